Background: an optimization exercise with open tools, aiming at small area, a short achievable clock period and few clock cycles per item. Do not read the settings as production practice.
At most, simulation tests tie the RTL to the original design; equivalence was not proved.
Order is by start time. A run may have started before the one above it ended, and the first run may already hold edits.
The series may have gaps, and a smaller design here may also do less where the tests do not look.
No functional check of the RTL was part of runs 6 to 17, 19, 24, 25, 30, 33 to 36, 38, 39, 43, 49 and 50.

==> design/flow/run.sh <==
#!/bin/bash
# synth_recipe.tcl (not shown) runs the flow's synth.tcl, then flattens the netlist and writes it again
# the make line also repeats each setting of config.mk as NAME=value (left out here)
make -C /OpenROAD-flow-scripts/flow DESIGN_CONFIG=/design/flow/config.mk WORK_HOME=/design/flow/orfs CLKGATE_MAP_FILE= SYNTH_SCRIPT=/design/flow/synth_recipe.tcl finish
==> design/flow/config.mk <==
export PLATFORM = sky130hd
export DESIGN_NAME = logarithm
export DESIGN_NICKNAME = logarithm
export VERILOG_FILES = /design/flow/design.v
export SDC_FILE = /design/flow/constraint.sdc
export NUM_CORES = 4
export LEC_CHECK = 0
export CAP_MARGIN = 20
export CORE_MARGIN = 2
export CORE_UTILIZATION = 40
export SLEW_MARGIN = 20
==> design/flow/constraint.sdc <==
create_clock -name core_clock -period 9.0 [get_ports {clk}]
set_input_delay 1.8000 -clock core_clock [delete_from_list [all_inputs] [get_ports {clk}]]
set_output_delay 1.8000 -clock core_clock [all_outputs]
set_load 0.01 [all_outputs]
==> design/flow/design.v <==
module logarithm #(
	parameter n = 16,
	parameter m = 24,
	parameter k = 5 ,
	parameter p = 24
) (
	input        clk  ,  
	input        reset,  
	input        start,
	input  [0:n] x    ,
	output [1:p] y    ,
	output reg   done
);
	reg [2:0] current_state;
	reg [2:0] next_state   ;
	wire      z_gt2        ;
	wire      i_positive   ;
	reg [2:0] sel_z        ;
	reg       load_z       ;
	reg       sel_i        ;
	reg       load_i       ;
	reg       shift_y      ;
	reg  [  m+1:0] z           ;
	wire [  m+1:0] trunc_square;
	wire [  m+1:0] trunc_div   ;
	wire [  m+1:0] z_input     ;
	reg  [  k-1:0] i           ;
	wire [  k-1:0] i_input     ;
	wire [  k-1:0] i_minus_1   ;
	reg  [    1:p] yy          ;
	wire [    m:0] mult_in     ;
	wire [2*m+1:0] mult_out    ;
	assign z_input = (sel_z == 2'd00) ?  {1'b0, x, {(m-n){1'd0}}} :
	(sel_z == 2'd01) ? 	trunc_square :
	trunc_div;
	assign mult_in     = z[m:0];
	assign mult_out     = mult_in * mult_in;
	assign trunc_square = mult_out[2*m+1:m];
	assign trunc_div    = {1'd0, z[m+1:1]};
	always @(posedge clk or negedge reset) begin : proc_z
		if(~reset) begin
			z <= 0;
		end else begin
			if (load_z == 1'b1)
				z <= z_input;
		end
	end
	assign i_input = sel_i ? i_minus_1 : p;
	assign i_minus_1 = i - 1;
	wire [15:0] binary_p = p;
	always @(posedge clk or negedge reset) begin : proc_i
		if(~reset) begin
			i <= 0;
		end else begin
			if (load_i == 1'b1)
				i <= i_input;
		end
	end
	always @(posedge clk or negedge reset) begin : proc_yy
		if(~reset) begin
			yy <= 0;
		end else begin
			if (shift_y == 1'b1)
				yy <= {yy[2:p], z[m+1]};
		end
	end
	always @(posedge clk or negedge reset) begin : proc_current_state
		if(~reset) begin
			current_state <= 0;
		end else begin
			current_state <= next_state;
		end
	end
	assign i_positive = i ? 1 : 0;
	assign z_gt2 = z[m+1];
	assign y = yy;
	always @(*) begin
		next_state = current_state;
		case (current_state)
			3'd0 : begin
				if (~start)
					next_state = 3'd1;
			end
			3'd1 : begin
				if (start)
					next_state = 3'd2;
			end
			3'd2 : begin
				next_state = 3'd3;
			end
			3'd3 : begin
				next_state = 3'd4;
			end
			3'd4 : begin
				if (z_gt2)
					next_state = 3'd5;
				else
					next_state = 3'd6;
			end
			3'd5 : begin
				next_state = 3'd6;
			end
			3'd6 : begin
				if (i_positive)
					next_state = 3'd3;
				else
					next_state = 3'd0;
			end
			default : next_state = 3'd0;
		endcase
	end
	always @(*) begin
		case (current_state)
			3'd0, 3'd1: begin
				sel_z   = 2'b00;
				load_z  = 1'b0;
				sel_i   = 1'b0;
				load_i  = 1'b0;
				shift_y = 1'b0;
				done    = 1'b1;
			end
			3'd2 : begin
				sel_z   = 2'b00;
				load_z  = 1'b1;
				sel_i   = 1'b0;
				load_i  = 1'b1;
				shift_y = 1'b0;
				done    = 1'b0;
			end
			3'd3 : begin
				sel_z   = 2'b01;
				load_z  = 1'b1;
				sel_i   = 1'b1;
				load_i  = 1'b1;
				shift_y = 1'b0;
				done    = 1'b0;
			end
			3'd4 : begin
				sel_z   = 2'b00;
				load_z  = 1'b0;
				sel_i   = 1'b0;
				load_i  = 1'b0;
				shift_y = 1'b1;
				done    = 1'b0;
			end
			3'd5 : begin
				sel_z   = 2'b10;
				load_z  = 1'b1;
				sel_i   = 1'b0;
				load_i  = 1'b0;
				shift_y = 1'b0;
				done    = 1'b0;
			end
			3'd6 : begin
				sel_z   = 2'b00;
				load_z  = 1'b0;
				sel_i   = 1'b0;
				load_i  = 1'b0;
				shift_y = 1'b0;
				done    = 1'b0;
			end
			default : begin
				sel_z   = 2'b00;
				load_z  = 1'b0;
				sel_i   = 1'b0;
				load_i  = 1'b0;
				shift_y = 1'b0;
				done    = 1'b0;
			end
		endcase
	end
endmodule
==> reports/qor.yml, run 1 <==
status:
  outcome: "no timing/DRC/antenna violations"
finish:
  layout_commonest_cell: "inv_1"
  nFillCells: 5026
  fin_nets: 2954
  layout-drive-gt1-share_pct: 3.68
  syn_to_final_growth_pct: 7.03
  diodes: 0
  final_cell_mix: "679 x inv_1, 465 x fa_1, 239 x nand2_1"
  final_area_sq_um: 22000
  instances_no_fill: 2963
critical_path:
  endpoint: "z[22]"
  crit_arrival_ns: 8.26
  r2r_cells: 23
  crit_start: "z[9]"
  critPathRequiredTime_ns: 9.25
  end_kind: "flop"
  critPathKind: "reg2reg"
  r2r_slack_ns: 0.99
  reg2reg_to: "z[22]"
  r2r_start: "z[9]"
  startpoint_type: "flop"
  critPathMaxFanout: 24
timing:
  worst_hold_slack_ns: 0.470
  rsz0062_at_grt: "false"
  worstMarginPinSlew_ns: 1.15
  fin_tns_setup_ns: 0
  maxSlewViolCount: 0
  finalCriticalPeriod_ns: 8.01
  fmax_mhz: 125
  finalClockSkew_ns: 0.00595
  hold_viol: 0
  finalCritPeriodShare_pct: 88.9
  final-setup-viol-count: 0
  relSlewSlack_pct: 23.3
logic_synthesis:
  syn_area_sq_um: 20600
  yosys_warnings: 1
  synth-async-reset-ratio_pct: 100
  synth_edf_count: 0
  postSynthCellCount: 2292
  yosys-top-cells-area: "fa_1 45%, inv_1 12%, ha_1 12%"
  synth_top_flop_cell: "dfrtp_1"
  yosysTopAreaCellShare_pct: 45.2
  yosys.area.top_type: "fa_1"
  syn_avg_cell_area_sq_um: 8.98
  synth_seq_cells: 58
  yosysSeqAreaShare_pct: 7.05
  yosys.cell_types.count: 64
global_routing:
  grt.total_usage_pct: 20.9
  grt_max_degree: 59
  grt_pass1_vias: 16500
  antenna_found_initial: 1
  grt_first_pass_wirelength_microns: 88000
  overflow: 0
placement:
  placed_cell_area_sq_um: 21700
  place_congestion: 0.918
  port_buffers: 44
  dp_hpwl_microns: 44100
  dp.cells: 2948
clock_tree:
  cts.clk_slew.worst_paths_ns: 0.05
  clk_latency_ns: 0.33
  tritoncts: "built"
  cts-root-buf: "clkbuf_16"
  cts_setup_buffers: 0
  cts_inserted_buffers: 9
  clockBufferDepth: 2
  cts_sinks: 58
  post_cts_resized: 0
  ctsHoldBuffers: 0
  cts_max_level: 3
floorplanning:
  die_h_microns: 231
  die-width_microns: 231
  fp.coreArea_sq_um: 51100
  boundaryPins: 45
  start_util_pct: 40.3
  die_area_sq_um: 53300
  rows: 83
hold_path:
  min_path_type: "reg2reg"
flow_run:
  drv_cap: 0
detailed_routing:
  drc_errors: 0
  vias_per_cell: 5.01
  num_vias: 14900
  avgRoutedWirePerCell_microns: 17.9
  drt_first_pass_iters: 5
  ant_nets: 0
  drtIter0Drc: 855
  wirelength_microns: 53000
## stage by stage
step	worst slack (ns)	util, %
2_1_floorplan	2.00	-
5_1_grt	0.645	43.1
3_3_place_gp	1.08	42.5
4_1_cts	1.03	43.1
6_report	0.995	43.1
3_5_place_dp	1.11	42.5
## worst min path at each step
stage / end / depth (start not counted) / slack (ns) / from
2_1_floorplan: i[4] / 1 / 0.44 / i[4]
3_3_place_gp: i[4] / 1 / 0.45 / i[4]
3_5_place_dp: i[4] / 1 / 0.47 / i[4]
4_1_cts: i[4] / 1 / 0.47 / i[4]
5_1_grt: i[4] / 1 / 0.49 / i[4]
6_report: i[3] / 1 / 0.47 / i[3]
## worst max-delay path, stage by stage (launching register included)
cell and delay [ns]:
dfrtp_1 1.09, inv_1 0.44, nor2_1 0.38, inv_1 0.11, fa_1 0.51, inv_1 0.05, fa_1 0.51, fa_1 0.56
ha_1 0.15, inv_1 0.05, fa_1 0.47, inv_1 0.06, fa_1 0.44, fa_1 0.48, ha_1 0.39, and3_1 0.24
and4_1 0.22, a32o_2 0.27, nor4_1 0.35, o31ai_2 0.21, a31oi_1 0.42, o211ai_1 0.18, xnor2_1 0.15, a21oi_1 0.15
## synth_stat cells, drive strengths merged, types with 6 or more instances
cell type,instances
inv,679
fa,465
nand2,239
ha,190
and2,122
clkbuf,90
a21oi,71
nor2,65
dfrtp,58
o21ai,37
mux2,25
a21o,21
nand3,19
xnor2,19
a31oi,16
xor2,16
nor2b,15
nand4,12
o21bai,12
nor3,10
a221oi,9
o22ai,9
and3,8
nand2b,8
o211ai,8
mux2i,7
buf,6
## per-layer routing
metal  track usage [%]  up-vias  part of all wire [%]
met1              27.4     7545                    41
met5                 0        -                 0.023
li1                  -     6751                     -
met3              1.84       96                   5.3
met2              37.1      458                    50
met4              5.56        2                   2.8
## state kept, by name (all words and copies together), names as in the netlist
register       flops
i                  5
z                 26
current_state      3
yy                24
## cell type report
cell class                      instances  area [sq um]  area share, %
Tap cell                              680           851           3.86
Clock inverter                          6          82.6          0.375
Multi-Input combinational cell       1459         16200           73.6
Sequential cell                        58          1450           6.59
Timing Repair Buffer                   72           646           2.93
Inverter                              679          2550           11.6
Clock buffer                            9           225           1.02
## kinds of logic (layout without fill, tap and decap cells)
logic type | Yosys count | count (layout) | synth area share, %
XOR/XNOR | 35 | 35 | 1.49
buffers and inverters | 775 | 766 | 14.1
flip-flops | 58 | 58 | 7.05
AO/OA/AOI/OAI | 220 | 220 | 6.89
AND/OR/NAND/NOR | 517 | 517 | 11.9
adder cells (fa/ha/maj) | 655 | 655 | 56.8
multiplexers | 32 | 32 | 1.71
Testbench counts, summed over its fixed seeds: cycles 139,586, items 1,600.
Power of run 1 is left out: the tool's default activity adds up to more than one toggle a clock period on the data nets, which glitch-free logic cannot reach.
==> run 2: changes to the inputs <==
==> design/flow/design.v (replaced) <==
module logarithm #(
	parameter n = 16,
	parameter m = 24,
	parameter k = 5 ,
	parameter p = 24
) (
	input        clk  ,  
	input        reset,  
	input        start,
	input  [0:n] x    ,
	output [1:p] y    ,
	output       done
);
	reg  [23:0] f;
	reg  [24:0] r;           
	wire [47:0] sq = f * f;
	wire [25:0] s  = {2'b00, sq[47:24]} + {1'b0, f, 1'b0};
	wire        b  = s[25] | s[24];
	wire [23:0] fn = b ? {s[25], s[23:1]} : s[23:0];
	always @(posedge clk)
		f <= r[24] ? {x[1:n], {(m-n){1'b0}}} : fn;
	always @(posedge clk or negedge reset) begin
		if (~reset)
			r[24] <= 1'b1;
		else if (start | ~r[24])
			r[24] <= start ? 1'b0 : r[23];
	end
	always @(posedge clk) begin
		if (start | ~r[24])
			r[23:0] <= start ? 24'd1 : {r[22:0], b & x[0]};
	end
	assign done = r[24];
	assign y    = r[23:0];
endmodule
==> reports/qor.yml, run 2 <==
status:
  outcome: "no timing/DRC/antenna violations"
clock_tree:
  ctsHoldBuffers: 0
  cts_max_level: 2
  cts_sinks: 49
  tritoncts: "built"
  clk_latency_ns: 0.29
  cts-root-buf: "clkbuf_16"
  cts_inserted_buffers: 5
  clockBufferDepth: 2
  cts.clk_slew.worst_paths_ns: 0.07
placement:
  place_congestion: 0.906
  port_buffers: 44
  dp_hpwl_microns: 40800
  dp.cells: 2782
global_routing:
  grt.total_usage_pct: 21.0
  antenna_found_initial: 1
  grt_first_pass_wirelength_microns: 78500
  overflow: 0
  grt_pass1_vias: 15300
  grt_max_degree: 44
finish:
  ff_latch_area_sq_um: 1280
  largestRegisters: "r x25, f x24"
  diodes: 0
  regMostFlops: "r"
  instances_no_fill: 2826
  final_cell_mix: "561 x inv_1, 412 x fa_1, 190 x buf_4"
  multiInputGateArea_sq_um: 15600
  largest_reg_flops: 25
  fin_nets: 2863
  layout-drive-gt1-share_pct: 17.6
  layout_commonest_cell: "inv_1"
  syn_to_final_growth_pct: 20.5
  nFillCells: 4278
critical_path:
  critPathRequiredTime_ns: 9.21
  critPathKind: "reg2reg"
  slowest_stage: "fa_1"
  slowest_delay_ns: 0.54
  end_kind: "flop"
  crit_arrival_ns: 9.04
  critPathMaxFanout: 6
  startpoint_type: "flop"
floorplanning:
  die-width_microns: 220
  boundaryPins: 45
  die_h_microns: 220
  fp.coreArea_sq_um: 45600
  die_area_sq_um: 48200
  rows: 78
  start_util_pct: 40.8
timing:
  finalCriticalPeriod_ns: 8.83
  fin_tns_setup_ns: 0
  relSlewSlack_pct: 40.2
  fmax_mhz: 113
  finalClockSkew_ns: 0.00870
  final-setup-viol-count: 0
  finalCritPeriodShare_pct: 98.1
  hold_viol: 0
  maxSlewViolCount: 0
  rsz0062_at_grt: "true"
  worstMarginPinSlew_ns: 0.895
logic_synthesis:
  yosys.cell_types.count: 62
  syn_area_sq_um: 18600
  yosysSeqAreaShare_pct: 6.61
  yosys-top-cells-area: "fa_1 46%, ha_1 13%, inv_1 12%"
  yosys_warnings: 1
  yosysTopAreaCellShare_pct: 45.6
  yosys.area.top_type: "fa_1"
  postSynthCellCount: 2015
  synth.most_common_cell: "inv_1"
  synth_edf_count: 24
  syn_avg_cell_area_sq_um: 9.22
  synth-async-reset-ratio_pct: 2.04
  synthTopCellsByCount: "573 x inv_1, 423 x fa_1, 195 x ha_1"
  synth_top_flop_cell: "edfxtp_1"
  synth_seq_cells: 49
hold_path:
  min_path_type: "reg2reg"
detailed_routing:
  wirelength_microns: 48700
  avgRoutedWirePerCell_microns: 17.2
  drt_first_pass_iters: 5
  ant_nets: 0
  drc_errors: 0
  vias_per_cell: 4.95
  num_vias: 14000
  drtIter0Drc: 765
flow_run:
  drv_cap: 0
==> run 2: cell count changes after synthesis, sizes merged, moves of 24 or more <==
cell	change
dfrtp	-58
clkbuf	-26
fa	-42
dfxtp	+24
nand2	-56
inv	-106
edfxtp	+24
==> run 2: final timing paths <==
kind                       startpoint    end  slack (ns)  depth (start not counted)
setup / recovery                 f[5]  f[18]        0.17                         37
max in group asynchronous       reset  r[24]        7.18                          1
hold / removal                  r[23]  r[24]        0.53                          2
hold reg to reg                 r[23]  r[24]        0.53                          2
setup reg to reg                 f[5]  f[18]        0.17                         37
min in group asynchronous       reset  r[24]        1.80                          1
==> run 2: area by class of cell <==
class,count,share of cell area [%]
tap,600,3.35
sequential,49,5.72
multi-input combinational,1324,69.7
clock inverter,3,0.307
timing repair buffer,272,10.8
inverter,573,9.61
clock buffer,5,0.559
==> run 2: worst max-delay path, delay by kind of cell (launching register included) <==
kind,cells,cell delay (ns)
AO/OA/AOI/OAI,13,2.77
adder cells (fa/ha/maj),9,4.05
buffers and inverters,9,0.43
flip-flops,1,0.34
AND/OR/NAND/NOR,6,1.16
==> run 2: through the flow <==
step | cell area [sq um] | utilization, % | worst slack [ns] | hold WS, ns
finish | 22400 | 49.1 | 0.170 | 0.534
floorplan | 18600 | - | 0.00299 | 0.535
detailed placement | 21100 | 46.3 | -0.200 | 0.529
global route | 22400 | 49.1 | -0.140 | 0.590
global placement | 21100 | 46.3 | -0.190 | 0.507
CTS | 21400 | 47.0 | 0.00948 | 0.539
==> run 2: cells by family after synthesis <==
kind of cell,after synthesis,share of synthesized area (%)
DFF,49,6.61
AOI/OAI and AO/OA,203,7.28
adders and majority gates,618,58.7
xor gates and xnor gates,46,2.17
and+or+nand+nor,454,12.0
buffers and inverters,642,13.0
muxes,3,0.175
==> run 2: what timing repair did <==
action / in CTS / in global routing
endpoints found under the setup margin: 25 / 25
pin swaps: 12 / 103
gates resized for setup: 30 / 180
setup buffers: 2 / 35
cloned: 0 / 0
==> run 2: layer usage <==
metal / track usage (%) / routed length, microns
met5: 0 / 0
met4: 4.89 / 1210
met3: 2.17 / 2010
met2: 38.8 / 25600
met1: 26.2 / 20000
Testbench counts for the RTL of run 2, summed over its fixed seeds: cycles 41,600, items 1,600.
Power of run 2 is left out for the same reason.
==> run 3: too many edits to list; what changed since run 2 <==
design/flow/design.v: 34 -> 1048 lines; modules unchanged: 0
  logarithm: edited, 34 -> 1048 lines, not shown
==> reports/qor.yml, run 3 <==
flow_run:
  drv_cap: 0
global_routing:
  grt_max_degree: 37
  grt.total_usage_pct: 21.3
  antenna_found_initial: 1
  grt_first_pass_wirelength_microns: 51300
  overflow: 0
  grt_pass1_vias: 9555
timing:
  finalCriticalPeriod_ns: 6.86
  fin_tns_setup_ns: 0
  relSlewSlack_pct: 41.0
  rsz0062_at_grt: "false"
  worstMarginPinSlew_ns: 0.884
  finalCritPeriodShare_pct: 76.2
  worst_hold_slack_ns: 0.536
  final-setup-viol-count: 0
  finalClockSkew_ns: 0.0102
  maxSlewViolCount: 0
  fmax_mhz: 146
  hold_viol: 0
critical_path:
  slowest_delay_ns: 0.90
  critPathRequiredTime_ns: 9.23
  crit_arrival_ns: 7.09
  cp.depth: 19
  end_kind: "flop"
  critPathKind: "reg2reg"
  r2r_start: "f[8]"
  cp_cell_sequence: "inv_1 > nor2_1 > fa_1 > inv_1 > fa_1 > fa_1 > inv_1 > fa_1 > fa_1 > ha_1 > a21oi_4 > o21ai_1 > or4_1 > or3_4 > and3_4 > or4b_4 > a21o_1 > a21oi_2 > o22a_1"
  path_buf_inv: 3
  r2r_slack_ns: 2.14
  worst_path_most_repeated_cell: "fa_1"
  endpoint: "f[23]"
  startpoint_type: "flop"
  path_delay_family: "adder cells"
  crit_start: "f[8]"
  critPathMaxFanout: 18
  reg2reg_to: "f[23]"
  r2r_cells: 19
  slowest_stage: "dfxtp_1"
logic_synthesis:
  synth.most_common_cell: "inv_1"
  yosysTopAreaCellShare_pct: 39.2
  synth_top_flop_cell: "edfxtp_1"
  yosys_warnings: 1
  yosysSeqAreaShare_pct: 10.5
  syn_avg_cell_area_sq_um: 8.65
  syn_area_sq_um: 11700
  synth_seq_cells: 49
  yosys-top-cells-area: "fa_1 39%, inv_1 9.8%, ha_1 8.2%"
  synth-async-reset-ratio_pct: 2.04
  synthTopCellsByCount: "305 x inv_1, 229 x fa_1, 165 x nand2_1"
  yosys.cell_types.count: 62
  yosys.area.top_type: "fa_1"
  postSynthCellCount: 1352
  synth_edf_count: 24
finish:
  layout_commonest_cell: "inv_1"
  regMostFlops: "r"
  nFillCells: 2892
  largestRegisters: "r x25, f x24"
  final_cell_mix: "305 x inv_1, 229 x fa_1, 165 x nand2_1"
  largest_reg_flops: 25
  syn_to_final_growth_pct: 8.54
  layout-drive-gt1-share_pct: 3.52
  fin_nets: 1690
placement:
  dp_hpwl_microns: 24600
  port_buffers: 44
  place_congestion: 0.897
floorplanning:
  die-width_microns: 175
  die_h_microns: 175
  fp.coreArea_sq_um: 28800
  rows: 62
  boundaryPins: 45
  die_area_sq_um: 30600
  start_util_pct: 40.6
clock_tree:
  cts_sinks: 49
  cts_setup_buffers: 0
  tritoncts: "built"
  post_cts_resized: 0
  cts_inserted_buffers: 5
  cts_max_level: 2
  cts.clk_slew.worst_paths_ns: 0.07
  ctsHoldBuffers: 0
  cts-root-buf: "clkbuf_16"
  clockBufferDepth: 2
  clk_latency_ns: 0.29
detailed_routing:
  ant_nets: 0
  drc_errors: 0
  num_vias: 9046
  avgRoutedWirePerCell_microns: 18.0
  drt_first_pass_iters: 5
  vias_per_cell: 5.17
  drtIter0Drc: 526
  wirelength_microns: 31500
hold_path:
  min_path_type: "reg2reg"
status:
  outcome: "no timing/DRC/antenna violations"
[run 3: changes by cell type in the layout (fill, tap and decap cells not counted), sizes merged, moves of 15 or more]
cell,change
nor2,+21
inv,-266
nand2,-17
fa,-194
buf,-205
o21ai,-15
ha,-118
xnor2,-17
[run 3: layer usage]
metal  up-vias  share of wire, %  track usage (%)  wire (microns)
met4         0               2.7             5.69             864
met1      4595                42             28.6           13400
li1       4139                 -                -               -
met5         -                 0                0               0
met3        48               5.9             3.00            1870
met2       264                49             36.2           15400
[run 3: through the flow]
stage	cell area [sq um]	setup slack, ns	cells	utilization [%]
after global placement	12500	2.31	1741	43.6
after CTS	12700	2.12	1749	44.1
final	12700	2.14	1750	44.1
after detailed placement	12500	2.16	1741	43.6
after floorplan	11700	2.94	1352	-
after global routing	12700	1.81	1749	44.1
[run 3: worst min-delay path by stage]
stage	cells past startpoint	end	slack [ns]	startpoint
floorplan	2	r[24]	0.54	r[23]
global placement	2	r[24]	0.48	r[23]
detailed placement	2	r[24]	0.50	r[23]
CTS	2	r[24]	0.53	r[23]
global route	1	r[3]	0.58	r[2]
finish	2	r[24]	0.54	r[23]
[run 3: worst min-delay path, stage by stage (launching register included)]
cell and delay (ns):
edfxtp_1 0.35, nor2_1 0.05, nor2_1 0.09
[run 3: kinds of logic (layout without fill, tap and decap cells)]
logic type               count (synthesis)  in the layout  share of synthesized area, %
AND/OR/NAND/NOR                        437            437                          18.5
buffers and inverters                  368            381                          12.0
adder cells (fa/ha/maj)                306            306                          47.4
AO/OA/AOI/OAI                          160            160                          9.12
flip-flops                              49             49                          10.5
XOR/XNOR                                24             24                          1.80
multiplexers                             8              8                         0.695
other                                    0              1                             0
[run 3: cell type report]
class / instances / area, sq um / share of cell area, %
antenna: 1 / 2.50 / 0.0197
clock buffer: 5 / 125 / 0.986
clock inverter: 3 / 23.8 / 0.187
inverter: 306 / 1150 / 9.05
multi-input combinational: 935 / 9070 / 71.5
sequential: 49 / 1230 / 9.67
tap: 384 / 480 / 3.79
timing repair buffer: 67 / 613 / 4.83
Testbench counts for the RTL of run 3, summed over its fixed seeds: cycles 41,600, items 1,600.
Power of run 3 is left out for the same reason.
==> run 4: changes to the inputs <==
--- a/design/flow/config.mk
+++ b/design/flow/config.mk
@@ -8,4 +8,6 @@
 export CAP_MARGIN = 20
 export CORE_MARGIN = 2
-export CORE_UTILIZATION = 40
+export CORE_UTILIZATION = 65
+export PLACE_DENSITY = 0.75
+export SETUP_SLACK_MARGIN = 3
 export SLEW_MARGIN = 20
==> reports/qor.yml, run 4 <==
status:
  outcome: "no timing/DRC/antenna violations"
clock_tree:
  cts-root-buf: "clkbuf_16"
  clockBufferDepth: 2
  cts_max_level: 2
  clk_latency_ns: 0.29
  cts_sinks: 49
  cts_inserted_buffers: 5
  tritoncts: "built"
  cts.clk_slew.worst_paths_ns: 0.07
placement:
  port_buffers: 44
  dp_hpwl_microns: 23500
  place_congestion: 0.943
  placed_cell_area_sq_um: 12300
finish:
  multiInputGateArea_sq_um: 9250
  syn_to_final_growth_pct: 17.0
  final_cell_mix: "292 x inv_1, 221 x fa_1, 164 x nand2_1"
  ff_latch_area_sq_um: 1300
  final_area_sq_um: 13700
  layout_commonest_cell: "inv_1"
  regMostFlops: "r"
  layout-drive-gt1-share_pct: 13.0
  largestRegisters: "r x25, f x24"
  nFillCells: 1314
  diodes: 0
  fin_nets: 1761
  largest_reg_flops: 25
logic_synthesis:
  postSynthCellCount: 1352
  yosys.cell_types.count: 62
  synth_edf_count: 24
  synth-async-reset-ratio_pct: 2.04
  synth_top_flop_cell: "edfxtp_1"
  yosys-top-cells-area: "fa_1 39%, inv_1 9.8%, ha_1 8.2%"
  syn_area_sq_um: 11700
  synthTopCellsByCount: "305 x inv_1, 229 x fa_1, 165 x nand2_1"
  synth_seq_cells: 49
  synth.most_common_cell: "inv_1"
  yosysTopAreaCellShare_pct: 39.2
  yosysSeqAreaShare_pct: 10.5
  yosys_warnings: 1
  syn_avg_cell_area_sq_um: 8.65
  yosys.area.top_type: "fa_1"
critical_path:
  slowest_stage: "or4_4"
  critPathKind: "reg2reg"
  cp_cell_sequence: "clkinvlp_4 > buf_4 > nor2_1 > fa_1 > inv_1 > fa_1 > fa_1 > inv_1 > fa_1 > fa_1 > ha_2 > a21oi_1 > o21ai_0 > nor2_1 > and4_1 > or4_4 > nand2_4 > buf_4 > a21oi_1 > a21oi_1 > o21ai_1"
  critPathRequiredTime_ns: 9.13
  end_kind: "flop"
  startpoint_type: "flop"
  slowest_delay_ns: 0.54
  critPathMaxFanout: 8
  r2r_start: "f[20]"
  crit_arrival_ns: 6.00
  crit_start: "f[20]"
  r2r_slack_ns: 3.13
  worst_path_most_repeated_cell: "fa_1"
timing:
  rsz0062_at_grt: "true"
  finalCritPeriodShare_pct: 65.2
  hold_viol: 0
  final-setup-viol-count: 0
  finalClockSkew_ns: 0.00793
  finalCriticalPeriod_ns: 5.87
  fmax_mhz: 170
  fin_tns_setup_ns: 0
  worstMarginPinSlew_ns: 0.888
  maxSlewViolCount: 0
  relSlewSlack_pct: 40.6
detailed_routing:
  drt_first_pass_iters: 6
  ant_nets: 0
  wl_met2_microns: 17700
  vias_per_cell: 5.88
  wl_met1_microns: 12700
  dr.max_layer_used: "met4"
  avgRoutedWirePerCell_microns: 20.8
  drtIter0Drc: 778
  met3_wirelength_microns: 2500
  drc_errors: 0
  num_vias: 9795
  wirelength_microns: 34600
floorplanning:
  die-width_microns: 138
  rows: 49
  boundaryPins: 45
  die_area_sq_um: 19100
  die_h_microns: 138
  fp.coreArea_sq_um: 17800
  start_util_pct: 65.8
hold_path:
  min_path_type: "reg2reg"
  hp-start: "r[23]"
global_routing:
  grt.total_usage_pct: 34.9
  antenna_found_initial: 1
  grt_pass1_vias: 9964
  overflow: 0
  grt_max_degree: 37
  grt_first_pass_wirelength_microns: 52300
flow_run:
  drv_cap: 0
-- run 4: cell types whose count changed in the layout (fill, tap and decap cells not counted), sizes merged --
cell | before | now
diode | 1 | 0
bufbuf | 0 | 3
inv | 308 | 295
clkinvlp | 0 | 11
clkbuf | 5 | 13
buf | 23 | 85
-- run 4: cell type report --
type | instances | area share (%)
Clock buffer | 7 | 1.12
Sequential cell | 49 | 9.53
Tap cell | 229 | 2.09
Multi-Input combinational cell | 935 | 67.6
Clock inverter | 1 | 0.0640
Inverter | 306 | 8.71
Timing Repair Buffer | 138 | 10.9
-- run 4: timing repair --
action                                  CTS  global route
gates resized for setup                  64            72
endpoints found under the setup margin   25            25
gates cloned                              3             5
pin swaps                                 4            24
hold buffers                              0             0
setup buffers                            29            43
-- run 4: path summary, 6_finish.rpt --
path,to,depth (start not counted)
setup / recovery,f[15],21
hold / removal,r[24],2
setup reg to reg,f[15],21
hold reg to reg,r[24],2
max in group asynchronous,r[24],1
min in group asynchronous,r[24],1
-- run 4: cell families (layout without fill, tap and decap cells) --
kind of cell               Yosys count  count (layout)  share of synthesized area, %
AOI/OAI and AO/OA                  160             160                          9.12
xor gates and xnor gates            24              24                          1.80
adders and majority gates          306             306                          47.4
buffers and inverters              368             452                          12.0
DFF                                 49              49                          10.5
muxes                                8               8                         0.695
and+or+nand+nor                    437             437                          18.5
-- run 4: routing by layer --
layer	track usage, %	up-vias
met1	43.9	4870
met5	0	-
met4	14.8	0
met2	61.1	489
met3	4.43	150
li1	-	4286
-- run 4: per-stage QoR --
stage	setup WS (ns)	hold slack, ns	cells	util (%)
after floorplan	3.01	0.535	1352	-
after global placement	2.08	0.483	1577	69.1
after detailed placement	2.03	0.483	1577	69.1
after CTS	3.00	0.500	1617	72.9
after global routing	2.91	0.539	1665	77.0
final	3.13	0.499	1665	77.0
-- run 4: critical path, delay by kind of cell (launching register included) --
| family | cells | cell delay (ns) |
|---|---|---|
| adders and majority gates | 6 | 2.70 |
| and+or+nand+nor | 5 | 1.18 |
| buffers and inverters | 5 | 0.76 |
| AOI/OAI and AO/OA | 5 | 0.66 |
| DFF | 1 | 0.42 |
Power of run 4 is left out for the same reason.
==> run 5: changes to the inputs <==
--- a/design/flow/config.mk
+++ b/design/flow/config.mk
@@ -10,4 +10,3 @@
 export CORE_UTILIZATION = 65
 export PLACE_DENSITY = 0.75
-export SETUP_SLACK_MARGIN = 3
 export SLEW_MARGIN = 20
==> reports/qor.yml, run 5 <==
critical_path:
  reg2reg_to: "f[23]"
  r2r_start: "f[8]"
  r2r_cells: 19
  critPathRequiredTime_ns: 9.24
  startpoint_type: "flop"
  critPathKind: "reg2reg"
  critPathMaxFanout: 18
  r2r_slack_ns: 2.12
  crit_start: "f[8]"
  endpoint: "f[23]"
  end_kind: "flop"
  crit_arrival_ns: 7.11
finish:
  largest_reg_flops: 25
  largestRegisters: "r x25, f x24"
  syn_to_final_growth_pct: 6.71
  fin_nets: 1685
  regMostFlops: "r"
  final_cell_mix: "305 x inv_1, 229 x fa_1, 165 x nand2_1"
  diodes: 0
  layout_commonest_cell: "inv_1"
  final_area_sq_um: 12500
  instances_no_fill: 1589
  layout-drive-gt1-share_pct: 3.16
detailed_routing:
  drc_errors: 0
  drt_first_pass_iters: 5
  num_vias: 9233
  vias_per_cell: 5.81
  avgRoutedWirePerCell_microns: 19.5
  drtIter0Drc: 614
  ant_nets: 0
  wirelength_microns: 30900
logic_synthesis:
  synth.most_common_cell: "inv_1"
  yosysSeqAreaShare_pct: 10.5
  synth_edf_count: 24
  synth_compound_area_share_pct: 9.12
  synth-async-reset-ratio_pct: 2.04
  yosysTopAreaCellShare_pct: 39.2
  yosys.cell_types.count: 62
  synthAdderAreaFrac_pct: 47.4
  syn_area_sq_um: 11700
  yosys.area.top_type: "fa_1"
  synthTopCellsByCount: "305 x inv_1, 229 x fa_1, 165 x nand2_1"
  yosys-top-cells-area: "fa_1 39%, inv_1 9.8%, ha_1 8.2%"
  yosys_warnings: 1
  synth_top_flop_cell: "edfxtp_1"
  synth_xor_area_share_pct: 1.80
  synthMuxAreaShare_pct: 0.695
  postSynthCellCount: 1352
  synth_seq_cells: 49
  synth_top_family_by_area: "adder cells"
  synthSimpleGateAreaFrac_pct: 18.5
  syn_avg_cell_area_sq_um: 8.65
hold_path:
  min_path_type: "reg2reg"
clock_tree:
  cts-root-buf: "clkbuf_16"
  cts_sinks: 49
  cts_max_level: 2
  cts_inserted_buffers: 5
  clockBufferDepth: 2
  ctsHoldBuffers: 0
  clk_latency_ns: 0.29
  post_cts_resized: 0
  tritoncts: "built"
  cts_setup_buffers: 0
  cts.clk_slew.worst_paths_ns: 0.07
floorplanning:
  start_util_pct: 65.8
  fp.coreArea_sq_um: 17800
  die_area_sq_um: 19100
  die_h_microns: 138
  die-width_microns: 138
  rows: 49
  boundaryPins: 45
status:
  outcome: "no timing/DRC/antenna violations"
timing:
  fin_ws_ns: 2.12
  relSlewSlack_pct: 38.5
  finalClockSkew_ns: 0.00499
  fin_tns_setup_ns: 0
  final-setup-viol-count: 0
  hold_viol: 0
  finalCriticalPeriod_ns: 6.88
  finalCritPeriodShare_pct: 76.4
  rsz0062_at_grt: "false"
  maxSlewViolCount: 0
  worstMarginPinSlew_ns: 0.921
  fmax_mhz: 145
global_routing:
  grt.total_usage_pct: 33.0
  grt_max_degree: 37
  grt_pass1_vias: 9740
  grt_first_pass_wirelength_microns: 50100
  overflow: 0
  antenna_found_initial: 0
placement:
  place_congestion: 0.949
  dp_hpwl_microns: 23700
  port_buffers: 44
  placed_cell_area_sq_um: 12300
  dp.cells: 1581
  pre_cts_slack_ns: 2.21
flow_run:
  drv_cap: 0
run 5: cell counts after synthesis:
No cell type changed its count.
run 5: cells by family (layout without fill, tap and decap cells):
kind of cell / after synthesis / count (layout)
simple gates: 437 / 437
buf+inv: 368 / 376
mux: 8 / 8
xor+xnor: 24 / 24
compound gates: 160 / 160
fa+ha+maj: 306 / 306
flops: 49 / 49
run 5: critical path: stages, from the launching register on:
cell	delay (ns)
dfxtp_1	0.93
inv_1	0.45
nor2_1	0.26
fa_1	0.41
inv_1	0.09
fa_1	0.41
fa_1	0.43
inv_1	0.08
fa_1	0.44
fa_1	0.47
ha_1	0.44
a21oi_4	0.17
o21ai_1	0.09
or4_1	0.54
or3_4	0.43
and3_4	0.19
or4b_4	0.52
a21o_1	0.19
a21oi_2	0.13
o22a_1	0.15
run 5: metal layers:
| layer | GRT usage (%) | wire, microns | vias up |
|---|---|---|---|
| met1 | 43.7 | 12200 | 4637 |
| met5 | 0 | 0 | - |
| li1 | - | - | 4129 |
| met2 | 57.8 | 15600 | 380 |
| met3 | 3.19 | 1960 | 87 |
| met4 | 10.7 | 1160 | 0 |
run 5: worst min-delay path by stage:
stage	start	endpoint	slack, ns	depth (start not counted)
after global placement	r[23]	r[24]	0.47	2
after floorplan	r[23]	r[24]	0.54	2
final	r[23]	r[24]	0.52	2
after CTS	r[23]	r[24]	0.52	2
after global routing	r[23]	r[24]	0.57	2
after detailed placement	r[23]	r[24]	0.50	2
run 5: cell type report:
type | instances | area [sq um]
Clock buffer | 6 | 129
Clock inverter | 2 | 38.8
Fill cell | 1458 | 5300
Inverter | 306 | 1150
Multi-Input combinational cell | 935 | 9070
Sequential cell | 49 | 1230
Tap cell | 229 | 287
Timing Repair Buffer | 62 | 576
run 5: through the flow:
stage	hold WS, ns	util [%]
floorplan	0.535	-
global placement	0.473	69.2
detailed placement	0.502	69.2
CTS	0.520	70.2
global route	0.566	70.2
finish	0.515	70.2
Power of run 5 is left out for the same reason.
==> run 6: too many edits to list; what changed since run 5 <==
design/flow/design.v: 1048 -> 807 lines; modules unchanged: 0
  logarithm: edited, 1048 -> 795 lines, shown in part
  log_fa: new, 4 lines
  log_ha: new, 4 lines
  log_han: new, 4 lines
==> module logarithm as of run 6, first 37 of 795 lines <==
module logarithm #(
	parameter n = 16,
	parameter m = 24,
	parameter k = 5 ,
	parameter p = 24
) (
	input        clk  ,  
	input        reset,  
	input        start,
	input  [0:n] x    ,
	output [1:p] y    ,
	output       done
);
	reg  [23:0] f;
	reg  [24:0] r;           
	wire s1;
	wire c2;
	wire s3;
	wire c4;
	wire s5;
	wire c6;
	wire s7;
	wire c8;
	wire s9;
	wire c10;
	wire s11;
	wire c12;
	wire s13;
	wire c14;
	wire s15;
	wire c16;
	wire s17;
	wire c18;
	wire s19;
	wire c20;
	wire s21;
	wire c22;
==> module log_fa as of run 6 <==
module log_fa (input a, input b, input c, output s, output co);
	assign s  = a ^ b ^ c;
	assign co = (a & b) | (a & c) | (b & c);
endmodule
==> module log_ha as of run 6 <==
module log_ha (input a, input b, output s, output co);
	assign s  = a ^ b;
	assign co = a & b;
endmodule
==> module log_han as of run 6 <==
module log_han (input a, input b, output s, output co);
	assign s  = ~(a ^ b);
	assign co = a | b;
endmodule
--- a/design/flow/config.mk
+++ b/design/flow/config.mk
@@ -8,5 +8,7 @@
 export CAP_MARGIN = 20
 export CORE_MARGIN = 2
-export CORE_UTILIZATION = 65
-export PLACE_DENSITY = 0.75
+export CORE_UTILIZATION = 40
+export SETUP_SLACK_MARGIN = 3.5
 export SLEW_MARGIN = 20
+export SYNTH_HIERARCHICAL = 1
+export SYNTH_MINIMUM_KEEP_SIZE = 0
==> reports/qor.yml, run 6 <==
finish:
  instances_no_fill: 1523
  fin_nets: 1504
  layout-drive-gt1-share_pct: 22.0
  largest_reg_flops: 25
  layout_commonest_cell: "nand2_1"
  final_cell_mix: "308 x nand2_1, 224 x fa_1, 69 x buf_4"
  largestRegisters: "r x25, f x24"
  syn_to_final_growth_pct: 29.5
  regMostFlops: "r"
  diodes: 0
timing:
  rsz0062_at_grt: "true"
  finalCritPeriodShare_pct: 60.7
  final-setup-viol-count: 0
  relSlewSlack_pct: 40.4
  maxSlewViolCount: 0
  fin_tns_setup_ns: 0
  finalClockSkew_ns: 0.00965
  hold_viol: 0
  worstMarginPinSlew_ns: 0.895
  fmax_mhz: 183
  finalCriticalPeriod_ns: 5.47
detailed_routing:
  drc_errors: 0
  drtIter0Drc: 947
  vias_per_cell: 5.80
  avgRoutedWirePerCell_microns: 23.2
  drt_first_pass_iters: 5
  wirelength_microns: 35400
  ant_nets: 0
  num_vias: 8835
floorplanning:
  fp.coreArea_sq_um: 25800
  boundaryPins: 45
  start_util_pct: 40.4
  die_area_sq_um: 27400
  rows: 59
  die-width_microns: 166
  die_h_microns: 166
hold_path:
  hold_end: "r[24]"
  whs_path_depth: 2
  min_path_type: "reg2reg"
  hp-start: "r[23]"
clock_tree:
  cts_max_level: 2
  clk_latency_ns: 0.30
  cts_inserted_buffers: 5
  tritoncts: "built"
  ctsHoldBuffers: 0
  cts.clk_slew.worst_paths_ns: 0.07
  cts-root-buf: "clkbuf_16"
  clockBufferDepth: 2
  cts_sinks: 49
critical_path:
  critPathKind: "reg2reg"
  r2r_cells: 18
  r2r_slack_ns: 3.53
  startpoint_type: "flop"
  crit_arrival_ns: 5.59
  r2r_start: "f[20]"
  critPathMaxFanout: 7
  reg2reg_to: "f[11]"
  end_kind: "flop"
  critPathRequiredTime_ns: 9.13
logic_synthesis:
  yosys.area.top_type: "fa_1"
  yosys.cell_types.count: 69
  syn_avg_cell_area_sq_um: 9.89
  synthMuxAreaShare_pct: 0.396
  syn_area_sq_um: 10400
  yosys_warnings: 7
  yosysTopAreaCellShare_pct: 48.5
  synthTopCellsByCount: "312 x nand2_1, 253 x fa_1, 60 x clkbuf_1"
  synth_top_flop_cell: "edfxtp_1"
  postSynthCellCount: 1055
  synthSimpleGateAreaFrac_pct: 17.1
  synth_top_family_by_area: "adder cells"
  synth_compound_area_share_pct: 11.8
  synth_xor_area_share_pct: 1.01
  synthAdderAreaFrac_pct: 53.8
  yosysSeqAreaShare_pct: 11.8
  synth.most_common_cell: "nand2_1"
  yosys-top-cells-area: "fa_1 49%, nand2_1 11%, edfxtp_1 6.9%"
  synth-async-reset-ratio_pct: 2.04
  synth_seq_cells: 49
  synth_edf_count: 24
global_routing:
  antenna_found_initial: 0
  grt_pass1_vias: 8879
  grt_first_pass_wirelength_microns: 50000
  grt.total_usage_pct: 24.4
  grt_max_degree: 42
  overflow: 0
placement:
  port_buffers: 44
  dp_hpwl_microns: 21400
  dp.cells: 1412
  place_congestion: 0.966
status:
  outcome: "no timing/DRC/antenna violations"
flow_run:
  drv_cap: 0
==> run 6: final cells by class <==
type,instances,area [sq um]
Clock buffer,5,125
Clock inverter,3,68.8
Fill cell,2275,12300
Inverter,42,184
Multi-Input combinational cell,922,9320
Sequential cell,49,1320
Tap cell,335,419
Timing Repair Buffer,167,2080
==> run 6: worst max-delay path, cell delays in order (launching register included) <==
cell and delay [ns]:
dfxtp_4 0.44, buf_12 0.13, nand2_1 0.07, fa_1 0.58, fa_1 0.44, fa_2 0.36, fa_1 0.49, fa_1 0.57
ha_4 0.21, a21o_1 0.17, a21o_1 0.19, nor2b_1 0.15, a41o_2 0.30, o211ai_4 0.24, a21oi_4 0.11, buf_6 0.13
o31a_4 0.35, nor4_4 0.30, a221oi_2 0.06
==> run 6: cell families (layout without fill, tap and decap cells) <==
kind of cell / after synthesis / after routing
compound gates: 165 / 168
xor+xnor: 12 / 12
fa+ha+maj: 297 / 297
buf+inv: 108 / 217
flops: 49 / 49
mux: 3 / 3
other cells: 1 / 22
simple gates: 420 / 420
==> run 6: repair_timing <==
item	4_1_cts	5_1_grt
cloned	11	10
endpoints found under the hold margin	0	0
buffers inserted	26	56
pin swaps	12	41
setup endpoints to repair	25	25
gates resized for setup	104	107
==> run 6: per-layer routing <==
metal	wire length (microns)	global-route usage [%]	vias to the layer above
met5	0	0	-
met1	13800	32.7	4519
li1	-	-	3717
met2	16700	40.8	491
met3	3210	3.60	108
met4	1640	8.27	0
==> run 6: how the worst max path moves through the flow <==
stage	endpoint	start	slack, ns	cells after the start
3_5_place_dp	f[14]	f[13]	2.46	16
4_1_cts	f[21]	f[10]	3.43	18
5_1_grt	f[11]	f[16]	3.42	19
2_1_floorplan	f[15]	f[13]	3.53	18
3_3_place_gp	f[14]	f[13]	2.63	16
6_report	f[11]	f[20]	3.53	18
==> run 6: modules after synthesis, one instance, submodules excluded <==
module	cells	times used	area (sq um)
logarithm	802	1	5370
log_fa	1	253	20.0
==> run 6: per-stage QoR <==
stage / worst slack [ns] / area [sq um] / hold WS [ns] / utilization, %
after floorplan: 3.53 / 10500 / 0.535 / -
after global placement: 2.63 / 11300 / 0.497 / 43.7
after detailed placement: 2.46 / 11300 / 0.500 / 43.7
after CTS: 3.43 / 12400 / 0.531 / 47.8
after global routing: 3.42 / 13500 / 0.541 / 52.3
final: 3.53 / 13500 / 0.529 / 52.3
Power of run 6 is left out for the same reason.
==> run 7: changes to the inputs <==
--- a/design/flow/config.mk
+++ b/design/flow/config.mk
@@ -9,5 +9,5 @@
 export CORE_MARGIN = 2
 export CORE_UTILIZATION = 40
-export SETUP_SLACK_MARGIN = 3.5
+export SETUP_SLACK_MARGIN = 4.5
 export SLEW_MARGIN = 20
 export SYNTH_HIERARCHICAL = 1
==> reports/qor.yml, run 7 <==
floorplanning:
  die_h_microns: 166
  die_area_sq_um: 27400
  fp.coreArea_sq_um: 25800
  start_util_pct: 40.4
  die-width_microns: 166
  rows: 59
  boundaryPins: 45
timing:
  fmax_mhz: 182
  maxSlewViolCount: 0
  fin_tns_setup_ns: 0
  worstMarginPinSlew_ns: 0.879
  finalClockSkew_ns: 0.00849
  hold_viol: 0
  rsz0062_at_grt: "true"
  fin_ws_ns: 3.51
  finalCriticalPeriod_ns: 5.49
  finalCritPeriodShare_pct: 61.0
  relSlewSlack_pct: 41.2
  final-setup-viol-count: 0
  worst_hold_slack_ns: 0.530
logic_synthesis:
  yosys_warnings: 7
  yosysSeqAreaShare_pct: 11.8
  synth.most_common_cell: "nand2_1"
  synthSimpleGateAreaFrac_pct: 17.1
  yosys-top-cells-area: "fa_1 49%, nand2_1 11%, edfxtp_1 6.9%"
  yosys.cell_types.count: 69
  yosys.area.top_type: "fa_1"
  synthTopCellsByCount: "312 x nand2_1, 253 x fa_1, 60 x clkbuf_1"
  synth-async-reset-ratio_pct: 2.04
  syn_avg_cell_area_sq_um: 9.89
  synth_compound_area_share_pct: 11.8
  synthMuxAreaShare_pct: 0.396
  synth_edf_count: 24
  postSynthCellCount: 1055
  syn_area_sq_um: 10400
  synth_xor_area_share_pct: 1.01
  synth_top_family_by_area: "adder cells"
  synth_seq_cells: 49
  synthAdderAreaFrac_pct: 53.8
  yosysTopAreaCellShare_pct: 48.5
  synth_top_flop_cell: "edfxtp_1"
finish:
  instances_no_fill: 1529
  syn_to_final_growth_pct: 28.6
  layout_commonest_cell: "nand2_1"
  nFillCells: 2330
  regMostFlops: "r"
  layout-drive-gt1-share_pct: 23.5
  largestRegisters: "r x25, f x24"
  fin_nets: 1510
  final_cell_mix: "301 x nand2_1, 232 x fa_1, 68 x buf_4"
  largest_reg_flops: 25
  diodes: 0
detailed_routing:
  vias_per_cell: 5.85
  drc_errors: 0
  drt_first_pass_iters: 5
  num_vias: 8947
  drtIter0Drc: 755
  wirelength_microns: 36600
  ant_nets: 0
  avgRoutedWirePerCell_microns: 23.9
clock_tree:
  clk_latency_ns: 0.29
  cts_inserted_buffers: 5
  cts-root-buf: "clkbuf_16"
  cts_sinks: 49
  tritoncts: "built"
  clockBufferDepth: 2
  cts_max_level: 2
  cts.clk_slew.worst_paths_ns: 0.07
critical_path:
  worst_path_most_repeated_cell: "fa_2"
  critPathMaxFanout: 6
  startpoint_type: "flop"
  slowest_delay_ns: 0.59
  critPathKind: "reg2reg"
  slowest_stage: "fa_2"
  cp_cell_sequence: "buf_12 > buf_4 > nand2_2 > fa_2 > fa_2 > fa_2 > fa_2 > fa_1 > ha_2 > a21o_1 > a211o_1 > a41oi_4 > o21ai_2 > a22oi_4 > a21oi_4 > buf_6 > buf_6 > o31a_4 > nor2_2 > a211oi_2"
  crit_arrival_ns: 5.64
  critPathRequiredTime_ns: 9.15
  end_kind: "flop"
placement:
  pre_cts_slack_ns: 2.80
  port_buffers: 44
  place_congestion: 0.878
  dp_hpwl_microns: 21600
  dp.cells: 1393
global_routing:
  grt_max_degree: 41
  grt_pass1_vias: 9383
  overflow: 0
  grt_first_pass_wirelength_microns: 55100
  antenna_found_initial: 0
  grt.total_usage_pct: 27.3
status:
  outcome: "no timing/DRC/antenna violations"
hold_path:
  min_path_type: "reg2reg"
flow_run:
  drv_cap: 0
-- run 7: cell counts after synthesis --
No cell type changed its count.
-- run 7: final cells by class --
type / instances / area [sq um] / share of cell area, %
repair buffers: 172 / 1840 / 13.7
clock inverters: 3 / 28.8 / 0.214
multi-input cells: 923 / 9520 / 70.9
well taps: 335 / 419 / 3.12
clock buffers: 5 / 125 / 0.932
flip-flops and latches: 49 / 1320 / 9.80
inverters: 42 / 173 / 1.29
-- run 7: final timing paths --
kind | to | cells after the start | slack (ns) | from
max reg2reg | f[7] | 20 | 3.51 | f[6]
max in group asynchronous | r[24] | 1 | 7.17 | reset
min reg2reg | r[24] | 2 | 0.53 | r[23]
max | f[7] | 20 | 3.51 | f[6]
min | r[24] | 2 | 0.53 | r[23]
min in group asynchronous | r[24] | 1 | 1.81 | reset
-- run 7: worst max-delay path, delay by kind of cell (launching register included) --
kind / cells / cell delay (ns)
adder cells (fa/ha/maj): 6 / 2.63
AO/OA/AOI/OAI: 8 / 1.62
buffers and inverters: 4 / 0.49
flip-flops: 1 / 0.40
AND/OR/NAND/NOR: 2 / 0.19
-- run 7: logic make-up after synthesis --
logic type,count (synthesis)
compound gates,165
buf+inv,108
flops,49
fa+ha+maj,297
mux,3
other cells,1
xor+xnor,12
simple gates,420
-- run 7: Yosys stat by module (local to each module, per instance) --
module	cells	flip-flops and latches	copies in the design	cell area [sq um]
logarithm	802	49	1	5370
log_fa	1	0	253	20.0
-- run 7: repair_timing --
action | in CTS | in global routing
pin swaps | 51 | 41
cloned | 6 | 0
buffers inserted | 91 | 31
resized for setup | 108 | 46
hold buffers | 0 | 0
setup endpoints to repair | 25 | 25
-- run 7: per-layer routing --
metal  up-vias  wire length, microns  track usage (%)
met5         -                     0                0
met4         0                  1650             9.76
met3        98                  2600             5.44
met2       429                 17600             45.4
met1      4692                 14700             35.7
li1       3728                     -                -
-- run 7: metrics by stage --
step	instance area [sq um]	utilization, %
after floorplan	10900	-
after global placement	11300	43.6
after detailed placement	11300	43.6
after CTS	12900	49.9
after global routing	13400	52.0
final	13400	52.0
Power of run 7 is left out for the same reason.
==> run 8: changes to the inputs <==
--- a/design/flow/config.mk
+++ b/design/flow/config.mk
@@ -9,5 +9,5 @@
 export CORE_MARGIN = 2
 export CORE_UTILIZATION = 40
-export SETUP_SLACK_MARGIN = 4.5
+export SETUP_SLACK_MARGIN = 0
 export SLEW_MARGIN = 20
 export SYNTH_HIERARCHICAL = 1
==> reports/qor.yml, run 8 <==
critical_path:
  critPathMaxFanout: 22
  crit_arrival_ns: 6.52
  slowest_stage: "dfxtp_1"
  slowest_delay_ns: 0.81
  critPathRequiredTime_ns: 9.22
  path_delay_family: "adder cells"
  path_buf_inv: 1
  cp_cell_sequence: "buf_4 > nand2_1 > fa_1 > fa_1 > fa_1 > fa_1 > fa_1 > ha_1 > a21o_1 > a211o_1 > a41oi_2 > o21ai_1 > a22oi_4 > a21oi_2 > o31ai_4 > o22ai_1 > a31oi_1"
  end_kind: "flop"
  worst_path_most_repeated_cell: "fa_1"
  startpoint_type: "flop"
  critPathKind: "reg2reg"
clock_tree:
  cts-root-buf: "clkbuf_16"
  tritoncts: "built"
  clk_latency_ns: 0.29
  cts_max_level: 2
  cts_sinks: 49
  cts_inserted_buffers: 5
  cts.clk_slew.worst_paths_ns: 0.07
  cts_setup_buffers: 0
  post_cts_resized: 0
  ctsHoldBuffers: 0
  clockBufferDepth: 2
placement:
  port_buffers: 44
  place_congestion: 0.959
  dp_hpwl_microns: 21800
  pre_cts_slack_ns: 2.74
detailed_routing:
  drt_first_pass_iters: 5
  drtIter0Drc: 525
  met3_wirelength_microns: 1620
  drc_errors: 0
  dr.max_layer_used: "met4"
  wirelength_microns: 28900
  num_vias: 7872
  ant_nets: 0
  wl_met1_microns: 12400
  vias_per_cell: 5.54
  wl_met2_microns: 14500
  avgRoutedWirePerCell_microns: 20.4
logic_synthesis:
  yosysSeqAreaShare_pct: 11.8
  syn_avg_cell_area_sq_um: 9.89
  yosysTopAreaCellShare_pct: 48.5
  yosys_warnings: 7
  yosys.cell_types.count: 69
  synthTopCellsByCount: "312 x nand2_1, 253 x fa_1, 60 x clkbuf_1"
  synth_edf_count: 24
  synth-async-reset-ratio_pct: 2.04
  synth.most_common_cell: "nand2_1"
  synth_top_flop_cell: "edfxtp_1"
  syn_area_sq_um: 10400
  postSynthCellCount: 1055
  synth_seq_cells: 49
  yosys-top-cells-area: "fa_1 49%, nand2_1 11%, edfxtp_1 6.9%"
  yosys.area.top_type: "fa_1"
timing:
  fmax_mhz: 159
  fin_ws_ns: 2.70
  finalCritPeriodShare_pct: 70.0
  hold_viol: 0
  finalClockSkew_ns: 0.00989
  relSlewSlack_pct: 41.2
  rsz0062_at_grt: "false"
  final-setup-viol-count: 0
  maxSlewViolCount: 0
  fin_tns_setup_ns: 0
  worstMarginPinSlew_ns: 0.883
  finalCriticalPeriod_ns: 6.30
finish:
  fin_nets: 1402
  syn_to_final_growth_pct: 9.83
  layout-drive-gt1-share_pct: 5.16
  layout_commonest_cell: "nand2_1"
  diodes: 0
  final_cell_mix: "312 x nand2_1, 253 x fa_1, 44 x ha_1, 44 x clkdlybuf4s50_1, 42 x a21oi_1"
  largestRegisters: "r x25, f x24"
  largest_reg_flops: 25
  regMostFlops: "r"
  nFillCells: 2517
flow_run:
  drv_cap: 0
global_routing:
  antenna_found_initial: 0
  grt_first_pass_wirelength_microns: 47300
  grt_max_degree: 42
  grt_pass1_vias: 8703
  grt.total_usage_pct: 22.7
  overflow: 0
floorplanning:
  die_h_microns: 166
  fp.coreArea_sq_um: 25800
  start_util_pct: 40.4
  die-width_microns: 166
  boundaryPins: 45
  rows: 59
  die_area_sq_um: 27400
hold_path:
  min_path_type: "reg2reg"
status:
  outcome: "no timing/DRC/antenna violations"
-- run 8: cell type report --
cell class	instances	area [sq um]	share of cell area, %
clock buffers	6	129	1.12
clock inverters	2	38.8	0.338
inverters	42	158	1.38
multi-input cells	919	8870	77.4
flip-flops and latches	49	1230	10.7
well taps	335	419	3.66
repair buffers	68	621	5.41
-- run 8: path summary, 6_finish.rpt --
kind / slack, ns / cells after the start / startpoint / end
worst max register to register: 2.70 / 17 / f[17] / f[14]
worst min register to register: 0.52 / 2 / r[23] / r[24]
max in group asynchronous: 7.17 / 1 / reset / r[24]
min in group asynchronous: 1.81 / 1 / reset / r[24]
worst min-delay path: 0.52 / 2 / r[23] / r[24]
worst max-delay path: 2.70 / 17 / f[17] / f[14]
-- run 8: worst register-to-register path, cell delays in order, from the launching register on --
cell and delay, ns:
dfxtp_1 0.81, buf_4 0.29, nand2_1 0.08, fa_1 0.52, fa_1 0.44, fa_1 0.41, fa_1 0.53, fa_1 0.42
ha_1 0.40, a21o_1 0.21, a211o_1 0.33, a41oi_2 0.20, o21ai_1 0.14, a22oi_4 0.20, a21oi_2 0.12, o31ai_4 0.77
o22ai_1 0.19, a31oi_1 0.17
-- run 8: per-stage QoR --
step | cell area (sq um) | util [%] | hold WS, ns | cells
2_1_floorplan | 10500 | - | 0.535 | 1076
3_3_place_gp | 11300 | 43.7 | 0.502 | 1413
3_5_place_dp | 11300 | 43.7 | 0.503 | 1413
4_1_cts | 11500 | 44.4 | 0.523 | 1421
5_1_grt | 11500 | 44.4 | 0.571 | 1421
6_report | 11500 | 44.4 | 0.522 | 1421
-- run 8: kinds of logic (layout without fill, tap and decap cells) --
kind of cell / after synthesis / in the layout / share of synthesized area [%]
flip-flops: 49 / 49 / 11.8
adder cells (fa/ha/maj): 297 / 297 / 53.8
XOR/XNOR: 12 / 12 / 1.01
AO/OA/AOI/OAI: 165 / 165 / 11.8
AND/OR/NAND/NOR: 420 / 420 / 17.1
buffers and inverters: 108 / 118 / 4.11
multiplexers: 3 / 3 / 0.396
other: 1 / 22 / 0.0359
-- run 8: layer usage --
layer,GRT usage (%),vias to the layer above
li1,-,3494
met1,30.6,4092
met2,39.1,258
met3,3.60,28
met4,4.27,0
met5,0,-
-- run 8: per-module statistics from Yosys, one instance, submodules excluded --
| module | times used | flops+latches |
|---|---|---|
| logarithm | 1 | 49 |
| log_fa | 253 | 0 |
Power of run 8 is left out for the same reason.
==> run 9: changes to the inputs <==
--- a/design/flow/config.mk
+++ b/design/flow/config.mk
@@ -9,5 +9,5 @@
 export CORE_MARGIN = 2
 export CORE_UTILIZATION = 40
-export SETUP_SLACK_MARGIN = 0
+export SETUP_SLACK_MARGIN = 2.5
 export SLEW_MARGIN = 20
 export SYNTH_HIERARCHICAL = 1
==> reports/qor.yml, run 9 <==
critical_path:
  r2r_cells: 17
  critPathMaxFanout: 23
  slowest_stage: "fa_1"
  slowest_delay_ns: 0.59
  startpoint_type: "flop"
  critPathKind: "reg2reg"
  crit_arrival_ns: 6.38
  path_delay_family: "adder cells"
  critPathRequiredTime_ns: 9.14
  cp_cell_sequence: "buf_4 > nand2_1 > fa_1 > fa_1 > fa_1 > fa_1 > fa_1 > ha_1 > nand2_1 > o211ai_1 > nand4_1 > a211oi_4 > o211ai_4 > a21oi_2 > o31a_4 > nor4_1 > a221oi_1"
  path_buf_inv: 1
  worst_path_most_repeated_cell: "fa_1"
  end_kind: "flop"
  cp.depth: 17
floorplanning:
  boundaryPins: 45
  die_h_microns: 166
  rows: 59
  fp.coreArea_sq_um: 25800
  die_area_sq_um: 27400
  die-width_microns: 166
  start_util_pct: 40.4
finish:
  layout-drive-gt1-share_pct: 5.70
  largest_reg_flops: 25
  nFillCells: 2512
  fin_nets: 1404
  regMostFlops: "r"
  layout_commonest_cell: "nand2_1"
  final_cell_mix: "312 x nand2_1, 253 x fa_1, 44 x ha_1, 44 x clkdlybuf4s50_1, 42 x a21oi_1"
  largestRegisters: "r x25, f x24"
  ff_latch_area_sq_um: 1230
  syn_to_final_growth_pct: 10.2
  multiInputGateArea_sq_um: 8890
  diodes: 0
placement:
  pre_cts_slack_ns: 2.74
  place_congestion: 0.959
  port_buffers: 44
  dp_hpwl_microns: 21800
clock_tree:
  cts-root-buf: "clkbuf_16"
  cts_max_level: 2
  tritoncts: "built"
  ctsHoldBuffers: 0
  cts_inserted_buffers: 5
  cts.clk_slew.worst_paths_ns: 0.07
  cts_sinks: 49
  clockBufferDepth: 2
  clk_latency_ns: 0.29
timing:
  finalClockSkew_ns: 0.0102
  finalCritPeriodShare_pct: 69.3
  fmax_mhz: 160
  worstMarginPinSlew_ns: 0.912
  maxSlewViolCount: 0
  rsz0062_at_grt: "false"
  final-setup-viol-count: 0
  hold_viol: 0
  fin_ws_ns: 2.76
  relSlewSlack_pct: 39.0
  finalCriticalPeriod_ns: 6.24
  fin_tns_setup_ns: 0
detailed_routing:
  num_vias: 7866
  drc_errors: 0
  drtIter0Drc: 521
  drt_first_pass_iters: 5
  avgRoutedWirePerCell_microns: 20.4
  wirelength_microns: 29100
  ant_nets: 0
  vias_per_cell: 5.53
global_routing:
  antenna_found_initial: 0
  grt_first_pass_wirelength_microns: 47300
  grt_max_degree: 42
  grt.total_usage_pct: 22.7
  overflow: 0
  grt_pass1_vias: 8703
logic_synthesis:
  syn_avg_cell_area_sq_um: 9.89
  yosys.cell_types.count: 69
  yosys.area.top_type: "fa_1"
  synth_top_flop_cell: "edfxtp_1"
  yosys-top-cells-area: "fa_1 49%, nand2_1 11%, edfxtp_1 6.9%"
  synth.most_common_cell: "nand2_1"
  postSynthCellCount: 1055
  yosysSeqAreaShare_pct: 11.8
  syn_area_sq_um: 10400
  synth-async-reset-ratio_pct: 2.04
  yosysTopAreaCellShare_pct: 48.5
  yosys_warnings: 7
  synth_edf_count: 24
  synth_seq_cells: 49
  synthTopCellsByCount: "312 x nand2_1, 253 x fa_1, 60 x clkbuf_1"
hold_path:
  min_path_type: "reg2reg"
  whs_path_depth: 2
status:
  outcome: "no timing/DRC/antenna violations"
flow_run:
  drv_cap: 0
[run 9: area by class of cell]
| cell class | count | area share (%) |
|---|---|---|
| Multi-Input combinational cell | 920 | 77.3 |
| Clock inverter | 2 | 0.337 |
| Timing Repair Buffer | 69 | 5.46 |
| Tap cell | 335 | 3.65 |
| Sequential cell | 49 | 10.7 |
| Clock buffer | 6 | 1.12 |
| Inverter | 42 | 1.37 |
[run 9: routing by layer]
metal  GRT usage (%)  vias to the layer above  share of wire [%]
li1                -                     3495                  -
met1            30.6                     4099                 43
met2            39.1                      252                 50
met4            4.27                        0                1.2
met5               0                        -                  0
met3            3.60                       20                5.5
[run 9: kinds of logic (layout without fill, tap and decap cells)]
| logic type | after synthesis | count (layout) | share of synthesized area, % |
|---|---|---|---|
| and+or+nand+nor | 420 | 420 | 17.1 |
| adders and majority gates | 297 | 297 | 53.8 |
| AOI/OAI and AO/OA | 165 | 166 | 11.8 |
| buffers and inverters | 108 | 119 | 4.11 |
| DFF | 49 | 49 | 11.8 |
| xor gates and xnor gates | 12 | 12 | 1.01 |
| muxes | 3 | 3 | 0.396 |
| other | 1 | 22 | 0.0359 |
[run 9: tightest hold or removal path: stages, from the launching register on]
cell and delay (ns):
edfxtp_1 0.36, nor2_1 0.05, nor2_1 0.08
[run 9: final timing paths]
check | startpoint | to | slack (ns)
hold reg to reg | r[23] | r[24] | 0.52
hold / removal | r[23] | r[24] | 0.52
setup / recovery | f[2] | f[20] | 2.76
min in group asynchronous | reset | r[24] | 1.81
max in group asynchronous | reset | r[24] | 7.17
setup reg to reg | f[2] | f[20] | 2.76
[run 9: timing repair]
action                                  CTS  global route
endpoints found under the hold margin     0             0
resized for setup                         0             5
endpoints found under the setup margin    0            14
buffers inserted                          0             1
[run 9: per-module statistics from Yosys, one instance, submodules excluded]
module     flip-flops and latches  cell area (sq um)  cells
logarithm                      49               5370    802
log_fa                          0               20.0      1
[run 9: metrics by stage]
stage	utilization, %	instances	hold slack (ns)	area [sq um]
after floorplan	-	1076	0.535	10500
after global placement	43.7	1413	0.502	11300
after detailed placement	43.7	1413	0.503	11300
after CTS	44.4	1421	0.523	11500
after global routing	44.5	1423	0.571	11500
final	44.5	1423	0.522	11500
Power of run 9 is left out for the same reason.
==> run 10: too many edits to list; what changed since run 9 <==
design/flow/design.v: 807 -> 1100 lines; modules unchanged: 1
  logarithm: edited, 795 -> 1084 lines, not shown
  log_xor: new, 3 lines
  log_maj: new, 3 lines
  log_xnor: new, 3 lines
  log_or: new, 3 lines
  removed: log_ha, log_han
==> module log_xor as of run 10 <==
module log_xor (input a, input b, output y);
	assign y = a ^ b;
endmodule
==> module log_maj as of run 10 <==
module log_maj (input a, input b, input c, output y);
	assign y = (a & b) | (a & c) | (b & c);
endmodule
==> module log_xnor as of run 10 <==
module log_xnor (input a, input b, output y);
	assign y = ~(a ^ b);
endmodule
==> module log_or as of run 10 <==
module log_or (input a, input b, output y);
	assign y = a | b;
endmodule
--- a/design/flow/config.mk
+++ b/design/flow/config.mk
@@ -9,5 +9,4 @@
 export CORE_MARGIN = 2
 export CORE_UTILIZATION = 40
-export SETUP_SLACK_MARGIN = 2.5
 export SLEW_MARGIN = 20
 export SYNTH_HIERARCHICAL = 1
==> reports/qor.yml, run 10 <==
global_routing:
  antenna_found_initial: 0
  grt.total_usage_pct: 21.4
  grt_pass1_vias: 9365
  grt_max_degree: 37
  overflow: 0
  grt_first_pass_wirelength_microns: 49600
critical_path:
  crit_arrival_ns: 6.69
  path_buf_inv: 2
  path_delay_family: "adder cells"
  slowest_stage: "dfxtp_1"
  end_kind: "flop"
  critPathKind: "reg2reg"
  critPathRequiredTime_ns: 9.19
  critPathMaxFanout: 24
  cp_cell_sequence: "inv_1 > or2_1 > fa_1 > fa_1 > maj3_2 > maj3_2 > ha_1 > a21oi_2 > nand2_1 > a311oi_1 > o22ai_2 > o21ai_2 > o21ai_2 > xnor2_1 > a21oi_4 > buf_16 > mux2_2 > o21a_1"
  startpoint_type: "flop"
  slowest_delay_ns: 1.05
logic_synthesis:
  yosysSeqAreaShare_pct: 10.8
  yosys_warnings: 7
  synthTopCellsByCount: "309 x nand2_1, 187 x xor2_1, 142 x fa_1"
  yosysTopAreaCellShare_pct: 25.1
  postSynthCellCount: 1305
  syn_area_sq_um: 11300
  synth_edf_count: 24
  yosys-top-cells-area: "fa_1 25%, xor2_1 14%, nand2_1 10%"
  yosys.area.top_type: "fa_1"
  yosys.cell_types.count: 68
  synth.most_common_cell: "nand2_1"
  syn_avg_cell_area_sq_um: 8.67
  synth_seq_cells: 49
  synth_top_flop_cell: "edfxtp_1"
  synth-async-reset-ratio_pct: 2.04
timing:
  rsz0062_at_grt: "false"
  fin_tns_setup_ns: 0
  finalCriticalPeriod_ns: 6.50
  worstMarginPinSlew_ns: 1.12
  final-setup-viol-count: 0
  finalClockSkew_ns: 0.00773
  maxSlewViolCount: 0
  relSlewSlack_pct: 25.3
  finalCritPeriodShare_pct: 72.3
  hold_viol: 0
  fmax_mhz: 154
placement:
  port_buffers: 44
  dp_hpwl_microns: 23800
  place_congestion: 0.886
  dp.cells: 1677
finish:
  fin_nets: 1513
  syn_to_final_growth_pct: 8.43
  regMostFlops: "r"
  instances_no_fill: 1686
  diodes: 0
  layout-drive-gt1-share_pct: 11.3
  ff_latch_area_sq_um: 1230
  multiInputGateArea_sq_um: 9600
  largestRegisters: "r x25, f x24"
  final_cell_mix: "309 x nand2_1, 187 x xor2_1, 142 x fa_1"
  layout_commonest_cell: "nand2_1"
  nFillCells: 2822
  largest_reg_flops: 25
clock_tree:
  tritoncts: "built"
  post_cts_resized: 0
  cts_inserted_buffers: 5
  clockBufferDepth: 2
  ctsHoldBuffers: 0
  cts_max_level: 2
  clk_latency_ns: 0.29
  cts-root-buf: "clkbuf_16"
  cts_setup_buffers: 0
  cts.clk_slew.worst_paths_ns: 0.07
  cts_sinks: 49
floorplanning:
  die_area_sq_um: 29700
  die_h_microns: 172
  start_util_pct: 40.7
  boundaryPins: 45
  die-width_microns: 172
  fp.coreArea_sq_um: 27800
  rows: 61
flow_run:
  drv_cap: 0
detailed_routing:
  drtIter0Drc: 624
  wirelength_microns: 30700
  vias_per_cell: 5.46
  num_vias: 9203
  ant_nets: 0
  avgRoutedWirePerCell_microns: 18.2
  drt_first_pass_iters: 5
  drc_errors: 0
hold_path:
  min_path_type: "reg2reg"
status:
  outcome: "no timing/DRC/antenna violations"
[run 10: cell types whose count changed after synthesis, moves of 11 or more]
cell     delta
o21ai_0    +13
a21oi_1    +16
a21o_1     -21
inv_1      +11
xnor2_1    +29
nor2_1     +16
or2_1      +22
maj3_2     +89
fa_1      -111
xor2_1    +181
[run 10: area by class of cell]
class                      count  area share, %
clock buffer                   5           1.02
clock inverter                 3          0.204
inverter                      53           1.62
multi-input combinational   1133           78.2
sequential                    49           10.0
tap                          378           3.85
timing repair buffer          65           5.04
[run 10: cell families (layout without fill, tap and decap cells)]
logic type / count (synthesis) / in the layout / synth area share, %
AND/OR/NAND/NOR: 457 / 457 / 17.5
adder cells (fa/ha/maj): 275 / 275 / 38.8
XOR/XNOR: 222 / 222 / 17.2
AO/OA/AOI/OAI: 168 / 168 / 10.3
buffers and inverters: 123 / 126 / 4.33
flip-flops: 49 / 49 / 10.8
multiplexers: 11 / 11 / 0.995
[run 10: through the flow]
step           util, %  cell area, sq um  hold WS, ns  setup slack, ns
2_1_floorplan        -             11300        0.535             3.99
3_3_place_gp      43.5             12100        0.512             2.31
3_5_place_dp      43.5             12100        0.524             2.28
4_1_cts           44.1             12200        0.543             2.27
5_1_grt           44.2             12300        0.568             2.14
6_report          44.2             12300        0.535             2.50
[run 10: worst reg2reg max path, cell delays in order (launching register included)]
cell and delay, ns:
dfxtp_1 1.05, inv_1 0.40, or2_1 0.33, fa_1 0.43, fa_1 0.45, maj3_2 0.35, maj3_2 0.31, ha_1 0.40
a21oi_2 0.28, nand2_1 0.08, a311oi_1 0.32, o22ai_2 0.24, o21ai_2 0.28, o21ai_2 0.10, xnor2_1 0.18, a21oi_4 0.52
buf_16 0.24, mux2_2 0.34, o21a_1 0.10
[run 10: final timing paths]
check | start | end | slack [ns] | depth (start not counted)
max | f[9] | f[13] | 2.50 | 18
min | r[23] | r[24] | 0.54 | 2
max reg2reg | f[9] | f[13] | 2.50 | 18
min reg2reg | r[23] | r[24] | 0.54 | 2
max in group asynchronous | reset | r[24] | 7.17 | 1
min in group asynchronous | reset | r[24] | 1.81 | 1
[run 10: routing by layer]
metal | GRT usage, % | vias to the layer above | part of all wire (%)
met2 | 37.4 | 246 | 50
met4 | 4.71 | 0 | 1.8
li1 | - | 4316 | -
met3 | 1.26 | 33 | 3.9
met5 | 0 | - | 0
met1 | 29.1 | 4608 | 45
Power of run 10 is left out for the same reason.
## Run 11: large edit since run 10, in outline
design/flow/design.v: 1100 -> 1526 lines; modules unchanged: 5
  logarithm: edited, 1084 -> 1510 lines, not shown
==> reports/qor.yml, run 11 <==
critical_path:
  critPathKind: "reg2reg"
  end_kind: "flop"
  critPathMaxFanout: 23
  startpoint_type: "flop"
  crit_arrival_ns: 6.29
  critPathRequiredTime_ns: 9.19
status:
  outcome: "no timing/DRC/antenna violations"
logic_synthesis:
  syn_area_sq_um: 12600
  synth-async-reset-ratio_pct: 2.04
  synthAdderAreaFrac_pct: 25.1
  yosys.area.top_type: "xor2_1"
  synth_top_family_by_area: "XOR/XNOR gates"
  synth_seq_cells: 49
  synth_edf_count: 24
  synthTopCellsByCount: "471 x xor2_1, 309 x nand2_1, 231 x maj3_2"
  synthSimpleGateAreaFrac_pct: 15.8
  yosysSeqAreaShare_pct: 9.77
  yosys-top-cells-area: "xor2_1 33%, maj3_2 21%, nand2_1 9.2%"
  syn_avg_cell_area_sq_um: 7.91
  synth_xor_area_share_pct: 35.3
  synth_compound_area_share_pct: 9.30
  postSynthCellCount: 1589
  yosys.cell_types.count: 67
  yosys_warnings: 7
  synthMuxAreaShare_pct: 0.896
  synth.most_common_cell: "xor2_1"
  synth_top_flop_cell: "edfxtp_1"
  yosysTopAreaCellShare_pct: 32.8
finish:
  ff_latch_area_sq_um: 1230
  layout-drive-gt1-share_pct: 18.4
  largestRegisters: "r x25, f x24"
  diodes: 0
  final_cell_mix: "471 x xor2_1, 309 x nand2_1, 231 x maj3_2"
  fin_nets: 1659
  regMostFlops: "r"
  syn_to_final_growth_pct: 8.03
  largest_reg_flops: 25
  nFillCells: 3117
  multiInputGateArea_sq_um: 10800
  layout_commonest_cell: "xor2_1"
  utilization_pct: 44.1
  final_area_sq_um: 13600
timing:
  finalCriticalPeriod_ns: 6.10
  hold_viol: 0
  rsz0062_at_grt: "false"
  worstMarginPinSlew_ns: 0.896
  relSlewSlack_pct: 40.1
  final-setup-viol-count: 0
  fmax_mhz: 164
  finalCritPeriodShare_pct: 67.8
  fin_tns_setup_ns: 0
  maxSlewViolCount: 0
  finalClockSkew_ns: 0.00926
clock_tree:
  clk_latency_ns: 0.30
  cts_sinks: 49
  cts_max_level: 2
  post_cts_resized: 0
  cts.clk_slew.worst_paths_ns: 0.07
  cts_inserted_buffers: 5
  clockBufferDepth: 2
  cts_setup_buffers: 0
  ctsHoldBuffers: 0
  cts-root-buf: "clkbuf_16"
  tritoncts: "built"
floorplanning:
  die-width_microns: 181
  die_h_microns: 181
  fp.coreArea_sq_um: 30700
  die_area_sq_um: 32800
  rows: 64
  start_util_pct: 40.9
  boundaryPins: 45
detailed_routing:
  num_vias: 10900
  drt_first_pass_iters: 5
  drtIter0Drc: 723
  wirelength_microns: 35200
  vias_per_cell: 5.49
  drc_errors: 0
  ant_nets: 0
  avgRoutedWirePerCell_microns: 17.7
placement:
  placed_cell_area_sq_um: 13400
  port_buffers: 44
  place_congestion: 0.904
  dp_hpwl_microns: 26900
global_routing:
  grt.total_usage_pct: 21.2
  overflow: 0
  grt_max_degree: 37
  grt_pass1_vias: 10900
  antenna_found_initial: 0
  grt_first_pass_wirelength_microns: 56600
flow_run:
  drv_cap: 0
hold_path:
  min_path_type: "reg2reg"
[run 11: layer usage]
layer	GRT usage, %	share of wire, %
met1	26.0	44
met2	39.7	51
met3	1.55	3.0
met4	5.63	2.2
met5	0	0
[run 11: worst max-delay path, cell delays in order (launching register included)]
cell,delay (ns)
dfxtp_1,0.76
buf_4,0.32
nand2_1,0.10
or2_1,0.29
maj3_2,0.34
xor2_1,0.16
xor2_1,0.27
xor2_1,0.22
xor2_1,0.28
xor2_1,0.21
xor2_1,0.09
ha_1,0.45
a21oi_1,0.17
o21ai_0,0.50
inv_1,0.09
nand3_1,0.18
o21ai_2,0.11
o21ai_2,0.18
xnor2_1,0.12
a21oi_4,0.43
buf_16,0.24
mux2_2,0.35
o21a_1,0.10
[run 11: modules after synthesis (local to each module, per instance)]
module / area [sq um] / flops+latches / cells
logarithm: 5590 / 49 / 852
log_or: 6.26 / 0 / 1
log_xor: 8.76 / 0 / 1
log_maj: 11.3 / 0 / 1
log_xnor: 8.76 / 0 / 1
[run 11: path summary, 6_finish.rpt]
kind | depth (start not counted) | slack [ns] | startpoint | endpoint
worst max-delay path | 22 | 2.90 | f[7] | f[13]
worst min register to register | 2 | 0.50 | r[23] | r[24]
worst max register to register | 22 | 2.90 | f[7] | f[13]
max in group asynchronous | 1 | 7.17 | reset | r[24]
worst min-delay path | 2 | 0.50 | r[23] | r[24]
min in group asynchronous | 1 | 1.81 | reset | r[24]
[run 11: area by class of cell]
class	count	area share [%]
Clock inverter	3	0.212
Timing Repair Buffer	69	4.78
Tap cell	396	3.65
Sequential cell	49	9.04
Inverter	53	1.47
Multi-Input combinational cell	1417	79.9
Clock buffer	5	0.922
[run 11: through the flow]
step | std cells | worst slack, ns | hold slack (ns)
final | 1992 | 2.90 | 0.502
after global routing | 1992 | 2.45 | 0.558
after CTS | 1991 | 2.65 | 0.510
after detailed placement | 1983 | 2.67 | 0.490
after global placement | 1983 | 2.82 | 0.483
after floorplan | 1589 | 4.14 | 0.535
Power of run 11 is left out for the same reason.
==> run 12: changes to the inputs <==
==> design/flow/design.v: back to that of run 6 <==
--- a/design/flow/config.mk
+++ b/design/flow/config.mk
@@ -9,5 +9,5 @@
 export CORE_MARGIN = 2
 export CORE_UTILIZATION = 40
-export SLEW_MARGIN = 20
+export SLEW_MARGIN = 60
 export SYNTH_HIERARCHICAL = 1
 export SYNTH_MINIMUM_KEEP_SIZE = 0
==> reports/qor.yml, run 12 <==
status:
  outcome: "no timing/DRC/antenna violations"
floorplanning:
  die_area_sq_um: 27400
  die-width_microns: 166
  die_h_microns: 166
  boundaryPins: 45
  start_util_pct: 40.4
  rows: 59
  fp.coreArea_sq_um: 25800
finish:
  final_cell_mix: "312 x nand2_1, 253 x fa_1, 44 x ha_1"
  largestRegisters: "r x25, f x24"
  layout_commonest_cell: "nand2_1"
  regMostFlops: "r"
  fin_nets: 1404
  largest_reg_flops: 25
  syn_to_final_growth_pct: 10.0
  layout-drive-gt1-share_pct: 5.70
  diodes: 0
  instances_no_fill: 1423
logic_synthesis:
  yosys_warnings: 7
  syn_avg_cell_area_sq_um: 9.89
  postSynthCellCount: 1055
  synth_seq_cells: 49
  yosysSeqAreaShare_pct: 11.8
  synth.most_common_cell: "nand2_1"
  yosys-top-cells-area: "fa_1 49%, nand2_1 11%, edfxtp_1 6.9%"
  yosysTopAreaCellShare_pct: 48.5
  yosys.area.top_type: "fa_1"
  synth_top_flop_cell: "edfxtp_1"
  synthTopCellsByCount: "312 x nand2_1, 253 x fa_1, 60 x clkbuf_1"
  yosys.cell_types.count: 69
  synth-async-reset-ratio_pct: 2.04
  syn_area_sq_um: 10400
  synth_edf_count: 24
timing:
  worst_hold_slack_ns: 0.531
  maxSlewViolCount: 0
  worstMarginPinSlew_ns: 0.536
  relSlewSlack_pct: 64.2
  fmax_mhz: 162
  fin_ws_ns: 2.84
  finalClockSkew_ns: 0.00393
  finalCritPeriodShare_pct: 68.4
  finalCriticalPeriod_ns: 6.16
  fin_tns_setup_ns: 0
  rsz0062_at_grt: "false"
  final-setup-viol-count: 0
  hold_viol: 0
global_routing:
  grt.total_usage_pct: 22.7
  grt_first_pass_wirelength_microns: 47200
  antenna_found_initial: 0
  grt_max_degree: 42
  overflow: 0
  grt_pass1_vias: 8667
critical_path:
  cp_cell_sequence: "buf_4 > nand2_1 > fa_1 > fa_1 > fa_1 > fa_1 > fa_1 > ha_1 > nand2_1 > o211ai_1 > nand4_1 > a211oi_4 > o211ai_4 > a21oi_2 > o31ai_4 > buf_4 > o41ai_1 > a31oi_1"
  r2r_start: "f[2]"
  slowest_stage: "dfxtp_1"
  reg2reg_to: "f[12]"
  critPathRequiredTime_ns: 9.16
  crit_arrival_ns: 6.32
  r2r_slack_ns: 2.84
  startpoint_type: "flop"
  critPathKind: "reg2reg"
  worst_path_most_repeated_cell: "fa_1"
  end_kind: "flop"
  path_buf_inv: 2
  slowest_delay_ns: 0.59
  critPathMaxFanout: 18
  r2r_cells: 18
  path_delay_family: "adder cells"
detailed_routing:
  avgRoutedWirePerCell_microns: 20.4
  wirelength_microns: 29000
  drt_first_pass_iters: 5
  ant_nets: 0
  wl_met2_microns: 14500
  dr.max_layer_used: "met4"
  drc_errors: 0
  vias_per_cell: 5.61
  drtIter0Drc: 649
  wl_met1_microns: 12200
  num_vias: 7988
  met3_wirelength_microns: 1690
clock_tree:
  clockBufferDepth: 2
  cts_sinks: 49
  tritoncts: "built"
  ctsHoldBuffers: 0
  cts_max_level: 2
  clk_latency_ns: 0.29
  cts.clk_slew.worst_paths_ns: 0.07
  post_cts_resized: 0
  cts_setup_buffers: 0
  cts_inserted_buffers: 5
  cts-root-buf: "clkbuf_16"
hold_path:
  min_path_type: "reg2reg"
  hold_end: "r[24]"
  whs_path_depth: 2
  hp-start: "r[23]"
placement:
  dp_hpwl_microns: 22000
  port_buffers: 44
  dp.cells: 1415
  place_congestion: 0.959
  pre_cts_slack_ns: 2.90
flow_run:
  drv_cap: 0
## run 12: cell count changes in the layout (fill, tap and decap cells not counted), sizes merged, moves of 21 or more
cell and delta:
xnor2 -29, fa +253, xor2 -465, a21o +21, conb +22, maj3 -231
## run 12: kinds of logic (layout without fill, tap and decap cells)
family,after synthesis,after routing,synth area share (%)
simple gates,420,420,17.1
xor+xnor,12,12,1.01
flops,49,49,11.8
other cells,1,22,0.0359
buf+inv,108,120,4.11
compound gates,165,165,11.8
mux,3,3,0.396
fa+ha+maj,297,297,53.8
## run 12: final cells by class
class                      count  area (sq um)
clock inverter                 2          38.8
multi-input combinational    919          8870
tap                          335           419
inverter                      42           158
clock buffer                   6           129
fill                        2523         14400
timing repair buffer          70           628
sequential                    49          1230
## run 12: through the flow
step	utilization [%]	instance area, sq um
global route	44.4	11500
finish	44.4	11500
CTS	44.4	11500
detailed placement	43.8	11300
floorplan	-	10500
global placement	43.7	11300
## run 12: per-layer routing
metal / global-route usage (%) / vias up
met4: 5.05 / 0
li1: - / 3500
met5: 0 / -
met3: 3.47 / 42
met2: 39.3 / 270
met1: 30.2 / 4176
## run 12: tightest hold or removal path, stage by stage (launching register included)
cell and delay (ns):
edfxtp_1 0.36, nor2_1 0.05, nor2_1 0.08
## run 12: per-module statistics from Yosys (local to each module, per instance)
module,cells,flip-flops and latches,times used
log_fa,1,0,253
logarithm,802,49,1
## run 12: worst max-delay path by stage
stage,startpoint,endpoint,slack [ns],depth (start not counted)
6_report,f[2],f[12],2.84,18
3_5_place_dp,f[18],f[20],2.90,17
2_1_floorplan,f[23],f[15],3.48,19
4_1_cts,f[18],f[12],2.87,18
3_3_place_gp,f[2],f[1],2.79,17
5_1_grt,f[18],f[21],2.50,18
Power of run 12 is left out for the same reason.
==> run 13: changes to the inputs <==
--- a/design/flow/config.mk
+++ b/design/flow/config.mk
@@ -9,4 +9,5 @@
 export CORE_MARGIN = 2
 export CORE_UTILIZATION = 40
+export SETUP_SLACK_MARGIN = 3
 export SLEW_MARGIN = 60
 export SYNTH_HIERARCHICAL = 1
==> reports/qor.yml, run 13 <==
critical_path:
  crit_arrival_ns: 5.98
  worst_path_most_repeated_cell: "fa_1"
  end_kind: "flop"
  critPathRequiredTime_ns: 9.14
  slowest_stage: "fa_1"
  critPathKind: "reg2reg"
  startpoint_type: "flop"
  slowest_delay_ns: 0.59
  cp_cell_sequence: "buf_4 > inv_1 > fa_1 > fa_1 > fa_1 > fa_1 > fa_1 > ha_1 > a21o_1 > a21o_1 > nor2b_1 > a41o_1 > o211ai_4 > a21oi_4 > o31a_4 > nor4_2 > a221oi_2"
  critPathMaxFanout: 24
logic_synthesis:
  yosysTopAreaCellShare_pct: 48.5
  synthMuxAreaShare_pct: 0.396
  synth_compound_area_share_pct: 11.8
  synth_top_flop_cell: "edfxtp_1"
  yosys_warnings: 7
  synthAdderAreaFrac_pct: 53.8
  yosys.area.top_type: "fa_1"
  syn_area_sq_um: 10400
  synth_xor_area_share_pct: 1.01
  synth.most_common_cell: "nand2_1"
  synth_top_family_by_area: "adder cells"
  synth-async-reset-ratio_pct: 2.04
  postSynthCellCount: 1055
  synth_edf_count: 24
  synthSimpleGateAreaFrac_pct: 17.1
  syn_avg_cell_area_sq_um: 9.89
  synth_seq_cells: 49
  synthTopCellsByCount: "312 x nand2_1, 253 x fa_1, 60 x clkbuf_1"
  yosys.cell_types.count: 69
  yosysSeqAreaShare_pct: 11.8
  yosys-top-cells-area: "fa_1 49%, nand2_1 11%, edfxtp_1 6.9%"
status:
  outcome: "no timing/DRC/antenna violations"
timing:
  hold_viol: 0
  fin_tns_setup_ns: 0
  fmax_mhz: 171
  relSlewSlack_pct: 65.9
  final-setup-viol-count: 0
  maxSlewViolCount: 0
  worstMarginPinSlew_ns: 0.511
  rsz0062_at_grt: "false"
  finalCriticalPeriod_ns: 5.84
  finalClockSkew_ns: 0.00765
  finalCritPeriodShare_pct: 64.9
  fin_ws_ns: 3.16
detailed_routing:
  ant_nets: 0
  vias_per_cell: 5.53
  avgRoutedWirePerCell_microns: 20.4
  wirelength_microns: 29100
  drtIter0Drc: 549
  num_vias: 7898
  drc_errors: 0
  drt_first_pass_iters: 5
clock_tree:
  cts_sinks: 49
  clk_latency_ns: 0.29
  cts-root-buf: "clkbuf_16"
  clockBufferDepth: 2
  cts.clk_slew.worst_paths_ns: 0.07
  tritoncts: "built"
  cts_inserted_buffers: 5
  cts_max_level: 2
  ctsHoldBuffers: 0
hold_path:
  min_path_type: "reg2reg"
global_routing:
  grt_pass1_vias: 8674
  grt.total_usage_pct: 22.7
  antenna_found_initial: 0
  grt_first_pass_wirelength_microns: 47200
  grt_max_degree: 42
  overflow: 0
finish:
  largest_reg_flops: 25
  final_cell_mix: "312 x nand2_1, 253 x fa_1, 44 x ha_1"
  syn_to_final_growth_pct: 11.5
  fin_nets: 1408
  largestRegisters: "r x25, f x24"
  regMostFlops: "r"
  diodes: 0
  layout-drive-gt1-share_pct: 6.87
  layout_commonest_cell: "nand2_1"
  instances_no_fill: 1427
floorplanning:
  die_area_sq_um: 27400
  die_h_microns: 166
  fp.coreArea_sq_um: 25800
  boundaryPins: 45
  die-width_microns: 166
  rows: 59
  start_util_pct: 40.4
placement:
  place_congestion: 0.959
  pre_cts_slack_ns: 2.90
  port_buffers: 44
  dp.cells: 1415
  dp_hpwl_microns: 22000
flow_run:
  drv_cap: 0
run 13: cell families (layout without fill, tap and decap cells):
| logic type | Yosys count | count (layout) |
|---|---|---|
| compound gates | 165 | 165 |
| xor+xnor | 12 | 12 |
| fa+ha+maj | 297 | 297 |
| buf+inv | 108 | 124 |
| flops | 49 | 49 |
| mux | 3 | 3 |
| other cells | 1 | 22 |
| simple gates | 420 | 420 |
run 13: Yosys stat by module (local to each module, per instance):
module	flip-flops and latches	copies in the design	area, sq um	cells inside
log_fa	0	253	20.0	1
logarithm	49	1	5370	802
run 13: through the flow:
| step | area, sq um | utilization (%) | hold WS (ns) |
|---|---|---|---|
| after global routing | 11600 | 45.0 | 0.559 |
| final | 11600 | 45.0 | 0.537 |
| after CTS | 11500 | 44.5 | 0.527 |
| after global placement | 11300 | 43.7 | 0.502 |
| after floorplan | 10500 | - | 0.535 |
| after detailed placement | 11300 | 43.8 | 0.509 |
run 13: layer usage:
metal	up-vias	track usage, %	share of wire, %
li1	3509	-	-
met1	4101	30.1	43
met2	247	39.3	50
met3	41	3.47	5.2
met4	0	5.05	2.1
met5	-	0	0
run 13: critical path: cells and delay by family, from the launching register on:
family                   cells  cell delay [ns]
adder cells (fa/ha/maj)      6             2.71
AND/OR/NAND/NOR              2             0.49
flip-flops                   1             0.31
buffers and inverters        2             0.54
AO/OA/AOI/OAI                7             1.63
run 13: final cells by class:
cell class              instances  area, sq um
clock buffers                   6          129
multi-input cells             919         8910
repair buffers                 74          722
fillers                      2511        14200
flip-flops and latches         49         1250
inverters                      42          161
well taps                     335          419
clock inverters                 2         38.8
run 13: path summary, 6_finish.rpt:
check | cells after the start | start | endpoint | slack, ns
max | 17 | f[11] | f[20] | 3.16
min | 2 | r[23] | r[24] | 0.54
max reg2reg | 17 | f[11] | f[20] | 3.16
min reg2reg | 2 | r[23] | r[24] | 0.54
max in group asynchronous | 1 | reset | r[24] | 7.18
min in group asynchronous | 1 | reset | r[24] | 1.81
run 13: timing repair:
action,in CTS,in global routing
pin swaps,1,4
endpoints found under the hold margin,0,0
setup endpoints to repair,12,23
setup buffers,1,3
resized for setup,4,29
Power of run 13 is left out for the same reason.
--- run 14: outline of the changes from run 13 ---
design/flow/design.v: 807 -> 833 lines; modules unchanged: 1
  logarithm: edited, 795 -> 817 lines, not shown
  log_xor: new, 3 lines
  log_maj: new, 3 lines
  log_xnor: new, 3 lines
  log_or: new, 3 lines
  removed: log_ha, log_han
==> module log_xor as of run 14 <==
module log_xor (input a, input b, output y);
	assign y = a ^ b;
endmodule
==> module log_maj as of run 14 <==
module log_maj (input a, input b, input c, output y);
	assign y = (a & b) | (a & c) | (b & c);
endmodule
==> module log_xnor as of run 14 <==
module log_xnor (input a, input b, output y);
	assign y = ~(a ^ b);
endmodule
==> module log_or as of run 14 <==
module log_or (input a, input b, output y);
	assign y = a | b;
endmodule
==> reports/qor.yml, run 14 <==
status:
  outcome: "no timing/DRC/antenna violations"
timing:
  worst_hold_slack_ns: 0.495
  finalClockSkew_ns: 0.00744
  fin_tns_setup_ns: 0
  final-setup-viol-count: 0
  rsz0062_at_grt: "true"
  hold_viol: 0
  finalCriticalPeriod_ns: 5.82
  maxSlewViolCount: 0
  relSlewSlack_pct: 64.5
  finalCritPeriodShare_pct: 64.7
  fmax_mhz: 172
  worstMarginPinSlew_ns: 0.529
  fin_ws_ns: 3.18
critical_path:
  crit_arrival_ns: 6.02
  critPathMaxFanout: 14
  startpoint_type: "flop"
  end_kind: "flop"
  critPathKind: "reg2reg"
  critPathRequiredTime_ns: 9.20
hold_path:
  min_path_type: "reg2reg"
global_routing:
  grt_max_degree: 27
  grt_first_pass_wirelength_microns: 49400
  grt_pass1_vias: 9020
  overflow: 0
  antenna_found_initial: 0
  grt.total_usage_pct: 22.4
placement:
  place_congestion: 0.923
  placed_cell_area_sq_um: 11300
  pre_cts_slack_ns: 2.91
  dp_hpwl_microns: 23700
  port_buffers: 44
  dp.cells: 1458
floorplanning:
  die_area_sq_um: 27600
  start_util_pct: 40.5
  die-width_microns: 166
  rows: 59
  boundaryPins: 45
  fp.coreArea_sq_um: 26000
  die_h_microns: 166
detailed_routing:
  drt_first_pass_iters: 5
  vias_per_cell: 5.73
  drtIter0Drc: 660
  ant_nets: 0
  avgRoutedWirePerCell_microns: 20.7
  drc_errors: 0
  wirelength_microns: 30300
  num_vias: 8408
logic_synthesis:
  yosys.area.top_type: "fa_1"
  synth_seq_cells: 49
  yosys_warnings: 7
  postSynthCellCount: 1135
  yosysTopAreaCellShare_pct: 43.9
  yosys-top-cells-area: "fa_1 44%, nand2_1 11%, edfxtp_1 6.8%"
  synth_edf_count: 24
  synth_top_flop_cell: "edfxtp_1"
  synth-async-reset-ratio_pct: 2.04
  synth.most_common_cell: "nand2_1"
  yosysSeqAreaShare_pct: 11.7
  syn_area_sq_um: 10500
  synthTopCellsByCount: "314 x nand2_1, 231 x fa_1, 72 x clkbuf_1"
  yosys.cell_types.count: 66
  syn_avg_cell_area_sq_um: 9.28
clock_tree:
  cts.clk_slew.worst_paths_ns: 0.08
  clk_latency_ns: 0.31
  clockBufferDepth: 2
  cts-root-buf: "clkbuf_16"
  ctsHoldBuffers: 0
  tritoncts: "built"
  cts_inserted_buffers: 5
  cts_max_level: 2
  cts_sinks: 49
finish:
  utilization_pct: 44.2
  diodes: 0
  final_cell_mix: "314 x nand2_1, 231 x fa_1, 48 x a21oi_1"
  layout-drive-gt1-share_pct: 5.57
  largestRegisters: "r x25, f x24"
  nFillCells: 2517
  layout_commonest_cell: "nand2_1"
  regMostFlops: "r"
  final_area_sq_um: 11500
  syn_to_final_growth_pct: 9.11
  fin_nets: 1426
  instances_no_fill: 1467
  largest_reg_flops: 25
flow_run:
  drv_cap: 0
## run 14: cell count changes after synthesis, moves of 8 or more
| cell | previous run | this run |
|---|---|---|
| clkbuf_1 | 60 | 72 |
| nor2_1 | 22 | 34 |
| fa_1 | 253 | 231 |
| a21o_1 | 32 | 14 |
| xnor2_1 | 6 | 32 |
| buf_2 | 1 | 9 |
| or2_1 | 1 | 23 |
| nand3_1 | 9 | 17 |
## run 14: cell families after synthesis
family | count (synthesis) | synth area share (%)
simple gates | 465 | 19.5
compound gates | 175 | 11.3
flops | 49 | 11.7
fa+ha+maj | 275 | 49.1
mux | 2 | 0.202
buf+inv | 125 | 4.56
xor+xnor | 44 | 3.66
## run 14: final timing paths
kind | from | endpoint | slack, ns | cells after the start
max | f[6] | f[22] | 3.18 | 16
min | r[23] | r[24] | 0.50 | 2
max reg2reg | f[6] | f[22] | 3.18 | 16
min reg2reg | r[23] | r[24] | 0.50 | 2
max in group asynchronous | reset | r[24] | 7.19 | 1
min in group asynchronous | reset | r[24] | 1.79 | 1
## run 14: worst max-delay path, cell delays in order (launching register included)
cell and delay, ns:
dfxtp_4 0.48, buf_4 0.23, inv_1 0.16, fa_1 0.59
fa_1 0.44, fa_1 0.42, fa_1 0.52, fa_1 0.42
ha_2 0.42, nand2_1 0.16, nor4b_4 0.38, nand3_2 0.12
a31oi_2 0.29, nor3_2 0.13, or4_1 0.52, o311a_1 0.14
a221o_1 0.28
## run 14: cell type report
type | count | area [sq um] | area share, %
clock inverter | 3 | 28.8 | 0.250
timing repair buffer | 70 | 647 | 5.63
inverter | 44 | 165 | 1.44
sequential | 49 | 1240 | 10.8
clock buffer | 5 | 125 | 1.09
tap | 335 | 419 | 3.65
multi-input combinational | 961 | 8860 | 77.1
## run 14: per-layer routing
layer	routed length (microns)	part of all wire [%]	track usage [%]
met3	1500	4.9	2.26
met5	0	0	0
met4	333	1.1	3.52
met2	15300	50	39.1
met1	13200	44	31.0
## run 14: repair_timing
action | CTS | global route
setup buffers | 0 | 1
pin swaps | 0 | 2
gates resized for setup | 4 | 13
setup endpoints to repair | 2 | 10
## run 14: per-module statistics from Yosys (local to each module, per instance)
module     area, sq um  flops+latches  copies in the design  cells inside
log_or            6.26              0                    22             1
log_xnor          8.76              0                    22             1
logarithm         5580             49                     1           860
log_fa            20.0              0                   231             1
Power of run 14 is left out for the same reason.
==> run 15: changes to the inputs <==
--- a/design/flow/config.mk
+++ b/design/flow/config.mk
@@ -9,5 +9,5 @@
 export CORE_MARGIN = 2
 export CORE_UTILIZATION = 40
-export SETUP_SLACK_MARGIN = 3
+export SETUP_SLACK_MARGIN = 4
 export SLEW_MARGIN = 60
 export SYNTH_HIERARCHICAL = 1
==> reports/qor.yml, run 15 <==
status:
  outcome: "no timing/DRC/antenna violations"
logic_synthesis:
  yosys.cell_types.count: 66
  synth_edf_count: 24
  synth-async-reset-ratio_pct: 2.04
  syn_area_sq_um: 10500
  synthTopCellsByCount: "314 x nand2_1, 231 x fa_1, 72 x clkbuf_1"
  yosys_warnings: 7
  synth_seq_cells: 49
  synth_top_flop_cell: "edfxtp_1"
  yosysSeqAreaShare_pct: 11.7
  yosysTopAreaCellShare_pct: 43.9
  syn_avg_cell_area_sq_um: 9.28
  synth.most_common_cell: "nand2_1"
  postSynthCellCount: 1135
  yosys-top-cells-area: "fa_1 44%, nand2_1 11%, edfxtp_1 6.8%"
  yosys.area.top_type: "fa_1"
clock_tree:
  cts_sinks: 49
  cts.clk_slew.worst_paths_ns: 0.08
  cts_max_level: 2
  clockBufferDepth: 2
  cts_inserted_buffers: 5
  clk_latency_ns: 0.30
  ctsHoldBuffers: 0
  tritoncts: "built"
  cts-root-buf: "clkbuf_16"
finish:
  diodes: 0
  largestRegisters: "r x25, f x24"
  fin_nets: 1555
  final_cell_mix: "302 x nand2_1, 199 x fa_1, 100 x buf_4"
  nFillCells: 2264
  ff_latch_area_sq_um: 1320
  multiInputGateArea_sq_um: 9610
  largest_reg_flops: 25
  syn_to_final_growth_pct: 32.9
  layout_commonest_cell: "nand2_1"
  layout-drive-gt1-share_pct: 26.3
  regMostFlops: "r"
global_routing:
  grt_first_pass_wirelength_microns: 55500
  antenna_found_initial: 0
  grt.total_usage_pct: 26.0
  grt_pass1_vias: 9860
  overflow: 0
  grt_max_degree: 27
critical_path:
  slowest_delay_ns: 0.55
  startpoint_type: "flop"
  worst_path_most_repeated_cell: "fa_1"
  crit_arrival_ns: 5.46
  critPathRequiredTime_ns: 9.19
  reg2reg_to: "f[22]"
  path_buf_inv: 1
  critPathKind: "reg2reg"
  path_delay_family: "adder cells"
  critPathMaxFanout: 6
  cp_cell_sequence: "clkinvlp_4 > fa_2 > fa_1 > fa_1 > fa_1 > fa_1 > ha_4 > and3_4 > nor4b_4 > nand3_2 > a31oi_4 > nor3_4 > or4_1 > o311a_1 > a221o_1"
  cp.depth: 15
  r2r_slack_ns: 3.73
  r2r_cells: 15
  crit_start: "f[7]"
  endpoint: "f[22]"
  end_kind: "flop"
  slowest_stage: "fa_1"
  r2r_start: "f[7]"
timing:
  finalCriticalPeriod_ns: 5.27
  fin_tns_setup_ns: 0
  maxSlewViolCount: 0
  final-setup-viol-count: 0
  hold_viol: 0
  relSlewSlack_pct: 64.1
  finalCritPeriodShare_pct: 58.5
  fmax_mhz: 190
  rsz0062_at_grt: "true"
  worstMarginPinSlew_ns: 0.539
  finalClockSkew_ns: 0.00495
detailed_routing:
  avgRoutedWirePerCell_microns: 22.7
  drt_first_pass_iters: 5
  vias_per_cell: 5.81
  num_vias: 9279
  drc_errors: 0
  drtIter0Drc: 651
  ant_nets: 0
  wirelength_microns: 36200
floorplanning:
  start_util_pct: 40.5
  die_area_sq_um: 27600
  rows: 59
  die-width_microns: 166
  fp.coreArea_sq_um: 26000
  die_h_microns: 166
  boundaryPins: 45
placement:
  place_congestion: 0.890
  port_buffers: 44
  dp_hpwl_microns: 23900
hold_path:
  min_path_type: "reg2reg"
flow_run:
  drv_cap: 0
==> run 15: cell counts after synthesis <==
Identical to the previous run, type by type.
==> run 15: cells by family after synthesis <==
family          Yosys count  synth area share [%]
compound gates          175                  11.3
xor+xnor                 44                  3.66
simple gates            465                  19.5
flops                    49                  11.7
mux                       2                 0.202
fa+ha+maj               275                  49.1
buf+inv                 125                  4.56
==> run 15: per-stage QoR <==
step / hold WS, ns / util, % / std cells / setup WS, ns / instance area (sq um)
floorplan: 0.535 / - / 1135 / 3.92 / 10800
global placement: 0.520 / 43.6 / 1456 / 2.91 / 11300
detailed placement: 0.519 / 43.6 / 1456 / 2.91 / 11300
CTS: 0.551 / 51.4 / 1564 / 3.74 / 13400
global route: 0.587 / 53.9 / 1596 / 3.54 / 14000
finish: 0.543 / 53.9 / 1596 / 3.73 / 14000
==> run 15: worst min path at each step <==
stage / startpoint / end / slack (ns) / cells after the start
finish: r[23] / r[24] / 0.54 / 2
floorplan: r[23] / r[24] / 0.54 / 2
global route: r[5] / r[6] / 0.59 / 1
CTS: r[23] / r[24] / 0.55 / 2
global placement: r[23] / r[24] / 0.52 / 2
detailed placement: r[23] / r[24] / 0.52 / 2
==> run 15: cell type report <==
type,count,area share (%)
Sequential cell,49,9.41
Clock inverter,3,0.206
Timing Repair Buffer,199,16.5
Tap cell,335,2.99
Clock buffer,5,0.894
Inverter,44,1.39
Multi-Input combinational cell,961,68.6
==> run 15: routing by layer <==
metal / global-route usage (%) / part of all wire, %
met3: 4.98 / 7.2
met4: 10.0 / 4.6
met2: 44.7 / 49
met5: 0 / 0
met1: 32.7 / 39
==> run 15: timing repair <==
item | CTS | global route
pin swaps | 61 | 53
buffers inserted | 85 | 32
setup endpoints to repair | 24 | 23
cloned | 15 | 0
resized for setup | 178 | 89
==> run 15: worst min-delay path, delay by kind of cell, from the launching register on <==
family,cells,cell delay [ns]
DFF,1,0.36
and+or+nand+nor,2,0.14
==> run 15: per-module statistics from Yosys, one instance, submodules excluded <==
| module | flip-flops and latches | copies in the design | cell area [sq um] |
|---|---|---|---|
| logarithm | 49 | 1 | 5580 |
| log_xnor | 0 | 22 | 8.76 |
| log_fa | 0 | 231 | 20.0 |
| log_or | 0 | 22 | 6.26 |
Power of run 15 is left out for the same reason.
==> run 16: too many edits to list; what changed since run 15 <==
design/flow/design.v: 833 -> 1478 lines; modules unchanged: 5
  logarithm: edited, 817 -> 1447 lines, not shown
  log_nand: new, 3 lines
  log_nor: new, 3 lines
  log_inv: new, 3 lines
  log_aoi21: new, 3 lines
  log_oai21: new, 3 lines
==> module log_nand as of run 16 <==
module log_nand (input a, input b, output y);
	assign y = ~(a & b);
endmodule
==> module log_nor as of run 16 <==
module log_nor (input a, input b, output y);
	assign y = ~(a | b);
endmodule
==> module log_inv as of run 16 <==
module log_inv (input a, output y);
	assign y = ~a;
endmodule
==> module log_aoi21 as of run 16 <==
module log_aoi21 (input a, input b, input c, output y);
	assign y = ~((a & b) | c);
endmodule
==> module log_oai21 as of run 16 <==
module log_oai21 (input a, input b, input c, output y);
	assign y = ~((a | b) & c);
endmodule
--- a/design/flow/config.mk
+++ b/design/flow/config.mk
@@ -9,5 +9,5 @@
 export CORE_MARGIN = 2
 export CORE_UTILIZATION = 40
-export SETUP_SLACK_MARGIN = 4
+export SETUP_SLACK_MARGIN = 3.5
 export SLEW_MARGIN = 60
 export SYNTH_HIERARCHICAL = 1
==> reports/qor.yml, run 16 <==
status:
  outcome: "no timing/DRC/antenna violations"
logic_synthesis:
  yosysTopAreaCellShare_pct: 44.8
  synth_top_family_by_area: "adder cells"
  yosys.area.top_type: "fa_1"
  synthSimpleGateAreaFrac_pct: 21.3
  synth_seq_cells: 49
  yosys-top-cells-area: "fa_1 45%, nand2_1 14%, edfxtp_1 7.0%"
  synthMuxAreaShare_pct: 0.145
  synth_xor_area_share_pct: 5.93
  syn_avg_cell_area_sq_um: 8.90
  synth_top_flop_cell: "edfxtp_1"
  yosys_warnings: 7
  synthAdderAreaFrac_pct: 44.8
  synth.most_common_cell: "nand2_1"
  synth_compound_area_share_pct: 10.7
  synth_edf_count: 24
  postSynthCellCount: 1161
  syn_area_sq_um: 10300
  synth-async-reset-ratio_pct: 2.04
  yosys.cell_types.count: 50
  synthTopCellsByCount: "373 x nand2_1, 231 x fa_1, 87 x nor2_1"
  yosysSeqAreaShare_pct: 11.9
detailed_routing:
  num_vias: 8530
  wl_met2_microns: 15900
  drt_first_pass_iters: 5
  drc_errors: 0
  avgRoutedWirePerCell_microns: 20.2
  met3_wirelength_microns: 2330
  ant_nets: 0
  dr.max_layer_used: "met4"
  wl_met1_microns: 12700
  vias_per_cell: 5.43
  wirelength_microns: 31700
  drtIter0Drc: 697
finish:
  syn_to_final_growth_pct: 22.3
  nFillCells: 2341
  largest_reg_flops: 25
  layout_commonest_cell: "nand2_1"
  layout-drive-gt1-share_pct: 19.8
  fin_nets: 1490
  final_cell_mix: "368 x nand2_1, 222 x fa_1, 81 x nor2_1"
  regMostFlops: "r"
  largestRegisters: "r x25, f x24"
  diodes: 0
floorplanning:
  boundaryPins: 45
  die-width_microns: 165
  fp.coreArea_sq_um: 25300
  rows: 58
  start_util_pct: 40.9
  die_h_microns: 165
  die_area_sq_um: 27100
placement:
  place_congestion: 0.845
  port_buffers: 44
  dp_hpwl_microns: 21000
global_routing:
  antenna_found_initial: 0
  grt_pass1_vias: 8407
  grt.total_usage_pct: 21.4
  grt_first_pass_wirelength_microns: 44600
  grt_max_degree: 36
  overflow: 0
clock_tree:
  tritoncts: "built"
  cts-root-buf: "clkbuf_16"
  cts.clk_slew.worst_paths_ns: 0.07
  ctsHoldBuffers: 0
  cts_inserted_buffers: 5
  cts_max_level: 2
  clk_latency_ns: 0.29
  cts_sinks: 49
  clockBufferDepth: 2
critical_path:
  path_buf_inv: 5
  critPathKind: "reg2reg"
  critPathRequiredTime_ns: 9.19
  end_kind: "flop"
  critPathMaxFanout: 13
  slowest_delay_ns: 0.58
  startpoint_type: "flop"
  slowest_stage: "fa_1"
  path_delay_family: "adder cells"
  crit_arrival_ns: 5.57
  worst_path_most_repeated_cell: "fa_1"
  cp_cell_sequence: "buf_12 > clkinvlp_4 > fa_1 > fa_1 > fa_1 > fa_1 > fa_1 > nand2_1 > nand2_1 > nor2_4 > nand2_1 > o21ai_2 > a21oi_4 > buf_12 > buf_12 > buf_4 > o21ai_1 > xor2_1 > xnor2_1 > a311oi_1"
timing:
  hold_viol: 0
  finalCriticalPeriod_ns: 5.39
  rsz0062_at_grt: "false"
  fin_tns_setup_ns: 0
  fmax_mhz: 186
  relSlewSlack_pct: 64.4
  worstMarginPinSlew_ns: 0.532
  finalClockSkew_ns: 0.00811
  finalCritPeriodShare_pct: 59.8
  maxSlewViolCount: 0
  final-setup-viol-count: 0
flow_run:
  drv_cap: 0
hold_path:
  min_path_type: "reg2reg"
==> run 16: per-layer routing <==
metal / track usage [%] / up-vias
met3: 2.59 / 50
met5: 0 / -
met2: 37.3 / 372
li1: - / 3770
met1: 28.6 / 4338
met4: 4.62 / 0
==> run 16: worst min-delay path: cells and delay by family (launching register included) <==
| family | cells | cell delay, ns |
|---|---|---|
| AND/OR/NAND/NOR | 2 | 0.13 |
| flip-flops | 1 | 0.36 |
==> run 16: metrics by stage <==
step	utilization, %	instances	hold WS, ns	worst slack [ns]	instance area, sq um
after floorplan	-	1165	0.535	3.51	10300
after detailed placement	43.9	1487	0.528	3.05	11100
after global routing	50.0	1570	0.557	3.45	12600
after CTS	45.4	1503	0.547	3.50	11500
after global placement	43.8	1485	0.506	2.78	11100
final	50.0	1570	0.539	3.61	12600
==> run 16: final timing paths <==
kind	slack, ns	cells past startpoint	to	start
setup / recovery	3.61	20	f[11]	f[11]
hold / removal	0.54	2	r[24]	r[23]
setup reg to reg	3.61	20	f[11]	f[11]
hold reg to reg	0.54	2	r[24]	r[23]
max in group asynchronous	7.17	1	r[24]	reset
min in group asynchronous	1.81	1	r[24]	reset
==> run 16: cell type report <==
cell class / instances / area (sq um) / share of cell area (%)
multi-input cells: 984 / 8710 / 69.0
repair buffers: 146 / 1820 / 14.4
flip-flops and latches: 49 / 1320 / 10.4
well taps: 330 / 413 / 3.27
inverters: 53 / 233 / 1.84
clock buffers: 7 / 133 / 1.05
clock inverters: 1 / 7.51 / 0.0594
==> run 16: cells by family (layout without fill, tap and decap cells) <==
| logic type | Yosys count | in the layout |
|---|---|---|
| simple gates | 533 | 533 |
| fa+ha+maj | 231 | 231 |
| compound gates | 144 | 144 |
| buf+inv | 132 | 207 |
| xor+xnor | 70 | 70 |
| flops | 49 | 49 |
| other cells | 1 | 5 |
| mux | 1 | 1 |
==> run 16: modules after synthesis, one instance, submodules excluded <==
module	area, sq um	cells	flip-flops and latches
log_xnor	8.76	1	0
log_oai21	5.00	1	0
log_or	6.26	1	0
logarithm	3950	599	49
log_inv	3.75	1	0
log_fa	20.0	1	0
log_aoi21	8.76	1	0
log_nand	3.75	1	0
log_nor	3.75	1	0
==> run 16: timing repair <==
action / 4_1_cts / 5_1_grt
pin swaps: 1 / 28
gates cloned: 1 / 17
setup endpoints to repair: 15 / 16
resized for setup: 32 / 111
setup buffers: 7 / 50
Power of run 16 is left out for the same reason.
--- run 17: outline of the changes from run 16 ---
design/flow/design.v: 1478 -> 1926 lines; modules unchanged: 10
  logarithm: edited, 1447 -> 1895 lines, not shown
==> reports/qor.yml, run 17 <==
clock_tree:
  cts_setup_buffers: 0
  clockBufferDepth: 2
  cts_max_level: 2
  cts.clk_slew.worst_paths_ns: 0.08
  cts-root-buf: "clkbuf_16"
  cts_inserted_buffers: 5
  ctsHoldBuffers: 0
  tritoncts: "built"
  cts_sinks: 49
  post_cts_resized: 2
  clk_latency_ns: 0.31
placement:
  dp_hpwl_microns: 29500
  dp.cells: 1762
  pre_cts_slack_ns: 3.33
  port_buffers: 44
  place_congestion: 0.978
  placed_cell_area_sq_um: 12300
detailed_routing:
  drt_first_pass_iters: 5
  num_vias: 9825
  ant_nets: 0
  drtIter0Drc: 869
  wirelength_microns: 37500
  avgRoutedWirePerCell_microns: 21.2
  drc_errors: 0
  vias_per_cell: 5.54
logic_synthesis:
  yosys-top-cells-area: "fa_1 40%, nand2_1 14%, a21oi_2 9.3%"
  yosys.area.top_type: "fa_1"
  syn_avg_cell_area_sq_um: 8.30
  synth.most_common_cell: "nand2_1"
  synth_top_flop_cell: "edfxtp_1"
  synth_edf_count: 24
  synthTopCellsByCount: "440 x nand2_1, 231 x fa_1, 138 x nor2_1"
  yosys.cell_types.count: 47
  synth_seq_cells: 49
  yosys_warnings: 7
  syn_area_sq_um: 11500
  synth-async-reset-ratio_pct: 2.04
  yosysSeqAreaShare_pct: 10.7
  postSynthCellCount: 1383
  yosysTopAreaCellShare_pct: 40.3
finish:
  final_cell_mix: "440 x nand2_1, 231 x fa_1, 129 x nor2_1"
  largestRegisters: "r x25, f x24"
  syn_to_final_growth_pct: 8.98
  layout_commonest_cell: "nand2_1"
  nFillCells: 2860
  fin_nets: 1637
  utilization_pct: 43.9
  layout-drive-gt1-share_pct: 13.3
  final_area_sq_um: 12500
  instances_no_fill: 1772
  regMostFlops: "r"
  largest_reg_flops: 25
hold_path:
  min_path_type: "reg2reg"
  hp-start: "r[23]"
timing:
  maxSlewViolCount: 0
  finalClockSkew_ns: 0.0106
  fin_ws_ns: 3.61
  worst_hold_slack_ns: 0.510
  finalCritPeriodShare_pct: 59.9
  finalCriticalPeriod_ns: 5.39
  fin_tns_setup_ns: 0
  final-setup-viol-count: 0
  rsz0062_at_grt: "true"
  fmax_mhz: 186
  hold_viol: 0
critical_path:
  cp_cell_sequence: "buf_4 > nand2_1 > fa_1 > fa_1 > fa_1 > fa_1 > fa_1 > nand2_1 > nand2_1 > nor2_2 > nand2_1 > nor2_1 > nand2_1 > o21ai_1 > xor2_1 > xnor2_1 > nor2_1 > o21ai_0 > o311ai_1"
  path_delay_family: "adder cells"
  startpoint_type: "flop"
  path_buf_inv: 1
  critPathKind: "reg2reg"
  slowest_stage: "fa_1"
  critPathRequiredTime_ns: 9.17
  critPathMaxFanout: 16
  crit_arrival_ns: 5.56
  slowest_delay_ns: 0.54
  crit_start: "f[4]"
  end_kind: "flop"
  r2r_start: "f[4]"
floorplanning:
  die_area_sq_um: 30100
  boundaryPins: 45
  start_util_pct: 40.3
  die-width_microns: 173
  die_h_microns: 173
  fp.coreArea_sq_um: 28500
  rows: 62
global_routing:
  grt_max_degree: 55
  grt_first_pass_wirelength_microns: 58700
  antenna_found_initial: 1
  grt_pass1_vias: 10100
  overflow: 0
  grt.total_usage_pct: 25.5
status:
  outcome: "no timing/DRC/antenna violations"
flow_run:
  drv_cap: 0
## run 17: worst reg2reg max path: stages (launching register included)
cell	delay (ns)
dfxtp_2	0.49
buf_4	0.30
nand2_1	0.12
fa_1	0.50
fa_1	0.54
fa_1	0.40
fa_1	0.49
fa_1	0.53
nand2_1	0.16
nand2_1	0.13
nor2_2	0.22
nand2_1	0.15
nor2_1	0.19
nand2_1	0.07
o21ai_1	0.31
xor2_1	0.23
xnor2_1	0.18
nor2_1	0.06
o21ai_0	0.09
o311ai_1	0.11
## run 17: Yosys stat by module (local to each module, per instance)
module / copies in the design / flip-flops and latches / cells / area (sq um)
logarithm: 1 / 49 / 608 / 3940
log_nor: 121 / 0 / 1 / 3.75
log_xnor: 22 / 0 / 1 / 8.76
log_inv: 13 / 0 / 1 / 3.75
log_aoi21: 117 / 0 / 1 / 8.76
log_fa: 231 / 0 / 1 / 20.0
log_oai21: 102 / 0 / 1 / 5.00
log_or: 22 / 0 / 1 / 6.26
log_nand: 147 / 0 / 1 / 3.75
## run 17: layout make-up
class / count / area [sq um] / area share [%]
antenna: 1 / 2.50 / 0.0200
sequential: 49 / 1250 / 10.0
multi-input combinational: 1224 / 9840 / 78.6
timing repair buffer: 67 / 638 / 5.10
inverter: 39 / 146 / 1.17
tap: 384 / 480 / 3.84
clock buffer: 5 / 125 / 1.00
clock inverter: 3 / 28.8 / 0.230
## run 17: final timing paths
path	endpoint	slack, ns	depth (start not counted)
hold reg to reg	r[24]	0.51	2
max in group asynchronous	r[24]	7.18	1
hold / removal	r[24]	0.51	2
setup / recovery	f[17]	3.61	19
setup reg to reg	f[17]	3.61	19
min in group asynchronous	r[24]	1.80	1
## run 17: cell families (layout without fill, tap and decap cells)
family                   count (synthesis)  after routing  share of synthesized area (%)
AND/OR/NAND/NOR                        633            633                           22.1
XOR/XNOR                                70             70                           5.34
buffers and inverters                  121            114                           4.34
other                                    2             14                         0.0654
AO/OA/AOI/OAI                          277            277                           17.1
adder cells (fa/ha/maj)                231            231                           40.3
flip-flops                              49             49                           10.7
## run 17: routing by layer
metal  wire, microns  part of all wire (%)  GRT usage, %  vias up
met5               0                     0             0        -
met4             895                   2.4          6.46        0
met3            2950                   7.9          5.37       53
met2           18100                    48          42.0      381
met1           15600                    42          34.4     4971
li1                -                     -             -     4420
Power of run 17 is left out for the same reason.
--- run 18: outline of the changes from run 17 ---
design/flow/design.v: 1926 -> 1506 lines; modules unchanged: 10
  logarithm: edited, 1895 -> 1475 lines, not shown
--- a/design/flow/config.mk
+++ b/design/flow/config.mk
@@ -9,5 +9,5 @@
 export CORE_MARGIN = 2
 export CORE_UTILIZATION = 40
-export SETUP_SLACK_MARGIN = 3.5
+export SETUP_SLACK_MARGIN = 3
 export SLEW_MARGIN = 60
 export SYNTH_HIERARCHICAL = 1
==> reports/qor.yml, run 18 <==
status:
  outcome: "no timing/DRC/antenna violations"
logic_synthesis:
  synth.most_common_cell: "nand2_1"
  synth-async-reset-ratio_pct: 2.04
  yosys-top-cells-area: "fa_1 45%, nand2_1 13%, edfxtp_1 7.0%"
  syn_avg_cell_area_sq_um: 8.69
  yosys_warnings: 7
  yosysTopAreaCellShare_pct: 44.9
  yosys.area.top_type: "fa_1"
  synth_seq_cells: 49
  yosys.cell_types.count: 32
  synth_top_flop_cell: "edfxtp_1"
  postSynthCellCount: 1185
  yosysSeqAreaShare_pct: 11.9
  synth_edf_count: 24
  synthTopCellsByCount: "367 x nand2_1, 231 x fa_1, 76 x clkbuf_1"
  syn_area_sq_um: 10300
placement:
  dp.cells: 1506
  pre_cts_slack_ns: 3.20
  place_congestion: 0.848
  dp_hpwl_microns: 20400
  placed_cell_area_sq_um: 11000
  port_buffers: 44
floorplanning:
  start_util_pct: 40.8
  die-width_microns: 164
  die_h_microns: 164
  fp.coreArea_sq_um: 25300
  boundaryPins: 45
  die_area_sq_um: 27000
  rows: 58
critical_path:
  critPathKind: "reg2reg"
  startpoint_type: "flop"
  end_kind: "flop"
  r2r_start: "f[13]"
  critPathMaxFanout: 25
  crit_arrival_ns: 5.87
  crit_start: "f[13]"
  critPathRequiredTime_ns: 9.21
timing:
  worstMarginPinSlew_ns: 0.568
  hold_viol: 0
  rsz0062_at_grt: "false"
  fin_ws_ns: 3.34
  finalClockSkew_ns: 0.00627
  finalCriticalPeriod_ns: 5.66
  relSlewSlack_pct: 61.8
  final-setup-viol-count: 0
  fin_tns_setup_ns: 0
  maxSlewViolCount: 0
  fmax_mhz: 177
  finalCritPeriodShare_pct: 62.9
global_routing:
  grt_use_met3_pct: 2.66
  gr-usage-met1_pct: 29.8
  grt_max_degree: 44
  grt_pass1_vias: 8442
  grt_busiest_layer: "met2"
  grt.total_usage_pct: 21.6
  grt_first_pass_wirelength_microns: 45100
  antenna_found_initial: 0
  use_met2_pct: 36.7
  overflow: 0
clock_tree:
  cts_inserted_buffers: 5
  clockBufferDepth: 2
  cts_sinks: 49
  cts.clk_slew.worst_paths_ns: 0.07
  tritoncts: "built"
  cts-root-buf: "clkbuf_16"
  clk_latency_ns: 0.29
  cts_max_level: 2
finish:
  regMostFlops: "r"
  final_area_sq_um: 11200
  largestRegisters: "r x25, f x24"
  layout_commonest_cell: "nand2_1"
  diodes: 0
  final_cell_mix: "367 x nand2_1, 231 x fa_1, 73 x nor2_1"
  largest_reg_flops: 25
  layout-drive-gt1-share_pct: 8.70
  fin_nets: 1434
  instances_no_fill: 1514
  syn_to_final_growth_pct: 8.81
detailed_routing:
  num_vias: 8116
  vias_per_cell: 5.36
  drt_first_pass_iters: 5
  drtIter0Drc: 542
  drc_errors: 0
  wirelength_microns: 28300
  ant_nets: 0
  avgRoutedWirePerCell_microns: 18.7
hold_path:
  hp-start: "r[23]"
  min_path_type: "reg2reg"
flow_run:
  drv_cap: 0
-- run 18: cell count changes in the layout (fill, tap and decap cells not counted), sizes merged, moves of 21 or more --
cell,before,now
a21oi,128,83
nand2,441,367
o21ai,118,67
xor2,16,48
nor2,138,73
inv,41,62
xnor2,54,23
-- run 18: worst paths after layout --
path	slack, ns	cells after the start	to
max reg2reg	3.34	19	f[19]
max	3.34	19	f[19]
max in group asynchronous	7.16	1	r[24]
min in group asynchronous	1.82	1	r[24]
min reg2reg	0.54	2	r[24]
min	0.54	2	r[24]
-- run 18: layout make-up --
| cell class | count | area, sq um |
|---|---|---|
| repair buffers | 69 | 628 |
| flip-flops and latches | 49 | 1240 |
| clock buffers | 5 | 125 |
| clock inverters | 3 | 21.3 |
| inverters | 61 | 229 |
| multi-input cells | 997 | 8550 |
| fillers | 2534 | 14000 |
| well taps | 330 | 413 |
-- run 18: cell families after synthesis --
family          count (synthesis)  share of synthesized area, %
xor+xnor                       71                          6.04
flops                          49                          11.9
compound gates                169                          10.7
simple gates                  520                          20.9
other cells                     1                        0.0364
buf+inv                       144                          5.58
fa+ha+maj                     231                          44.9
-- run 18: what timing repair did --
action	in CTS	in global routing
buffers inserted	0	0
hold buffers	0	0
endpoints found under the setup margin	0	12
resized for setup	0	1
-- run 18: worst max-delay path, cell delays in order (launching register included) --
cell	delay [ns]
dfxtp_1	0.31
buf_4	0.33
inv_1	0.22
fa_1	0.59
fa_1	0.46
fa_1	0.51
fa_1	0.52
fa_1	0.59
nand2_1	0.13
nand2_1	0.10
o21ai_1	0.18
a21oi_2	0.17
o21ai_1	0.10
a21oi_4	0.36
inv_1	0.31
a21oi_2	0.18
inv_1	0.05
xor2_1	0.19
a31oi_1	0.10
a21oi_1	0.17
-- run 18: per-stage QoR --
stage                     hold slack [ns]  utilization (%)
final                               0.542             44.4
after global routing                0.572             44.4
after CTS                           0.549             44.3
after detailed placement            0.516             43.7
after global placement              0.512             43.6
after floorplan                     0.535                -
-- run 18: per-layer routing --
layer  wire length (microns)  vias up  part of all wire, %
li1                        -     3666                    -
met1                   11900     4128                   42
met2                   14000      278                   49
met3                    1800       44                  6.3
met4                     575        0                  2.0
met5                       0        -                    0
Testbench counts for the RTL of run 18, summed over its fixed seeds: cycles 41,600, items 1,600.
Power of run 18 is left out for the same reason.
--- run 19: outline of the changes from run 18 ---
design/flow/design.v: 1506 -> 1954 lines; modules unchanged: 10
  logarithm: edited, 1475 -> 1923 lines, not shown
==> reports/qor.yml, run 19 <==
status:
  outcome: "no timing/DRC/antenna violations"
logic_synthesis:
  synth_top_flop_cell: "edfxtp_1"
  synth.most_common_cell: "nand2_1"
  yosysTopAreaCellShare_pct: 40.4
  postSynthCellCount: 1397
  synthTopCellsByCount: "423 x nand2_1, 231 x fa_1, 124 x nor2_1"
  yosysSeqAreaShare_pct: 10.7
  yosys_warnings: 7
  syn_avg_cell_area_sq_um: 8.20
  yosys.cell_types.count: 32
  synth_edf_count: 24
  yosys.area.top_type: "fa_1"
  yosys-top-cells-area: "fa_1 40%, nand2_1 14%, a21oi_2 8.9%"
  synth_seq_cells: 49
  syn_area_sq_um: 11500
  synth-async-reset-ratio_pct: 2.04
placement:
  pre_cts_slack_ns: 3.50
  place_congestion: 0.979
  port_buffers: 44
  dp_hpwl_microns: 28600
clock_tree:
  post_cts_resized: 0
  cts.clk_slew.worst_paths_ns: 0.08
  cts_setup_buffers: 0
  cts_inserted_buffers: 5
  cts_sinks: 49
  clk_latency_ns: 0.31
  tritoncts: "built"
  ctsHoldBuffers: 0
  clockBufferDepth: 2
  cts_max_level: 2
  cts-root-buf: "clkbuf_16"
finish:
  largestRegisters: "r x25, f x24"
  syn_to_final_growth_pct: 8.82
  fin_nets: 1655
  final_cell_mix: "423 x nand2_1, 231 x fa_1, 124 x nor2_1"
  layout-drive-gt1-share_pct: 11.4
  regMostFlops: "r"
  layout_commonest_cell: "nand2_1"
  diodes: 0
  largest_reg_flops: 25
  nFillCells: 2878
  utilization_pct: 44.5
  ff_latch_area_sq_um: 1230
  multiInputGateArea_sq_um: 9780
detailed_routing:
  num_vias: 9899
  wirelength_microns: 37200
  avgRoutedWirePerCell_microns: 20.8
  vias_per_cell: 5.55
  drtIter0Drc: 748
  drt_first_pass_iters: 5
  ant_nets: 0
  drc_errors: 0
global_routing:
  grt_pass1_vias: 10600
  overflow: 0
  grt.total_usage_pct: 25.3
  grt_max_degree: 44
  antenna_found_initial: 0
  grt_first_pass_wirelength_microns: 58800
timing:
  worstMarginPinSlew_ns: 0.508
  relSlewSlack_pct: 65.9
  finalCriticalPeriod_ns: 5.60
  fin_tns_setup_ns: 0
  final-setup-viol-count: 0
  rsz0062_at_grt: "false"
  fmax_mhz: 179
  maxSlewViolCount: 0
  fin_ws_ns: 3.40
  finalCritPeriodShare_pct: 62.2
  finalClockSkew_ns: 0.00843
  hold_viol: 0
floorplanning:
  die-width_microns: 173
  die_area_sq_um: 30000
  die_h_microns: 173
  boundaryPins: 45
  rows: 61
  fp.coreArea_sq_um: 28000
  start_util_pct: 40.9
critical_path:
  crit_arrival_ns: 5.83
  end_kind: "flop"
  critPathMaxFanout: 16
  critPathRequiredTime_ns: 9.24
  critPathKind: "reg2reg"
  startpoint_type: "flop"
flow_run:
  drv_cap: 0
hold_path:
  min_path_type: "reg2reg"
==> run 19: critical path: stages (launching register included) <==
cell,delay (ns)
dfxtp_1,0.64
buf_4,0.33
inv_1,0.20
fa_1,0.48
fa_1,0.51
fa_1,0.54
fa_1,0.46
fa_1,0.53
nand2_1,0.14
nand2_1,0.12
nor2_1,0.26
nand2_1,0.19
nor2_1,0.30
nand2_1,0.09
o21ai_1,0.26
xor2_1,0.21
a31oi_1,0.10
a21oi_1,0.15
==> run 19: cells by family after synthesis <==
group | share of synthesized area (%)
buf+inv | 4.52
fa+ha+maj | 40.4
other cells | 0.0655
flops | 10.7
compound gates | 16.7
xor+xnor | 5.43
simple gates | 22.2
==> run 19: layout make-up <==
cell class | count | share of cell area (%)
clock inverter | 3 | 0.351
inverter | 46 | 1.38
clock buffer | 5 | 1.00
multi-input combinational | 1231 | 78.4
timing repair buffer | 71 | 5.16
sequential | 49 | 9.88
tap | 378 | 3.79
==> run 19: metrics by stage <==
stage          cells  hold WS [ns]  area [sq um]
6_report        1783         0.520         12500
5_1_grt         1783         0.593         12500
4_1_cts         1783         0.528         12500
3_5_place_dp    1775         0.500         12300
3_3_place_gp    1775         0.509         12300
2_1_floorplan   1409         0.535         11500
==> run 19: modules after synthesis, one instance, submodules excluded, excerpt <==
module,flip-flops and latches,cells
log_fa,0,1
log_aoi21,0,1
log_oai21,0,1
log_inv,0,1
log_nor,0,1
log_nand,0,1
==> run 19: per-layer routing <==
layer | share of wire (%) | track usage [%] | vias to the layer above | wire length (microns)
met5 | 0 | 0 | - | 0
met2 | 47 | 42.1 | 380 | 17400
li1 | - | - | 4446 | -
met1 | 44 | 35.0 | 5011 | 16400
met4 | 3.1 | 7.87 | 0 | 1170
met3 | 5.9 | 2.41 | 62 | 2190
==> run 19: worst paths after layout <==
kind                       start    end  slack [ns]  cells past startpoint
max                         f[4]  f[19]        3.40                     17
min                        r[23]  r[24]        0.52                      2
max reg2reg                 f[4]  f[19]        3.40                     17
min reg2reg                r[23]  r[24]        0.52                      2
max in group asynchronous  reset  r[24]        7.18                      1
min in group asynchronous  reset  r[24]        1.80                      1
Power of run 19 is left out for the same reason.
==> run 20: changes to the inputs <==
==> design/flow/design.v: back to that of run 18 <==
--- a/design/flow/config.mk
+++ b/design/flow/config.mk
@@ -8,5 +8,6 @@
 export CAP_MARGIN = 20
 export CORE_MARGIN = 2
-export CORE_UTILIZATION = 40
+export CORE_UTILIZATION = 60
+export PLACE_DENSITY = 0.7
 export SETUP_SLACK_MARGIN = 3
 export SLEW_MARGIN = 60
==> reports/qor.yml, run 20 <==
critical_path:
  cp_cell_sequence: "buf_4 > nand2_1 > fa_1 > fa_1 > fa_1 > fa_1 > fa_1 > nand2_1 > a21oi_2 > o21ai_1 > a21oi_2 > o21ai_1 > a21oi_4 > inv_1 > a21oi_2 > inv_1 > xor2_1 > o21ai_0 > a21oi_1"
  r2r_start: "f[19]"
  critPathMaxFanout: 19
  critPathKind: "reg2reg"
  end_kind: "flop"
  crit_start: "f[19]"
  critPathRequiredTime_ns: 9.22
  slowest_stage: "fa_1"
  worst_path_most_repeated_cell: "fa_1"
  crit_arrival_ns: 5.85
  r2r_cells: 19
  startpoint_type: "flop"
  slowest_delay_ns: 0.58
finish:
  diodes: 0
  fin_nets: 1430
  final_cell_mix: "367 x nand2_1, 231 x fa_1, 73 x nor2_1"
  largest_reg_flops: 25
  largestRegisters: "r x25, f x24"
  layout-drive-gt1-share_pct: 8.73
  layout_commonest_cell: "nand2_1"
  syn_to_final_growth_pct: 7.36
  regMostFlops: "r"
global_routing:
  grt_max_degree: 44
  grt_pass1_vias: 8368
  grt.total_usage_pct: 30.3
  antenna_found_initial: 0
  overflow: 0
  grt_first_pass_wirelength_microns: 43200
timing:
  worstMarginPinSlew_ns: 0.576
  maxSlewViolCount: 0
  finalCritPeriodShare_pct: 62.6
  finalCriticalPeriod_ns: 5.63
  fin_tns_setup_ns: 0
  fmax_mhz: 178
  rsz0062_at_grt: "false"
  hold_viol: 0
  relSlewSlack_pct: 61.6
  final-setup-viol-count: 0
  finalClockSkew_ns: 0.00624
status:
  outcome: "no timing/DRC/antenna violations"
hold_path:
  hp-start: "r[23]"
  min_path_type: "reg2reg"
  whs_path_depth: 2
floorplanning:
  die_area_sq_um: 18200
  fp.coreArea_sq_um: 16700
  start_util_pct: 61.7
  rows: 47
  die_h_microns: 135
  boundaryPins: 45
  die-width_microns: 135
flow_run:
  drv_cap: 0
detailed_routing:
  wirelength_microns: 25900
  drt_first_pass_iters: 5
  drtIter0Drc: 526
  avgRoutedWirePerCell_microns: 18.5
  num_vias: 8070
  vias_per_cell: 5.76
  drc_errors: 0
  ant_nets: 0
clock_tree:
  cts_max_level: 2
  cts_setup_buffers: 0
  cts_sinks: 49
  clk_latency_ns: 0.29
  clockBufferDepth: 2
  cts-root-buf: "clkbuf_16"
  ctsHoldBuffers: 0
  post_cts_resized: 0
  cts.clk_slew.worst_paths_ns: 0.07
  tritoncts: "built"
  cts_inserted_buffers: 5
logic_synthesis:
  syn_area_sq_um: 10300
  yosys_warnings: 7
  synth.most_common_cell: "nand2_1"
  yosysTopAreaCellShare_pct: 44.9
  yosys.area.top_type: "fa_1"
  postSynthCellCount: 1185
  synthTopCellsByCount: "367 x nand2_1, 231 x fa_1, 76 x clkbuf_1"
  yosys.cell_types.count: 32
  synth_seq_cells: 49
  yosysSeqAreaShare_pct: 11.9
  synth-async-reset-ratio_pct: 2.04
  synth_edf_count: 24
  yosys-top-cells-area: "fa_1 45%, nand2_1 13%, edfxtp_1 7.0%"
  syn_avg_cell_area_sq_um: 8.69
  synth_top_flop_cell: "edfxtp_1"
placement:
  dp_hpwl_microns: 19400
  port_buffers: 44
  place_congestion: 0.876
## run 20: changes by cell type after synthesis
cell,change
o21ai_1,-61
a21oi_2,-58
nand2_1,-56
nor2_1,-51
inv_1,+15
conb_1,-1
## run 20: area by class of cell
class                      instances  area, sq um
fill                            1409         5650
sequential                        49         1240
inverter                          61          229
clock buffer                       5          125
multi-input combinational        997         8540
tap                              220          275
clock inverter                     3         48.8
timing repair buffer              65          593
## run 20: final timing paths
path,to,slack [ns]
min reg2reg,r[24],0.53
max reg2reg,f[18],3.37
min in group asynchronous,r[24],1.82
min,r[24],0.53
max in group asynchronous,r[24],7.16
max,f[18],3.37
## run 20: metrics by stage
step | hold slack (ns) | setup slack (ns) | utilization [%] | instance area (sq um) | instances
detailed placement | 0.507 | 3.39 | 65.1 | 10900 | 1392
global placement | 0.492 | 2.98 | 65.0 | 10800 | 1392
floorplan | 0.535 | 3.85 | - | 10300 | 1190
CTS | 0.540 | 3.37 | 66.2 | 11100 | 1400
global route | 0.572 | 3.02 | 66.2 | 11100 | 1400
finish | 0.531 | 3.37 | 66.2 | 11100 | 1400
## run 20: cell families (layout without fill, tap and decap cells)
logic type                 count (synthesis)  after routing  share of synthesized area, %
AOI/OAI and AO/OA                        169            169                          10.7
xor gates and xnor gates                  71             71                          6.04
DFF                                       49             49                          11.9
other                                      1              6                        0.0364
buffers and inverters                    144            134                          5.58
and+or+nand+nor                          520            520                          20.9
adders and majority gates                231            231                          44.9
## run 20: layer usage
layer | global-route usage [%] | up-vias | routed length (microns)
met5 | 0 | - | 0
met4 | 6.25 | 0 | 577
met3 | 3.64 | 40 | 1780
met2 | 50.4 | 317 | 12800
met1 | 43.4 | 4066 | 10800
li1 | - | 3647 | -
## run 20: worst max-delay path: cells and delay by family, from the launching register on
family,cells,cell delay (ns)
buf+inv,3,0.68
flops,1,0.49
xor+xnor,1,0.19
fa+ha+maj,5,2.40
compound gates,8,1.57
simple gates,2,0.20
## run 20: per-module statistics from Yosys (local to each module, per instance)
| module | cell area (sq um) | flip-flops and latches |
|---|---|---|
| log_nand | 3.75 | 0 |
| log_fa | 20.0 | 0 |
| logarithm | 3700 | 49 |
| log_inv | 3.75 | 0 |
| log_aoi21 | 8.76 | 0 |
| log_xnor | 8.76 | 0 |
| log_xor | 8.76 | 0 |
| log_or | 6.26 | 0 |
| log_nor | 3.75 | 0 |
| log_oai21 | 5.00 | 0 |
Testbench counts for the RTL of run 20, summed over its fixed seeds: cycles 41,600, items 1,600.
Power of run 20 is left out for the same reason.
==> run 21: changes to the inputs <==
--- a/design/flow/config.mk
+++ b/design/flow/config.mk
@@ -8,7 +8,6 @@
 export CAP_MARGIN = 20
 export CORE_MARGIN = 2
-export CORE_UTILIZATION = 60
-export PLACE_DENSITY = 0.7
-export SETUP_SLACK_MARGIN = 3
+export CORE_UTILIZATION = 40
+export SETUP_SLACK_MARGIN = 3.5
 export SLEW_MARGIN = 60
 export SYNTH_HIERARCHICAL = 1
==> reports/qor.yml, run 21 <==
status:
  outcome: "no timing/DRC/antenna violations"
clock_tree:
  cts_max_level: 2
  cts.clk_slew.worst_paths_ns: 0.07
  clockBufferDepth: 2
  cts-root-buf: "clkbuf_16"
  tritoncts: "built"
  clk_latency_ns: 0.29
  ctsHoldBuffers: 0
  cts_sinks: 49
  cts_inserted_buffers: 5
critical_path:
  slowest_stage: "fa_1"
  slowest_delay_ns: 0.55
  end_kind: "flop"
  cp_cell_sequence: "buf_4 > nand2_1 > fa_1 > fa_1 > fa_1 > fa_1 > fa_1 > nand2_1 > a21oi_2 > o21ai_1 > a21oi_4 > o21ai_1 > a21oi_4 > clkinvlp_4 > a21oi_2 > inv_1 > xor2_1 > a31oi_1 > a21oi_1"
  critPathMaxFanout: 16
  critPathKind: "reg2reg"
  startpoint_type: "flop"
  crit_arrival_ns: 5.52
  critPathRequiredTime_ns: 9.21
  worst_path_most_repeated_cell: "fa_1"
logic_synthesis:
  synth_edf_count: 24
  synth_top_flop_cell: "edfxtp_1"
  postSynthCellCount: 1185
  syn_area_sq_um: 10300
  synth.most_common_cell: "nand2_1"
  synth_seq_cells: 49
  yosysTopAreaCellShare_pct: 44.9
  yosys_warnings: 7
  yosysSeqAreaShare_pct: 11.9
  synthTopCellsByCount: "367 x nand2_1, 231 x fa_1, 76 x clkbuf_1"
  syn_avg_cell_area_sq_um: 8.69
  yosys-top-cells-area: "fa_1 45%, nand2_1 13%, edfxtp_1 7.0%"
  yosys.area.top_type: "fa_1"
  synth-async-reset-ratio_pct: 2.04
  yosys.cell_types.count: 32
finish:
  final_cell_mix: "367 x nand2_1, 231 x fa_1, 72 x nor2_1"
  final_area_sq_um: 11300
  regMostFlops: "r"
  fin_nets: 1436
  diodes: 0
  largestRegisters: "r x25, f x24"
  largest_reg_flops: 25
  layout-drive-gt1-share_pct: 9.19
  layout_commonest_cell: "nand2_1"
  syn_to_final_growth_pct: 9.99
placement:
  dp_hpwl_microns: 20400
  placed_cell_area_sq_um: 11000
  port_buffers: 44
  place_congestion: 0.848
timing:
  finalCritPeriodShare_pct: 59.0
  fin_tns_setup_ns: 0
  relSlewSlack_pct: 61.6
  worst_hold_slack_ns: 0.542
  finalCriticalPeriod_ns: 5.31
  finalClockSkew_ns: 0.00552
  fmax_mhz: 188
  rsz0062_at_grt: "true"
  maxSlewViolCount: 0
  hold_viol: 0
  final-setup-viol-count: 0
  worstMarginPinSlew_ns: 0.571
global_routing:
  grt_first_pass_wirelength_microns: 45100
  grt.total_usage_pct: 21.7
  grt_max_degree: 44
  grt_pass1_vias: 8446
  overflow: 0
  antenna_found_initial: 0
hold_path:
  min_path_type: "reg2reg"
detailed_routing:
  avgRoutedWirePerCell_microns: 18.9
  vias_per_cell: 5.38
  drc_errors: 0
  num_vias: 8149
  wirelength_microns: 28600
  ant_nets: 0
  drtIter0Drc: 537
  drt_first_pass_iters: 5
floorplanning:
  rows: 58
  die-width_microns: 164
  start_util_pct: 40.8
  boundaryPins: 45
  fp.coreArea_sq_um: 25300
  die_area_sq_um: 27000
  die_h_microns: 164
flow_run:
  drv_cap: 0
## run 21: cell counts after synthesis
Identical to the previous run, type by type.
## run 21: cell type report
| type | instances | area [sq um] |
|---|---|---|
| tap | 330 | 413 |
| inverter | 61 | 233 |
| clock inverter | 3 | 21.3 |
| timing repair buffer | 71 | 723 |
| multi-input combinational | 997 | 8560 |
| sequential | 49 | 1250 |
| clock buffer | 5 | 125 |
| fill | 2512 | 13900 |
## run 21: cell families (layout without fill, tap and decap cells)
| kind of cell | count (synthesis) | after routing | share of synthesized area [%] |
|---|---|---|---|
| AO/OA/AOI/OAI | 169 | 169 | 10.7 |
| XOR/XNOR | 71 | 71 | 6.04 |
| adder cells (fa/ha/maj) | 231 | 231 | 44.9 |
| buffers and inverters | 144 | 140 | 5.58 |
| flip-flops | 49 | 49 | 11.9 |
| other | 1 | 6 | 0.0364 |
| AND/OR/NAND/NOR | 520 | 520 | 20.9 |
## run 21: path summary, 6_finish.rpt
path / cells after the start / from / end / slack [ns]
setup / recovery: 19 / f[19] / f[19] / 3.69
hold / removal: 2 / r[23] / r[24] / 0.54
setup reg to reg: 19 / f[19] / f[19] / 3.69
hold reg to reg: 2 / r[23] / r[24] / 0.54
max in group asynchronous: 1 / reset / r[24] / 7.16
min in group asynchronous: 1 / reset / r[24] / 1.82
## run 21: timing repair
| action | in CTS | in global routing |
|---|---|---|
| gates resized for setup | 2 | 27 |
| setup endpoints to repair | 14 | 17 |
| pin swaps | 0 | 1 |
| setup buffers | 1 | 1 |
## run 21: per-stage QoR
| step | util [%] | worst slack (ns) | instances |
|---|---|---|---|
| after floorplan | - | 3.85 | 1190 |
| after global placement | 43.6 | 2.78 | 1506 |
| after detailed placement | 43.7 | 3.20 | 1506 |
| after CTS | 44.4 | 3.54 | 1515 |
| after global routing | 44.8 | 3.46 | 1516 |
| final | 44.8 | 3.69 | 1516 |
## run 21: worst max-delay path, delay by kind of cell, from the launching register on
kind | cells | cell delay [ns]
and+or+nand+nor | 2 | 0.18
buffers and inverters | 3 | 0.62
DFF | 1 | 0.48
xor gates and xnor gates | 1 | 0.19
AOI/OAI and AO/OA | 8 | 1.35
adders and majority gates | 5 | 2.39
## run 21: routing by layer
metal	routed length, microns	global-route usage (%)
met5	0	0
met4	531	5.14
met3	1670	2.66
met2	14100	36.6
met1	12300	29.9
Power of run 21 is left out for the same reason.
==> run 22: changes to the inputs <==
--- a/design/flow/config.mk
+++ b/design/flow/config.mk
@@ -9,5 +9,5 @@
 export CORE_MARGIN = 2
 export CORE_UTILIZATION = 40
-export SETUP_SLACK_MARGIN = 3.5
+export SETUP_SLACK_MARGIN = 4
 export SLEW_MARGIN = 60
 export SYNTH_HIERARCHICAL = 1
==> reports/qor.yml, run 22 <==
critical_path:
  r2r_start: "f[5]"
  r2r_slack_ns: 4.01
  r2r_cells: 20
  endpoint: "f[12]"
  crit_start: "f[5]"
  critPathKind: "reg2reg"
  startpoint_type: "flop"
  end_kind: "flop"
  reg2reg_to: "f[12]"
  critPathRequiredTime_ns: 9.17
  crit_arrival_ns: 5.16
  critPathMaxFanout: 7
finish:
  regMostFlops: "r"
  layout-drive-gt1-share_pct: 21.7
  syn_to_final_growth_pct: 27.3
  layout_commonest_cell: "nand2_1"
  largest_reg_flops: 25
  largestRegisters: "r x25, f x24"
  multiInputGateArea_sq_um: 8730
  fin_nets: 1541
  instances_no_fill: 1623
  final_cell_mix: "352 x nand2_1, 220 x fa_1, 77 x buf_4"
  ff_latch_area_sq_um: 1320
  nFillCells: 2249
timing:
  finalClockSkew_ns: 0.00753
  finalCriticalPeriod_ns: 4.99
  final-setup-viol-count: 0
  fin_ws_ns: 4.01
  hold_viol: 0
  maxSlewViolCount: 0
  fmax_mhz: 200
  worstMarginPinSlew_ns: 0.497
  relSlewSlack_pct: 66.7
  finalCritPeriodShare_pct: 55.5
  fin_tns_setup_ns: 0
  rsz0062_at_grt: "true"
hold_path:
  min_path_type: "reg2reg"
  hp-start: "r[23]"
  whs_path_depth: 2
  hold_end: "r[24]"
logic_synthesis:
  yosys_warnings: 7
  synthTopCellsByCount: "367 x nand2_1, 231 x fa_1, 76 x clkbuf_1"
  syn_area_sq_um: 10300
  yosys-top-cells-area: "fa_1 45%, nand2_1 13%, edfxtp_1 7.0%"
  yosysTopAreaCellShare_pct: 44.9
  syn_avg_cell_area_sq_um: 8.69
  synth.most_common_cell: "nand2_1"
  yosys.cell_types.count: 32
  synth_top_flop_cell: "edfxtp_1"
  synth_seq_cells: 49
  synth_edf_count: 24
  postSynthCellCount: 1185
  synth-async-reset-ratio_pct: 2.04
  yosys.area.top_type: "fa_1"
  yosysSeqAreaShare_pct: 11.9
clock_tree:
  cts_sinks: 49
  cts_inserted_buffers: 5
  clockBufferDepth: 2
  cts_max_level: 2
  cts-root-buf: "clkbuf_16"
  clk_latency_ns: 0.29
  cts.clk_slew.worst_paths_ns: 0.06
  tritoncts: "built"
  ctsHoldBuffers: 0
floorplanning:
  die_h_microns: 164
  start_util_pct: 40.8
  die_area_sq_um: 27000
  rows: 58
  fp.coreArea_sq_um: 25300
  die-width_microns: 164
  boundaryPins: 45
detailed_routing:
  drtIter0Drc: 744
  num_vias: 8866
  drc_errors: 0
  vias_per_cell: 5.46
  wirelength_microns: 33400
  drt_first_pass_iters: 5
  ant_nets: 0
  avgRoutedWirePerCell_microns: 20.6
global_routing:
  grt_max_degree: 44
  grt_pass1_vias: 8650
  antenna_found_initial: 1
  overflow: 0
  grt_first_pass_wirelength_microns: 46200
  grt.total_usage_pct: 22.4
placement:
  dp_hpwl_microns: 20100
  port_buffers: 44
  dp.cells: 1507
  pre_cts_slack_ns: 3.61
  place_congestion: 0.863
flow_run:
  drv_cap: 0
status:
  outcome: "no timing/DRC/antenna violations"
## run 22: cell counts after synthesis
No cell type changed its count.
## run 22: area by class of cell
class / instances / share of cell area [%]
Antenna cell: 2 / 0.0382
Clock buffer: 7 / 1.17
Clock inverter: 1 / 0.0382
Inverter: 61 / 1.99
Multi-Input combinational cell: 997 / 66.6
Sequential cell: 49 / 10.0
Tap cell: 330 / 3.15
Timing Repair Buffer: 176 / 17.0
## run 22: critical path: stages (launching register included)
cell        delay, ns
dfxtp_4          0.36
buf_12           0.12
buf_12           0.11
clkinvlp_4       0.12
fa_1             0.55
fa_1             0.45
fa_1             0.57
fa_2             0.45
fa_1             0.57
nor2_2           0.08
a21oi_2          0.14
o21ai_2          0.09
a21oi_2          0.13
o21ai_2          0.08
a21oi_4          0.25
clkinv_4         0.16
a21oi_2          0.16
inv_1            0.06
xor2_1           0.17
a31oi_1          0.16
a21oi_1          0.09
## run 22: layer usage
metal	wire length [microns]	global-route usage [%]	share of wire (%)
met5	0	0	0
met4	1080	6.17	3.2
met3	2880	4.32	8.6
met2	16500	38.3	49
met1	12900	29.1	39
## run 22: logic make-up after synthesis
| logic type | count (synthesis) | synth area share (%) |
|---|---|---|
| flip-flops | 49 | 11.9 |
| other | 1 | 0.0364 |
| adder cells (fa/ha/maj) | 231 | 44.9 |
| XOR/XNOR | 71 | 6.04 |
| AND/OR/NAND/NOR | 520 | 20.9 |
| buffers and inverters | 144 | 5.58 |
| AO/OA/AOI/OAI | 169 | 10.7 |
## run 22: per-module statistics from Yosys, one instance, submodules excluded, a selection
module | flip-flops and latches | times used | cell area [sq um]
logarithm | 49 | 1 | 3700
log_fa | 0 | 231 | 20.0
log_xor | 0 | 25 | 8.76
log_xnor | 0 | 22 | 8.76
log_or | 0 | 22 | 6.26
log_oai21 | 0 | 41 | 5.00
log_inv | 0 | 26 | 3.75
log_nand | 0 | 91 | 3.75
## run 22: per-stage QoR
step / hold WS, ns / instance area (sq um) / utilization [%]
3_5_place_dp: 0.500 / 11100 / 43.8
3_3_place_gp: 0.485 / 11000 / 43.7
6_report: 0.514 / 13100 / 51.9
5_1_grt: 0.545 / 13100 / 51.9
2_1_floorplan: 0.535 / 10300 / -
4_1_cts: 0.520 / 11600 / 45.8
## run 22: what timing repair did
item                                    in CTS  in global routing
resized for setup                           59                120
endpoints found under the setup margin      19                 23
pin swaps                                    3                 37
buffers inserted                             6                 78
cloned                                       3                 19
Power of run 22 is left out for the same reason.
==> run 23: changes to the inputs <==
--- a/design/flow/design.v
+++ b/design/flow/design.v
@@ -667,4 +667,6 @@
 	wire cg29;
 	wire ct29;
+	wire ci6;
+	wire ci7;
 	wire cg30;
 	wire ct30;
@@ -674,4 +676,6 @@
 	wire cg33;
 	wire ct33;
+	wire ci8;
+	wire ci9;
 	wire cg34;
 	wire ct34;
@@ -684,6 +688,6 @@
 	wire cg39;
 	wire ct39;
-	wire ci6;
-	wire ci7;
+	wire ci10;
+	wire ci11;
 	wire cg40;
 	wire ct40;
@@ -691,6 +695,6 @@
 	wire ct41;
 	wire cg42;
-	wire ci8;
-	wire ci9;
+	wire ci12;
+	wire ci13;
 	wire cg43;
 	wire ct43;
@@ -709,13 +713,16 @@
 	wire ct50;
 	wire cg51;
-	wire ci10;
+	wire ci14;
+	wire ci15;
 	wire cg52;
 	wire cg53;
 	wire ct53;
 	wire cg54;
-	wire ci11;
-	wire ci12;
+	wire ci16;
+	wire ci17;
 	wire cg55;
 	wire ct55;
+	wire ci18;
+	wire ci19;
 	wire cg56;
 	wire cg57;
@@ -723,4 +730,6 @@
 	wire cg58;
 	wire ct58;
+	wire ci20;
+	wire ci21;
 	wire cg59;
 	wire cg60;
@@ -729,11 +738,11 @@
 	wire cg62;
 	wire ct62;
-	wire ci13;
-	wire ci14;
+	wire ci22;
+	wire ci23;
 	wire cg63;
 	wire ct63;
 	wire cg64;
-	wire ci15;
-	wire ci16;
+	wire ci24;
+	wire ci25;
 	wire cg65;
 	wire ct65;
@@ -748,8 +757,10 @@
 	wire ct70;
 	wire cg71;
-	wire ci17;
-	wire ci18;
+	wire ci26;
+	wire ci27;
 	wire cg72;
 	wire ct72;
+	wire ci28;
+	wire ci29;
 	wire cg73;
 	wire cg74;
@@ -757,11 +768,17 @@
 	wire cg75;
 	wire ct75;
+	wire ci30;
+	wire ci31;
 	wire cg76;
-	wire ci19;
-	wire ci20;
+	wire ci32;
+	wire ci33;
 	wire cg77;
 	wire ct77;
+	wire ci34;
+	wire ci35;
 	wire cg78;
 	wire ct78;
+	wire ci36;
+	wire ci37;
 	wire cg79;
 	wire cg80;
@@ -769,6 +786,10 @@
 	wire cg81;
 	wire ct81;
+	wire ci38;
+	wire ci39;
 	wire cg82;
 	wire ct82;
+	wire ci40;
+	wire ci41;
 	wire cg83;
 	wire cg84;
@@ -776,16 +797,20 @@
 	wire cg85;
 	wire ct85;
+	wire ci42;
+	wire ci43;
 	wire cg86;
 	wire cg87;
 	wire ct87;
-	wire ci21;
-	wire ci22;
+	wire ci44;
+	wire ci45;
 	wire cg88;
 	wire ct88;
 	wire cg89;
 	wire ct89;
+	wire ci46;
+	wire ci47;
 	wire cg90;
-	wire ci23;
-	wire ci24;
+	wire ci48;
+	wire ci49;
 	wire cg91;
 	wire ct91;
@@ -794,4 +819,6 @@
 	wire cg93;
 	wire ct93;
+	wire ci50;
+	wire ci51;
 	wire cg94;
 	wire cg95;
@@ -803,6 +830,8 @@
 	wire cg98;
 	wire ct98;
+	wire ci52;
+	wire ci53;
 	wire cg99;
-	wire ci25;
+	wire ci54;
 	wire cg100;
 	wire ct100;
@@ -1219,9 +1248,9 @@
 	log_inv u_ci1 (cg22, ci1);
 	log_oai21 u_cg23 (ct7, ci1, cg7, cg23);
-	log_inv u_ci2 (cg7, ci2);
-	log_inv u_ci3 (ct7, ci3);
-	log_aoi21 u_cg24 (pt24, ci2, pg24, cg24);
-	log_nand u_ct24 (pt24, ci3, ct24);
-	log_oai21 u_cg25 (ct24, ci1, cg24, cg25);
+	log_inv u_ci2 (pg24, ci2);
+	log_inv u_ci3 (pt24, ci3);
+	log_oai21 u_cg24 (ci3, cg7, ci2, cg24);
+	log_nor u_ct24 (ci3, ct7, ct24);
+	log_aoi21 u_cg25 (ct24, cg22, cg24, cg25);
 	log_aoi21 u_cg26 (pt25, pg24, pg25, cg26);
 	log_nand u_ct26 (pt25, pt24, ct26);
@@ -1229,10 +1258,12 @@
 	log_nor u_ct27 (ct26, ct7, ct27);
 	log_aoi21 u_cg28 (ct27, cg22, cg27, cg28);
-	log_inv u_ci4 (cg26, ci4);
-	log_inv u_ci5 (ct26, ci5);
-	log_aoi21 u_cg29 (pt26, ci4, pg26, cg29);
-	log_nand u_ct29 (pt26, ci5, ct29);
-	log_oai21 u_cg30 (ct29, cg7, cg29, cg30);
-	log_nor u_ct30 (ct29, ct7, ct30);
+	log_inv u_ci4 (pg26, ci4);
+	log_inv u_ci5 (pt26, ci5);
+	log_oai21 u_cg29 (ci5, cg26, ci4, cg29);
+	log_nor u_ct29 (ci5, ct26, ct29);
+	log_inv u_ci6 (cg29, ci6);
+	log_inv u_ci7 (ct29, ci7);
+	log_oai21 u_cg30 (ci7, cg7, ci6, cg30);
+	log_nor u_ct30 (ci7, ct7, ct30);
 	log_aoi21 u_cg31 (ct30, cg22, cg30, cg31);
 	log_aoi21 u_cg32 (pt27, pg26, pg27, cg32);
@@ -1240,7 +1271,9 @@
 	log_oai21 u_cg33 (ct32, cg26, cg32, cg33);
 	log_nor u_ct33 (ct32, ct26, ct33);
-	log_aoi21 u_cg34 (ct33, ci2, cg33, cg34);
-	log_nand u_ct34 (ct33, ci3, ct34);
-	log_oai21 u_cg35 (ct34, ci1, cg34, cg35);
+	log_inv u_ci8 (cg33, ci8);
+	log_inv u_ci9 (ct33, ci9);
+	log_oai21 u_cg34 (ci9, cg7, ci8, cg34);
+	log_nor u_ct34 (ci9, ct7, ct34);
+	log_aoi21 u_cg35 (ct34, cg22, cg34, cg35);
 	log_aoi21 u_cg36 (pt28, cg33, pg28, cg36);
 	log_nand u_ct36 (pt28, ct33, ct36);
@@ -1250,20 +1283,20 @@
 	log_aoi21 u_cg39 (pt29, pg28, pg29, cg39);
 	log_nand u_ct39 (pt29, pt28, ct39);
-	log_inv u_ci6 (cg33, ci6);
-	log_inv u_ci7 (ct33, ci7);
-	log_oai21 u_cg40 (ct39, ci6, cg39, cg40);
-	log_nor u_ct40 (ct39, ci7, ct40);
-	log_aoi21 u_cg41 (ct40, ci2, cg40, cg41);
-	log_nand u_ct41 (ct40, ci3, ct41);
-	log_oai21 u_cg42 (ct41, ci1, cg41, cg42);
-	log_inv u_ci8 (cg39, ci8);
-	log_inv u_ci9 (ct39, ci9);
-	log_aoi21 u_cg43 (pt30, ci8, pg30, cg43);
-	log_nand u_ct43 (pt30, ci9, ct43);
-	log_oai21 u_cg44 (ct43, ci6, cg43, cg44);
-	log_nor u_ct44 (ct43, ci7, ct44);
-	log_aoi21 u_cg45 (ct44, ci2, cg44, cg45);
-	log_nand u_ct45 (ct44, ci3, ct45);
-	log_oai21 u_cg46 (ct45, ci1, cg45, cg46);
+	log_inv u_ci10 (cg39, ci10);
+	log_inv u_ci11 (ct39, ci11);
+	log_aoi21 u_cg40 (ci11, cg33, ci10, cg40);
+	log_nand u_ct40 (ci11, ct33, ct40);
+	log_oai21 u_cg41 (ct40, cg7, cg40, cg41);
+	log_nor u_ct41 (ct40, ct7, ct41);
+	log_aoi21 u_cg42 (ct41, cg22, cg41, cg42);
+	log_inv u_ci12 (pg30, ci12);
+	log_inv u_ci13 (pt30, ci13);
+	log_oai21 u_cg43 (ci13, cg39, ci12, cg43);
+	log_nor u_ct43 (ci13, ct39, ct43);
+	log_aoi21 u_cg44 (ct43, cg33, cg43, cg44);
+	log_nand u_ct44 (ct43, ct33, ct44);
+	log_oai21 u_cg45 (ct44, cg7, cg44, cg45);
+	log_nor u_ct45 (ct44, ct7, ct45);
+	log_aoi21 u_cg46 (ct45, cg22, cg45, cg46);
 	log_aoi21 u_cg47 (pt31, pg30, pg31, cg47);
 	log_nand u_ct47 (pt31, pt30, ct47);
@@ -1275,19 +1308,24 @@
 	log_nor u_ct50 (ct49, ct7, ct50);
 	log_aoi21 u_cg51 (ct50, cg22, cg50, cg51);
-	log_inv u_ci10 (cg51, ci10);
-	log_aoi21 u_cg52 (pt32, ci10, pg32, cg52);
+	log_inv u_ci14 (pg32, ci14);
+	log_inv u_ci15 (pt32, ci15);
+	log_oai21 u_cg52 (ci15, cg51, ci14, cg52);
 	log_aoi21 u_cg53 (pt33, pg32, pg33, cg53);
 	log_nand u_ct53 (pt33, pt32, ct53);
 	log_oai21 u_cg54 (ct53, cg51, cg53, cg54);
-	log_inv u_ci11 (cg53, ci11);
-	log_inv u_ci12 (ct53, ci12);
-	log_aoi21 u_cg55 (pt34, ci11, pg34, cg55);
-	log_nand u_ct55 (pt34, ci12, ct55);
-	log_oai21 u_cg56 (ct55, cg51, cg55, cg56);
+	log_inv u_ci16 (pg34, ci16);
+	log_inv u_ci17 (pt34, ci17);
+	log_oai21 u_cg55 (ci17, cg53, ci16, cg55);
+	log_nor u_ct55 (ci17, ct53, ct55);
+	log_inv u_ci18 (cg55, ci18);
+	log_inv u_ci19 (ct55, ci19);
+	log_oai21 u_cg56 (ci19, cg51, ci18, cg56);
 	log_aoi21 u_cg57 (pt35, pg34, pg35, cg57);
 	log_nand u_ct57 (pt35, pt34, ct57);
 	log_oai21 u_cg58 (ct57, cg53, cg57, cg58);
 	log_nor u_ct58 (ct57, ct53, ct58);
-	log_aoi21 u_cg59 (ct58, ci10, cg58, cg59);
+	log_inv u_ci20 (cg58, ci20);
+	log_inv u_ci21 (ct58, ci21);
+	log_oai21 u_cg59 (ci21, cg51, ci20, cg59);
 	log_aoi21 u_cg60 (pt36, cg58, pg36, cg60);
 	log_nand u_ct60 (pt36, ct58, ct60);
@@ -1295,16 +1333,16 @@
 	log_aoi21 u_cg62 (pt37, pg36, pg37, cg62);
 	log_nand u_ct62 (pt37, pt36, ct62);
-	log_inv u_ci13 (cg58, ci13);
-	log_inv u_ci14 (ct58, ci14);
-	log_oai21 u_cg63 (ct62, ci13, cg62, cg63);
-	log_nor u_ct63 (ct62, ci14, ct63);
-	log_aoi21 u_cg64 (ct63, ci10, cg63, cg64);
-	log_inv u_ci15 (cg62, ci15);
-	log_inv u_ci16 (ct62, ci16);
-	log_aoi21 u_cg65 (pt38, ci15, pg38, cg65);
-	log_nand u_ct65 (pt38, ci16, ct65);
-	log_oai21 u_cg66 (ct65, ci13, cg65, cg66);
-	log_nor u_ct66 (ct65, ci14, ct66);
-	log_aoi21 u_cg67 (ct66, ci10, cg66, cg67);
+	log_inv u_ci22 (cg62, ci22);
+	log_inv u_ci23 (ct62, ci23);
+	log_aoi21 u_cg63 (ci23, cg58, ci22, cg63);
+	log_nand u_ct63 (ci23, ct58, ct63);
+	log_oai21 u_cg64 (ct63, cg51, cg63, cg64);
+	log_inv u_ci24 (pg38, ci24);
+	log_inv u_ci25 (pt38, ci25);
+	log_oai21 u_cg65 (ci25, cg62, ci24, cg65);
+	log_nor u_ct65 (ci25, ct62, ct65);
+	log_aoi21 u_cg66 (ct65, cg58, cg65, cg66);
+	log_nand u_ct66 (ct65, ct58, ct66);
+	log_oai21 u_cg67 (ct66, cg51, cg66, cg67);
 	log_aoi21 u_cg68 (pt39, pg38, pg39, cg68);
 	log_nand u_ct68 (pt39, pt38, ct68);
@@ -1314,51 +1352,69 @@
 	log_nand u_ct70 (ct69, ct58, ct70);
 	log_oai21 u_cg71 (ct70, cg51, cg70, cg71);
-	log_inv u_ci17 (cg70, ci17);
-	log_inv u_ci18 (ct70, ci18);
-	log_aoi21 u_cg72 (pt40, ci17, pg40, cg72);
-	log_nand u_ct72 (pt40, ci18, ct72);
-	log_oai21 u_cg73 (ct72, cg51, cg72, cg73);
+	log_inv u_ci26 (pg40, ci26);
+	log_inv u_ci27 (pt40, ci27);
+	log_oai21 u_cg72 (ci27, cg70, ci26, cg72);
+	log_nor u_ct72 (ci27, ct70, ct72);
+	log_inv u_ci28 (cg72, ci28);
+	log_inv u_ci29 (ct72, ci29);
+	log_oai21 u_cg73 (ci29, cg51, ci28, cg73);
 	log_aoi21 u_cg74 (pt41, pg40, pg41, cg74);
 	log_nand u_ct74 (pt41, pt40, ct74);
 	log_oai21 u_cg75 (ct74, cg70, cg74, cg75);
 	log_nor u_ct75 (ct74, ct70, ct75);
-	log_aoi21 u_cg76 (ct75, ci10, cg75, cg76);
-	log_inv u_ci19 (cg74, ci19);
-	log_inv u_ci20 (ct74, ci20);
-	log_aoi21 u_cg77 (pt42, ci19, pg42, cg77);
-	log_nand u_ct77 (pt42, ci20, ct77);
-	log_oai21 u_cg78 (ct77, cg70, cg77, cg78);
-	log_nor u_ct78 (ct77, ct70, ct78);
-	log_aoi21 u_cg79 (ct78, ci10, cg78, cg79);
+	log_inv u_ci30 (cg75, ci30);
+	log_inv u_ci31 (ct75, ci31);
+	log_oai21 u_cg76 (ci31, cg51, ci30, cg76);
+	log_inv u_ci32 (pg42, ci32);
+	log_inv u_ci33 (pt42, ci33);
+	log_oai21 u_cg77 (ci33, cg74, ci32, cg77);
+	log_nor u_ct77 (ci33, ct74, ct77);
+	log_inv u_ci34 (cg77, ci34);
+	log_inv u_ci35 (ct77, ci35);
+	log_oai21 u_cg78 (ci35, cg70, ci34, cg78);
+	log_nor u_ct78 (ci35, ct70, ct78);
+	log_inv u_ci36 (cg78, ci36);
+	log_inv u_ci37 (ct78, ci37);
+	log_oai21 u_cg79 (ci37, cg51, ci36, cg79);
 	log_aoi21 u_cg80 (pt43, pg42, pg43, cg80);
 	log_nand u_ct80 (pt43, pt42, ct80);
 	log_oai21 u_cg81 (ct80, cg74, cg80, cg81);
 	log_nor u_ct81 (ct80, ct74, ct81);
-	log_aoi21 u_cg82 (ct81, ci17, cg81, cg82);
-	log_nand u_ct82 (ct81, ci18, ct82);
-	log_oai21 u_cg83 (ct82, cg51, cg82, cg83);
+	log_inv u_ci38 (cg81, ci38);
+	log_inv u_ci39 (ct81, ci39);
+	log_oai21 u_cg82 (ci39, cg70, ci38, cg82);
+	log_nor u_ct82 (ci39, ct70, ct82);
+	log_inv u_ci40 (cg82, ci40);
+	log_inv u_ci41 (ct82, ci41);
+	log_oai21 u_cg83 (ci41, cg51, ci40, cg83);
 	log_aoi21 u_cg84 (pt44, cg81, pg44, cg84);
 	log_nand u_ct84 (pt44, ct81, ct84);
 	log_oai21 u_cg85 (ct84, cg70, cg84, cg85);
 	log_nor u_ct85 (ct84, ct70, ct85);
-	log_aoi21 u_cg86 (ct85, ci10, cg85, cg86);
+	log_inv u_ci42 (cg85, ci42);
+	log_inv u_ci43 (ct85, ci43);
+	log_oai21 u_cg86 (ci43, cg51, ci42, cg86);
 	log_aoi21 u_cg87 (pt45, pg44, pg45, cg87);
 	log_nand u_ct87 (pt45, pt44, ct87);
-	log_inv u_ci21 (cg81, ci21);
-	log_inv u_ci22 (ct81, ci22);
-	log_oai21 u_cg88 (ct87, ci21, cg87, cg88);
-	log_nor u_ct88 (ct87, ci22, ct88);
-	log_aoi21 u_cg89 (ct88, ci17, cg88, cg89);
-	log_nand u_ct89 (ct88, ci18, ct89);
-	log_oai21 u_cg90 (ct89, cg51, cg89, cg90);
-	log_inv u_ci23 (cg87, ci23);
-	log_inv u_ci24 (ct87, ci24);
-	log_aoi21 u_cg91 (pt46, ci23, pg46, cg91);
-	log_nand u_ct91 (pt46, ci24, ct91);
-	log_oai21 u_cg92 (ct91, ci21, cg91, cg92);
-	log_nor u_ct92 (ct91, ci22, ct92);
-	log_aoi21 u_cg93 (ct92, ci17, cg92, cg93);
-	log_nand u_ct93 (ct92, ci18, ct93);
-	log_oai21 u_cg94 (ct93, cg51, cg93, cg94);
+	log_inv u_ci44 (cg87, ci44);
+	log_inv u_ci45 (ct87, ci45);
+	log_aoi21 u_cg88 (ci45, cg81, ci44, cg88);
+	log_nand u_ct88 (ci45, ct81, ct88);
+	log_oai21 u_cg89 (ct88, cg70, cg88, cg89);
+	log_nor u_ct89 (ct88, ct70, ct89);
+	log_inv u_ci46 (cg89, ci46);
+	log_inv u_ci47 (ct89, ci47);
+	log_oai21 u_cg90 (ci47, cg51, ci46, cg90);
+	log_inv u_ci48 (pg46, ci48);
+	log_inv u_ci49 (pt46, ci49);
+	log_oai21 u_cg91 (ci49, cg87, ci48, cg91);
+	log_nor u_ct91 (ci49, ct87, ct91);
+	log_aoi21 u_cg92 (ct91, cg81, cg91, cg92);
+	log_nand u_ct92 (ct91, ct81, ct92);
+	log_oai21 u_cg93 (ct92, cg70, cg92, cg93);
+	log_nor u_ct93 (ct92, ct70, ct93);
+	log_inv u_ci50 (cg93, ci50);
+	log_inv u_ci51 (ct93, ci51);
+	log_oai21 u_cg94 (ci51, cg51, ci50, cg94);
 	log_aoi21 u_cg95 (pt47, pg46, pg47, cg95);
 	log_nand u_ct95 (pt47, pt46, ct95);
@@ -1369,34 +1425,36 @@
 	log_oai21 u_cg98 (ct97, cg70, cg97, cg98);
 	log_nor u_ct98 (ct97, ct70, ct98);
-	log_aoi21 u_cg99 (ct98, ci10, cg98, cg99);
-	log_inv u_ci25 (~f[23], ci25);
-	log_aoi21 u_cg100 (ci25, cg98, 1'b0, cg100);
-	log_nand u_ct100 (ci25, ct98, ct100);
+	log_inv u_ci52 (cg98, ci52);
+	log_inv u_ci53 (ct98, ci53);
+	log_oai21 u_cg99 (ci53, cg51, ci52, cg99);
+	log_inv u_ci54 (~f[23], ci54);
+	log_aoi21 u_cg100 (ci54, cg98, 1'b0, cg100);
+	log_nand u_ct100 (ci54, ct98, ct100);
 	log_oai21 u_cg101 (ct100, cg51, cg100, cg101);
 	assign cy[24] = cg23;
-	assign cy[25] = cg25;
+	assign cy[25] = ~cg25;
 	assign cy[26] = ~cg28;
 	assign cy[27] = ~cg31;
-	assign cy[28] = cg35;
+	assign cy[28] = ~cg35;
 	assign cy[29] = ~cg38;
-	assign cy[30] = cg42;
-	assign cy[31] = cg46;
+	assign cy[30] = ~cg42;
+	assign cy[31] = ~cg46;
 	assign cy[32] = ~cg51;
-	assign cy[33] = ~cg52;
+	assign cy[33] = cg52;
 	assign cy[34] = cg54;
 	assign cy[35] = cg56;
-	assign cy[36] = ~cg59;
+	assign cy[36] = cg59;
 	assign cy[37] = cg61;
-	assign cy[38] = ~cg64;
-	assign cy[39] = ~cg67;
+	assign cy[38] = cg64;
+	assign cy[39] = cg67;
 	assign cy[40] = cg71;
 	assign cy[41] = cg73;
-	assign cy[42] = ~cg76;
-	assign cy[43] = ~cg79;
+	assign cy[42] = cg76;
+	assign cy[43] = cg79;
 	assign cy[44] = cg83;
-	assign cy[45] = ~cg86;
+	assign cy[45] = cg86;
 	assign cy[46] = cg90;
 	assign cy[47] = cg94;
-	assign cy[48] = ~cg99;
+	assign cy[48] = cg99;
 	assign cy[49] = cg101;
 	assign pp_[24] = c460 ^ s461;
--- a/design/flow/config.mk
+++ b/design/flow/config.mk
@@ -9,5 +9,5 @@
 export CORE_MARGIN = 2
 export CORE_UTILIZATION = 40
-export SETUP_SLACK_MARGIN = 4
+export SETUP_SLACK_MARGIN = 3.5
 export SLEW_MARGIN = 60
 export SYNTH_HIERARCHICAL = 1
==> reports/qor.yml, run 23 <==
status:
  outcome: "no timing/DRC/antenna violations"
detailed_routing:
  ant_nets: 0
  drc_errors: 0
  num_vias: 8175
  wirelength_microns: 28100
  avgRoutedWirePerCell_microns: 18.2
  drt_first_pass_iters: 5
  drtIter0Drc: 537
  vias_per_cell: 5.31
clock_tree:
  cts_max_level: 2
  ctsHoldBuffers: 0
  post_cts_resized: 1
  cts_inserted_buffers: 5
  cts.clk_slew.worst_paths_ns: 0.08
  cts_sinks: 49
  clockBufferDepth: 2
  cts_setup_buffers: 1
  cts-root-buf: "clkbuf_16"
  tritoncts: "built"
  clk_latency_ns: 0.29
placement:
  placed_cell_area_sq_um: 11100
  dp_hpwl_microns: 20300
  place_congestion: 0.878
  port_buffers: 44
finish:
  final_cell_mix: "358 x nand2_1, 231 x fa_1, 85 x inv_1"
  layout-drive-gt1-share_pct: 8.02
  utilization_pct: 44.7
  final_area_sq_um: 11300
  diodes: 0
  syn_to_final_growth_pct: 9.18
  largest_reg_flops: 25
  regMostFlops: "r"
  layout_commonest_cell: "nand2_1"
  largestRegisters: "r x25, f x24"
  fin_nets: 1460
logic_synthesis:
  yosys-top-cells-area: "fa_1 45%, nand2_1 13%, edfxtp_1 7.0%"
  syn_area_sq_um: 10300
  synth_top_flop_cell: "edfxtp_1"
  synth.most_common_cell: "nand2_1"
  synth_seq_cells: 49
  yosys.cell_types.count: 32
  yosysTopAreaCellShare_pct: 44.7
  postSynthCellCount: 1209
  yosys.area.top_type: "fa_1"
  synth_edf_count: 24
  synth-async-reset-ratio_pct: 2.04
  syn_avg_cell_area_sq_um: 8.56
  yosysSeqAreaShare_pct: 11.9
  synthTopCellsByCount: "359 x nand2_1, 231 x fa_1, 85 x inv_1"
  yosys_warnings: 7
critical_path:
  critPathRequiredTime_ns: 9.18
  reg2reg_to: "f[23]"
  end_kind: "flop"
  r2r_slack_ns: 3.85
  path_buf_inv: 2
  r2r_start: "f[6]"
  path_delay_family: "adder cells"
  critPathKind: "reg2reg"
  startpoint_type: "flop"
  cp_cell_sequence: "buf_4 > inv_1 > fa_1 > fa_1 > fa_1 > fa_1 > fa_1 > nor2_1 > a21oi_2 > o21ai_2 > a21oi_2 > o21ai_1 > a21oi_2 > o21ai_1 > xor2_1 > o21ai_0 > a21oi_1"
  slowest_delay_ns: 0.63
  r2r_cells: 17
  worst_path_most_repeated_cell: "fa_1"
  crit_arrival_ns: 5.33
  critPathMaxFanout: 25
  cp.depth: 17
  slowest_stage: "fa_1"
floorplanning:
  start_util_pct: 41.0
  rows: 58
  die-width_microns: 165
  die_h_microns: 165
  die_area_sq_um: 27200
  fp.coreArea_sq_um: 25300
  boundaryPins: 45
timing:
  maxSlewViolCount: 0
  fmax_mhz: 194
  worstMarginPinSlew_ns: 0.567
  relSlewSlack_pct: 62.1
  finalClockSkew_ns: 0.00659
  final-setup-viol-count: 0
  hold_viol: 0
  fin_tns_setup_ns: 0
  rsz0062_at_grt: "false"
  finalCritPeriodShare_pct: 57.3
  finalCriticalPeriod_ns: 5.15
hold_path:
  whs_path_depth: 2
  hp-start: "r[23]"
  hold_end: "r[24]"
  min_path_type: "reg2reg"
global_routing:
  grt_first_pass_wirelength_microns: 45400
  grt_pass1_vias: 8682
  grt.total_usage_pct: 21.7
  grt_max_degree: 44
  overflow: 0
  antenna_found_initial: 0
flow_run:
  drv_cap: 0
## run 23: cell count changes in the layout (fill, tap and decap cells not counted), sizes merged, moves of 11 or more
cell	previous run	this run
a21oi	83	72
inv	53	86
o21ai	67	78
clkbuf	26	5
buf	110	28
## run 23: cells by family (layout without fill, tap and decap cells)
| family | Yosys count | after routing | synth area share (%) |
|---|---|---|---|
| XOR/XNOR | 71 | 71 | 6.01 |
| adder cells (fa/ha/maj) | 231 | 231 | 44.7 |
| other | 1 | 6 | 0.0362 |
| AND/OR/NAND/NOR | 520 | 520 | 20.8 |
| AO/OA/AOI/OAI | 169 | 169 | 10.2 |
| flip-flops | 49 | 49 | 11.9 |
| buffers and inverters | 168 | 164 | 6.42 |
## run 23: final cells by class
class / count / area, sq um
sequential: 49 / 1240
tap: 330 / 413
clock buffer: 5 / 125
timing repair buffer: 71 / 654
clock inverter: 3 / 28.8
inverter: 85 / 319
fill: 2511 / 14000
multi-input combinational: 997 / 8520
## run 23: stage by stage
step           worst slack (ns)  hold WS, ns  std cells
2_1_floorplan              3.96        0.535       1214
3_3_place_gp               3.15        0.512       1531
3_5_place_dp               3.39        0.517       1531
4_1_cts                    3.60        0.547       1540
5_1_grt                    3.54        0.594       1540
6_report                   3.85        0.527       1540
## run 23: worst max-delay path by stage
| stage | start | end | slack, ns |
|---|---|---|---|
| final | f[6] | f[23] | 3.85 |
| after global routing | f[6] | f[17] | 3.54 |
| after CTS | f[19] | f[10] | 3.60 |
| after detailed placement | f[19] | f[11] | 3.39 |
| after global placement | f[13] | f[23] | 3.15 |
| after floorplan | f[13] | f[11] | 3.96 |
## run 23: layer usage
metal	track usage, %	wire length, microns	vias to the layer above
li1	-	-	3705
met1	28.1	11800	4202
met2	38.9	14300	238
met3	2.44	1490	30
met4	5.10	511	0
met5	0	0	-
## run 23: per-module statistics from Yosys, one instance, submodules excluded
| module | flip-flops and latches | cell area (sq um) | cells inside |
|---|---|---|---|
| log_aoi21 | 0 | 8.76 | 1 |
| log_nor | 0 | 3.75 | 1 |
| log_xnor | 0 | 8.76 | 1 |
| log_oai21 | 0 | 5.00 | 1 |
| log_or | 0 | 6.26 | 1 |
| log_xor | 0 | 8.76 | 1 |
| log_inv | 0 | 3.75 | 1 |
| log_nand | 0 | 3.75 | 1 |
| log_fa | 0 | 20.0 | 1 |
| logarithm | 49 | 3690 | 595 |
Testbench counts for the RTL of run 23, summed over its fixed seeds: cycles 41,600, items 1,600.
Power of run 23 is left out for the same reason.
--- run 24: outline of the changes from run 23 ---
design/flow/design.v: 1564 -> 1713 lines; modules unchanged: 10
  logarithm: edited, 1533 -> 1682 lines, shown in part
==> module logarithm, changes in run 24, first 74 of 866 lines <==
@@ -128,4 +128,5 @@
 	wire s113;
 	wire c114;
+	wire ps113;
 	wire s115;
 	wire c116;
@@ -160,10 +161,13 @@
 	wire s145;
 	wire c146;
+	wire ps145;
 	wire s147;
 	wire c148;
 	wire s149;
 	wire c150;
+	wire ps149;
 	wire s151;
 	wire c152;
+	wire ps151;
 	wire s153;
 	wire c154;
@@ -186,6 +190,8 @@
 	wire s171;
 	wire c172;
+	wire ps171;
 	wire s173;
 	wire c174;
+	wire ps173;
 	wire s175;
 	wire c176;
@@ -276,34 +282,48 @@
 	wire s261;
 	wire c262;
+	wire ps261;
 	wire s263;
 	wire c264;
 	wire s265;
 	wire c266;
+	wire ps265;
 	wire s267;
 	wire c268;
 	wire s269;
 	wire c270;
+	wire ps269;
 	wire s271;
 	wire c272;
+	wire ps271;
 	wire s273;
 	wire c274;
+	wire ps273;
 	wire s275;
 	wire c276;
+	wire ps275;
 	wire s277;
 	wire c278;
+	wire ps277;
 	wire s279;
 	wire c280;
+	wire ps279;
 	wire s281;
 	wire c282;
+	wire ps281;
 	wire s283;
 	wire c284;
+	wire ps283;
 	wire s285;
 	wire c286;
+	wire ps285;
 	wire s287;
 	wire c288;
+	wire ps287;
 	wire s289;
 	wire c290;
+	wire ps289;
 	wire s291;
--- a/design/flow/config.mk
+++ b/design/flow/config.mk
@@ -9,5 +9,5 @@
 export CORE_MARGIN = 2
 export CORE_UTILIZATION = 40
-export SETUP_SLACK_MARGIN = 3.5
+export SETUP_SLACK_MARGIN = 3.8
 export SLEW_MARGIN = 60
 export SYNTH_HIERARCHICAL = 1
==> reports/qor.yml, run 24 <==
status:
  outcome: "no timing/DRC/antenna violations"
finish:
  instances_no_fill: 1653
  diodes: 0
  nFillCells: 2675
  regMostFlops: "r"
  fin_nets: 1513
  largestRegisters: "r x25, f x24"
  layout-drive-gt1-share_pct: 11.4
  largest_reg_flops: 25
  layout_commonest_cell: "nand2_1"
  final_area_sq_um: 11800
  final_cell_mix: "358 x nand2_1, 182 x fa_1, 145 x xor2_1"
  utilization_pct: 44.2
  syn_to_final_growth_pct: 9.42
critical_path:
  critPathMaxFanout: 25
  end_kind: "flop"
  slowest_delay_ns: 0.56
  path_buf_inv: 3
  critPathRequiredTime_ns: 9.23
  slowest_stage: "fa_1"
  critPathKind: "reg2reg"
  startpoint_type: "flop"
  cp_cell_sequence: "buf_4 > inv_1 > fa_1 > xor2_1 > fa_1 > fa_1 > fa_1 > nand2_1 > a21oi_2 > o21ai_1 > a21oi_4 > o21ai_1 > a21oi_4 > buf_12 > o21ai_1 > xor2_1 > a31oi_1 > a21oi_1"
  crit_arrival_ns: 5.04
  worst_path_most_repeated_cell: "fa_1"
  path_delay_family: "adder cells"
global_routing:
  grt_first_pass_wirelength_microns: 46800
  grt_max_degree: 44
  gr-usage-met1_pct: 28.2
  grt_busiest_layer: "met2"
  use_met2_pct: 36.5
  grt_pass1_vias: 8875
  antenna_found_initial: 0
  overflow: 0
  grt_use_met3_pct: 2.07
  grt.total_usage_pct: 21.0
logic_synthesis:
  synth_top_family_by_area: "adder cells"
  synthAdderAreaFrac_pct: 38.9
  synth-async-reset-ratio_pct: 2.04
  yosys.cell_types.count: 33
  yosysTopAreaCellShare_pct: 33.8
  synthTopCellsByCount: "359 x nand2_1, 182 x fa_1, 146 x xor2_1"
  postSynthCellCount: 1309
  synth.most_common_cell: "nand2_1"
  synth_xor_area_share_pct: 13.7
  yosys.area.top_type: "fa_1"
  synth_seq_cells: 49
  syn_area_sq_um: 10800
  synth_edf_count: 24
  yosys-top-cells-area: "fa_1 34%, nand2_1 12%, xor2_1 12%"
  yosysSeqAreaShare_pct: 11.4
  synthMuxAreaShare_pct: 0
  synth_compound_area_share_pct: 9.84
  syn_avg_cell_area_sq_um: 8.24
  synthSimpleGateAreaFrac_pct: 19.9
  synth_top_flop_cell: "edfxtp_1"
  yosys_warnings: 7
detailed_routing:
  drc_errors: 0
  vias_per_cell: 5.25
  ant_nets: 0
  drtIter0Drc: 526
  avgRoutedWirePerCell_microns: 17.6
  drt_first_pass_iters: 5
  wirelength_microns: 29100
  num_vias: 8671
timing:
  finalCriticalPeriod_ns: 4.82
  worstMarginPinSlew_ns: 0.555
  fin_ws_ns: 4.18
  hold_viol: 0
  final-setup-viol-count: 0
  worst_hold_slack_ns: 0.540
  maxSlewViolCount: 0
  rsz0062_at_grt: "false"
  finalClockSkew_ns: 0.00736
  relSlewSlack_pct: 62.7
  fin_tns_setup_ns: 0
  fmax_mhz: 208
  finalCritPeriodShare_pct: 53.5
clock_tree:
  cts_inserted_buffers: 5
  cts-root-buf: "clkbuf_16"
  cts_sinks: 49
  tritoncts: "built"
  cts_max_level: 2
  clockBufferDepth: 2
  clk_latency_ns: 0.29
  cts.clk_slew.worst_paths_ns: 0.07
  ctsHoldBuffers: 0
placement:
  place_congestion: 0.851
  dp.cells: 1643
  pre_cts_slack_ns: 3.66
  port_buffers: 44
  placed_cell_area_sq_um: 11600
  dp_hpwl_microns: 20600
flow_run:
  drv_cap: 0
hold_path:
  min_path_type: "reg2reg"
floorplanning:
  start_util_pct: 40.4
  die_area_sq_um: 28300
  rows: 60
  boundaryPins: 45
  die-width_microns: 168
  die_h_microns: 168
  fp.coreArea_sq_um: 26700
-- run 24: worst reg2reg max path, cell delays in order (launching register included) --
cell     delay (ns)
dfxtp_1        0.31
buf_4          0.33
inv_1          0.21
fa_1           0.56
xor2_1         0.21
fa_1           0.39
fa_1           0.46
fa_1           0.53
nand2_1        0.08
a21oi_2        0.13
o21ai_1        0.11
a21oi_4        0.31
o21ai_1        0.19
a21oi_4        0.17
buf_12         0.17
o21ai_1        0.11
xor2_1         0.21
a31oi_1        0.10
a21oi_1        0.15
-- run 24: what timing repair did --
| action | in CTS | in global routing |
|---|---|---|
| buffers inserted | 1 | 1 |
| pin swaps | 0 | 1 |
| hold endpoints to repair | 0 | 0 |
| resized for setup | 0 | 15 |
| setup endpoints to repair | 17 | 18 |
-- run 24: worst paths after layout --
check / endpoint / start / cells after the start / slack (ns)
max: f[20] / f[10] / 18 / 4.18
min: r[24] / r[23] / 2 / 0.54
max reg2reg: f[20] / f[10] / 18 / 4.18
min reg2reg: r[24] / r[23] / 2 / 0.54
max in group asynchronous: r[24] / reset / 1 / 7.18
min in group asynchronous: r[24] / reset / 1 / 1.81
-- run 24: cells by family (layout without fill, tap and decap cells) --
logic type / after synthesis / in the layout
simple gates: 520 / 520
buf+inv: 170 / 168
fa+ha+maj: 231 / 231
flops: 49 / 49
compound gates: 169 / 169
other cells: 1 / 6
xor+xnor: 169 / 169
-- run 24: per-module statistics from Yosys (local to each module, per instance), a selection --
module	cells inside	flops+latches	cell area, sq um	copies in the design
log_aoi21	1	0	8.76	49
log_fa	1	0	20.0	182
log_inv	1	0	3.75	54
log_maj	1	0	11.3	49
log_nor	1	0	3.75	78
log_or	1	0	6.26	22
logarithm	596	49	3690	1
-- run 24: metal layers --
layer	vias to the layer above	routed length (microns)
met2	224	14300
met1	4348	12700
met3	45	1390
li1	4054	-
met4	0	637
met5	-	0
-- run 24: area by class of cell --
class | count | area (sq um) | share of cell area (%)
Timing Repair Buffer | 73 | 693 | 5.87
Multi-Input combinational cell | 1095 | 8970 | 76.0
Clock inverter | 3 | 25.0 | 0.212
Inverter | 87 | 327 | 2.77
Sequential cell | 49 | 1240 | 10.5
Clock buffer | 5 | 125 | 1.06
Tap cell | 341 | 427 | 3.61
Power of run 24 is left out for the same reason.
==> run 25: changes to the inputs <==
--- a/design/flow/config.mk
+++ b/design/flow/config.mk
@@ -9,5 +9,5 @@
 export CORE_MARGIN = 2
 export CORE_UTILIZATION = 40
-export SETUP_SLACK_MARGIN = 3.8
+export SETUP_SLACK_MARGIN = 4.2
 export SLEW_MARGIN = 60
 export SYNTH_HIERARCHICAL = 1
==> reports/qor.yml, run 25 <==
critical_path:
  path_buf_inv: 1
  worst_path_most_repeated_cell: "xor2_1"
  r2r_start: "f[7]"
  cp_cell_sequence: "nand2_1 > or2_1 > fa_1 > xor2_1 > xor2_1 > xor2_1 > xor2_2 > xor2_1 > xor2_2 > nor2_2 > a21oi_4 > o21ai_4 > a21oi_2 > o21ai_2 > a21oi_4 > buf_12 > o21ai_1 > xor2_1 > a31oi_1 > a21oi_1"
  startpoint_type: "flop"
  slowest_stage: "dfxtp_4"
  r2r_cells: 20
  critPathRequiredTime_ns: 9.23
  end_kind: "flop"
  path_delay_family: "XOR/XNOR gates"
  slowest_delay_ns: 0.56
  crit_arrival_ns: 4.84
  critPathKind: "reg2reg"
  reg2reg_to: "f[20]"
  critPathMaxFanout: 24
  r2r_slack_ns: 4.39
hold_path:
  min_path_type: "reg2reg"
  hold_end: "r[24]"
  hp-start: "r[23]"
  whs_path_depth: 2
timing:
  finalClockSkew_ns: 0.00650
  rsz0062_at_grt: "false"
  hold_viol: 0
  finalCritPeriodShare_pct: 51.2
  fin_tns_setup_ns: 0
  worstMarginPinSlew_ns: 0.557
  finalCriticalPeriod_ns: 4.61
  relSlewSlack_pct: 62.6
  maxSlewViolCount: 0
  final-setup-viol-count: 0
  fmax_mhz: 217
placement:
  port_buffers: 44
  placed_cell_area_sq_um: 11600
  place_congestion: 0.851
  dp_hpwl_microns: 20600
detailed_routing:
  drt_first_pass_iters: 6
  drc_errors: 0
  vias_per_cell: 5.33
  ant_nets: 0
  wirelength_microns: 30700
  num_vias: 8935
  drtIter0Drc: 630
  avgRoutedWirePerCell_microns: 18.3
logic_synthesis:
  yosys_warnings: 7
  synthTopCellsByCount: "359 x nand2_1, 182 x fa_1, 146 x xor2_1"
  postSynthCellCount: 1309
  synth.most_common_cell: "nand2_1"
  syn_area_sq_um: 10800
  yosysSeqAreaShare_pct: 11.4
  synth_top_flop_cell: "edfxtp_1"
  synth_edf_count: 24
  synth_seq_cells: 49
  yosys.area.top_type: "fa_1"
  yosys-top-cells-area: "fa_1 34%, nand2_1 12%, xor2_1 12%"
  syn_avg_cell_area_sq_um: 8.24
  yosysTopAreaCellShare_pct: 33.8
  yosys.cell_types.count: 33
  synth-async-reset-ratio_pct: 2.04
global_routing:
  grt.total_usage_pct: 21.1
  grt_first_pass_wirelength_microns: 47000
  grt_max_degree: 44
  overflow: 0
  grt_pass1_vias: 8892
  antenna_found_initial: 0
floorplanning:
  start_util_pct: 40.4
  rows: 60
  die-width_microns: 168
  fp.coreArea_sq_um: 26700
  die_h_microns: 168
  die_area_sq_um: 28300
  boundaryPins: 45
finish:
  layout_commonest_cell: "nand2_1"
  layout-drive-gt1-share_pct: 15.8
  largestRegisters: "r x25, f x24"
  syn_to_final_growth_pct: 16.1
  final_area_sq_um: 12500
  largest_reg_flops: 25
  regMostFlops: "r"
  final_cell_mix: "354 x nand2_1, 177 x fa_1, 135 x xor2_1"
  fin_nets: 1537
  diodes: 0
clock_tree:
  tritoncts: "built"
  cts.clk_slew.worst_paths_ns: 0.07
  ctsHoldBuffers: 0
  cts-root-buf: "clkbuf_16"
  cts_sinks: 49
  cts_inserted_buffers: 5
  cts_max_level: 2
  clk_latency_ns: 0.29
  clockBufferDepth: 2
status:
  outcome: "no timing/DRC/antenna violations"
flow_run:
  drv_cap: 0
==> run 25: Yosys stat by module, one instance, submodules excluded, excerpt <==
module,copies in the design,cell area [sq um],cells inside,flops+latches
log_aoi21,49,8.76,1,0
log_nand,83,3.75,1,0
log_oai21,51,5.00,1,0
log_xor,123,8.76,1,0
log_or,22,6.26,1,0
log_nor,78,3.75,1,0
log_xnor,22,8.76,1,0
log_inv,54,3.75,1,0
logarithm,1,3690,596,49
==> run 25: timing repair <==
item / 4_1_cts / 5_1_grt
pin swaps: 1 / 25
gates cloned: 1 / 6
buffers inserted: 1 / 18
gates resized for setup: 13 / 107
setup endpoints to repair: 23 / 24
==> run 25: cell families after synthesis <==
family	share of synthesized area, %
other cells	0.0348
simple gates	19.9
fa+ha+maj	38.9
compound gates	9.84
flops	11.4
buf+inv	6.23
xor+xnor	13.7
==> run 25: final cells by class <==
cell class | instances | area (sq um)
Clock buffer | 5 | 125
Clock inverter | 3 | 25.0
Fill cell | 2577 | 14200
Inverter | 87 | 342
Multi-Input combinational cell | 1096 | 9150
Sequential cell | 49 | 1260
Tap cell | 341 | 427
Timing Repair Buffer | 96 | 1200
==> run 25: through the flow <==
| stage | std cells | worst slack, ns | utilization [%] | hold WS, ns |
|---|---|---|---|---|
| floorplan | 1314 | 4.25 | - | 0.535 |
| global placement | 1643 | 3.34 | 43.2 | 0.517 |
| detailed placement | 1643 | 3.66 | 43.2 | 0.523 |
| CTS | 1653 | 4.20 | 44.1 | 0.542 |
| global route | 1677 | 4.13 | 46.9 | 0.587 |
| finish | 1677 | 4.39 | 46.9 | 0.540 |
==> run 25: how the worst max path moves through the flow <==
| stage | startpoint | end | slack, ns | depth (start not counted) |
|---|---|---|---|---|
| floorplan | f[14] | f[10] | 4.25 | 17 |
| global placement | f[7] | f[22] | 3.34 | 15 |
| detailed placement | f[17] | f[22] | 3.66 | 19 |
| CTS | f[16] | f[22] | 4.20 | 17 |
| global route | f[6] | f[11] | 4.13 | 21 |
| finish | f[7] | f[20] | 4.39 | 20 |
==> run 25: per-layer routing <==
metal	part of all wire (%)	global-route usage, %	vias up	wire [microns]
met1	43	28.3	4502	13100
met2	50	36.6	284	15300
met3	5.0	2.07	41	1520
met4	2.4	5.17	0	722
li1	-	-	4108	-
met5	0	0	-	0
Power of run 25 is left out for the same reason.
==> run 26: changes to the inputs <==
==> design/flow/design.v: back to that of run 23 <==
--- a/design/flow/config.mk
+++ b/design/flow/config.mk
@@ -9,5 +9,5 @@
 export CORE_MARGIN = 2
 export CORE_UTILIZATION = 40
-export SETUP_SLACK_MARGIN = 4.2
+export SETUP_SLACK_MARGIN = 3.8
 export SLEW_MARGIN = 60
 export SYNTH_HIERARCHICAL = 1
==> reports/qor.yml, run 26 <==
hold_path:
  whs_path_depth: 2
  min_path_type: "reg2reg"
  hold_end: "r[24]"
  hp-start: "r[23]"
timing:
  rsz0062_at_grt: "false"
  fin_ws_ns: 4.07
  finalClockSkew_ns: 0.00680
  relSlewSlack_pct: 61.3
  final-setup-viol-count: 0
  fin_tns_setup_ns: 0
  worst_hold_slack_ns: 0.527
  maxSlewViolCount: 0
  finalCritPeriodShare_pct: 54.7
  finalCriticalPeriod_ns: 4.93
  fmax_mhz: 203
  worstMarginPinSlew_ns: 0.579
  hold_viol: 0
clock_tree:
  cts.clk_slew.worst_paths_ns: 0.08
  clockBufferDepth: 2
  cts_sinks: 49
  cts_inserted_buffers: 5
  cts_max_level: 2
  cts-root-buf: "clkbuf_16"
  tritoncts: "built"
  ctsHoldBuffers: 0
  clk_latency_ns: 0.29
placement:
  port_buffers: 44
  place_congestion: 0.878
  placed_cell_area_sq_um: 11100
  pre_cts_slack_ns: 3.39
  dp_hpwl_microns: 20300
logic_synthesis:
  synth_edf_count: 24
  synth.most_common_cell: "nand2_1"
  yosysSeqAreaShare_pct: 11.9
  synth_top_flop_cell: "edfxtp_1"
  synth_seq_cells: 49
  synth-async-reset-ratio_pct: 2.04
  yosys-top-cells-area: "fa_1 45%, nand2_1 13%, edfxtp_1 7.0%"
  yosys.area.top_type: "fa_1"
  yosys_warnings: 7
  syn_area_sq_um: 10300
  yosysTopAreaCellShare_pct: 44.7
  syn_avg_cell_area_sq_um: 8.56
  synthTopCellsByCount: "359 x nand2_1, 231 x fa_1, 85 x inv_1"
  postSynthCellCount: 1209
  yosys.cell_types.count: 32
finish:
  syn_to_final_growth_pct: 11.3
  regMostFlops: "r"
  largest_reg_flops: 25
  fin_nets: 1462
  diodes: 0
  layout-drive-gt1-share_pct: 8.75
  final_area_sq_um: 11500
  ff_latch_area_sq_um: 1240
  multiInputGateArea_sq_um: 8570
  final_cell_mix: "357 x nand2_1, 230 x fa_1, 84 x inv_1"
  largestRegisters: "r x25, f x24"
  nFillCells: 2496
  layout_commonest_cell: "nand2_1"
floorplanning:
  die_area_sq_um: 27200
  die-width_microns: 165
  fp.coreArea_sq_um: 25300
  rows: 58
  die_h_microns: 165
  start_util_pct: 41.0
  boundaryPins: 45
global_routing:
  overflow: 0
  use_met2_pct: 39.1
  antenna_found_initial: 0
  grt_first_pass_wirelength_microns: 45400
  grt_pass1_vias: 8693
  grt_busiest_layer: "met2"
  gr-usage-met1_pct: 28.0
  grt.total_usage_pct: 21.7
  grt_use_met3_pct: 2.44
  grt_max_degree: 44
detailed_routing:
  avgRoutedWirePerCell_microns: 18.2
  vias_per_cell: 5.33
  num_vias: 8221
  drc_errors: 0
  drtIter0Drc: 514
  ant_nets: 0
  drt_first_pass_iters: 7
  wirelength_microns: 28100
critical_path:
  critPathKind: "reg2reg"
  end_kind: "flop"
  slowest_stage: "fa_1"
  r2r_slack_ns: 4.07
  r2r_cells: 17
  slowest_delay_ns: 0.59
  critPathRequiredTime_ns: 9.21
  critPathMaxFanout: 25
  reg2reg_to: "f[13]"
  r2r_start: "f[13]"
  path_buf_inv: 2
  cp_cell_sequence: "inv_1 > fa_1 > fa_1 > fa_1 > fa_1 > fa_1 > nor2_1 > a21oi_2 > o21ai_4 > a21oi_2 > o21ai_2 > a21oi_4 > buf_12 > o21ai_1 > xor2_1 > a31oi_1 > a21oi_1"
  crit_arrival_ns: 5.13
  worst_path_most_repeated_cell: "fa_1"
  startpoint_type: "flop"
  path_delay_family: "adder cells"
status:
  outcome: "no timing/DRC/antenna violations"
flow_run:
  drv_cap: 0
-- run 26: kinds of logic after synthesis --
| group | Yosys count | share of synthesized area (%) |
|---|---|---|
| AO/OA/AOI/OAI | 169 | 10.2 |
| XOR/XNOR | 71 | 6.01 |
| adder cells (fa/ha/maj) | 231 | 44.7 |
| buffers and inverters | 168 | 6.42 |
| flip-flops | 49 | 11.9 |
| other | 1 | 0.0362 |
| AND/OR/NAND/NOR | 520 | 20.8 |
-- run 26: how the worst max path moves through the flow --
stage	start	to	slack, ns	depth (start not counted)
after floorplan	f[13]	f[11]	3.96	18
after global placement	f[13]	f[23]	3.15	16
after detailed placement	f[19]	f[11]	3.39	17
after CTS	f[6]	f[22]	3.87	17
after global routing	f[18]	f[11]	3.79	18
final	f[13]	f[13]	4.07	17
-- run 26: layout make-up --
cell class,count,area share (%)
multi-input combinational,997,74.4
sequential,49,10.8
timing repair buffer,73,7.09
clock inverter,3,0.250
tap,330,3.59
inverter,85,2.80
clock buffer,5,1.09
-- run 26: repair_timing --
item                                    CTS  global route
endpoints found under the setup margin   19            19
buffers inserted                          1             2
resized for setup                         7            53
pin swaps                                 0             1
-- run 26: per-module statistics from Yosys (local to each module, per instance) --
module | cells inside | area, sq um | times used
log_nor | 1 | 3.75 | 78
log_or | 1 | 6.26 | 22
logarithm | 595 | 3690 | 1
log_fa | 1 | 20.0 | 231
log_aoi21 | 1 | 8.76 | 48
log_xor | 1 | 8.76 | 25
log_oai21 | 1 | 5.00 | 52
log_xnor | 1 | 8.76 | 22
log_nand | 1 | 3.75 | 83
log_inv | 1 | 3.75 | 53
-- run 26: per-layer routing --
layer | vias to the layer above | wire, microns
li1 | 3707 | -
met1 | 4212 | 11500
met2 | 265 | 14300
met3 | 37 | 1710
met4 | 0 | 620
met5 | - | 0
-- run 26: through the flow --
stage / instances / utilization, %
2_1_floorplan: 1214 / -
3_3_place_gp: 1531 / 43.8
3_5_place_dp: 1531 / 43.9
4_1_cts: 1540 / 44.7
5_1_grt: 1542 / 45.6
6_report: 1542 / 45.6
Testbench counts for the RTL of run 26, summed over its fixed seeds: cycles 41,600, items 1,600.
Power of run 26 is left out for the same reason.
==> run 27: too many edits to list; what changed since run 26 <==
design/flow/design.v: 1564 -> 1564 lines; modules unchanged: 10
  logarithm: edited, 1533 -> 1533 lines, not shown
==> reports/qor.yml, run 27 <==
timing:
  rsz0062_at_grt: "true"
  worst_hold_slack_ns: 0.529
  hold_viol: 0
  worstMarginPinSlew_ns: 0.557
  finalCritPeriodShare_pct: 55.4
  maxSlewViolCount: 0
  finalCriticalPeriod_ns: 4.98
  fmax_mhz: 201
  fin_tns_setup_ns: 0
  finalClockSkew_ns: 0.0101
  relSlewSlack_pct: 62.6
  fin_ws_ns: 4.02
  final-setup-viol-count: 0
global_routing:
  overflow: 0
  grt_max_degree: 44
  grt_pass1_vias: 8423
  grt_first_pass_wirelength_microns: 43700
  antenna_found_initial: 0
  grt.total_usage_pct: 20.5
critical_path:
  slowest_delay_ns: 0.59
  crit_arrival_ns: 5.19
  r2r_slack_ns: 4.02
  end_kind: "flop"
  critPathKind: "reg2reg"
  critPathMaxFanout: 24
  path_delay_family: "adder cells"
  worst_path_most_repeated_cell: "fa_1"
  reg2reg_to: "f[17]"
  slowest_stage: "fa_1"
  r2r_cells: 18
  path_buf_inv: 2
  critPathRequiredTime_ns: 9.21
  startpoint_type: "flop"
  cp_cell_sequence: "buf_4 > nand2_1 > fa_1 > fa_1 > fa_1 > fa_1 > fa_1 > nand2_1 > nand2_1 > nor2_4 > nand2_1 > o21ai_2 > a21oi_4 > buf_12 > o21ai_1 > xor2_1 > a31oi_1 > a21oi_1"
  r2r_start: "f[5]"
clock_tree:
  tritoncts: "built"
  clockBufferDepth: 2
  cts_sinks: 49
  ctsHoldBuffers: 0
  cts_inserted_buffers: 5
  clk_latency_ns: 0.30
  cts.clk_slew.worst_paths_ns: 0.08
  cts_max_level: 2
  cts-root-buf: "clkbuf_16"
finish:
  layout-drive-gt1-share_pct: 8.44
  diodes: 0
  largestRegisters: "r x25, f x24"
  final_area_sq_um: 11400
  utilization_pct: 45.1
  largest_reg_flops: 25
  fin_nets: 1459
  instances_no_fill: 1539
  layout_commonest_cell: "nand2_1"
  regMostFlops: "r"
  syn_to_final_growth_pct: 10.2
  final_cell_mix: "357 x nand2_1, 231 x fa_1, 85 x inv_1"
status:
  outcome: "no timing/DRC/antenna violations"
floorplanning:
  die_h_microns: 165
  die-width_microns: 165
  die_area_sq_um: 27200
  boundaryPins: 45
  fp.coreArea_sq_um: 25300
  rows: 58
  start_util_pct: 41.0
logic_synthesis:
  yosysTopAreaCellShare_pct: 44.7
  synth_seq_cells: 49
  synthTopCellsByCount: "359 x nand2_1, 231 x fa_1, 85 x inv_1"
  syn_avg_cell_area_sq_um: 8.56
  synth.most_common_cell: "nand2_1"
  syn_area_sq_um: 10300
  yosys.cell_types.count: 32
  yosys_warnings: 7
  synth_edf_count: 24
  synth_top_flop_cell: "edfxtp_1"
  synth-async-reset-ratio_pct: 2.04
  postSynthCellCount: 1209
  yosysSeqAreaShare_pct: 11.9
  yosys-top-cells-area: "fa_1 45%, nand2_1 13%, edfxtp_1 7.0%"
  yosys.area.top_type: "fa_1"
hold_path:
  whs_path_depth: 2
  hp-start: "r[23]"
  hold_end: "r[24]"
  min_path_type: "reg2reg"
detailed_routing:
  drtIter0Drc: 551
  wirelength_microns: 26900
  avgRoutedWirePerCell_microns: 17.5
  drc_errors: 0
  num_vias: 8119
  drt_first_pass_iters: 5
  ant_nets: 0
  vias_per_cell: 5.28
placement:
  dp_hpwl_microns: 19600
  placed_cell_area_sq_um: 11100
  place_congestion: 0.848
  dp.cells: 1530
  pre_cts_slack_ns: 3.41
  port_buffers: 44
flow_run:
  drv_cap: 0
## run 27: cell counts after synthesis
Identical to the previous run, type by type.
## run 27: kinds of logic (layout without fill, tap and decap cells)
family                     count (synthesis)  in the layout  synth area share, %
DFF                                       49             49                 11.9
AOI/OAI and AO/OA                        169            169                 10.2
xor gates and xnor gates                  71             71                 6.01
adders and majority gates                231            231                 44.7
buffers and inverters                    168            163                 6.42
other                                      1              6               0.0362
and+or+nand+nor                          520            520                 20.8
## run 27: what timing repair did
item	4_1_cts	5_1_grt
cloned	0	0
setup buffers	1	0
setup endpoints to repair	17	19
pin swaps	0	1
gates resized for setup	5	25
## run 27: worst max path at each step
stage	start	end	slack [ns]	cells past startpoint
6_report	f[5]	f[17]	4.02	18
5_1_grt	f[23]	f[17]	3.79	18
4_1_cts	f[8]	f[17]	3.81	18
3_5_place_dp	f[9]	f[17]	3.41	17
3_3_place_gp	f[3]	f[17]	3.05	16
2_1_floorplan	f[0]	f[11]	4.02	18
## run 27: cell type report
type                       count  area, sq um
sequential                    49         1250
clock buffer                   5          125
fill                        2528        13900
clock inverter                 3         47.5
inverter                      85          319
tap                          330          413
timing repair buffer          70          689
multi-input combinational    997         8560
## run 27: layer usage
layer	up-vias	global-route usage, %	part of all wire, %
met3	40	1.63	4.6
li1	3704	-	-
met5	-	0	0
met4	0	4.55	1.8
met2	215	34.9	49
met1	4160	28.8	45
## run 27: worst reg2reg max path, cell delays in order, from the launching register on
cell and delay (ns):
dfxtp_1 0.31, buf_4 0.32, nand2_1 0.15, fa_1 0.47
fa_1 0.60, fa_1 0.45, fa_1 0.53, fa_1 0.46
nand2_1 0.12, nand2_1 0.14, nor2_4 0.18, nand2_1 0.12
o21ai_2 0.19, a21oi_4 0.05, buf_12 0.16, o21ai_1 0.17
xor2_1 0.19, a31oi_1 0.10, a21oi_1 0.20
## run 27: modules after synthesis, one instance, submodules excluded, a selection
module,cell area (sq um),copies in the design,flops+latches
log_inv,3.75,53,0
log_or,6.26,22,0
log_nor,3.75,78,0
log_xor,8.76,25,0
log_oai21,5.00,52,0
logarithm,3690,1,49
log_xnor,8.76,22,0
log_nand,3.75,83,0
log_aoi21,8.76,48,0
Testbench counts for the RTL of run 27, summed over its fixed seeds: cycles 41,600, items 1,600.
Power of run 27 is left out for the same reason.
==> run 28: changes to the inputs <==
==> design/flow/flow/run.sh (new file) <==
#!/bin/bash
# Standard layout, with the smallest buffer on the ports instead of the
# delay buffer that buffer_ports picks by default.
set -e
export BUFFER_PORTS_ARGS="-buffer_cell sky130_fd_sc_hd__buf_1"
bash standard.sh finish > standard_flow.log 2>&1
==> design/flow/standard.sh (new file) <==
#!/bin/bash
# synth_recipe.tcl (not shown) runs the flow's synth.tcl, then flattens the netlist and writes it again
# the make line also repeats each setting of config.mk as NAME=value (left out here)
make -C /OpenROAD-flow-scripts/flow DESIGN_CONFIG=/design/flow/config.mk WORK_HOME=/design/flow/orfs CLKGATE_MAP_FILE= SYNTH_SCRIPT=/design/flow/synth_recipe.tcl "${@:-finish}"
removed: design/flow/run.sh
==> reports/qor.yml, run 28 <==
detailed_routing:
  drc_errors: 0
  avgRoutedWirePerCell_microns: 17.7
  num_vias: 8053
  drt_first_pass_iters: 5
  drtIter0Drc: 524
  ant_nets: 0
  wirelength_microns: 27300
  vias_per_cell: 5.22
critical_path:
  slowest_stage: "fa_1"
  path_buf_inv: 2
  end_kind: "flop"
  path_delay_family: "adder cells"
  cp.depth: 18
  worst_path_most_repeated_cell: "fa_1"
  critPathKind: "reg2reg"
  startpoint_type: "flop"
  slowest_delay_ns: 0.58
  r2r_cells: 18
  cp_cell_sequence: "buf_6 > nand2_1 > fa_1 > fa_1 > fa_1 > fa_1 > fa_1 > nand2_1 > a21oi_2 > o21ai_1 > a21oi_4 > o21ai_1 > a21oi_4 > buf_12 > o21ai_1 > xor2_1 > a31oi_1 > a21oi_1"
  crit_arrival_ns: 5.24
  critPathMaxFanout: 24
  critPathRequiredTime_ns: 9.23
global_routing:
  overflow: 0
  grt.total_usage_pct: 21.0
  grt_first_pass_wirelength_microns: 44200
  antenna_found_initial: 0
  grt_max_degree: 44
  grt_pass1_vias: 8529
floorplanning:
  die-width_microns: 165
  boundaryPins: 45
  start_util_pct: 41.0
  rows: 58
  fp.coreArea_sq_um: 25300
  die_area_sq_um: 27200
  die_h_microns: 165
logic_synthesis:
  yosysTopAreaCellShare_pct: 44.7
  synth_seq_cells: 49
  yosysSeqAreaShare_pct: 11.9
  yosys-top-cells-area: "fa_1 45%, nand2_1 13%, edfxtp_1 7.0%"
  postSynthCellCount: 1209
  synthTopCellsByCount: "359 x nand2_1, 231 x fa_1, 85 x inv_1"
  syn_avg_cell_area_sq_um: 8.56
  synth.most_common_cell: "nand2_1"
  synth-async-reset-ratio_pct: 2.04
  syn_area_sq_um: 10300
  yosys_warnings: 7
  synth_top_flop_cell: "edfxtp_1"
  synth_edf_count: 24
  yosys.area.top_type: "fa_1"
  yosys.cell_types.count: 32
clock_tree:
  cts_inserted_buffers: 5
  clk_latency_ns: 0.29
  clockBufferDepth: 2
  cts.clk_slew.worst_paths_ns: 0.07
  cts_max_level: 2
  ctsHoldBuffers: 0
  cts-root-buf: "clkbuf_16"
  tritoncts: "built"
  cts_sinks: 49
finish:
  largestRegisters: "r x25, f x24"
  fin_nets: 1464
  nFillCells: 2507
  diodes: 0
  ff_latch_area_sq_um: 1260
  multiInputGateArea_sq_um: 8560
  layout_commonest_cell: "nand2_1"
  layout-drive-gt1-share_pct: 8.98
  final_cell_mix: "358 x nand2_1, 230 x fa_1, 85 x inv_1"
  syn_to_final_growth_pct: 8.08
  largest_reg_flops: 25
  regMostFlops: "r"
placement:
  port_buffers: 44
  place_congestion: 0.847
  dp_hpwl_microns: 19700
hold_path:
  whs_path_depth: 2
  min_path_type: "reg2reg"
timing:
  finalCritPeriodShare_pct: 55.7
  finalCriticalPeriod_ns: 5.01
  worstMarginPinSlew_ns: 0.540
  final-setup-viol-count: 0
  relSlewSlack_pct: 63.9
  hold_viol: 0
  fin_tns_setup_ns: 0
  rsz0062_at_grt: "false"
  finalClockSkew_ns: 0.00943
  maxSlewViolCount: 0
  fmax_mhz: 200
status:
  outcome: "no timing/DRC/antenna violations"
flow_run:
  drv_cap: 0
run 28: cell counts after synthesis:
Identical to the previous run, type by type.
run 28: layout make-up:
cell class | instances | share of cell area, %
inverter | 85 | 2.85
sequential | 49 | 11.3
timing repair buffer | 75 | 4.34
multi-input combinational | 997 | 76.5
tap | 330 | 3.69
clock inverter | 3 | 0.179
clock buffer | 5 | 1.12
run 28: kinds of logic after synthesis:
logic type / Yosys count / synth area share (%)
compound gates: 169 / 10.2
fa+ha+maj: 231 / 44.7
flops: 49 / 11.9
simple gates: 520 / 20.8
buf+inv: 168 / 6.42
xor+xnor: 71 / 6.01
other cells: 1 / 0.0362
run 28: worst paths after layout:
check,startpoint,endpoint,slack [ns]
max in group asynchronous,reset,r[24],7.55
min in group asynchronous,reset,r[24],1.44
min,r[23],r[24],0.54
max reg2reg,f[19],f[16],3.99
max,f[19],f[16],3.99
min reg2reg,r[23],r[24],0.54
run 28: modules after synthesis (local to each module, per instance):
module     cell area (sq um)  copies in the design  cells inside
log_xor                 8.76                    25             1
log_nand                3.75                    83             1
log_fa                  20.0                   231             1
logarithm               3690                     1           595
log_xnor                8.76                    22             1
log_inv                 3.75                    53             1
log_or                  6.26                    22             1
log_oai21               5.00                    52             1
log_nor                 3.75                    78             1
log_aoi21               8.76                    48             1
run 28: tightest hold or removal path, cell delays in order (launching register included):
cell and delay [ns]:
edfxtp_1 0.36, nor2_1 0.05, nor2_1 0.09
run 28: timing repair:
action | 4_1_cts | 5_1_grt
setup endpoints to repair | 17 | 21
setup buffers | 1 | 7
pin swaps | 0 | 1
gates resized for setup | 5 | 28
run 28: metal layers:
layer / track usage (%) / up-vias / wire length [microns]
met5: 0 / - / 0
met4: 4.78 / 0 / 467
met3: 2.29 / 36 / 1390
met2: 35.8 / 229 / 13500
met1: 28.8 / 4066 / 12000
li1: - / 3722 / -
run 28: stage by stage:
step	util (%)	hold slack, ns	instance area (sq um)	setup slack [ns]	instances
global placement	42.6	0.500	10800	2.99	1526
detailed placement	42.8	0.517	10800	3.47	1526
global route	44.3	0.578	11200	3.80	1544
CTS	43.6	0.537	11000	3.80	1535
floorplan	-	0.535	10400	4.02	1214
finish	44.3	0.537	11200	3.99	1544
Power of run 28 is left out for the same reason.
==> run 29: changes to the inputs <==
--- a/design/flow/config.mk
+++ b/design/flow/config.mk
@@ -9,5 +9,5 @@
 export CORE_MARGIN = 2
 export CORE_UTILIZATION = 40
-export SETUP_SLACK_MARGIN = 3.8
+export SETUP_SLACK_MARGIN = 4.0
 export SLEW_MARGIN = 60
 export SYNTH_HIERARCHICAL = 1
==> reports/qor.yml, run 29 <==
status:
  outcome: "no timing/DRC/antenna violations"
placement:
  dp_hpwl_microns: 19700
  port_buffers: 44
  place_congestion: 0.847
critical_path:
  end_kind: "flop"
  critPathKind: "reg2reg"
  startpoint_type: "flop"
  critPathRequiredTime_ns: 9.22
  critPathMaxFanout: 17
  cp_cell_sequence: "buf_12 > nand2_1 > fa_2 > fa_1 > fa_1 > fa_1 > fa_2 > nor2_1 > a21oi_2 > o21ai_4 > a21oi_2 > o21ai_2 > a21oi_4 > buf_12 > o21ai_1 > xor2_1 > a31oi_1 > a21oi_1"
  worst_path_most_repeated_cell: "fa_1"
  slowest_stage: "fa_2"
  crit_arrival_ns: 5.05
  slowest_delay_ns: 0.63
  path_buf_inv: 2
  path_delay_family: "adder cells"
timing:
  hold_viol: 0
  fmax_mhz: 207
  finalCritPeriodShare_pct: 53.6
  relSlewSlack_pct: 63.7
  final-setup-viol-count: 0
  rsz0062_at_grt: "true"
  worstMarginPinSlew_ns: 0.543
  finalCriticalPeriod_ns: 4.83
  finalClockSkew_ns: 0.00962
  maxSlewViolCount: 0
  fin_tns_setup_ns: 0
floorplanning:
  die-width_microns: 165
  die_area_sq_um: 27200
  die_h_microns: 165
  boundaryPins: 45
  fp.coreArea_sq_um: 25300
  rows: 58
  start_util_pct: 41.0
logic_synthesis:
  synth-async-reset-ratio_pct: 2.04
  yosys.cell_types.count: 32
  synth.most_common_cell: "nand2_1"
  yosys_warnings: 7
  yosys.area.top_type: "fa_1"
  synth_top_flop_cell: "edfxtp_1"
  syn_avg_cell_area_sq_um: 8.56
  postSynthCellCount: 1209
  synth_seq_cells: 49
  yosys-top-cells-area: "fa_1 45%, nand2_1 13%, edfxtp_1 7.0%"
  synthTopCellsByCount: "359 x nand2_1, 231 x fa_1, 85 x inv_1"
  yosysTopAreaCellShare_pct: 44.7
  synth_edf_count: 24
  syn_area_sq_um: 10300
  yosysSeqAreaShare_pct: 11.9
global_routing:
  grt_pass1_vias: 8554
  overflow: 0
  antenna_found_initial: 0
  grt_max_degree: 44
  grt_first_pass_wirelength_microns: 44400
  grt.total_usage_pct: 21.0
clock_tree:
  cts_max_level: 2
  cts.clk_slew.worst_paths_ns: 0.07
  cts_inserted_buffers: 5
  tritoncts: "built"
  clockBufferDepth: 2
  cts_sinks: 49
  cts-root-buf: "clkbuf_16"
  clk_latency_ns: 0.30
detailed_routing:
  ant_nets: 0
  drt_first_pass_iters: 5
  drtIter0Drc: 735
  num_vias: 8308
  drc_errors: 0
  wirelength_microns: 29400
  avgRoutedWirePerCell_microns: 18.8
  vias_per_cell: 5.32
hold_path:
  min_path_type: "reg2reg"
finish:
  largestRegisters: "r x25, f x24"
  regMostFlops: "r"
  fin_nets: 1481
  syn_to_final_growth_pct: 12.9
  final_cell_mix: "352 x nand2_1, 227 x fa_1, 85 x inv_1"
  nFillCells: 2446
  diodes: 0
  largest_reg_flops: 25
  layout-drive-gt1-share_pct: 11.9
  layout_commonest_cell: "nand2_1"
flow_run:
  drv_cap: 0
[run 29: path summary, 6_finish.rpt]
| path | startpoint | end | slack, ns | cells after the start |
|---|---|---|---|---|
| setup / recovery | f[21] | f[11] | 4.17 | 18 |
| hold / removal | r[23] | r[24] | 0.54 | 2 |
| setup reg to reg | f[21] | f[11] | 4.17 | 18 |
| hold reg to reg | r[23] | r[24] | 0.54 | 2 |
| max in group asynchronous | reset | r[24] | 7.55 | 1 |
| min in group asynchronous | reset | r[24] | 1.43 | 1 |
[run 29: logic make-up after synthesis]
logic type      after synthesis  share of synthesized area [%]
buf+inv                     168                           6.42
flops                        49                           11.9
xor+xnor                     71                           6.01
fa+ha+maj                   231                           44.7
compound gates              169                           10.2
other cells                   1                         0.0362
simple gates                520                           20.8
[run 29: metrics by stage]
stage          std cells  utilization (%)  hold slack [ns]  area, sq um  worst slack, ns
2_1_floorplan       1214                -            0.535        10400             4.02
3_3_place_gp        1526             42.6            0.500        10800             2.99
3_5_place_dp        1526             42.8            0.517        10800             3.47
4_1_cts             1536             43.8            0.537        11100             3.99
5_1_grt             1561             46.2            0.578        11700             3.96
6_report            1561             46.2            0.537        11700             4.17
[run 29: metal layers]
layer,routed length [microns],global-route usage (%)
met4,566,4.98
met3,1890,2.26
met1,12400,28.9
met5,0,0
met2,14500,36.0
[run 29: layout make-up]
cell class	count	area (sq um)	area share [%]
Timing Repair Buffer	92	906	7.76
Sequential cell	49	1290	11.0
Inverter	85	319	2.73
Tap cell	330	413	3.54
Clock inverter	3	20.0	0.171
Multi-Input combinational cell	997	8600	73.7
Clock buffer	5	125	1.07
[run 29: Yosys stat by module (local to each module, per instance)]
module     copies in the design  cells  flip-flops and latches
log_aoi21                    48      1                       0
log_or                       22      1                       0
log_nor                      78      1                       0
log_xnor                     22      1                       0
log_fa                      231      1                       0
log_nand                     83      1                       0
log_inv                      53      1                       0
log_xor                      25      1                       0
log_oai21                    52      1                       0
logarithm                     1    595                      49
[run 29: repair_timing]
| item | in CTS | in global routing |
|---|---|---|
| hold buffers | 0 | 0 |
| buffers inserted | 2 | 15 |
| setup endpoints to repair | 22 | 24 |
| cloned | 0 | 9 |
| pin swaps | 1 | 11 |
| resized for setup | 18 | 72 |
Power of run 29 is left out for the same reason.
--- run 30: outline of the changes from run 29 ---
design/flow/design.v: 1564 -> 1719 lines; modules unchanged: 10
  logarithm: edited, 1533 -> 1688 lines, shown in part
==> module logarithm, changes in run 30, first 68 of 886 lines <==
@@ -128,4 +128,5 @@
 	wire s113;
 	wire c114;
+	wire ps113;
 	wire s115;
 	wire c116;
@@ -158,16 +159,22 @@
 	wire s143;
 	wire c144;
+	wire ps143;
 	wire s145;
 	wire c146;
+	wire ps145;
 	wire s147;
 	wire c148;
+	wire ps147;
 	wire s149;
 	wire c150;
+	wire ps149;
 	wire s151;
 	wire c152;
 	wire s153;
 	wire c154;
+	wire ps153;
 	wire s155;
 	wire c156;
+	wire ps155;
 	wire s157;
 	wire c158;
@@ -194,4 +201,5 @@
 	wire s179;
 	wire c180;
+	wire ps179;
 	wire s181;
 	wire c182;
@@ -276,38 +284,52 @@
 	wire s261;
 	wire c262;
+	wire ps261;
 	wire s263;
 	wire c264;
 	wire s265;
 	wire c266;
+	wire ps265;
 	wire s267;
 	wire c268;
 	wire s269;
 	wire c270;
+	wire ps269;
 	wire s271;
 	wire c272;
+	wire ps271;
 	wire s273;
 	wire c274;
+	wire ps273;
 	wire s275;
 	wire c276;
+	wire ps275;
 	wire s277;
 	wire c278;
+	wire ps277;
 	wire s279;
 	wire c280;
+	wire ps279;
 	wire s281;
 	wire c282;
 	wire s283;
 	wire c284;
--- a/design/flow/config.mk
+++ b/design/flow/config.mk
@@ -9,5 +9,6 @@
 export CORE_MARGIN = 2
 export CORE_UTILIZATION = 40
-export SETUP_SLACK_MARGIN = 4.0
+export CTS_BUF_LIST = sky130_fd_sc_hd__clkbuf_4 sky130_fd_sc_hd__clkbuf_8
+export SETUP_SLACK_MARGIN = 3.8
 export SLEW_MARGIN = 60
 export SYNTH_HIERARCHICAL = 1
==> reports/qor.yml, run 30 <==
global_routing:
  grt.total_usage_pct: 21.1
  overflow: 0
  grt_pass1_vias: 9315
  antenna_found_initial: 0
  grt_first_pass_wirelength_microns: 47600
  grt_max_degree: 44
finish:
  largest_reg_flops: 25
  syn_to_final_growth_pct: 5.89
  final_cell_mix: "358 x nand2_1, 180 x fa_1, 150 x xor2_1"
  nFillCells: 2698
  largestRegisters: "r x25, f x24"
  layout_commonest_cell: "nand2_1"
  diodes: 0
  regMostFlops: "r"
  final_area_sq_um: 11400
  fin_nets: 1511
  layout-drive-gt1-share_pct: 11.4
floorplanning:
  die-width_microns: 168
  die_h_microns: 168
  die_area_sq_um: 28300
  fp.coreArea_sq_um: 26700
  start_util_pct: 40.4
  rows: 60
  boundaryPins: 45
logic_synthesis:
  syn_avg_cell_area_sq_um: 8.23
  syn_area_sq_um: 10800
  postSynthCellCount: 1313
  synth_edf_count: 24
  yosysSeqAreaShare_pct: 11.4
  yosys.cell_types.count: 33
  synth.most_common_cell: "nand2_1"
  yosys-top-cells-area: "fa_1 33%, nand2_1 12%, xor2_1 12%"
  yosys.area.top_type: "fa_1"
  yosys_warnings: 7
  synth_seq_cells: 49
  yosysTopAreaCellShare_pct: 33.4
  synth-async-reset-ratio_pct: 2.04
  synthTopCellsByCount: "359 x nand2_1, 180 x fa_1, 150 x xor2_1"
  synth_top_flop_cell: "edfxtp_1"
detailed_routing:
  drt_first_pass_iters: 6
  num_vias: 8761
  drtIter0Drc: 458
  avgRoutedWirePerCell_microns: 17.5
  ant_nets: 0
  drc_errors: 0
  vias_per_cell: 5.30
  wirelength_microns: 28900
critical_path:
  crit_arrival_ns: 5.07
  critPathRequiredTime_ns: 9.26
  slowest_stage: "dfxtp_2"
  worst_path_most_repeated_cell: "fa_1"
  slowest_delay_ns: 0.66
  end_kind: "flop"
  critPathKind: "reg2reg"
  cp_cell_sequence: "nand2_1 > fa_1 > xor2_1 > fa_1 > fa_1 > fa_1 > nand2_1 > nand2_1 > nor2_1 > nand2_2 > nor2_1 > a21oi_4 > buf_12 > o21ai_1 > xor2_1 > a31oi_1 > a21oi_1"
  critPathMaxFanout: 25
  startpoint_type: "flop"
hold_path:
  min_path_type: "reg2reg"
timing:
  worst_hold_slack_ns: 0.569
  worstMarginPinSlew_ns: 0.557
  relSlewSlack_pct: 62.9
  final-setup-viol-count: 0
  rsz0062_at_grt: "false"
  maxSlewViolCount: 0
  fmax_mhz: 208
  finalClockSkew_ns: 0.0116
  finalCriticalPeriod_ns: 4.81
  finalCritPeriodShare_pct: 53.4
  hold_viol: 0
  fin_tns_setup_ns: 0
clock_tree:
  cts_max_level: 2
  cts-root-buf: "clkbuf_8"
  clk_latency_ns: 0.32
  tritoncts: "built"
  cts_inserted_buffers: 5
  ctsHoldBuffers: 0
  cts_sinks: 49
  cts.clk_slew.worst_paths_ns: 0.11
  clockBufferDepth: 2
placement:
  port_buffers: 44
  placed_cell_area_sq_um: 11300
  place_congestion: 0.811
  dp_hpwl_microns: 20500
status:
  outcome: "no timing/DRC/antenna violations"
flow_run:
  drv_cap: 0
[run 30: timing repair]
action,CTS,global route
gates resized for setup,0,5
endpoints found under the setup margin,3,17
buffers inserted,1,0
[run 30: cells by family (layout without fill, tap and decap cells)]
family | Yosys count | after routing | share of synthesized area (%)
xor+xnor | 173 | 173 | 14.0
fa+ha+maj | 231 | 231 | 38.7
flops | 49 | 49 | 11.4
buf+inv | 170 | 164 | 6.22
other cells | 1 | 6 | 0.0347
simple gates | 520 | 520 | 19.9
compound gates | 169 | 169 | 9.82
[run 30: final timing paths]
check,from,to,slack [ns],cells past startpoint
max,f[0],f[11],4.19,17
min,r[23],r[24],0.57,2
max reg2reg,f[0],f[11],4.19,17
min reg2reg,r[23],r[24],0.57,2
max in group asynchronous,reset,r[24],7.57,1
min in group asynchronous,reset,r[24],1.41,1
[run 30: area by class of cell]
type                       count  area [sq um]  share of cell area, %
timing repair buffer          69           373                   3.26
sequential                    49          1240                   10.9
tap                          341           427                   3.73
multi-input combinational   1099          8980                   78.5
inverter                      87           327                   2.85
clock buffer                   5          68.8                  0.601
clock inverter                 3          26.3                  0.230
[run 30: Yosys stat by module (local to each module, per instance)]
module,copies in the design,cells,flip-flops and latches
log_nand,83,1,0
log_nor,78,1,0
log_aoi21,49,1,0
log_fa,180,1,0
log_xor,127,1,0
log_xnor,22,1,0
log_or,22,1,0
log_inv,54,1,0
log_oai21,51,1,0
log_maj,51,1,0
logarithm,1,596,49
[run 30: worst max-delay path, delay by kind of cell, from the launching register on]
family	cells	cell delay, ns
fa+ha+maj	4	1.83
simple gates	6	1.13
flops	1	0.66
compound gates	4	0.53
xor+xnor	2	0.41
buf+inv	1	0.16
[run 30: routing by layer]
metal / share of wire (%) / wire [microns] / up-vias / GRT usage [%]
met2: 49 / 14200 / 245 / 36.5
met3: 5.0 / 1450 / 58 / 3.08
met1: 43 / 12600 / 4387 / 27.2
met5: 0 / 0 / - / 0
met4: 2.7 / 770 / 0 / 6.56
li1: - / - / 4071 / -
[run 30: per-stage QoR]
step | std cells | setup slack, ns | util, %
6_report | 1653 | 4.19 | 42.8
5_1_grt | 1653 | 3.81 | 42.8
4_1_cts | 1653 | 4.06 | 42.7
3_5_place_dp | 1644 | 3.81 | 42.2
3_3_place_gp | 1644 | 3.34 | 42.1
2_1_floorplan | 1318 | 4.25 | -
Power of run 30 is left out for the same reason.
## Run 31: large edit since run 30, in outline
design/flow/design.v: 1719 -> 1630 lines; modules unchanged: 10
  logarithm: edited, 1688 -> 1599 lines, shown in part
==> module logarithm, changes in run 31, first 92 of 802 lines <==
@@ -128,5 +128,4 @@
 	wire s113;
 	wire c114;
-	wire ps113;
 	wire s115;
 	wire c116;
@@ -159,22 +158,16 @@
 	wire s143;
 	wire c144;
-	wire ps143;
 	wire s145;
 	wire c146;
-	wire ps145;
 	wire s147;
 	wire c148;
-	wire ps147;
 	wire s149;
 	wire c150;
-	wire ps149;
 	wire s151;
 	wire c152;
 	wire s153;
 	wire c154;
-	wire ps153;
 	wire s155;
 	wire c156;
-	wire ps155;
 	wire s157;
 	wire c158;
@@ -201,5 +194,4 @@
 	wire s179;
 	wire c180;
-	wire ps179;
 	wire s181;
 	wire c182;
@@ -284,52 +276,39 @@
 	wire s261;
 	wire c262;
-	wire ps261;
 	wire s263;
 	wire c264;
 	wire s265;
 	wire c266;
-	wire ps265;
 	wire s267;
 	wire c268;
 	wire s269;
 	wire c270;
-	wire ps269;
 	wire s271;
 	wire c272;
-	wire ps271;
 	wire s273;
 	wire c274;
-	wire ps273;
 	wire s275;
 	wire c276;
-	wire ps275;
 	wire s277;
 	wire c278;
-	wire ps277;
 	wire s279;
 	wire c280;
-	wire ps279;
 	wire s281;
 	wire c282;
+	wire ps281;
 	wire s283;
 	wire c284;
-	wire ps283;
 	wire s285;
 	wire c286;
-	wire ps285;
 	wire s287;
 	wire c288;
-	wire ps287;
 	wire s289;
 	wire c290;
 	wire s291;
 	wire c292;
-	wire ps291;
 	wire s293;
 	wire c294;
-	wire ps293;
 	wire s295;
 	wire c296;
-	wire ps295;
 	wire s297;
 	wire c298;
@@ -338,5 +317,4 @@
 	wire s301;
 	wire c302;
==> reports/qor.yml, run 31 <==
finish:
  regMostFlops: "r"
  syn_to_final_growth_pct: 6.93
  layout-drive-gt1-share_pct: 10.3
  fin_nets: 1482
  largestRegisters: "r x25, f x24"
  instances_no_fill: 1589
  final_cell_mix: "357 x nand2_1, 209 x fa_1, 92 x xor2_1"
  diodes: 0
  layout_commonest_cell: "nand2_1"
  largest_reg_flops: 25
placement:
  pre_cts_slack_ns: 3.64
  place_congestion: 0.806
  dp.cells: 1577
  port_buffers: 44
  dp_hpwl_microns: 20600
logic_synthesis:
  yosys.cell_types.count: 33
  synth_edf_count: 24
  synth-async-reset-ratio_pct: 2.04
  synthTopCellsByCount: "359 x nand2_1, 209 x fa_1, 92 x xor2_1"
  synth.most_common_cell: "nand2_1"
  yosys_warnings: 7
  yosys.area.top_type: "fa_1"
  postSynthCellCount: 1253
  synth_top_flop_cell: "edfxtp_1"
  yosysSeqAreaShare_pct: 11.6
  yosysTopAreaCellShare_pct: 39.7
  syn_area_sq_um: 10500
  yosys-top-cells-area: "fa_1 40%, nand2_1 13%, xor2_1 7.6%"
  syn_avg_cell_area_sq_um: 8.41
  synth_seq_cells: 49
clock_tree:
  ctsHoldBuffers: 0
  tritoncts: "built"
  clk_latency_ns: 0.31
  cts_sinks: 49
  clockBufferDepth: 2
  cts_inserted_buffers: 5
  cts_max_level: 2
  cts-root-buf: "clkbuf_8"
  cts.clk_slew.worst_paths_ns: 0.11
critical_path:
  critPathRequiredTime_ns: 9.25
  slowest_delay_ns: 0.58
  cp.depth: 18
  path_delay_family: "adder cells"
  critPathMaxFanout: 26
  end_kind: "flop"
  path_buf_inv: 2
  critPathKind: "reg2reg"
  cp_cell_sequence: "buf_6 > nand2_1 > fa_1 > fa_1 > fa_1 > maj3_2 > fa_1 > nor2_1 > a21oi_2 > o21ai_2 > a21oi_2 > o21ai_1 > a21oi_4 > buf_6 > o21ai_1 > xor2_1 > a31oi_1 > a21oi_1"
  startpoint_type: "flop"
  crit_arrival_ns: 5.11
  r2r_cells: 18
  worst_path_most_repeated_cell: "fa_1"
  slowest_stage: "fa_1"
timing:
  maxSlewViolCount: 0
  finalCriticalPeriod_ns: 4.86
  rsz0062_at_grt: "false"
  hold_viol: 0
  fin_tns_setup_ns: 0
  finalClockSkew_ns: 0.0128
  relSlewSlack_pct: 65.5
  worstMarginPinSlew_ns: 0.517
  finalCritPeriodShare_pct: 54.0
  final-setup-viol-count: 0
  fin_ws_ns: 4.14
  fmax_mhz: 206
hold_path:
  whs_path_depth: 2
  min_path_type: "reg2reg"
floorplanning:
  rows: 59
  die-width_microns: 166
  start_util_pct: 40.6
  die_area_sq_um: 27700
  die_h_microns: 166
  boundaryPins: 45
  fp.coreArea_sq_um: 26000
global_routing:
  grt.total_usage_pct: 20.8
  grt_max_degree: 44
  grt_first_pass_wirelength_microns: 46400
  antenna_found_initial: 0
  grt_pass1_vias: 8859
  overflow: 0
detailed_routing:
  drtIter0Drc: 434
  num_vias: 8297
  drc_errors: 0
  drt_first_pass_iters: 5
  wirelength_microns: 27500
  ant_nets: 0
  avgRoutedWirePerCell_microns: 17.3
  vias_per_cell: 5.22
flow_run:
  drv_cap: 0
status:
  outcome: "no timing/DRC/antenna violations"
run 31: changes by cell type after synthesis:
| cell | before | now |
|---|---|---|
| xor2_1 | 150 | 92 |
| fa_1 | 180 | 209 |
| maj3_2 | 51 | 22 |
| inv_1 | 87 | 85 |
| a21oi_2 | 49 | 48 |
| o21ai_1 | 54 | 55 |
run 31: cell type report:
class	instances	area [sq um]
Clock inverter	3	17.5
Timing Repair Buffer	71	429
Clock buffer	5	68.8
Fill cell	2594	14700
Inverter	85	319
Multi-Input combinational cell	1041	8750
Tap cell	335	419
Sequential cell	49	1260
run 31: cell families (layout without fill, tap and decap cells):
logic type / after synthesis / after routing / share of synthesized area (%)
other: 1 / 6 / 0.0356
DFF: 49 / 49 / 11.6
buffers and inverters: 168 / 164 / 6.30
adders and majority gates: 231 / 231 / 42.1
AOI/OAI and AO/OA: 169 / 169 / 10.0
xor gates and xnor gates: 115 / 115 / 9.56
and+or+nand+nor: 520 / 520 / 20.4
run 31: per-stage QoR:
step	cell area (sq um)	hold WS, ns	utilization [%]
6_report	11300	0.561	43.4
4_1_cts	11200	0.563	43.0
2_1_floorplan	10600	0.535	-
5_1_grt	11300	0.600	43.4
3_5_place_dp	11000	0.540	42.5
3_3_place_gp	11000	0.516	42.2
run 31: per-module statistics from Yosys, one instance, submodules excluded:
module     cell area (sq um)  copies in the design  flip-flops and latches
logarithm               3690                     1                      49
log_fa                  20.0                   209                       0
log_maj                 11.3                    22                       0
log_aoi21               8.76                    48                       0
log_xnor                8.76                    22                       0
log_xor                 8.76                    69                       0
log_or                  6.26                    22                       0
log_oai21               5.00                    52                       0
log_inv                 3.75                    53                       0
log_nand                3.75                    83                       0
log_nor                 3.75                    78                       0
run 31: path summary, 6_finish.rpt:
path	from	to	slack, ns
min in group asynchronous	reset	r[24]	1.41
min	r[23]	r[24]	0.56
max in group asynchronous	reset	r[24]	7.58
max	f[18]	f[10]	4.14
min reg2reg	r[23]	r[24]	0.56
max reg2reg	f[18]	f[10]	4.14
run 31: per-layer routing:
| layer | track usage, % | wire, microns | up-vias |
|---|---|---|---|
| li1 | - | - | 3873 |
| met1 | 27.6 | 11900 | 4173 |
| met2 | 36.7 | 13800 | 215 |
| met3 | 2.55 | 1320 | 36 |
| met4 | 4.31 | 508 | 0 |
| met5 | 0 | 0 | - |
run 31: repair_timing:
action                     CTS  global route
cloned                       0             0
setup endpoints to repair   17            18
resized for setup            4            21
buffers inserted             1             3
Testbench counts for the RTL of run 31, summed over its fixed seeds: cycles 41,600, items 1,600.
Power of run 31 is left out for the same reason.
==> run 32: changes to the inputs <==
--- a/design/flow/config.mk
+++ b/design/flow/config.mk
@@ -10,4 +10,5 @@
 export CORE_UTILIZATION = 40
 export CTS_BUF_LIST = sky130_fd_sc_hd__clkbuf_4 sky130_fd_sc_hd__clkbuf_8
+export PLACE_DENSITY = 0.75
 export SETUP_SLACK_MARGIN = 3.8
 export SLEW_MARGIN = 60
==> reports/qor.yml, run 32 <==
placement:
  place_congestion: 0.866
  port_buffers: 44
  dp_hpwl_microns: 19500
global_routing:
  antenna_found_initial: 0
  overflow: 0
  grt_pass1_vias: 9128
  grt.total_usage_pct: 19.4
  grt_max_degree: 44
  grt_first_pass_wirelength_microns: 44100
finish:
  largest_reg_flops: 25
  regMostFlops: "r"
  diodes: 0
  largestRegisters: "r x25, f x24"
  nFillCells: 2527
  syn_to_final_growth_pct: 6.35
  fin_nets: 1473
  final_cell_mix: "357 x nand2_1, 209 x fa_1, 92 x xor2_1"
  layout_commonest_cell: "nand2_1"
  utilization_pct: 43.1
  layout-drive-gt1-share_pct: 9.80
critical_path:
  crit_start: "f[18]"
  critPathKind: "reg2reg"
  endpoint: "f[22]"
  crit_arrival_ns: 5.18
  r2r_slack_ns: 4.07
  reg2reg_to: "f[22]"
  r2r_start: "f[18]"
  r2r_cells: 18
  end_kind: "flop"
  worst_path_most_repeated_cell: "fa_1"
  startpoint_type: "flop"
  cp_cell_sequence: "buf_4 > nand2_1 > fa_1 > fa_1 > fa_1 > fa_1 > maj3_2 > nand2_1 > nand2_1 > nor2_1 > nand2_2 > nor2_1 > a21oi_4 > buf_12 > o21ai_1 > xor2_1 > o21ai_0 > a21oi_1"
  critPathMaxFanout: 26
  critPathRequiredTime_ns: 9.25
  slowest_delay_ns: 0.52
  slowest_stage: "fa_1"
floorplanning:
  rows: 59
  boundaryPins: 45
  fp.coreArea_sq_um: 26000
  die-width_microns: 166
  start_util_pct: 40.6
  die_area_sq_um: 27700
  die_h_microns: 166
clock_tree:
  clk_latency_ns: 0.32
  cts-root-buf: "clkbuf_8"
  clockBufferDepth: 2
  cts_max_level: 2
  tritoncts: "built"
  cts_inserted_buffers: 5
  cts.clk_slew.worst_paths_ns: 0.11
  cts_sinks: 49
timing:
  finalCriticalPeriod_ns: 4.93
  fmax_mhz: 203
  worst_hold_slack_ns: 0.540
  hold_viol: 0
  relSlewSlack_pct: 62.3
  finalCritPeriodShare_pct: 54.8
  fin_tns_setup_ns: 0
  finalClockSkew_ns: 0.00981
  final-setup-viol-count: 0
  worstMarginPinSlew_ns: 0.565
  rsz0062_at_grt: "false"
  maxSlewViolCount: 0
status:
  outcome: "no timing/DRC/antenna violations"
logic_synthesis:
  yosysTopAreaCellShare_pct: 39.7
  synthTopCellsByCount: "359 x nand2_1, 209 x fa_1, 92 x xor2_1"
  syn_area_sq_um: 10500
  yosysSeqAreaShare_pct: 11.6
  synth.most_common_cell: "nand2_1"
  synth_edf_count: 24
  yosys_warnings: 7
  synth_seq_cells: 49
  postSynthCellCount: 1253
  yosys.cell_types.count: 33
  syn_avg_cell_area_sq_um: 8.41
  synth_top_flop_cell: "edfxtp_1"
  yosys-top-cells-area: "fa_1 40%, nand2_1 13%, xor2_1 7.6%"
  yosys.area.top_type: "fa_1"
  synth-async-reset-ratio_pct: 2.04
detailed_routing:
  ant_nets: 0
  drtIter0Drc: 709
  vias_per_cell: 5.42
  drc_errors: 0
  avgRoutedWirePerCell_microns: 16.8
  drt_first_pass_iters: 5
  wirelength_microns: 26500
  num_vias: 8564
hold_path:
  min_path_type: "reg2reg"
flow_run:
  drv_cap: 0
## run 32: cell counts after synthesis
Identical to the previous run, type by type.
## run 32: kinds of logic (layout without fill, tap and decap cells)
logic type / count (synthesis) / after routing / synth area share [%]
compound gates: 169 / 169 / 10.0
xor+xnor: 115 / 115 / 9.56
fa+ha+maj: 231 / 231 / 42.1
buf+inv: 168 / 155 / 6.30
flops: 49 / 49 / 11.6
other cells: 1 / 6 / 0.0356
simple gates: 520 / 520 / 20.4
## run 32: area by class of cell
type	instances	area, sq um	area share, %
inverters	85	319	2.85
clock buffers	5	68.8	0.614
repair buffers	62	328	2.92
flip-flops and latches	49	1280	11.4
clock inverters	3	50.0	0.447
multi-input cells	1041	8750	78.0
well taps	335	419	3.74
## run 32: worst min path at each step
stage,from,to,slack [ns],depth (start not counted)
2_1_floorplan,r[23],r[24],0.54,2
3_3_place_gp,r[23],r[24],0.52,2
3_5_place_dp,r[23],r[24],0.50,2
4_1_cts,r[23],r[24],0.54,2
5_1_grt,r[23],r[24],0.61,2
6_report,r[23],r[24],0.54,2
## run 32: metal layers
layer | wire length [microns] | vias to the layer above | global-route usage (%)
met5 | 0 | - | 0
met4 | 597 | 0 | 5.40
met3 | 1980 | 49 | 3.60
met2 | 13200 | 369 | 33.8
met1 | 10700 | 4290 | 24.8
li1 | - | 3856 | -
## run 32: per-module statistics from Yosys (local to each module, per instance)
module	cells inside	flip-flops and latches	area [sq um]	times used
logarithm	595	49	3690	1
log_aoi21	1	0	8.76	48
log_or	1	0	6.26	22
log_maj	1	0	11.3	22
log_nor	1	0	3.75	78
log_nand	1	0	3.75	83
log_inv	1	0	3.75	53
log_oai21	1	0	5.00	52
log_xor	1	0	8.76	69
log_fa	1	0	20.0	209
log_xnor	1	0	8.76	22
## run 32: timing repair
item,4_1_cts,5_1_grt
endpoints found under the setup margin,3,17
gates resized for setup,0,13
hold buffers,0,0
setup buffers,1,0
## run 32: worst max-delay path, delay by kind of cell (launching register included)
kind / cells / cell delay, ns
flops: 1 / 0.33
xor+xnor: 1 / 0.23
buf+inv: 2 / 0.48
fa+ha+maj: 5 / 2.20
simple gates: 6 / 1.06
compound gates: 4 / 0.53
## run 32: stage by stage
step	setup WS, ns	instances	area (sq um)
floorplan	4.17	1258	10600
global route	3.81	1580	11200
global placement	3.25	1569	10900
finish	4.07	1580	11200
CTS	3.91	1580	11100
detailed placement	3.80	1571	11000
Power of run 32 is left out for the same reason.
==> run 33: changes to the inputs <==
--- a/design/flow/design.v
+++ b/design/flow/design.v
@@ -13,5 +13,5 @@
 );
 	reg  [23:0] f;
-	reg  [24:0] r;           
+	reg  [23:0] r;           
 	wire s1;
 	wire c2;
@@ -1579,22 +1579,72 @@
 	wire [25:0] s  = t[49:24];
 	wire        b  = f >= 24'd6949351;
-	wire        ld = r[24];
-	wire        sh = ~ld & b;    
-	wire        sk = ~ld & ~b;   
+	wire        dn = r[23];        
+	wire        sh = ~dn & b;      
+	wire        sk = ~dn & ~b;     
+	wire        hd = dn & ~start;  
+	wire [23:0] fh;
+	log_and u_hold0 (hd, f[0], fh[0]);
+	log_and u_hold1 (hd, f[1], fh[1]);
+	log_and u_hold2 (hd, f[2], fh[2]);
+	log_and u_hold3 (hd, f[3], fh[3]);
+	log_and u_hold4 (hd, f[4], fh[4]);
+	log_and u_hold5 (hd, f[5], fh[5]);
+	log_and u_hold6 (hd, f[6], fh[6]);
+	log_and u_hold7 (hd, f[7], fh[7]);
+	log_and u_hold8 (hd, f[8], fh[8]);
+	log_and u_hold9 (hd, f[9], fh[9]);
+	log_and u_hold10 (hd, f[10], fh[10]);
+	log_and u_hold11 (hd, f[11], fh[11]);
+	log_and u_hold12 (hd, f[12], fh[12]);
+	log_and u_hold13 (hd, f[13], fh[13]);
+	log_and u_hold14 (hd, f[14], fh[14]);
+	log_and u_hold15 (hd, f[15], fh[15]);
+	log_and u_hold16 (hd, f[16], fh[16]);
+	log_and u_hold17 (hd, f[17], fh[17]);
+	log_and u_hold18 (hd, f[18], fh[18]);
+	log_and u_hold19 (hd, f[19], fh[19]);
+	log_and u_hold20 (hd, f[20], fh[20]);
+	log_and u_hold21 (hd, f[21], fh[21]);
+	log_and u_hold22 (hd, f[22], fh[22]);
+	log_and u_hold23 (hd, f[23], fh[23]);
+	wire [23:0] fs;                
+	log_a22oi u_sel0 (sh, s[1], sk, s[0], fs[0]);
+	log_a22oi u_sel1 (sh, s[2], sk, s[1], fs[1]);
+	log_a22oi u_sel2 (sh, s[3], sk, s[2], fs[2]);
+	log_a22oi u_sel3 (sh, s[4], sk, s[3], fs[3]);
+	log_a22oi u_sel4 (sh, s[5], sk, s[4], fs[4]);
+	log_a22oi u_sel5 (sh, s[6], sk, s[5], fs[5]);
+	log_a22oi u_sel6 (sh, s[7], sk, s[6], fs[6]);
+	log_a22oi u_sel7 (sh, s[8], sk, s[7], fs[7]);
+	log_a22oi u_sel8 (sh, s[9], sk, s[8], fs[8]);
+	log_a22oi u_sel9 (sh, s[10], sk, s[9], fs[9]);
+	log_a22oi u_sel10 (sh, s[11], sk, s[10], fs[10]);
+	log_a22oi u_sel11 (sh, s[12], sk, s[11], fs[11]);
+	log_a22oi u_sel12 (sh, s[13], sk, s[12], fs[12]);
+	log_a22oi u_sel13 (sh, s[14], sk, s[13], fs[13]);
+	log_a22oi u_sel14 (sh, s[15], sk, s[14], fs[14]);
+	log_a22oi u_sel15 (sh, s[16], sk, s[15], fs[15]);
+	log_a22oi u_sel16 (sh, s[17], sk, s[16], fs[16]);
+	log_a22oi u_sel17 (sh, s[18], sk, s[17], fs[17]);
+	log_a22oi u_sel18 (sh, s[19], sk, s[18], fs[18]);
+	log_a22oi u_sel19 (sh, s[20], sk, s[19], fs[19]);
+	log_a22oi u_sel20 (sh, s[21], sk, s[20], fs[20]);
+	log_a22oi u_sel21 (sh, s[22], sk, s[21], fs[21]);
+	log_a22oi u_sel22 (sh, s[23], sk, s[22], fs[22]);
+	log_a22oi u_sel23 (sh, s[25], sk, s[23], fs[23]);
 	always @(posedge clk)
-		f <= ({24{sh}} & {s[25], s[23:1]}) | ({24{sk}} & s[23:0]) |
-		     ({24{ld}} & {x[1:n], {(m-n){1'b0}}});
+		f <= ~fs | fh | ({24{start & x[0]}} & {x[1:n], {(m-n){1'b0}}});
 	always @(posedge clk or negedge reset) begin
 		if (~reset)
-			r[24] <= 1'b1;
-		else if (start | ~r[24])
-			r[24] <= start ? 1'b0 : r[23];
+			r[23] <= 1'b1;
+		else if (start | ~r[23])
+			r[23] <= start ? 1'b0 : r[22];
 	end
 	always @(posedge clk) begin
-		if (start | ~r[24])
-			r[23:0] <= start ? 24'd1 : {r[22:0], b & x[0]};
+		if (start | ~r[23])
+			r[22:0] <= start ? 23'd1 : {r[21:0], b};
 	end
-	assign done = r[24];
-	assign y    = r[23:0];
+	assign done = r[23];
+	assign y    = {r[22:0], b};
 endmodule
 module log_fa (input a, input b, input c, output s, output co);
@@ -1608,4 +1658,10 @@
 	assign y = (a & b) | (a & c) | (b & c);
 endmodule
+module log_a22oi (input a, input b, input c, input d, output y);
+	assign y = ~((a & b) | (c & d));
+endmodule
+module log_and (input a, input b, output y);
+	assign y = a & b;
+endmodule
 module log_nand (input a, input b, output y);
 	assign y = ~(a & b);
--- a/design/flow/config.mk
+++ b/design/flow/config.mk
@@ -10,5 +10,4 @@
 export CORE_UTILIZATION = 40
 export CTS_BUF_LIST = sky130_fd_sc_hd__clkbuf_4 sky130_fd_sc_hd__clkbuf_8
-export PLACE_DENSITY = 0.75
 export SETUP_SLACK_MARGIN = 3.8
 export SLEW_MARGIN = 60
==> reports/qor.yml, run 33 <==
global_routing:
  grt.total_usage_pct: 20.2
  grt_first_pass_wirelength_microns: 45300
  overflow: 0
  antenna_found_initial: 0
  use_met2_pct: 35.2
  grt_use_met3_pct: 3.43
  grt_max_degree: 28
  grt_busiest_layer: "met2"
  gr-usage-met1_pct: 26.5
  grt_pass1_vias: 8836
logic_synthesis:
  synth-async-reset-ratio_pct: 2.08
  synth.most_common_cell: "nand2_1"
  yosys.area.top_type: "fa_1"
  synth_top_flop_cell: "dfxtp_1"
  yosys_warnings: 7
  yosys-top-cells-area: "fa_1 39%, nand2_1 13%, xor2_1 7.6%"
  yosysTopAreaCellShare_pct: 39.3
  yosysSeqAreaShare_pct: 11.2
  postSynthCellCount: 1243
  synth_edf_count: 23
  synthTopCellsByCount: "376 x nand2_1, 209 x fa_1, 92 x xor2_1"
  yosys.cell_types.count: 35
  syn_avg_cell_area_sq_um: 8.58
  syn_area_sq_um: 10700
  synth_seq_cells: 48
critical_path:
  path_delay_family: "compound AO/OA/AOI/OAI gates"
  cp_cell_sequence: "buf_4 > nand2_1 > or2_1 > fa_1 > fa_1 > xor2_1 > xor2_1 > xor2_1 > xor2_1 > nand2_1 > a21oi_2 > o21ai_1 > a21oi_2 > o21ai_1 > a21oi_4 > buf_12 > o21ai_1 > xor2_1 > a22oi_2 > nand3b_1"
  startpoint_type: "flop"
  critPathKind: "reg2reg"
  r2r_slack_ns: 4.03
  r2r_cells: 20
  slowest_delay_ns: 0.59
  worst_path_most_repeated_cell: "xor2_1"
  slowest_stage: "fa_1"
  crit_arrival_ns: 5.17
  critPathRequiredTime_ns: 9.20
  end_kind: "flop"
  path_buf_inv: 2
  r2r_start: "f[16]"
  critPathMaxFanout: 17
  reg2reg_to: "f[8]"
placement:
  dp_hpwl_microns: 20400
  place_congestion: 0.850
  port_buffers: 44
finish:
  largestRegisters: "f x24, r x24"
  fin_nets: 1486
  syn_to_final_growth_pct: 7.36
  final_cell_mix: "374 x nand2_1, 209 x fa_1, 92 x xor2_1"
  layout-drive-gt1-share_pct: 11.8
  diodes: 0
  layout_commonest_cell: "nand2_1"
timing:
  hold_viol: 0
  finalClockSkew_ns: 0.0124
  finalCriticalPeriod_ns: 4.97
  finalCritPeriodShare_pct: 55.2
  final-setup-viol-count: 0
  rsz0062_at_grt: "true"
  worst_hold_slack_ns: 0.556
  fin_tns_setup_ns: 0
  fmax_mhz: 201
  maxSlewViolCount: 0
hold_path:
  whs_path_depth: 2
  hp-start: "r[22]"
  min_path_type: "reg2reg"
  hold_end: "r[23]"
detailed_routing:
  drc_errors: 0
  num_vias: 8354
  wirelength_microns: 27700
  drtIter0Drc: 535
  vias_per_cell: 5.24
  ant_nets: 0
  avgRoutedWirePerCell_microns: 17.4
  drt_first_pass_iters: 6
clock_tree:
  clockBufferDepth: 2
  cts_sinks: 48
  cts.clk_slew.worst_paths_ns: 0.11
  cts_max_level: 2
  cts_inserted_buffers: 5
  clk_latency_ns: 0.32
  cts-root-buf: "clkbuf_8"
  tritoncts: "built"
  ctsHoldBuffers: 0
floorplanning:
  fp.coreArea_sq_um: 26100
  boundaryPins: 45
  start_util_pct: 40.8
  die-width_microns: 167
  die_h_microns: 167
  die_area_sq_um: 28000
  rows: 59
status:
  outcome: "no timing/DRC/antenna violations"
flow_run:
  drv_cap: 0
## run 33: changes by cell type after synthesis, sizes merged, moves of 7 or more
cell    delta
o21ai     -25
nand2b     +7
nand3      -8
clkbuf     -8
a21oi     -23
a22oi     +24
nand3b    +17
and2      +25
a31oi     -16
nor2b     -17
nand2     +17
## run 33: worst max path at each step
stage                     startpoint  endpoint  slack [ns]  cells past startpoint
after floorplan                f[22]     f[10]        4.06                     18
after global placement          f[0]      f[8]        3.26                     16
after detailed placement       f[16]     f[18]        3.60                     17
after CTS                      f[14]      f[8]        3.94                     19
after global routing           f[16]      f[9]        3.79                     20
final                          f[16]      f[8]        4.03                     20
## run 33: kinds of logic (layout without fill, tap and decap cells)
kind of cell             Yosys count  in the layout  share of synthesized area, %
XOR/XNOR                         115            115                          9.45
AND/OR/NAND/NOR                  559            559                          22.4
other                              1              6                        0.0352
flip-flops                        48             48                          11.2
adder cells (fa/ha/maj)          231            231                          41.6
buffers and inverters            160            169                          5.78
AO/OA/AOI/OAI                    129            130                          9.57
## run 33: timing repair
item,CTS,global route
cloned,0,1
resized for setup,1,15
endpoints found under the setup margin,17,17
pin swaps,0,1
buffers inserted,1,0
## run 33: per-layer routing
| layer | up-vias | part of all wire, % |
|---|---|---|
| met1 | 4216 | 42 |
| li1 | 3852 | - |
| met5 | - | 0 |
| met4 | 0 | 1.9 |
| met2 | 253 | 49 |
| met3 | 33 | 6.8 |
## run 33: cell type report
cell class	count	area (sq um)
timing repair buffer	74	433
multi-input combinational	1041	8920
inverter	87	327
fill	2625	14700
clock buffer	5	68.8
clock inverter	3	68.8
tap	335	419
sequential	48	1210
## run 33: worst min-delay path, stage by stage (launching register included)
cell      delay, ns
edfxtp_1       0.39
nor2_1         0.05
nor2_1         0.08
## run 33: per-module statistics from Yosys (local to each module, per instance), a selection
module	cell area, sq um	copies in the design	flip-flops and latches
log_oai21	5.00	52	0
log_nand	3.75	83	0
log_fa	20.0	209	0
log_and	6.26	24	0
log_maj	11.3	22	0
logarithm	3360	1	48
## run 33: through the flow
step	util, %	cell area [sq um]	setup WS [ns]	instances
after floorplan	-	10700	4.06	1248
after global placement	42.8	11200	3.26	1580
final	43.8	11400	4.03	1593
after global routing	43.8	11400	3.79	1593
after detailed placement	42.9	11200	3.60	1583
after CTS	43.5	11400	3.94	1592
Power of run 33 is left out for the same reason.
## Run 34: large edit since run 33, in outline
design/flow/design.v: 1686 -> 1852 lines; modules unchanged: 12
  logarithm: edited, 1649 -> 1815 lines, not shown
==> reports/qor.yml, run 34 <==
finish:
  diodes: 0
  syn_to_final_growth_pct: 6.81
  layout_commonest_cell: "nand2_1"
  fin_nets: 1582
  largestRegisters: "r x25, f x24"
  nFillCells: 2745
  final_cell_mix: "377 x nand2_1, 209 x fa_1, 133 x inv_1"
  largest_reg_flops: 25
  instances_no_fill: 1726
  layout-drive-gt1-share_pct: 11.6
  regMostFlops: "r"
critical_path:
  reg2reg_to: "f[18]"
  r2r_start: "f[6]"
  critPathMaxFanout: 25
  r2r_slack_ns: 4.11
  critPathKind: "reg2reg"
  startpoint_type: "flop"
  crit_arrival_ns: 5.12
  r2r_cells: 20
  crit_start: "f[6]"
  end_kind: "flop"
  endpoint: "f[18]"
  critPathRequiredTime_ns: 9.23
logic_synthesis:
  yosysSeqAreaShare_pct: 11.1
  synth.most_common_cell: "nand2_1"
  postSynthCellCount: 1353
  syn_area_sq_um: 11100
  synth_top_family_by_area: "adder cells"
  synth_edf_count: 24
  yosys-top-cells-area: "fa_1 38%, nand2_1 13%, xor2_1 7.3%"
  synthMuxAreaShare_pct: 0
  synthAdderAreaFrac_pct: 40.0
  yosys.area.top_type: "fa_1"
  synth-async-reset-ratio_pct: 2.04
  synth_compound_area_share_pct: 12.0
  yosysTopAreaCellShare_pct: 37.8
  synth_top_flop_cell: "edfxtp_1"
  synthSimpleGateAreaFrac_pct: 20.1
  synthTopCellsByCount: "377 x nand2_1, 209 x fa_1, 133 x inv_1"
  yosys_warnings: 7
  synth_seq_cells: 49
  synth_xor_area_share_pct: 9.09
  syn_avg_cell_area_sq_um: 8.19
  yosys.cell_types.count: 33
timing:
  finalCriticalPeriod_ns: 4.89
  fin_ws_ns: 4.11
  maxSlewViolCount: 0
  finalCritPeriodShare_pct: 54.3
  worstMarginPinSlew_ns: 0.548
  final-setup-viol-count: 0
  fmax_mhz: 205
  hold_viol: 0
  fin_tns_setup_ns: 0
  relSlewSlack_pct: 63.2
  finalClockSkew_ns: 0.00755
  rsz0062_at_grt: "false"
clock_tree:
  cts_max_level: 2
  cts_sinks: 49
  clockBufferDepth: 2
  cts_inserted_buffers: 5
  clk_latency_ns: 0.31
  cts.clk_slew.worst_paths_ns: 0.10
  tritoncts: "built"
  cts-root-buf: "clkbuf_8"
global_routing:
  overflow: 0
  antenna_found_initial: 0
  grt_max_degree: 44
  grt.total_usage_pct: 21.5
  grt_first_pass_wirelength_microns: 49200
  grt_pass1_vias: 9542
floorplanning:
  die_h_microns: 170
  boundaryPins: 45
  die-width_microns: 170
  start_util_pct: 40.9
  fp.coreArea_sq_um: 27100
  die_area_sq_um: 29000
  rows: 60
detailed_routing:
  wirelength_microns: 29700
  num_vias: 8962
  drtIter0Drc: 598
  drc_errors: 0
  avgRoutedWirePerCell_microns: 17.2
  vias_per_cell: 5.19
  drt_first_pass_iters: 5
  ant_nets: 0
hold_path:
  min_path_type: "reg2reg"
  hold_end: "r[11]"
  hp-start: "r[10]"
  whs_path_depth: 1
placement:
  place_congestion: 0.895
  pre_cts_slack_ns: 3.92
  dp_hpwl_microns: 22100
  port_buffers: 44
  dp.cells: 1715
status:
  outcome: "no timing/DRC/antenna violations"
flow_run:
  drv_cap: 0
## run 34: cell types whose count changed after synthesis, moves of 7 or more
cell	before	now
a21oi_1	1	24
a21oi_2	48	81
a22oi_2	24	0
a31oi_1	0	16
and2_1	25	0
clkbuf_1	68	76
inv_1	87	133
nand2b_1	9	2
nand3_1	1	9
nand3b_1	17	0
nor2b_1	22	39
o21ai_0	1	23
## run 34: worst max-delay path, cell delays in order, from the launching register on
cell and delay, ns:
dfxtp_1 0.32, buf_4 0.33, nand2_1 0.14, fa_1 0.41, fa_1 0.45, fa_1 0.53, xor2_1 0.20, xor2_1 0.25
xor2_1 0.19, xor2_1 0.42, nor2_1 0.14, a21oi_2 0.21, o21ai_1 0.10, a21oi_2 0.16, o21ai_4 0.11, buf_8 0.17
a21oi_2 0.11, inv_1 0.05, xor2_1 0.20, a31oi_1 0.11, a21oi_1 0.18
## run 34: per-module statistics from Yosys (local to each module, per instance)
module     cells inside  area, sq um
log_xnor              1         8.76
log_fa                1         20.0
log_nor               1         3.75
log_inv               1         3.75
logarithm           605         3730
log_maj               1         11.3
log_nand              1         3.75
log_oai21             1         5.00
log_xor               1         8.76
log_aoi21             1         8.76
log_or                1         6.26
## run 34: stage by stage
stage / hold WS (ns) / util [%] / instance area (sq um)
after floorplan: 0.535 / - / 11100
after global placement: 0.543 / 42.6 / 11500
after detailed placement: 0.547 / 42.9 / 11600
after CTS: 0.570 / 43.4 / 11800
after global routing: 0.592 / 43.7 / 11800
final: 0.573 / 43.7 / 11800
## run 34: area by class of cell
class | instances | area [sq um] | share of cell area, %
clock buffer | 5 | 68.8 | 0.582
timing repair buffer | 71 | 393 | 3.32
clock inverter | 3 | 68.8 | 0.582
inverter | 133 | 499 | 4.22
sequential | 49 | 1250 | 10.6
tap | 372 | 465 | 3.93
multi-input combinational | 1093 | 9080 | 76.8
## run 34: layer usage
layer / global-route usage (%) / vias to the layer above / part of all wire (%)
met5: 0 / - / 0
met4: 4.91 / 0 / 2.3
met3: 2.51 / 48 / 4.5
met2: 38.9 / 221 / 51
met1: 27.4 / 4533 / 42
li1: - / 4160 / -
## run 34: repair_timing
item,4_1_cts,5_1_grt
setup endpoints to repair,0,14
hold buffers,0,0
setup buffers,0,3
resized for setup,0,11
Power of run 34 is left out for the same reason.
--- run 35: outline of the changes from run 34 ---
design/flow/design.v: 1852 -> 1851 lines; modules unchanged: 12
  logarithm: edited, 1815 -> 1814 lines, not shown
==> reports/qor.yml, run 35 <==
status:
  outcome: "no timing/DRC/antenna violations"
finish:
  fin_nets: 1552
  largest_reg_flops: 25
  largestRegisters: "r x25, f x24"
  final_area_sq_um: 11800
  nFillCells: 2846
  utilization_pct: 42.9
  instances_no_fill: 1773
  regMostFlops: "r"
  final_cell_mix: "359 x nand2_1, 234 x xor2_1, 138 x fa_1"
  layout_commonest_cell: "nand2_1"
  diodes: 0
  layout-drive-gt1-share_pct: 13.5
  syn_to_final_growth_pct: 5.99
timing:
  fmax_mhz: 208
  fin_tns_setup_ns: 0
  finalCritPeriodShare_pct: 53.4
  finalClockSkew_ns: 0.00577
  hold_viol: 0
  finalCriticalPeriod_ns: 4.80
  maxSlewViolCount: 0
  relSlewSlack_pct: 62.2
  final-setup-viol-count: 0
  rsz0062_at_grt: "false"
  worstMarginPinSlew_ns: 0.566
detailed_routing:
  ant_nets: 0
  vias_per_cell: 5.23
  drtIter0Drc: 571
  drc_errors: 0
  num_vias: 9272
  wirelength_microns: 29600
  avgRoutedWirePerCell_microns: 16.7
  drt_first_pass_iters: 6
critical_path:
  r2r_slack_ns: 4.20
  r2r_start: "f[22]"
  critPathRequiredTime_ns: 9.21
  path_delay_family: "adder cells"
  path_buf_inv: 1
  reg2reg_to: "f[23]"
  slowest_stage: "fa_1"
  critPathMaxFanout: 23
  crit_arrival_ns: 5.01
  critPathKind: "reg2reg"
  slowest_delay_ns: 0.57
  end_kind: "flop"
  startpoint_type: "flop"
  cp.depth: 17
  crit_start: "f[22]"
  cp_cell_sequence: "buf_4 > nand2_1 > fa_1 > fa_1 > fa_1 > xor2_1 > xor2_1 > nor2_1 > a21oi_2 > o21ai_2 > a21oi_2 > o21ai_1 > a21oi_2 > o21ai_1 > xor2_1 > o21ai_0 > a21oi_1"
  r2r_cells: 17
  endpoint: "f[23]"
logic_synthesis:
  synth_seq_cells: 49
  yosys_warnings: 7
  yosysSeqAreaShare_pct: 11.0
  postSynthCellCount: 1397
  yosys-top-cells-area: "fa_1 25%, xor2_1 18%, nand2_1 12%"
  synth_edf_count: 24
  yosys.area.top_type: "fa_1"
  yosys.cell_types.count: 33
  synth-async-reset-ratio_pct: 2.04
  synth_top_flop_cell: "edfxtp_1"
  syn_avg_cell_area_sq_um: 8.00
  synth.most_common_cell: "nand2_1"
  syn_area_sq_um: 11200
  synthTopCellsByCount: "359 x nand2_1, 234 x xor2_1, 138 x fa_1"
  yosysTopAreaCellShare_pct: 24.7
placement:
  dp.cells: 1763
  placed_cell_area_sq_um: 11700
  port_buffers: 44
  dp_hpwl_microns: 21100
  place_congestion: 0.830
clock_tree:
  clockBufferDepth: 2
  cts_inserted_buffers: 5
  clk_latency_ns: 0.31
  tritoncts: "built"
  cts_max_level: 2
  cts-root-buf: "clkbuf_8"
  cts.clk_slew.worst_paths_ns: 0.10
  ctsHoldBuffers: 0
  cts_sinks: 49
hold_path:
  whs_path_depth: 2
  min_path_type: "reg2reg"
floorplanning:
  boundaryPins: 45
  die_h_microns: 171
  die_area_sq_um: 29300
  start_util_pct: 40.4
  rows: 61
  fp.coreArea_sq_um: 27600
  die-width_microns: 171
flow_run:
  drv_cap: 0
global_routing:
  grt.total_usage_pct: 21.1
  antenna_found_initial: 0
  grt_max_degree: 44
  grt_first_pass_wirelength_microns: 49100
  overflow: 0
  grt_pass1_vias: 9523
==> run 35: cell types whose count changed after synthesis, sizes merged <==
cell | before | now
nor2 | 85 | 81
a21oi | 105 | 73
nand2 | 377 | 359
o21ai | 75 | 77
inv | 133 | 87
maj3 | 22 | 93
xor2 | 92 | 234
fa | 209 | 138
==> run 35: cells by family after synthesis <==
logic type | share of synthesized area, %
xor+xnor | 20.1
simple gates | 19.2
flops | 11.0
buf+inv | 6.01
other cells | 0.0336
fa+ha+maj | 34.1
compound gates | 9.50
==> run 35: per-layer routing <==
metal | vias to the layer above | wire, microns | GRT usage, %
met5 | - | 0 | 0
met4 | 0 | 495 | 4.31
met3 | 39 | 1180 | 1.16
met2 | 220 | 14600 | 37.3
met1 | 4641 | 13400 | 28.5
li1 | 4372 | - | -
==> run 35: how the worst min path moves through the flow <==
stage	startpoint	end	slack, ns
CTS	r[23]	r[24]	0.54
floorplan	r[23]	r[24]	0.54
finish	r[23]	r[24]	0.54
global placement	r[23]	r[24]	0.47
global route	r[23]	r[24]	0.56
detailed placement	r[23]	r[24]	0.52
==> run 35: through the flow <==
step | hold slack (ns) | worst slack, ns
detailed placement | 0.516 | 3.95
CTS | 0.540 | 3.87
floorplan | 0.535 | 4.25
finish | 0.535 | 4.20
global route | 0.563 | 3.86
global placement | 0.471 | 3.40
==> run 35: Yosys stat by module (local to each module, per instance) <==
module	flip-flops and latches	times used	cells inside
log_xor	0	211	1
log_aoi21	0	49	1
log_fa	0	138	1
logarithm	49	1	596
log_nor	0	78	1
log_or	0	22	1
log_xnor	0	22	1
log_inv	0	54	1
log_maj	0	93	1
log_oai21	0	51	1
log_nand	0	83	1
==> run 35: cell type report <==
type	instances	area [sq um]	area share (%)
multi-input combinational	1183	9330	78.8
sequential	49	1250	10.6
tap	378	473	3.99
timing repair buffer	68	372	3.14
inverter	87	327	2.76
clock buffer	5	68.8	0.581
clock inverter	3	21.3	0.180
==> run 35: repair_timing <==
action / 4_1_cts / 5_1_grt
setup buffers: 0 / 1
endpoints found under the setup margin: 0 / 17
gates resized for setup: 0 / 7
==> run 35: worst min-delay path: stages, from the launching register on <==
cell      delay, ns
edfxtp_1       0.36
nor2_1         0.04
nor2_1         0.09
Power of run 35 is left out for the same reason.
--- run 36: outline of the changes from run 35 ---
design/flow/design.v: 1851 -> 1671 lines; modules unchanged: 12
  logarithm: edited, 1814 -> 1634 lines, shown in part
==> module logarithm as of run 36, first 106 of 1634 lines <==
module logarithm #(
	parameter n = 16,
	parameter m = 24,
	parameter k = 5 ,
	parameter p = 24
) (
	input        clk  ,  
	input        reset,  
	input        start,
	input  [0:n] x    ,
	output [1:p] y    ,
	output       done
);
	reg  [23:0] f;
	wire s1;
	wire c2;
	wire s3;
	wire c4;
	wire s5;
	wire c6;
	wire s7;
	wire c8;
	wire s9;
	wire c10;
	wire s11;
	wire c12;
	wire s13;
	wire c14;
	wire s15;
	wire c16;
	wire s17;
	wire c18;
	wire s19;
	wire c20;
	wire s21;
	wire c22;
	wire s23;
	wire c24;
	wire s25;
	wire c26;
	wire s27;
	wire c28;
	wire s29;
	wire c30;
	wire s31;
	wire c32;
	wire s33;
	wire c34;
	wire s35;
	wire c36;
	wire s37;
	wire c38;
	wire s39;
	wire c40;
	wire s41;
	wire c42;
	wire s43;
	wire c44;
	wire s45;
	wire c46;
	wire s47;
	wire c48;
	wire s49;
	wire c50;
	wire s51;
	wire c52;
	wire s53;
	wire c54;
	wire s55;
	wire c56;
	wire s57;
	wire c58;
	wire s59;
	wire c60;
	wire s61;
	wire c62;
	wire s63;
	wire c64;
	wire s65;
	wire c66;
	wire s67;
	wire c68;
	wire s69;
	wire c70;
	wire s71;
	wire c72;
	wire s73;
	wire c74;
	wire s75;
	wire c76;
	wire s77;
	wire c78;
	wire s79;
	wire c80;
	wire s81;
	wire c82;
	wire s83;
	wire c84;
	wire s85;
	wire c86;
	wire s87;
	wire c88;
	wire s89;
	wire c90;
	wire s91;
	wire c92;
==> reports/qor.yml, run 36 <==
placement:
  pre_cts_slack_ns: 3.72
  port_buffers: 44
  dp_hpwl_microns: 20000
  place_congestion: 0.832
  placed_cell_area_sq_um: 11100
  dp.cells: 1577
critical_path:
  critPathRequiredTime_ns: 9.29
  end_kind: "flop"
  r2r_cells: 18
  critPathKind: "reg2reg"
  crit_arrival_ns: 5.20
  startpoint_type: "flop"
  critPathMaxFanout: 27
clock_tree:
  cts_max_level: 2
  cts.clk_slew.worst_paths_ns: 0.12
  cts-root-buf: "clkbuf_8"
  cts_sinks: 50
  ctsHoldBuffers: 0
  clockBufferDepth: 2
  cts_inserted_buffers: 5
  tritoncts: "built"
  clk_latency_ns: 0.34
global_routing:
  grt_first_pass_wirelength_microns: 45100
  grt_max_degree: 29
  grt_pass1_vias: 8769
  grt.total_usage_pct: 20.0
  overflow: 0
  antenna_found_initial: 0
finish:
  regMostFlops: "f"
  final_cell_mix: "390 x nand2_1, 209 x fa_1, 93 x inv_1"
  instances_no_fill: 1586
  largest_reg_flops: 24
  nFillCells: 2674
  largestRegisters: "f x24, sr x23, q x2"
  fin_nets: 1473
  diodes: 0
  layout-drive-gt1-share_pct: 12.0
  utilization_pct: 42.4
  layout_commonest_cell: "nand2_1"
  syn_to_final_growth_pct: 5.08
  final_area_sq_um: 11300
timing:
  maxSlewViolCount: 0
  relSlewSlack_pct: 66.6
  hold_viol: 0
  final-setup-viol-count: 0
  finalClockSkew_ns: 0.0162
  rsz0062_at_grt: "false"
  finalCritPeriodShare_pct: 54.5
  fmax_mhz: 204
  finalCriticalPeriod_ns: 4.91
  fin_tns_setup_ns: 0
  worst_hold_slack_ns: 0.566
  worstMarginPinSlew_ns: 0.501
  fin_ws_ns: 4.09
logic_synthesis:
  synth_xor_area_share_pct: 9.35
  yosys.cell_types.count: 39
  synthMuxAreaShare_pct: 0
  synth.most_common_cell: "nand2_1"
  synthAdderAreaFrac_pct: 41.1
  synthSimpleGateAreaFrac_pct: 20.0
  yosysTopAreaCellShare_pct: 38.8
  yosysSeqAreaShare_pct: 11.7
  synth_top_family_by_area: "adder cells"
  synth-async-reset-ratio_pct: 2.00
  synth_compound_area_share_pct: 10.2
  yosys.area.top_type: "fa_1"
  syn_area_sq_um: 10800
  synth_seq_cells: 50
  synth_top_flop_cell: "edfxtp_1"
  synth_edf_count: 25
  yosys-top-cells-area: "fa_1 39%, nand2_1 14%, xor2_1 7.5%"
  synthTopCellsByCount: "391 x nand2_1, 209 x fa_1, 94 x inv_1"
  yosys_warnings: 7
  syn_avg_cell_area_sq_um: 8.56
  postSynthCellCount: 1259
detailed_routing:
  wirelength_microns: 26800
  drtIter0Drc: 600
  drt_first_pass_iters: 5
  ant_nets: 0
  drc_errors: 0
  avgRoutedWirePerCell_microns: 16.9
  num_vias: 8225
  vias_per_cell: 5.19
status:
  outcome: "no timing/DRC/antenna violations"
floorplanning:
  die_area_sq_um: 28300
  fp.coreArea_sq_um: 26700
  die-width_microns: 168
  die_h_microns: 168
  boundaryPins: 45
  start_util_pct: 40.3
  rows: 60
hold_path:
  min_path_type: "reg2reg"
  whs_path_depth: 1
flow_run:
  drv_cap: 0
run 36: path summary, 6_finish.rpt:
kind	to	startpoint	slack, ns
max	f[13]	f[20]	4.09
min in group asynchronous	dn	reset	1.38
max reg2reg	f[13]	f[20]	4.09
min	sr[1]	sr[0]	0.57
min reg2reg	sr[1]	sr[0]	0.57
max in group asynchronous	dn	reset	7.60
run 36: modules after synthesis (local to each module, per instance), a selection:
module,cells,area (sq um),times used,flip-flops and latches
log_a22oi,1,12.5,24,0
log_xnor,1,8.76,22,0
log_xor,1,8.76,69,0
log_aoi21,1,8.76,48,0
log_or,1,6.26,22,0
log_nand,1,3.75,83,0
run 36: layer usage:
| layer | global-route usage [%] | part of all wire (%) |
|---|---|---|
| met5 | 0 | 0 |
| met3 | 2.44 | 4.1 |
| met4 | 4.76 | 1.9 |
| met1 | 27.0 | 45 |
| met2 | 34.4 | 49 |
run 36: logic make-up (layout without fill, tap and decap cells):
logic type,after synthesis,count (layout)
xor+xnor,115,115
compound gates,137,137
fa+ha+maj,231,231
flops,50,50
simple gates,534,534
other cells,1,6
buf+inv,191,172
run 36: what timing repair did:
action	4_1_cts	5_1_grt
endpoints found under the hold margin	0	0
resized for setup	1	6
buffers inserted	1	0
pin swaps	0	0
endpoints found under the setup margin	17	17
run 36: worst max-delay path, stage by stage (launching register included):
cell and delay, ns:
dfxtp_1 0.32, buf_4 0.32, nand2_1 0.13, fa_1 0.57
fa_1 0.43, fa_1 0.43, fa_1 0.48, maj3_2 0.33
nand2_1 0.11, nand2_1 0.09, nor2_1 0.16, nand2_1 0.28
nor2_1 0.29, a21oi_4 0.09, buf_12 0.16, o21ai_1 0.17
xor2_1 0.30, a22oi_2 0.12, nand2_1 0.06
run 36: cell type report:
| type | count | area (sq um) | share of cell area, % |
|---|---|---|---|
| Tap cell | 341 | 427 | 3.77 |
| Clock buffer | 5 | 68.8 | 0.608 |
| Sequential cell | 50 | 1280 | 11.3 |
| Multi-Input combinational cell | 1023 | 8770 | 77.4 |
| Timing Repair Buffer | 69 | 377 | 3.33 |
| Clock inverter | 3 | 47.5 | 0.420 |
| Inverter | 95 | 357 | 3.15 |
Power of run 36 is left out for the same reason.
==> run 37: changes to the inputs <==
--- a/design/flow/design.v
+++ b/design/flow/design.v
@@ -1578,14 +1578,19 @@
 	wire [25:0] s  = t[49:24];
 	wire        b  = f >= 24'd6949351;
-	wire ge1 = f >= 24'd3174369;
-	wire ge2 = b;
-	wire ge3 = f >= 24'd11438586;
-	wire tb0 = ge2;
-	wire tb1 = (tb0 ? ge3 : ge1);
-	wire [1:0] tbits = {tb0, tb1};
-	reg  [22:0] sr;          
-	reg  [1:0] q;           
+	wire ge1 = f >= 24'd1518468;
+	wire ge2 = f >= 24'd3174369;
+	wire ge3 = f >= 24'd4980142;
+	wire ge4 = b;
+	wire ge5 = f >= 24'd9096789;
+	wire ge6 = f >= 24'd11438586;
+	wire ge7 = f >= 24'd13992335;
+	wire tb0 = ge4;
+	wire tb1 = (tb0 ? ge6 : ge2);
+	wire tb2 = (tb0 ? (tb1 ? ge7 : ge5) : (tb1 ? ge3 : ge1));
+	wire [2:0] tbits = {tb0, tb1, tb2};
+	reg  [21:0] sr;          
+	reg  [2:0] q;           
 	reg         dn;          
-	wire        last = sr[22] & ~dn;
+	wire        last = sr[21] & ~dn;
 	wire        ld = dn;
 	wire        sh = ~ld & b;    
@@ -1626,10 +1631,10 @@
 	always @(posedge clk) begin
 		if (start | (~dn & ~last))
-			sr <= start ? 23'd1 : {sr[21:0], b};
+			sr <= start ? 22'd1 : {sr[20:0], b};
 		if (last)
 			q <= tbits;
 	end
 	assign done = dn;
-	assign y    = {sr[21:0], q};
+	assign y    = {sr[20:0], q};
 endmodule
 module log_fa (input a, input b, input c, output s, output co);
==> reports/qor.yml, run 37 <==
logic_synthesis:
  synth_edf_count: 25
  synth-async-reset-ratio_pct: 2.00
  yosysTopAreaCellShare_pct: 38.0
  synth_seq_cells: 50
  syn_area_sq_um: 11000
  yosys.area.top_type: "fa_1"
  synth_top_flop_cell: "edfxtp_1"
  yosys_warnings: 7
  yosysSeqAreaShare_pct: 11.4
  synth.most_common_cell: "nand2_1"
  yosys.cell_types.count: 49
  yosys-top-cells-area: "fa_1 38%, nand2_1 13%, xor2_1 7.3%"
  syn_avg_cell_area_sq_um: 8.50
  synthTopCellsByCount: "391 x nand2_1, 209 x fa_1, 94 x inv_1"
  postSynthCellCount: 1294
detailed_routing:
  ant_nets: 0
  drc_errors: 0
  avgRoutedWirePerCell_microns: 17.6
  wirelength_microns: 28600
  vias_per_cell: 5.31
  num_vias: 8625
  drtIter0Drc: 605
  drt_first_pass_iters: 5
critical_path:
  cp.depth: 18
  r2r_start: "f[19]"
  endpoint: "f[11]"
  r2r_slack_ns: 4.08
  cp_cell_sequence: "buf_4 > nand2_1 > fa_1 > fa_1 > fa_1 > fa_1 > maj3_2 > nand2_1 > nand2_1 > nor2_1 > nand2_2 > nor2_1 > a21oi_4 > buf_12 > o21ai_1 > xor2_1 > a22oi_2 > nand2_1"
  crit_start: "f[19]"
  end_kind: "flop"
  r2r_cells: 18
  path_delay_family: "adder cells"
  critPathMaxFanout: 27
  crit_arrival_ns: 5.19
  slowest_delay_ns: 0.59
  startpoint_type: "flop"
  critPathKind: "reg2reg"
  path_buf_inv: 2
  critPathRequiredTime_ns: 9.27
  slowest_stage: "fa_1"
  reg2reg_to: "f[11]"
finish:
  regMostFlops: "f"
  nFillCells: 2699
  layout_commonest_cell: "nand2_1"
  ff_latch_area_sq_um: 1270
  layout-drive-gt1-share_pct: 11.5
  fin_nets: 1511
  syn_to_final_growth_pct: 4.80
  diodes: 0
  utilization_pct: 42.8
  largestRegisters: "f x24, sr x22, q x3"
  largest_reg_flops: 24
  multiInputGateArea_sq_um: 8990
  final_cell_mix: "389 x nand2_1, 209 x fa_1, 93 x inv_1"
global_routing:
  grt_first_pass_wirelength_microns: 47300
  grt_max_degree: 31
  overflow: 0
  grt.total_usage_pct: 20.9
  antenna_found_initial: 0
  grt_pass1_vias: 8939
timing:
  finalCritPeriodShare_pct: 54.7
  fin_tns_setup_ns: 0
  finalCriticalPeriod_ns: 4.92
  maxSlewViolCount: 0
  final-setup-viol-count: 0
  worstMarginPinSlew_ns: 0.596
  hold_viol: 0
  worst_hold_slack_ns: 0.574
  relSlewSlack_pct: 60.1
  rsz0062_at_grt: "true"
  fmax_mhz: 203
  finalClockSkew_ns: 0.0152
flow_run:
  drv_cap: 0
status:
  outcome: "no timing/DRC/antenna violations"
floorplanning:
  rows: 60
  die_h_microns: 170
  die_area_sq_um: 28800
  die-width_microns: 170
  fp.coreArea_sq_um: 27000
  start_util_pct: 40.8
  boundaryPins: 45
hold_path:
  whs_path_depth: 2
  hp-start: "sr[21]"
  min_path_type: "reg2reg"
  hold_end: "dn"
placement:
  dp_hpwl_microns: 21500
  port_buffers: 44
  place_congestion: 0.862
clock_tree:
  post_cts_resized: 1
  cts_sinks: 50
  cts_inserted_buffers: 5
  clk_latency_ns: 0.32
  cts-root-buf: "clkbuf_8"
  clockBufferDepth: 2
  ctsHoldBuffers: 0
  cts_setup_buffers: 1
  tritoncts: "built"
  cts.clk_slew.worst_paths_ns: 0.11
  cts_max_level: 2
-- run 37: stage by stage --
| stage | cells | cell area, sq um | setup slack [ns] |
|---|---|---|---|
| finish | 1624 | 11500 | 4.08 |
| CTS | 1624 | 11500 | 3.89 |
| global route | 1624 | 11500 | 3.80 |
| floorplan | 1299 | 11000 | 3.92 |
| global placement | 1614 | 11300 | 3.29 |
| detailed placement | 1615 | 11400 | 3.55 |
-- run 37: cell families (layout without fill, tap and decap cells) --
group / after synthesis / after routing / synth area share (%)
other: 1 / 6 / 0.0341
adders and majority gates: 231 / 231 / 40.3
AOI/OAI and AO/OA: 153 / 153 / 10.9
buffers and inverters: 189 / 173 / 7.50
DFF: 50 / 50 / 11.4
and+or+nand+nor: 555 / 555 / 20.7
xor gates and xnor gates: 115 / 115 / 9.16
-- run 37: area by class of cell --
type / count / area share, %
Multi-Input combinational cell: 1060 / 78.0
Sequential cell: 50 / 11.0
Tap cell: 341 / 3.70
Timing Repair Buffer: 71 / 3.38
Inverter: 94 / 3.06
Clock buffer: 5 / 0.597
Clock inverter: 3 / 0.250
-- run 37: worst register-to-register path: stages (launching register included) --
cell and delay, ns:
dfxtp_1 0.32, buf_4 0.33, nand2_1 0.15, fa_1 0.59
fa_1 0.46, fa_1 0.43, fa_1 0.49, maj3_2 0.33
nand2_1 0.10, nand2_1 0.07, nor2_1 0.25, nand2_2 0.22
nor2_1 0.23, a21oi_4 0.09, buf_12 0.16, o21ai_1 0.17
xor2_1 0.29, a22oi_2 0.12, nand2_1 0.07
-- run 37: Yosys stat by module, one instance, submodules excluded --
module | flops+latches | area (sq um) | cells inside | copies in the design
log_xnor | 0 | 8.76 | 1 | 22
log_nor | 0 | 3.75 | 1 | 78
log_inv | 0 | 3.75 | 1 | 53
log_maj | 0 | 11.3 | 1 | 22
log_nand | 0 | 3.75 | 1 | 83
logarithm | 50 | 3850 | 612 | 1
log_or | 0 | 6.26 | 1 | 22
log_oai21 | 0 | 5.00 | 1 | 52
log_aoi21 | 0 | 8.76 | 1 | 48
log_a22oi | 0 | 12.5 | 1 | 24
log_xor | 0 | 8.76 | 1 | 69
log_fa | 0 | 20.0 | 1 | 209
-- run 37: metal layers --
layer / up-vias / track usage, % / part of all wire (%)
met5: - / 0 / 0
met4: 0 / 4.20 / 1.8
met3: 33 / 2.98 / 6.4
met2: 294 / 35.6 / 49
met1: 4302 / 28.7 / 43
li1: 3996 / - / -
Testbench counts for the RTL of run 37, summed over its fixed seeds: cycles 38,400, items 1,600.
Power of run 37 is left out for the same reason.
==> run 38: changes to the inputs <==
--- a/design/flow/design.v
+++ b/design/flow/design.v
@@ -1578,19 +1578,28 @@
 	wire [25:0] s  = t[49:24];
 	wire        b  = f >= 24'd6949351;
-	wire ge1 = f >= 24'd1518468;
-	wire ge2 = f >= 24'd3174369;
-	wire ge3 = f >= 24'd4980142;
-	wire ge4 = b;
-	wire ge5 = f >= 24'd9096789;
-	wire ge6 = f >= 24'd11438586;
-	wire ge7 = f >= 24'd13992335;
-	wire tb0 = ge4;
-	wire tb1 = (tb0 ? ge6 : ge2);
-	wire tb2 = (tb0 ? (tb1 ? ge7 : ge5) : (tb1 ? ge3 : ge1));
-	wire [2:0] tbits = {tb0, tb1, tb2};
-	reg  [21:0] sr;          
-	reg  [2:0] q;           
+	wire ge1 = f >= 24'd742791;
+	wire ge2 = f >= 24'd1518468;
+	wire ge3 = f >= 24'd2328488;
+	wire ge4 = f >= 24'd3174369;
+	wire ge5 = f >= 24'd4057702;
+	wire ge6 = f >= 24'd4980142;
+	wire ge7 = f >= 24'd5943423;
+	wire ge8 = b;
+	wire ge9 = f >= 24'd7999816;
+	wire ge10 = f >= 24'd9096789;
+	wire ge11 = f >= 24'd10242329;
+	wire ge12 = f >= 24'd11438586;
+	wire ge13 = f >= 24'd12687807;
+	wire ge14 = f >= 24'd13992335;
+	wire ge15 = f >= 24'd15354619;
+	wire tb0 = ge8;
+	wire tb1 = (tb0 ? ge12 : ge4);
+	wire tb2 = (tb0 ? (tb1 ? ge14 : ge10) : (tb1 ? ge6 : ge2));
+	wire tb3 = (tb0 ? (tb1 ? (tb2 ? ge15 : ge13) : (tb2 ? ge11 : ge9)) : (tb1 ? (tb2 ? ge7 : ge5) : (tb2 ? ge3 : ge1)));
+	wire [3:0] tbits = {tb0, tb1, tb2, tb3};
+	reg  [20:0] sr;          
+	reg  [3:0] q;           
 	reg         dn;          
-	wire        last = sr[21] & ~dn;
+	wire        last = sr[20] & ~dn;
 	wire        ld = dn;
 	wire        sh = ~ld & b;    
@@ -1631,10 +1640,10 @@
 	always @(posedge clk) begin
 		if (start | (~dn & ~last))
-			sr <= start ? 22'd1 : {sr[20:0], b};
+			sr <= start ? 21'd1 : {sr[19:0], b};
 		if (last)
 			q <= tbits;
 	end
 	assign done = dn;
-	assign y    = {sr[20:0], q};
+	assign y    = {sr[19:0], q};
 endmodule
 module log_fa (input a, input b, input c, output s, output co);
==> reports/qor.yml, run 38 <==
detailed_routing:
  drt_first_pass_iters: 5
  vias_per_cell: 5.42
  drc_errors: 0
  wirelength_microns: 32500
  avgRoutedWirePerCell_microns: 18.5
  num_vias: 9501
  ant_nets: 0
  drtIter0Drc: 826
critical_path:
  slowest_delay_ns: 0.62
  crit_arrival_ns: 5.23
  r2r_cells: 17
  cp_cell_sequence: "buf_4 > nand2_1 > fa_1 > fa_1 > fa_1 > fa_1 > nand2_1 > nand2_1 > o21ai_1 > a21oi_4 > o21ai_1 > a21oi_4 > buf_4 > o21ai_1 > xor2_2 > a22oi_2 > nand2_1"
  end_kind: "flop"
  r2r_slack_ns: 4.05
  crit_start: "f[16]"
  endpoint: "f[10]"
  critPathMaxFanout: 30
  slowest_stage: "fa_1"
  startpoint_type: "flop"
  critPathRequiredTime_ns: 9.28
  r2r_start: "f[16]"
  reg2reg_to: "f[10]"
  critPathKind: "reg2reg"
clock_tree:
  clockBufferDepth: 2
  tritoncts: "built"
  cts_inserted_buffers: 5
  cts_max_level: 2
  clk_latency_ns: 0.33
  cts_sinks: 50
  ctsHoldBuffers: 0
  cts.clk_slew.worst_paths_ns: 0.10
  cts-root-buf: "clkbuf_8"
finish:
  layout-drive-gt1-share_pct: 11.3
  utilization_pct: 42.8
  regMostFlops: "f"
  fin_nets: 1596
  diodes: 0
  largest_reg_flops: 24
  syn_to_final_growth_pct: 6.15
  layout_commonest_cell: "nand2_1"
  final_cell_mix: "396 x nand2_1, 209 x fa_1, 95 x inv_1"
  largestRegisters: "f x24, sr x21, q x4"
  instances_no_fill: 1752
logic_synthesis:
  synth_edf_count: 25
  yosysSeqAreaShare_pct: 11.0
  yosys_warnings: 7
  syn_avg_cell_area_sq_um: 8.32
  synth_top_flop_cell: "edfxtp_1"
  postSynthCellCount: 1380
  yosys.area.top_type: "fa_1"
  syn_area_sq_um: 11500
  synth_top_family_by_area: "adder cells"
  synth_seq_cells: 50
  synthSimpleGateAreaFrac_pct: 20.9
  synth.most_common_cell: "nand2_1"
  synth-async-reset-ratio_pct: 2.00
  synthMuxAreaShare_pct: 0
  yosysTopAreaCellShare_pct: 36.4
  synth_compound_area_share_pct: 13.7
  synthTopCellsByCount: "397 x nand2_1, 209 x fa_1, 98 x nor2_1"
  synthAdderAreaFrac_pct: 38.6
  yosys.cell_types.count: 58
  yosys-top-cells-area: "fa_1 36%, nand2_1 13%, xor2_1 7.0%"
  synth_xor_area_share_pct: 8.77
global_routing:
  grt_first_pass_wirelength_microns: 52900
  antenna_found_initial: 0
  grt_pass1_vias: 9765
  overflow: 0
  grt_max_degree: 38
  grt.total_usage_pct: 22.2
timing:
  relSlewSlack_pct: 64.1
  hold_viol: 0
  fin_tns_setup_ns: 0
  final-setup-viol-count: 0
  worstMarginPinSlew_ns: 0.525
  fmax_mhz: 202
  finalClockSkew_ns: 0.00841
  maxSlewViolCount: 0
  finalCriticalPeriod_ns: 4.95
  rsz0062_at_grt: "true"
  finalCritPeriodShare_pct: 55.0
placement:
  place_congestion: 0.893
  dp_hpwl_microns: 23700
  port_buffers: 44
  dp.cells: 1743
floorplanning:
  rows: 62
  die_area_sq_um: 30100
  boundaryPins: 45
  die_h_microns: 173
  start_util_pct: 40.3
  fp.coreArea_sq_um: 28500
  die-width_microns: 173
flow_run:
  drv_cap: 0
status:
  outcome: "no timing/DRC/antenna violations"
hold_path:
  min_path_type: "reg2reg"
-- run 38: changes by cell type after synthesis, moves of 7 or more --
cell,before,now
clkbuf_1,43,52
o21ai_0,3,10
a21oi_1,6,16
nor2_1,88,98
a31oi_1,2,9
nor3_1,4,16
buf_4,27,20
-- run 38: modules after synthesis, one instance, submodules excluded, excerpt --
module,area (sq um),times used,flops+latches
log_fa,20.0,209,0
log_inv,3.75,53,0
log_oai21,5.00,52,0
log_or,6.26,22,0
log_xnor,8.76,22,0
log_xor,8.76,69,0
logarithm,4330,1,50
-- run 38: area by class of cell --
cell class | count | area (sq um)
clock buffers | 5 | 68.8
repair buffers | 73 | 440
flip-flops and latches | 50 | 1260
well taps | 384 | 480
clock inverters | 3 | 45.0
inverters | 97 | 364
fillers | 2862 | 16300
multi-input cells | 1140 | 9520
-- run 38: through the flow --
| step | hold WS [ns] | worst slack [ns] | cell area (sq um) |
|---|---|---|---|
| final | 0.569 | 4.05 | 12200 |
| after global routing | 0.590 | 3.79 | 12200 |
| after CTS | 0.570 | 3.83 | 12100 |
| after detailed placement | 0.530 | 3.54 | 12000 |
| after global placement | 0.541 | 3.51 | 11900 |
| after floorplan | 0.496 | 3.85 | 11500 |
-- run 38: per-layer routing --
layer	wire length, microns	track usage (%)	up-vias
met3	2240	3.55	73
met2	15200	36.5	369
met1	14000	30.1	4701
li1	-	-	4358
met5	0	0	-
met4	999	6.85	0
-- run 38: critical path: cells and delay by family, from the launching register on --
family                     cells  cell delay (ns)
buffers and inverters          2             0.54
AOI/OAI and AO/OA              6             1.30
DFF                            1             0.32
xor gates and xnor gates       1             0.27
and+or+nand+nor                4             0.40
adders and majority gates      4             2.03
-- run 38: timing repair --
item,4_1_cts,5_1_grt
gates resized for setup,2,22
cloned,0,0
buffers inserted,0,1
setup endpoints to repair,17,17
pin swaps,0,1
-- run 38: worst min path at each step --
| stage | start | endpoint | slack, ns | depth (start not counted) |
|---|---|---|---|---|
| 6_report | sr[15] | sr[16] | 0.57 | 1 |
| 2_1_floorplan | sr[20] | dn | 0.50 | 2 |
| 5_1_grt | sr[20] | dn | 0.59 | 2 |
| 4_1_cts | sr[15] | sr[16] | 0.57 | 1 |
| 3_5_place_dp | sr[20] | dn | 0.53 | 2 |
| 3_3_place_gp | sr[0] | sr[1] | 0.54 | 1 |
Power of run 38 is left out for the same reason.
==> run 39: changes to the inputs <==
--- a/design/flow/design.v
+++ b/design/flow/design.v
@@ -1578,31 +1578,40 @@
 	wire [25:0] s  = t[49:24];
 	wire        b  = f >= 24'd6949351;
-	wire ge1 = f >= 24'd742791;
-	wire ge2 = f >= 24'd1518468;
-	wire ge3 = f >= 24'd2328488;
-	wire ge4 = f >= 24'd3174369;
-	wire ge5 = f >= 24'd4057702;
-	wire ge6 = f >= 24'd4980142;
-	wire ge7 = f >= 24'd5943423;
-	wire ge8 = b;
-	wire ge9 = f >= 24'd7999816;
-	wire ge10 = f >= 24'd9096789;
-	wire ge11 = f >= 24'd10242329;
-	wire ge12 = f >= 24'd11438586;
-	wire ge13 = f >= 24'd12687807;
-	wire ge14 = f >= 24'd13992335;
-	wire ge15 = f >= 24'd15354619;
-	wire tb0 = ge8;
-	wire tb1 = (tb0 ? ge12 : ge4);
-	wire tb2 = (tb0 ? (tb1 ? ge14 : ge10) : (tb1 ? ge6 : ge2));
-	wire tb3 = (tb0 ? (tb1 ? (tb2 ? ge15 : ge13) : (tb2 ? ge11 : ge9)) : (tb1 ? (tb2 ? ge7 : ge5) : (tb2 ? ge3 : ge1)));
-	wire [3:0] tbits = {tb0, tb1, tb2, tb3};
-	reg  [20:0] sr;          
-	reg  [3:0] q;           
-	reg         dn;          
-	wire        last = sr[20] & ~dn;
-	wire        ld = dn;
-	wire        sh = ~ld & b;    
-	wire        sk = ~ld & ~b;   
+	wire ge1 = f >= 24'd3174369;
+	wire ge2 = b;
+	wire ge3 = f >= 24'd11438586;
+	wire tb0 = ge2;
+	wire tb1 = (tb0 ? ge3 : ge1);
+	wire [1:0] tbits = {tb0, tb1};
+	reg  [22:0] sr;          
+	wire        dn = sr[22];
+	wire        sh = ~dn & b;      
+	wire        sk = ~dn & ~b;     
+	wire        hd = dn & ~start;  
+	wire [23:0] fh;
+	log_and u_hold0 (hd, f[0], fh[0]);
+	log_and u_hold1 (hd, f[1], fh[1]);
+	log_and u_hold2 (hd, f[2], fh[2]);
+	log_and u_hold3 (hd, f[3], fh[3]);
+	log_and u_hold4 (hd, f[4], fh[4]);
+	log_and u_hold5 (hd, f[5], fh[5]);
+	log_and u_hold6 (hd, f[6], fh[6]);
+	log_and u_hold7 (hd, f[7], fh[7]);
+	log_and u_hold8 (hd, f[8], fh[8]);
+	log_and u_hold9 (hd, f[9], fh[9]);
+	log_and u_hold10 (hd, f[10], fh[10]);
+	log_and u_hold11 (hd, f[11], fh[11]);
+	log_and u_hold12 (hd, f[12], fh[12]);
+	log_and u_hold13 (hd, f[13], fh[13]);
+	log_and u_hold14 (hd, f[14], fh[14]);
+	log_and u_hold15 (hd, f[15], fh[15]);
+	log_and u_hold16 (hd, f[16], fh[16]);
+	log_and u_hold17 (hd, f[17], fh[17]);
+	log_and u_hold18 (hd, f[18], fh[18]);
+	log_and u_hold19 (hd, f[19], fh[19]);
+	log_and u_hold20 (hd, f[20], fh[20]);
+	log_and u_hold21 (hd, f[21], fh[21]);
+	log_and u_hold22 (hd, f[22], fh[22]);
+	log_and u_hold23 (hd, f[23], fh[23]);
 	wire [23:0] fs;              
 	log_a22oi u_sel0 (sh, s[1], sk, s[0], fs[0]);
@@ -1631,19 +1640,17 @@
 	log_a22oi u_sel23 (sh, s[25], sk, s[23], fs[23]);
 	always @(posedge clk)
-		f <= ~fs | ({24{ld & x[0]}} & {x[1:n], {(m-n){1'b0}}});
+		f <= ~fs | fh | ({24{start & x[0]}} & {x[1:n], {(m-n){1'b0}}});
 	always @(posedge clk or negedge reset) begin
 		if (~reset)
-			dn <= 1'b1;
-		else if (start | last)
-			dn <= ~start;
+			sr[22] <= 1'b1;
+		else if (start | ~dn)
+			sr[22] <= start ? 1'b0 : sr[21];
 	end
 	always @(posedge clk) begin
-		if (start | (~dn & ~last))
-			sr <= start ? 21'd1 : {sr[19:0], b};
-		if (last)
-			q <= tbits;
+		if (start | ~dn)
+			sr[21:0] <= start ? 22'd1 : {sr[20:0], b};
 	end
 	assign done = dn;
-	assign y    = {sr[19:0], q};
+	assign y    = {sr[21:0], tbits};
 endmodule
 module log_fa (input a, input b, input c, output s, output co);
==> reports/qor.yml, run 39 <==
clock_tree:
  cts.clk_slew.worst_paths_ns: 0.10
  cts-root-buf: "clkbuf_8"
  cts_inserted_buffers: 5
  clk_latency_ns: 0.31
  cts_sinks: 47
  clockBufferDepth: 2
  cts_max_level: 2
  tritoncts: "built"
placement:
  place_congestion: 0.800
  dp.cells: 1594
  placed_cell_area_sq_um: 11300
  dp_hpwl_microns: 21000
  port_buffers: 44
timing:
  finalCriticalPeriod_ns: 4.96
  worstMarginPinSlew_ns: 0.561
  rsz0062_at_grt: "true"
  hold_viol: 0
  final-setup-viol-count: 0
  relSlewSlack_pct: 62.6
  worst_hold_slack_ns: 0.514
  fmax_mhz: 202
  fin_tns_setup_ns: 0
  maxSlewViolCount: 0
  finalClockSkew_ns: 0.0141
  finalCritPeriodShare_pct: 55.1
detailed_routing:
  ant_nets: 0
  wirelength_microns: 27900
  avgRoutedWirePerCell_microns: 17.4
  drtIter0Drc: 432
  num_vias: 8309
  drc_errors: 0
  drt_first_pass_iters: 5
  vias_per_cell: 5.17
floorplanning:
  die_h_microns: 168
  fp.coreArea_sq_um: 26200
  start_util_pct: 41.0
  die-width_microns: 168
  die_area_sq_um: 28200
  boundaryPins: 45
  rows: 59
critical_path:
  worst_path_most_repeated_cell: "fa_1"
  path_buf_inv: 2
  crit_start: "f[18]"
  crit_arrival_ns: 5.21
  cp.depth: 18
  cp_cell_sequence: "buf_6 > nand2_1 > fa_1 > fa_1 > fa_1 > maj3_2 > fa_1 > nor2_1 > a21oi_2 > o21ai_2 > a21oi_2 > o21ai_1 > a21oi_4 > buf_12 > o21ai_1 > xor2_1 > a22oi_2 > nand3b_1"
  endpoint: "f[10]"
  critPathKind: "reg2reg"
  reg2reg_to: "f[10]"
  path_delay_family: "adder cells"
  r2r_start: "f[18]"
  critPathRequiredTime_ns: 9.25
  r2r_slack_ns: 4.04
  slowest_stage: "fa_1"
  startpoint_type: "flop"
  slowest_delay_ns: 0.57
  critPathMaxFanout: 21
  r2r_cells: 18
  end_kind: "flop"
global_routing:
  antenna_found_initial: 0
  grt.total_usage_pct: 20.5
  grt_max_degree: 29
  grt_pass1_vias: 8832
  overflow: 0
  grt_first_pass_wirelength_microns: 46000
logic_synthesis:
  synth_edf_count: 22
  yosys-top-cells-area: "fa_1 39%, nand2_1 13%, xor2_1 7.5%"
  yosys.cell_types.count: 40
  synth.most_common_cell: "nand2_1"
  yosys.area.top_type: "fa_1"
  yosysTopAreaCellShare_pct: 39.0
  synth_seq_cells: 47
  syn_avg_cell_area_sq_um: 8.52
  yosysSeqAreaShare_pct: 10.9
  synthTopCellsByCount: "374 x nand2_1, 209 x fa_1, 92 x xor2_1"
  synth-async-reset-ratio_pct: 2.13
  postSynthCellCount: 1260
  synth_top_flop_cell: "dfxtp_1"
  syn_area_sq_um: 10700
  yosys_warnings: 7
finish:
  largestRegisters: "f x24, sr x23"
  layout-drive-gt1-share_pct: 11.8
  final_cell_mix: "372 x nand2_1, 209 x fa_1, 92 x xor2_1"
  largest_reg_flops: 24
  instances_no_fill: 1606
  fin_nets: 1499
  syn_to_final_growth_pct: 6.69
  nFillCells: 2593
  diodes: 0
  layout_commonest_cell: "nand2_1"
  final_area_sq_um: 11500
  regMostFlops: "f"
flow_run:
  drv_cap: 0
hold_path:
  min_path_type: "reg2reg"
status:
  outcome: "no timing/DRC/antenna violations"
[run 39: cell types whose count changed in the layout (fill, tap and decap cells not counted), moves of 7 or more]
cell and delta:
a21oi_1 -13, and2_1 +25, buf_6 -8, inv_1 -9, nand3_1 -7, nand2_1 -24, a31oi_1 -8, nand3b_1 +16
o21ai_0 -9, nor3_1 -15, buf_4 +9, nand2b_1 +9, nor2_1 -11
[run 39: cell families (layout without fill, tap and decap cells)]
group           after synthesis  after routing  share of synthesized area [%]
fa+ha+maj                   231            231                           41.3
compound gates              138            138                           10.2
flops                        47             47                           10.9
buf+inv                     163            169                           5.85
xor+xnor                    115            115                           9.38
other cells                   1              6                         0.0349
simple gates                565            565                           22.4
[run 39: through the flow]
stage | util [%] | setup slack (ns)
3_5_place_dp | 42.9 | 3.41
3_3_place_gp | 42.9 | 3.19
5_1_grt | 43.7 | 3.78
6_report | 43.7 | 4.04
2_1_floorplan | - | 4.07
4_1_cts | 43.4 | 3.82
[run 39: worst min-delay path, delay by kind of cell, from the launching register on]
kind,cells,cell delay (ns)
flip-flops,1,0.36
AND/OR/NAND/NOR,2,0.12
[run 39: metal layers]
metal / share of wire [%] / track usage [%] / vias to the layer above
met5: 0 / 0 / -
met1: 44 / 28.0 / 4178
met3: 4.4 / 2.37 / 32
met2: 50 / 35.3 / 192
met4: 1.8 / 4.42 / 0
li1: - / - / 3907
[run 39: worst min path at each step]
stage	from	to	slack (ns)	depth (start not counted)
6_report	sr[21]	sr[22]	0.51	2
5_1_grt	sr[21]	sr[22]	0.57	2
4_1_cts	sr[21]	sr[22]	0.52	2
3_5_place_dp	sr[21]	sr[22]	0.49	2
3_3_place_gp	sr[21]	sr[22]	0.47	2
2_1_floorplan	f[0]	f[0]	0.51	2
[run 39: area by class of cell]
cell class / instances / area [sq um] / share of cell area, %
clock inverters: 3 / 27.5 / 0.240
clock buffers: 5 / 68.8 / 0.601
inverters: 87 / 327 / 2.85
well taps: 335 / 419 / 3.66
repair buffers: 74 / 423 / 3.69
multi-input cells: 1055 / 9010 / 78.6
flip-flops and latches: 47 / 1180 / 10.3
[run 39: repair_timing]
item	CTS	global route
endpoints found under the setup margin	17	17
endpoints found under the hold margin	0	0
buffers inserted	1	3
hold buffers	0	0
resized for setup	5	11
Power of run 39 is left out for the same reason.
==> run 40: changes to the inputs <==
--- a/design/flow/design.v
+++ b/design/flow/design.v
@@ -1578,12 +1578,17 @@
 	wire [25:0] s  = t[49:24];
 	wire        b  = f >= 24'd6949351;
-	wire ge1 = f >= 24'd3174369;
-	wire ge2 = b;
-	wire ge3 = f >= 24'd11438586;
-	wire tb0 = ge2;
-	wire tb1 = (tb0 ? ge3 : ge1);
-	wire [1:0] tbits = {tb0, tb1};
-	reg  [22:0] sr;          
-	wire        dn = sr[22];
+	wire ge1 = f >= 24'd1518468;
+	wire ge2 = f >= 24'd3174369;
+	wire ge3 = f >= 24'd4980142;
+	wire ge4 = b;
+	wire ge5 = f >= 24'd9096789;
+	wire ge6 = f >= 24'd11438586;
+	wire ge7 = f >= 24'd13992335;
+	wire tb0 = ge4;
+	wire tb1 = (tb0 ? ge6 : ge2);
+	wire tb2 = (tb0 ? (tb1 ? ge7 : ge5) : (tb1 ? ge3 : ge1));
+	wire [2:0] tbits = {tb0, tb1, tb2};
+	reg  [21:0] sr;          
+	wire        dn = sr[21];
 	wire        sh = ~dn & b;      
 	wire        sk = ~dn & ~b;     
@@ -1643,14 +1648,14 @@
 	always @(posedge clk or negedge reset) begin
 		if (~reset)
-			sr[22] <= 1'b1;
+			sr[21] <= 1'b1;
 		else if (start | ~dn)
-			sr[22] <= start ? 1'b0 : sr[21];
+			sr[21] <= start ? 1'b0 : sr[20];
 	end
 	always @(posedge clk) begin
 		if (start | ~dn)
-			sr[21:0] <= start ? 22'd1 : {sr[20:0], b};
+			sr[20:0] <= start ? 21'd1 : {sr[19:0], b};
 	end
 	assign done = dn;
-	assign y    = {sr[21:0], tbits};
+	assign y    = {sr[20:0], tbits};
 endmodule
 module log_fa (input a, input b, input c, output s, output co);
==> reports/qor.yml, run 40 <==
status:
  outcome: "no timing/DRC/antenna violations"
clock_tree:
  cts_max_level: 2
  ctsHoldBuffers: 0
  clk_latency_ns: 0.31
  cts-root-buf: "clkbuf_8"
  cts_inserted_buffers: 5
  tritoncts: "built"
  clockBufferDepth: 2
  cts_sinks: 46
  cts.clk_slew.worst_paths_ns: 0.11
timing:
  relSlewSlack_pct: 62.9
  fin_tns_setup_ns: 0
  finalClockSkew_ns: 0.0139
  rsz0062_at_grt: "false"
  maxSlewViolCount: 0
  finalCritPeriodShare_pct: 54.7
  worstMarginPinSlew_ns: 0.552
  finalCriticalPeriod_ns: 4.92
  final-setup-viol-count: 0
  hold_viol: 0
  fmax_mhz: 203
logic_synthesis:
  synthTopCellsByCount: "373 x nand2_1, 209 x fa_1, 92 x xor2_1"
  postSynthCellCount: 1298
  synth.most_common_cell: "nand2_1"
  yosysTopAreaCellShare_pct: 38.0
  yosys.cell_types.count: 54
  yosysSeqAreaShare_pct: 10.3
  synth_edf_count: 21
  synth_top_flop_cell: "dfxtp_1"
  synth-async-reset-ratio_pct: 2.17
  synth_seq_cells: 46
  syn_area_sq_um: 11000
  yosys.area.top_type: "fa_1"
  syn_avg_cell_area_sq_um: 8.48
  yosys_warnings: 7
  yosys-top-cells-area: "fa_1 38%, nand2_1 13%, xor2_1 7.3%"
floorplanning:
  start_util_pct: 40.7
  fp.coreArea_sq_um: 27000
  die_area_sq_um: 28900
  boundaryPins: 45
  die_h_microns: 170
  die-width_microns: 170
  rows: 60
critical_path:
  startpoint_type: "flop"
  path_delay_family: "adder cells"
  end_kind: "flop"
  slowest_stage: "fa_1"
  slowest_delay_ns: 0.55
  critPathRequiredTime_ns: 9.25
  cp_cell_sequence: "buf_6 > nand2_1 > fa_1 > fa_1 > fa_1 > xor2_1 > xor2_1 > fa_1 > nor2_1 > a21oi_2 > o21ai_2 > a21oi_2 > o21ai_1 > a21oi_4 > buf_12 > o21ai_1 > xor2_1 > a22oi_2 > nand3b_1"
  critPathMaxFanout: 26
  path_buf_inv: 2
  worst_path_most_repeated_cell: "fa_1"
  crit_arrival_ns: 5.17
  critPathKind: "reg2reg"
global_routing:
  grt_use_met3_pct: 3.09
  use_met2_pct: 37.4
  grt_pass1_vias: 9172
  grt.total_usage_pct: 21.7
  grt_busiest_layer: "met2"
  grt_first_pass_wirelength_microns: 49300
  antenna_found_initial: 0
  overflow: 0
  grt_max_degree: 31
  gr-usage-met1_pct: 29.0
detailed_routing:
  ant_nets: 0
  wl_met2_microns: 14700
  drc_errors: 0
  wl_met1_microns: 12900
  dr.max_layer_used: "met4"
  avgRoutedWirePerCell_microns: 18.3
  met3_wirelength_microns: 1800
  drtIter0Drc: 607
  drt_first_pass_iters: 5
  vias_per_cell: 5.38
  num_vias: 8851
  wirelength_microns: 30200
finish:
  layout_commonest_cell: "nand2_1"
  regMostFlops: "f"
  fin_nets: 1533
  final_cell_mix: "371 x nand2_1, 209 x fa_1, 92 x xor2_1"
  layout-drive-gt1-share_pct: 12.3
  syn_to_final_growth_pct: 6.17
  nFillCells: 2706
  diodes: 0
  largestRegisters: "f x24, sr x22"
  largest_reg_flops: 24
placement:
  dp_hpwl_microns: 22600
  port_buffers: 44
  place_congestion: 0.892
flow_run:
  drv_cap: 0
hold_path:
  min_path_type: "reg2reg"
run 40: cell count changes after synthesis, moves of 3 or more:
cell	previous run	this run
o211ai_1	0	4
nor3_1	1	5
nor2_1	85	90
nor4_1	1	4
buf_1	3	21
nand3_1	2	6
buf_4	2	7
a21oi_1	2	9
buf_2	7	13
clkbuf_1	64	37
a311oi_1	0	3
run 40: modules after synthesis (local to each module, per instance), excerpt:
module | cells | area (sq um)
log_a22oi | 1 | 12.5
log_and | 1 | 6.26
log_aoi21 | 1 | 8.76
log_fa | 1 | 20.0
log_inv | 1 | 3.75
log_maj | 1 | 11.3
log_nand | 1 | 3.75
log_nor | 1 | 3.75
log_or | 1 | 6.26
log_xnor | 1 | 8.76
log_xor | 1 | 8.76
logarithm | 592 | 3710
run 40: final cells by class:
type,instances,area [sq um],area share [%]
Multi-Input combinational cell,1090,9270,79.3
Sequential cell,46,1140,9.79
Timing Repair Buffer,73,430,3.68
Tap cell,341,427,3.65
Inverter,88,330,2.83
Clock buffer,5,68.8,0.589
Clock inverter,3,23.8,0.203
run 40: final timing paths:
check	endpoint	start	cells after the start	slack (ns)
setup / recovery	f[9]	f[21]	19	4.08
max in group asynchronous	sr[21]	reset	1	7.57
hold / removal	sr[21]	sr[20]	2	0.54
min in group asynchronous	sr[21]	reset	1	1.41
hold reg to reg	sr[21]	sr[20]	2	0.54
setup reg to reg	f[9]	f[21]	19	4.08
run 40: kinds of logic after synthesis:
kind of cell             after synthesis  share of synthesized area [%]
buffers and inverters                167                           6.15
flip-flops                            46                           10.3
AO/OA/AOI/OAI                        158                           11.4
adder cells (fa/ha/maj)              231                           40.2
AND/OR/NAND/NOR                      580                           22.7
other                                  1                         0.0341
XOR/XNOR                             115                           9.15
run 40: per-stage QoR:
step / area [sq um] / util, % / std cells / hold WS [ns] / worst slack (ns)
after floorplan: 11000 / - / 1303 / 0.501 / 4.02
after global placement: 11500 / 42.5 / 1637 / 0.475 / 3.45
after detailed placement: 11500 / 42.6 / 1637 / 0.510 / 3.61
after CTS: 11600 / 43.0 / 1646 / 0.538 / 3.81
after global routing: 11700 / 43.3 / 1646 / 0.561 / 3.80
final: 11700 / 43.3 / 1646 / 0.545 / 4.08
run 40: repair_timing:
action | in CTS | in global routing
setup buffers | 1 | 0
setup endpoints to repair | 17 | 18
resized for setup | 1 | 19
Testbench counts for the RTL of run 40, summed over its fixed seeds: cycles 36,800, items 1,600.
Power of run 40 is left out for the same reason.
==> run 41: changes to the inputs <==
--- a/design/flow/config.mk
+++ b/design/flow/config.mk
@@ -10,5 +10,5 @@
 export CORE_UTILIZATION = 40
 export CTS_BUF_LIST = sky130_fd_sc_hd__clkbuf_4 sky130_fd_sc_hd__clkbuf_8
-export SETUP_SLACK_MARGIN = 3.8
+export SETUP_SLACK_MARGIN = 3.6
 export SLEW_MARGIN = 60
 export SYNTH_HIERARCHICAL = 1
==> reports/qor.yml, run 41 <==
finish:
  nFillCells: 2702
  largestRegisters: "f x24, sr x22"
  fin_nets: 1533
  largest_reg_flops: 24
  syn_to_final_growth_pct: 5.87
  diodes: 0
  ff_latch_area_sq_um: 1140
  final_cell_mix: "371 x nand2_1, 209 x fa_1, 92 x xor2_1"
  multiInputGateArea_sq_um: 9270
  layout-drive-gt1-share_pct: 12.0
  instances_no_fill: 1646
  regMostFlops: "f"
  layout_commonest_cell: "nand2_1"
floorplanning:
  die-width_microns: 170
  boundaryPins: 45
  rows: 60
  die_area_sq_um: 28900
  die_h_microns: 170
  fp.coreArea_sq_um: 27000
  start_util_pct: 40.7
timing:
  worst_hold_slack_ns: 0.534
  final-setup-viol-count: 0
  hold_viol: 0
  rsz0062_at_grt: "false"
  maxSlewViolCount: 0
  relSlewSlack_pct: 62.5
  finalCriticalPeriod_ns: 5.03
  fin_tns_setup_ns: 0
  fmax_mhz: 199
  finalClockSkew_ns: 0.0138
  finalCritPeriodShare_pct: 55.9
  worstMarginPinSlew_ns: 0.557
logic_synthesis:
  yosys.area.top_type: "fa_1"
  synth-async-reset-ratio_pct: 2.17
  synth_compound_area_share_pct: 11.4
  yosys-top-cells-area: "fa_1 38%, nand2_1 13%, xor2_1 7.3%"
  synthTopCellsByCount: "373 x nand2_1, 209 x fa_1, 92 x xor2_1"
  syn_avg_cell_area_sq_um: 8.48
  yosys_warnings: 7
  synth_edf_count: 21
  yosys.cell_types.count: 54
  synth.most_common_cell: "nand2_1"
  synth_top_family_by_area: "adder cells"
  synthMuxAreaShare_pct: 0
  yosysTopAreaCellShare_pct: 38.0
  synthAdderAreaFrac_pct: 40.2
  synth_seq_cells: 46
  synthSimpleGateAreaFrac_pct: 22.7
  synth_top_flop_cell: "dfxtp_1"
  postSynthCellCount: 1298
  syn_area_sq_um: 11000
  yosysSeqAreaShare_pct: 10.3
  synth_xor_area_share_pct: 9.15
clock_tree:
  cts_inserted_buffers: 5
  cts-root-buf: "clkbuf_8"
  tritoncts: "built"
  clockBufferDepth: 2
  clk_latency_ns: 0.31
  cts_max_level: 2
  cts.clk_slew.worst_paths_ns: 0.11
  cts_sinks: 46
  ctsHoldBuffers: 0
flow_run:
  drv_cap: 0
critical_path:
  critPathRequiredTime_ns: 9.20
  startpoint_type: "flop"
  r2r_cells: 19
  end_kind: "flop"
  critPathKind: "reg2reg"
  crit_arrival_ns: 5.24
  critPathMaxFanout: 21
placement:
  port_buffers: 44
  dp_hpwl_microns: 22600
  dp.cells: 1637
  place_congestion: 0.892
global_routing:
  grt_first_pass_wirelength_microns: 49300
  overflow: 0
  grt_pass1_vias: 9169
  antenna_found_initial: 0
  grt_max_degree: 31
  grt.total_usage_pct: 21.7
detailed_routing:
  drc_errors: 0
  drtIter0Drc: 688
  ant_nets: 0
  vias_per_cell: 5.37
  num_vias: 8836
  drt_first_pass_iters: 5
  wirelength_microns: 30300
  avgRoutedWirePerCell_microns: 18.4
status:
  outcome: "no timing/DRC/antenna violations"
hold_path:
  min_path_type: "reg2reg"
  whs_path_depth: 1
run 41: final timing paths:
check | from | endpoint | slack (ns)
min in group asynchronous | reset | sr[21] | 1.41
max | f[6] | f[15] | 3.97
max reg2reg | f[6] | f[15] | 3.97
max in group asynchronous | reset | sr[21] | 7.57
min reg2reg | f[23] | sr[0] | 0.53
min | f[23] | sr[0] | 0.53
run 41: routing by layer:
metal  GRT usage [%]  part of all wire [%]
met1            29.1                    43
met2            37.4                    49
met3            3.09                   5.8
met4            5.28                   2.2
met5               0                     0
run 41: timing repair:
action | in CTS | in global routing
setup buffers | 1 | 0
gates resized for setup | 0 | 9
setup endpoints to repair | 2 | 16
pin swaps | 0 | 0
run 41: per-stage QoR:
stage | util, % | cell area [sq um] | setup WS [ns]
after floorplan | - | 11000 | 4.02
after global placement | 42.5 | 11500 | 3.45
after detailed placement | 42.6 | 11500 | 3.61
after CTS | 43.0 | 11600 | 3.73
after global routing | 43.1 | 11700 | 3.66
final | 43.1 | 11700 | 3.97
run 41: kinds of logic after synthesis:
logic type | Yosys count
other | 1
DFF | 46
adders and majority gates | 231
AOI/OAI and AO/OA | 158
and+or+nand+nor | 580
xor gates and xnor gates | 115
buffers and inverters | 167
run 41: modules after synthesis, one instance, submodules excluded, a selection:
| module | flops+latches | times used | cells inside |
|---|---|---|---|
| log_oai21 | 0 | 52 | 1 |
| log_maj | 0 | 22 | 1 |
| log_or | 0 | 22 | 1 |
| log_aoi21 | 0 | 48 | 1 |
| log_inv | 0 | 53 | 1 |
| log_fa | 0 | 209 | 1 |
| log_and | 0 | 24 | 1 |
run 41: final cells by class:
cell class,count,area share (%)
Clock inverter,3,0.204
Multi-Input combinational cell,1090,79.5
Tap cell,341,3.66
Inverter,88,2.83
Clock buffer,5,0.590
Timing Repair Buffer,73,3.47
Sequential cell,46,9.79
run 41: critical path: stages (launching register included):
cell and delay (ns):
dfxtp_1 0.50, buf_4 0.37, nand2_1 0.13, fa_1 0.47, fa_1 0.55, fa_1 0.47, maj3_2 0.37, xor2_1 0.19
xor2_1 0.28, nand2_1 0.14, a21oi_2 0.21, o21ai_1 0.12, a21oi_2 0.10, o21ai_1 0.10, a21oi_4 0.16, buf_12 0.17
o21ai_1 0.10, xor2_1 0.21, a22oi_2 0.17, nand3b_1 0.08
Power of run 41 is left out for the same reason.
==> run 42: changes to the inputs <==
--- a/design/flow/config.mk
+++ b/design/flow/config.mk
@@ -9,6 +9,5 @@
 export CORE_MARGIN = 2
 export CORE_UTILIZATION = 40
-export CTS_BUF_LIST = sky130_fd_sc_hd__clkbuf_4 sky130_fd_sc_hd__clkbuf_8
-export SETUP_SLACK_MARGIN = 3.6
+export SETUP_SLACK_MARGIN = 4.2
 export SLEW_MARGIN = 60
 export SYNTH_HIERARCHICAL = 1
==> reports/qor.yml, run 42 <==
global_routing:
  grt.total_usage_pct: 21.9
  grt_pass1_vias: 9273
  grt_max_degree: 32
  grt_first_pass_wirelength_microns: 49600
  overflow: 0
  antenna_found_initial: 1
clock_tree:
  cts_inserted_buffers: 5
  clockBufferDepth: 2
  cts.clk_slew.worst_paths_ns: 0.07
  cts_max_level: 2
  cts_sinks: 46
  tritoncts: "built"
  clk_latency_ns: 0.30
  ctsHoldBuffers: 0
  cts-root-buf: "clkbuf_16"
logic_synthesis:
  syn_area_sq_um: 11000
  synthAdderAreaFrac_pct: 40.2
  postSynthCellCount: 1298
  synthSimpleGateAreaFrac_pct: 22.7
  yosysTopAreaCellShare_pct: 38.0
  synthTopCellsByCount: "373 x nand2_1, 209 x fa_1, 92 x xor2_1"
  synth_xor_area_share_pct: 9.15
  yosys.area.top_type: "fa_1"
  synth_seq_cells: 46
  yosys_warnings: 7
  synth_edf_count: 21
  synthMuxAreaShare_pct: 0
  yosys-top-cells-area: "fa_1 38%, nand2_1 13%, xor2_1 7.3%"
  yosys.cell_types.count: 54
  synth-async-reset-ratio_pct: 2.17
  synth_top_family_by_area: "adder cells"
  yosysSeqAreaShare_pct: 10.3
  synth_compound_area_share_pct: 11.4
  synth_top_flop_cell: "dfxtp_1"
  syn_avg_cell_area_sq_um: 8.48
  synth.most_common_cell: "nand2_1"
floorplanning:
  boundaryPins: 45
  start_util_pct: 40.7
  rows: 60
  fp.coreArea_sq_um: 27000
  die_area_sq_um: 28900
  die-width_microns: 170
  die_h_microns: 170
finish:
  layout-drive-gt1-share_pct: 20.4
  largest_reg_flops: 24
  largestRegisters: "f x24, sr x22"
  regMostFlops: "f"
  final_cell_mix: "363 x nand2_1, 198 x fa_1, 90 x xor2_1"
  diodes: 0
  syn_to_final_growth_pct: 20.2
  fin_nets: 1605
  layout_commonest_cell: "nand2_1"
timing:
  fmax_mhz: 211
  final-setup-viol-count: 0
  finalClockSkew_ns: 0.00507
  maxSlewViolCount: 0
  hold_viol: 0
  finalCritPeriodShare_pct: 52.7
  fin_tns_setup_ns: 0
  finalCriticalPeriod_ns: 4.74
  rsz0062_at_grt: "true"
status:
  outcome: "no timing/DRC/antenna violations"
detailed_routing:
  wirelength_microns: 35300
  drt_first_pass_iters: 5
  num_vias: 9460
  drc_errors: 0
  vias_per_cell: 5.51
  ant_nets: 0
  drtIter0Drc: 893
  avgRoutedWirePerCell_microns: 20.5
critical_path:
  slowest_stage: "fa_1"
  slowest_delay_ns: 0.57
  critPathMaxFanout: 14
  worst_path_most_repeated_cell: "fa_1"
  critPathKind: "reg2reg"
  critPathRequiredTime_ns: 9.18
  startpoint_type: "flop"
  cp_cell_sequence: "buf_12 > nand2_1 > fa_1 > fa_1 > fa_1 > maj3_2 > fa_1 > nor2_1 > a21oi_2 > o21ai_4 > a21oi_2 > o21ai_2 > a21oi_4 > clkbuf_16 > o21ai_1 > xor2_1 > a22oi_2 > nand3b_1"
  crit_arrival_ns: 4.93
  end_kind: "flop"
placement:
  dp_hpwl_microns: 22100
  port_buffers: 44
  place_congestion: 0.894
hold_path:
  min_path_type: "reg2reg"
flow_run:
  drv_cap: 0
==> run 42: cell counts after synthesis <==
Identical to the previous run, type by type.
==> run 42: worst max-delay path, delay by kind of cell (launching register included) <==
kind	cells	cell delay [ns]
adders and majority gates	5	2.31
AOI/OAI and AO/OA	7	1.06
DFF	1	0.39
buffers and inverters	2	0.38
and+or+nand+nor	3	0.27
xor gates and xnor gates	1	0.19
==> run 42: stage by stage <==
step | std cells | worst slack (ns) | instance area (sq um) | util, % | hold WS, ns
floorplan | 1303 | 4.21 | 11100 | - | 0.501
global placement | 1636 | 3.88 | 11500 | 42.6 | 0.485
detailed placement | 1636 | 3.78 | 11500 | 42.6 | 0.492
CTS | 1646 | 4.21 | 11800 | 43.7 | 0.520
global route | 1718 | 4.09 | 13200 | 49.0 | 0.547
finish | 1718 | 4.26 | 13200 | 49.0 | 0.511
==> run 42: what timing repair did <==
item,4_1_cts,5_1_grt
setup endpoints to repair,18,18
pin swaps,1,28
cloned,1,24
buffers inserted,1,48
resized for setup,28,138
==> run 42: Yosys stat by module (local to each module, per instance) <==
module | cell area (sq um) | flops+latches | times used
log_a22oi | 12.5 | 0 | 24
log_and | 6.26 | 0 | 24
log_aoi21 | 8.76 | 0 | 48
log_fa | 20.0 | 0 | 209
log_inv | 3.75 | 0 | 53
log_maj | 11.3 | 0 | 22
log_nand | 3.75 | 0 | 83
log_nor | 3.75 | 0 | 78
log_oai21 | 5.00 | 0 | 52
log_or | 6.26 | 0 | 22
log_xnor | 8.76 | 0 | 22
log_xor | 8.76 | 0 | 69
logarithm | 3710 | 46 | 1
==> run 42: path summary, 6_finish.rpt <==
kind                         from      to  slack (ns)  depth (start not counted)
max                         f[18]   f[11]        4.26                         18
max in group asynchronous   reset  sr[21]        7.56                          1
max reg2reg                 f[18]   f[11]        4.26                         18
min                        sr[20]  sr[21]        0.51                          2
min in group asynchronous   reset  sr[21]        1.42                          1
min reg2reg                sr[20]  sr[21]        0.51                          2
==> run 42: metal layers <==
metal  global-route usage, %  part of all wire (%)
met5                       0                     0
met4                    4.76                   3.9
met3                    2.49                   8.0
met2                    37.2                    48
met1                    30.3                    40
==> run 42: final cells by class <==
class                      count  area [sq um]
sequential                    46          1220
multi-input combinational   1091          9450
timing repair buffer         144          1660
clock buffer                   5           125
inverter                      88           334
tap                          341           427
clock inverter                 3          23.8
fill                        2514         13800
Power of run 42 is left out for the same reason.
==> run 43: changes to the inputs <==
--- a/design/flow/design.v
+++ b/design/flow/design.v
@@ -1578,17 +1578,26 @@
 	wire [25:0] s  = t[49:24];
 	wire        b  = f >= 24'd6949351;
-	wire ge1 = f >= 24'd1518468;
-	wire ge2 = f >= 24'd3174369;
-	wire ge3 = f >= 24'd4980142;
-	wire ge4 = b;
-	wire ge5 = f >= 24'd9096789;
-	wire ge6 = f >= 24'd11438586;
-	wire ge7 = f >= 24'd13992335;
-	wire tb0 = ge4;
-	wire tb1 = (tb0 ? ge6 : ge2);
-	wire tb2 = (tb0 ? (tb1 ? ge7 : ge5) : (tb1 ? ge3 : ge1));
-	wire [2:0] tbits = {tb0, tb1, tb2};
-	reg  [21:0] sr;          
-	wire        dn = sr[21];
+	wire ge1 = f >= 24'd742791;
+	wire ge2 = f >= 24'd1518468;
+	wire ge3 = f >= 24'd2328488;
+	wire ge4 = f >= 24'd3174369;
+	wire ge5 = f >= 24'd4057702;
+	wire ge6 = f >= 24'd4980142;
+	wire ge7 = f >= 24'd5943423;
+	wire ge8 = b;
+	wire ge9 = f >= 24'd7999816;
+	wire ge10 = f >= 24'd9096789;
+	wire ge11 = f >= 24'd10242329;
+	wire ge12 = f >= 24'd11438586;
+	wire ge13 = f >= 24'd12687807;
+	wire ge14 = f >= 24'd13992335;
+	wire ge15 = f >= 24'd15354619;
+	wire tb0 = ge8;
+	wire tb1 = (tb0 ? ge12 : ge4);
+	wire tb2 = (tb0 ? (tb1 ? ge14 : ge10) : (tb1 ? ge6 : ge2));
+	wire tb3 = (tb0 ? (tb1 ? (tb2 ? ge15 : ge13) : (tb2 ? ge11 : ge9)) : (tb1 ? (tb2 ? ge7 : ge5) : (tb2 ? ge3 : ge1)));
+	wire [3:0] tbits = {tb0, tb1, tb2, tb3};
+	reg  [20:0] sr;          
+	wire        dn = sr[20];
 	wire        sh = ~dn & b;      
 	wire        sk = ~dn & ~b;     
@@ -1648,14 +1657,14 @@
 	always @(posedge clk or negedge reset) begin
 		if (~reset)
-			sr[21] <= 1'b1;
+			sr[20] <= 1'b1;
 		else if (start | ~dn)
-			sr[21] <= start ? 1'b0 : sr[20];
+			sr[20] <= start ? 1'b0 : sr[19];
 	end
 	always @(posedge clk) begin
 		if (start | ~dn)
-			sr[20:0] <= start ? 21'd1 : {sr[19:0], b};
+			sr[19:0] <= start ? 20'd1 : {sr[18:0], b};
 	end
 	assign done = dn;
-	assign y    = {sr[20:0], tbits};
+	assign y    = {sr[19:0], tbits};
 endmodule
 module log_fa (input a, input b, input c, output s, output co);
--- a/design/flow/config.mk
+++ b/design/flow/config.mk
@@ -9,5 +9,5 @@
 export CORE_MARGIN = 2
 export CORE_UTILIZATION = 40
-export SETUP_SLACK_MARGIN = 4.2
+export SETUP_SLACK_MARGIN = 4.0
 export SLEW_MARGIN = 60
 export SYNTH_HIERARCHICAL = 1
==> reports/qor.yml, run 43 <==
status:
  outcome: "no timing/DRC/antenna violations"
logic_synthesis:
  yosys.area.top_type: "fa_1"
  yosys-top-cells-area: "fa_1 36%, nand2_1 13%, xor2_1 7.0%"
  synth-async-reset-ratio_pct: 2.22
  yosys.cell_types.count: 66
  synth.most_common_cell: "nand2_1"
  yosysTopAreaCellShare_pct: 36.4
  syn_area_sq_um: 11500
  synth_edf_count: 20
  postSynthCellCount: 1384
  yosys_warnings: 7
  synth_top_flop_cell: "dfxtp_1"
  syn_avg_cell_area_sq_um: 8.31
  synth_seq_cells: 45
  yosysSeqAreaShare_pct: 9.62
  synthTopCellsByCount: "388 x nand2_1, 209 x fa_1, 94 x nor2_1"
floorplanning:
  start_util_pct: 40.3
  die_h_microns: 174
  die_area_sq_um: 30100
  fp.coreArea_sq_um: 28500
  boundaryPins: 45
  rows: 62
  die-width_microns: 174
finish:
  diodes: 0
  final_cell_mix: "383 x nand2_1, 202 x fa_1, 87 x nor2_1"
  largestRegisters: "f x24, sr x21"
  nFillCells: 2797
  instances_no_fill: 1830
  layout_commonest_cell: "nand2_1"
  regMostFlops: "f"
  fin_nets: 1674
  layout-drive-gt1-share_pct: 17.4
  largest_reg_flops: 24
  syn_to_final_growth_pct: 16.9
  utilization_pct: 47.1
  final_area_sq_um: 13400
timing:
  hold_viol: 0
  final-setup-viol-count: 0
  worstMarginPinSlew_ns: 0.554
  finalCritPeriodShare_pct: 55.9
  rsz0062_at_grt: "true"
  maxSlewViolCount: 0
  relSlewSlack_pct: 63.0
  fin_tns_setup_ns: 0
  finalCriticalPeriod_ns: 5.03
  fmax_mhz: 199
  fin_ws_ns: 3.97
  worst_hold_slack_ns: 0.516
  finalClockSkew_ns: 0.0107
critical_path:
  cp_cell_sequence: "buf_6 > nand2_1 > a2111oi_0 > a21oi_1 > o41ai_1 > o21ai_0 > and3b_1 > a32oi_2 > buf_1"
  critPathKind: "reg2out"
  slowest_delay_ns: 0.55
  end_kind: "output pin"
  critPathMaxFanout: 31
  critPathRequiredTime_ns: 7.20
  startpoint_type: "flop"
  slowest_stage: "a2111oi_0"
  path_delay_family: "compound AO/OA/AOI/OAI gates"
  crit_arrival_ns: 3.23
  path_buf_inv: 2
detailed_routing:
  vias_per_cell: 5.69
  avgRoutedWirePerCell_microns: 21.7
  num_vias: 10400
  drt_first_pass_iters: 8
  wirelength_microns: 39700
  drc_errors: 0
  ant_nets: 0
  drtIter0Drc: 1103
clock_tree:
  cts-root-buf: "clkbuf_16"
  cts_max_level: 2
  cts_sinks: 45
  tritoncts: "built"
  clk_latency_ns: 0.31
  cts.clk_slew.worst_paths_ns: 0.08
  clockBufferDepth: 2
  cts_inserted_buffers: 5
global_routing:
  grt_max_degree: 36
  grt.total_usage_pct: 24.4
  grt_first_pass_wirelength_microns: 57600
  overflow: 0
  antenna_found_initial: 0
  grt_pass1_vias: 10400
placement:
  place_congestion: 0.937
  placed_cell_area_sq_um: 12100
  dp_hpwl_microns: 26000
  dp.cells: 1764
  port_buffers: 44
  pre_cts_slack_ns: 3.45
hold_path:
  min_path_type: "reg2reg"
flow_run:
  drv_cap: 0
[run 43: cell types whose count changed after synthesis, moves of 7 or more]
| cell | previous run | this run |
|---|---|---|
| clkbuf_1 | 37 | 18 |
| buf_1 | 21 | 39 |
| nor4_1 | 4 | 11 |
| nand2_1 | 373 | 388 |
| o21ai_0 | 3 | 12 |
[run 43: repair_timing]
item	CTS	global route
buffers inserted	6	36
hold buffers	0	0
gates cloned	0	16
setup endpoints to repair	19	18
gates resized for setup	45	89
pin swaps	3	19
[run 43: cells by family (layout without fill, tap and decap cells)]
| logic type | Yosys count | in the layout | synth area share, % |
|---|---|---|---|
| xor gates and xnor gates | 115 | 115 | 8.75 |
| AOI/OAI and AO/OA | 194 | 194 | 13.1 |
| buffers and inverters | 169 | 226 | 5.90 |
| DFF | 45 | 45 | 9.62 |
| and+or+nand+nor | 629 | 629 | 24.1 |
| other | 1 | 6 | 0.0326 |
| adders and majority gates | 231 | 231 | 38.5 |
[run 43: metal layers]
metal	up-vias	global-route usage (%)	share of wire, %
li1	4579	-	-
met1	5163	33.3	41
met2	558	39.9	46
met3	106	3.84	9.2
met4	0	7.74	3.8
met5	-	0	0
[run 43: layout make-up]
cell class | instances | area [sq um] | share of cell area (%)
Sequential cell | 45 | 1170 | 8.68
Inverter | 88 | 334 | 2.48
Multi-Input combinational cell | 1175 | 9930 | 73.8
Clock inverter | 3 | 25.0 | 0.186
Tap cell | 384 | 480 | 3.57
Timing Repair Buffer | 130 | 1390 | 10.3
Clock buffer | 5 | 125 | 0.930
[run 43: path summary, 6_finish.rpt]
check,startpoint,depth (start not counted),slack (ns),end
setup / recovery,f[10],9,3.97,y[24]
hold / removal,sr[19],2,0.52,sr[20]
setup reg to reg,f[14],20,4.08,f[14]
hold reg to reg,sr[19],2,0.52,sr[20]
max in group asynchronous,reset,1,7.57,sr[20]
min in group asynchronous,reset,1,1.41,sr[20]
[run 43: worst reg2reg max path: stages (launching register included)]
cell       delay (ns)
dfxtp_1          0.34
clkbuf_8         0.30
nand2_1          0.21
fa_1             0.53
fa_1             0.40
fa_1             0.46
maj3_2           0.36
xor2_1           0.28
xor2_2           0.26
nand2_1          0.12
a21oi_2          0.20
o21ai_1          0.11
a21oi_2          0.13
o21ai_2          0.08
a21oi_4          0.14
buf_12           0.15
clkbuf_16        0.15
o21ai_1          0.10
xor2_1           0.21
a22oi_2          0.18
nand3b_1         0.10
Power of run 43 is left out for the same reason.
==> run 44: changes to the inputs <==
--- a/design/flow/design.v
+++ b/design/flow/design.v
@@ -1578,26 +1578,17 @@
 	wire [25:0] s  = t[49:24];
 	wire        b  = f >= 24'd6949351;
-	wire ge1 = f >= 24'd742791;
-	wire ge2 = f >= 24'd1518468;
-	wire ge3 = f >= 24'd2328488;
-	wire ge4 = f >= 24'd3174369;
-	wire ge5 = f >= 24'd4057702;
-	wire ge6 = f >= 24'd4980142;
-	wire ge7 = f >= 24'd5943423;
-	wire ge8 = b;
-	wire ge9 = f >= 24'd7999816;
-	wire ge10 = f >= 24'd9096789;
-	wire ge11 = f >= 24'd10242329;
-	wire ge12 = f >= 24'd11438586;
-	wire ge13 = f >= 24'd12687807;
-	wire ge14 = f >= 24'd13992335;
-	wire ge15 = f >= 24'd15354619;
-	wire tb0 = ge8;
-	wire tb1 = (tb0 ? ge12 : ge4);
-	wire tb2 = (tb0 ? (tb1 ? ge14 : ge10) : (tb1 ? ge6 : ge2));
-	wire tb3 = (tb0 ? (tb1 ? (tb2 ? ge15 : ge13) : (tb2 ? ge11 : ge9)) : (tb1 ? (tb2 ? ge7 : ge5) : (tb2 ? ge3 : ge1)));
-	wire [3:0] tbits = {tb0, tb1, tb2, tb3};
-	reg  [20:0] sr;          
-	wire        dn = sr[20];
+	wire ge1 = f >= 24'd1518468;
+	wire ge2 = f >= 24'd3174369;
+	wire ge3 = f >= 24'd4980142;
+	wire ge4 = b;
+	wire ge5 = f >= 24'd9096789;
+	wire ge6 = f >= 24'd11438586;
+	wire ge7 = f >= 24'd13992335;
+	wire tb0 = ge4;
+	wire tb1 = (tb0 ? ge6 : ge2);
+	wire tb2 = (tb0 ? (tb1 ? ge7 : ge5) : (tb1 ? ge3 : ge1));
+	wire [2:0] tbits = {tb0, tb1, tb2};
+	reg  [21:0] sr;          
+	wire        dn = sr[21];
 	wire        sh = ~dn & b;      
 	wire        sk = ~dn & ~b;     
@@ -1657,14 +1648,14 @@
 	always @(posedge clk or negedge reset) begin
 		if (~reset)
-			sr[20] <= 1'b1;
+			sr[21] <= 1'b1;
 		else if (start | ~dn)
-			sr[20] <= start ? 1'b0 : sr[19];
+			sr[21] <= start ? 1'b0 : sr[20];
 	end
 	always @(posedge clk) begin
 		if (start | ~dn)
-			sr[19:0] <= start ? 20'd1 : {sr[18:0], b};
+			sr[20:0] <= start ? 21'd1 : {sr[19:0], b};
 	end
 	assign done = dn;
-	assign y    = {sr[19:0], tbits};
+	assign y    = {sr[20:0], tbits};
 endmodule
 module log_fa (input a, input b, input c, output s, output co);
--- a/design/flow/config.mk
+++ b/design/flow/config.mk
@@ -9,4 +9,5 @@
 export CORE_MARGIN = 2
 export CORE_UTILIZATION = 40
+export CTS_BUF_LIST = sky130_fd_sc_hd__clkbuf_4 sky130_fd_sc_hd__clkbuf_8
 export SETUP_SLACK_MARGIN = 4.0
 export SLEW_MARGIN = 60
==> reports/qor.yml, run 44 <==
clock_tree:
  cts_inserted_buffers: 5
  tritoncts: "built"
  cts-root-buf: "clkbuf_8"
  clockBufferDepth: 2
  cts_sinks: 46
  clk_latency_ns: 0.32
  cts_max_level: 2
  cts.clk_slew.worst_paths_ns: 0.11
logic_synthesis:
  yosysTopAreaCellShare_pct: 38.0
  synth.most_common_cell: "nand2_1"
  synthTopCellsByCount: "373 x nand2_1, 209 x fa_1, 92 x xor2_1"
  yosys.cell_types.count: 54
  yosys_warnings: 7
  synth_top_flop_cell: "dfxtp_1"
  syn_area_sq_um: 11000
  yosysSeqAreaShare_pct: 10.3
  synth-async-reset-ratio_pct: 2.17
  syn_avg_cell_area_sq_um: 8.48
  synth_edf_count: 21
  yosys-top-cells-area: "fa_1 38%, nand2_1 13%, xor2_1 7.3%"
  yosys.area.top_type: "fa_1"
  postSynthCellCount: 1298
  synth_seq_cells: 46
status:
  outcome: "no timing/DRC/antenna violations"
floorplanning:
  rows: 60
  start_util_pct: 40.7
  boundaryPins: 45
  die_area_sq_um: 28900
  fp.coreArea_sq_um: 27000
  die_h_microns: 170
  die-width_microns: 170
global_routing:
  antenna_found_initial: 0
  overflow: 0
  grt_pass1_vias: 9198
  grt_first_pass_wirelength_microns: 49600
  grt.total_usage_pct: 21.8
  grt_max_degree: 31
critical_path:
  path_delay_family: "adder cells"
  path_buf_inv: 2
  critPathMaxFanout: 26
  startpoint_type: "flop"
  critPathKind: "reg2reg"
  slowest_stage: "fa_1"
  end_kind: "flop"
  worst_path_most_repeated_cell: "fa_1"
  slowest_delay_ns: 0.57
  critPathRequiredTime_ns: 9.25
  cp_cell_sequence: "buf_6 > nand2_1 > fa_1 > fa_1 > fa_1 > fa_1 > maj3_2 > nand2_1 > nand2_1 > nor2_2 > nand2_2 > nor2_2 > a21oi_4 > buf_12 > o21ai_1 > xor2_1 > a22oi_2 > nand3b_1"
  crit_arrival_ns: 5.01
placement:
  dp_hpwl_microns: 22600
  port_buffers: 44
  place_congestion: 0.892
detailed_routing:
  num_vias: 8918
  wirelength_microns: 30600
  vias_per_cell: 5.40
  avgRoutedWirePerCell_microns: 18.5
  drc_errors: 0
  ant_nets: 0
  drt_first_pass_iters: 5
  drtIter0Drc: 632
timing:
  worst_hold_slack_ns: 0.546
  rsz0062_at_grt: "false"
  worstMarginPinSlew_ns: 0.561
  fmax_mhz: 210
  final-setup-viol-count: 0
  hold_viol: 0
  relSlewSlack_pct: 62.2
  finalCritPeriodShare_pct: 52.9
  fin_tns_setup_ns: 0
  finalClockSkew_ns: 0.0161
  maxSlewViolCount: 0
  finalCriticalPeriod_ns: 4.76
finish:
  regMostFlops: "f"
  layout-drive-gt1-share_pct: 13.1
  final_cell_mix: "370 x nand2_1, 209 x fa_1, 92 x xor2_1"
  largestRegisters: "f x24, sr x22"
  syn_to_final_growth_pct: 8.15
  nFillCells: 2685
  largest_reg_flops: 24
  fin_nets: 1538
  layout_commonest_cell: "nand2_1"
  diodes: 0
hold_path:
  min_path_type: "reg2reg"
flow_run:
  drv_cap: 0
run 44: what timing repair did:
item                                    4_1_cts  5_1_grt
setup buffers                                 1        3
hold buffers                                  0        0
gates resized for setup                      12       53
cloned                                        1        1
endpoints found under the setup margin       18       18
pin swaps                                     1        0
run 44: cell families after synthesis:
group	synth area share, %
xor+xnor	9.15
fa+ha+maj	40.2
buf+inv	6.15
compound gates	11.4
flops	10.3
other cells	0.0341
simple gates	22.7
run 44: per-stage QoR:
| step | instance area [sq um] | util, % | instances | worst slack, ns |
|---|---|---|---|---|
| final | 11900 | 44.1 | 1651 | 4.24 |
| after floorplan | 11000 | - | 1303 | 4.02 |
| after global placement | 11500 | 42.5 | 1637 | 3.45 |
| after global routing | 11900 | 44.1 | 1651 | 3.99 |
| after detailed placement | 11500 | 42.6 | 1637 | 3.61 |
| after CTS | 11700 | 43.2 | 1647 | 4.03 |
run 44: final timing paths:
kind	depth (start not counted)	to	start	slack, ns
hold reg to reg	2	sr[21]	sr[20]	0.55
setup / recovery	18	f[15]	f[20]	4.24
max in group asynchronous	1	sr[21]	reset	7.57
setup reg to reg	18	f[15]	f[20]	4.24
hold / removal	2	sr[21]	sr[20]	0.55
min in group asynchronous	1	sr[21]	reset	1.41
run 44: cell type report:
| class | count | area (sq um) | share of cell area, % |
|---|---|---|---|
| Timing Repair Buffer | 77 | 594 | 4.99 |
| Tap cell | 341 | 427 | 3.58 |
| Clock inverter | 3 | 23.8 | 0.200 |
| Clock buffer | 5 | 68.8 | 0.578 |
| Sequential cell | 46 | 1160 | 9.73 |
| Inverter | 88 | 330 | 2.77 |
| Multi-Input combinational cell | 1091 | 9310 | 78.1 |
run 44: per-module statistics from Yosys (local to each module, per instance), excerpt:
module,times used,cells inside,area (sq um)
log_and,24,1,6.26
log_aoi21,48,1,8.76
log_inv,53,1,3.75
log_maj,22,1,11.3
log_or,22,1,6.26
log_xnor,22,1,8.76
log_xor,69,1,8.76
logarithm,1,592,3710
run 44: per-layer routing:
layer,routed length [microns],global-route usage [%],vias to the layer above
met1,13200,29.2,4505
li1,-,-,4093
met3,1800,3.07,48
met2,14900,37.6,272
met4,738,5.24,0
met5,0,0,-
Testbench counts for the RTL of run 44, summed over its fixed seeds: cycles 36,800, items 1,600.
Power of run 44 is left out for the same reason.
==> run 45: changes to the inputs <==
--- a/design/flow/config.mk
+++ b/design/flow/config.mk
@@ -9,5 +9,5 @@
 export CORE_MARGIN = 2
 export CORE_UTILIZATION = 40
-export CTS_BUF_LIST = sky130_fd_sc_hd__clkbuf_4 sky130_fd_sc_hd__clkbuf_8
+export CTS_BUF_LIST = sky130_fd_sc_hd__clkbuf_8 sky130_fd_sc_hd__clkbuf_16
 export SETUP_SLACK_MARGIN = 4.0
 export SLEW_MARGIN = 60
==> reports/qor.yml, run 45 <==
status:
  outcome: "no timing/DRC/antenna violations"
clock_tree:
  cts-root-buf: "clkbuf_16"
  cts_max_level: 2
  cts_sinks: 46
  cts_inserted_buffers: 5
  cts.clk_slew.worst_paths_ns: 0.07
  ctsHoldBuffers: 0
  tritoncts: "built"
  clk_latency_ns: 0.30
  clockBufferDepth: 2
critical_path:
  critPathKind: "reg2reg"
  end_kind: "flop"
  startpoint_type: "flop"
  crit_arrival_ns: 5.00
  r2r_slack_ns: 4.24
  critPathMaxFanout: 26
  r2r_cells: 18
  critPathRequiredTime_ns: 9.24
  crit_start: "f[20]"
  r2r_start: "f[20]"
  reg2reg_to: "f[9]"
detailed_routing:
  wirelength_microns: 30900
  ant_nets: 0
  vias_per_cell: 5.42
  wl_met2_microns: 15000
  num_vias: 8957
  wl_met1_microns: 13000
  drt_first_pass_iters: 5
  drc_errors: 0
  met3_wirelength_microns: 2070
  drtIter0Drc: 685
  dr.max_layer_used: "met4"
  avgRoutedWirePerCell_microns: 18.7
global_routing:
  grt_first_pass_wirelength_microns: 49700
  gr-usage-met1_pct: 29.3
  overflow: 0
  grt_use_met3_pct: 3.07
  use_met2_pct: 37.7
  grt.total_usage_pct: 22.0
  grt_busiest_layer: "met2"
  grt_max_degree: 31
  grt_pass1_vias: 9211
  antenna_found_initial: 0
timing:
  worstMarginPinSlew_ns: 0.553
  rsz0062_at_grt: "false"
  fin_tns_setup_ns: 0
  final-setup-viol-count: 0
  worst_hold_slack_ns: 0.528
  maxSlewViolCount: 0
  finalCriticalPeriod_ns: 4.76
  finalClockSkew_ns: 0.00744
  relSlewSlack_pct: 62.8
  finalCritPeriodShare_pct: 52.9
  fmax_mhz: 210
  hold_viol: 0
finish:
  syn_to_final_growth_pct: 9.13
  fin_nets: 1540
  final_cell_mix: "371 x nand2_1, 209 x fa_1, 92 x xor2_1"
  regMostFlops: "f"
  largest_reg_flops: 24
  diodes: 0
  largestRegisters: "f x24, sr x22"
  utilization_pct: 44.5
  instances_no_fill: 1653
  layout_commonest_cell: "nand2_1"
  layout-drive-gt1-share_pct: 13.3
logic_synthesis:
  synth_top_flop_cell: "dfxtp_1"
  syn_avg_cell_area_sq_um: 8.48
  synthAdderAreaFrac_pct: 40.2
  yosysTopAreaCellShare_pct: 38.0
  synth.most_common_cell: "nand2_1"
  yosys.area.top_type: "fa_1"
  synthTopCellsByCount: "373 x nand2_1, 209 x fa_1, 92 x xor2_1"
  yosys_warnings: 7
  synthSimpleGateAreaFrac_pct: 22.7
  synthMuxAreaShare_pct: 0
  yosys-top-cells-area: "fa_1 38%, nand2_1 13%, xor2_1 7.3%"
  yosys.cell_types.count: 54
  synth_compound_area_share_pct: 11.4
  postSynthCellCount: 1298
  synth-async-reset-ratio_pct: 2.17
  synth_top_family_by_area: "adder cells"
  syn_area_sq_um: 11000
  synth_xor_area_share_pct: 9.15
  synth_edf_count: 21
  yosysSeqAreaShare_pct: 10.3
  synth_seq_cells: 46
hold_path:
  hp-start: "sr[20]"
  min_path_type: "reg2reg"
  whs_path_depth: 2
  hold_end: "sr[21]"
placement:
  port_buffers: 44
  place_congestion: 0.892
  dp_hpwl_microns: 22600
  dp.cells: 1637
floorplanning:
  die_h_microns: 170
  boundaryPins: 45
  start_util_pct: 40.7
  fp.coreArea_sq_um: 27000
  rows: 60
  die-width_microns: 170
  die_area_sq_um: 28900
flow_run:
  drv_cap: 0
[run 45: cell counts after synthesis]
Identical to the previous run, type by type.
[run 45: through the flow]
| step | instance area, sq um | setup slack [ns] |
|---|---|---|
| after CTS | 11700 | 4.00 |
| after global placement | 11500 | 3.45 |
| after global routing | 12000 | 3.99 |
| after floorplan | 11000 | 4.02 |
| after detailed placement | 11500 | 3.61 |
| final | 12000 | 4.24 |
[run 45: how the worst max path moves through the flow]
stage / end / cells after the start / slack [ns]
2_1_floorplan: f[10] / 18 / 4.02
3_3_place_gp: f[17] / 18 / 3.45
3_5_place_dp: f[22] / 18 / 3.61
4_1_cts: f[14] / 19 / 4.00
5_1_grt: f[10] / 18 / 3.99
6_report: f[9] / 18 / 4.24
[run 45: logic make-up after synthesis]
| group | after synthesis |
|---|---|
| xor+xnor | 115 |
| simple gates | 580 |
| buf+inv | 167 |
| other cells | 1 |
| compound gates | 158 |
| fa+ha+maj | 231 |
| flops | 46 |
[run 45: Yosys stat by module (local to each module, per instance), excerpt]
module	cell area [sq um]	cells
log_fa	20.0	1
log_a22oi	12.5	1
log_maj	11.3	1
log_xor	8.76	1
log_aoi21	8.76	1
log_xnor	8.76	1
log_and	6.26	1
log_or	6.26	1
log_oai21	5.00	1
log_nand	3.75	1
log_nor	3.75	1
log_inv	3.75	1
[run 45: worst max-delay path: stages (launching register included)]
cell and delay [ns]:
dfxtp_1 0.33, buf_6 0.27, nand2_1 0.13, fa_1 0.57, fa_1 0.44, fa_1 0.43, fa_1 0.49, maj3_2 0.33
nand2_1 0.11, nand2_1 0.09, nor2_2 0.18, nand2_2 0.20, nor2_2 0.21, a21oi_4 0.08, buf_12 0.15, o21ai_1 0.16
xor2_1 0.30, a22oi_2 0.12, nand3b_1 0.09
[run 45: area by class of cell]
| class | instances | area [sq um] |
|---|---|---|
| clock buffers | 5 | 125 |
| multi-input cells | 1091 | 9310 |
| inverters | 88 | 330 |
| well taps | 341 | 427 |
| clock inverters | 3 | 23.8 |
| fillers | 2668 | 15000 |
| flip-flops and latches | 46 | 1160 |
| repair buffers | 79 | 644 |
[run 45: what timing repair did]
action / CTS / global route
pin swaps: 1 / 1
setup endpoints to repair: 18 / 19
cloned: 1 / 3
setup buffers: 1 / 3
gates resized for setup: 10 / 56
hold endpoints to repair: 0 / 0
Power of run 45 is left out for the same reason.
==> run 46: changes to the inputs <==
--- a/design/flow/config.mk
+++ b/design/flow/config.mk
@@ -9,5 +9,4 @@
 export CORE_MARGIN = 2
 export CORE_UTILIZATION = 40
-export CTS_BUF_LIST = sky130_fd_sc_hd__clkbuf_8 sky130_fd_sc_hd__clkbuf_16
 export SETUP_SLACK_MARGIN = 4.0
 export SLEW_MARGIN = 60
==> reports/qor.yml, run 46 <==
status:
  outcome: "no timing/DRC/antenna violations"
logic_synthesis:
  yosys_warnings: 7
  yosysSeqAreaShare_pct: 10.3
  synth_seq_cells: 46
  yosysTopAreaCellShare_pct: 38.0
  syn_avg_cell_area_sq_um: 8.48
  yosys.cell_types.count: 54
  syn_area_sq_um: 11000
  synth_xor_area_share_pct: 9.15
  synthSimpleGateAreaFrac_pct: 22.7
  synth_top_family_by_area: "adder cells"
  yosys.area.top_type: "fa_1"
  yosys-top-cells-area: "fa_1 38%, nand2_1 13%, xor2_1 7.3%"
  synthTopCellsByCount: "373 x nand2_1, 209 x fa_1, 92 x xor2_1"
  synth_compound_area_share_pct: 11.4
  synth-async-reset-ratio_pct: 2.17
  synthAdderAreaFrac_pct: 40.2
  synth_top_flop_cell: "dfxtp_1"
  postSynthCellCount: 1298
  synthMuxAreaShare_pct: 0
  synth_edf_count: 21
  synth.most_common_cell: "nand2_1"
detailed_routing:
  drt_first_pass_iters: 5
  wirelength_microns: 30900
  num_vias: 8957
  drc_errors: 0
  drtIter0Drc: 685
  ant_nets: 0
  avgRoutedWirePerCell_microns: 18.7
  vias_per_cell: 5.42
timing:
  rsz0062_at_grt: "false"
  fmax_mhz: 210
  hold_viol: 0
  worstMarginPinSlew_ns: 0.553
  finalClockSkew_ns: 0.00744
  finalCritPeriodShare_pct: 52.9
  final-setup-viol-count: 0
  fin_tns_setup_ns: 0
  finalCriticalPeriod_ns: 4.76
  maxSlewViolCount: 0
  relSlewSlack_pct: 62.8
critical_path:
  startpoint_type: "flop"
  r2r_slack_ns: 4.24
  slowest_stage: "fa_1"
  critPathKind: "reg2reg"
  r2r_cells: 18
  crit_start: "f[20]"
  r2r_start: "f[20]"
  worst_path_most_repeated_cell: "fa_1"
  reg2reg_to: "f[9]"
  cp_cell_sequence: "buf_6 > nand2_1 > fa_1 > fa_1 > fa_1 > fa_1 > maj3_2 > nand2_1 > nand2_1 > nor2_2 > nand2_2 > nor2_2 > a21oi_4 > buf_12 > o21ai_1 > xor2_1 > a22oi_2 > nand3b_1"
  end_kind: "flop"
  critPathMaxFanout: 26
  critPathRequiredTime_ns: 9.24
  slowest_delay_ns: 0.57
  crit_arrival_ns: 5.00
  endpoint: "f[9]"
floorplanning:
  start_util_pct: 40.7
  boundaryPins: 45
  die-width_microns: 170
  die_h_microns: 170
  die_area_sq_um: 28900
  rows: 60
  fp.coreArea_sq_um: 27000
finish:
  regMostFlops: "f"
  largest_reg_flops: 24
  nFillCells: 2668
  fin_nets: 1540
  multiInputGateArea_sq_um: 9310
  largestRegisters: "f x24, sr x22"
  syn_to_final_growth_pct: 9.13
  diodes: 0
  ff_latch_area_sq_um: 1160
  final_cell_mix: "371 x nand2_1, 209 x fa_1, 92 x xor2_1"
  layout-drive-gt1-share_pct: 13.3
  layout_commonest_cell: "nand2_1"
placement:
  place_congestion: 0.892
  dp_hpwl_microns: 22600
  port_buffers: 44
clock_tree:
  cts.clk_slew.worst_paths_ns: 0.07
  clk_latency_ns: 0.30
  cts_inserted_buffers: 5
  cts-root-buf: "clkbuf_16"
  clockBufferDepth: 2
  cts_max_level: 2
  cts_sinks: 46
  tritoncts: "built"
global_routing:
  grt_pass1_vias: 9211
  antenna_found_initial: 0
  grt.total_usage_pct: 22.0
  overflow: 0
  grt_max_degree: 31
  grt_first_pass_wirelength_microns: 49700
hold_path:
  min_path_type: "reg2reg"
  whs_path_depth: 2
flow_run:
  drv_cap: 0
## run 46: how the worst min path moves through the flow
stage,from,end,slack [ns]
after floorplan,f[4],f[4],0.50
after CTS,f[23],sr[0],0.53
after global routing,sr[20],sr[21],0.55
after detailed placement,f[23],sr[0],0.51
final,sr[20],sr[21],0.53
after global placement,sr[20],sr[21],0.47
## run 46: per-module statistics from Yosys (local to each module, per instance), excerpt
module     area (sq um)  cells  flip-flops and latches
log_maj            11.3      1                       0
log_a22oi          12.5      1                       0
log_aoi21          8.76      1                       0
log_nand           3.75      1                       0
log_and            6.26      1                       0
logarithm          3710    592                      46
log_nor            3.75      1                       0
log_xor            8.76      1                       0
log_fa             20.0      1                       0
log_oai21          5.00      1                       0
log_or             6.26      1                       0
## run 46: per-layer routing
metal | track usage, % | share of wire, %
met1 | 29.3 | 42
met2 | 37.7 | 49
met3 | 3.07 | 6.7
met4 | 6.06 | 2.5
met5 | 0 | 0
## run 46: worst max-delay path: cells and delay by family (launching register included)
kind	cells	cell delay, ns
AO/OA/AOI/OAI	3	0.36
AND/OR/NAND/NOR	7	1.01
flip-flops	1	0.33
adder cells (fa/ha/maj)	5	2.26
XOR/XNOR	1	0.30
buffers and inverters	2	0.42
## run 46: cell type report
cell class,count,share of cell area (%)
sequential,46,9.66
clock buffer,5,1.04
multi-input combinational,1091,77.4
timing repair buffer,79,5.36
clock inverter,3,0.198
inverter,88,2.75
tap,341,3.55
## run 46: timing repair
item / in CTS / in global routing
resized for setup: 10 / 56
setup buffers: 1 / 3
hold buffers: 0 / 0
setup endpoints to repair: 18 / 19
pin swaps: 1 / 1
cloned: 1 / 3
## run 46: logic make-up after synthesis
kind of cell	count (synthesis)
compound gates	158
xor+xnor	115
fa+ha+maj	231
buf+inv	167
flops	46
other cells	1
simple gates	580
## run 46: per-stage QoR
stage | instance area (sq um) | worst slack, ns | cells | utilization (%) | hold WS, ns
floorplan | 11000 | 4.02 | 1303 | - | 0.501
global placement | 11500 | 3.45 | 1637 | 42.5 | 0.475
detailed placement | 11500 | 3.61 | 1637 | 42.6 | 0.510
CTS | 11700 | 4.00 | 1647 | 43.4 | 0.529
global route | 12000 | 3.99 | 1653 | 44.5 | 0.545
finish | 12000 | 4.24 | 1653 | 44.5 | 0.528
Power of run 46 is left out for the same reason.
==> run 47: changes to the inputs <==
--- a/design/flow/config.mk
+++ b/design/flow/config.mk
@@ -9,6 +9,7 @@
 export CORE_MARGIN = 2
 export CORE_UTILIZATION = 40
+export CTS_BUF_LIST = sky130_fd_sc_hd__clkbuf_4 sky130_fd_sc_hd__clkbuf_8
 export SETUP_SLACK_MARGIN = 4.0
-export SLEW_MARGIN = 60
+export SLEW_MARGIN = 80
 export SYNTH_HIERARCHICAL = 1
 export SYNTH_MINIMUM_KEEP_SIZE = 0
==> reports/qor.yml, run 47 <==
floorplanning:
  die_h_microns: 170
  die-width_microns: 170
  fp.coreArea_sq_um: 27000
  start_util_pct: 40.7
  die_area_sq_um: 28900
  boundaryPins: 45
  rows: 60
critical_path:
  crit_arrival_ns: 5.06
  critPathRequiredTime_ns: 9.21
  r2r_cells: 20
  critPathKind: "reg2reg"
  slowest_delay_ns: 0.53
  cp_cell_sequence: "buf_6 > inv_1 > fa_1 > fa_1 > fa_1 > maj3_2 > xor2_1 > xor2_1 > nand2_1 > a21oi_2 > o21ai_1 > a21oi_2 > o21ai_2 > a21oi_4 > buf_6 > buf_4 > o21ai_1 > xor2_1 > a22oi_2 > nand3b_1"
  end_kind: "flop"
  path_delay_family: "adder cells"
  cp.depth: 20
  critPathMaxFanout: 28
  startpoint_type: "flop"
  path_buf_inv: 4
  slowest_stage: "fa_1"
logic_synthesis:
  synth_edf_count: 21
  yosys_warnings: 7
  synth_seq_cells: 46
  yosys.area.top_type: "fa_1"
  syn_avg_cell_area_sq_um: 8.48
  synth-async-reset-ratio_pct: 2.17
  synth_top_flop_cell: "dfxtp_1"
  yosysTopAreaCellShare_pct: 38.0
  syn_area_sq_um: 11000
  postSynthCellCount: 1298
  synth.most_common_cell: "nand2_1"
  yosys-top-cells-area: "fa_1 38%, nand2_1 13%, xor2_1 7.3%"
  yosysSeqAreaShare_pct: 10.3
  synthTopCellsByCount: "373 x nand2_1, 209 x fa_1, 92 x xor2_1"
  yosys.cell_types.count: 54
finish:
  multiInputGateArea_sq_um: 9560
  diodes: 0
  layout-drive-gt1-share_pct: 18.9
  final_cell_mix: "367 x nand2_1, 204 x fa_1, 80 x nor2_1"
  regMostFlops: "f"
  nFillCells: 2600
  largest_reg_flops: 24
  largestRegisters: "f x24, sr x22"
  syn_to_final_growth_pct: 15.8
  fin_nets: 1570
  layout_commonest_cell: "nand2_1"
  ff_latch_area_sq_um: 1190
  instances_no_fill: 1683
flow_run:
  drv_cap: 0
detailed_routing:
  dr.max_layer_used: "met4"
  drtIter0Drc: 619
  num_vias: 9173
  met3_wirelength_microns: 2340
  avgRoutedWirePerCell_microns: 19.3
  drc_errors: 0
  ant_nets: 0
  vias_per_cell: 5.45
  wirelength_microns: 32500
  drt_first_pass_iters: 5
  wl_met1_microns: 13400
  wl_met2_microns: 15900
placement:
  port_buffers: 44
  pre_cts_slack_ns: 3.69
  dp.cells: 1645
  place_congestion: 0.892
  dp_hpwl_microns: 22800
timing:
  finalCritPeriodShare_pct: 53.9
  fin_tns_setup_ns: 0
  hold_viol: 0
  finalCriticalPeriod_ns: 4.85
  fmax_mhz: 206
  final-setup-viol-count: 0
  rsz0062_at_grt: "false"
  finalClockSkew_ns: 0.00442
  maxSlewViolCount: 0
  fin_ws_ns: 4.15
global_routing:
  grt.total_usage_pct: 22.0
  grt_first_pass_wirelength_microns: 49600
  overflow: 0
  antenna_found_initial: 0
  grt_max_degree: 31
  grt_pass1_vias: 9279
clock_tree:
  ctsHoldBuffers: 0
  cts_max_level: 2
  cts.clk_slew.worst_paths_ns: 0.10
  clk_latency_ns: 0.32
  cts_sinks: 46
  tritoncts: "built"
  cts_inserted_buffers: 5
  clockBufferDepth: 2
  cts-root-buf: "clkbuf_8"
status:
  outcome: "no timing/DRC/antenna violations"
hold_path:
  min_path_type: "reg2reg"
  whs_path_depth: 2
run 47: cell families (layout without fill, tap and decap cells):
group                    Yosys count  in the layout  share of synthesized area [%]
AND/OR/NAND/NOR                  580            580                           22.7
adder cells (fa/ha/maj)          231            231                           40.2
buffers and inverters            167            206                           6.15
AO/OA/AOI/OAI                    158            158                           11.4
XOR/XNOR                         115            115                           9.15
flip-flops                        46             46                           10.3
other                              1              6                         0.0341
run 47: area by class of cell:
cell class              count  area share [%]
clock buffers               5           0.539
well taps                 341            3.34
inverters                  88            2.64
repair buffers            110            9.09
multi-input cells        1090            74.9
clock inverters             3           0.186
flip-flops and latches     46            9.30
run 47: stage by stage:
step | utilization [%] | instance area (sq um) | hold WS [ns]
final | 47.2 | 12800 | 0.521
after global routing | 47.2 | 12800 | 0.548
after CTS | 44.6 | 12100 | 0.525
after detailed placement | 43.6 | 11800 | 0.510
after global placement | 42.5 | 11500 | 0.475
after floorplan | - | 11000 | 0.501
run 47: metal layers:
| metal | vias up | global-route usage (%) |
|---|---|---|
| li1 | 4141 | - |
| met1 | 4619 | 29.2 |
| met2 | 357 | 37.7 |
| met3 | 56 | 3.05 |
| met4 | 0 | 6.35 |
| met5 | - | 0 |
run 47: timing repair:
| action | in CTS | in global routing |
|---|---|---|
| pin swaps | 2 | 9 |
| gates cloned | 1 | 9 |
| setup endpoints to repair | 16 | 17 |
| resized for setup | 34 | 60 |
| buffers inserted | 3 | 15 |
run 47: worst paths after layout:
| kind | from | end | slack [ns] |
|---|---|---|---|
| setup / recovery | f[13] | f[18] | 4.15 |
| hold / removal | sr[20] | sr[21] | 0.52 |
| setup reg to reg | f[13] | f[18] | 4.15 |
| hold reg to reg | sr[20] | sr[21] | 0.52 |
| max in group asynchronous | reset | sr[21] | 7.59 |
| min in group asynchronous | reset | sr[21] | 1.39 |
run 47: worst min-delay path, stage by stage (launching register included):
cell and delay (ns):
edfxtp_1 0.37, nor2_1 0.04, nor2_1 0.08
run 47: per-module statistics from Yosys, one instance, submodules excluded:
module,cell area (sq um),flops+latches,cells
log_a22oi,12.5,0,1
log_and,6.26,0,1
log_aoi21,8.76,0,1
log_fa,20.0,0,1
log_inv,3.75,0,1
log_maj,11.3,0,1
log_nand,3.75,0,1
log_nor,3.75,0,1
log_oai21,5.00,0,1
log_or,6.26,0,1
log_xnor,8.76,0,1
log_xor,8.76,0,1
logarithm,3710,46,592
Power of run 47 is left out for the same reason.
==> run 48: changes to the inputs <==
--- a/design/flow/config.mk
+++ b/design/flow/config.mk
@@ -6,10 +6,10 @@
 export NUM_CORES = 4
 export LEC_CHECK = 0
-export CAP_MARGIN = 20
+export CAP_MARGIN = 50
 export CORE_MARGIN = 2
 export CORE_UTILIZATION = 40
 export CTS_BUF_LIST = sky130_fd_sc_hd__clkbuf_4 sky130_fd_sc_hd__clkbuf_8
 export SETUP_SLACK_MARGIN = 4.0
-export SLEW_MARGIN = 80
+export SLEW_MARGIN = 60
 export SYNTH_HIERARCHICAL = 1
 export SYNTH_MINIMUM_KEEP_SIZE = 0
==> reports/qor.yml, run 48 <==
status:
  outcome: "no timing/DRC/antenna violations"
timing:
  rsz0062_at_grt: "false"
  finalCritPeriodShare_pct: 52.9
  maxSlewViolCount: 0
  fmax_mhz: 210
  finalCriticalPeriod_ns: 4.76
  worstMarginPinSlew_ns: 0.561
  final-setup-viol-count: 0
  hold_viol: 0
  relSlewSlack_pct: 62.2
  finalClockSkew_ns: 0.0161
  fin_tns_setup_ns: 0
finish:
  utilization_pct: 44.1
  layout_commonest_cell: "nand2_1"
  syn_to_final_growth_pct: 8.15
  layout-drive-gt1-share_pct: 13.1
  final_cell_mix: "370 x nand2_1, 209 x fa_1, 92 x xor2_1"
  largestRegisters: "f x24, sr x22"
  nFillCells: 2685
  largest_reg_flops: 24
  fin_nets: 1538
  regMostFlops: "f"
  diodes: 0
detailed_routing:
  wirelength_microns: 30600
  ant_nets: 0
  drt_first_pass_iters: 5
  avgRoutedWirePerCell_microns: 18.5
  drtIter0Drc: 632
  num_vias: 8918
  vias_per_cell: 5.40
  drc_errors: 0
clock_tree:
  clockBufferDepth: 2
  cts_max_level: 2
  cts.clk_slew.worst_paths_ns: 0.11
  cts_inserted_buffers: 5
  clk_latency_ns: 0.32
  cts_sinks: 46
  cts-root-buf: "clkbuf_8"
  tritoncts: "built"
critical_path:
  end_kind: "flop"
  reg2reg_to: "f[15]"
  r2r_cells: 18
  critPathRequiredTime_ns: 9.25
  critPathKind: "reg2reg"
  crit_start: "f[20]"
  r2r_start: "f[20]"
  crit_arrival_ns: 5.01
  critPathMaxFanout: 26
  r2r_slack_ns: 4.24
  startpoint_type: "flop"
  endpoint: "f[15]"
logic_synthesis:
  synth_top_flop_cell: "dfxtp_1"
  yosysTopAreaCellShare_pct: 38.0
  syn_area_sq_um: 11000
  yosys-top-cells-area: "fa_1 38%, nand2_1 13%, xor2_1 7.3%"
  yosys.area.top_type: "fa_1"
  syn_avg_cell_area_sq_um: 8.48
  synth_seq_cells: 46
  synth-async-reset-ratio_pct: 2.17
  yosys_warnings: 7
  synth_edf_count: 21
  yosysSeqAreaShare_pct: 10.3
  synth.most_common_cell: "nand2_1"
  synthTopCellsByCount: "373 x nand2_1, 209 x fa_1, 92 x xor2_1"
  postSynthCellCount: 1298
  yosys.cell_types.count: 54
global_routing:
  gr-usage-met1_pct: 29.2
  grt_first_pass_wirelength_microns: 49600
  grt_max_degree: 31
  antenna_found_initial: 0
  use_met2_pct: 37.6
  grt_pass1_vias: 9198
  overflow: 0
  grt_busiest_layer: "met2"
  grt_use_met3_pct: 3.07
  grt.total_usage_pct: 21.8
floorplanning:
  fp.coreArea_sq_um: 27000
  rows: 60
  die_h_microns: 170
  boundaryPins: 45
  start_util_pct: 40.7
  die_area_sq_um: 28900
  die-width_microns: 170
hold_path:
  min_path_type: "reg2reg"
placement:
  dp_hpwl_microns: 22600
  place_congestion: 0.892
  port_buffers: 44
flow_run:
  drv_cap: 0
[run 48: cell counts after synthesis]
No cell type changed its count.
[run 48: repair_timing]
action,CTS,global route
resized for setup,12,53
gates cloned,1,1
pin swaps,1,0
buffers inserted,1,3
hold buffers,0,0
setup endpoints to repair,18,18
[run 48: metrics by stage]
| stage | cells | hold slack, ns | setup slack (ns) | instance area (sq um) |
|---|---|---|---|---|
| 2_1_floorplan | 1303 | 0.501 | 4.02 | 11000 |
| 3_3_place_gp | 1637 | 0.475 | 3.45 | 11500 |
| 3_5_place_dp | 1637 | 0.510 | 3.61 | 11500 |
| 4_1_cts | 1647 | 0.538 | 4.03 | 11700 |
| 5_1_grt | 1651 | 0.561 | 3.99 | 11900 |
| 6_report | 1651 | 0.546 | 4.24 | 11900 |
[run 48: cell families after synthesis]
group                    count (synthesis)  share of synthesized area (%)
AND/OR/NAND/NOR                        580                           22.7
adder cells (fa/ha/maj)                231                           40.2
buffers and inverters                  167                           6.15
AO/OA/AOI/OAI                          158                           11.4
XOR/XNOR                               115                           9.15
flip-flops                              46                           10.3
other                                    1                         0.0341
[run 48: layer usage]
layer	vias up	wire length, microns
met5	-	0
met4	0	738
met3	48	1800
met2	272	14900
met1	4505	13200
li1	4093	-
[run 48: worst max-delay path, cell delays in order, from the launching register on]
cell	delay (ns)
dfxtp_1	0.34
buf_6	0.26
nand2_1	0.13
fa_1	0.57
fa_1	0.44
fa_1	0.43
fa_1	0.49
maj3_2	0.33
nand2_1	0.11
nand2_1	0.09
nor2_2	0.18
nand2_2	0.20
nor2_2	0.20
a21oi_4	0.08
buf_12	0.15
o21ai_1	0.18
xor2_1	0.27
a22oi_2	0.12
nand3b_1	0.09
[run 48: layout make-up]
class,count,area [sq um],share of cell area (%)
clock buffer,5,68.8,0.578
timing repair buffer,77,594,4.99
multi-input combinational,1091,9310,78.1
sequential,46,1160,9.73
clock inverter,3,23.8,0.200
tap,341,427,3.58
inverter,88,330,2.77
[run 48: worst min path at each step]
stage	startpoint	cells past startpoint	to	slack [ns]
floorplan	f[4]	2	f[4]	0.50
global placement	sr[20]	2	sr[21]	0.47
detailed placement	f[23]	1	sr[0]	0.51
CTS	f[23]	1	sr[0]	0.54
global route	sr[20]	2	sr[21]	0.56
finish	sr[20]	2	sr[21]	0.55
Power of run 48 is left out for the same reason.
==> run 49: changes to the inputs <==
--- a/design/flow/design.v
+++ b/design/flow/design.v
@@ -295,5 +295,4 @@
 	wire s281;
 	wire c282;
-	wire ps281;
 	wire s283;
 	wire c284;
@@ -388,40 +387,28 @@
 	wire s373;
 	wire c374;
-	wire ps373;
 	wire s375;
 	wire c376;
 	wire s377;
 	wire c378;
-	wire ps377;
 	wire s379;
 	wire c380;
-	wire ps379;
 	wire s381;
 	wire c382;
-	wire ps381;
 	wire s383;
 	wire c384;
-	wire ps383;
 	wire s385;
 	wire c386;
-	wire ps385;
 	wire s387;
 	wire c388;
-	wire ps387;
 	wire s389;
 	wire c390;
-	wire ps389;
 	wire s391;
 	wire c392;
-	wire ps391;
 	wire s393;
 	wire c394;
-	wire ps393;
 	wire s395;
 	wire c396;
-	wire ps395;
 	wire s397;
 	wire c398;
-	wire ps397;
 	wire s399;
 	wire c400;
@@ -484,8 +471,6 @@
 	wire s457;
 	wire c458;
-	wire ps457;
 	wire s459;
 	wire c460;
-	wire ps459;
 	wire s461;
 	wire c462;
@@ -494,27 +479,20 @@
 	wire s465;
 	wire c466;
-	wire ps465;
 	wire s467;
 	wire c468;
-	wire ps467;
 	wire s469;
 	wire c470;
-	wire ps469;
 	wire s471;
 	wire c472;
-	wire ps471;
 	wire s473;
 	wire c474;
-	wire ps473;
 	wire s475;
 	wire c476;
 	wire s477;
 	wire c478;
-	wire ps477;
 	wire s479;
 	wire c480;
 	wire s481;
 	wire c482;
-	wire ps481;
 	wire s483;
 	wire c484;
@@ -1016,7 +994,5 @@
 	log_fa us277 (s141, c138, s143, s277, c278);
 	log_fa us279 (c140, s145, c142, s279, c280);
-	log_xor ups281 (s147, c144, ps281);
-	log_xor us281 (ps281, s149, s281);
-	log_maj uc282 (s147, c144, s149, c282);
+	log_fa us281 (s147, c144, s149, s281, c282);
 	log_fa us283 (s151, c146, s153, s283, c284);
 	log_fa us285 (c148, c150, s155, s285, c286);
@@ -1066,41 +1042,17 @@
 	log_fa us369 (c248, s251, c250, s369, c370);
 	log_fa us371 (s255, c252, c254, s371, c372);
-	log_xor ups373 (c256, s259, ps373);
-	log_xor us373 (ps373, c258, s373);
-	log_maj uc374 (c256, s259, c258, c374);
+	log_fa us373 (c256, s259, c258, s373, c374);
 	log_fa us375 (c260, s263, c262, s375, c376);
-	log_xor ups377 (s267, c264, ps377);
-	log_xor us377 (ps377, c266, s377);
-	log_maj uc378 (s267, c264, c266, c378);
-	log_xor ups379 (c268, s271, ps379);
-	log_xor us379 (ps379, c270, s379);
-	log_maj uc380 (c268, s271, c270, c380);
-	log_xor ups381 (s275, c272, ps381);
-	log_xor us381 (ps381, c274, s381);
-	log_maj uc382 (s275, c272, c274, c382);
-	log_xor ups383 (s279, c276, ps383);
-	log_xor us383 (ps383, c278, s383);
-	log_maj uc384 (s279, c276, c278, c384);
-	log_xor ups385 (c280, s283, ps385);
-	log_xor us385 (ps385, c282, s385);
-	log_maj uc386 (c280, s283, c282, c386);
-	log_xor ups387 (c284, s287, ps387);
-	log_xor us387 (ps387, c286, s387);
-	log_maj uc388 (c284, s287, c286, c388);
-	log_xor ups389 (s291, c288, ps389);
-	log_xor us389 (ps389, s293, s389);
-	log_maj uc390 (s291, c288, s293, c390);
-	log_xor ups391 (s295, c292, ps391);
-	log_xor us391 (ps391, c294, s391);
-	log_maj uc392 (s295, c292, c294, c392);
-	log_xor ups393 (s299, c296, ps393);
-	log_xor us393 (ps393, s301, s393);
-	log_maj uc394 (s299, c296, s301, c394);
-	log_xor ups395 (c300, s303, ps395);
-	log_xor us395 (ps395, c302, s395);
-	log_maj uc396 (c300, s303, c302, c396);
-	log_xor ups397 (c304, s307, ps397);
-	log_xor us397 (ps397, s309, s397);
-	log_maj uc398 (c304, s307, s309, c398);
+	log_fa us377 (s267, c264, c266, s377, c378);
+	log_fa us379 (c268, s271, c270, s379, c380);
+	log_fa us381 (s275, c272, c274, s381, c382);
+	log_fa us383 (s279, c276, c278, s383, c384);
+	log_fa us385 (c280, s283, c282, s385, c386);
+	log_fa us387 (c284, s287, c286, s387, c388);
+	log_fa us389 (s291, c288, s293, s389, c390);
+	log_fa us391 (s295, c292, c294, s391, c392);
+	log_fa us393 (s299, c296, s301, s393, c394);
+	log_fa us395 (c300, s303, c302, s395, c396);
+	log_fa us397 (c304, s307, s309, s397, c398);
 	log_fa us399 (s311, c308, s313, s399, c400);
 	log_fa us401 (s315, c312, s317, s401, c402);
@@ -1134,35 +1086,17 @@
 	log_fa us453 (s257, s371, c370, s453, c454);
 	log_fa us455 (s261, s373, c372, s455, c456);
-	log_xor ups457 (s265, c374, ps457);
-	log_xor us457 (ps457, s375, s457);
-	log_maj uc458 (s265, c374, s375, c458);
-	log_xor ups459 (s269, s377, ps459);
-	log_xor us459 (ps459, c376, s459);
-	log_maj uc460 (s269, s377, c376, c460);
+	log_fa us457 (s265, c374, s375, s457, c458);
+	log_fa us459 (s269, s377, c376, s459, c460);
 	log_fa us461 (s273, s379, c378, s461, c462);
 	log_fa us463 (s277, s381, c380, s463, c464);
-	log_xor ups465 (s281, s383, ps465);
-	log_xor us465 (ps465, c382, s465);
-	log_maj uc466 (s281, s383, c382, c466);
-	log_xor ups467 (s285, c384, ps467);
-	log_xor us467 (ps467, s385, s467);
-	log_maj uc468 (s285, c384, s385, c468);
-	log_xor ups469 (s289, c386, ps469);
-	log_xor us469 (ps469, s387, s469);
-	log_maj uc470 (s289, c386, s387, c470);
-	log_xor ups471 (c290, c388, ps471);
-	log_xor us471 (ps471, s389, s471);
-	log_maj uc472 (c290, c388, s389, c472);
-	log_xor ups473 (s297, s391, ps473);
-	log_xor us473 (ps473, c390, s473);
-	log_maj uc474 (s297, s391, c390, c474);
+	log_fa us465 (s281, s383, c382, s465, c466);
+	log_fa us467 (s285, c384, s385, s467, c468);
+	log_fa us469 (s289, c386, s387, s469, c470);
+	log_fa us471 (c290, c388, s389, s471, c472);
+	log_fa us473 (s297, s391, c390, s473, c474);
 	log_fa us475 (c298, s393, c392, s475, c476);
-	log_xor ups477 (s305, s395, ps477);
-	log_xor us477 (ps477, c394, s477);
-	log_maj uc478 (s305, s395, c394, c478);
+	log_fa us477 (s305, s395, c394, s477, c478);
 	log_fa us479 (c306, s397, c396, s479, c480);
-	log_xor ups481 (c310, s399, ps481);
-	log_xor us481 (ps481, c398, s481);
-	log_maj uc482 (c310, s399, c398, c482);
+	log_fa us481 (c310, s399, c398, s481, c482);
 	log_fa us483 (c314, s401, c400, s483, c484);
 	log_fa us485 (c318, s403, c402, s485, c486);
--- a/design/flow/config.mk
+++ b/design/flow/config.mk
@@ -6,8 +6,7 @@
 export NUM_CORES = 4
 export LEC_CHECK = 0
-export CAP_MARGIN = 50
+export CAP_MARGIN = 20
 export CORE_MARGIN = 2
 export CORE_UTILIZATION = 40
-export CTS_BUF_LIST = sky130_fd_sc_hd__clkbuf_4 sky130_fd_sc_hd__clkbuf_8
 export SETUP_SLACK_MARGIN = 4.0
 export SLEW_MARGIN = 60
==> reports/qor.yml, run 49 <==
placement:
  dp_hpwl_microns: 21200
  placed_cell_area_sq_um: 11300
  port_buffers: 44
  place_congestion: 0.859
critical_path:
  r2r_slack_ns: 4.17
  r2r_cells: 18
  critPathKind: "reg2reg"
  reg2reg_to: "f[18]"
  r2r_start: "f[0]"
  startpoint_type: "flop"
  critPathMaxFanout: 17
  critPathRequiredTime_ns: 9.19
  end_kind: "flop"
  crit_arrival_ns: 5.02
logic_synthesis:
  synthTopCellsByCount: "373 x nand2_1, 231 x fa_1, 90 x nor2_1"
  yosysTopAreaCellShare_pct: 42.7
  yosysSeqAreaShare_pct: 10.5
  synth.most_common_cell: "nand2_1"
  postSynthCellCount: 1254
  yosys.cell_types.count: 53
  synth_edf_count: 21
  yosys.area.top_type: "fa_1"
  yosys_warnings: 7
  yosys-top-cells-area: "fa_1 43%, nand2_1 13%, edfxtp_1 5.8%"
  syn_avg_cell_area_sq_um: 8.63
  synth_top_flop_cell: "dfxtp_1"
  synth-async-reset-ratio_pct: 2.17
  syn_area_sq_um: 10800
  synth_seq_cells: 46
global_routing:
  overflow: 0
  grt_pass1_vias: 9157
  antenna_found_initial: 2
  grt_first_pass_wirelength_microns: 47900
  grt_max_degree: 32
  grt.total_usage_pct: 21.5
finish:
  regMostFlops: "f"
  layout_commonest_cell: "nand2_1"
  utilization_pct: 46.5
  fin_nets: 1540
  final_area_sq_um: 12400
  ff_latch_area_sq_um: 1190
  largestRegisters: "f x24, sr x22"
  nFillCells: 2510
  largest_reg_flops: 24
  final_cell_mix: "368 x nand2_1, 230 x fa_1, 86 x inv_1"
  syn_to_final_growth_pct: 15.0
  multiInputGateArea_sq_um: 9190
  diodes: 0
  layout-drive-gt1-share_pct: 14.7
hold_path:
  hp-start: "sr[20]"
  min_path_type: "reg2reg"
  whs_path_depth: 2
  hold_end: "sr[21]"
timing:
  relSlewSlack_pct: 59.9
  fin_tns_setup_ns: 0
  finalCritPeriodShare_pct: 53.6
  finalCriticalPeriod_ns: 4.83
  worst_hold_slack_ns: 0.517
  fmax_mhz: 207
  hold_viol: 0
  finalClockSkew_ns: 0.0223
  final-setup-viol-count: 0
  maxSlewViolCount: 0
  worstMarginPinSlew_ns: 0.601
  rsz0062_at_grt: "true"
floorplanning:
  rows: 60
  die_h_microns: 168
  die-width_microns: 168
  boundaryPins: 45
  die_area_sq_um: 28400
  start_util_pct: 40.5
  fp.coreArea_sq_um: 26700
clock_tree:
  clk_latency_ns: 0.32
  cts_inserted_buffers: 5
  cts-root-buf: "clkbuf_16"
  cts_max_level: 2
  ctsHoldBuffers: 0
  cts.clk_slew.worst_paths_ns: 0.10
  tritoncts: "built"
  clockBufferDepth: 2
  cts_sinks: 46
detailed_routing:
  vias_per_cell: 5.45
  ant_nets: 0
  drtIter0Drc: 625
  num_vias: 8893
  avgRoutedWirePerCell_microns: 19.9
  drc_errors: 0
  drt_first_pass_iters: 5
  wirelength_microns: 32400
flow_run:
  drv_cap: 0
status:
  outcome: "no timing/DRC/antenna violations"
run 49: cell types whose count changed after synthesis, sizes merged:
cell  delta
maj3    -22
xor2    -44
fa      +22
run 49: repair_timing:
item	CTS	global route
setup endpoints to repair	17	19
resized for setup	21	100
buffers inserted	1	14
pin swaps	0	7
gates cloned	0	16
run 49: kinds of logic after synthesis:
kind of cell | after synthesis | synth area share [%]
fa+ha+maj | 231 | 42.7
simple gates | 580 | 23.1
buf+inv | 167 | 6.26
flops | 46 | 10.5
xor+xnor | 71 | 5.75
compound gates | 158 | 11.6
other cells | 1 | 0.0347
run 49: through the flow:
stage          worst slack (ns)  cells
5_1_grt                    3.97   1631
4_1_cts                    4.00   1601
2_1_floorplan              4.00   1259
3_3_place_gp               3.44   1592
3_5_place_dp               3.53   1592
6_report                   4.17   1631
run 49: worst max path at each step:
stage,startpoint,end,slack (ns),cells after the start
after floorplan,f[0],f[15],4.00,18
after global placement,f[4],f[21],3.44,16
after detailed placement,f[3],f[12],3.53,17
after CTS,f[18],f[12],4.00,18
after global routing,f[9],f[18],3.97,17
final,f[0],f[18],4.17,18
run 49: layout make-up:
| cell class | instances | share of cell area [%] |
|---|---|---|
| flip-flops and latches | 46 | 9.59 |
| repair buffers | 101 | 9.27 |
| clock inverters | 3 | 0.191 |
| multi-input cells | 1047 | 73.9 |
| well taps | 341 | 3.43 |
| clock buffers | 5 | 1.01 |
| inverters | 88 | 2.66 |
run 49: Yosys stat by module (local to each module, per instance), a selection:
module     times used  flip-flops and latches  cells
log_nand           83                       0      1
log_fa            231                       0      1
log_oai21          52                       0      1
log_aoi21          48                       0      1
log_xor            25                       0      1
log_inv            53                       0      1
run 49: metal layers:
| metal | wire length, microns | GRT usage [%] | vias up |
|---|---|---|---|
| met5 | 0 | 0 | - |
| met4 | 1110 | 5.88 | 0 |
| met3 | 2650 | 3.16 | 48 |
| met2 | 15800 | 36.7 | 379 |
| met1 | 12800 | 28.7 | 4473 |
| li1 | - | - | 3993 |
run 49: critical path: stages (launching register included):
cell and delay [ns]:
dfxtp_4 0.42, buf_12 0.16, nand2_1 0.09, fa_1 0.52, fa_1 0.51, fa_1 0.40, fa_1 0.46, fa_1 0.55
nand2_1 0.13, a21oi_4 0.22, o21ai_4 0.12, a21oi_2 0.15, o21ai_2 0.09, a21oi_4 0.14, buf_12 0.17, o21ai_1 0.09
xor2_1 0.20, a22oi_2 0.17, nand3b_1 0.08
Power of run 49 is left out for the same reason.
## Run 50: large edit since run 49, in outline
design/flow/design.v: 1631 -> 1786 lines; modules unchanged: 12
  logarithm: edited, 1594 -> 1749 lines, shown in part
==> module logarithm, changes in run 50, first 92 of 886 lines <==
@@ -127,4 +127,5 @@
 	wire s113;
 	wire c114;
+	wire ps113;
 	wire s115;
 	wire c116;
@@ -157,16 +158,22 @@
 	wire s143;
 	wire c144;
+	wire ps143;
 	wire s145;
 	wire c146;
+	wire ps145;
 	wire s147;
 	wire c148;
+	wire ps147;
 	wire s149;
 	wire c150;
+	wire ps149;
 	wire s151;
 	wire c152;
 	wire s153;
 	wire c154;
+	wire ps153;
 	wire s155;
 	wire c156;
+	wire ps155;
 	wire s157;
 	wire c158;
@@ -193,4 +200,5 @@
 	wire s179;
 	wire c180;
+	wire ps179;
 	wire s181;
 	wire c182;
@@ -275,38 +283,52 @@
 	wire s261;
 	wire c262;
+	wire ps261;
 	wire s263;
 	wire c264;
 	wire s265;
 	wire c266;
+	wire ps265;
 	wire s267;
 	wire c268;
 	wire s269;
 	wire c270;
+	wire ps269;
 	wire s271;
 	wire c272;
+	wire ps271;
 	wire s273;
 	wire c274;
+	wire ps273;
 	wire s275;
 	wire c276;
+	wire ps275;
 	wire s277;
 	wire c278;
+	wire ps277;
 	wire s279;
 	wire c280;
+	wire ps279;
 	wire s281;
 	wire c282;
 	wire s283;
 	wire c284;
+	wire ps283;
 	wire s285;
 	wire c286;
+	wire ps285;
 	wire s287;
 	wire c288;
+	wire ps287;
 	wire s289;
 	wire c290;
 	wire s291;
 	wire c292;
+	wire ps291;
 	wire s293;
 	wire c294;
+	wire ps293;
 	wire s295;
 	wire c296;
+	wire ps295;
 	wire s297;
 	wire c298;
@@ -315,4 +337,5 @@
 	wire s301;
 	wire c302;
+	wire ps301;
==> reports/qor.yml, run 50 <==
critical_path:
  r2r_slack_ns: 4.26
  path_delay_family: "compound AO/OA/AOI/OAI gates"
  critPathKind: "reg2out"
  slowest_delay_ns: 0.64
  cp_cell_sequence: "buf_4 > nand2_1 > a2111oi_2 > a21oi_1 > o32ai_1 > a32oi_1 > a31o_1 > buf_1"
  reg2reg_to: "f[9]"
  slowest_stage: "a2111oi_2"
  end_kind: "output pin"
  path_buf_inv: 2
  r2r_start: "f[17]"
  critPathRequiredTime_ns: 7.20
  r2r_cells: 19
  crit_arrival_ns: 3.00
  startpoint_type: "flop"
  critPathMaxFanout: 26
placement:
  dp.cells: 1740
  placed_cell_area_sq_um: 11800
  dp_hpwl_microns: 22500
  pre_cts_slack_ns: 3.76
  place_congestion: 0.855
  port_buffers: 44
timing:
  maxSlewViolCount: 0
  final-setup-viol-count: 0
  finalCritPeriodShare_pct: 53.4
  worst_hold_slack_ns: 0.538
  relSlewSlack_pct: 61.7
  fin_ws_ns: 4.20
  worstMarginPinSlew_ns: 0.573
  rsz0062_at_grt: "false"
  finalClockSkew_ns: 0.00658
  finalCriticalPeriod_ns: 4.80
  fin_tns_setup_ns: 0
  fmax_mhz: 208
  hold_viol: 0
logic_synthesis:
  postSynthCellCount: 1362
  yosysTopAreaCellShare_pct: 32.0
  syn_avg_cell_area_sq_um: 8.27
  synth_top_flop_cell: "dfxtp_1"
  synth_seq_cells: 46
  synthTopCellsByCount: "379 x nand2_1, 180 x fa_1, 150 x xor2_1"
  synth-async-reset-ratio_pct: 2.17
  synth_edf_count: 21
  syn_area_sq_um: 11300
  yosys.cell_types.count: 50
  yosys-top-cells-area: "fa_1 32%, nand2_1 13%, xor2_1 12%"
  yosys_warnings: 7
  yosysSeqAreaShare_pct: 10.1
  yosys.area.top_type: "fa_1"
  synth.most_common_cell: "nand2_1"
flow_run:
  drv_cap: 0
clock_tree:
  cts.clk_slew.worst_paths_ns: 0.07
  cts_max_level: 2
  clockBufferDepth: 2
  ctsHoldBuffers: 0
  cts-root-buf: "clkbuf_16"
  cts_sinks: 46
  cts_inserted_buffers: 5
  clk_latency_ns: 0.31
  tritoncts: "built"
finish:
  fin_nets: 1571
  layout_commonest_cell: "nand2_1"
  regMostFlops: "f"
  instances_no_fill: 1750
  multiInputGateArea_sq_um: 9530
  ff_latch_area_sq_um: 1140
  diodes: 0
  largest_reg_flops: 24
  final_area_sq_um: 12100
  utilization_pct: 43.6
  syn_to_final_growth_pct: 7.58
  nFillCells: 2795
  final_cell_mix: "377 x nand2_1, 180 x fa_1, 150 x xor2_1"
  layout-drive-gt1-share_pct: 13.3
  largestRegisters: "f x24, sr x22"
detailed_routing:
  drt_first_pass_iters: 5
  drc_errors: 0
  ant_nets: 0
  vias_per_cell: 5.31
  avgRoutedWirePerCell_microns: 17.5
  drtIter0Drc: 594
  wirelength_microns: 30600
  num_vias: 9289
hold_path:
  whs_path_depth: 2
  min_path_type: "reg2reg"
  hold_end: "sr[21]"
  hp-start: "sr[20]"
global_routing:
  grt_pass1_vias: 9609
  overflow: 0
  grt_max_degree: 35
  grt.total_usage_pct: 21.8
  grt_first_pass_wirelength_microns: 50500
  antenna_found_initial: 0
floorplanning:
  rows: 61
  fp.coreArea_sq_um: 27800
  start_util_pct: 40.5
  die_area_sq_um: 29500
  die_h_microns: 172
  die-width_microns: 172
  boundaryPins: 45
status:
  outcome: "no timing/DRC/antenna violations"
-- run 50: cell types whose count changed after synthesis, moves of 3 or more --
cell,change
nand2_1,+6
buf_1,+7
clkbuf_1,-4
buf_4,-3
xor2_1,+102
o21ai_0,+3
maj3_2,+51
or3_1,+4
a41oi_1,+3
fa_1,-51
nand3_1,-3
nor2_1,-4
-- run 50: area by class of cell --
cell class | count | share of cell area (%)
multi-input combinational | 1154 | 78.7
sequential | 46 | 9.42
timing repair buffer | 75 | 3.99
tap | 378 | 3.90
inverter | 89 | 2.76
clock buffer | 5 | 1.03
clock inverter | 3 | 0.196
-- run 50: metal layers --
metal / vias to the layer above / track usage (%) / routed length, microns
li1: 4309 / - / -
met1: 4632 / 28.1 / 13100
met4: 0 / 6.25 / 835
met2: 295 / 38.3 / 15000
met3: 53 / 2.99 / 1640
met5: - / 0 / 0
-- run 50: cell families after synthesis --
family / Yosys count / share of synthesized area, %
simple gates: 585 / 22.4
other cells: 1 / 0.0333
buf+inv: 167 / 5.90
xor+xnor: 173 / 13.5
flops: 46 / 10.1
fa+ha+maj: 231 / 37.1
compound gates: 159 / 11.0
-- run 50: repair_timing --
action | 4_1_cts | 5_1_grt
resized for setup | 1 | 25
endpoints found under the setup margin | 17 | 17
buffers inserted | 1 | 1
pin swaps | 0 | 0
-- run 50: Yosys stat by module, one instance, submodules excluded, excerpt --
| module | flops+latches | copies in the design | cell area (sq um) |
|---|---|---|---|
| log_aoi21 | 0 | 49 | 8.76 |
| log_or | 0 | 22 | 6.26 |
| log_maj | 0 | 51 | 11.3 |
| logarithm | 46 | 1 | 3700 |
| log_xnor | 0 | 22 | 8.76 |
| log_oai21 | 0 | 51 | 5.00 |
| log_inv | 0 | 54 | 3.75 |
| log_xor | 0 | 127 | 8.76 |
| log_and | 0 | 24 | 6.26 |
| log_nand | 0 | 83 | 3.75 |
-- run 50: worst max path at each step --
| stage | start | cells after the start | end | slack [ns] |
|---|---|---|---|---|
| 2_1_floorplan | f[21] | 20 | f[15] | 4.06 |
| 3_3_place_gp | f[21] | 17 | f[21] | 3.82 |
| 3_5_place_dp | f[9] | 16 | f[18] | 3.76 |
| 4_1_cts | f[22] | 19 | f[23] | 4.05 |
| 5_1_grt | f[19] | 20 | f[10] | 3.99 |
| 6_report | f[5] | 8 | y[24] | 4.20 |
Power of run 50 is left out for the same reason.
## Run 51: large edit since run 50, in outline
design/flow/design.v: 1786 -> 1697 lines; modules unchanged: 12
  logarithm: edited, 1749 -> 1660 lines, shown in part
==> module logarithm, changes in run 51, first 92 of 864 lines <==
@@ -127,5 +127,4 @@
 	wire s113;
 	wire c114;
-	wire ps113;
 	wire s115;
 	wire c116;
@@ -158,22 +157,16 @@
 	wire s143;
 	wire c144;
-	wire ps143;
 	wire s145;
 	wire c146;
-	wire ps145;
 	wire s147;
 	wire c148;
-	wire ps147;
 	wire s149;
 	wire c150;
-	wire ps149;
 	wire s151;
 	wire c152;
 	wire s153;
 	wire c154;
-	wire ps153;
 	wire s155;
 	wire c156;
-	wire ps155;
 	wire s157;
 	wire c158;
@@ -200,5 +193,4 @@
 	wire s179;
 	wire c180;
-	wire ps179;
 	wire s181;
 	wire c182;
@@ -283,52 +275,39 @@
 	wire s261;
 	wire c262;
-	wire ps261;
 	wire s263;
 	wire c264;
 	wire s265;
 	wire c266;
-	wire ps265;
 	wire s267;
 	wire c268;
 	wire s269;
 	wire c270;
-	wire ps269;
 	wire s271;
 	wire c272;
-	wire ps271;
 	wire s273;
 	wire c274;
-	wire ps273;
 	wire s275;
 	wire c276;
-	wire ps275;
 	wire s277;
 	wire c278;
-	wire ps277;
 	wire s279;
 	wire c280;
-	wire ps279;
 	wire s281;
 	wire c282;
+	wire ps281;
 	wire s283;
 	wire c284;
-	wire ps283;
 	wire s285;
 	wire c286;
-	wire ps285;
 	wire s287;
 	wire c288;
-	wire ps287;
 	wire s289;
 	wire c290;
 	wire s291;
 	wire c292;
-	wire ps291;
 	wire s293;
 	wire c294;
-	wire ps293;
 	wire s295;
 	wire c296;
-	wire ps295;
 	wire s297;
 	wire c298;
@@ -337,5 +316,4 @@
 	wire s301;
 	wire c302;
==> reports/qor.yml, run 51 <==
status:
  outcome: "no timing/DRC/antenna violations"
critical_path:
  startpoint_type: "flop"
  r2r_slack_ns: 4.20
  end_kind: "flop"
  critPathMaxFanout: 13
  r2r_start: "f[22]"
  r2r_cells: 18
  critPathKind: "reg2reg"
  reg2reg_to: "f[23]"
  crit_arrival_ns: 4.98
  critPathRequiredTime_ns: 9.18
timing:
  final-setup-viol-count: 0
  finalCriticalPeriod_ns: 4.80
  maxSlewViolCount: 0
  fin_ws_ns: 4.20
  worstMarginPinSlew_ns: 0.611
  hold_viol: 0
  fin_tns_setup_ns: 0
  fmax_mhz: 208
  rsz0062_at_grt: "true"
  finalClockSkew_ns: 0.00416
  finalCritPeriodShare_pct: 53.3
  relSlewSlack_pct: 59.2
floorplanning:
  die_h_microns: 169
  die-width_microns: 169
  die_area_sq_um: 28600
  boundaryPins: 45
  start_util_pct: 40.5
  fp.coreArea_sq_um: 26900
  rows: 60
finish:
  nFillCells: 2680
  layout_commonest_cell: "nand2_1"
  largestRegisters: "f x24, sr x22"
  final_cell_mix: "402 x nand2_1, 209 x fa_1, 92 x xor2_1"
  fin_nets: 1539
  largest_reg_flops: 24
  diodes: 0
  regMostFlops: "f"
  layout-drive-gt1-share_pct: 12.9
  ff_latch_area_sq_um: 1150
  syn_to_final_growth_pct: 8.37
  multiInputGateArea_sq_um: 9200
detailed_routing:
  ant_nets: 0
  avgRoutedWirePerCell_microns: 18.3
  drc_errors: 0
  drt_first_pass_iters: 7
  num_vias: 8856
  wirelength_microns: 30200
  vias_per_cell: 5.36
  drtIter0Drc: 565
logic_synthesis:
  postSynthCellCount: 1298
  synth_seq_cells: 46
  yosys.area.top_type: "fa_1"
  synth_top_flop_cell: "dfxtp_1"
  yosysSeqAreaShare_pct: 10.4
  syn_area_sq_um: 10900
  synth-async-reset-ratio_pct: 2.17
  yosysTopAreaCellShare_pct: 38.4
  synthTopCellsByCount: "405 x nand2_1, 209 x fa_1, 92 x xor2_1"
  yosys_warnings: 7
  syn_avg_cell_area_sq_um: 8.39
  yosys.cell_types.count: 53
  synth_edf_count: 21
  synth.most_common_cell: "nand2_1"
  yosys-top-cells-area: "fa_1 38%, nand2_1 14%, xor2_1 7.4%"
global_routing:
  grt_first_pass_wirelength_microns: 48900
  grt_pass1_vias: 9130
  grt_max_degree: 31
  overflow: 0
  antenna_found_initial: 0
  grt.total_usage_pct: 21.7
clock_tree:
  cts_sinks: 46
  clk_latency_ns: 0.29
  clockBufferDepth: 2
  cts_max_level: 2
  cts.clk_slew.worst_paths_ns: 0.07
  cts_inserted_buffers: 5
  cts-root-buf: "clkbuf_16"
  tritoncts: "built"
  ctsHoldBuffers: 0
hold_path:
  whs_path_depth: 2
  hold_end: "f[11]"
  hp-start: "f[11]"
  min_path_type: "reg2reg"
flow_run:
  drv_cap: 0
placement:
  pre_cts_slack_ns: 3.61
  dp_hpwl_microns: 22000
  port_buffers: 44
  place_congestion: 0.869
==> run 51: timing repair <==
item,CTS,global route
resized for setup,10,39
buffers inserted,2,4
gates cloned,0,0
setup endpoints to repair,17,18
endpoints found under the hold margin,0,0
pin swaps,1,1
==> run 51: worst max-delay path: stages (launching register included) <==
cell and delay [ns]:
dfxtp_4 0.42, buf_4 0.23, nand2_1 0.10, fa_1 0.59, fa_1 0.45, fa_1 0.45
maj3_2 0.34, fa_1 0.56, nand2_1 0.11, a21oi_2 0.26, o21ai_4 0.14, a21oi_4 0.19
buf_12 0.14, o21ai_1 0.08, a21oi_2 0.11, o21ai_1 0.09, xor2_1 0.18, a22oi_2 0.16
nand3_1 0.08
==> run 51: worst max path at each step <==
stage	cells past startpoint	slack [ns]	startpoint	endpoint
after global routing	18	3.98	f[22]	f[21]
after floorplan	18	4.02	f[3]	f[22]
after detailed placement	17	3.61	f[0]	f[22]
after CTS	19	4.03	f[13]	f[22]
after global placement	17	3.33	f[22]	f[10]
final	18	4.20	f[22]	f[23]
==> run 51: cells by family (layout without fill, tap and decap cells) <==
| kind of cell | Yosys count | after routing | share of synthesized area, % |
|---|---|---|---|
| DFF | 46 | 46 | 10.4 |
| AOI/OAI and AO/OA | 158 | 158 | 11.6 |
| adders and majority gates | 231 | 231 | 40.7 |
| other | 1 | 6 | 0.0344 |
| and+or+nand+nor | 580 | 580 | 21.8 |
| xor gates and xnor gates | 115 | 115 | 9.25 |
| buffers and inverters | 167 | 175 | 6.21 |
==> run 51: routing by layer <==
layer | track usage, % | share of wire, %
met1 | 29.5 | 43
met2 | 36.8 | 49
met3 | 3.11 | 6.5
met4 | 5.09 | 2.2
met5 | 0 | 0
==> run 51: metrics by stage <==
stage	instance area, sq um	cells	utilization (%)	hold WS [ns]
after floorplan	10900	1303	-	0.418
after global placement	11400	1637	42.3	0.442
after detailed placement	11400	1638	42.4	0.443
after CTS	11600	1648	43.3	0.461
after global routing	11800	1652	43.9	0.514
final	11800	1652	43.9	0.485
==> run 51: cell type report <==
class                      count  share of cell area (%)
inverter                      88                    2.80
sequential                    46                    9.71
timing repair buffer          79                    4.68
tap                          341                    3.61
clock buffer                   5                    1.06
multi-input combinational   1090                    77.9
clock inverter                 3                   0.201
Testbench counts for the RTL of run 51, summed over its fixed seeds: cycles 36,800, items 1,600.
Power of run 51 is left out for the same reason.
==> run 52: changes to the inputs <==
--- a/design/flow/config.mk
+++ b/design/flow/config.mk
@@ -9,4 +9,5 @@
 export CORE_MARGIN = 2
 export CORE_UTILIZATION = 40
+export CTS_BUF_LIST = sky130_fd_sc_hd__clkbuf_4 sky130_fd_sc_hd__clkbuf_8
 export SETUP_SLACK_MARGIN = 4.0
 export SLEW_MARGIN = 60
==> reports/qor.yml, run 52 <==
timing:
  fin_tns_setup_ns: 0
  finalClockSkew_ns: 0.00320
  finalCriticalPeriod_ns: 4.79
  relSlewSlack_pct: 59.1
  final-setup-viol-count: 0
  finalCritPeriodShare_pct: 53.2
  hold_viol: 0
  maxSlewViolCount: 0
  worstMarginPinSlew_ns: 0.612
  rsz0062_at_grt: "true"
  worst_hold_slack_ns: 0.491
  fmax_mhz: 209
detailed_routing:
  drtIter0Drc: 567
  num_vias: 8909
  drt_first_pass_iters: 5
  drc_errors: 0
  wirelength_microns: 30200
  vias_per_cell: 5.39
  avgRoutedWirePerCell_microns: 18.3
  ant_nets: 0
flow_run:
  drv_cap: 0
clock_tree:
  cts-root-buf: "clkbuf_8"
  cts_sinks: 46
  cts.clk_slew.worst_paths_ns: 0.10
  cts_inserted_buffers: 5
  cts_max_level: 2
  clk_latency_ns: 0.31
  ctsHoldBuffers: 0
  clockBufferDepth: 2
  tritoncts: "built"
finish:
  regMostFlops: "f"
  fin_nets: 1539
  largestRegisters: "f x24, sr x22"
  syn_to_final_growth_pct: 8.01
  layout-drive-gt1-share_pct: 12.9
  largest_reg_flops: 24
  diodes: 0
  final_cell_mix: "402 x nand2_1, 209 x fa_1, 92 x xor2_1"
  layout_commonest_cell: "nand2_1"
logic_synthesis:
  yosysTopAreaCellShare_pct: 38.4
  syn_avg_cell_area_sq_um: 8.39
  yosysSeqAreaShare_pct: 10.4
  syn_area_sq_um: 10900
  synth_edf_count: 21
  synthSimpleGateAreaFrac_pct: 21.8
  synthAdderAreaFrac_pct: 40.7
  synth_compound_area_share_pct: 11.6
  synth_xor_area_share_pct: 9.25
  yosys_warnings: 7
  yosys.cell_types.count: 53
  synth.most_common_cell: "nand2_1"
  synth_seq_cells: 46
  synth_top_flop_cell: "dfxtp_1"
  synth-async-reset-ratio_pct: 2.17
  postSynthCellCount: 1298
  synthMuxAreaShare_pct: 0
  synth_top_family_by_area: "adder cells"
  yosys-top-cells-area: "fa_1 38%, nand2_1 14%, xor2_1 7.4%"
  yosys.area.top_type: "fa_1"
  synthTopCellsByCount: "405 x nand2_1, 209 x fa_1, 92 x xor2_1"
floorplanning:
  rows: 60
  die_h_microns: 169
  die-width_microns: 169
  die_area_sq_um: 28600
  start_util_pct: 40.5
  fp.coreArea_sq_um: 26900
  boundaryPins: 45
placement:
  dp_hpwl_microns: 22000
  place_congestion: 0.869
  port_buffers: 44
global_routing:
  grt_max_degree: 31
  grt.total_usage_pct: 21.7
  grt_pass1_vias: 9127
  grt_first_pass_wirelength_microns: 48900
  antenna_found_initial: 1
  overflow: 0
critical_path:
  end_kind: "flop"
  path_delay_family: "adder cells"
  slowest_delay_ns: 0.57
  cp_cell_sequence: "buf_4 > nand2_1 > fa_1 > fa_1 > fa_1 > maj3_2 > fa_1 > nand2_1 > a21oi_2 > o21ai_4 > a21oi_2 > o21ai_2 > a21oi_4 > buf_12 > o21ai_1 > xor2_1 > a22oi_2 > nand3_1"
  worst_path_most_repeated_cell: "fa_1"
  critPathRequiredTime_ns: 9.21
  critPathMaxFanout: 17
  r2r_slack_ns: 4.21
  crit_arrival_ns: 5.00
  critPathKind: "reg2reg"
  path_buf_inv: 2
  slowest_stage: "fa_1"
  startpoint_type: "flop"
status:
  outcome: "no timing/DRC/antenna violations"
hold_path:
  min_path_type: "reg2reg"
==> run 52: cell counts after synthesis <==
No cell type changed its count.
==> run 52: path summary, 6_finish.rpt <==
check	from	endpoint	cells past startpoint
worst min-delay path	f[11]	f[11]	2
worst min register to register	f[11]	f[11]	2
max in group asynchronous	reset	sr[21]	1
min in group asynchronous	reset	sr[21]	1
worst max register to register	f[22]	f[22]	18
worst max-delay path	f[22]	f[22]	18
==> run 52: kinds of logic (layout without fill, tap and decap cells) <==
family                   after synthesis  in the layout
AND/OR/NAND/NOR                      580            580
adder cells (fa/ha/maj)              231            231
buffers and inverters                167            175
AO/OA/AOI/OAI                        158            158
XOR/XNOR                             115            115
flip-flops                            46             46
other                                  1              6
==> run 52: layout make-up <==
type                       instances  area (sq um)
clock buffer                       5          68.8
clock inverter                     3          23.8
fill                            2685         15100
inverter                          88           330
multi-input combinational       1090          9210
sequential                        46          1150
tap                              341           427
timing repair buffer              79           557
==> run 52: worst reg2reg max path, delay by kind of cell (launching register included) <==
family	cells	cell delay, ns
xor gates and xnor gates	1	0.20
adders and majority gates	5	2.30
and+or+nand+nor	3	0.29
buffers and inverters	2	0.40
AOI/OAI and AO/OA	7	1.07
DFF	1	0.44
==> run 52: metal layers <==
| layer | wire, microns | GRT usage [%] |
|---|---|---|
| met1 | 13000 | 29.4 |
| met2 | 14700 | 36.9 |
| met3 | 1850 | 3.30 |
| met4 | 670 | 4.87 |
| met5 | 13 | 0 |
==> run 52: per-stage QoR <==
stage,utilization [%],area [sq um],std cells,setup WS [ns]
3_5_place_dp,42.4,11400,1638,3.61
5_1_grt,43.8,11800,1652,3.98
4_1_cts,43.1,11600,1648,4.02
6_report,43.8,11800,1652,4.21
2_1_floorplan,-,10900,1303,4.02
3_3_place_gp,42.3,11400,1637,3.33
==> run 52: what timing repair did <==
action                                  4_1_cts  5_1_grt
gates resized for setup                      10       42
buffers inserted                              2        4
endpoints found under the hold margin         0        0
pin swaps                                     1        1
endpoints found under the setup margin       17       18
==> run 52: Yosys stat by module (local to each module, per instance), excerpt <==
module / times used / flops+latches / area, sq um / cells
log_inv: 53 / 0 / 3.75 / 1
log_nand: 107 / 0 / 3.75 / 1
log_fa: 209 / 0 / 20.0 / 1
log_nor: 78 / 0 / 3.75 / 1
log_xor: 69 / 0 / 8.76 / 1
log_a22oi: 24 / 0 / 12.5 / 1
Power of run 52 is left out for the same reason.
==> run 53: changes to the inputs <==
--- a/design/flow/config.mk
+++ b/design/flow/config.mk
@@ -9,6 +9,5 @@
 export CORE_MARGIN = 2
 export CORE_UTILIZATION = 40
-export CTS_BUF_LIST = sky130_fd_sc_hd__clkbuf_4 sky130_fd_sc_hd__clkbuf_8
-export SETUP_SLACK_MARGIN = 4.0
+export SETUP_SLACK_MARGIN = 4.1
 export SLEW_MARGIN = 60
 export SYNTH_HIERARCHICAL = 1
==> reports/qor.yml, run 53 <==
status:
  outcome: "no timing/DRC/antenna violations"
global_routing:
  overflow: 0
  grt_first_pass_wirelength_microns: 48500
  grt_pass1_vias: 9099
  antenna_found_initial: 0
  grt_max_degree: 31
  grt.total_usage_pct: 21.6
logic_synthesis:
  synthSimpleGateAreaFrac_pct: 21.8
  yosys.cell_types.count: 53
  yosysTopAreaCellShare_pct: 38.4
  synth_xor_area_share_pct: 9.25
  synth_edf_count: 21
  yosys-top-cells-area: "fa_1 38%, nand2_1 14%, xor2_1 7.4%"
  postSynthCellCount: 1298
  synth_compound_area_share_pct: 11.6
  synth_top_flop_cell: "dfxtp_1"
  synth_top_family_by_area: "adder cells"
  yosys.area.top_type: "fa_1"
  synth.most_common_cell: "nand2_1"
  syn_area_sq_um: 10900
  synthTopCellsByCount: "405 x nand2_1, 209 x fa_1, 92 x xor2_1"
  syn_avg_cell_area_sq_um: 8.39
  synthMuxAreaShare_pct: 0
  yosysSeqAreaShare_pct: 10.4
  synthAdderAreaFrac_pct: 40.7
  synth_seq_cells: 46
  synth-async-reset-ratio_pct: 2.17
  yosys_warnings: 7
timing:
  worstMarginPinSlew_ns: 0.546
  maxSlewViolCount: 0
  hold_viol: 0
  fmax_mhz: 213
  finalCritPeriodShare_pct: 52.3
  finalCriticalPeriod_ns: 4.70
  rsz0062_at_grt: "false"
  relSlewSlack_pct: 63.4
  finalClockSkew_ns: 0.0134
  worst_hold_slack_ns: 0.503
  fin_tns_setup_ns: 0
  final-setup-viol-count: 0
clock_tree:
  cts-root-buf: "clkbuf_16"
  clockBufferDepth: 2
  cts_inserted_buffers: 5
  cts.clk_slew.worst_paths_ns: 0.07
  cts_max_level: 2
  clk_latency_ns: 0.30
  ctsHoldBuffers: 0
  tritoncts: "built"
  cts_setup_buffers: 1
  post_cts_resized: 12
  cts_sinks: 46
finish:
  syn_to_final_growth_pct: 10.3
  final_cell_mix: "403 x nand2_1, 209 x fa_1, 91 x xor2_1"
  fin_nets: 1543
  layout_commonest_cell: "nand2_1"
  layout-drive-gt1-share_pct: 13.5
  largest_reg_flops: 24
  diodes: 0
  final_area_sq_um: 12000
  utilization_pct: 44.7
  nFillCells: 2651
  regMostFlops: "f"
  largestRegisters: "f x24, sr x22"
hold_path:
  min_path_type: "reg2reg"
critical_path:
  critPathRequiredTime_ns: 9.24
  path_delay_family: "adder cells"
  crit_arrival_ns: 4.94
  end_kind: "flop"
  startpoint_type: "flop"
  slowest_stage: "fa_1"
  slowest_delay_ns: 0.56
  path_buf_inv: 2
  cp_cell_sequence: "buf_12 > nand2_1 > fa_1 > fa_1 > fa_1 > xor2_1 > xor2_1 > fa_1 > nand2_1 > nand2_1 > nor2_4 > nand2_1 > o21ai_2 > a21oi_4 > buf_12 > o21ai_1 > xor2_1 > a22oi_2 > nand3_1"
  critPathMaxFanout: 17
  critPathKind: "reg2reg"
flow_run:
  drv_cap: 0
detailed_routing:
  wirelength_microns: 30800
  drt_first_pass_iters: 5
  dr.max_layer_used: "met4"
  drc_errors: 0
  wl_met1_microns: 13500
  num_vias: 8836
  vias_per_cell: 5.34
  met3_wirelength_microns: 1880
  avgRoutedWirePerCell_microns: 18.6
  ant_nets: 0
  drtIter0Drc: 587
  wl_met2_microns: 14800
placement:
  dp_hpwl_microns: 21700
  port_buffers: 44
  place_congestion: 0.854
  placed_cell_area_sq_um: 11400
floorplanning:
  start_util_pct: 40.5
  boundaryPins: 45
  die_area_sq_um: 28600
  die_h_microns: 169
  rows: 60
  die-width_microns: 169
  fp.coreArea_sq_um: 26900
==> run 53: changes by cell type in the layout (fill, tap and decap cells not counted), moves of 2 or more <==
cell,delta
a21oi_2,+2
buf_12,+11
buf_4,-4
buf_6,-6
buf_8,-3
clkbuf_16,+10
clkbuf_8,-5
dfxtp_1,-4
dfxtp_2,+6
dfxtp_4,-2
nor2_4,-2
==> run 53: per-module statistics from Yosys (local to each module, per instance), excerpt <==
module	flip-flops and latches	area, sq um	cells
log_nor	0	3.75	1
log_inv	0	3.75	1
log_aoi21	0	8.76	1
log_maj	0	11.3	1
log_a22oi	0	12.5	1
log_xor	0	8.76	1
log_nand	0	3.75	1
==> run 53: layout make-up <==
class | instances | area (sq um) | area share (%)
inverters | 88 | 335 | 2.79
flip-flops and latches | 46 | 1150 | 9.53
well taps | 341 | 427 | 3.55
clock inverters | 3 | 23.8 | 0.198
repair buffers | 82 | 759 | 6.32
clock buffers | 5 | 125 | 1.04
multi-input cells | 1091 | 9200 | 76.6
==> run 53: logic make-up (layout without fill, tap and decap cells) <==
family,count (synthesis),after routing
xor gates and xnor gates,115,115
and+or+nand+nor,580,580
AOI/OAI and AO/OA,158,159
other,1,6
DFF,46,46
adders and majority gates,231,231
buffers and inverters,167,178
==> run 53: path summary, 6_finish.rpt <==
| path | from | end | slack [ns] | cells after the start |
|---|---|---|---|---|
| max in group asynchronous | reset | sr[21] | 7.55 | 1 |
| worst min-delay path | f[11] | f[11] | 0.50 | 2 |
| worst min register to register | f[11] | f[11] | 0.50 | 2 |
| min in group asynchronous | reset | sr[21] | 1.43 | 1 |
| worst max register to register | f[22] | f[14] | 4.30 | 19 |
| worst max-delay path | f[22] | f[14] | 4.30 | 19 |
==> run 53: stage by stage <==
stage | worst slack (ns) | std cells
after detailed placement | 3.75 | 1637
final | 4.30 | 1656
after global routing | 4.08 | 1656
after floorplan | 4.13 | 1303
after global placement | 3.87 | 1637
after CTS | 4.11 | 1646
==> run 53: tightest hold or removal path: stages (launching register included) <==
cell	delay, ns
dfxtp_1	0.33
nand2_1	0.06
nand3_1	0.07
==> run 53: layer usage <==
layer / up-vias / global-route usage (%)
met5: - / 0
met4: 0 / 5.35
met3: 35 / 3.72
met2: 260 / 36.1
met1: 4434 / 29.4
li1: 4107 / -
Power of run 53 is left out for the same reason.
==> run 54: changes to the inputs <==
--- a/design/flow/config.mk
+++ b/design/flow/config.mk
@@ -9,5 +9,5 @@
 export CORE_MARGIN = 2
 export CORE_UTILIZATION = 40
-export SETUP_SLACK_MARGIN = 4.1
+export SETUP_SLACK_MARGIN = 3.9
 export SLEW_MARGIN = 60
 export SYNTH_HIERARCHICAL = 1
==> reports/qor.yml, run 54 <==
clock_tree:
  cts_sinks: 46
  cts_max_level: 2
  clockBufferDepth: 2
  tritoncts: "built"
  clk_latency_ns: 0.29
  cts.clk_slew.worst_paths_ns: 0.07
  cts-root-buf: "clkbuf_16"
  cts_inserted_buffers: 5
floorplanning:
  die_area_sq_um: 28600
  start_util_pct: 40.5
  fp.coreArea_sq_um: 26900
  rows: 60
  boundaryPins: 45
  die_h_microns: 169
  die-width_microns: 169
global_routing:
  grt.total_usage_pct: 21.7
  overflow: 0
  grt_first_pass_wirelength_microns: 48800
  antenna_found_initial: 0
  grt_pass1_vias: 9125
  grt_max_degree: 31
detailed_routing:
  drt_first_pass_iters: 5
  dr.max_layer_used: "met4"
  drtIter0Drc: 523
  vias_per_cell: 5.37
  avgRoutedWirePerCell_microns: 18.3
  ant_nets: 0
  wl_met1_microns: 13000
  wirelength_microns: 30300
  drc_errors: 0
  wl_met2_microns: 14800
  num_vias: 8878
  met3_wirelength_microns: 1820
critical_path:
  r2r_start: "f[23]"
  worst_path_most_repeated_cell: "fa_1"
  cp_cell_sequence: "buf_6 > nand2_1 > fa_1 > fa_1 > fa_1 > maj3_2 > fa_1 > nand2_1 > a21oi_2 > o21ai_4 > a21oi_4 > o21ai_1 > a21oi_2 > o21ai_1 > xor2_1 > a22oi_2 > nand3_1"
  path_delay_family: "adder cells"
  r2r_cells: 17
  r2r_slack_ns: 4.14
  critPathKind: "reg2reg"
  crit_start: "f[23]"
  slowest_delay_ns: 0.62
  slowest_stage: "fa_1"
  critPathRequiredTime_ns: 9.18
  reg2reg_to: "f[23]"
  end_kind: "flop"
  startpoint_type: "flop"
  critPathMaxFanout: 29
  cp.depth: 17
  path_buf_inv: 1
  endpoint: "f[23]"
  crit_arrival_ns: 5.05
logic_synthesis:
  yosys-top-cells-area: "fa_1 38%, nand2_1 14%, xor2_1 7.4%"
  yosys.area.top_type: "fa_1"
  yosys.cell_types.count: 53
  synth_top_flop_cell: "dfxtp_1"
  yosysSeqAreaShare_pct: 10.4
  yosys_warnings: 7
  syn_avg_cell_area_sq_um: 8.39
  synthTopCellsByCount: "405 x nand2_1, 209 x fa_1, 92 x xor2_1"
  synth_edf_count: 21
  postSynthCellCount: 1298
  syn_area_sq_um: 10900
  synth_seq_cells: 46
  synth.most_common_cell: "nand2_1"
  synth-async-reset-ratio_pct: 2.17
  yosysTopAreaCellShare_pct: 38.4
placement:
  dp_hpwl_microns: 22000
  place_congestion: 0.869
  port_buffers: 44
finish:
  final_cell_mix: "403 x nand2_1, 209 x fa_1, 92 x xor2_1"
  layout-drive-gt1-share_pct: 12.4
  nFillCells: 2693
  layout_commonest_cell: "nand2_1"
  largest_reg_flops: 24
  syn_to_final_growth_pct: 7.56
  diodes: 0
  fin_nets: 1539
  utilization_pct: 43.6
  largestRegisters: "f x24, sr x22"
  regMostFlops: "f"
status:
  outcome: "no timing/DRC/antenna violations"
flow_run:
  drv_cap: 0
timing:
  worstMarginPinSlew_ns: 0.616
  fmax_mhz: 206
  hold_viol: 0
  finalClockSkew_ns: 0.00465
  relSlewSlack_pct: 58.9
  maxSlewViolCount: 0
  fin_tns_setup_ns: 0
  rsz0062_at_grt: "false"
  finalCriticalPeriod_ns: 4.86
  final-setup-viol-count: 0
  finalCritPeriodShare_pct: 54.0
  worst_hold_slack_ns: 0.472
hold_path:
  whs_path_depth: 2
  min_path_type: "reg2reg"
  hp-start: "f[23]"
  hold_end: "f[23]"
run 54: cell counts after synthesis:
Identical to the previous run, type by type.
run 54: logic make-up (layout without fill, tap and decap cells):
kind of cell             count (synthesis)  count (layout)  share of synthesized area, %
AO/OA/AOI/OAI                          158             159                          11.6
flip-flops                              46              46                          10.4
other                                    1               6                        0.0344
adder cells (fa/ha/maj)                231             231                          40.7
AND/OR/NAND/NOR                        580             580                          21.8
XOR/XNOR                               115             115                          9.25
buffers and inverters                  167             174                          6.21
run 54: worst reg2reg max path, delay by kind of cell (launching register included):
| kind | cells | cell delay (ns) |
|---|---|---|
| AOI/OAI and AO/OA | 7 | 1.19 |
| xor gates and xnor gates | 1 | 0.18 |
| adders and majority gates | 5 | 2.43 |
| buffers and inverters | 1 | 0.28 |
| DFF | 1 | 0.34 |
| and+or+nand+nor | 3 | 0.34 |
run 54: layout make-up:
cell class                 instances  area [sq um]  area share, %
multi-input combinational       1091          9180           78.3
sequential                        46          1140           9.77
timing repair buffer              78           487           4.15
tap                              341           427           3.64
inverter                          88           330           2.82
clock buffer                       5           125           1.07
clock inverter                     3          23.8          0.203
run 54: repair_timing:
item,in CTS,in global routing
endpoints found under the setup margin,17,21
hold buffers,0,0
buffers inserted,1,4
pin swaps,0,1
gates resized for setup,3,24
gates cloned,0,1
run 54: modules after synthesis (local to each module, per instance):
module / flip-flops and latches / cells
log_nand: 0 / 1
log_nor: 0 / 1
log_fa: 0 / 1
log_oai21: 0 / 1
log_xor: 0 / 1
log_aoi21: 0 / 1
log_inv: 0 / 1
log_a22oi: 0 / 1
log_xnor: 0 / 1
log_or: 0 / 1
logarithm: 46 / 592
log_maj: 0 / 1
run 54: layer usage:
| metal | global-route usage, % | vias up |
|---|---|---|
| met5 | 0 | - |
| met4 | 5.09 | 0 |
| met2 | 36.7 | 271 |
| met3 | 3.11 | 43 |
| li1 | - | 4085 |
| met1 | 29.5 | 4479 |
run 54: metrics by stage:
stage,area (sq um),std cells,setup slack (ns)
after floorplan,10900,1303,4.02
after global placement,11400,1637,3.33
after detailed placement,11400,1638,3.61
after CTS,11600,1647,3.91
after global routing,11700,1652,3.90
final,11700,1652,4.14
Power of run 54 is left out for the same reason.

## separate check: timing with driven ports
The flow's constraints put no driver on any port. The routed layouts listed below were extracted and timed again, unchanged, in two steps.
Step 1, drivers: a clkbuf_16 drives clk and a buf_2 each remaining input, both assumed.
Step 2 also shifts input and output timing later by t, the mid clock arrival at the registers, as if the neighbouring blocks saw the same clock.
Slacks: no drivers / after step 1 / after step 2; pairs: no drivers / after step 1.
| run | t (ns) | slack for setup (ns) | hold slack, ns | pins driven straight from the clock port |
|---|---|---|---|---|
| run 1 | 0.367 | 0.995 / 0.995 / 0.995 | 0.470 / 0.470 / 0.470 | 1 |
| run 2 | 0.323 | 0.170 / 0.170 / 0.170 | 0.534 / 0.534 / 0.534 | 1 |
| run 3 | 0.329 | 2.139 / 2.139 / 2.139 | 0.536 / 0.536 / 0.536 | 1 |
| run 4 | 0.322 | 3.128 / 3.128 / 3.128 | 0.499 / 0.499 / 0.499 | 1 |
| run 5 | 0.322 | 2.122 / 2.122 / 2.122 | 0.515 / 0.515 / 0.515 | 1 |
| run 6 | 0.333 | 3.535 / 3.535 / 3.535 | 0.529 / 0.529 / 0.529 | 1 |
| run 7 | 0.322 | 3.510 / 3.510 / 3.510 | 0.530 / 0.530 / 0.530 | 1 |
| run 8 | 0.329 | 2.696 / 2.696 / 2.696 | 0.522 / 0.522 / 0.522 | 1 |
| run 9 | 0.328 | 2.760 / 2.760 / 2.760 | 0.522 / 0.522 / 0.522 | 1 |
| run 10 | 0.317 | 2.497 / 2.497 / 2.497 | 0.535 / 0.535 / 0.535 | 1 |
| run 11 | 0.335 | 2.901 / 2.901 / 2.901 | 0.502 / 0.502 / 0.502 | 1 |
| run 12 | 0.328 | 2.840 / 2.840 / 2.840 | 0.531 / 0.531 / 0.531 | 1 |
| run 13 | 0.329 | 3.159 / 3.159 / 3.159 | 0.537 / 0.537 / 0.537 | 1 |
| run 14 | 0.341 | 3.181 / 3.181 / 3.181 | 0.495 / 0.495 / 0.495 | 1 |
| run 15 | 0.337 | 3.734 / 3.734 / 3.734 | 0.543 / 0.543 / 0.543 | 1 |
| run 16 | 0.312 | 3.615 / 3.615 / 3.615 | 0.539 / 0.539 / 0.539 | 1 |
| run 17 | 0.349 | 3.612 / 3.612 / 3.612 | 0.510 / 0.510 / 0.510 | 1 |
| run 18 | 0.317 | 3.340 / 3.340 / 3.340 | 0.542 / 0.542 / 0.542 | 1 |
| run 19 | 0.346 | 3.404 / 3.404 / 3.404 | 0.520 / 0.520 / 0.520 | 1 |
| run 20 | 0.321 | 3.368 / 3.368 / 3.368 | 0.531 / 0.531 / 0.531 | 1 |
| run 21 | 0.317 | 3.686 / 3.686 / 3.686 | 0.542 / 0.542 / 0.542 | 1 |
| run 22 | 0.318 | 4.009 / 4.009 / 4.009 | 0.514 / 0.514 / 0.514 | 1 |
| run 23 | 0.319 | 3.846 / 3.846 / 3.846 | 0.527 / 0.527 / 0.527 | 1 |
| run 24 | 0.333 | 4.185 / 4.185 / 4.185 | 0.540 / 0.540 / 0.540 | 1 |
| run 25 | 0.333 | 4.389 / 4.389 / 4.389 | 0.540 / 0.540 / 0.540 | 1 |
| run 26 | 0.319 | 4.073 / 4.073 / 4.073 | 0.527 / 0.527 / 0.527 | 1 |
| run 27 | 0.324 | 4.017 / 4.017 / 4.017 | 0.529 / 0.529 / 0.529 | 1 |
| run 28 | 0.324 | 3.990 / 3.990 / 3.990 | 0.537 / 0.537 / 0.537 | 1 |
| run 29 | 0.326 | 4.173 / 4.173 / 4.173 | 0.537 / 0.537 / 0.537 | 1 |
| run 30 | 0.350 | 4.191 / 4.191 / 4.191 | 0.569 / 0.569 / 0.569 | 1 |
| run 31 | 0.335 | 4.137 / 4.137 / 4.137 | 0.561 / 0.561 / 0.561 | 1 |
| run 32 | 0.340 | 4.068 / 4.068 / 4.068 | 0.540 / 0.540 / 0.540 | 1 |
| run 33 | 0.350 | 4.030 / 4.030 / 4.030 | 0.556 / 0.556 / 0.556 | 1 |
| run 34 | 0.333 | 4.114 / 4.114 / 4.114 | 0.573 / 0.573 / 0.573 | 1 |
| run 35 | 0.338 | 4.198 / 4.198 / 4.198 | 0.535 / 0.535 / 0.535 | 1 |
| run 36 | 0.370 | 4.092 / 4.092 / 4.092 | 0.566 / 0.566 / 0.566 | 1 |
| run 37 | 0.350 | 4.080 / 4.080 / 4.080 | 0.574 / 0.574 / 0.574 | 1 |
| run 38 | 0.365 | 4.053 / 4.053 / 4.053 | 0.569 / 0.569 / 0.569 | 1 |
| run 39 | 0.339 | 4.042 / 4.042 / 4.042 | 0.514 / 0.514 / 0.514 | 1 |
| run 40 | 0.344 | 4.076 / 4.076 / 4.076 | 0.545 / 0.545 / 0.545 | 1 |
| run 41 | 0.344 | 3.966 / 3.966 / 3.966 | 0.534 / 0.534 / 0.534 | 1 |
| run 42 | 0.339 | 4.255 / 4.255 / 4.255 | 0.511 / 0.511 / 0.511 | 1 |
| run 43 | 0.347 | 3.969 / 3.927 / 4.080 | 0.516 / 0.516 / 0.516 | 1 |
| run 44 | 0.345 | 4.242 / 4.242 / 4.242 | 0.546 / 0.546 / 0.546 | 1 |
| run 45 | 0.343 | 4.236 / 4.236 / 4.236 | 0.528 / 0.528 / 0.528 | 1 |
| run 46 | 0.343 | 4.236 / 4.236 / 4.236 | 0.528 / 0.528 / 0.528 | 1 |
| run 47 | 0.357 | 4.149 / 4.149 / 4.149 | 0.521 / 0.521 / 0.521 | 1 |
| run 48 | 0.345 | 4.242 / 4.242 / 4.242 | 0.546 / 0.546 / 0.546 | 1 |
| run 49 | 0.357 | 4.173 / 4.173 / 4.173 | 0.517 / 0.517 / 0.517 | 1 |
| run 50 | 0.345 | 4.198 / 4.158 / 4.261 | 0.538 / 0.538 / 0.538 | 1 |
| run 51 | 0.327 | 4.201 / 4.201 / 4.201 | 0.485 / 0.485 / 0.485 | 1 |
| run 52 | 0.346 | 4.208 / 4.208 / 4.208 | 0.491 / 0.491 / 0.491 | 1 |
| run 53 | 0.334 | 4.297 / 4.297 / 4.297 | 0.503 / 0.503 / 0.503 | 1 |
| run 54 | 0.326 | 4.139 / 4.139 / 4.139 | 0.472 / 0.472 / 0.472 | 1 |
After both steps every run listed still meets setup and hold.
